This is an optimization exercise on Yosys and OpenROAD, whose aim is small area and a short achievable clock period, not a production implementation. At most, simulation tests tie the RTL to the original design; equivalence was not proved. Runs are listed by start time; runs that overlapped did not see each other's results, and the first one shown may already differ from the original design. Some runs may be left out. An edit can pass the tests and still lose a function that they never use. No functional check of the RTL was part of runs 2 to 6, 9 to 12, 15 to 17, 21, 23, 31, 33 and 36.

==> design/flow/config.mk <==
export PLATFORM = sky130hd
export DESIGN_NAME = BMD_64_RWDMA_FSM
export DESIGN_NICKNAME = BMD_64_RWDMA_FSM
export VERILOG_FILES = /design/flow/design.v
export SDC_FILE = /design/flow/constraint.sdc
export NUM_CORES = 4
export LEC_CHECK = 0
export CAP_MARGIN = 20
export CORE_MARGIN = 2
export CORE_UTILIZATION = 40
export PLACE_DENSITY = 0.6
export SLEW_MARGIN = 20
==> design/flow/design.v <==
`timescale 1ns/1ns
module BMD_64_RWDMA_FSM (
    clk,
    rst_n,
    init_rst_i,
    wdma_rst_o,
    mwr_len_i,
    mwr_count_i,
    wdma_start_o,
    wdma_addr_o,
    wdma_done_i,
    wdma_irq_o,
    next_wdma_addr_i,
    next_wdma_up_addr_i,
    next_wdma_valid_i,
    wdma_start_i,
    wdma_stop_i,
    wdma_running_o,
    wdma_frame_len_i,
    timeframe_end_i,
    wdma_buf_ptr_o,
    wdma_status_o,
    cc_timeout_o
);
input           clk;
input           rst_n;
input           init_rst_i;
output          wdma_rst_o;
input  [9:0]    mwr_len_i;
input  [15:0]   mwr_count_i;
output          wdma_start_o;
output [39:0]   wdma_addr_o;
input           wdma_done_i;
output          wdma_irq_o;
input  [31:0]   next_wdma_addr_i;
input  [7:0]    next_wdma_up_addr_i;
input           next_wdma_valid_i;
input           wdma_start_i;
input           wdma_stop_i;
output          wdma_running_o;
input  [15:0]   wdma_frame_len_i;
input           timeframe_end_i;
output [15:0]   wdma_buf_ptr_o;
output [3:0]    wdma_status_o;
output          cc_timeout_o;
reg    [39:0]   wdma_addr_o;
reg             wdma_irq_o;
reg             wdma_start_o;
reg             wdma_running_o;
reg    [3:0]    wdma_status_o;
reg             timeframe_end_prev;
reg [15:0]      wdma_buf_cnt;
reg [5:0]       wdma_state;
reg [5:0]       wdma_state_prev;
wire [31:0]     wdma_frame_size  = 4 * mwr_len_i * mwr_count_i;
wire [15:0]     wdma_buf_size = wdma_frame_len_i[15:0];
wire            wdma_rst_o = timeframe_end_i && (wdma_state == 6'h04);
wire [15:0]     wdma_buf_ptr_o = wdma_buf_cnt;
reg         next_wdma_valid;
reg         wdma_stop;
reg [15:0]  cnt_16bit;
wire        cc_timeout_o = cnt_16bit[15];
always @ (posedge clk)
begin
    if (!rst_n) begin
        cnt_16bit <= 0;
    end
    else begin
        if (init_rst_i || timeframe_end_i)
            cnt_16bit <= 0;
        else if (!cnt_16bit[15] && wdma_state == 6'h04)
            cnt_16bit <= cnt_16bit + 1;
    end
end
always @ (posedge clk)
begin
    if (!rst_n) begin
        wdma_state <= 6'h01;
        timeframe_end_prev <= 1'b0;
        wdma_addr_o <= 40'h0;
        wdma_irq_o <= 1'b0;
        wdma_start_o <= 1'b0;
        wdma_buf_cnt <=  16'h0;
        next_wdma_valid <= 1'b0;
        wdma_running_o <= 1'b0;
        wdma_status_o <= 4'b0000;
        wdma_stop <= 1'b0;
    end
    else begin
        if (init_rst_i) begin
            wdma_state <= 6'h01;
            wdma_state_prev <= 6'h01;
            wdma_addr_o <= 40'h0;
            wdma_irq_o <= 1'b0;
            wdma_start_o <= 1'b0;
            wdma_buf_cnt <=  16'h0;
            wdma_running_o <= 1'b0;
            wdma_status_o <= 4'b0000;
            wdma_stop <= 1'b0;
        end
        wdma_state_prev <= wdma_state;
        timeframe_end_prev <= timeframe_end_i;
        if (next_wdma_valid_i)
            next_wdma_valid <= 1'b1;
        else if ((wdma_state == 6'h02 && next_wdma_valid && !wdma_stop)
                        || wdma_state == 6'h20)
            next_wdma_valid <= 1'b0;
        if (wdma_stop_i)
            wdma_stop <= 1'b1;
        else if (wdma_state == 6'h20)
            wdma_stop <= 1'b0;
        case (wdma_state)
            6'h01 : begin
                if (wdma_start_i)
                    wdma_state <= 6'h02;
            end
            6'h02 : begin
                wdma_buf_cnt <= 16'h0;
                if (next_wdma_valid && !wdma_stop) begin
                    wdma_state <= 6'h04;
                    wdma_addr_o <= {next_wdma_up_addr_i, next_wdma_addr_i};
                    wdma_running_o <= 1'b1;
                end
                else begin
                    wdma_state <= 6'h20;
                end
                if ((!next_wdma_valid || wdma_stop) && wdma_state_prev != 6'h10)
                    wdma_irq_o <= 1'b1;
                else
                    wdma_irq_o <= 1'b0;
            end
            6'h04 : begin
                if (cc_timeout_o) begin
                    wdma_state <= 6'h20;
                    wdma_irq_o <= 1'b1;
                end
                else if (timeframe_end_prev) begin
                    wdma_start_o <= 1'b1;
                    wdma_state <= 6'h08;
                end
            end
            6'h08 : begin
                wdma_start_o <= 1'b0;
                if (wdma_done_i) begin
                    wdma_addr_o <= wdma_addr_o + wdma_frame_size;
                    wdma_buf_cnt <=  wdma_buf_cnt + 1;
                    wdma_state <= 6'h10;
                end
            end
            6'h10 : begin
                if (wdma_stop) begin
                    wdma_state <= 6'h20;
                    wdma_irq_o <= 1'b1;
                end
                else if (wdma_buf_cnt == wdma_buf_size) begin
                    wdma_irq_o <= 1'b1;
                    wdma_state <= 6'h02;
                end
                else
                    wdma_state <= 6'h04;
            end
            6'h20 : begin
                wdma_irq_o <= 1'b0;
                wdma_running_o <= 1'b0;
            end
        endcase
        if (wdma_state == 6'h02 && wdma_state_prev == 6'h10 && next_wdma_valid && !wdma_stop)
            wdma_status_o <= 4'b0001;
        else if (wdma_state == 6'h02 && wdma_state_prev == 6'h10 && !next_wdma_valid && !wdma_stop)
            wdma_status_o <= 4'b0011;
        else if (wdma_state == 6'h02 && wdma_state_prev != 6'h10 && !next_wdma_valid && !wdma_stop)
            wdma_status_o <= 4'b0010;
        else if ((wdma_state == 6'h10 || wdma_state == 6'h02) && wdma_stop)
            wdma_status_o <= 4'b0100;
        else if (wdma_state == 6'h04 && cc_timeout_o)
            wdma_status_o <= 4'b1000;
    end
end
endmodule
==> design/flow/run.sh <==
#!/bin/bash
# synth_recipe.tcl (not shown) runs the flow's synth.tcl, then flattens the netlist and writes it again
# the make line also repeats each setting of config.mk as NAME=value (left out here)
make -C /OpenROAD-flow-scripts/flow DESIGN_CONFIG=/design/flow/config.mk WORK_HOME=/design/flow/orfs CLKGATE_MAP_FILE= SYNTH_SCRIPT=/design/flow/synth_recipe.tcl finish
==> design/flow/constraint.sdc <==
create_clock -name core_clock -period 8.5 [get_ports {clk}]
set_input_delay 1.7000 -clock core_clock [delete_from_list [all_inputs] [get_ports {clk}]]
set_output_delay 1.7000 -clock core_clock [all_outputs]
set_load 0.01 [all_outputs]
==> reports/results.ini, run 1 <==
[synthesis]
async_flop_share_pct=0
postSynthCellCount=1338
synth-edff-count=6
avgSynthCellArea_um2=8.23
synth.lib_cells_used.distinct=72
number_of_warnings_issued_by_yosys=1
synth-main-ff-cell=sky130_fd_sc_hd__dfxtp_1
postSynthRegisterBits=94
syn-cell-area_um2=11000
ys_seq_area_share_pct=17.6

[floorplan]
initial_utilization_pct=40.8
die-height_um=170
number_of_placed_i_o_pins=155
core_area_um2=27000
placement_rows=60
fp.dieArea_um2=28900
fp.dieW_um=170

[place]
post_dp_cell_area_um2=13800
port-buffer-count=154
placedCellCount=1912
dp_hpwl_um=24900
place.gp.congestion=0.861

[cts]
htree_levels=3
clk_slew_on_worst_s_h_paths_ns=0.07
worst_skew_late_latency_ns=0.35
numCtsBuffers=9
clock-sinks=94
cts-root-to-sink-buffers=2
root_buffer=sky130_fd_sc_hd__clkbuf_16
clock_tree_from_tritoncts=built

[setup_path]
critical_path_required_ns=8.80
endpoint_kind=flop
crit_type=in -> reg
slowest_stage=sky130_fd_sc_hd__fa_1
worst_path_largest_cell_delay_ns=0.54
worst-endpoint-arrival_ns=8.56
critical_path.max_fanout=8
critical_path.startpoint_type=input pin

[cells_and_area]
register_area_um2=1940
layout.cells.most_common_list=186 x sky130_fd_sc_hd__nand2_1, 145 x sky130_fd_sc_hd__buf_4, 144 x sky130_fd_sc_hd__inv_1, 134 x sky130_fd_sc_hd__clkdlybuf4s50_1, 109 x sky130_fd_sc_hd__fa_1
final_layout_size_suffix_gt1_share_pct=15.1
antenna_cells_inserted=0
layoutNonFillerInstCount=1941
n_fill_cell=2587
fin_nets=1887
areaGrowthSynthToFinish_pct=31.4
post-route-util_pct=53.7
finish.instance_area_um2=14500
layout.cells.most_common=sky130_fd_sc_hd__nand2_1
multi_input_area_um2=8550

[timing]
fin_worst_skew_ns=0.00819
hold_violations=0
slew_headroom_pct=33.0
period_needed_ns=8.27
timing.final.crit_share_pct=97.2
final_slew_viol_count=0
hold_slack_ns=0.470
max_slew.worst_pin.slew_ns=1.00
fmaxAchievable_mhz=121
setup_viol=0

[detailed_routing]
wirelength_um=32000
post_drt_via_cell_ratio=5.35
pre_antenna_drt_iters=5
met3_wirelength_um=1260
met2WireLength_um=15500
m1WireLength_um=15000
wl_per_cell_um=16.5
drc=0
detailroute.via_count=10400
dr.first_iter.drc_count=607
ant_nets=0
maxUsedRoutingLayer=met4

[grt]
antenna_violations_before_repair=0
overflow=0
grt_first_pass_wirelength_um=52200
grt_max_degree=57
groute.usage.overall_pct=22.4
first_global_vias=10300

[outcome]
status=complete, no violations

[min_path]
kind_of_path_behind_the_tightest_hold_check=reg -> reg

[job]
drv_cap=0

-- logic make-up (layout without fill, tap and decap cells) --
logic type,count (synthesis),count (layout),synth area share (%)
AND/OR/NAND/NOR,491,491,22.0
AO/OA/AOI/OAI,271,271,16.5
buffers and inverters,206,468,7.37
adder cells (fa/ha/maj),201,201,30.4
flip-flops,94,94,17.6
XOR/XNOR,71,71,5.65
multiplexers,4,4,0.375
-- path summary, 6_finish.rpt --
check | endpoint | startpoint | slack (ns) | cells past startpoint
setup / recovery | wdma_addr_o[33] | mwr_count_i[3] | 0.23 | 29
hold / removal | wdma_running_o | wdma_running_o | 0.47 | 2
setup reg to reg | wdma_addr_o[16] | wdma_state[1] | 5.23 | 7
hold reg to reg | wdma_running_o | wdma_running_o | 0.47 | 2
-- cell type report --
class                   instances  share of cell area [%]
clock inverters                 4                   0.346
multi-input cells            1038                    59.1
clock buffers                  11                    1.83
repair buffers                306                    18.5
well taps                     341                    2.95
flip-flops and latches         94                    13.4
inverters                     147                    3.81
-- worst max-delay path, delay by kind of cell --
| kind | cells | cell delay, ns |
|---|---|---|
| AND/OR/NAND/NOR | 4 | 1.05 |
| XOR/XNOR | 1 | 0.14 |
| adder cells (fa/ha/maj) | 7 | 2.99 |
| buffers and inverters | 8 | 1.18 |
| AO/OA/AOI/OAI | 9 | 1.50 |
-- cell usage after synthesis (6+ instances only) --
cell | instances | area (um2)
sky130_fd_sc_hd__nor3b_1 | 6 | 45.0
sky130_fd_sc_hd__a211oi_1 | 13 | 97.6
sky130_fd_sc_hd__a22oi_1 | 25 | 188
sky130_fd_sc_hd__nor4_1 | 9 | 56.3
sky130_fd_sc_hd__o211ai_1 | 14 | 105
sky130_fd_sc_hd__edfxtp_1 | 6 | 180
sky130_fd_sc_hd__fa_1 | 111 | 2220
sky130_fd_sc_hd__nor2b_1 | 9 | 56.3
sky130_fd_sc_hd__xor2_1 | 22 | 193
sky130_fd_sc_hd__ha_1 | 90 | 1130
sky130_fd_sc_hd__nand4_1 | 15 | 93.8
sky130_fd_sc_hd__xnor2_1 | 49 | 429
sky130_fd_sc_hd__a22o_1 | 6 | 52.6
sky130_fd_sc_hd__a21oi_1 | 67 | 335
sky130_fd_sc_hd__a21o_1 | 21 | 158
sky130_fd_sc_hd__o21ai_0 | 39 | 195
sky130_fd_sc_hd__and2_1 | 88 | 551
sky130_fd_sc_hd__or3_1 | 7 | 43.8
sky130_fd_sc_hd__o21bai_1 | 7 | 52.6
sky130_fd_sc_hd__nand2b_1 | 6 | 37.5
sky130_fd_sc_hd__inv_1 | 147 | 552
sky130_fd_sc_hd__and3_1 | 12 | 75.1
sky130_fd_sc_hd__nor2_1 | 83 | 312
sky130_fd_sc_hd__nand2_1 | 188 | 706
sky130_fd_sc_hd__clkbuf_1 | 50 | 188
sky130_fd_sc_hd__a311oi_1 | 6 | 52.6
sky130_fd_sc_hd__dfxtp_1 | 88 | 1760
sky130_fd_sc_hd__a31oi_1 | 18 | 113
sky130_fd_sc_hd__o21a_1 | 11 | 82.6
sky130_fd_sc_hd__a221oi_1 | 7 | 61.3
sky130_fd_sc_hd__nand3_1 | 24 | 120
sky130_fd_sc_hd__nor3_1 | 13 | 65.1
-- stage by stage --
step / worst slack, ns / setup TNS (ns)
after floorplan: 0.182 / 0
after global placement: -0.518 / -7.86
after detailed placement: -0.661 / -8.64
after CTS: 0.00225 / 0
after global routing: -0.0335 / -0.0719
final: 0.234 / 0
-- layer usage --
| layer | global-route usage, % | vias up |
|---|---|---|
| met5 | 0 | - |
| met2 | 37.5 | 229 |
| li1 | - | 5042 |
| met4 | 2.19 | 0 |
| met3 | 3.14 | 14 |
| met1 | 32.0 | 5094 |
-- state kept, by name, summed over array words and instances (netlist names) --
register / count
timeframe_end_prev: 1
wdma_buf_cnt: 16
wdma_start_o: 1
cnt_16bit: 16
wdma_state: 6
next_wdma_valid: 1
wdma_irq_o: 1
wdma_stop: 1
wdma_running_o: 1
wdma_addr_o: 40
wdma_status_o: 4
wdma_state_prev: 6
-- timing repair --
action | in CTS | in global routing
gates resized for setup | 19 | 82
buffers inserted | 4 | 6
hold buffers | 0 | 0
pin swaps | 10 | 50
gates cloned | 0 | 4
setup endpoints to repair | 15 | 20
Power of run 1 is not shown: the default activity estimate is doubtful for this run.
==> run 2: changes to the inputs <==
==> design/flow/design.v (replaced) <==
`timescale 1ns/1ns
module BMD_64_RWDMA_FSM (
    clk,
    rst_n,
    init_rst_i,
    wdma_rst_o,
    mwr_len_i,
    mwr_count_i,
    wdma_start_o,
    wdma_addr_o,
    wdma_done_i,
    wdma_irq_o,
    next_wdma_addr_i,
    next_wdma_up_addr_i,
    next_wdma_valid_i,
    wdma_start_i,
    wdma_stop_i,
    wdma_running_o,
    wdma_frame_len_i,
    timeframe_end_i,
    wdma_buf_ptr_o,
    wdma_status_o,
    cc_timeout_o
);
input           clk;
input           rst_n;
input           init_rst_i;
output          wdma_rst_o;
input  [9:0]    mwr_len_i;
input  [15:0]   mwr_count_i;
output          wdma_start_o;
output [39:0]   wdma_addr_o;
input           wdma_done_i;
output          wdma_irq_o;
input  [31:0]   next_wdma_addr_i;
input  [7:0]    next_wdma_up_addr_i;
input           next_wdma_valid_i;
input           wdma_start_i;
input           wdma_stop_i;
output          wdma_running_o;
input  [15:0]   wdma_frame_len_i;
input           timeframe_end_i;
output [15:0]   wdma_buf_ptr_o;
output [3:0]    wdma_status_o;
output          cc_timeout_o;
reg             wdma_irq_o;
reg             wdma_start_o;
reg             wdma_running_o;
reg    [3:0]    wdma_status_o;
reg             st_idle, st_load, st_wait, st_dma, st_check, st_stop;
reg             prev_check;          
reg             timeframe_end_prev;
reg [15:0]      wdma_buf_cnt;
reg             next_wdma_valid;
reg             wdma_stop;
reg [15:0]      cnt_16bit;
reg [1:0]       a_lo;
reg [11:0]      a_hi;
reg [26:0]      s_q;
reg [26:0]      c_q;
wire            cc_timeout_o = cnt_16bit[15];
wire            wdma_rst_o = timeframe_end_i & st_wait;
wire [15:0]     wdma_buf_ptr_o = wdma_buf_cnt;
wire [26:0]     mid = s_q + c_q;
wire [11:0]     a_hi_inc = a_hi + 12'd1;
wire [11:0]     out_hi = mid[26] ? a_hi_inc : a_hi;
assign wdma_addr_o = {out_hi, mid[25:0], a_lo};
wire [25:0]     x = s_q[25:0];
wire [26:0]     ts;
wire [26:0]     tc;
    wire pp0_0 = mwr_len_i[0] & mwr_count_i[0];
    wire pp0_1 = mwr_len_i[0] & mwr_count_i[1];
    wire pp0_2 = mwr_len_i[0] & mwr_count_i[2];
    wire pp0_3 = mwr_len_i[0] & mwr_count_i[3];
    wire pp0_4 = mwr_len_i[0] & mwr_count_i[4];
    wire pp0_5 = mwr_len_i[0] & mwr_count_i[5];
    wire pp0_6 = mwr_len_i[0] & mwr_count_i[6];
    wire pp0_7 = mwr_len_i[0] & mwr_count_i[7];
    wire pp0_8 = mwr_len_i[0] & mwr_count_i[8];
    wire pp0_9 = mwr_len_i[0] & mwr_count_i[9];
    wire pp0_10 = mwr_len_i[0] & mwr_count_i[10];
    wire pp0_11 = mwr_len_i[0] & mwr_count_i[11];
    wire pp0_12 = mwr_len_i[0] & mwr_count_i[12];
    wire pp0_13 = mwr_len_i[0] & mwr_count_i[13];
    wire pp0_14 = mwr_len_i[0] & mwr_count_i[14];
    wire pp0_15 = mwr_len_i[0] & mwr_count_i[15];
    wire pp1_0 = mwr_len_i[1] & mwr_count_i[0];
    wire pp1_1 = mwr_len_i[1] & mwr_count_i[1];
    wire pp1_2 = mwr_len_i[1] & mwr_count_i[2];
    wire pp1_3 = mwr_len_i[1] & mwr_count_i[3];
    wire pp1_4 = mwr_len_i[1] & mwr_count_i[4];
    wire pp1_5 = mwr_len_i[1] & mwr_count_i[5];
    wire pp1_6 = mwr_len_i[1] & mwr_count_i[6];
    wire pp1_7 = mwr_len_i[1] & mwr_count_i[7];
    wire pp1_8 = mwr_len_i[1] & mwr_count_i[8];
    wire pp1_9 = mwr_len_i[1] & mwr_count_i[9];
    wire pp1_10 = mwr_len_i[1] & mwr_count_i[10];
    wire pp1_11 = mwr_len_i[1] & mwr_count_i[11];
    wire pp1_12 = mwr_len_i[1] & mwr_count_i[12];
    wire pp1_13 = mwr_len_i[1] & mwr_count_i[13];
    wire pp1_14 = mwr_len_i[1] & mwr_count_i[14];
    wire pp1_15 = mwr_len_i[1] & mwr_count_i[15];
    wire pp2_0 = mwr_len_i[2] & mwr_count_i[0];
    wire pp2_1 = mwr_len_i[2] & mwr_count_i[1];
    wire pp2_2 = mwr_len_i[2] & mwr_count_i[2];
    wire pp2_3 = mwr_len_i[2] & mwr_count_i[3];
    wire pp2_4 = mwr_len_i[2] & mwr_count_i[4];
    wire pp2_5 = mwr_len_i[2] & mwr_count_i[5];
    wire pp2_6 = mwr_len_i[2] & mwr_count_i[6];
    wire pp2_7 = mwr_len_i[2] & mwr_count_i[7];
    wire pp2_8 = mwr_len_i[2] & mwr_count_i[8];
    wire pp2_9 = mwr_len_i[2] & mwr_count_i[9];
    wire pp2_10 = mwr_len_i[2] & mwr_count_i[10];
    wire pp2_11 = mwr_len_i[2] & mwr_count_i[11];
    wire pp2_12 = mwr_len_i[2] & mwr_count_i[12];
    wire pp2_13 = mwr_len_i[2] & mwr_count_i[13];
    wire pp2_14 = mwr_len_i[2] & mwr_count_i[14];
    wire pp2_15 = mwr_len_i[2] & mwr_count_i[15];
    wire pp3_0 = mwr_len_i[3] & mwr_count_i[0];
    wire pp3_1 = mwr_len_i[3] & mwr_count_i[1];
    wire pp3_2 = mwr_len_i[3] & mwr_count_i[2];
    wire pp3_3 = mwr_len_i[3] & mwr_count_i[3];
    wire pp3_4 = mwr_len_i[3] & mwr_count_i[4];
    wire pp3_5 = mwr_len_i[3] & mwr_count_i[5];
    wire pp3_6 = mwr_len_i[3] & mwr_count_i[6];
    wire pp3_7 = mwr_len_i[3] & mwr_count_i[7];
    wire pp3_8 = mwr_len_i[3] & mwr_count_i[8];
    wire pp3_9 = mwr_len_i[3] & mwr_count_i[9];
    wire pp3_10 = mwr_len_i[3] & mwr_count_i[10];
    wire pp3_11 = mwr_len_i[3] & mwr_count_i[11];
    wire pp3_12 = mwr_len_i[3] & mwr_count_i[12];
    wire pp3_13 = mwr_len_i[3] & mwr_count_i[13];
    wire pp3_14 = mwr_len_i[3] & mwr_count_i[14];
    wire pp3_15 = mwr_len_i[3] & mwr_count_i[15];
    wire pp4_0 = mwr_len_i[4] & mwr_count_i[0];
    wire pp4_1 = mwr_len_i[4] & mwr_count_i[1];
    wire pp4_2 = mwr_len_i[4] & mwr_count_i[2];
    wire pp4_3 = mwr_len_i[4] & mwr_count_i[3];
    wire pp4_4 = mwr_len_i[4] & mwr_count_i[4];
    wire pp4_5 = mwr_len_i[4] & mwr_count_i[5];
    wire pp4_6 = mwr_len_i[4] & mwr_count_i[6];
    wire pp4_7 = mwr_len_i[4] & mwr_count_i[7];
    wire pp4_8 = mwr_len_i[4] & mwr_count_i[8];
    wire pp4_9 = mwr_len_i[4] & mwr_count_i[9];
    wire pp4_10 = mwr_len_i[4] & mwr_count_i[10];
    wire pp4_11 = mwr_len_i[4] & mwr_count_i[11];
    wire pp4_12 = mwr_len_i[4] & mwr_count_i[12];
    wire pp4_13 = mwr_len_i[4] & mwr_count_i[13];
    wire pp4_14 = mwr_len_i[4] & mwr_count_i[14];
    wire pp4_15 = mwr_len_i[4] & mwr_count_i[15];
    wire pp5_0 = mwr_len_i[5] & mwr_count_i[0];
    wire pp5_1 = mwr_len_i[5] & mwr_count_i[1];
    wire pp5_2 = mwr_len_i[5] & mwr_count_i[2];
    wire pp5_3 = mwr_len_i[5] & mwr_count_i[3];
    wire pp5_4 = mwr_len_i[5] & mwr_count_i[4];
    wire pp5_5 = mwr_len_i[5] & mwr_count_i[5];
    wire pp5_6 = mwr_len_i[5] & mwr_count_i[6];
    wire pp5_7 = mwr_len_i[5] & mwr_count_i[7];
    wire pp5_8 = mwr_len_i[5] & mwr_count_i[8];
    wire pp5_9 = mwr_len_i[5] & mwr_count_i[9];
    wire pp5_10 = mwr_len_i[5] & mwr_count_i[10];
    wire pp5_11 = mwr_len_i[5] & mwr_count_i[11];
    wire pp5_12 = mwr_len_i[5] & mwr_count_i[12];
    wire pp5_13 = mwr_len_i[5] & mwr_count_i[13];
    wire pp5_14 = mwr_len_i[5] & mwr_count_i[14];
    wire pp5_15 = mwr_len_i[5] & mwr_count_i[15];
    wire pp6_0 = mwr_len_i[6] & mwr_count_i[0];
    wire pp6_1 = mwr_len_i[6] & mwr_count_i[1];
    wire pp6_2 = mwr_len_i[6] & mwr_count_i[2];
    wire pp6_3 = mwr_len_i[6] & mwr_count_i[3];
    wire pp6_4 = mwr_len_i[6] & mwr_count_i[4];
    wire pp6_5 = mwr_len_i[6] & mwr_count_i[5];
    wire pp6_6 = mwr_len_i[6] & mwr_count_i[6];
    wire pp6_7 = mwr_len_i[6] & mwr_count_i[7];
    wire pp6_8 = mwr_len_i[6] & mwr_count_i[8];
    wire pp6_9 = mwr_len_i[6] & mwr_count_i[9];
    wire pp6_10 = mwr_len_i[6] & mwr_count_i[10];
    wire pp6_11 = mwr_len_i[6] & mwr_count_i[11];
    wire pp6_12 = mwr_len_i[6] & mwr_count_i[12];
    wire pp6_13 = mwr_len_i[6] & mwr_count_i[13];
    wire pp6_14 = mwr_len_i[6] & mwr_count_i[14];
    wire pp6_15 = mwr_len_i[6] & mwr_count_i[15];
    wire pp7_0 = mwr_len_i[7] & mwr_count_i[0];
    wire pp7_1 = mwr_len_i[7] & mwr_count_i[1];
    wire pp7_2 = mwr_len_i[7] & mwr_count_i[2];
    wire pp7_3 = mwr_len_i[7] & mwr_count_i[3];
    wire pp7_4 = mwr_len_i[7] & mwr_count_i[4];
    wire pp7_5 = mwr_len_i[7] & mwr_count_i[5];
    wire pp7_6 = mwr_len_i[7] & mwr_count_i[6];
    wire pp7_7 = mwr_len_i[7] & mwr_count_i[7];
    wire pp7_8 = mwr_len_i[7] & mwr_count_i[8];
    wire pp7_9 = mwr_len_i[7] & mwr_count_i[9];
    wire pp7_10 = mwr_len_i[7] & mwr_count_i[10];
    wire pp7_11 = mwr_len_i[7] & mwr_count_i[11];
    wire pp7_12 = mwr_len_i[7] & mwr_count_i[12];
    wire pp7_13 = mwr_len_i[7] & mwr_count_i[13];
    wire pp7_14 = mwr_len_i[7] & mwr_count_i[14];
    wire pp7_15 = mwr_len_i[7] & mwr_count_i[15];
    wire pp8_0 = mwr_len_i[8] & mwr_count_i[0];
    wire pp8_1 = mwr_len_i[8] & mwr_count_i[1];
    wire pp8_2 = mwr_len_i[8] & mwr_count_i[2];
    wire pp8_3 = mwr_len_i[8] & mwr_count_i[3];
    wire pp8_4 = mwr_len_i[8] & mwr_count_i[4];
    wire pp8_5 = mwr_len_i[8] & mwr_count_i[5];
    wire pp8_6 = mwr_len_i[8] & mwr_count_i[6];
    wire pp8_7 = mwr_len_i[8] & mwr_count_i[7];
    wire pp8_8 = mwr_len_i[8] & mwr_count_i[8];
    wire pp8_9 = mwr_len_i[8] & mwr_count_i[9];
    wire pp8_10 = mwr_len_i[8] & mwr_count_i[10];
    wire pp8_11 = mwr_len_i[8] & mwr_count_i[11];
    wire pp8_12 = mwr_len_i[8] & mwr_count_i[12];
    wire pp8_13 = mwr_len_i[8] & mwr_count_i[13];
    wire pp8_14 = mwr_len_i[8] & mwr_count_i[14];
    wire pp8_15 = mwr_len_i[8] & mwr_count_i[15];
    wire pp9_0 = mwr_len_i[9] & mwr_count_i[0];
    wire pp9_1 = mwr_len_i[9] & mwr_count_i[1];
    wire pp9_2 = mwr_len_i[9] & mwr_count_i[2];
    wire pp9_3 = mwr_len_i[9] & mwr_count_i[3];
    wire pp9_4 = mwr_len_i[9] & mwr_count_i[4];
    wire pp9_5 = mwr_len_i[9] & mwr_count_i[5];
    wire pp9_6 = mwr_len_i[9] & mwr_count_i[6];
    wire pp9_7 = mwr_len_i[9] & mwr_count_i[7];
    wire pp9_8 = mwr_len_i[9] & mwr_count_i[8];
    wire pp9_9 = mwr_len_i[9] & mwr_count_i[9];
    wire pp9_10 = mwr_len_i[9] & mwr_count_i[10];
    wire pp9_11 = mwr_len_i[9] & mwr_count_i[11];
    wire pp9_12 = mwr_len_i[9] & mwr_count_i[12];
    wire pp9_13 = mwr_len_i[9] & mwr_count_i[13];
    wire pp9_14 = mwr_len_i[9] & mwr_count_i[14];
    wire pp9_15 = mwr_len_i[9] & mwr_count_i[15];
    wire hs0 = x[8] ^ pp0_8;
    wire hc0 = x[8] & pp0_8;
    wire fs0 = x[9] ^ pp0_9 ^ pp1_8;
    wire fc0 = (x[9] & pp0_9) | (x[9] & pp1_8) | (pp0_9 & pp1_8);
    wire hs1 = pp2_7 ^ pp3_6;
    wire hc1 = pp2_7 & pp3_6;
    wire fs1 = x[10] ^ pp0_10 ^ pp1_9;
    wire fc1 = (x[10] & pp0_10) | (x[10] & pp1_9) | (pp0_10 & pp1_9);
    wire fs2 = pp2_8 ^ pp3_7 ^ pp4_6;
    wire fc2 = (pp2_8 & pp3_7) | (pp2_8 & pp4_6) | (pp3_7 & pp4_6);
    wire fs3 = x[11] ^ pp0_11 ^ pp1_10;
    wire fc3 = (x[11] & pp0_11) | (x[11] & pp1_10) | (pp0_11 & pp1_10);
    wire fs4 = pp2_9 ^ pp3_8 ^ pp4_7;
    wire fc4 = (pp2_9 & pp3_8) | (pp2_9 & pp4_7) | (pp3_8 & pp4_7);
    wire fs5 = x[12] ^ pp0_12 ^ pp1_11;
    wire fc5 = (x[12] & pp0_12) | (x[12] & pp1_11) | (pp0_12 & pp1_11);
    wire fs6 = pp2_10 ^ pp3_9 ^ pp4_8;
    wire fc6 = (pp2_10 & pp3_9) | (pp2_10 & pp4_8) | (pp3_9 & pp4_8);
    wire fs7 = x[13] ^ pp0_13 ^ pp1_12;
    wire fc7 = (x[13] & pp0_13) | (x[13] & pp1_12) | (pp0_13 & pp1_12);
    wire fs8 = pp2_11 ^ pp3_10 ^ pp4_9;
    wire fc8 = (pp2_11 & pp3_10) | (pp2_11 & pp4_9) | (pp3_10 & pp4_9);
    wire fs9 = x[14] ^ pp0_14 ^ pp1_13;
    wire fc9 = (x[14] & pp0_14) | (x[14] & pp1_13) | (pp0_14 & pp1_13);
    wire fs10 = pp2_12 ^ pp3_11 ^ pp4_10;
    wire fc10 = (pp2_12 & pp3_11) | (pp2_12 & pp4_10) | (pp3_11 & pp4_10);
    wire fs11 = x[15] ^ pp0_15 ^ pp1_14;
    wire fc11 = (x[15] & pp0_15) | (x[15] & pp1_14) | (pp0_15 & pp1_14);
    wire fs12 = pp2_13 ^ pp3_12 ^ pp4_11;
    wire fc12 = (pp2_13 & pp3_12) | (pp2_13 & pp4_11) | (pp3_12 & pp4_11);
    wire fs13 = x[16] ^ pp1_15 ^ pp2_14;
    wire fc13 = (x[16] & pp1_15) | (x[16] & pp2_14) | (pp1_15 & pp2_14);
    wire hs2 = pp3_13 ^ pp4_12;
    wire hc2 = pp3_13 & pp4_12;
    wire fs14 = x[17] ^ pp2_15 ^ pp3_14;
    wire fc14 = (x[17] & pp2_15) | (x[17] & pp3_14) | (pp2_15 & pp3_14);
    wire hs3 = x[5] ^ pp0_5;
    wire hc3 = x[5] & pp0_5;
    wire fs15 = x[6] ^ pp0_6 ^ pp1_5;
    wire fc15 = (x[6] & pp0_6) | (x[6] & pp1_5) | (pp0_6 & pp1_5);
    wire hs4 = pp2_4 ^ pp3_3;
    wire hc4 = pp2_4 & pp3_3;
    wire fs16 = x[7] ^ pp0_7 ^ pp1_6;
    wire fc16 = (x[7] & pp0_7) | (x[7] & pp1_6) | (pp0_7 & pp1_6);
    wire fs17 = pp2_5 ^ pp3_4 ^ pp4_3;
    wire fc17 = (pp2_5 & pp3_4) | (pp2_5 & pp4_3) | (pp3_4 & pp4_3);
    wire hs5 = pp5_2 ^ pp6_1;
    wire hc5 = pp5_2 & pp6_1;
    wire fs18 = pp1_7 ^ pp2_6 ^ pp3_5;
    wire fc18 = (pp1_7 & pp2_6) | (pp1_7 & pp3_5) | (pp2_6 & pp3_5);
    wire fs19 = pp4_4 ^ pp5_3 ^ pp6_2;
    wire fc19 = (pp4_4 & pp5_3) | (pp4_4 & pp6_2) | (pp5_3 & pp6_2);
    wire fs20 = pp7_1 ^ pp8_0 ^ hs0;
    wire fc20 = (pp7_1 & pp8_0) | (pp7_1 & hs0) | (pp8_0 & hs0);
    wire fs21 = pp4_5 ^ pp5_4 ^ pp6_3;
    wire fc21 = (pp4_5 & pp5_4) | (pp4_5 & pp6_3) | (pp5_4 & pp6_3);
    wire fs22 = pp7_2 ^ pp8_1 ^ pp9_0;
    wire fc22 = (pp7_2 & pp8_1) | (pp7_2 & pp9_0) | (pp8_1 & pp9_0);
    wire fs23 = hc0 ^ hs1 ^ fs0;
    wire fc23 = (hc0 & hs1) | (hc0 & fs0) | (hs1 & fs0);
    wire fs24 = pp5_5 ^ pp6_4 ^ pp7_3;
    wire fc24 = (pp5_5 & pp6_4) | (pp5_5 & pp7_3) | (pp6_4 & pp7_3);
    wire fs25 = pp8_2 ^ pp9_1 ^ hc1;
    wire fc25 = (pp8_2 & pp9_1) | (pp8_2 & hc1) | (pp9_1 & hc1);
    wire fs26 = fc0 ^ fs1 ^ fs2;
    wire fc26 = (fc0 & fs1) | (fc0 & fs2) | (fs1 & fs2);
    wire fs27 = pp5_6 ^ pp6_5 ^ pp7_4;
    wire fc27 = (pp5_6 & pp6_5) | (pp5_6 & pp7_4) | (pp6_5 & pp7_4);
    wire fs28 = pp8_3 ^ pp9_2 ^ fc1;
    wire fc28 = (pp8_3 & pp9_2) | (pp8_3 & fc1) | (pp9_2 & fc1);
    wire fs29 = fc2 ^ fs3 ^ fs4;
    wire fc29 = (fc2 & fs3) | (fc2 & fs4) | (fs3 & fs4);
    wire fs30 = pp5_7 ^ pp6_6 ^ pp7_5;
    wire fc30 = (pp5_7 & pp6_6) | (pp5_7 & pp7_5) | (pp6_6 & pp7_5);
    wire fs31 = pp8_4 ^ pp9_3 ^ fc3;
    wire fc31 = (pp8_4 & pp9_3) | (pp8_4 & fc3) | (pp9_3 & fc3);
    wire fs32 = fc4 ^ fs5 ^ fs6;
    wire fc32 = (fc4 & fs5) | (fc4 & fs6) | (fs5 & fs6);
    wire fs33 = pp5_8 ^ pp6_7 ^ pp7_6;
    wire fc33 = (pp5_8 & pp6_7) | (pp5_8 & pp7_6) | (pp6_7 & pp7_6);
    wire fs34 = pp8_5 ^ pp9_4 ^ fc5;
    wire fc34 = (pp8_5 & pp9_4) | (pp8_5 & fc5) | (pp9_4 & fc5);
    wire fs35 = fc6 ^ fs7 ^ fs8;
    wire fc35 = (fc6 & fs7) | (fc6 & fs8) | (fs7 & fs8);
    wire fs36 = pp5_9 ^ pp6_8 ^ pp7_7;
    wire fc36 = (pp5_9 & pp6_8) | (pp5_9 & pp7_7) | (pp6_8 & pp7_7);
    wire fs37 = pp8_6 ^ pp9_5 ^ fc7;
    wire fc37 = (pp8_6 & pp9_5) | (pp8_6 & fc7) | (pp9_5 & fc7);
    wire fs38 = fc8 ^ fs9 ^ fs10;
    wire fc38 = (fc8 & fs9) | (fc8 & fs10) | (fs9 & fs10);
    wire fs39 = pp5_10 ^ pp6_9 ^ pp7_8;
    wire fc39 = (pp5_10 & pp6_9) | (pp5_10 & pp7_8) | (pp6_9 & pp7_8);
    wire fs40 = pp8_7 ^ pp9_6 ^ fc9;
    wire fc40 = (pp8_7 & pp9_6) | (pp8_7 & fc9) | (pp9_6 & fc9);
    wire fs41 = fc10 ^ fs11 ^ fs12;
    wire fc41 = (fc10 & fs11) | (fc10 & fs12) | (fs11 & fs12);
    wire fs42 = pp5_11 ^ pp6_10 ^ pp7_9;
    wire fc42 = (pp5_11 & pp6_10) | (pp5_11 & pp7_9) | (pp6_10 & pp7_9);
    wire fs43 = pp8_8 ^ pp9_7 ^ hs2;
    wire fc43 = (pp8_8 & pp9_7) | (pp8_8 & hs2) | (pp9_7 & hs2);
    wire fs44 = fc11 ^ fc12 ^ fs13;
    wire fc44 = (fc11 & fc12) | (fc11 & fs13) | (fc12 & fs13);
    wire fs45 = pp4_13 ^ pp5_12 ^ pp6_11;
    wire fc45 = (pp4_13 & pp5_12) | (pp4_13 & pp6_11) | (pp5_12 & pp6_11);
    wire fs46 = pp7_10 ^ pp8_9 ^ pp9_8;
    wire fc46 = (pp7_10 & pp8_9) | (pp7_10 & pp9_8) | (pp8_9 & pp9_8);
    wire fs47 = hc2 ^ fc13 ^ fs14;
    wire fc47 = (hc2 & fc13) | (hc2 & fs14) | (fc13 & fs14);
    wire fs48 = x[18] ^ pp3_15 ^ pp4_14;
    wire fc48 = (x[18] & pp3_15) | (x[18] & pp4_14) | (pp3_15 & pp4_14);
    wire fs49 = pp5_13 ^ pp6_12 ^ pp7_11;
    wire fc49 = (pp5_13 & pp6_12) | (pp5_13 & pp7_11) | (pp6_12 & pp7_11);
    wire fs50 = pp8_10 ^ pp9_9 ^ fc14;
    wire fc50 = (pp8_10 & pp9_9) | (pp8_10 & fc14) | (pp9_9 & fc14);
    wire fs51 = x[19] ^ pp4_15 ^ pp5_14;
    wire fc51 = (x[19] & pp4_15) | (x[19] & pp5_14) | (pp4_15 & pp5_14);
    wire fs52 = pp6_13 ^ pp7_12 ^ pp8_11;
    wire fc52 = (pp6_13 & pp7_12) | (pp6_13 & pp8_11) | (pp7_12 & pp8_11);
    wire fs53 = x[20] ^ pp5_15 ^ pp6_14;
    wire fc53 = (x[20] & pp5_15) | (x[20] & pp6_14) | (pp5_15 & pp6_14);
    wire hs6 = x[3] ^ pp0_3;
    wire hc6 = x[3] & pp0_3;
    wire fs54 = x[4] ^ pp0_4 ^ pp1_3;
    wire fc54 = (x[4] & pp0_4) | (x[4] & pp1_3) | (pp0_4 & pp1_3);
    wire hs7 = pp2_2 ^ pp3_1;
    wire hc7 = pp2_2 & pp3_1;
    wire fs55 = pp1_4 ^ pp2_3 ^ pp3_2;
    wire fc55 = (pp1_4 & pp2_3) | (pp1_4 & pp3_2) | (pp2_3 & pp3_2);
    wire fs56 = pp4_1 ^ pp5_0 ^ hs3;
    wire fc56 = (pp4_1 & pp5_0) | (pp4_1 & hs3) | (pp5_0 & hs3);
    wire fs57 = pp4_2 ^ pp5_1 ^ pp6_0;
    wire fc57 = (pp4_2 & pp5_1) | (pp4_2 & pp6_0) | (pp5_1 & pp6_0);
    wire fs58 = hc3 ^ hs4 ^ fs15;
    wire fc58 = (hc3 & hs4) | (hc3 & fs15) | (hs4 & fs15);
    wire fs59 = pp7_0 ^ hc4 ^ hs5;
    wire fc59 = (pp7_0 & hc4) | (pp7_0 & hs5) | (hc4 & hs5);
    wire fs60 = fc15 ^ fs16 ^ fs17;
    wire fc60 = (fc15 & fs16) | (fc15 & fs17) | (fs16 & fs17);
    wire fs61 = hc5 ^ fc16 ^ fc17;
    wire fc61 = (hc5 & fc16) | (hc5 & fc17) | (fc16 & fc17);
    wire fs62 = fs18 ^ fs19 ^ fs20;
    wire fc62 = (fs18 & fs19) | (fs18 & fs20) | (fs19 & fs20);
    wire fs63 = fc18 ^ fc19 ^ fs21;
    wire fc63 = (fc18 & fc19) | (fc18 & fs21) | (fc19 & fs21);
    wire fs64 = fs22 ^ fc20 ^ fs23;
    wire fc64 = (fs22 & fc20) | (fs22 & fs23) | (fc20 & fs23);
    wire fs65 = fc21 ^ fc22 ^ fs24;
    wire fc65 = (fc21 & fc22) | (fc21 & fs24) | (fc22 & fs24);
    wire fs66 = fs25 ^ fc23 ^ fs26;
    wire fc66 = (fs25 & fc23) | (fs25 & fs26) | (fc23 & fs26);
    wire fs67 = fc24 ^ fs27 ^ fc25;
    wire fc67 = (fc24 & fs27) | (fc24 & fc25) | (fs27 & fc25);
    wire fs68 = fc26 ^ fs28 ^ fs29;
    wire fc68 = (fc26 & fs28) | (fc26 & fs29) | (fs28 & fs29);
    wire fs69 = fc27 ^ fs30 ^ fc28;
    wire fc69 = (fc27 & fs30) | (fc27 & fc28) | (fs30 & fc28);
    wire fs70 = fc29 ^ fs31 ^ fs32;
    wire fc70 = (fc29 & fs31) | (fc29 & fs32) | (fs31 & fs32);
    wire fs71 = fc30 ^ fs33 ^ fc31;
    wire fc71 = (fc30 & fs33) | (fc30 & fc31) | (fs33 & fc31);
    wire fs72 = fc32 ^ fs34 ^ fs35;
    wire fc72 = (fc32 & fs34) | (fc32 & fs35) | (fs34 & fs35);
    wire fs73 = fc33 ^ fs36 ^ fc34;
    wire fc73 = (fc33 & fs36) | (fc33 & fc34) | (fs36 & fc34);
    wire fs74 = fc35 ^ fs37 ^ fs38;
    wire fc74 = (fc35 & fs37) | (fc35 & fs38) | (fs37 & fs38);
    wire fs75 = fc36 ^ fs39 ^ fc37;
    wire fc75 = (fc36 & fs39) | (fc36 & fc37) | (fs39 & fc37);
    wire fs76 = fc38 ^ fs40 ^ fs41;
    wire fc76 = (fc38 & fs40) | (fc38 & fs41) | (fs40 & fs41);
    wire fs77 = fc39 ^ fs42 ^ fs43;
    wire fc77 = (fc39 & fs42) | (fc39 & fs43) | (fs42 & fs43);
    wire fs78 = fc40 ^ fc41 ^ fs44;
    wire fc78 = (fc40 & fc41) | (fc40 & fs44) | (fc41 & fs44);
    wire fs79 = fc42 ^ fs45 ^ fs46;
    wire fc79 = (fc42 & fs45) | (fc42 & fs46) | (fs45 & fs46);
    wire fs80 = fc43 ^ fc44 ^ fs47;
    wire fc80 = (fc43 & fc44) | (fc43 & fs47) | (fc44 & fs47);
    wire fs81 = fc45 ^ fc46 ^ fs48;
    wire fc81 = (fc45 & fc46) | (fc45 & fs48) | (fc46 & fs48);
    wire fs82 = fs49 ^ fc47 ^ fs50;
    wire fc82 = (fs49 & fc47) | (fs49 & fs50) | (fc47 & fs50);
    wire fs83 = pp9_10 ^ fc48 ^ fc49;
    wire fc83 = (pp9_10 & fc48) | (pp9_10 & fc49) | (fc48 & fc49);
    wire fs84 = fs51 ^ fs52 ^ fc50;
    wire fc84 = (fs51 & fs52) | (fs51 & fc50) | (fs52 & fc50);
    wire fs85 = pp7_13 ^ pp8_12 ^ pp9_11;
    wire fc85 = (pp7_13 & pp8_12) | (pp7_13 & pp9_11) | (pp8_12 & pp9_11);
    wire fs86 = fc51 ^ fc52 ^ fs53;
    wire fc86 = (fc51 & fc52) | (fc51 & fs53) | (fc52 & fs53);
    wire fs87 = x[21] ^ pp6_15 ^ pp7_14;
    wire fc87 = (x[21] & pp6_15) | (x[21] & pp7_14) | (pp6_15 & pp7_14);
    wire fs88 = pp8_13 ^ pp9_12 ^ fc53;
    wire fc88 = (pp8_13 & pp9_12) | (pp8_13 & fc53) | (pp9_12 & fc53);
    wire fs89 = x[22] ^ pp7_15 ^ pp8_14;
    wire fc89 = (x[22] & pp7_15) | (x[22] & pp8_14) | (pp7_15 & pp8_14);
    wire hs8 = x[2] ^ pp0_2;
    wire hc8 = x[2] & pp0_2;
    wire fs90 = pp1_2 ^ pp2_1 ^ pp3_0;
    wire fc90 = (pp1_2 & pp2_1) | (pp1_2 & pp3_0) | (pp2_1 & pp3_0);
    wire fs91 = pp4_0 ^ hc6 ^ hs7;
    wire fc91 = (pp4_0 & hc6) | (pp4_0 & hs7) | (hc6 & hs7);
    wire fs92 = hc7 ^ fc54 ^ fs55;
    wire fc92 = (hc7 & fc54) | (hc7 & fs55) | (fc54 & fs55);
    wire fs93 = fc55 ^ fs57 ^ fc56;
    wire fc93 = (fc55 & fs57) | (fc55 & fc56) | (fs57 & fc56);
    wire fs94 = fc57 ^ fs59 ^ fc58;
    wire fc94 = (fc57 & fs59) | (fc57 & fc58) | (fs59 & fc58);
    wire fs95 = fc59 ^ fc60 ^ fs61;
    wire fc95 = (fc59 & fc60) | (fc59 & fs61) | (fc60 & fs61);
    wire fs96 = fc61 ^ fs63 ^ fc62;
    wire fc96 = (fc61 & fs63) | (fc61 & fc62) | (fs63 & fc62);
    wire fs97 = fc63 ^ fs65 ^ fc64;
    wire fc97 = (fc63 & fs65) | (fc63 & fc64) | (fs65 & fc64);
    wire fs98 = fc65 ^ fs67 ^ fc66;
    wire fc98 = (fc65 & fs67) | (fc65 & fc66) | (fs67 & fc66);
    wire fs99 = fc67 ^ fc68 ^ fs69;
    wire fc99 = (fc67 & fc68) | (fc67 & fs69) | (fc68 & fs69);
    wire fs100 = fc69 ^ fc70 ^ fs71;
    wire fc100 = (fc69 & fc70) | (fc69 & fs71) | (fc70 & fs71);
    wire fs101 = fc71 ^ fc72 ^ fs73;
    wire fc101 = (fc71 & fc72) | (fc71 & fs73) | (fc72 & fs73);
    wire fs102 = fc73 ^ fc74 ^ fs75;
    wire fc102 = (fc73 & fc74) | (fc73 & fs75) | (fc74 & fs75);
    wire fs103 = fs77 ^ fc75 ^ fc76;
    wire fc103 = (fs77 & fc75) | (fs77 & fc76) | (fc75 & fc76);
    wire fs104 = fs79 ^ fc77 ^ fc78;
    wire fc104 = (fs79 & fc77) | (fs79 & fc78) | (fc77 & fc78);
    wire fs105 = fc79 ^ fs81 ^ fc80;
    wire fc105 = (fc79 & fs81) | (fc79 & fc80) | (fs81 & fc80);
    wire fs106 = fc81 ^ fs83 ^ fc82;
    wire fc106 = (fc81 & fs83) | (fc81 & fc82) | (fs83 & fc82);
    wire fs107 = fs85 ^ fc83 ^ fs86;
    wire fc107 = (fs85 & fc83) | (fs85 & fs86) | (fc83 & fs86);
    wire fs108 = fc85 ^ fs87 ^ fc86;
    wire fc108 = (fc85 & fs87) | (fc85 & fc86) | (fs87 & fc86);
    wire fs109 = pp9_13 ^ fc87 ^ fs89;
    wire fc109 = (pp9_13 & fc87) | (pp9_13 & fs89) | (fc87 & fs89);
    wire fs110 = x[23] ^ pp8_15 ^ pp9_14;
    wire fc110 = (x[23] & pp8_15) | (x[23] & pp9_14) | (pp8_15 & pp9_14);
    wire hs9 = x[1] ^ pp0_1;
    wire hc9 = x[1] & pp0_1;
    wire fs111 = pp1_1 ^ pp2_0 ^ hs8;
    wire fc111 = (pp1_1 & pp2_0) | (pp1_1 & hs8) | (pp2_0 & hs8);
    wire fs112 = hc8 ^ hs6 ^ fs90;
    wire fc112 = (hc8 & hs6) | (hc8 & fs90) | (hs6 & fs90);
    wire fs113 = fc90 ^ fs54 ^ fs91;
    wire fc113 = (fc90 & fs54) | (fc90 & fs91) | (fs54 & fs91);
    wire fs114 = fc91 ^ fs56 ^ fs92;
    wire fc114 = (fc91 & fs56) | (fc91 & fs92) | (fs56 & fs92);
    wire fs115 = fc92 ^ fs58 ^ fs93;
    wire fc115 = (fc92 & fs58) | (fc92 & fs93) | (fs58 & fs93);
    wire fs116 = fs60 ^ fc93 ^ fs94;
    wire fc116 = (fs60 & fc93) | (fs60 & fs94) | (fc93 & fs94);
    wire fs117 = fs62 ^ fc94 ^ fs95;
    wire fc117 = (fs62 & fc94) | (fs62 & fs95) | (fc94 & fs95);
    wire fs118 = fc95 ^ fs64 ^ fs96;
    wire fc118 = (fc95 & fs64) | (fc95 & fs96) | (fs64 & fs96);
    wire fs119 = fs66 ^ fc96 ^ fs97;
    wire fc119 = (fs66 & fc96) | (fs66 & fs97) | (fc96 & fs97);
    wire fs120 = fs68 ^ fc97 ^ fs98;
    wire fc120 = (fs68 & fc97) | (fs68 & fs98) | (fc97 & fs98);
    wire fs121 = fs70 ^ fc98 ^ fs99;
    wire fc121 = (fs70 & fc98) | (fs70 & fs99) | (fc98 & fs99);
    wire fs122 = fs72 ^ fc99 ^ fs100;
    wire fc122 = (fs72 & fc99) | (fs72 & fs100) | (fc99 & fs100);
    wire fs123 = fs74 ^ fc100 ^ fs101;
    wire fc123 = (fs74 & fc100) | (fs74 & fs101) | (fc100 & fs101);
    wire fs124 = fs76 ^ fc101 ^ fs102;
    wire fc124 = (fs76 & fc101) | (fs76 & fs102) | (fc101 & fs102);
    wire fs125 = fs78 ^ fc102 ^ fs103;
    wire fc125 = (fs78 & fc102) | (fs78 & fs103) | (fc102 & fs103);
    wire fs126 = fs80 ^ fc103 ^ fs104;
    wire fc126 = (fs80 & fc103) | (fs80 & fs104) | (fc103 & fs104);
    wire fs127 = fs82 ^ fc104 ^ fs105;
    wire fc127 = (fs82 & fc104) | (fs82 & fs105) | (fc104 & fs105);
    wire fs128 = fs84 ^ fc105 ^ fs106;
    wire fc128 = (fs84 & fc105) | (fs84 & fs106) | (fc105 & fs106);
    wire fs129 = fs107 ^ fc84 ^ fc106;
    wire fc129 = (fs107 & fc84) | (fs107 & fc106) | (fc84 & fc106);
    wire fs130 = fs88 ^ fc107 ^ fs108;
    wire fc130 = (fs88 & fc107) | (fs88 & fs108) | (fc107 & fs108);
    wire fs131 = fs109 ^ fc88 ^ fc108;
    wire fc131 = (fs109 & fc88) | (fs109 & fc108) | (fc88 & fc108);
    wire fs132 = fs110 ^ fc89 ^ fc109;
    wire fc132 = (fs110 & fc89) | (fs110 & fc109) | (fc89 & fc109);
    wire fs133 = x[24] ^ pp9_15 ^ fc110;
    wire fc133 = (x[24] & pp9_15) | (x[24] & fc110) | (pp9_15 & fc110);
    assign ts[0] = x[0];
    assign tc[0] = pp0_0;
    assign ts[1] = pp1_0;
    assign tc[1] = hs9;
    assign ts[2] = hc9;
    assign tc[2] = fs111;
    assign ts[3] = fc111;
    assign tc[3] = fs112;
    assign ts[4] = fc112;
    assign tc[4] = fs113;
    assign ts[5] = fc113;
    assign tc[5] = fs114;
    assign ts[6] = fc114;
    assign tc[6] = fs115;
    assign ts[7] = fc115;
    assign tc[7] = fs116;
    assign ts[8] = fc116;
    assign tc[8] = fs117;
    assign ts[9] = fc117;
    assign tc[9] = fs118;
    assign ts[10] = fc118;
    assign tc[10] = fs119;
    assign ts[11] = fc119;
    assign tc[11] = fs120;
    assign ts[12] = fc120;
    assign tc[12] = fs121;
    assign ts[13] = fc121;
    assign tc[13] = fs122;
    assign ts[14] = fc122;
    assign tc[14] = fs123;
    assign ts[15] = fc123;
    assign tc[15] = fs124;
    assign ts[16] = fc124;
    assign tc[16] = fs125;
    assign ts[17] = fc125;
    assign tc[17] = fs126;
    assign ts[18] = fc126;
    assign tc[18] = fs127;
    assign ts[19] = fc127;
    assign tc[19] = fs128;
    assign ts[20] = fc128;
    assign tc[20] = fs129;
    assign ts[21] = fs130;
    assign tc[21] = fc129;
    assign ts[22] = fc130;
    assign tc[22] = fs131;
    assign ts[23] = fs132;
    assign tc[23] = fc131;
    assign ts[24] = fs133;
    assign tc[24] = fc132;
    assign ts[25] = x[25];
    assign tc[25] = fc133;
    assign ts[26] = 1'b0;
    assign tc[26] = 1'b0;
wire            load_go  = st_load & next_wdma_valid & ~wdma_stop;
wire            dma_done = st_dma & wdma_done_i;
wire            buf_full = (wdma_buf_cnt == wdma_frame_len_i);
always @(posedge clk) begin
    if (!rst_n) begin
        a_lo <= 2'b0;
        a_hi <= 12'b0;
        s_q  <= 27'b0;
        c_q  <= 27'b0;
    end
    else if (load_go) begin
        a_lo <= next_wdma_addr_i[1:0];
        a_hi <= {next_wdma_up_addr_i, next_wdma_addr_i[31:28]};
        s_q  <= {1'b0, next_wdma_addr_i[27:2]};
        c_q  <= 27'b0;
    end
    else if (dma_done) begin
        a_hi <= out_hi;
        s_q  <= ts;
        c_q  <= tc;
    end
    else if (init_rst_i) begin
        a_lo <= 2'b0;
        a_hi <= 12'b0;
        s_q  <= 27'b0;
        c_q  <= 27'b0;
    end
    else begin
        a_hi <= out_hi;
        s_q  <= {1'b0, mid[25:0]};
        c_q  <= 27'b0;
    end
end
always @(posedge clk) begin
    if (!rst_n) begin
        cnt_16bit <= 16'b0;
    end
    else if (init_rst_i || timeframe_end_i) begin
        cnt_16bit <= 16'b0;
    end
    else if (!cnt_16bit[15] && st_wait) begin
        cnt_16bit <= cnt_16bit + 16'd1;
    end
end
always @(posedge clk) begin
    prev_check <= st_check;
end
always @(posedge clk) begin
    if (!rst_n) begin
        st_idle  <= 1'b1;
        st_load  <= 1'b0;
        st_wait  <= 1'b0;
        st_dma   <= 1'b0;
        st_check <= 1'b0;
        st_stop  <= 1'b0;
        timeframe_end_prev <= 1'b0;
        wdma_irq_o <= 1'b0;
        wdma_start_o <= 1'b0;
        wdma_buf_cnt <= 16'h0;
        next_wdma_valid <= 1'b0;
        wdma_running_o <= 1'b0;
        wdma_status_o <= 4'b0000;
        wdma_stop <= 1'b0;
    end
    else begin
        timeframe_end_prev <= timeframe_end_i;
        st_idle  <= (st_idle & ~wdma_start_i)
                  | (init_rst_i & ((st_wait & ~cc_timeout_o & ~timeframe_end_prev)
                                   | (st_dma & ~wdma_done_i) | st_stop));
        st_load  <= (st_idle & wdma_start_i) | (st_check & ~wdma_stop & buf_full);
        st_wait  <= load_go
                  | (st_wait & ~cc_timeout_o & ~timeframe_end_prev & ~init_rst_i)
                  | (st_check & ~wdma_stop & ~buf_full);
        st_dma   <= (st_wait & ~cc_timeout_o & timeframe_end_prev)
                  | (st_dma & ~wdma_done_i & ~init_rst_i);
        st_check <= dma_done;
        st_stop  <= (st_load & ~(next_wdma_valid & ~wdma_stop))
                  | (st_wait & cc_timeout_o)
                  | (st_check & wdma_stop)
                  | (st_stop & ~init_rst_i);
        if (next_wdma_valid_i)
            next_wdma_valid <= 1'b1;
        else if (load_go || st_stop)
            next_wdma_valid <= 1'b0;
        if (wdma_stop_i)
            wdma_stop <= 1'b1;
        else if (st_stop || init_rst_i)
            wdma_stop <= 1'b0;
        if (st_load)
            wdma_irq_o <= (~next_wdma_valid | wdma_stop) & ~prev_check;
        else if ((st_wait & cc_timeout_o) | (st_check & (wdma_stop | buf_full)))
            wdma_irq_o <= 1'b1;
        else if (st_stop || init_rst_i)
            wdma_irq_o <= 1'b0;
        if (st_wait & ~cc_timeout_o & timeframe_end_prev)
            wdma_start_o <= 1'b1;
        else if (st_dma || init_rst_i)
            wdma_start_o <= 1'b0;
        if (st_load || (init_rst_i && !dma_done))
            wdma_buf_cnt <= 16'h0;
        else if (dma_done)
            wdma_buf_cnt <= wdma_buf_cnt + 16'd1;
        if (load_go)
            wdma_running_o <= 1'b1;
        else if (st_stop || init_rst_i)
            wdma_running_o <= 1'b0;
        if (st_load & ~wdma_stop & (prev_check | ~next_wdma_valid))
            wdma_status_o <= {2'b00, ~next_wdma_valid, prev_check};
        else if ((st_check | st_load) & wdma_stop)
            wdma_status_o <= 4'b0100;
        else if (st_wait & cc_timeout_o)
            wdma_status_o <= 4'b1000;
        else if (init_rst_i)
            wdma_status_o <= 4'b0000;
    end
end
endmodule
==> reports/results.ini, run 2 <==
[outcome]
status=complete, no violations

[synthesis]
syn-cell-area_um2=10400  ; -5.8%
number_of_warnings_issued_by_yosys=1  ; unchanged
ys_seq_area_share_pct=22.2  ; +4.6 points
synth-main-ff-cell=sky130_fd_sc_hd__dfxtp_1
synth_simple_gate_area_share_pct=21.1  ; -0.91 points
synth.area.mux_share_pct=0.109  ; -0.27 points
avgSynthCellArea_um2=8.66  ; +5.2%
async_flop_share_pct=0  ; unchanged
synth_top_family_by_area=adder cells
synth_top_cell_by_area=sky130_fd_sc_hd__fa_1
ys_top_cells_by_area=sky130_fd_sc_hd__fa_1 25%, sky130_fd_sc_hd__dfxtp_1 22%, sky130_fd_sc_hd__and2_1 6.5%
synth-compound-area-share_pct=12.2  ; -4.4 points
ys_top_cells_by_count=139 x sky130_fd_sc_hd__nand2_1, 136 x sky130_fd_sc_hd__inv_1, 130 x sky130_fd_sc_hd__fa_1
synth_fa_ha_area_share_pct=30.4  ; about the same
yosys.area_share.xor_xnor_pct=7.01  ; +1.4 points
postSynthCellCount=1198  ; -10%
synth.lib_cells_used.distinct=57  ; -21%
postSynthRegisterBits=115  ; +22%
synth-edff-count=0  ; -6
synthMostInstantiatedCell=sky130_fd_sc_hd__nand2_1
synthDominantCellAreaShare_pct=25.1  ; +4.9 points

[setup_path]
crit_family=simple AND/OR/NAND/NOR gates
worst_path_largest_cell_delay_ns=0.56  ; +0.02 ns
timing.reg2reg.worst_path_depth=9  ; +2
path_buf_inv=1  ; -7
worst-endpoint-arrival_ns=3.76  ; -4.80 ns
slowest_stage=sky130_fd_sc_hd__or4_4
critical_path.startpoint_type=flop
endpoint_kind=output port
critical_path_required_ns=6.80  ; -2.00 ns
critical_path.max_fanout=8  ; unchanged
crit_path_cell_chain=ha_1 > fa_1 > a21o_1 > a221oi_2 > or4_4 > a211oi_4 > nor2_1 > nor3_1 > xor2_1 > clkdlybuf4s50_1
reg2reg_to=s_q[15]
crit_type=reg -> out
regToRegSetupSlack_ns=5.31  ; +0.08 ns
worst_r2r_startpoint=s_q[12]

[cts]
cts.hold.buffers_added=0  ; unchanged
clock-sinks=115  ; +22%
root_buffer=sky130_fd_sc_hd__clkbuf_16
cts_post_setup_buffers_inserted=0  ; -4
worst_skew_late_latency_ns=0.41  ; +0.06 ns
post_cts_resize_count=0  ; -19
clk_slew_on_worst_s_h_paths_ns=0.06  ; about the same
cts-root-to-sink-buffers=2  ; unchanged
numCtsBuffers=17  ; +8
clock_tree_from_tritoncts=built
htree_levels=4  ; +1

[timing]
fmaxAchievable_mhz=183  ; +51%
max_slew.worst_pin.slew_ns=1.13  ; +0.123 ns
period_needed_ns=5.46  ; -2.81 ns
totalNegativeSetupSlack_ns=0  ; unchanged
hold_violations=0  ; unchanged
final_slew_viol_count=0  ; unchanged
slew_headroom_pct=24.6  ; -8.3 points
rsz0062_at_grt=false
fin_worst_skew_ns=0.0103  ; +0.00209 ns
setup_viol=0  ; unchanged
timing.final.crit_share_pct=64.2  ; -33 points

[place]
place.gp.congestion=0.873  ; +1.4%
dp_hpwl_um=22700  ; -8.8%
port-buffer-count=154  ; unchanged

[cells_and_area]
areaGrowthSynthToFinish_pct=23.0
final_layout_size_suffix_gt1_share_pct=3.60  ; -12 points
reg_top3=c_q (26), s_q (26)
n_fill_cell=2388  ; -7.7%
layout.cells.most_common_list=154 x sky130_fd_sc_hd__clkdlybuf4s50_1, 139 x sky130_fd_sc_hd__nand2_1, 136 x sky130_fd_sc_hd__inv_1, 130 x sky130_fd_sc_hd__fa_1, 115 x sky130_fd_sc_hd__dfxtp_1
antenna_cells_inserted=0  ; unchanged
fin_nets=1584  ; -16%
layout.cells.most_common=sky130_fd_sc_hd__clkdlybuf4s50_1

[detailed_routing]
pre_antenna_drt_iters=5  ; unchanged
dr.first_iter.drc_count=578  ; -4.8%
wl_per_cell_um=17.7  ; +7.5%
ant_nets=0  ; unchanged
post_drt_via_cell_ratio=5.18  ; -3.2%
wirelength_um=29400  ; -7.9%
detailroute.via_count=8609  ; -17%
drc=0  ; unchanged

[floorplan]
number_of_placed_i_o_pins=155  ; unchanged
fp.dieW_um=165  ; -2.9%
die-height_um=165  ; -2.9%
initial_utilization_pct=40.9  ; +0.10 points
fp.dieArea_um2=27200  ; -5.7%
placement_rows=58  ; -3.3%
core_area_um2=25300  ; -6.0%

[min_path]
min_from=st_check
hold_path_end=prev_check
hold-path-cell-count=0  ; -2
kind_of_path_behind_the_tightest_hold_check=reg -> reg

[job]
drv_cap=0  ; unchanged

[grt]
grt_first_pass_wirelength_um=47400  ; -9.1%
overflow=0  ; unchanged
groute.usage.overall_pct=22.7  ; +0.27 points
grt_max_degree=38  ; -33%
first_global_vias=8878  ; -14%
antenna_violations_before_repair=0  ; unchanged

==> run 2: cell types whose count changed after synthesis, moves of 18 or more <==
cell	previous run	this run
sky130_fd_sc_hd__fa_1	111	130
sky130_fd_sc_hd__ha_1	90	44
sky130_fd_sc_hd__a22oi_1	25	4
sky130_fd_sc_hd__dfxtp_1	88	115
sky130_fd_sc_hd__nand2_1	188	139
sky130_fd_sc_hd__and2_1	88	108
sky130_fd_sc_hd__xor2_1	22	40
==> run 2: worst max path at each step <==
stage          slack [ns]              end  depth (start not counted)         start
2_1_floorplan        3.77          s_q[18]                         12  mwr_len_i[1]
3_3_place_gp         3.01          s_q[18]                         12  mwr_len_i[1]
3_5_place_dp         2.95          s_q[17]                         11  mwr_len_i[4]
4_1_cts              3.05  wdma_addr_o[36]                         10        s_q[0]
5_1_grt              2.89  wdma_addr_o[25]                          8        s_q[3]
6_report             3.04  wdma_addr_o[36]                         10        s_q[0]
==> run 2: stage by stage <==
stage               cells  setup slack, ns  hold slack (ns)  util (%)  cell area (um2)
detailed placement   1631             2.95            0.414      48.0            12200
floorplan            1198             3.77            0.383         -            10400
global placement     1631             3.01            0.410      48.0            12200
CTS                  1663             3.05            0.406      50.3            12700
finish               1663             3.04            0.415      50.4            12800
global route         1663             2.89            0.438      50.4            12800
==> run 2: logic make-up (layout without fill, tap and decap cells) <==
family	count (synthesis)	count (layout)
multiplexers	1	1
buffers and inverters	193	328
AND/OR/NAND/NOR	445	445
XOR/XNOR	83	83
AO/OA/AOI/OAI	187	187
adder cells (fa/ha/maj)	174	174
flip-flops	115	115
==> run 2: layer usage <==
layer / part of all wire (%) / vias up / track usage [%]
met4: 1.3 / 0 / 4.90
met3: 3.3 / 24 / 2.94
met2: 49 / 179 / 38.6
met1: 46 / 4269 / 31.0
li1: - / 4137 / -
met5: 0 / - / 0
==> run 2: layout make-up <==
type                       instances  area, um2  share of cell area, %
multi-input combinational        890       7350                   57.7
sequential                       115       2300                   18.1
timing repair buffer             159       1580                   12.4
inverter                         137        514                   4.03
clock buffer                      18        439                   3.44
tap                              330        413                   3.24
clock inverter                    14        153                   1.20
Power of run 2 is not shown: the default activity estimate is doubtful for this run.
==> run 3: changes to the inputs <==
==> design/flow/flow/run.sh (new file) <==
#!/bin/bash
# Standard layout, but with sky130_fd_sc_hd__buf_1 as the port buffer cell
# (instead of the default clkdlybuf4s50_1, which is larger and slower).
set -euo pipefail
export BUFFER_PORTS_ARGS="-buffer_cell sky130_fd_sc_hd__buf_1"
bash standard.sh finish > flow_make.log 2>&1
==> design/flow/standard.sh (new file) <==
#!/bin/bash
# synth_recipe.tcl (not shown) runs the flow's synth.tcl, then flattens the netlist and writes it again
# the make line also repeats each setting of config.mk as NAME=value (left out here)
make -C /OpenROAD-flow-scripts/flow DESIGN_CONFIG=/design/flow/config.mk WORK_HOME=/design/flow/orfs CLKGATE_MAP_FILE= SYNTH_SCRIPT=/design/flow/synth_recipe.tcl "${@:-finish}"
--- a/design/flow/config.mk
+++ b/design/flow/config.mk
@@ -9,4 +9,5 @@
 export CORE_MARGIN = 2
 export CORE_UTILIZATION = 40
 export PLACE_DENSITY = 0.6
+export SETUP_SLACK_MARGIN = 4.0
 export SLEW_MARGIN = 20
removed: design/flow/run.sh
==> reports/results.ini, run 3 <==
[detailed_routing]
drc=0  ; unchanged
detailroute.via_count=8881  ; +3.2%
wl_per_cell_um=18.0  ; +1.7%
wirelength_um=30500  ; +3.7%
dr.first_iter.drc_count=699  ; +21%
post_drt_via_cell_ratio=5.24  ; +1.2%
pre_antenna_drt_iters=6  ; +1
ant_nets=0  ; unchanged

[cells_and_area]
layout.cells.most_common_list=136 x sky130_fd_sc_hd__nand2_1, 133 x sky130_fd_sc_hd__inv_1, 116 x sky130_fd_sc_hd__buf_1, 114 x sky130_fd_sc_hd__fa_1, 112 x sky130_fd_sc_hd__dfxtp_1
reg_top3=c_q (26), s_q (26)
layout.cells.most_common=sky130_fd_sc_hd__nand2_1
antenna_cells_inserted=0  ; unchanged
final_layout_size_suffix_gt1_share_pct=15.3  ; +12 points
areaGrowthSynthToFinish_pct=22.1
n_fill_cell=2403  ; +0.63%
fin_nets=1617  ; +2.1%

[setup_path]
path_buf_inv=2  ; +1
endpoint_kind=output port
critical_path.startpoint_type=flop
worst_path_largest_cell_delay_ns=0.54  ; -0.02 ns
crit_family=simple AND/OR/NAND/NOR gates
worst-endpoint-arrival_ns=2.97  ; -0.79 ns
crit_path_cell_chain=ha_4 > fa_2 > a21o_1 > a221oi_4 > or4_4 > a211oi_4 > buf_6 > nor2_4 > nor3_4 > xor2_1 > buf_2
slowest_stage=sky130_fd_sc_hd__or4_4
crit_type=reg -> out
critical_path_required_ns=6.80  ; about the same
critical_path.max_fanout=5  ; -3

[synthesis]
ys_top_cells_by_count=139 x sky130_fd_sc_hd__nand2_1, 136 x sky130_fd_sc_hd__inv_1, 130 x sky130_fd_sc_hd__fa_1
synth.lib_cells_used.distinct=57  ; unchanged
postSynthCellCount=1198  ; unchanged
async_flop_share_pct=0  ; unchanged
postSynthRegisterBits=115  ; unchanged
synthMostInstantiatedCell=sky130_fd_sc_hd__nand2_1
number_of_warnings_issued_by_yosys=1  ; unchanged
ys_top_cells_by_area=sky130_fd_sc_hd__fa_1 25%, sky130_fd_sc_hd__dfxtp_1 22%, sky130_fd_sc_hd__and2_1 6.5%
syn-cell-area_um2=10400  ; unchanged
avgSynthCellArea_um2=8.66  ; unchanged
synth-main-ff-cell=sky130_fd_sc_hd__dfxtp_1
synth-edff-count=0  ; unchanged
ys_seq_area_share_pct=22.2  ; unchanged
synthDominantCellAreaShare_pct=25.1  ; unchanged
synth_top_cell_by_area=sky130_fd_sc_hd__fa_1

[cts]
cts-root-to-sink-buffers=2  ; unchanged
cts.hold.buffers_added=0  ; unchanged
clock-sinks=115  ; unchanged
htree_levels=4  ; unchanged
worst_skew_late_latency_ns=0.42  ; about the same
numCtsBuffers=17  ; unchanged
root_buffer=sky130_fd_sc_hd__clkbuf_16
clock_tree_from_tritoncts=built
clk_slew_on_worst_s_h_paths_ns=0.05  ; about the same

[grt]
groute.usage.overall_pct=23.1  ; +0.43 points
antenna_violations_before_repair=0  ; unchanged
grt_max_degree=38  ; unchanged
overflow=0  ; unchanged
first_global_vias=9238  ; +4.1%
grt_first_pass_wirelength_um=48400  ; +2.0%

[timing]
fin_worst_skew_ns=0.00771  ; -0.00258 ns
max_slew.worst_pin.slew_ns=1.03  ; -0.0995 ns
fmaxAchievable_mhz=214  ; +17%
slew_headroom_pct=31.3  ; +6.7 points
final_slew_viol_count=0  ; unchanged
period_needed_ns=4.67  ; -0.792 ns
hold_violations=0  ; unchanged
timing.final.crit_share_pct=54.9  ; -9.3 points
totalNegativeSetupSlack_ns=0  ; unchanged
setup_viol=0  ; unchanged
rsz0062_at_grt=true

[floorplan]
core_area_um2=25300  ; unchanged
number_of_placed_i_o_pins=155  ; unchanged
initial_utilization_pct=40.9  ; unchanged
placement_rows=58  ; unchanged
fp.dieW_um=165  ; unchanged
die-height_um=165  ; unchanged
fp.dieArea_um2=27200  ; unchanged

[place]
port-buffer-count=154  ; unchanged
place.gp.congestion=0.850  ; -2.6%
dp_hpwl_um=22800  ; +0.58%

[job]
drv_cap=0  ; unchanged

[outcome]
status=complete, no violations

[min_path]
kind_of_path_behind_the_tightest_hold_check=reg -> reg

-- run 3: path summary, 6_finish.rpt --
path | start | end | slack [ns] | cells past startpoint
max | s_q[0] | wdma_addr_o[36] | 3.83 | 11
min | st_check | prev_check | 0.43 | 0
max reg2reg | s_q[16] | s_q[18] | 5.31 | 11
min reg2reg | st_check | prev_check | 0.43 | 0
-- run 3: worst reg2reg max path: cells and delay by family, from the launching register on --
family,cells,cell delay (ns)
fa+ha+maj,5,2.16
flops,1,0.34
compound gates,1,0.27
buf+inv,4,0.25
simple gates,1,0.07
-- run 3: cell type report --
class / count / area (um2) / share of cell area, %
sequential: 115 / 2310 / 18.2
multi-input combinational: 890 / 7890 / 62.3
inverter: 137 / 514 / 4.06
clock inverter: 12 / 140 / 1.11
tap: 330 / 413 / 3.26
clock buffer: 19 / 433 / 3.42
timing repair buffer: 192 / 962 / 7.60
-- run 3: routing by layer --
metal | global-route usage [%] | up-vias | wire length (um)
li1 | - | 4190 | -
met1 | 30.9 | 4380 | 13400
met2 | 38.2 | 253 | 14800
met3 | 3.44 | 58 | 1420
met4 | 8.30 | 0 | 926
met5 | 0 | - | 0
-- run 3: what timing repair did --
item	4_1_cts	5_1_grt
resized for setup	80	67
setup endpoints to repair	47	36
buffers inserted	17	12
pin swaps	19	18
-- run 3: logic make-up after synthesis --
logic type,after synthesis,share of synthesized area (%)
AO/OA/AOI/OAI,187,12.2
XOR/XNOR,83,7.01
adder cells (fa/ha/maj),174,30.4
buffers and inverters,193,6.99
flip-flops,115,22.2
multiplexers,1,0.109
AND/OR/NAND/NOR,445,21.1
-- run 3: stage by stage --
stage | utilization (%) | std cells | setup slack [ns] | hold slack [ns] | cell area (um2)
finish | 50.0 | 1695 | 3.83 | 0.431 | 12700
global route | 50.0 | 1695 | 3.73 | 0.439 | 12700
CTS | 48.7 | 1683 | 3.82 | 0.424 | 12300
detailed placement | 44.8 | 1635 | 3.23 | 0.418 | 11300
global placement | 44.8 | 1634 | 3.29 | 0.416 | 11300
floorplan | - | 1198 | 3.90 | 0.383 | 10600
Power of run 3 is not shown: the default activity estimate is doubtful for this run.
==> run 4: changes to the inputs <==
--- a/design/flow/config.mk
+++ b/design/flow/config.mk
@@ -9,5 +9,4 @@
 export CORE_MARGIN = 2
 export CORE_UTILIZATION = 40
 export PLACE_DENSITY = 0.6
-export SETUP_SLACK_MARGIN = 4.0
 export SLEW_MARGIN = 20
==> reports/results.ini, run 4 <==
[outcome]
status=complete, no violations

[cells_and_area]
areaGrowthSynthToFinish_pct=14.3
multi_input_area_um2=7350  ; -6.9%
layout.cells.most_common_list=154 x sky130_fd_sc_hd__buf_1, 139 x sky130_fd_sc_hd__nand2_1, 136 x sky130_fd_sc_hd__inv_1, 130 x sky130_fd_sc_hd__fa_1, 115 x sky130_fd_sc_hd__dfxtp_1
layout.cells.most_common=sky130_fd_sc_hd__buf_1
n_fill_cell=2503  ; +4.2%
antenna_cells_inserted=0  ; unchanged
post-route-util_pct=46.8  ; -3.2 points
register_area_um2=2300  ; -0.16%
reg_top3=c_q (26), s_q (26)
final_layout_size_suffix_gt1_share_pct=3.67  ; -12 points
fin_nets=1587  ; -1.9%

[place]
place.gp.congestion=0.890  ; +4.6%
port-buffer-count=154  ; unchanged
dp_hpwl_um=22700  ; -0.30%

[setup_path]
path_buf_inv=1  ; -1
reg2reg_to=s_q[18]
slowest_stage=sky130_fd_sc_hd__or4_4
endpoint_kind=output port
crit_family=simple AND/OR/NAND/NOR gates
worst-endpoint-arrival_ns=3.37  ; +0.40 ns
critical_path_required_ns=6.80  ; about the same
worst_r2r_startpoint=s_q[16]
crit_path_cell_chain=ha_1 > and3_1 > a221oi_2 > or4_4 > a211oi_4 > nor2_1 > nor3_1 > xor2_1 > buf_1
critical_path.startpoint_type=flop
critical_path.max_fanout=8  ; +3
worst_path_largest_cell_delay_ns=0.56  ; +0.02 ns
timing.reg2reg.worst_path_depth=11  ; unchanged
crit_type=reg -> out
regToRegSetupSlack_ns=5.32  ; about the same

[floorplan]
placement_rows=58  ; unchanged
initial_utilization_pct=40.9  ; unchanged
core_area_um2=25300  ; unchanged
fp.dieArea_um2=27200  ; unchanged
number_of_placed_i_o_pins=155  ; unchanged
die-height_um=165  ; unchanged
fp.dieW_um=165  ; unchanged

[cts]
clock_tree_from_tritoncts=built
htree_levels=4  ; unchanged
clock-sinks=115  ; unchanged
cts_post_setup_buffers_inserted=0  ; -17
cts-root-to-sink-buffers=2  ; unchanged
cts.hold.buffers_added=0  ; unchanged
root_buffer=sky130_fd_sc_hd__clkbuf_16
worst_skew_late_latency_ns=0.42  ; about the same
post_cts_resize_count=0  ; -100%
clk_slew_on_worst_s_h_paths_ns=0.05  ; about the same
numCtsBuffers=17  ; unchanged

[synthesis]
number_of_warnings_issued_by_yosys=1  ; unchanged
synth_simple_gate_area_share_pct=21.1  ; unchanged
avgSynthCellArea_um2=8.66  ; unchanged
postSynthCellCount=1198  ; unchanged
async_flop_share_pct=0  ; unchanged
yosys.area_share.xor_xnor_pct=7.01  ; unchanged
synthDominantCellAreaShare_pct=25.1  ; unchanged
synth-compound-area-share_pct=12.2  ; unchanged
ys_seq_area_share_pct=22.2  ; unchanged
ys_top_cells_by_area=sky130_fd_sc_hd__fa_1 25%, sky130_fd_sc_hd__dfxtp_1 22%, sky130_fd_sc_hd__and2_1 6.5%
synth.area.mux_share_pct=0.109  ; unchanged
synth-main-ff-cell=sky130_fd_sc_hd__dfxtp_1
ys_top_cells_by_count=139 x sky130_fd_sc_hd__nand2_1, 136 x sky130_fd_sc_hd__inv_1, 130 x sky130_fd_sc_hd__fa_1
synth-edff-count=0  ; unchanged
synth_top_family_by_area=adder cells
synth_fa_ha_area_share_pct=30.4  ; unchanged
synthMostInstantiatedCell=sky130_fd_sc_hd__nand2_1
syn-cell-area_um2=10400  ; unchanged
postSynthRegisterBits=115  ; unchanged
synth.lib_cells_used.distinct=57  ; unchanged
synth_top_cell_by_area=sky130_fd_sc_hd__fa_1

[grt]
global_route.usage.met2_pct=37.3  ; -0.98 points
antenna_violations_before_repair=0  ; unchanged
globalRouteMet3Util_pct=2.74  ; -0.70 points
grt_max_degree=38  ; unchanged
grt_first_pass_wirelength_um=46600  ; -3.8%
grt_busiest_layer=met2
groute.usage.overall_pct=22.3  ; -0.82 points
grt_util_met1_pct=29.6  ; -1.3 points
overflow=0  ; unchanged
first_global_vias=8876  ; -3.9%

[timing]
rsz0062_at_grt=false
fin_worst_skew_ns=0.0108  ; +0.00308 ns
max_slew.worst_pin.slew_ns=1.09  ; +0.0615 ns
totalNegativeSetupSlack_ns=0  ; unchanged
slew_headroom_pct=27.0  ; -4.2 points
fmaxAchievable_mhz=197  ; -8.0%
period_needed_ns=5.07  ; +0.405 ns
final_slew_viol_count=0  ; unchanged
hold_violations=0  ; unchanged
timing.final.crit_share_pct=59.7  ; +4.8 points
setup_viol=0  ; unchanged

[min_path]
min_from=st_check
hold-path-cell-count=0  ; unchanged
hold_path_end=prev_check
kind_of_path_behind_the_tightest_hold_check=reg -> reg

[detailed_routing]
wl_per_cell_um=17.4  ; -3.2%
pre_antenna_drt_iters=6  ; unchanged
dr.first_iter.drc_count=549  ; -21%
detailroute.via_count=8725  ; -1.8%
drc=0  ; unchanged
ant_nets=0  ; unchanged
post_drt_via_cell_ratio=5.24  ; about the same
wirelength_um=29000  ; -4.9%

[job]
drv_cap=0  ; unchanged

## run 4: cell counts after synthesis
No cell type changed its count.
## run 4: how the worst max path moves through the flow
stage / start / to / slack (ns) / cells after the start
3_5_place_dp: mwr_len_i[1] / s_q[18] / 3.27 / 12
3_3_place_gp: mwr_len_i[1] / s_q[18] / 3.32 / 12
5_1_grt: s_q[0] / wdma_addr_o[36] / 3.21 / 10
2_1_floorplan: mwr_len_i[1] / s_q[18] / 3.77 / 12
6_report: s_q[4] / wdma_addr_o[36] / 3.43 / 9
4_1_cts: s_q[4] / wdma_addr_o[36] / 3.42 / 9
## run 4: per-layer routing
layer	up-vias	routed length [um]	part of all wire (%)
li1	4137	-	-
met1	4303	13100	45
met2	226	13900	48
met3	59	1150	4.0
met4	0	890	3.1
met5	-	0	0
## run 4: through the flow
step | cell area [um2] | worst slack [ns] | instances | hold WS [ns]
global placement | 11200 | 3.32 | 1633 | 0.419
CTS | 11800 | 3.42 | 1665 | 0.422
finish | 11900 | 3.43 | 1666 | 0.431
global route | 11900 | 3.21 | 1666 | 0.444
detailed placement | 11200 | 3.27 | 1633 | 0.402
floorplan | 10400 | 3.77 | 1198 | 0.383
## run 4: area by class of cell
| type | instances | area share [%] |
|---|---|---|
| Sequential cell | 115 | 19.4 |
| Clock inverter | 9 | 1.27 |
| Clock buffer | 23 | 4.12 |
| Timing Repair Buffer | 162 | 5.38 |
| Tap cell | 330 | 3.48 |
| Inverter | 137 | 4.34 |
| Multi-Input combinational cell | 890 | 62.0 |
## run 4: worst reg2reg max path: stages, from the launching register on
cell and delay [ns]:
sky130_fd_sc_hd__dfxtp_1 0.34, sky130_fd_sc_hd__inv_1 0.08, sky130_fd_sc_hd__fa_1 0.53, sky130_fd_sc_hd__inv_1 0.05, sky130_fd_sc_hd__fa_1 0.47, sky130_fd_sc_hd__inv_1 0.05
sky130_fd_sc_hd__fa_1 0.35, sky130_fd_sc_hd__inv_1 0.07, sky130_fd_sc_hd__fa_1 0.43, sky130_fd_sc_hd__fa_1 0.37, sky130_fd_sc_hd__a221oi_1 0.26, sky130_fd_sc_hd__nor2_1 0.07
## run 4: kinds of logic (layout without fill, tap and decap cells)
logic type,after synthesis,in the layout
buffers and inverters,193,331
AOI/OAI and AO/OA,187,187
adders and majority gates,174,174
and+or+nand+nor,445,445
xor gates and xnor gates,83,83
DFF,115,115
muxes,1,1
Power of run 4 is not shown: the default activity estimate is doubtful for this run.
==> run 5: too many edits to list; what changed since run 4 <==
design/flow/design.v: 689 -> 969 lines; modules unchanged: 0
  BMD_64_RWDMA_FSM: edited, 688 -> 951 lines, not shown
  rw_fa: new, 4 lines
  rw_ha: new, 4 lines
  rw_ao21: new, 3 lines
  rw_a2: new, 3 lines
  rw_x2: new, 3 lines
==> module rw_fa as of run 5 <==
module rw_fa (input a, input b, input c, output s, output co);
assign s = a ^ b ^ c;
assign co = (a & b) | (a & c) | (b & c);
endmodule
==> module rw_ha as of run 5 <==
module rw_ha (input a, input b, output s, output co);
assign s = a ^ b;
assign co = a & b;
endmodule
==> module rw_ao21 as of run 5 <==
module rw_ao21 (input a, input b, input c, output y);
assign y = a | (b & c);
endmodule
==> module rw_a2 as of run 5 <==
module rw_a2 (input a, input b, output y);
assign y = a & b;
endmodule
==> module rw_x2 as of run 5 <==
module rw_x2 (input a, input b, output y);
assign y = a ^ b;
endmodule
--- a/design/flow/config.mk
+++ b/design/flow/config.mk
@@ -10,3 +10,5 @@
 export CORE_UTILIZATION = 40
 export PLACE_DENSITY = 0.6
 export SLEW_MARGIN = 20
+export SYNTH_HIERARCHICAL = 1
+export SYNTH_MINIMUM_KEEP_SIZE = 0
==> reports/results.ini, run 5 <==
[synthesis]
synth_top_cell_by_area=sky130_fd_sc_hd__fa_1
postSynthCellCount=1065  ; -11%
async_flop_share_pct=0  ; unchanged
synth.lib_cells_used.distinct=47  ; -18%
synth-main-ff-cell=sky130_fd_sc_hd__dfxtp_1
avgSynthCellArea_um2=9.70  ; +12%
syn-cell-area_um2=10300  ; -0.41%
synth-edff-count=0  ; unchanged
number_of_warnings_issued_by_yosys=7  ; +6
ys_top_cells_by_count=224 x sky130_fd_sc_hd__and2_1, 134 x sky130_fd_sc_hd__fa_1, 115 x sky130_fd_sc_hd__dfxtp_1
ys_seq_area_share_pct=22.3  ; +0.091 points
ys_top_cells_by_area=sky130_fd_sc_hd__fa_1 26%, sky130_fd_sc_hd__dfxtp_1 22%, sky130_fd_sc_hd__and2_1 14%
synthDominantCellAreaShare_pct=26.0  ; +0.88 points
postSynthRegisterBits=115  ; unchanged
synthMostInstantiatedCell=sky130_fd_sc_hd__and2_1

[grt]
grt_first_pass_wirelength_um=42100  ; -9.6%
overflow=0  ; unchanged
groute.usage.overall_pct=20.1  ; -2.2 points
antenna_violations_before_repair=1  ; +1
first_global_vias=8023  ; -9.6%
grt_max_degree=82  ; +120%

[cells_and_area]
finish.instance_area_um2=11600  ; -2.0%
post-route-util_pct=46.0  ; -0.82 points
layout.cells.most_common=sky130_fd_sc_hd__and2_1
reg_top3=c_q (26), s_q (26)
layout.cells.most_common_list=224 x sky130_fd_sc_hd__and2_1, 153 x sky130_fd_sc_hd__buf_1, 134 x sky130_fd_sc_hd__fa_1, 115 x sky130_fd_sc_hd__dfxtp_1, 89 x sky130_fd_sc_hd__xor2_1
final_layout_size_suffix_gt1_share_pct=3.62  ; -0.045 points
areaGrowthSynthToFinish_pct=12.4
fin_nets=1410  ; -11%

[cts]
post_cts_resize_count=0  ; unchanged
numCtsBuffers=17  ; unchanged
worst_skew_late_latency_ns=0.42  ; about the same
htree_levels=4  ; unchanged
cts_post_setup_buffers_inserted=0  ; unchanged
clock-sinks=115  ; unchanged
root_buffer=sky130_fd_sc_hd__clkbuf_16
clk_slew_on_worst_s_h_paths_ns=0.06  ; about the same
cts.hold.buffers_added=0  ; unchanged
clock_tree_from_tritoncts=built
cts-root-to-sink-buffers=2  ; unchanged

[setup_path]
critical_path.max_fanout=12  ; +4
slowest_stage=sky130_fd_sc_hd__xor2_1
critPathMostFrequentCell=sky130_fd_sc_hd__a21o_1
critical_path.startpoint_type=flop
crit_path_cell_chain=xor2_1 > and2_1 > a21o_1 > a21o_1 > a21o_1 > a21o_1 > xor2_1 > and2_1 > xor2_1 > buf_1
timing.reg2reg.worst_path_depth=11  ; unchanged
worst_r2r_startpoint=s_q[2]
crit_type=reg -> out
worst-endpoint-arrival_ns=3.73  ; +0.36 ns
worst_path_largest_cell_delay_ns=0.63  ; +0.07 ns
crit_family=compound AO/OA/AOI/OAI gates
critical_path_required_ns=6.80  ; about the same
path_buf_inv=1  ; unchanged
endpoint_kind=output port
regToRegSetupSlack_ns=5.06  ; -0.26 ns
reg2reg_to=a_hi[11]

[min_path]
hold_path_end=prev_check
hold-path-cell-count=0  ; unchanged
kind_of_path_behind_the_tightest_hold_check=reg -> reg
min_from=st_check

[detailed_routing]
ant_nets=0  ; unchanged
wl_per_cell_um=17.1  ; -2.2%
dr.first_iter.drc_count=402  ; -27%
detailroute.via_count=7897  ; -9.5%
drc=0  ; unchanged
post_drt_via_cell_ratio=5.20  ; -0.67%
wirelength_um=25900  ; -11%
pre_antenna_drt_iters=5  ; -1

[timing]
rsz0062_at_grt=false
final_slew_viol_count=0  ; unchanged
setup_viol=0  ; unchanged
timing.final.crit_share_pct=63.8  ; +4.2 points
max_slew.worst_pin.slew_ns=1.11  ; +0.0228 ns
fin_worst_skew_ns=0.0129  ; +0.00213 ns
hold_violations=0  ; unchanged
slew_headroom_pct=25.9  ; -1.1 points
fmaxAchievable_mhz=184  ; -6.5%
totalNegativeSetupSlack_ns=0  ; unchanged
period_needed_ns=5.43  ; +0.355 ns

[place]
post_dp_cell_area_um2=11000  ; -1.8%
port-buffer-count=154  ; unchanged
dp_hpwl_um=19800  ; -13%
place.gp.congestion=0.794  ; -11%

[floorplan]
fp.dieW_um=165  ; -0.20%
core_area_um2=25300  ; -0.29%
fp.dieArea_um2=27100  ; -0.40%
die-height_um=165  ; -0.20%
initial_utilization_pct=40.9  ; -0.051 points
number_of_placed_i_o_pins=155  ; unchanged
placement_rows=58  ; unchanged

[outcome]
status=complete, no violations

[job]
drv_cap=0  ; unchanged

## run 5: changes by cell type in the layout (fill, tap and decap cells not counted), moves of 17 or more
| cell | before | now |
|---|---|---|
| sky130_fd_sc_hd__nor2_1 | 90 | 24 |
| sky130_fd_sc_hd__nand2_1 | 139 | 49 |
| sky130_fd_sc_hd__o21ai_0 | 31 | 14 |
| sky130_fd_sc_hd__inv_1 | 136 | 9 |
| sky130_fd_sc_hd__nand3b_1 | 2 | 28 |
| sky130_fd_sc_hd__o211a_1 | 0 | 27 |
| sky130_fd_sc_hd__xnor2_1 | 43 | 10 |
| sky130_fd_sc_hd__and3_1 | 25 | 48 |
| sky130_fd_sc_hd__ha_1 | 44 | 12 |
| sky130_fd_sc_hd__nor2b_1 | 5 | 23 |
| sky130_fd_sc_hd__and2_1 | 108 | 224 |
| sky130_fd_sc_hd__a21o_1 | 13 | 57 |
| sky130_fd_sc_hd__a21oi_1 | 53 | 14 |
| sky130_fd_sc_hd__xor2_1 | 40 | 89 |
## run 5: routing by layer
metal | GRT usage [%] | up-vias | wire [um]
met5 | 0 | - | 0
met4 | 4.98 | 0 | 400
met3 | 3.97 | 29 | 1060
met2 | 33.8 | 145 | 12700
met1 | 26.7 | 3963 | 11800
li1 | - | 3760 | -
## run 5: logic make-up (layout without fill, tap and decap cells)
logic type      count (synthesis)  count (layout)  share of synthesized area [%]
compound gates                145             145                           10.5
flops                         115             115                           22.3
fa+ha+maj                     146             146                           27.4
buf+inv                        79             200                           3.83
other cells                     2               4                         0.0727
xor+xnor                       99              99                           8.40
simple gates                  479             479                           27.4
## run 5: worst max-delay path by stage
| stage | depth (start not counted) | slack, ns | startpoint | to |
|---|---|---|---|---|
| finish | 10 | 3.07 | s_q[2] | wdma_addr_o[34] |
| global route | 10 | 2.77 | s_q[2] | wdma_addr_o[38] |
| CTS | 10 | 3.07 | s_q[2] | wdma_addr_o[36] |
| detailed placement | 10 | 3.27 | mwr_len_i[5] | s_q[14] |
| global placement | 10 | 3.32 | mwr_len_i[5] | s_q[15] |
| floorplan | 10 | 3.82 | mwr_len_i[0] | s_q[11] |
## run 5: through the flow
step           hold slack [ns]  setup WS, ns  instances
2_1_floorplan            0.393          3.82       1066
3_3_place_gp             0.443          3.32       1485
3_5_place_dp             0.440          3.27       1485
4_1_cts                  0.446          3.07       1517
5_1_grt                  0.475          2.77       1517
6_report                 0.438          3.07       1518
## run 5: modules after synthesis (local to each module, per instance)
module	cell area [um2]	cells	flip-flops and latches	times used
BMD_64_RWDMA_FSM	6450	787	115	1
rw_fa	20.0	1	0	134
rw_ha	12.5	1	0	10
rw_x2	8.76	1	0	65
rw_ao21	7.51	1	0	57
rw_a2	6.26	1	0	12
## run 5: layout make-up
type	count	area (um2)
fill	2505	13600
multi-input combinational	872	7640
sequential	115	2300
timing repair buffer	159	617
clock buffer	23	478
tap	330	413
clock inverter	9	126
inverter	9	33.8
antenna	1	2.50
Power of run 5 is not shown: the default activity estimate is doubtful for this run.
==> run 6: changes to the inputs <==
--- a/design/flow/config.mk
+++ b/design/flow/config.mk
@@ -7,8 +7,9 @@
 export LEC_CHECK = 0
 export CAP_MARGIN = 20
 export CORE_MARGIN = 2
-export CORE_UTILIZATION = 40
-export PLACE_DENSITY = 0.6
+export CORE_UTILIZATION = 60
+export PLACE_DENSITY = 0.75
+export SETUP_SLACK_MARGIN = 4.3
 export SLEW_MARGIN = 20
 export SYNTH_HIERARCHICAL = 1
 export SYNTH_MINIMUM_KEEP_SIZE = 0
==> reports/results.ini, run 6 <==
[min_path]
hold_path_end=prev_check
hold-path-cell-count=0  ; unchanged
min_from=st_check
kind_of_path_behind_the_tightest_hold_check=reg -> reg

[grt]
first_global_vias=8425  ; +5.0%
grt_max_degree=82  ; unchanged
grt_first_pass_wirelength_um=42600  ; +1.0%
antenna_violations_before_repair=0  ; -1
grt_util_met1_pct=40.5  ; +14 points
grt_busiest_layer=met2
globalRouteMet3Util_pct=5.01  ; +1.0 points
global_route.usage.met2_pct=50.4  ; +17 points
groute.usage.overall_pct=29.9  ; +9.8 points
overflow=0  ; unchanged

[cts]
cts-root-to-sink-buffers=2  ; unchanged
clk_slew_on_worst_s_h_paths_ns=0.06  ; about the same
numCtsBuffers=17  ; unchanged
clock_tree_from_tritoncts=built
htree_levels=4  ; unchanged
cts.hold.buffers_added=0  ; unchanged
root_buffer=sky130_fd_sc_hd__clkbuf_16
clock-sinks=115  ; unchanged
worst_skew_late_latency_ns=0.42  ; about the same

[synthesis]
synth.area.mux_share_pct=0  ; unchanged
synth_top_cell_by_area=sky130_fd_sc_hd__fa_1
syn-cell-area_um2=10300  ; unchanged
synth.lib_cells_used.distinct=47  ; unchanged
avgSynthCellArea_um2=9.70  ; unchanged
ys_top_cells_by_count=224 x sky130_fd_sc_hd__and2_1, 134 x sky130_fd_sc_hd__fa_1, 115 x sky130_fd_sc_hd__dfxtp_1
synth-compound-area-share_pct=10.5  ; unchanged
postSynthRegisterBits=115  ; unchanged
synth-main-ff-cell=sky130_fd_sc_hd__dfxtp_1
synthMostInstantiatedCell=sky130_fd_sc_hd__and2_1
number_of_warnings_issued_by_yosys=7  ; unchanged
async_flop_share_pct=0  ; unchanged
ys_top_cells_by_area=sky130_fd_sc_hd__fa_1 26%, sky130_fd_sc_hd__dfxtp_1 22%, sky130_fd_sc_hd__and2_1 14%
ys_seq_area_share_pct=22.3  ; unchanged
postSynthCellCount=1065  ; unchanged
synthDominantCellAreaShare_pct=26.0  ; unchanged
synth_top_family_by_area=simple AND/OR/NAND/NOR gates
synth-edff-count=0  ; unchanged
synth_simple_gate_area_share_pct=27.4  ; unchanged
yosys.area_share.xor_xnor_pct=8.40  ; unchanged
synth_fa_ha_area_share_pct=27.4  ; unchanged

[place]
port-buffer-count=154  ; unchanged
dp_hpwl_um=18300  ; -7.2%
post_dp_cell_area_um2=11100  ; +0.45%
placedCellCount=1375  ; -7.4%
place.gp.congestion=0.851  ; +7.1%

[job]
drv_cap=0  ; unchanged

[setup_path]
crit_path_cell_chain=xor2_4 > a21o_1 > a21o_1 > a21o_1 > a21o_1 > a21o_4 > xor2_4 > and2_4 > xor2_2 > buf_2
worst-endpoint-arrival_ns=2.78  ; -0.95 ns
critical_path_required_ns=6.80  ; about the same
critical_path.startpoint_type=flop
crit_type=reg -> out
endpoint_kind=output port
critPathMostFrequentCell=sky130_fd_sc_hd__a21o_1
number_of_logic_stages_on_the_critical_path_including_buffering=10  ; unchanged
crit_family=compound AO/OA/AOI/OAI gates
path_buf_inv=1  ; unchanged
worst_r2r_startpoint=s_q[17]
reg2reg_to=a_hi[10]
regToRegSetupSlack_ns=5.73  ; +0.67 ns
worst_path_largest_cell_delay_ns=0.37  ; -0.26 ns
slowest_stage=sky130_fd_sc_hd__dfxtp_4
critical_path.max_fanout=6  ; -6
timing.reg2reg.worst_path_depth=13  ; +2

[timing]
fin_worst_skew_ns=0.0168  ; +0.00389 ns
final_slew_viol_count=0  ; unchanged
hold_slack_ns=0.450  ; +0.0121 ns
totalNegativeSetupSlack_ns=0  ; unchanged
period_needed_ns=4.48  ; -0.949 ns
slew_headroom_pct=29.6  ; +3.6 points
timing.final.crit_share_pct=52.7  ; -11 points
fmaxAchievable_mhz=223  ; +21%
setup_viol=0  ; unchanged
rsz0062_at_grt=true
max_slew.worst_pin.slew_ns=1.06  ; -0.0545 ns
hold_violations=0  ; unchanged

[detailed_routing]
wirelength_um=27400  ; +5.9%
drc=0  ; unchanged
pre_antenna_drt_iters=5  ; unchanged
wl_per_cell_um=18.9  ; +11%
ant_nets=0  ; unchanged
post_drt_via_cell_ratio=5.69  ; +9.4%
dr.first_iter.drc_count=438  ; +9.0%
detailroute.via_count=8261  ; +4.6%

[cells_and_area]
final_layout_size_suffix_gt1_share_pct=27.1  ; +23 points
layout.cells.most_common=sky130_fd_sc_hd__and2_1
reg_top3=c_q (26), s_q (26)
finish.instance_area_um2=12900  ; +11%
fin_nets=1455  ; +3.2%
areaGrowthSynthToFinish_pct=25.1
antenna_cells_inserted=0  ; -1
layout.cells.most_common_list=169 x sky130_fd_sc_hd__and2_1, 110 x sky130_fd_sc_hd__buf_1, 91 x sky130_fd_sc_hd__dfxtp_1, 70 x sky130_fd_sc_hd__fa_1, 64 x sky130_fd_sc_hd__fa_2
layoutNonFillerInstCount=1452  ; -4.3%

[outcome]
status=complete, no violations

[floorplan]
number_of_placed_i_o_pins=155  ; unchanged
placement_rows=47  ; -19%
fp.dieW_um=135  ; -18%
fp.dieArea_um2=18300  ; -33%
initial_utilization_pct=61.8  ; +21 points
die-height_um=135  ; -18%
core_area_um2=16700  ; -34%

run 6: changes by cell type in the layout (fill, tap and decap cells not counted), moves of 7 or more:
cell                      before  now
sky130_fd_sc_hd__and2_1      224  169
sky130_fd_sc_hd__xor2_4        0    9
sky130_fd_sc_hd__xor2_1       89   48
sky130_fd_sc_hd__fa_2          0   64
sky130_fd_sc_hd__xor2_2        0   33
sky130_fd_sc_hd__buf_2         0   25
sky130_fd_sc_hd__and2_4        0   55
sky130_fd_sc_hd__dfxtp_4       0    7
sky130_fd_sc_hd__buf_12        0   12
sky130_fd_sc_hd__buf_1       153  110
sky130_fd_sc_hd__fa_1        134   70
sky130_fd_sc_hd__dfxtp_2       0   17
sky130_fd_sc_hd__buf_4         5   45
sky130_fd_sc_hd__dfxtp_1     115   91
run 6: worst reg2reg max path, cell delays in order (launching register included):
cell	delay (ns)
sky130_fd_sc_hd__dfxtp_4	0.37
sky130_fd_sc_hd__xor2_4	0.20
sky130_fd_sc_hd__a21o_1	0.23
sky130_fd_sc_hd__a21o_1	0.22
sky130_fd_sc_hd__a21o_1	0.20
sky130_fd_sc_hd__a21o_1	0.18
sky130_fd_sc_hd__a21o_4	0.23
sky130_fd_sc_hd__xor2_4	0.22
sky130_fd_sc_hd__and2_4	0.19
sky130_fd_sc_hd__xor2_2	0.14
sky130_fd_sc_hd__buf_4	0.13
sky130_fd_sc_hd__buf_4	0.12
sky130_fd_sc_hd__a22oi_1	0.15
sky130_fd_sc_hd__nor2b_1	0.07
run 6: routing by layer:
layer / vias to the layer above / part of all wire, %
met5: - / 0
met4: 0 / 1.9
met3: 43 / 5.7
met2: 262 / 50
met1: 4134 / 42
li1: 3822 / -
run 6: worst max path at each step:
stage                             from  slack (ns)               to
final                          s_q[17]        4.02  wdma_addr_o[39]
after global routing           s_q[17]        3.94  wdma_addr_o[28]
after CTS                       c_q[1]        4.04  wdma_addr_o[28]
after detailed placement  mwr_len_i[5]        3.31          s_q[14]
after global placement    mwr_len_i[5]        3.41          s_q[14]
after floorplan           mwr_len_i[2]        3.97          s_q[14]
run 6: cell type report:
cell class	count	area (um2)
clock buffer	19	453
clock inverter	13	98.8
fill	1136	3780
inverter	9	33.8
multi-input combinational	873	8440
sequential	115	2350
tap	220	275
timing repair buffer	203	1260
run 6: Yosys stat by module, one instance, submodules excluded:
module,cell area [um2],flops+latches,cells inside
rw_x2,8.76,0,1
rw_ao21,7.51,0,1
rw_fa,20.0,0,1
rw_ha,12.5,0,1
rw_a2,6.26,0,1
BMD_64_RWDMA_FSM,6450,115,787
run 6: through the flow:
step | utilization [%] | setup WS, ns
2_1_floorplan | - | 3.97
3_3_place_gp | 66.2 | 3.41
3_5_place_dp | 66.2 | 3.31
4_1_cts | 73.5 | 4.04
5_1_grt | 77.3 | 3.94
6_report | 77.3 | 4.02
run 6: timing repair:
action,4_1_cts,5_1_grt
gates cloned,1,2
setup buffers,14,28
setup endpoints to repair,55,48
pin swaps,59,71
resized for setup,156,97
run 6: cells by family after synthesis:
kind of cell	after synthesis
compound gates	145
simple gates	479
buf+inv	79
fa+ha+maj	146
flops	115
other cells	2
xor+xnor	99
Power of run 6 is not shown: the default activity estimate is doubtful for this run.
==> run 7: too many edits to list; what changed since run 6 <==
design/flow/design.v: 969 -> 995 lines; modules unchanged: 4
  BMD_64_RWDMA_FSM: edited, 951 -> 969 lines, shown in part
  rw_xn2: new, 3 lines
  rw_or2: new, 3 lines
  rw_o21ai: new, 3 lines
  rw_nor2: new, 3 lines
  removed: rw_ha
==> module BMD_64_RWDMA_FSM as of run 7, first 64 of 969 lines <==
module BMD_64_RWDMA_FSM (
    clk,
    rst_n,
    init_rst_i,
    wdma_rst_o,
    mwr_len_i,
    mwr_count_i,
    wdma_start_o,
    wdma_addr_o,
    wdma_done_i,
    wdma_irq_o,
    next_wdma_addr_i,
    next_wdma_up_addr_i,
    next_wdma_valid_i,
    wdma_start_i,
    wdma_stop_i,
    wdma_running_o,
    wdma_frame_len_i,
    timeframe_end_i,
    wdma_buf_ptr_o,
    wdma_status_o,
    cc_timeout_o
);
input           clk;
input           rst_n;
input           init_rst_i;
output          wdma_rst_o;
input  [9:0]    mwr_len_i;
input  [15:0]   mwr_count_i;
output          wdma_start_o;
output [39:0]   wdma_addr_o;
input           wdma_done_i;
output          wdma_irq_o;
input  [31:0]   next_wdma_addr_i;
input  [7:0]    next_wdma_up_addr_i;
input           next_wdma_valid_i;
input           wdma_start_i;
input           wdma_stop_i;
output          wdma_running_o;
input  [15:0]   wdma_frame_len_i;
input           timeframe_end_i;
output [15:0]   wdma_buf_ptr_o;
output [3:0]    wdma_status_o;
output          cc_timeout_o;
reg             wdma_irq_o;
reg             wdma_start_o;
reg             wdma_running_o;
reg    [3:0]    wdma_status_o;
reg             st_idle, st_load, st_wait, st_dma, st_check, st_stop;
reg             prev_check;          
reg             timeframe_end_prev;
reg [15:0]      wdma_buf_cnt;
reg             next_wdma_valid;
reg             wdma_stop;
reg [15:0]      cnt_16bit;
reg [1:0]       a_lo;
reg [11:0]      a_hi;
reg [26:0]      s_q;
reg [26:0]      c_q;
wire            cc_timeout_o = cnt_16bit[15];
wire            wdma_rst_o = timeframe_end_i & st_wait;
wire [15:0]     wdma_buf_ptr_o = wdma_buf_cnt;
wire [26:0]     mid;
    wire ag0 = s_q[0] & c_q[0];
==> module rw_xn2 as of run 7 <==
module rw_xn2 (input a, input b, output y);
assign y = ~(a ^ b);
endmodule
==> module rw_or2 as of run 7 <==
module rw_or2 (input a, input b, output y);
assign y = a | b;
endmodule
==> module rw_o21ai as of run 7 <==
module rw_o21ai (input a1, input a2, input b1, output y);
assign y = ~((a1 | a2) & b1);
endmodule
==> module rw_nor2 as of run 7 <==
module rw_nor2 (input a, input b, output y);
assign y = ~(a | b);
endmodule
--- a/design/flow/config.mk
+++ b/design/flow/config.mk
@@ -9,7 +9,6 @@
 export CORE_MARGIN = 2
 export CORE_UTILIZATION = 60
 export PLACE_DENSITY = 0.75
-export SETUP_SLACK_MARGIN = 4.3
 export SLEW_MARGIN = 20
 export SYNTH_HIERARCHICAL = 1
 export SYNTH_MINIMUM_KEEP_SIZE = 0
==> reports/results.ini, run 7 <==
[setup_path]
critPathMostFrequentCell=sky130_fd_sc_hd__a21o_1
worst-endpoint-arrival_ns=3.63  ; +0.85 ns
crit_type=reg -> out
critical_path_required_ns=6.80  ; about the same
crit_path_cell_chain=xor2_1 > a21o_1 > a21o_1 > a21o_1 > a21o_1 > a21o_1 > xor2_1 > and2_1 > xor2_1 > buf_1
critical_path.startpoint_type=flop
critical_path.max_fanout=12  ; +6
slowest_stage=sky130_fd_sc_hd__xor2_1
endpoint_kind=output port
worst_path_largest_cell_delay_ns=0.51  ; +0.14 ns

[cts]
cts_post_setup_buffers_inserted=0  ; -14
clock-sinks=117  ; +1.7%
cts-root-to-sink-buffers=2  ; unchanged
clock_tree_from_tritoncts=built
numCtsBuffers=17  ; unchanged
root_buffer=sky130_fd_sc_hd__clkbuf_16
post_cts_resize_count=0  ; -100%
cts.hold.buffers_added=0  ; unchanged
htree_levels=4  ; unchanged
worst_skew_late_latency_ns=0.42  ; about the same
clk_slew_on_worst_s_h_paths_ns=0.05  ; about the same

[synthesis]
ys_top_cells_by_count=185 x sky130_fd_sc_hd__nand2_1, 134 x sky130_fd_sc_hd__fa_1, 117 x sky130_fd_sc_hd__dfxtp_1
async_flop_share_pct=0  ; unchanged
synth.lib_cells_used.distinct=54  ; +15%
ys_top_cells_by_area=sky130_fd_sc_hd__fa_1 28%, sky130_fd_sc_hd__dfxtp_1 24%, sky130_fd_sc_hd__xor2_1 8.0%
synth_top_cell_by_area=sky130_fd_sc_hd__fa_1
synth-main-ff-cell=sky130_fd_sc_hd__dfxtp_1
number_of_warnings_issued_by_yosys=7  ; unchanged
synthDominantCellAreaShare_pct=27.7  ; +1.7 points
synthMostInstantiatedCell=sky130_fd_sc_hd__nand2_1
syn-cell-area_um2=9700  ; -6.0%
postSynthRegisterBits=117  ; +1.7%
avgSynthCellArea_um2=9.20  ; -5.2%
postSynthCellCount=1055  ; -0.94%
synth-edff-count=0  ; unchanged
ys_seq_area_share_pct=24.1  ; +1.8 points

[detailed_routing]
ant_nets=0  ; unchanged
wirelength_um=22900  ; -17%
pre_antenna_drt_iters=5  ; unchanged
dr.first_iter.drc_count=419  ; -4.3%
wl_per_cell_um=16.5  ; -12%
met2WireLength_um=11400  ; -18%
maxUsedRoutingLayer=met4
met3_wirelength_um=1370  ; -13%
drc=0  ; unchanged
detailroute.via_count=7718  ; -6.6%
post_drt_via_cell_ratio=5.58  ; -1.9%
m1WireLength_um=9660  ; -16%

[cells_and_area]
multi_input_area_um2=6810  ; -19%
antenna_cells_inserted=0  ; unchanged
register_area_um2=2340  ; -0.32%
final_layout_size_suffix_gt1_share_pct=3.94  ; -23 points
layout.cells.most_common_list=185 x sky130_fd_sc_hd__nand2_1, 154 x sky130_fd_sc_hd__buf_1, 134 x sky130_fd_sc_hd__fa_1, 117 x sky130_fd_sc_hd__dfxtp_1, 89 x sky130_fd_sc_hd__xor2_1
layout.cells.most_common=sky130_fd_sc_hd__nand2_1
reg_top3=c_q (27), s_q (27)
areaGrowthSynthToFinish_pct=11.4
fin_nets=1380  ; -5.2%
n_fill_cell=1283  ; +13%

[grt]
first_global_vias=7762  ; -7.9%
groute.usage.overall_pct=27.3  ; -2.6 points
antenna_violations_before_repair=0  ; unchanged
overflow=0  ; unchanged
grt_first_pass_wirelength_um=37600  ; -12%
grt_max_degree=55  ; -33%

[min_path]
kind_of_path_behind_the_tightest_hold_check=reg -> reg

[floorplan]
placement_rows=46  ; -2.1%
core_area_um2=15800  ; -5.2%
fp.dieW_um=131  ; -3.0%
die-height_um=131  ; -3.0%
initial_utilization_pct=61.3  ; -0.53 points
number_of_placed_i_o_pins=155  ; unchanged
fp.dieArea_um2=17200  ; -5.9%

[place]
port-buffer-count=154  ; unchanged
dp_hpwl_um=17300  ; -5.5%
place.gp.congestion=0.853  ; +0.24%

[timing]
final_slew_viol_count=0  ; unchanged
slew_headroom_pct=22.3  ; -7.2 points
rsz0062_at_grt=false
setup_viol=0  ; unchanged
totalNegativeSetupSlack_ns=0  ; unchanged
period_needed_ns=5.33  ; +0.852 ns
max_slew.worst_pin.slew_ns=1.17  ; +0.109 ns
fin_worst_skew_ns=0.00753  ; -0.00929 ns
hold_violations=0  ; unchanged
timing.final.crit_share_pct=62.7  ; +10 points
fmaxAchievable_mhz=188  ; -16%
hold_slack_ns=0.445  ; -0.00469 ns

[outcome]
status=complete, no violations

[job]
drv_cap=0  ; unchanged

## run 7: cells by family after synthesis
group / after synthesis / share of synthesized area (%)
flops: 117 / 24.1
simple gates: 402 / 20.1
compound gates: 170 / 12.0
xor+xnor: 110 / 9.93
fa+ha+maj: 136 / 27.9
other cells: 1 / 0.0387
buf+inv: 119 / 5.87
## run 7: path summary, 6_finish.rpt
| path | startpoint | to | slack (ns) | depth (start not counted) |
|---|---|---|---|---|
| min | s_q[1] | c_q[1] | 0.45 | 2 |
| max reg2reg | s_q[1] | a_hi[3] | 5.25 | 10 |
| min reg2reg | s_q[1] | c_q[1] | 0.45 | 2 |
| max | s_q[1] | wdma_addr_o[31] | 3.17 | 10 |
## run 7: per-module statistics from Yosys, one instance, submodules excluded
module	flops+latches	cells inside	times used	area, um2
BMD_64_RWDMA_FSM	117	713	1	5560
rw_a2	0	1	12	6.26
rw_ao21	0	1	57	7.51
rw_fa	0	1	134	20.0
rw_nor2	0	1	27	3.75
rw_o21ai	0	1	27	5.00
rw_or2	0	1	10	6.26
rw_x2	0	1	65	8.76
rw_xn2	0	1	10	8.76
## run 7: area by class of cell
class / instances / area share, %
Timing Repair Buffer: 155 / 5.42
Inverter: 41 / 1.42
Clock buffer: 18 / 4.06
Multi-Input combinational cell: 822 / 63.0
Tap cell: 216 / 2.50
Clock inverter: 14 / 1.92
Sequential cell: 117 / 21.7
## run 7: metal layers
layer | global-route usage, % | up-vias
met3 | 5.36 | 41
met4 | 9.54 | 0
li1 | - | 3608
met1 | 35.9 | 3795
met2 | 45.5 | 274
met5 | 0 | -
## run 7: metrics by stage
stage | std cells | cell area, um2 | setup WS, ns | util, %
final | 1383 | 10800 | 3.17 | 68.3
after global routing | 1383 | 10800 | 2.86 | 68.3
after CTS | 1383 | 10800 | 3.14 | 68.3
after detailed placement | 1351 | 10200 | 3.27 | 64.2
after global placement | 1351 | 10200 | 3.35 | 64.2
after floorplan | 1058 | 9710 | 3.58 | -
## run 7: worst max-delay path, delay by kind of cell (launching register included)
| kind | cells | cell delay [ns] |
|---|---|---|
| AO/OA/AOI/OAI | 5 | 1.39 |
| AND/OR/NAND/NOR | 1 | 0.23 |
| flip-flops | 1 | 0.35 |
| XOR/XNOR | 3 | 1.03 |
| buffers and inverters | 1 | 0.20 |
Power of run 7 is not shown: the default activity estimate is doubtful for this run.
==> run 8: changes to the inputs <==
--- a/design/flow/config.mk
+++ b/design/flow/config.mk
@@ -9,6 +9,7 @@
 export CORE_MARGIN = 2
 export CORE_UTILIZATION = 60
 export PLACE_DENSITY = 0.75
+export SETUP_SLACK_MARGIN = 4.3
 export SLEW_MARGIN = 20
 export SYNTH_HIERARCHICAL = 1
 export SYNTH_MINIMUM_KEEP_SIZE = 0
==> reports/results.ini, run 8 <==
[outcome]
status=complete, no violations

[cells_and_area]
n_fill_cell=1142  ; -11%
final_layout_size_suffix_gt1_share_pct=18.7  ; +15 points
reg_top3=c_q (27), s_q (27)
register_area_um2=2350  ; +0.21%
antenna_cells_inserted=0  ; unchanged
areaGrowthSynthToFinish_pct=19.8
fin_nets=1399  ; +1.4%
multi_input_area_um2=7360  ; +8.1%
layout.cells.most_common=sky130_fd_sc_hd__nand2_1
layout.cells.most_common_list=171 x sky130_fd_sc_hd__nand2_1, 114 x sky130_fd_sc_hd__buf_1, 113 x sky130_fd_sc_hd__dfxtp_1, 86 x sky130_fd_sc_hd__fa_1, 60 x sky130_fd_sc_hd__nor2_1

[job]
drv_cap=0  ; unchanged

[timing]
hold_violations=0  ; unchanged
rsz0062_at_grt=true
final_slew_viol_count=0  ; unchanged
totalNegativeSetupSlack_ns=0  ; unchanged
slew_headroom_pct=27.3  ; +4.9 points
setup_viol=0  ; unchanged
fmaxAchievable_mhz=222  ; +18%
timing.final.crit_share_pct=53.0  ; -9.7 points
max_slew.worst_pin.slew_ns=1.09  ; -0.0742 ns
fin_worst_skew_ns=0.00876  ; +0.00123 ns
finalWorstSetupSlack_ns=4.00  ; +0.825 ns
period_needed_ns=4.50  ; -0.825 ns

[min_path]
kind_of_path_behind_the_tightest_hold_check=reg -> reg
hold_path_end=prev_check
min_from=st_check
hold-path-cell-count=0  ; -2

[floorplan]
fp.dieW_um=131  ; unchanged
placement_rows=46  ; unchanged
fp.dieArea_um2=17200  ; unchanged
initial_utilization_pct=61.3  ; unchanged
number_of_placed_i_o_pins=155  ; unchanged
die-height_um=131  ; unchanged
core_area_um2=15800  ; unchanged

[synthesis]
synth-edff-count=0  ; unchanged
ys_top_cells_by_area=sky130_fd_sc_hd__fa_1 28%, sky130_fd_sc_hd__dfxtp_1 24%, sky130_fd_sc_hd__xor2_1 8.0%
postSynthCellCount=1055  ; unchanged
synth_top_cell_by_area=sky130_fd_sc_hd__fa_1
avgSynthCellArea_um2=9.20  ; unchanged
syn-cell-area_um2=9700  ; unchanged
synth-main-ff-cell=sky130_fd_sc_hd__dfxtp_1
ys_top_cells_by_count=185 x sky130_fd_sc_hd__nand2_1, 134 x sky130_fd_sc_hd__fa_1, 117 x sky130_fd_sc_hd__dfxtp_1
synthMostInstantiatedCell=sky130_fd_sc_hd__nand2_1
postSynthRegisterBits=117  ; unchanged
async_flop_share_pct=0  ; unchanged
synthDominantCellAreaShare_pct=27.7  ; unchanged
synth.lib_cells_used.distinct=54  ; unchanged
number_of_warnings_issued_by_yosys=7  ; unchanged
ys_seq_area_share_pct=24.1  ; unchanged

[setup_path]
timing.reg2reg.worst_path_depth=12  ; +2
crit_family=compound AO/OA/AOI/OAI gates
worst_r2r_startpoint=c_q[3]
path_buf_inv=1  ; unchanged
worst_path_largest_cell_delay_ns=0.33  ; -0.18 ns
reg2reg_to=a_hi[6]
critPathMostFrequentCell=sky130_fd_sc_hd__a21o_4
slowest_stage=sky130_fd_sc_hd__dfxtp_2
crit_type=reg -> out
critical_path.max_fanout=6  ; -6
critical_path.startpoint_type=flop
endpoint_kind=output port
regToRegSetupSlack_ns=5.80  ; +0.55 ns
crit_path_cell_chain=xor2_2 > and2_1 > a21o_1 > a21o_4 > a21o_4 > a21o_4 > xor2_4 > and2_4 > xor2_4 > buf_2
worst-endpoint-arrival_ns=2.80  ; -0.83 ns
critical_path_required_ns=6.80  ; about the same

[cts]
htree_levels=4  ; unchanged
numCtsBuffers=17  ; unchanged
clock_tree_from_tritoncts=built
cts.hold.buffers_added=0  ; unchanged
clk_slew_on_worst_s_h_paths_ns=0.05  ; about the same
worst_skew_late_latency_ns=0.42  ; about the same
root_buffer=sky130_fd_sc_hd__clkbuf_16
cts-root-to-sink-buffers=2  ; unchanged
clock-sinks=117  ; unchanged

[grt]
first_global_vias=7902  ; +1.8%
antenna_violations_before_repair=0  ; unchanged
overflow=0  ; unchanged
grt_max_degree=55  ; unchanged
grt_first_pass_wirelength_um=38500  ; +2.3%
groute.usage.overall_pct=28.1  ; +0.77 points

[place]
place.gp.congestion=0.838  ; -1.7%
port-buffer-count=154  ; unchanged
dp_hpwl_um=17500  ; +0.72%
dpl_worst_slack_ns=3.27  ; +0.00781 ns

[detailed_routing]
pre_antenna_drt_iters=5  ; unchanged
met3_wirelength_um=1390  ; +1.5%
maxUsedRoutingLayer=met4
drc=0  ; unchanged
wirelength_um=23900  ; +4.6%
detailroute.via_count=7827  ; +1.4%
post_drt_via_cell_ratio=5.59  ; +0.11%
met2WireLength_um=11700  ; +3.1%
dr.first_iter.drc_count=454  ; +8.4%
ant_nets=0  ; unchanged
m1WireLength_um=9840  ; +1.9%
wl_per_cell_um=17.1  ; +3.2%

-- run 8: worst register-to-register path, stage by stage, from the launching register on --
cell and delay [ns]:
sky130_fd_sc_hd__dfxtp_2 0.33, sky130_fd_sc_hd__xor2_2 0.18, sky130_fd_sc_hd__and2_1 0.16, sky130_fd_sc_hd__a21o_1 0.21, sky130_fd_sc_hd__a21o_4 0.24, sky130_fd_sc_hd__a21o_4 0.21, sky130_fd_sc_hd__a21o_4 0.26, sky130_fd_sc_hd__xor2_4 0.19
sky130_fd_sc_hd__and2_4 0.20, sky130_fd_sc_hd__xor2_2 0.17, sky130_fd_sc_hd__buf_4 0.13, sky130_fd_sc_hd__buf_4 0.12, sky130_fd_sc_hd__a22o_1 0.18
-- run 8: worst max path at each step --
stage | from | to | cells after the start
3_5_place_dp | mwr_len_i[2] | c_q[16] | 8
5_1_grt | s_q[16] | wdma_addr_o[35] | 10
2_1_floorplan | mwr_len_i[1] | c_q[11] | 9
3_3_place_gp | mwr_len_i[2] | c_q[16] | 8
4_1_cts | s_q[1] | wdma_addr_o[35] | 10
6_report | c_q[3] | wdma_addr_o[35] | 10
-- run 8: Yosys stat by module, one instance, submodules excluded --
module            flip-flops and latches  cells  copies in the design  area (um2)
rw_xn2                                 0      1                    10        8.76
rw_ao21                                0      1                    57        7.51
rw_o21ai                               0      1                    27        5.00
rw_nor2                                0      1                    27        3.75
BMD_64_RWDMA_FSM                     117    713                     1        5560
rw_fa                                  0      1                   134        20.0
rw_or2                                 0      1                    10        6.26
rw_x2                                  0      1                    65        8.76
rw_a2                                  0      1                    12        6.26
-- run 8: per-layer routing --
| metal | track usage [%] | up-vias |
|---|---|---|
| met1 | 36.0 | 3847 |
| met3 | 5.48 | 69 |
| li1 | - | 3615 |
| met2 | 46.3 | 296 |
| met4 | 13.3 | 0 |
| met5 | 0 | - |
-- run 8: final cells by class --
cell class                      instances  area share, %
Multi-Input combinational cell        823           63.4
Sequential cell                       117           20.2
Timing Repair Buffer                  173           7.42
Clock buffer                           22           4.08
Tap cell                              216           2.33
Inverter                               41           1.32
Clock inverter                          9           1.29
-- run 8: cells by family (layout without fill, tap and decap cells) --
kind of cell    after synthesis  count (layout)  share of synthesized area (%)
simple gates                402             402                           20.1
compound gates              170             170                           12.0
fa+ha+maj                   136             136                           27.9
buf+inv                     119             245                           5.87
flops                       117             117                           24.1
xor+xnor                    110             111                           9.93
other cells                   1               4                         0.0387
-- run 8: repair_timing --
| item | 4_1_cts | 5_1_grt |
|---|---|---|
| resized for setup | 101 | 49 |
| setup endpoints to repair | 58 | 36 |
| cloned | 1 | 0 |
| pin swaps | 10 | 26 |
| setup buffers | 9 | 9 |
-- run 8: stage by stage --
| stage | hold WS [ns] | utilization [%] | instance area (um2) | instances |
|---|---|---|---|---|
| after detailed placement | 0.421 | 65.3 | 10300 | 1351 |
| after global routing | 0.446 | 73.4 | 11600 | 1401 |
| after global placement | 0.429 | 65.3 | 10300 | 1351 |
| final | 0.439 | 73.4 | 11600 | 1401 |
| after floorplan | 0.392 | - | 10100 | 1058 |
| after CTS | 0.433 | 71.7 | 11400 | 1392 |
Power of run 8 is not shown: the default activity estimate is doubtful for this run.
==> run 9: changes to the inputs <==
--- a/design/flow/design.v
+++ b/design/flow/design.v
@@ -315,6 +315,10 @@
     wire ap26;
     rw_x2 u_ap26 (.a(s_q[26]), .b(c_q[26]), .y(ap26));
     rw_x2 u_sum26 (.a(ap26), .b(g16_25), .y(mid[26]));
+    assign c26 = g16_25;
+    assign p26 = ap26;
+wire            c26;
+wire            p26;
 wire [11:0]     hi_ones;
 wire [11:0]     out_hi;
 assign hi_ones[0] = 1'b1;
@@ -322,10 +326,10 @@
 generate for (gi = 1; gi < 12; gi = gi + 1) begin : g_hi
     assign hi_ones[gi] = hi_ones[gi-1] & a_hi[gi-1];
 end endgenerate
+wire [11:0]     hi_c0 = a_hi ^ (hi_ones & {12{p26}});
+wire [11:0]     hi_c1 = a_hi ^ (hi_ones & {12{~p26}});
 generate for (gi = 0; gi < 12; gi = gi + 1) begin : g_hx
-    wire inc;
-    rw_a2 u_hc (.a(mid[26]), .b(hi_ones[gi]), .y(inc));
-    rw_x2 u_hx (.a(a_hi[gi]), .b(inc), .y(out_hi[gi]));
+    rw_mux2 u_hm (.a(hi_c0[gi]), .b(hi_c1[gi]), .s(c26), .y(out_hi[gi]));
 end endgenerate
 assign wdma_addr_o = {out_hi, mid[25:0], a_lo};
 wire [25:0]     x = s_q[25:0];
@@ -987,6 +991,9 @@
 module rw_nor2 (input a, input b, output y);
 assign y = ~(a | b);
 endmodule
+module rw_mux2 (input a, input b, input s, output y);
+assign y = s ? b : a;
+endmodule
 module rw_a2 (input a, input b, output y);
 assign y = a & b;
 endmodule
==> reports/results.ini, run 9 <==
[grt]
first_global_vias=8200  ; +3.8%
grt_max_degree=55  ; unchanged
groute.usage.overall_pct=30.0  ; +1.9 points
antenna_violations_before_repair=0  ; unchanged
grt_first_pass_wirelength_um=41400  ; +7.5%
overflow=0  ; unchanged

[detailed_routing]
ant_nets=0  ; unchanged
post_drt_via_cell_ratio=5.63  ; +0.83%
dr.first_iter.drc_count=413  ; -9.0%
pre_antenna_drt_iters=4  ; -1
detailroute.via_count=8106  ; +3.6%
wirelength_um=25800  ; +8.0%
drc=0  ; unchanged
wl_per_cell_um=17.9  ; +5.1%

[timing]
final_slew_viol_count=0  ; unchanged
fin_worst_skew_ns=0.00812  ; -0.000638 ns
rsz0062_at_grt=true
fmaxAchievable_mhz=235  ; +5.9%
period_needed_ns=4.25  ; -0.250 ns
setup_viol=0  ; unchanged
totalNegativeSetupSlack_ns=0  ; unchanged
timing.final.crit_share_pct=50.0  ; -2.9 points
slew_headroom_pct=30.7  ; +3.4 points
hold_violations=0  ; unchanged
max_slew.worst_pin.slew_ns=1.04  ; -0.0537 ns

[synthesis]
synth.lib_cells_used.distinct=54  ; unchanged
avgSynthCellArea_um2=9.19  ; about the same
ys_top_cells_by_area=sky130_fd_sc_hd__fa_1 27%, sky130_fd_sc_hd__dfxtp_1 24%, sky130_fd_sc_hd__xor2_1 7.8%
synth_top_cell_by_area=sky130_fd_sc_hd__fa_1
postSynthRegisterBits=117  ; unchanged
postSynthCellCount=1064  ; +0.85%
ys_seq_area_share_pct=24.0  ; -0.19 points
synthMostInstantiatedCell=sky130_fd_sc_hd__nand2_1
synthDominantCellAreaShare_pct=27.4  ; -0.22 points
ys_top_cells_by_count=189 x sky130_fd_sc_hd__nand2_1, 134 x sky130_fd_sc_hd__fa_1, 117 x sky130_fd_sc_hd__dfxtp_1
number_of_warnings_issued_by_yosys=7  ; unchanged
syn-cell-area_um2=9780  ; +0.80%
async_flop_share_pct=0  ; unchanged
synth-main-ff-cell=sky130_fd_sc_hd__dfxtp_1
synth-edff-count=0  ; unchanged

[cts]
clk_slew_on_worst_s_h_paths_ns=0.06  ; about the same
numCtsBuffers=17  ; unchanged
clock-sinks=117  ; unchanged
clock_tree_from_tritoncts=built
cts.hold.buffers_added=0  ; unchanged
cts-root-to-sink-buffers=2  ; unchanged
worst_skew_late_latency_ns=0.42  ; about the same
root_buffer=sky130_fd_sc_hd__clkbuf_16
htree_levels=4  ; unchanged

[setup_path]
crit_type=reg -> out
critical_path.max_fanout=6  ; unchanged
critical_path_required_ns=6.80  ; about the same
endpoint_kind=output port
critical_path.startpoint_type=flop
worst-endpoint-arrival_ns=2.55  ; -0.25 ns

[job]
drv_cap=0  ; unchanged

[cells_and_area]
fin_nets=1438  ; +2.8%
n_fill_cell=1184  ; +3.7%
areaGrowthSynthToFinish_pct=21.1
reg_top3=c_q (27), s_q (27)
final_layout_size_suffix_gt1_share_pct=18.3  ; -0.42 points
layout.cells.most_common=sky130_fd_sc_hd__nand2_1
antenna_cells_inserted=0  ; unchanged
layout.cells.most_common_list=174 x sky130_fd_sc_hd__nand2_1, 110 x sky130_fd_sc_hd__buf_1, 105 x sky130_fd_sc_hd__dfxtp_1, 87 x sky130_fd_sc_hd__fa_1, 70 x sky130_fd_sc_hd__xor2_1

[min_path]
kind_of_path_behind_the_tightest_hold_check=reg -> reg

[floorplan]
fp.dieW_um=132  ; +0.39%
core_area_um2=15900  ; +0.36%
die-height_um=132  ; +0.39%
initial_utilization_pct=61.6  ; +0.27 points
placement_rows=46  ; unchanged
number_of_placed_i_o_pins=155  ; unchanged
fp.dieArea_um2=17300  ; +0.77%

[place]
place.gp.congestion=0.895  ; +6.8%
port-buffer-count=154  ; unchanged
dp_hpwl_um=18000  ; +3.0%

[outcome]
status=complete, no violations

## run 9: changes by cell type after synthesis, sizes merged, moves of 5 or more
cell,before,now
xnor2,21,34
buf,44,17
clkbuf,34,40
and2,64,44
a21oi,18,11
mux2,0,13
nand4,6,15
nor3,8,13
nor2,61,70
## run 9: critical path, stage by stage (launching register included)
cell,delay [ns]
sky130_fd_sc_hd__dfxtp_1,0.35
sky130_fd_sc_hd__xor2_2,0.20
sky130_fd_sc_hd__and2_4,0.19
sky130_fd_sc_hd__a21o_1,0.21
sky130_fd_sc_hd__a21o_1,0.23
sky130_fd_sc_hd__a21o_4,0.24
sky130_fd_sc_hd__a21o_4,0.25
sky130_fd_sc_hd__mux2_4,0.33
sky130_fd_sc_hd__buf_6,0.12
## run 9: final timing paths
check            from               to  slack [ns]  cells after the start
max           s_q[19]  wdma_addr_o[28]        4.25                      8
max reg2reg   s_q[18]          c_q[19]        5.89                      6
min          st_check       prev_check        0.44                      0
min reg2reg  st_check       prev_check        0.44                      0
## run 9: cells by family after synthesis
family / count (synthesis) / share of synthesized area (%)
muxes: 14 / 2.06
adders and majority gates: 138 / 27.9
buffers and inverters: 101 / 4.02
other: 1 / 0.0383
DFF: 117 / 24.0
AOI/OAI and AO/OA: 162 / 11.6
and+or+nand+nor: 410 / 19.6
xor gates and xnor gates: 121 / 10.8
## run 9: through the flow
stage / setup WS [ns] / hold WS (ns) / instances / area (um2) / utilization [%]
2_1_floorplan: 3.99 / 0.392 / 1066 / 10200 / -
3_3_place_gp: 3.35 / 0.430 / 1382 / 10600 / 66.8
3_5_place_dp: 3.23 / 0.422 / 1382 / 10600 / 66.8
4_1_cts: 4.21 / 0.439 / 1427 / 11600 / 72.8
5_1_grt: 4.19 / 0.458 / 1439 / 11800 / 74.6
6_report: 4.25 / 0.443 / 1439 / 11800 / 74.6
## run 9: area by class of cell
type | count | area, um2 | share of cell area, %
well taps | 216 | 270 | 2.28
repair buffers | 181 | 1010 | 8.54
clock inverters | 15 | 183 | 1.54
multi-input cells | 849 | 7430 | 62.7
flip-flops and latches | 117 | 2360 | 19.9
clock buffers | 17 | 425 | 3.59
inverters | 44 | 165 | 1.39
## run 9: timing repair
action	4_1_cts	5_1_grt
pin swaps	9	26
setup buffers	12	12
gates resized for setup	93	63
cloned	1	0
setup endpoints to repair	57	37
## run 9: modules after synthesis (local to each module, per instance)
| module | flops+latches | times used | area [um2] |
|---|---|---|---|
| BMD_64_RWDMA_FSM | 117 | 1 | 5650 |
| rw_fa | 0 | 134 | 20.0 |
| rw_mux2 | 0 | 12 | 15.0 |
| rw_x2 | 0 | 52 | 8.76 |
| rw_xn2 | 0 | 10 | 8.76 |
| rw_ao21 | 0 | 57 | 7.51 |
| rw_or2 | 0 | 10 | 6.26 |
| rw_o21ai | 0 | 27 | 5.00 |
| rw_nor2 | 0 | 27 | 3.75 |
## run 9: per-layer routing
| metal | share of wire (%) | global-route usage, % | vias to the layer above | routed length [um] |
|---|---|---|---|---|
| met5 | 0 | 0 | - | 0 |
| li1 | - | - | 3772 | - |
| met4 | 2.3 | 9.96 | 0 | 592 |
| met1 | 42 | 38.9 | 4010 | 10900 |
| met2 | 50 | 50.9 | 282 | 13000 |
| met3 | 5.4 | 5.67 | 42 | 1380 |
Power of run 9 is not shown: the default activity estimate is doubtful for this run.
==> run 10: changes to the inputs <==
--- a/design/flow/config.mk
+++ b/design/flow/config.mk
@@ -9,7 +9,7 @@
 export CORE_MARGIN = 2
 export CORE_UTILIZATION = 60
 export PLACE_DENSITY = 0.75
-export SETUP_SLACK_MARGIN = 4.3
+export SETUP_SLACK_MARGIN = 4.5
 export SLEW_MARGIN = 20
 export SYNTH_HIERARCHICAL = 1
 export SYNTH_MINIMUM_KEEP_SIZE = 0
==> reports/results.ini, run 10 <==
[min_path]
kind_of_path_behind_the_tightest_hold_check=reg -> reg
hold_path_end=prev_check
hold-path-cell-count=0  ; unchanged
min_from=st_check

[cts]
worst_skew_late_latency_ns=0.42  ; about the same
clk_slew_on_worst_s_h_paths_ns=0.06  ; about the same
numCtsBuffers=17  ; unchanged
cts-root-to-sink-buffers=2  ; unchanged
cts.hold.buffers_added=0  ; unchanged
clock-sinks=117  ; unchanged
htree_levels=4  ; unchanged
root_buffer=sky130_fd_sc_hd__clkbuf_16
clock_tree_from_tritoncts=built

[setup_path]
slowest_stage=sky130_fd_sc_hd__dfxtp_1
critical_path.startpoint_type=flop
critical_path.max_fanout=6  ; unchanged
crit_path_cell_chain=xor2_2 > and2_2 > nand2_1 > nor2b_1 > a21o_4 > a21o_4 > mux2_4 > buf_6
worst-endpoint-arrival_ns=2.61  ; +0.06 ns
crit_family=simple AND/OR/NAND/NOR gates
worst_path_largest_cell_delay_ns=0.40  ; +0.05 ns
path_buf_inv=1  ; unchanged
worst_r2r_startpoint=s_q[16]
regToRegSetupSlack_ns=5.82  ; -0.07 ns
critPathMostFrequentCell=sky130_fd_sc_hd__a21o_4
endpoint_kind=output port
critical_path_required_ns=6.80  ; about the same
reg2reg_to=c_q[17]
crit_type=reg -> out
number_of_logic_stages_on_the_critical_path_including_buffering=8  ; unchanged
timing.reg2reg.worst_path_depth=6  ; unchanged

[cells_and_area]
fin_nets=1459  ; +1.5%
final_layout_size_suffix_gt1_share_pct=24.8  ; +6.5 points
reg_top3=c_q (27), s_q (27)
n_fill_cell=1071  ; -9.5%
areaGrowthSynthToFinish_pct=27.6
register_area_um2=2360  ; unchanged
post-route-util_pct=78.6  ; +4.0 points
multi_input_area_um2=7690  ; +3.5%
layout.cells.most_common_list=155 x sky130_fd_sc_hd__nand2_1, 107 x sky130_fd_sc_hd__dfxtp_1, 99 x sky130_fd_sc_hd__buf_1, 74 x sky130_fd_sc_hd__fa_2, 69 x sky130_fd_sc_hd__nor2_1
layout.cells.most_common=sky130_fd_sc_hd__nand2_1
antenna_cells_inserted=0  ; unchanged

[synthesis]
synth_fa_ha_area_share_pct=27.9  ; unchanged
synth-main-ff-cell=sky130_fd_sc_hd__dfxtp_1
async_flop_share_pct=0  ; unchanged
synth_simple_gate_area_share_pct=19.6  ; unchanged
number_of_warnings_issued_by_yosys=7  ; unchanged
ys_top_cells_by_area=sky130_fd_sc_hd__fa_1 27%, sky130_fd_sc_hd__dfxtp_1 24%, sky130_fd_sc_hd__xor2_1 7.8%
avgSynthCellArea_um2=9.19  ; unchanged
ys_top_cells_by_count=189 x sky130_fd_sc_hd__nand2_1, 134 x sky130_fd_sc_hd__fa_1, 117 x sky130_fd_sc_hd__dfxtp_1
synth-compound-area-share_pct=11.6  ; unchanged
yosys.area_share.xor_xnor_pct=10.8  ; unchanged
postSynthCellCount=1064  ; unchanged
synth.lib_cells_used.distinct=54  ; unchanged
synth-edff-count=0  ; unchanged
synth_top_cell_by_area=sky130_fd_sc_hd__fa_1
synthMostInstantiatedCell=sky130_fd_sc_hd__nand2_1
ys_seq_area_share_pct=24.0  ; unchanged
syn-cell-area_um2=9780  ; unchanged
synthDominantCellAreaShare_pct=27.4  ; unchanged
synth_top_family_by_area=adder cells
synth.area.mux_share_pct=2.06  ; unchanged
postSynthRegisterBits=117  ; unchanged

[detailed_routing]
post_drt_via_cell_ratio=5.76  ; +2.2%
wirelength_um=27600  ; +6.9%
drc=0  ; unchanged
ant_nets=0  ; unchanged
wl_per_cell_um=18.9  ; +5.3%
pre_antenna_drt_iters=6  ; +2
dr.first_iter.drc_count=534  ; +29%
detailroute.via_count=8406  ; +3.7%

[grt]
grt_max_degree=40  ; -27%
antenna_violations_before_repair=0  ; unchanged
groute.usage.overall_pct=30.6  ; +0.58 points
grt_first_pass_wirelength_um=41900  ; +1.3%
overflow=0  ; unchanged
first_global_vias=8398  ; +2.4%

[floorplan]
fp.dieArea_um2=17300  ; unchanged
die-height_um=132  ; unchanged
core_area_um2=15900  ; unchanged
initial_utilization_pct=61.6  ; unchanged
number_of_placed_i_o_pins=155  ; unchanged
placement_rows=46  ; unchanged
fp.dieW_um=132  ; unchanged

[timing]
hold_slack_ns=0.439  ; -0.00471 ns
final_slew_viol_count=0  ; unchanged
totalNegativeSetupSlack_ns=0  ; unchanged
timing.final.crit_share_pct=50.7  ; +0.69 points
hold_violations=0  ; unchanged
slew_headroom_pct=30.6  ; -0.067 points
rsz0062_at_grt=true
fin_worst_skew_ns=0.00967  ; +0.00155 ns
fmaxAchievable_mhz=232  ; -1.4%
max_slew.worst_pin.slew_ns=1.04  ; +0.000996 ns
period_needed_ns=4.31  ; +0.0586 ns
setup_viol=0  ; unchanged

[place]
dp_hpwl_um=18200  ; +1.4%
place.gp.congestion=0.883  ; -1.4%
port-buffer-count=154  ; unchanged

[outcome]
status=complete, no violations

[job]
drv_cap=0  ; unchanged

[run 10: cell counts after synthesis]
No cell type changed its count.
[run 10: through the flow]
step | cells | worst slack (ns) | instance area (um2)
2_1_floorplan | 1066 | 3.99 | 10200
3_3_place_gp | 1382 | 3.38 | 10600
3_5_place_dp | 1382 | 3.26 | 10600
4_1_cts | 1440 | 4.20 | 11900
5_1_grt | 1460 | 4.14 | 12500
6_report | 1460 | 4.19 | 12500
[run 10: modules after synthesis, one instance, submodules excluded]
module	flops+latches	copies in the design	cells
BMD_64_RWDMA_FSM	117	1	735
rw_o21ai	0	27	1
rw_ao21	0	57	1
rw_nor2	0	27	1
rw_xn2	0	10	1
rw_x2	0	52	1
rw_mux2	0	12	1
rw_fa	0	134	1
rw_or2	0	10	1
[run 10: metal layers]
| metal | GRT usage (%) | vias to the layer above | part of all wire (%) |
|---|---|---|---|
| met4 | 11.6 | 0 | 3.3 |
| met2 | 51.5 | 406 | 50 |
| met3 | 4.98 | 79 | 6.6 |
| met1 | 39.9 | 4114 | 40 |
| li1 | - | 3807 | - |
| met5 | 0 | - | 0 |
[run 10: cells by family after synthesis]
| logic type | count (synthesis) |
|---|---|
| adder cells (fa/ha/maj) | 138 |
| buffers and inverters | 101 |
| XOR/XNOR | 121 |
| AND/OR/NAND/NOR | 410 |
| other | 1 |
| flip-flops | 117 |
| multiplexers | 14 |
| AO/OA/AOI/OAI | 162 |
[run 10: layout make-up]
class | instances | share of cell area [%]
multi-input combinational | 849 | 61.6
sequential | 117 | 18.9
timing repair buffer | 202 | 11.3
clock buffer | 19 | 3.55
tap | 216 | 2.16
inverter | 44 | 1.32
clock inverter | 13 | 1.17
[run 10: worst max path at each step]
stage / start / to
2_1_floorplan: mwr_len_i[1] / c_q[11]
3_3_place_gp: mwr_len_i[2] / c_q[17]
3_5_place_dp: mwr_len_i[5] / c_q[16]
4_1_cts: s_q[0] / wdma_addr_o[28]
5_1_grt: s_q[13] / wdma_addr_o[28]
6_report: s_q[8] / wdma_addr_o[28]
[run 10: timing repair]
item / CTS / global route
pin swaps: 36 / 65
buffers inserted: 25 / 18
hold endpoints to repair: 0 / 0
endpoints found under the setup margin: 65 / 51
cloned: 1 / 2
gates resized for setup: 179 / 97
Power of run 10 is not shown: the default activity estimate is doubtful for this run.
==> run 11: changes to the inputs <==
--- a/design/flow/design.v
+++ b/design/flow/design.v
@@ -53,12 +53,13 @@
 reg [15:0]      wdma_buf_cnt;
 reg             next_wdma_valid;
 reg             wdma_stop;
-reg [15:0]      cnt_16bit;
+reg [14:0]      to_lfsr;
+reg             cc_timeout_q;
 reg [1:0]       a_lo;
 reg [11:0]      a_hi;
 reg [26:0]      s_q;
 reg [26:0]      c_q;
-wire            cc_timeout_o = cnt_16bit[15];
+wire            cc_timeout_o = cc_timeout_q;
 wire            wdma_rst_o = timeframe_end_i & st_wait;
 wire [15:0]     wdma_buf_ptr_o = wdma_buf_cnt;
 wire [26:0]     mid;
@@ -888,15 +889,16 @@
         a_hi <= out_hi;
     end
 end
+wire            to_fb = to_lfsr[14] ^ to_lfsr[13] ^ (to_lfsr[13:0] == 14'd0);
 always @(posedge clk) begin
-    if (!rst_n) begin
-        cnt_16bit <= 16'b0;
-    end
-    else if (init_rst_i || timeframe_end_i) begin
-        cnt_16bit <= 16'b0;
+    if (!rst_n || init_rst_i || timeframe_end_i) begin
+        to_lfsr <= 15'd0;
+        cc_timeout_q <= 1'b0;
     end
-    else if (!cnt_16bit[15] && st_wait) begin
-        cnt_16bit <= cnt_16bit + 16'd1;
+    else if (!cc_timeout_q && st_wait) begin
+        to_lfsr <= {to_lfsr[13:0], to_fb};
+        if (to_lfsr == 15'h4000)
+            cc_timeout_q <= 1'b1;
     end
 end
 always @(posedge clk) begin
--- a/design/flow/config.mk
+++ b/design/flow/config.mk
@@ -9,7 +9,7 @@
 export CORE_MARGIN = 2
 export CORE_UTILIZATION = 60
 export PLACE_DENSITY = 0.75
-export SETUP_SLACK_MARGIN = 4.5
+export SETUP_SLACK_MARGIN = 4.3
 export SLEW_MARGIN = 20
 export SYNTH_HIERARCHICAL = 1
 export SYNTH_MINIMUM_KEEP_SIZE = 0
==> reports/results.ini, run 11 <==
[place]
dp_hpwl_um=17500  ; -4.2%
dpl_worst_slack_ns=3.24  ; -0.0208 ns
port-buffer-count=154  ; unchanged
place.gp.congestion=0.882  ; -0.10%

[detailed_routing]
wirelength_um=23700  ; -14%
drc=0  ; unchanged
post_drt_via_cell_ratio=5.57  ; -3.2%
pre_antenna_drt_iters=5  ; -1
dr.first_iter.drc_count=486  ; -9.0%
detailroute.via_count=7881  ; -6.2%
wl_per_cell_um=16.8  ; -11%
ant_nets=0  ; unchanged

[setup_path]
crit_family=compound AO/OA/AOI/OAI gates
worst-endpoint-arrival_ns=2.49  ; -0.12 ns
critical_path.startpoint_type=flop
slowest_stage=sky130_fd_sc_hd__dfxtp_2
critical_path_required_ns=6.80  ; about the same
worst_path_largest_cell_delay_ns=0.33  ; -0.07 ns
endpoint_kind=output port
path_buf_inv=2  ; +1
crit_type=reg -> out
critical_path.max_fanout=10  ; +4
number_of_logic_stages_on_the_critical_path_including_buffering=9  ; +1
timing.reg2reg.worst_path_depth=6  ; unchanged
crit_path_cell_chain=xor2_2 > and2_1 > a21o_1 > a21o_4 > a21o_4 > buf_12 > a21o_1 > xor2_2 > buf_2

[floorplan]
placement_rows=46  ; unchanged
number_of_placed_i_o_pins=155  ; unchanged
fp.dieW_um=131  ; -0.52%
core_area_um2=15800  ; -0.36%
fp.dieArea_um2=17200  ; -1.0%
die-height_um=131  ; -0.52%
initial_utilization_pct=61.1  ; -0.44 points

[timing]
slew_headroom_pct=24.5  ; -6.1 points
timing.final.crit_share_pct=49.2  ; -1.5 points
fmaxAchievable_mhz=239  ; +3.0%
hold_violations=0  ; unchanged
rsz0062_at_grt=true
period_needed_ns=4.19  ; -0.128 ns
hold_slack_ns=0.440  ; +0.00108 ns
setup_viol=0  ; unchanged
totalNegativeSetupSlack_ns=0  ; unchanged
finalWorstSetupSlack_ns=4.31  ; +0.128 ns
fin_worst_skew_ns=0.00908  ; -0.000592 ns
final_slew_viol_count=0  ; unchanged
max_slew.worst_pin.slew_ns=1.13  ; +0.0934 ns

[grt]
grt_first_pass_wirelength_um=37800  ; -9.9%
grt_util_met1_pct=37.5  ; -2.4 points
global_route.usage.met2_pct=47.6  ; -3.8 points
groute.usage.overall_pct=28.5  ; -2.1 points
antenna_violations_before_repair=0  ; unchanged
grt_busiest_layer=met2
first_global_vias=7804  ; -7.1%
grt_max_degree=55  ; +38%
globalRouteMet3Util_pct=5.94  ; +0.97 points
overflow=0  ; unchanged

[cells_and_area]
layout.cells.most_common_list=195 x sky130_fd_sc_hd__nand2_1, 113 x sky130_fd_sc_hd__buf_1, 110 x sky130_fd_sc_hd__dfxtp_1, 88 x sky130_fd_sc_hd__fa_1, 64 x sky130_fd_sc_hd__xor2_1
layout.cells.most_common=sky130_fd_sc_hd__nand2_1
n_fill_cell=1202  ; +12%
areaGrowthSynthToFinish_pct=20.7
fin_nets=1412  ; -3.2%
final_layout_size_suffix_gt1_share_pct=17.4  ; -7.5 points
antenna_cells_inserted=0  ; unchanged
reg_top3=c_q (27), s_q (27), wdma_buf_cnt (16)

[synthesis]
synthMostInstantiatedCell=sky130_fd_sc_hd__nand2_1
postSynthRegisterBits=117  ; unchanged
synth.lib_cells_used.distinct=51  ; -5.6%
ys_seq_area_share_pct=24.2  ; +0.26 points
syn-cell-area_um2=9670  ; -1.1%
number_of_warnings_issued_by_yosys=7  ; unchanged
postSynthCellCount=1050  ; -1.3%
ys_top_cells_by_count=211 x sky130_fd_sc_hd__nand2_1, 134 x sky130_fd_sc_hd__fa_1, 117 x sky130_fd_sc_hd__dfxtp_1
async_flop_share_pct=0  ; unchanged
synth_top_cell_by_area=sky130_fd_sc_hd__fa_1
synth-main-ff-cell=sky130_fd_sc_hd__dfxtp_1
ys_top_cells_by_area=sky130_fd_sc_hd__fa_1 28%, sky130_fd_sc_hd__dfxtp_1 24%, sky130_fd_sc_hd__nand2_1 8.2%
synthDominantCellAreaShare_pct=27.7  ; +0.30 points
avgSynthCellArea_um2=9.21  ; +0.24%
synth-edff-count=0  ; unchanged

[cts]
numCtsBuffers=17  ; unchanged
htree_levels=4  ; unchanged
clock_tree_from_tritoncts=built
cts.hold.buffers_added=0  ; unchanged
root_buffer=sky130_fd_sc_hd__clkbuf_16
clock-sinks=117  ; unchanged
cts-root-to-sink-buffers=2  ; unchanged
clk_slew_on_worst_s_h_paths_ns=0.05  ; about the same
worst_skew_late_latency_ns=0.41  ; about the same

[min_path]
kind_of_path_behind_the_tightest_hold_check=reg -> reg
hold-path-cell-count=2  ; +2

[job]
drv_cap=0  ; unchanged

[outcome]
status=complete, no violations

run 11: per-stage QoR:
step,util (%),std cells,instance area (um2)
after global routing,73.8,1414,11700
after CTS,71.9,1405,11400
after floorplan,-,1052,10100
final,73.8,1414,11700
after global placement,66.2,1363,10500
after detailed placement,66.2,1363,10500
run 11: tightest hold or removal path: stages, from the launching register on:
cell and delay (ns):
sky130_fd_sc_hd__dfxtp_1 0.32, sky130_fd_sc_hd__inv_1 0.05, sky130_fd_sc_hd__nor2_1 0.03
run 11: layer usage:
layer | share of wire (%) | up-vias | routed length [um]
met5 | 0 | - | 0
met4 | 1.9 | 0 | 450
met3 | 6.3 | 37 | 1480
met2 | 49 | 298 | 11700
met1 | 42 | 3855 | 10100
li1 | - | 3691 | -
run 11: what timing repair did:
action	in CTS	in global routing
gates cloned	1	0
endpoints found under the setup margin	58	36
setup buffers	9	9
resized for setup	84	74
pin swaps	11	23
run 11: modules after synthesis, one instance, submodules excluded:
| module | flops+latches | area [um2] | cells |
|---|---|---|---|
| BMD_64_RWDMA_FSM | 117 | 5540 | 721 |
| rw_ao21 | 0 | 7.51 | 1 |
| rw_fa | 0 | 20.0 | 1 |
| rw_mux2 | 0 | 15.0 | 1 |
| rw_nor2 | 0 | 3.75 | 1 |
| rw_o21ai | 0 | 5.00 | 1 |
| rw_or2 | 0 | 6.26 | 1 |
| rw_x2 | 0 | 8.76 | 1 |
| rw_xn2 | 0 | 8.76 | 1 |
run 11: layout make-up:
cell class | count | area [um2] | share of cell area, %
Clock inverter | 8 | 98.8 | 0.846
Inverter | 36 | 135 | 1.16
Tap cell | 216 | 270 | 2.31
Clock buffer | 24 | 482 | 4.13
Sequential cell | 117 | 2350 | 20.1
Timing Repair Buffer | 173 | 966 | 8.27
Multi-Input combinational cell | 840 | 7370 | 63.2
run 11: cell families (layout without fill, tap and decap cells):
logic type / count (synthesis) / after routing / synth area share, %
other: 1 / 3 / 0.0388
AND/OR/NAND/NOR: 399 / 399 / 19.4
AO/OA/AOI/OAI: 178 / 179 / 12.5
adder cells (fa/ha/maj): 137 / 137 / 28.1
buffers and inverters: 96 / 241 / 3.88
flip-flops: 117 / 117 / 24.2
XOR/XNOR: 110 / 110 / 9.96
multiplexers: 12 / 12 / 1.86
run 11: worst paths after layout:
kind | from | to | slack, ns
worst min register to register | s_q[25] | c_q[25] | 0.44
worst min-delay path | s_q[25] | c_q[25] | 0.44
worst max register to register | s_q[18] | c_q[19] | 5.92
worst max-delay path | c_q[3] | wdma_addr_o[19] | 4.31
Power of run 11 is not shown: the default activity estimate is doubtful for this run.
==> run 12: changes to the inputs <==
--- a/design/flow/config.mk
+++ b/design/flow/config.mk
@@ -7,8 +7,9 @@
 export LEC_CHECK = 0
 export CAP_MARGIN = 20
 export CORE_MARGIN = 2
-export CORE_UTILIZATION = 60
-export PLACE_DENSITY = 0.75
+export CORE_UTILIZATION = 70
+export CTS_BUF_LIST = sky130_fd_sc_hd__clkbuf_4 sky130_fd_sc_hd__clkbuf_8
+export PLACE_DENSITY = 0.8
 export SETUP_SLACK_MARGIN = 4.3
 export SLEW_MARGIN = 20
 export SYNTH_HIERARCHICAL = 1
==> reports/results.ini, run 12 <==
[outcome]
status=complete, no violations

[synthesis]
ys_top_cells_by_count=211 x sky130_fd_sc_hd__nand2_1, 134 x sky130_fd_sc_hd__fa_1, 117 x sky130_fd_sc_hd__dfxtp_1
synth-main-ff-cell=sky130_fd_sc_hd__dfxtp_1
ys_seq_area_share_pct=24.2  ; unchanged
async_flop_share_pct=0  ; unchanged
synth_top_cell_by_area=sky130_fd_sc_hd__fa_1
synth.lib_cells_used.distinct=51  ; unchanged
syn-cell-area_um2=9670  ; unchanged
synthDominantCellAreaShare_pct=27.7  ; unchanged
postSynthCellCount=1050  ; unchanged
synth-edff-count=0  ; unchanged
ys_top_cells_by_area=sky130_fd_sc_hd__fa_1 28%, sky130_fd_sc_hd__dfxtp_1 24%, sky130_fd_sc_hd__nand2_1 8.2%
number_of_warnings_issued_by_yosys=7  ; unchanged
avgSynthCellArea_um2=9.21  ; unchanged
synthMostInstantiatedCell=sky130_fd_sc_hd__nand2_1
postSynthRegisterBits=117  ; unchanged

[timing]
hold_violations=0  ; unchanged
final_slew_viol_count=0  ; unchanged
rsz0062_at_grt=true
fmaxAchievable_mhz=233  ; -2.5%
fin_worst_skew_ns=0.0131  ; +0.00398 ns
totalNegativeSetupSlack_ns=0  ; unchanged
max_slew.worst_pin.slew_ns=1.11  ; -0.0191 ns
setup_viol=0  ; unchanged
period_needed_ns=4.29  ; +0.109 ns
slew_headroom_pct=25.8  ; +1.3 points
timing.final.crit_share_pct=50.5  ; +1.3 points

[setup_path]
crit_type=reg -> out
critical_path_required_ns=6.80  ; about the same
timing.reg2reg.worst_path_depth=6  ; unchanged
crit_path_start=c_q[5]
endpoint_kind=output port
worst-endpoint-arrival_ns=2.59  ; +0.10 ns
worst_r2r_startpoint=s_q[14]
critical_path.max_fanout=6  ; -4
critical_path.startpoint_type=flop

[cells_and_area]
final_layout_size_suffix_gt1_share_pct=17.4  ; +0.083 points
n_fill_cell=727  ; -40%
fin_nets=1412  ; unchanged
antenna_cells_inserted=0  ; unchanged
layout.cells.most_common=sky130_fd_sc_hd__nand2_1
reg_top3=c_q (27), s_q (27), wdma_buf_cnt (16)
areaGrowthSynthToFinish_pct=18.6
layout.cells.most_common_list=197 x sky130_fd_sc_hd__nand2_1, 118 x sky130_fd_sc_hd__buf_1, 110 x sky130_fd_sc_hd__dfxtp_1, 88 x sky130_fd_sc_hd__fa_1, 59 x sky130_fd_sc_hd__xor2_1

[grt]
overflow=0  ; unchanged
grt_first_pass_wirelength_um=39100  ; +3.4%
antenna_violations_before_repair=0  ; unchanged
groute.usage.overall_pct=34.1  ; +5.5 points
first_global_vias=8134  ; +4.2%
grt_max_degree=55  ; unchanged

[detailed_routing]
wl_per_cell_um=18.7  ; +11%
dr.first_iter.drc_count=781  ; +61%
post_drt_via_cell_ratio=6.01  ; +7.8%
detailroute.via_count=8253  ; +4.7%
pre_antenna_drt_iters=5  ; unchanged
wirelength_um=25700  ; +8.3%
ant_nets=0  ; unchanged
drc=0  ; unchanged

[cts]
cts-root-to-sink-buffers=2  ; unchanged
clock_tree_from_tritoncts=built
root_buffer=sky130_fd_sc_hd__clkbuf_8
worst_skew_late_latency_ns=0.45  ; +0.04 ns
numCtsBuffers=17  ; unchanged
clk_slew_on_worst_s_h_paths_ns=0.07  ; +0.02 ns
clock-sinks=117  ; unchanged
cts.hold.buffers_added=0  ; unchanged
htree_levels=4  ; unchanged

[place]
place.gp.congestion=0.867  ; -1.6%
dp_hpwl_um=17400  ; -0.20%
port-buffer-count=154  ; unchanged

[floorplan]
fp.dieW_um=122  ; -7.2%
die-height_um=122  ; -7.2%
placement_rows=42  ; -8.7%
fp.dieArea_um2=14800  ; -14%
initial_utilization_pct=72.5  ; +11 points
core_area_um2=13300  ; -16%
number_of_placed_i_o_pins=155  ; unchanged

[min_path]
hold-path-cell-count=2  ; unchanged
min_from=s_q[1]
kind_of_path_behind_the_tightest_hold_check=reg -> reg

[job]
drv_cap=0  ; unchanged

## run 12: per-layer routing
layer,routed length [um],global-route usage [%],up-vias
li1,-,-,3681
met4,727,8.98,0
met3,2090,7.44,81
met5,0,0,-
met1,9710,44.3,4014
met2,13200,58.3,477
## run 12: cells by family (layout without fill, tap and decap cells)
group           Yosys count  after routing  share of synthesized area [%]
xor+xnor                110            110                           9.96
fa+ha+maj               137            137                           28.1
mux                      12             12                           1.86
other cells               1              3                         0.0388
buf+inv                  96            240                           3.88
simple gates            399            399                           19.4
flops                   117            117                           24.2
compound gates          178            180                           12.5
## run 12: timing repair
item                                    CTS  global route
resized for setup                        83            49
endpoints found under the setup margin   55            37
buffers inserted                          8             7
pin swaps                                 9            16
gates cloned                              2             0
## run 12: path summary, 6_finish.rpt
kind,to,slack [ns]
setup / recovery,wdma_addr_o[39],4.21
hold / removal,c_q[1],0.46
setup reg to reg,c_q[15],5.81
hold reg to reg,c_q[1],0.46
## run 12: critical path, cell delays in order (launching register included)
cell                      delay (ns)
sky130_fd_sc_hd__dfxtp_1        0.34
sky130_fd_sc_hd__xor2_2         0.20
sky130_fd_sc_hd__a21o_1         0.21
sky130_fd_sc_hd__a21o_1         0.18
sky130_fd_sc_hd__a21o_4         0.23
sky130_fd_sc_hd__a21o_4         0.26
sky130_fd_sc_hd__a21o_4         0.27
sky130_fd_sc_hd__mux2_4         0.33
sky130_fd_sc_hd__buf_6          0.12
## run 12: layout make-up
cell class | count | area (um2) | share of cell area [%]
flip-flops and latches | 117 | 2350 | 20.5
inverters | 36 | 135 | 1.18
repair buffers | 172 | 892 | 7.77
clock inverters | 10 | 170 | 1.48
multi-input cells | 841 | 7420 | 64.6
well taps | 176 | 220 | 1.92
clock buffers | 22 | 290 | 2.53
## run 12: Yosys stat by module (local to each module, per instance)
module | cell area [um2] | copies in the design | flip-flops and latches | cells inside
rw_xn2 | 8.76 | 10 | 0 | 1
rw_mux2 | 15.0 | 12 | 0 | 1
rw_nor2 | 3.75 | 27 | 0 | 1
BMD_64_RWDMA_FSM | 5540 | 1 | 117 | 721
rw_o21ai | 5.00 | 27 | 0 | 1
rw_or2 | 6.26 | 10 | 0 | 1
rw_ao21 | 7.51 | 57 | 0 | 1
rw_fa | 20.0 | 134 | 0 | 1
rw_x2 | 8.76 | 52 | 0 | 1
## run 12: stage by stage
stage               worst slack [ns]  std cells  hold WS, ns  utilization [%]  area [um2]
global placement                3.37       1325        0.428             78.2       10400
CTS                             4.19       1367        0.444             84.1       11200
finish                          4.21       1374        0.460             86.0       11500
global route                    4.12       1374        0.481             86.0       11500
detailed placement              3.30       1325        0.435             78.2       10400
floorplan                       3.99       1052        0.392                -       10100
Power of run 12 is not shown: the default activity estimate is doubtful for this run.
==> run 13: too many edits to list; what changed since run 12 <==
design/flow/design.v: 1004 -> 1004 lines; modules unchanged: 9
  BMD_64_RWDMA_FSM: edited, 975 -> 975 lines, shown in part
==> module BMD_64_RWDMA_FSM, changes in run 13, first 36 of 462 lines <==
@@ -497,307 +497,307 @@
     wire pp9_15 = ~(mwr_len_i[9] & mwr_count_i[15]);
     wire [25:0] xn = ~x;
     wire hs0, hc0;
-    rw_xn2 u_hs0 (.a(pp0_8), .b(pp1_7), .y(hs0));
-    rw_or2 u_hc0 (.a(pp0_8), .b(pp1_7), .y(hc0));
+    rw_xn2 u_hs0 (.a(xn[8]), .b(pp0_8), .y(hs0));
+    rw_or2 u_hc0 (.a(xn[8]), .b(pp0_8), .y(hc0));
     wire fs0, fc0;
-    rw_fa u_fa0 (.a(pp0_9), .b(pp1_8), .c(pp2_7), .s(fs0), .co(fc0));
+    rw_fa u_fa0 (.a(xn[9]), .b(pp0_9), .c(pp1_8), .s(fs0), .co(fc0));
     wire hs1, hc1;
-    rw_xn2 u_hs1 (.a(pp3_6), .b(pp4_5), .y(hs1));
-    rw_or2 u_hc1 (.a(pp3_6), .b(pp4_5), .y(hc1));
+    rw_xn2 u_hs1 (.a(pp2_7), .b(pp3_6), .y(hs1));
+    rw_or2 u_hc1 (.a(pp2_7), .b(pp3_6), .y(hc1));
     wire fs1, fc1;
-    rw_fa u_fa1 (.a(pp0_10), .b(pp1_9), .c(pp2_8), .s(fs1), .co(fc1));
+    rw_fa u_fa1 (.a(xn[10]), .b(pp0_10), .c(pp1_9), .s(fs1), .co(fc1));
     wire fs2, fc2;
-    rw_fa u_fa2 (.a(pp3_7), .b(pp4_6), .c(pp5_5), .s(fs2), .co(fc2));
+    rw_fa u_fa2 (.a(pp2_8), .b(pp3_7), .c(pp4_6), .s(fs2), .co(fc2));
     wire fs3, fc3;
-    rw_fa u_fa3 (.a(pp0_11), .b(pp1_10), .c(pp2_9), .s(fs3), .co(fc3));
+    rw_fa u_fa3 (.a(xn[11]), .b(pp0_11), .c(pp1_10), .s(fs3), .co(fc3));
     wire fs4, fc4;
-    rw_fa u_fa4 (.a(pp3_8), .b(pp4_7), .c(pp5_6), .s(fs4), .co(fc4));
+    rw_fa u_fa4 (.a(pp2_9), .b(pp3_8), .c(pp4_7), .s(fs4), .co(fc4));
     wire fs5, fc5;
-    rw_fa u_fa5 (.a(pp0_12), .b(pp1_11), .c(pp2_10), .s(fs5), .co(fc5));
+    rw_fa u_fa5 (.a(xn[12]), .b(pp0_12), .c(pp1_11), .s(fs5), .co(fc5));
     wire fs6, fc6;
-    rw_fa u_fa6 (.a(pp3_9), .b(pp4_8), .c(pp5_7), .s(fs6), .co(fc6));
+    rw_fa u_fa6 (.a(pp2_10), .b(pp3_9), .c(pp4_8), .s(fs6), .co(fc6));
     wire fs7, fc7;
-    rw_fa u_fa7 (.a(pp0_13), .b(pp1_12), .c(pp2_11), .s(fs7), .co(fc7));
==> reports/results.ini, run 13 <==
[floorplan]
fp.dieArea_um2=14800  ; unchanged
initial_utilization_pct=72.5  ; unchanged
die-height_um=122  ; unchanged
core_area_um2=13300  ; unchanged
number_of_placed_i_o_pins=155  ; unchanged
fp.dieW_um=122  ; unchanged
placement_rows=42  ; unchanged

[job]
drv_cap=0  ; unchanged

[timing]
final_slew_viol_count=0  ; unchanged
max_slew.worst_pin.slew_ns=0.958  ; -0.155 ns
hold_violations=0  ; unchanged
fmaxAchievable_mhz=229  ; -1.7%
finalWorstSetupSlack_ns=4.13  ; -0.0761 ns
totalNegativeSetupSlack_ns=0  ; unchanged
slew_headroom_pct=36.0  ; +10 points
fin_worst_skew_ns=0.00931  ; -0.00376 ns
timing.final.crit_share_pct=51.4  ; +0.89 points
setup_viol=0  ; unchanged
period_needed_ns=4.37  ; +0.0761 ns
rsz0062_at_grt=true

[synthesis]
synthMostInstantiatedCell=sky130_fd_sc_hd__nand2_1
synth-main-ff-cell=sky130_fd_sc_hd__dfxtp_1
postSynthCellCount=1050  ; unchanged
ys_top_cells_by_area=sky130_fd_sc_hd__fa_1 28%, sky130_fd_sc_hd__dfxtp_1 24%, sky130_fd_sc_hd__nand2_1 8.2%
synth-edff-count=0  ; unchanged
synth_top_cell_by_area=sky130_fd_sc_hd__fa_1
synthDominantCellAreaShare_pct=27.7  ; unchanged
avgSynthCellArea_um2=9.21  ; unchanged
postSynthRegisterBits=117  ; unchanged
ys_top_cells_by_count=211 x sky130_fd_sc_hd__nand2_1, 134 x sky130_fd_sc_hd__fa_1, 117 x sky130_fd_sc_hd__dfxtp_1
ys_seq_area_share_pct=24.2  ; unchanged
async_flop_share_pct=0  ; unchanged
syn-cell-area_um2=9670  ; unchanged
number_of_warnings_issued_by_yosys=7  ; unchanged
synth.lib_cells_used.distinct=51  ; unchanged

[place]
dp_hpwl_um=17700  ; +1.5%
port-buffer-count=154  ; unchanged
dpl_worst_slack_ns=3.28  ; -0.0229 ns
place.gp.congestion=0.877  ; +1.1%

[setup_path]
endpoint_kind=output port
crit_path_start=s_q[5]
critical_path_required_ns=6.80  ; about the same
worst-endpoint-arrival_ns=2.67  ; +0.08 ns
worst_r2r_startpoint=s_q[12]
critical_path.max_fanout=7  ; +1
crit_type=reg -> out
critical_path.startpoint_type=flop

[min_path]
min_from=s_q[25]
kind_of_path_behind_the_tightest_hold_check=reg -> reg

[cells_and_area]
antenna_cells_inserted=0  ; unchanged
fin_nets=1415  ; +0.21%
post-route-util_pct=84.7  ; -1.3 points
areaGrowthSynthToFinish_pct=16.9
reg_top3=c_q (27), s_q (27), wdma_buf_cnt (16)
layout.cells.most_common_list=206 x sky130_fd_sc_hd__nand2_1, 111 x sky130_fd_sc_hd__buf_1, 110 x sky130_fd_sc_hd__fa_1, 110 x sky130_fd_sc_hd__dfxtp_1, 56 x sky130_fd_sc_hd__xor2_1
layout.cells.most_common=sky130_fd_sc_hd__nand2_1
final_layout_size_suffix_gt1_share_pct=16.1  ; -1.4 points

[cts]
clock_tree_from_tritoncts=built
root_buffer=sky130_fd_sc_hd__clkbuf_8
worst_skew_late_latency_ns=0.45  ; about the same
cts.hold.buffers_added=0  ; unchanged
clk_slew_on_worst_s_h_paths_ns=0.08  ; about the same
htree_levels=4  ; unchanged
numCtsBuffers=17  ; unchanged
cts-root-to-sink-buffers=2  ; unchanged
clock-sinks=117  ; unchanged

[detailed_routing]
post_drt_via_cell_ratio=5.98  ; -0.48%
drc=0  ; unchanged
wirelength_um=25700  ; +0.14%
dr.first_iter.drc_count=529  ; -32%
detailroute.via_count=8231  ; -0.27%
ant_nets=0  ; unchanged
pre_antenna_drt_iters=6  ; +1
wl_per_cell_um=18.7  ; about the same

[outcome]
status=complete, no violations

[grt]
grt_first_pass_wirelength_um=38500  ; -1.5%
overflow=0  ; unchanged
grt_max_degree=55  ; unchanged
groute.usage.overall_pct=33.9  ; -0.12 points
antenna_violations_before_repair=0  ; unchanged
first_global_vias=8015  ; -1.5%

[run 13: cells by family after synthesis]
family / after synthesis / share of synthesized area [%]
DFF: 117 / 24.2
AOI/OAI and AO/OA: 178 / 12.5
and+or+nand+nor: 399 / 19.4
buffers and inverters: 96 / 3.88
other: 1 / 0.0388
xor gates and xnor gates: 110 / 9.96
adders and majority gates: 137 / 28.1
muxes: 12 / 1.86
[run 13: final timing paths]
path	to	slack (ns)	cells after the start
setup reg to reg	c_q[14]	5.34	7
hold / removal	c_q[25]	0.46	2
setup / recovery	wdma_addr_o[13]	4.13	9
hold reg to reg	c_q[25]	0.46	2
[run 13: stage by stage]
| step | hold slack (ns) | area, um2 | instances |
|---|---|---|---|
| 2_1_floorplan | 0.392 | 9950 | 1052 |
| 3_3_place_gp | 0.430 | 10300 | 1323 |
| 3_5_place_dp | 0.448 | 10300 | 1323 |
| 4_1_cts | 0.458 | 11000 | 1367 |
| 5_1_grt | 0.479 | 11300 | 1377 |
| 6_report | 0.460 | 11300 | 1377 |
[run 13: modules after synthesis, one instance, submodules excluded]
module            cell area [um2]  cells  flip-flops and latches  copies in the design
rw_o21ai                     5.00      1                       0                    27
BMD_64_RWDMA_FSM             5540    721                     117                     1
rw_mux2                      15.0      1                       0                    12
rw_or2                       6.26      1                       0                    10
rw_xn2                       8.76      1                       0                    10
rw_ao21                      7.51      1                       0                    57
rw_x2                        8.76      1                       0                    52
rw_fa                        20.0      1                       0                   134
rw_nor2                      3.75      1                       0                    27
[run 13: routing by layer]
| metal | vias to the layer above | GRT usage (%) | part of all wire, % |
|---|---|---|---|
| li1 | 3689 | - | - |
| met1 | 4078 | 44.3 | 40 |
| met2 | 401 | 55.9 | 49 |
| met3 | 63 | 6.79 | 7.4 |
| met4 | 0 | 14.2 | 3.2 |
| met5 | - | 0 | 0 |
[run 13: timing repair]
item	4_1_cts	5_1_grt
setup endpoints to repair	49	37
gates cloned	2	0
pin swaps	9	16
setup buffers	10	10
gates resized for setup	72	56
[run 13: worst max-delay path, stage by stage, from the launching register on]
cell and delay (ns):
sky130_fd_sc_hd__dfxtp_1 0.36, sky130_fd_sc_hd__xor2_2 0.19, sky130_fd_sc_hd__a21o_1 0.23, sky130_fd_sc_hd__a21o_1 0.20, sky130_fd_sc_hd__a21o_4 0.23, sky130_fd_sc_hd__buf_4 0.16
sky130_fd_sc_hd__buf_4 0.16, sky130_fd_sc_hd__a21o_1 0.19, sky130_fd_sc_hd__xor2_1 0.31, sky130_fd_sc_hd__clkbuf_2 0.20
[run 13: final cells by class]
class,count,area [um2]
tap,176,220
sequential,117,2350
inverter,36,135
timing repair buffer,175,887
clock inverter,13,103
clock buffer,19,262
multi-input combinational,841,7350
fill,793,2040
Power of run 13 is not shown: the default activity estimate is doubtful for this run.
==> run 14: changes to the inputs <==
--- a/design/flow/config.mk
+++ b/design/flow/config.mk
@@ -10,7 +10,7 @@
 export CORE_UTILIZATION = 70
 export CTS_BUF_LIST = sky130_fd_sc_hd__clkbuf_4 sky130_fd_sc_hd__clkbuf_8
 export PLACE_DENSITY = 0.8
-export SETUP_SLACK_MARGIN = 4.3
+export SETUP_SLACK_MARGIN = 4.4
 export SLEW_MARGIN = 20
 export SYNTH_HIERARCHICAL = 1
 export SYNTH_MINIMUM_KEEP_SIZE = 0
==> reports/results.ini, run 14 <==
[outcome]
status=complete, no violations

[timing]
finalWorstSetupSlack_ns=4.14  ; +0.00869 ns
setup_viol=0  ; unchanged
hold_violations=0  ; unchanged
fmaxAchievable_mhz=229  ; +0.20%
timing.final.crit_share_pct=51.3  ; -0.10 points
slew_headroom_pct=32.8  ; -3.2 points
rsz0062_at_grt=true
period_needed_ns=4.36  ; -0.00869 ns
final_slew_viol_count=0  ; unchanged
fin_worst_skew_ns=0.0173  ; +0.00795 ns
max_slew.worst_pin.slew_ns=1.01  ; +0.0482 ns
totalNegativeSetupSlack_ns=0  ; unchanged

[floorplan]
fp.dieArea_um2=14800  ; unchanged
number_of_placed_i_o_pins=155  ; unchanged
core_area_um2=13300  ; unchanged
fp.dieW_um=122  ; unchanged
placement_rows=42  ; unchanged
initial_utilization_pct=72.5  ; unchanged
die-height_um=122  ; unchanged

[setup_path]
worst-endpoint-arrival_ns=2.66  ; about the same
critical_path_required_ns=6.80  ; about the same
timing.reg2reg.worst_path_depth=7  ; unchanged
crit_type=reg -> out
critical_path.startpoint_type=flop
regToRegSetupSlack_ns=5.34  ; about the same
endpoint_kind=output port
critical_path.max_fanout=7  ; unchanged

[cells_and_area]
n_fill_cell=729  ; -8.1%
final_layout_size_suffix_gt1_share_pct=17.9  ; +1.9 points
fin_nets=1424  ; +0.64%
areaGrowthSynthToFinish_pct=19.3
antenna_cells_inserted=0  ; unchanged
reg_top3=c_q (27), s_q (27), wdma_buf_cnt (16)
finish.instance_area_um2=11500  ; +2.0%
layoutNonFillerInstCount=1385  ; +0.58%
layout.cells.most_common=sky130_fd_sc_hd__nand2_1
layout.cells.most_common_list=206 x sky130_fd_sc_hd__nand2_1, 109 x sky130_fd_sc_hd__dfxtp_1, 106 x sky130_fd_sc_hd__fa_1, 103 x sky130_fd_sc_hd__buf_1, 54 x sky130_fd_sc_hd__a21o_1

[min_path]
hold-path-cell-count=2  ; unchanged
kind_of_path_behind_the_tightest_hold_check=reg -> reg

[place]
dp_hpwl_um=17600  ; -0.34%
port-buffer-count=154  ; unchanged
dpl_worst_slack_ns=3.42  ; +0.136 ns
placedCellCount=1324  ; +0.076%
place.gp.congestion=0.915  ; +4.3%
post_dp_cell_area_um2=10400  ; +0.22%

[job]
drv_cap=0  ; unchanged

[grt]
grt_first_pass_wirelength_um=40000  ; +4.1%
overflow=0  ; unchanged
first_global_vias=8116  ; +1.3%
grt_max_degree=55  ; unchanged
groute.usage.overall_pct=35.2  ; +1.3 points
antenna_violations_before_repair=0  ; unchanged

[detailed_routing]
ant_nets=0  ; unchanged
dr.first_iter.drc_count=760  ; +44%
drc=0  ; unchanged
post_drt_via_cell_ratio=6.10  ; +2.1%
pre_antenna_drt_iters=5  ; -1
wirelength_um=27300  ; +6.2%
wl_per_cell_um=19.7  ; +5.6%
detailroute.via_count=8450  ; +2.7%

[synthesis]
avgSynthCellArea_um2=9.21  ; unchanged
async_flop_share_pct=0  ; unchanged
ys_top_cells_by_count=211 x sky130_fd_sc_hd__nand2_1, 134 x sky130_fd_sc_hd__fa_1, 117 x sky130_fd_sc_hd__dfxtp_1
synthMostInstantiatedCell=sky130_fd_sc_hd__nand2_1
synth-main-ff-cell=sky130_fd_sc_hd__dfxtp_1
postSynthRegisterBits=117  ; unchanged
synth.lib_cells_used.distinct=51  ; unchanged
ys_seq_area_share_pct=24.2  ; unchanged
number_of_warnings_issued_by_yosys=7  ; unchanged
syn-cell-area_um2=9670  ; unchanged
synth-edff-count=0  ; unchanged
ys_top_cells_by_area=sky130_fd_sc_hd__fa_1 28%, sky130_fd_sc_hd__dfxtp_1 24%, sky130_fd_sc_hd__nand2_1 8.2%
synthDominantCellAreaShare_pct=27.7  ; unchanged
postSynthCellCount=1050  ; unchanged
synth_top_cell_by_area=sky130_fd_sc_hd__fa_1

[cts]
clock-sinks=117  ; unchanged
root_buffer=sky130_fd_sc_hd__clkbuf_8
worst_skew_late_latency_ns=0.45  ; about the same
numCtsBuffers=17  ; unchanged
clock_tree_from_tritoncts=built
clk_slew_on_worst_s_h_paths_ns=0.08  ; about the same
cts-root-to-sink-buffers=2  ; unchanged
htree_levels=4  ; unchanged

[run 14: cell counts after synthesis]
Identical to the previous run, type by type.
[run 14: what timing repair did]
action                                  in CTS  in global routing
resized for setup                           90                 74
pin swaps                                   14                 26
hold buffers                                 0                  0
endpoints found under the setup margin      55                 42
buffers inserted                            13                 15
cloned                                       1                  0
[run 14: cell families after synthesis]
family / synth area share (%)
other cells: 0.0388
flops: 24.2
simple gates: 19.4
buf+inv: 3.88
fa+ha+maj: 28.1
compound gates: 12.5
xor+xnor: 9.96
mux: 1.86
[run 14: area by class of cell]
class                           instances  area, um2  area share (%)
Multi-Input combinational cell        840       7420            64.3
Sequential cell                       117       2350            20.4
Timing Repair Buffer                  185       1030            8.91
Clock buffer                           19        255            2.21
Tap cell                              176        220            1.91
Inverter                               36        135            1.17
Clock inverter                         12        131            1.14
[run 14: path summary, 6_finish.rpt]
kind | startpoint | endpoint
worst max register to register | s_q[15] | c_q[16]
worst max-delay path | s_q[7] | wdma_addr_o[31]
worst min-delay path | s_q[25] | c_q[25]
worst min register to register | s_q[25] | c_q[25]
[run 14: stage by stage]
stage                     hold slack (ns)  utilization (%)
after detailed placement            0.436             77.6
final                               0.463             86.4
after CTS                           0.449             83.5
after global routing                0.485             86.4
after global placement              0.429             77.6
after floorplan                     0.392                -
[run 14: layer usage]
metal	vias up	share of wire, %	global-route usage [%]
met5	-	0	0
met4	0	3.4	12.9
met3	98	9.6	9.83
met2	504	48	57.0
met1	4140	39	45.7
li1	3708	-	-
[run 14: critical path, stage by stage (launching register included)]
cell,delay [ns]
sky130_fd_sc_hd__dfxtp_1,0.40
sky130_fd_sc_hd__xor2_1,0.36
sky130_fd_sc_hd__and2_1,0.23
sky130_fd_sc_hd__and2_1,0.19
sky130_fd_sc_hd__a21o_4,0.15
sky130_fd_sc_hd__a21o_4,0.20
sky130_fd_sc_hd__a21o_4,0.23
sky130_fd_sc_hd__mux2_4,0.33
sky130_fd_sc_hd__buf_6,0.12
[run 14: per-module statistics from Yosys, one instance, submodules excluded]
module,flip-flops and latches,cells
rw_o21ai,0,1
rw_or2,0,1
rw_fa,0,1
rw_nor2,0,1
BMD_64_RWDMA_FSM,117,721
rw_ao21,0,1
rw_mux2,0,1
rw_xn2,0,1
rw_x2,0,1
Power of run 14 is not shown: the default activity estimate is doubtful for this run.
==> run 15: too many edits to list; what changed since run 14 <==
design/flow/design.v: 1004 -> 1033 lines; modules unchanged: 9
  BMD_64_RWDMA_FSM: edited, 975 -> 992 lines, shown in part
  rw_nor3: new, 3 lines
  rw_gfa: new, 6 lines
  rw_mj3: new, 3 lines
==> module BMD_64_RWDMA_FSM as of run 15, first 68 of 992 lines <==
module BMD_64_RWDMA_FSM (
    clk,
    rst_n,
    init_rst_i,
    wdma_rst_o,
    mwr_len_i,
    mwr_count_i,
    wdma_start_o,
    wdma_addr_o,
    wdma_done_i,
    wdma_irq_o,
    next_wdma_addr_i,
    next_wdma_up_addr_i,
    next_wdma_valid_i,
    wdma_start_i,
    wdma_stop_i,
    wdma_running_o,
    wdma_frame_len_i,
    timeframe_end_i,
    wdma_buf_ptr_o,
    wdma_status_o,
    cc_timeout_o
);
input           clk;
input           rst_n;
input           init_rst_i;
output          wdma_rst_o;
input  [9:0]    mwr_len_i;
input  [15:0]   mwr_count_i;
output          wdma_start_o;
output [39:0]   wdma_addr_o;
input           wdma_done_i;
output          wdma_irq_o;
input  [31:0]   next_wdma_addr_i;
input  [7:0]    next_wdma_up_addr_i;
input           next_wdma_valid_i;
input           wdma_start_i;
input           wdma_stop_i;
output          wdma_running_o;
input  [15:0]   wdma_frame_len_i;
input           timeframe_end_i;
output [15:0]   wdma_buf_ptr_o;
output [3:0]    wdma_status_o;
output          cc_timeout_o;
reg             wdma_irq_o;
reg             wdma_start_o;
reg             wdma_running_o;
reg    [3:0]    wdma_status_o;
reg             st_idle, st_load, st_wait, st_dma, st_check, st_stop;
reg             prev_check;          
reg             timeframe_end_prev;
reg [15:0]      wdma_buf_cnt;
reg             next_wdma_valid;
reg             wdma_stop;
reg [14:0]      to_lfsr;
reg             cc_timeout_q;
reg [1:0]       a_lo;
reg [11:0]      a_hi;
reg [26:0]      p_q;
reg [25:0]      g_q;
wire            cc_timeout_o = cc_timeout_q;
wire            wdma_rst_o = timeframe_end_i & st_wait;
wire [15:0]     wdma_buf_ptr_o = wdma_buf_cnt;
wire [26:0]     mid;
    wire ag0 = g_q[0];
    wire ap0 = p_q[0];
    wire ag1 = g_q[1];
    wire ap1 = p_q[1];
==> module rw_nor3 as of run 15 <==
module rw_nor3 (input a, input b, input c, output y);
assign y = ~(a | b | c);
endmodule
==> module rw_gfa as of run 15 <==
module rw_gfa (input a, input b, input c, output s, output co);
wire ab;
rw_x2 u_ab (.a(a), .b(b), .y(ab));
rw_x2 u_s (.a(ab), .b(c), .y(s));
rw_mj3 u_co (.a(a), .b(b), .c(c), .y(co));
endmodule
==> module rw_mj3 as of run 15 <==
module rw_mj3 (input a, input b, input c, output y);
assign y = (a & b) | (a & c) | (b & c);
endmodule
==> reports/results.ini, run 15 <==
[outcome]
status=complete, no violations

[cells_and_area]
reg_top3=p_q (27), g_q (26), wdma_buf_cnt (16)
layout.cells.most_common_list=203 x sky130_fd_sc_hd__xor2_1, 190 x sky130_fd_sc_hd__nand2_1, 114 x sky130_fd_sc_hd__buf_1, 108 x sky130_fd_sc_hd__dfxtp_1, 78 x sky130_fd_sc_hd__maj3_2
n_fill_cell=935  ; +28%
largest_register_ffs=27
layoutNonFillerInstCount=1536  ; +11%
final_layout_size_suffix_gt1_share_pct=21.8  ; +3.8 points
areaGrowthSynthToFinish_pct=16.5
registers.top_by_ff_count=p_q
fin_nets=1489  ; +4.6%
layout.cells.most_common=sky130_fd_sc_hd__xor2_1

[floorplan]
placement_rows=44  ; +4.8%
number_of_placed_i_o_pins=155  ; unchanged
fp.dieArea_um2=15700  ; +6.5%
fp.dieW_um=125  ; +3.2%
die-height_um=125  ; +3.2%
core_area_um2=14500  ; +8.5%
initial_utilization_pct=71.3  ; -1.1 points

[place]
port-buffer-count=154  ; unchanged
dp_hpwl_um=18400  ; +4.5%
dpl_worst_slack_ns=3.34  ; -0.0721 ns
place.gp.congestion=0.859  ; -6.1%
placedCellCount=1465  ; +11%

[min_path]
kind_of_path_behind_the_tightest_hold_check=reg -> reg

[synthesis]
postSynthRegisterBits=116  ; -0.85%
avgSynthCellArea_um2=8.73  ; -5.2%
synthDominantCellAreaShare_pct=22.5  ; -5.2 points
synth_top_cell_by_area=sky130_fd_sc_hd__dfxtp_1
synth.lib_cells_used.distinct=58  ; +14%
synth-main-ff-cell=sky130_fd_sc_hd__dfxtp_1
ys_seq_area_share_pct=22.5  ; -1.7 points
async_flop_share_pct=0  ; unchanged
ys_top_cells_by_area=sky130_fd_sc_hd__dfxtp_1 22%, sky130_fd_sc_hd__xor2_1 18%, sky130_fd_sc_hd__fa_1 11%
syn-cell-area_um2=10300  ; +6.8%
synth-edff-count=0  ; unchanged
postSynthCellCount=1183  ; +13%
number_of_warnings_issued_by_yosys=7  ; unchanged
ys_top_cells_by_count=212 x sky130_fd_sc_hd__nand2_1, 212 x sky130_fd_sc_hd__xor2_1, 116 x sky130_fd_sc_hd__dfxtp_1

[setup_path]
endpoint_kind=output port
crit_type=reg -> out
critical_path.max_fanout=6  ; -1
critical_path_required_ns=6.80  ; about the same
critical_path.startpoint_type=flop
worst-endpoint-arrival_ns=2.44  ; -0.22 ns
regToRegSetupSlack_ns=5.52  ; +0.18 ns

[timing]
max_slew.worst_pin.slew_ns=0.956  ; -0.0503 ns
setup_viol=0  ; unchanged
totalNegativeSetupSlack_ns=0  ; unchanged
hold_violations=0  ; unchanged
period_needed_ns=4.14  ; -0.225 ns
timing.final.crit_share_pct=48.7  ; -2.6 points
rsz0062_at_grt=true
final_slew_viol_count=0  ; unchanged
fin_worst_skew_ns=0.0168  ; -0.000449 ns
fmaxAchievable_mhz=242  ; +5.4%
finalWorstSetupSlack_ns=4.36  ; +0.225 ns
slew_headroom_pct=36.1  ; +3.4 points

[grt]
overflow=0  ; unchanged
groute.usage.overall_pct=32.1  ; -3.1 points
grt_max_degree=54  ; -1.8%
first_global_vias=8681  ; +7.0%
grt_first_pass_wirelength_um=41600  ; +4.0%
antenna_violations_before_repair=0  ; unchanged

[detailed_routing]
detailroute.via_count=8996  ; +6.5%
post_drt_via_cell_ratio=5.86  ; -4.0%
ant_nets=0  ; unchanged
drc=0  ; unchanged
dr.first_iter.drc_count=652  ; -14%
wl_per_cell_um=17.2  ; -13%
pre_antenna_drt_iters=5  ; unchanged
wirelength_um=26500  ; -3.2%

[cts]
clock-sinks=116  ; -0.85%
root_buffer=sky130_fd_sc_hd__clkbuf_8
htree_levels=4  ; unchanged
cts-root-to-sink-buffers=2  ; unchanged
numCtsBuffers=17  ; unchanged
worst_skew_late_latency_ns=0.45  ; about the same
clk_slew_on_worst_s_h_paths_ns=0.07  ; about the same
clock_tree_from_tritoncts=built
cts.hold.buffers_added=0  ; unchanged

[job]
drv_cap=0  ; unchanged

run 15: repair_timing:
item,in CTS,in global routing
setup buffers,9,30
gates cloned,1,0
pin swaps,11,71
setup endpoints to repair,58,40
gates resized for setup,72,89
run 15: worst max-delay path, stage by stage, from the launching register on:
cell and delay [ns]:
sky130_fd_sc_hd__dfxtp_2 0.34, sky130_fd_sc_hd__a21o_1 0.19, sky130_fd_sc_hd__a21o_1 0.26, sky130_fd_sc_hd__a21o_1 0.23
sky130_fd_sc_hd__a21o_1 0.24, sky130_fd_sc_hd__a21o_4 0.27, sky130_fd_sc_hd__mux2_4 0.33, sky130_fd_sc_hd__clkbuf_2 0.13
run 15: path summary, 6_finish.rpt:
check,end,cells after the start,start
worst max-delay path,wdma_addr_o[33],7,p_q[17]
worst min-delay path,prev_check,0,st_check
worst min register to register,prev_check,0,st_check
worst max register to register,p_q[16],12,p_q[16]
run 15: per-stage QoR:
stage / hold WS [ns] / instance area [um2] / utilization, %
finish: 0.436 / 12000 / 83.1
global route: 0.453 / 12000 / 83.1
CTS: 0.437 / 11500 / 79.7
detailed placement: 0.426 / 11000 / 76.1
global placement: 0.428 / 11000 / 76.1
floorplan: 0.392 / 10800 / -
run 15: logic make-up (layout without fill, tap and decap cells):
group | count (synthesis) | after routing | synth area share [%]
compound gates | 175 | 176 | 11.7
xor+xnor | 267 | 267 | 22.6
simple gates | 375 | 375 | 17.9
fa+ha+maj | 137 | 137 | 19.7
mux | 12 | 12 | 1.74
buf+inv | 100 | 266 | 3.80
other cells | 1 | 3 | 0.0363
flops | 116 | 116 | 22.5
run 15: final cells by class:
type                            instances  area [um2]  share of cell area (%)
Antenna cell                            1        2.50                  0.0208
Sequential cell                       116        2330                    19.4
Timing Repair Buffer                  195        1100                    9.12
Clock buffer                           25         325                    2.70
Inverter                               41         154                    1.28
Tap cell                              184         230                    1.91
Clock inverter                          5        25.0                   0.208
Multi-Input combinational cell        969        7870                    65.4
run 15: routing by layer:
layer / track usage, % / part of all wire [%] / vias up
li1: - / - / 4262
met1: 43.2 / 42 / 4286
met4: 8.76 / 1.3 / 0
met3: 6.29 / 7.9 / 43
met2: 53.2 / 49 / 405
met5: 0 / 0 / -
run 15: modules after synthesis, one instance, submodules excluded, a selection:
module,area [um2],cells inside
rw_o21ai,5.00,1
rw_fa,20.0,1
rw_ao21,7.51,1
rw_or2,6.26,1
rw_x2,8.76,1
rw_xn2,8.76,1
BMD_64_RWDMA_FSM,5360,700
rw_mux2,15.0,1
rw_mj3,11.3,1
rw_nor3,10.0,1
Power of run 15 is not shown: the default activity estimate is doubtful for this run.
==> run 16: changes to the inputs <==
--- a/design/flow/design.v
+++ b/design/flow/design.v
@@ -488,36 +488,36 @@
     rw_xn2 u_hs1 (.a(pp2_7), .b(pp3_6), .y(hs1));
     rw_or2 u_hc1 (.a(pp2_7), .b(pp3_6), .y(hc1));
     wire fs1, fc1;
-    rw_gfa u_fs1 (.a(xn[10]), .b(pp0_10), .c(pp1_9), .s(fs1), .co(fc1));
+    rw_fa u_fs1 (.a(xn[10]), .b(pp0_10), .c(pp1_9), .s(fs1), .co(fc1));
     wire fs2, fc2;
-    rw_gfa u_fs2 (.a(pp2_8), .b(pp3_7), .c(pp4_6), .s(fs2), .co(fc2));
+    rw_fa u_fs2 (.a(pp2_8), .b(pp3_7), .c(pp4_6), .s(fs2), .co(fc2));
     wire fs3, fc3;
-    rw_gfa u_fs3 (.a(xn[11]), .b(pp0_11), .c(pp1_10), .s(fs3), .co(fc3));
+    rw_fa u_fs3 (.a(xn[11]), .b(pp0_11), .c(pp1_10), .s(fs3), .co(fc3));
     wire fs4, fc4;
-    rw_gfa u_fs4 (.a(pp2_9), .b(pp3_8), .c(pp4_7), .s(fs4), .co(fc4));
+    rw_fa u_fs4 (.a(pp2_9), .b(pp3_8), .c(pp4_7), .s(fs4), .co(fc4));
     wire fs5, fc5;
-    rw_gfa u_fs5 (.a(xn[12]), .b(pp0_12), .c(pp1_11), .s(fs5), .co(fc5));
+    rw_fa u_fs5 (.a(xn[12]), .b(pp0_12), .c(pp1_11), .s(fs5), .co(fc5));
     wire fs6, fc6;
-    rw_gfa u_fs6 (.a(pp2_10), .b(pp3_9), .c(pp4_8), .s(fs6), .co(fc6));
+    rw_fa u_fs6 (.a(pp2_10), .b(pp3_9), .c(pp4_8), .s(fs6), .co(fc6));
     wire fs7, fc7;
-    rw_gfa u_fs7 (.a(xn[13]), .b(pp0_13), .c(pp1_12), .s(fs7), .co(fc7));
+    rw_fa u_fs7 (.a(xn[13]), .b(pp0_13), .c(pp1_12), .s(fs7), .co(fc7));
     wire fs8, fc8;
-    rw_gfa u_fs8 (.a(pp2_11), .b(pp3_10), .c(pp4_9), .s(fs8), .co(fc8));
+    rw_fa u_fs8 (.a(pp2_11), .b(pp3_10), .c(pp4_9), .s(fs8), .co(fc8));
     wire fs9, fc9;
-    rw_gfa u_fs9 (.a(xn[14]), .b(pp0_14), .c(pp1_13), .s(fs9), .co(fc9));
+    rw_fa u_fs9 (.a(xn[14]), .b(pp0_14), .c(pp1_13), .s(fs9), .co(fc9));
     wire fs10, fc10;
-    rw_gfa u_fs10 (.a(pp2_12), .b(pp3_11), .c(pp4_10), .s(fs10), .co(fc10));
+    rw_fa u_fs10 (.a(pp2_12), .b(pp3_11), .c(pp4_10), .s(fs10), .co(fc10));
     wire fs11, fc11;
-    rw_gfa u_fs11 (.a(xn[15]), .b(pp0_15), .c(pp1_14), .s(fs11), .co(fc11));
+    rw_fa u_fs11 (.a(xn[15]), .b(pp0_15), .c(pp1_14), .s(fs11), .co(fc11));
     wire fs12, fc12;
-    rw_gfa u_fs12 (.a(pp2_13), .b(pp3_12), .c(pp4_11), .s(fs12), .co(fc12));
+    rw_fa u_fs12 (.a(pp2_13), .b(pp3_12), .c(pp4_11), .s(fs12), .co(fc12));
     wire fs13, fc13;
-    rw_gfa u_fs13 (.a(xn[16]), .b(pp1_15), .c(pp2_14), .s(fs13), .co(fc13));
+    rw_fa u_fs13 (.a(xn[16]), .b(pp1_15), .c(pp2_14), .s(fs13), .co(fc13));
     wire hs2, hc2;
     rw_xn2 u_hs2 (.a(pp3_13), .b(pp4_12), .y(hs2));
     rw_or2 u_hc2 (.a(pp3_13), .b(pp4_12), .y(hc2));
     wire fs14, fc14;
-    rw_gfa u_fs14 (.a(xn[17]), .b(pp2_15), .c(pp3_14), .s(fs14), .co(fc14));
+    rw_fa u_fs14 (.a(xn[17]), .b(pp2_15), .c(pp3_14), .s(fs14), .co(fc14));
     wire hs3, hc3;
     rw_xn2 u_hs3 (.a(xn[5]), .b(pp0_5), .y(hs3));
     rw_or2 u_hc3 (.a(xn[5]), .b(pp0_5), .y(hc3));
@@ -598,7 +598,7 @@
     wire fs49, fc49;
     rw_fa u_fs49 (.a(pp5_13), .b(pp6_12), .c(pp7_11), .s(fs49), .co(fc49));
     wire fs50, fc50;
-    rw_gfa u_fs50 (.a(pp8_10), .b(pp9_9), .c(fc14), .s(fs50), .co(fc50));
+    rw_fa u_fs50 (.a(pp8_10), .b(pp9_9), .c(fc14), .s(fs50), .co(fc50));
     wire fs51, fc51;
     rw_fa u_fs51 (.a(xn[19]), .b(pp4_15), .c(pp5_14), .s(fs51), .co(fc51));
     wire fs52, fc52;
@@ -628,41 +628,41 @@
     wire fs61, fc61;
     rw_fa u_fs61 (.a(hc5), .b(fs18), .c(fs19), .s(fs61), .co(fc61));
     wire fs62, fc62;
-    rw_gfa u_fs62 (.a(fc16), .b(fc17), .c(fs20), .s(fs62), .co(fc62));
+    rw_fa u_fs62 (.a(fc16), .b(fc17), .c(fs20), .s(fs62), .co(fc62));
     wire fs63, fc63;
-    rw_gfa u_fs63 (.a(fs21), .b(fs22), .c(fc18), .s(fs63), .co(fc63));
+    rw_fa u_fs63 (.a(fs21), .b(fs22), .c(fc18), .s(fs63), .co(fc63));
     wire fs64, fc64;
-    rw_gfa u_fs64 (.a(fc19), .b(fs23), .c(fc20), .s(fs64), .co(fc64));
+    rw_fa u_fs64 (.a(fc19), .b(fs23), .c(fc20), .s(fs64), .co(fc64));
     wire fs65, fc65;
-    rw_gfa u_fs65 (.a(fs24), .b(fc21), .c(fc22), .s(fs65), .co(fc65));
+    rw_fa u_fs65 (.a(fs24), .b(fc21), .c(fc22), .s(fs65), .co(fc65));
     wire fs66, fc66;
     rw_fa u_fs66 (.a(fs25), .b(fs26), .c(fc23), .s(fs66), .co(fc66));
     wire fs67, fc67;
-    rw_gfa u_fs67 (.a(fs27), .b(fc24), .c(fs28), .s(fs67), .co(fc67));
+    rw_fa u_fs67 (.a(fs27), .b(fc24), .c(fs28), .s(fs67), .co(fc67));
     wire fs68, fc68;
     rw_gfa u_fs68 (.a(fc25), .b(fs29), .c(fc26), .s(fs68), .co(fc68));
     wire fs69, fc69;
-    rw_gfa u_fs69 (.a(fs30), .b(fc27), .c(fs31), .s(fs69), .co(fc69));
+    rw_fa u_fs69 (.a(fs30), .b(fc27), .c(fs31), .s(fs69), .co(fc69));
     wire fs70, fc70;
     rw_gfa u_fs70 (.a(fc28), .b(fs32), .c(fc29), .s(fs70), .co(fc70));
     wire fs71, fc71;
-    rw_gfa u_fs71 (.a(fs33), .b(fc30), .c(fs34), .s(fs71), .co(fc71));
+    rw_fa u_fs71 (.a(fs33), .b(fc30), .c(fs34), .s(fs71), .co(fc71));
     wire fs72, fc72;
     rw_gfa u_fs72 (.a(fc31), .b(fs35), .c(fc32), .s(fs72), .co(fc72));
     wire fs73, fc73;
-    rw_gfa u_fs73 (.a(fs36), .b(fc33), .c(fs37), .s(fs73), .co(fc73));
+    rw_fa u_fs73 (.a(fs36), .b(fc33), .c(fs37), .s(fs73), .co(fc73));
     wire fs74, fc74;
     rw_gfa u_fs74 (.a(fc34), .b(fs38), .c(fc35), .s(fs74), .co(fc74));
     wire fs75, fc75;
-    rw_gfa u_fs75 (.a(fs39), .b(fc36), .c(fs40), .s(fs75), .co(fc75));
+    rw_fa u_fs75 (.a(fs39), .b(fc36), .c(fs40), .s(fs75), .co(fc75));
     wire fs76, fc76;
     rw_gfa u_fs76 (.a(fc37), .b(fs41), .c(fc38), .s(fs76), .co(fc76));
     wire fs77, fc77;
-    rw_gfa u_fs77 (.a(fs42), .b(fc39), .c(fs43), .s(fs77), .co(fc77));
+    rw_fa u_fs77 (.a(fs42), .b(fc39), .c(fs43), .s(fs77), .co(fc77));
     wire fs78, fc78;
     rw_gfa u_fs78 (.a(fc40), .b(fs44), .c(fc41), .s(fs78), .co(fc78));
     wire fs79, fc79;
-    rw_gfa u_fs79 (.a(fs45), .b(fs46), .c(fc42), .s(fs79), .co(fc79));
+    rw_fa u_fs79 (.a(fs45), .b(fs46), .c(fc42), .s(fs79), .co(fc79));
     wire fs80, fc80;
     rw_gfa u_fs80 (.a(fc43), .b(fs47), .c(fc44), .s(fs80), .co(fc80));
     wire fs81, fc81;
@@ -672,7 +672,7 @@
     wire fs83, fc83;
     rw_fa u_fs83 (.a(pp9_10), .b(fs51), .c(fs52), .s(fs83), .co(fc83));
     wire fs84, fc84;
-    rw_gfa u_fs84 (.a(fc48), .b(fc49), .c(fc50), .s(fs84), .co(fc84));
+    rw_fa u_fs84 (.a(fc48), .b(fc49), .c(fc50), .s(fs84), .co(fc84));
     wire fs85, fc85;
     rw_fa u_fs85 (.a(pp7_13), .b(pp8_12), .c(pp9_11), .s(fs85), .co(fc85));
     wire fs86, fc86;
@@ -693,15 +693,15 @@
     wire fs92, fc92;
     rw_fa u_fs92 (.a(hc7), .b(fs55), .c(fc54), .s(fs92), .co(fc92));
     wire fs93, fc93;
-    rw_gfa u_fs93 (.a(fs57), .b(fc55), .c(fs58), .s(fs93), .co(fc93));
+    rw_fa u_fs93 (.a(fs57), .b(fc55), .c(fs58), .s(fs93), .co(fc93));
     wire fs94, fc94;
-    rw_gfa u_fs94 (.a(fc57), .b(fs59), .c(fs60), .s(fs94), .co(fc94));
+    rw_fa u_fs94 (.a(fc57), .b(fs59), .c(fs60), .s(fs94), .co(fc94));
     wire fs95, fc95;
     rw_gfa u_fs95 (.a(fc59), .b(fs61), .c(fs62), .s(fs95), .co(fc95));
     wire fs96, fc96;
-    rw_gfa u_fs96 (.a(fs63), .b(fc61), .c(fc62), .s(fs96), .co(fc96));
+    rw_fa u_fs96 (.a(fs63), .b(fc61), .c(fc62), .s(fs96), .co(fc96));
     wire fs97, fc97;
-    rw_gfa u_fs97 (.a(fs65), .b(fc63), .c(fc64), .s(fs97), .co(fc97));
+    rw_fa u_fs97 (.a(fs65), .b(fc63), .c(fc64), .s(fs97), .co(fc97));
     wire fs98, fc98;
     rw_gfa u_fs98 (.a(fs67), .b(fc65), .c(fs68), .s(fs98), .co(fc98));
     wire fs99, fc99;
@@ -721,7 +721,7 @@
     wire fs106, fc106;
     rw_gfa u_fs106 (.a(fs83), .b(fc81), .c(fs84), .s(fs106), .co(fc106));
     wire fs107, fc107;
-    rw_gfa u_fs107 (.a(fs85), .b(fc83), .c(fs86), .s(fs107), .co(fc107));
+    rw_fa u_fs107 (.a(fs85), .b(fc83), .c(fs86), .s(fs107), .co(fc107));
     wire fs108, fc108;
     rw_fa u_fs108 (.a(fs87), .b(fc85), .c(fs88), .s(fs108), .co(fc108));
     wire fs109, fc109;
@@ -744,7 +744,7 @@
     wire fs116, fc116;
     rw_gfa u_fs116 (.a(fc58), .b(fs94), .c(fc93), .s(fs116), .co(fc116));
     wire fs117, fc117;
-    rw_gfa u_fs117 (.a(fc60), .b(fs95), .c(fc94), .s(fs117), .co(fc117));
+    rw_fa u_fs117 (.a(fc60), .b(fs95), .c(fc94), .s(fs117), .co(fc117));
     wire fs118, fc118;
     rw_gfa u_fs118 (.a(fs64), .b(fs96), .c(fc95), .s(fs118), .co(fc118));
     wire fs119, fc119;
@@ -770,7 +770,7 @@
     wire fs129, fc129;
     rw_gfa u_fs129 (.a(fs107), .b(fc84), .c(fc106), .s(fs129), .co(fc129));
     wire fs130, fc130;
-    rw_gfa u_fs130 (.a(fc86), .b(fs108), .c(fc107), .s(fs130), .co(fc130));
+    rw_fa u_fs130 (.a(fc86), .b(fs108), .c(fc107), .s(fs130), .co(fc130));
     wire fs131, fc131;
     rw_fa u_fs131 (.a(fs109), .b(fc88), .c(fc108), .s(fs131), .co(fc131));
     wire fs132, fc132;
==> reports/results.ini, run 16 <==
[cells_and_area]
largest_register_ffs=27  ; unchanged
n_fill_cell=779  ; -17%
areaGrowthSynthToFinish_pct=19.6
layout.cells.most_common_list=193 x sky130_fd_sc_hd__nand2_1, 141 x sky130_fd_sc_hd__xor2_1, 117 x sky130_fd_sc_hd__buf_1, 111 x sky130_fd_sc_hd__dfxtp_1, 81 x sky130_fd_sc_hd__fa_1
layout.cells.most_common=sky130_fd_sc_hd__nand2_1
final_layout_size_suffix_gt1_share_pct=21.2  ; -0.58 points
antenna_cells_inserted=0  ; -1
reg_top3=p_q (27), g_q (26), wdma_buf_cnt (16)
fin_nets=1473  ; -1.1%
registers.top_by_ff_count=p_q
finish.instance_area_um2=12000  ; -0.30%

[cts]
numCtsBuffers=17  ; unchanged
htree_levels=4  ; unchanged
clk_slew_on_worst_s_h_paths_ns=0.07  ; about the same
clock_tree_from_tritoncts=built
root_buffer=sky130_fd_sc_hd__clkbuf_8
worst_skew_late_latency_ns=0.45  ; about the same
cts-root-to-sink-buffers=2  ; unchanged
clock-sinks=116  ; unchanged

[setup_path]
critical_path.startpoint_type=input pin
worst_path_largest_cell_delay_ns=0.59  ; +0.25 ns
path_buf_inv=2  ; +1
endpoint_kind=flop
worst-endpoint-arrival_ns=4.62  ; +2.18 ns
crit_type=in -> reg
critical_path_required_ns=8.80  ; +2.00 ns
critPathMostFrequentCell=sky130_fd_sc_hd__xor2_1
critical_path.max_fanout=7  ; +1
crit_family=XOR/XNOR gates
crit_path_cell_chain=buf_12 > buf_12 > nand2_4 > fa_1 > xor2_1 > xor2_1 > xor2_1 > xor2_1 > xor2_1 > xor2_1 > xor2_1 > xnor2_1 > o21ai_1
regToRegSetupSlack_ns=5.17  ; -0.35 ns
slowest_stage=sky130_fd_sc_hd__fa_1

[outcome]
status=complete, no violations

[min_path]
kind_of_path_behind_the_tightest_hold_check=reg -> reg

[timing]
slew_headroom_pct=28.6  ; -7.5 points
totalNegativeSetupSlack_ns=0  ; unchanged
setup_viol=0  ; unchanged
fmaxAchievable_mhz=231  ; -4.3%
rsz0062_at_grt=true
max_slew.worst_pin.slew_ns=1.07  ; +0.114 ns
timing.final.crit_share_pct=50.9  ; +2.2 points
hold_violations=0  ; unchanged
final_slew_viol_count=0  ; unchanged
fin_worst_skew_ns=0.0115  ; -0.00533 ns
period_needed_ns=4.32  ; +0.186 ns
finalWorstSetupSlack_ns=4.18  ; -0.186 ns

[synthesis]
async_flop_share_pct=0  ; unchanged
syn-cell-area_um2=10000  ; -2.9%
number_of_warnings_issued_by_yosys=7  ; unchanged
ys_seq_area_share_pct=23.2  ; +0.67 points
postSynthCellCount=1115  ; -5.7%
synth_top_cell_by_area=sky130_fd_sc_hd__dfxtp_1
ys_top_cells_by_count=212 x sky130_fd_sc_hd__nand2_1, 144 x sky130_fd_sc_hd__xor2_1, 116 x sky130_fd_sc_hd__dfxtp_1
synth-edff-count=0  ; unchanged
avgSynthCellArea_um2=9.00  ; +3.0%
synth.lib_cells_used.distinct=58  ; unchanged
synthDominantCellAreaShare_pct=23.2  ; +0.67 points
synth-main-ff-cell=sky130_fd_sc_hd__dfxtp_1
postSynthRegisterBits=116  ; unchanged
synthMostInstantiatedCell=sky130_fd_sc_hd__nand2_1
ys_top_cells_by_area=sky130_fd_sc_hd__dfxtp_1 23%, sky130_fd_sc_hd__fa_1 18%, sky130_fd_sc_hd__xor2_1 13%

[grt]
overflow=0  ; unchanged
antenna_violations_before_repair=0  ; unchanged
groute.usage.overall_pct=32.3  ; +0.16 points
first_global_vias=8116  ; -6.5%
grt_first_pass_wirelength_um=38300  ; -8.0%
grt_max_degree=54  ; unchanged

[detailed_routing]
dr.first_iter.drc_count=687  ; +5.4%
wirelength_um=28700  ; +8.3%
pre_antenna_drt_iters=5  ; unchanged
ant_nets=0  ; unchanged
wl_per_cell_um=19.3  ; +12%
drc=0  ; unchanged
detailroute.via_count=9120  ; +1.4%
post_drt_via_cell_ratio=6.15  ; +5.0%

[floorplan]
placement_rows=43  ; -2.3%
fp.dieW_um=124  ; -1.4%
number_of_placed_i_o_pins=155  ; unchanged
initial_utilization_pct=72.0  ; +0.65 points
core_area_um2=13900  ; -3.8%
die-height_um=124  ; -1.4%
fp.dieArea_um2=15300  ; -2.8%

[place]
dpl_worst_slack_ns=3.22  ; -0.119 ns
place.gp.congestion=0.893  ; +4.0%
dp_hpwl_um=17800  ; -3.3%
port-buffer-count=154  ; unchanged
post_dp_cell_area_um2=10700  ; -2.9%

[job]
drv_cap=0  ; unchanged

[run 16: per-layer routing]
metal  share of wire, %  up-vias  track usage, %
met5                  0        -               0
met4                5.1        0            11.8
met3                9.4      145            7.55
met2                 48      552            54.6
met1                 37     4360            40.4
li1                   -     4063               -
[run 16: final cells by class]
class	instances	area, um2	area share (%)
repair buffers	213	1350	11.2
clock buffers	18	241	2.01
inverters	41	155	1.29
multi-input cells	901	7540	62.8
well taps	180	225	1.88
clock inverters	14	163	1.36
flip-flops and latches	116	2330	19.4
[run 16: final timing paths]
path	start	cells after the start	end
setup / recovery	mwr_len_i[3]	13	p_q[11]
hold / removal	to_lfsr[12]	2	to_lfsr[13]
setup reg to reg	p_q[11]	11	p_q[11]
hold reg to reg	to_lfsr[12]	2	to_lfsr[13]
[run 16: cells by family (layout without fill, tap and decap cells)]
logic type	Yosys count	count (layout)	synth area share (%)
muxes	12	12	1.80
other	1	2	0.0374
adders and majority gates	137	137	23.3
DFF	116	116	23.2
AOI/OAI and AO/OA	175	176	12.1
xor gates and xnor gates	199	199	17.4
and+or+nand+nor	375	375	18.4
buffers and inverters	100	286	3.92
[run 16: Yosys stat by module (local to each module, per instance), a selection]
module / cells inside / flip-flops and latches / cell area, um2 / times used
rw_or2: 1 / 0 / 6.26 / 10
rw_fa: 1 / 0 / 20.0 / 90
rw_nor3: 1 / 0 / 10.0 / 26
rw_x2: 1 / 0 / 8.76 / 113
BMD_64_RWDMA_FSM: 700 / 116 / 5360 / 1
rw_o21ai: 1 / 0 / 5.00 / 27
rw_ao21: 1 / 0 / 7.51 / 57
rw_mux2: 1 / 0 / 15.0 / 12
[run 16: metrics by stage]
stage               hold WS [ns]  utilization [%]  cells
finish                     0.460             86.1   1483
global route               0.490             86.1   1483
CTS                        0.458             81.8   1444
detailed placement         0.442             76.8   1393
global placement           0.447             76.8   1393
floorplan                  0.392                -   1116
[run 16: worst register-to-register path: cells and delay by family (launching register included)]
kind | cells | cell delay [ns]
AOI/OAI and AO/OA | 1 | 0.10
adders and majority gates | 2 | 1.12
DFF | 1 | 0.39
xor gates and xnor gates | 6 | 1.37
buffers and inverters | 2 | 0.20
[run 16: repair_timing]
action / in CTS / in global routing
hold buffers: 0 / 0
gates cloned: 1 / 1
gates resized for setup: 82 / 85
pin swaps: 19 / 71
endpoints found under the setup margin: 57 / 46
setup buffers: 18 / 38
Power of run 16 is not shown: the default activity estimate is doubtful for this run.
==> run 17: changes to the inputs <==
--- a/design/flow/design.v
+++ b/design/flow/design.v
@@ -63,236 +63,10 @@
 wire            wdma_rst_o = timeframe_end_i & st_wait;
 wire [15:0]     wdma_buf_ptr_o = wdma_buf_cnt;
 wire [26:0]     mid;
-    wire ag0 = g_q[0];
-    wire ap0 = p_q[0];
-    wire ag1 = g_q[1];
-    wire ap1 = p_q[1];
-    wire ag2 = g_q[2];
-    wire ap2 = p_q[2];
-    wire ag3 = g_q[3];
-    wire ap3 = p_q[3];
-    wire ag4 = g_q[4];
-    wire ap4 = p_q[4];
-    wire ag5 = g_q[5];
-    wire ap5 = p_q[5];
-    wire ag6 = g_q[6];
-    wire ap6 = p_q[6];
-    wire ag7 = g_q[7];
-    wire ap7 = p_q[7];
-    wire ag8 = g_q[8];
-    wire ap8 = p_q[8];
-    wire ag9 = g_q[9];
-    wire ap9 = p_q[9];
-    wire ag10 = g_q[10];
-    wire ap10 = p_q[10];
-    wire ag11 = g_q[11];
-    wire ap11 = p_q[11];
-    wire ag12 = g_q[12];
-    wire ap12 = p_q[12];
-    wire ag13 = g_q[13];
-    wire ap13 = p_q[13];
-    wire ag14 = g_q[14];
-    wire ap14 = p_q[14];
-    wire ag15 = g_q[15];
-    wire ap15 = p_q[15];
-    wire ag16 = g_q[16];
-    wire ap16 = p_q[16];
-    wire ag17 = g_q[17];
-    wire ap17 = p_q[17];
-    wire ag18 = g_q[18];
-    wire ap18 = p_q[18];
-    wire ag19 = g_q[19];
-    wire ap19 = p_q[19];
-    wire ag20 = g_q[20];
-    wire ap20 = p_q[20];
-    wire ag21 = g_q[21];
-    wire ap21 = p_q[21];
-    wire ag22 = g_q[22];
-    wire ap22 = p_q[22];
-    wire ag23 = g_q[23];
-    wire ap23 = p_q[23];
-    wire ag24 = g_q[24];
-    wire ap24 = p_q[24];
-    wire ag25 = g_q[25];
-    wire ap25 = p_q[25];
-    wire g1_1;
-    rw_ao21 u_g1_1 (.a(ag1), .b(ap1), .c(ag0), .y(g1_1));
-    wire g1_3;
-    rw_ao21 u_g1_3 (.a(ag3), .b(ap3), .c(ag2), .y(g1_3));
-    wire p1_3 = ap3 & ap2;
-    wire g1_5;
-    rw_ao21 u_g1_5 (.a(ag5), .b(ap5), .c(ag4), .y(g1_5));
-    wire p1_5 = ap5 & ap4;
-    wire g1_7;
-    rw_ao21 u_g1_7 (.a(ag7), .b(ap7), .c(ag6), .y(g1_7));
-    wire p1_7 = ap7 & ap6;
-    wire g1_9;
-    rw_ao21 u_g1_9 (.a(ag9), .b(ap9), .c(ag8), .y(g1_9));
-    wire p1_9 = ap9 & ap8;
-    wire g1_11;
-    rw_ao21 u_g1_11 (.a(ag11), .b(ap11), .c(ag10), .y(g1_11));
-    wire p1_11 = ap11 & ap10;
-    wire g1_13;
-    rw_ao21 u_g1_13 (.a(ag13), .b(ap13), .c(ag12), .y(g1_13));
-    wire p1_13 = ap13 & ap12;
-    wire g1_15;
-    rw_ao21 u_g1_15 (.a(ag15), .b(ap15), .c(ag14), .y(g1_15));
-    wire p1_15 = ap15 & ap14;
-    wire g1_17;
-    rw_ao21 u_g1_17 (.a(ag17), .b(ap17), .c(ag16), .y(g1_17));
-    wire p1_17 = ap17 & ap16;
-    wire g1_19;
-    rw_ao21 u_g1_19 (.a(ag19), .b(ap19), .c(ag18), .y(g1_19));
-    wire p1_19 = ap19 & ap18;
-    wire g1_21;
-    rw_ao21 u_g1_21 (.a(ag21), .b(ap21), .c(ag20), .y(g1_21));
-    wire p1_21 = ap21 & ap20;
-    wire g1_23;
-    rw_ao21 u_g1_23 (.a(ag23), .b(ap23), .c(ag22), .y(g1_23));
-    wire p1_23 = ap23 & ap22;
-    wire g1_25;
-    rw_ao21 u_g1_25 (.a(ag25), .b(ap25), .c(ag24), .y(g1_25));
-    wire p1_25 = ap25 & ap24;
-    wire g2_2;
-    rw_ao21 u_g2_2 (.a(ag2), .b(ap2), .c(g1_1), .y(g2_2));
-    wire g2_3;
-    rw_ao21 u_g2_3 (.a(g1_3), .b(p1_3), .c(g1_1), .y(g2_3));
-    wire g2_6;
-    rw_ao21 u_g2_6 (.a(ag6), .b(ap6), .c(g1_5), .y(g2_6));
-    wire p2_6 = ap6 & p1_5;
-    wire g2_7;
-    rw_ao21 u_g2_7 (.a(g1_7), .b(p1_7), .c(g1_5), .y(g2_7));
-    wire p2_7 = p1_7 & p1_5;
-    wire g2_10;
-    rw_ao21 u_g2_10 (.a(ag10), .b(ap10), .c(g1_9), .y(g2_10));
-    wire p2_10 = ap10 & p1_9;
-    wire g2_11;
-    rw_ao21 u_g2_11 (.a(g1_11), .b(p1_11), .c(g1_9), .y(g2_11));
-    wire p2_11 = p1_11 & p1_9;
-    wire g2_14;
-    rw_ao21 u_g2_14 (.a(ag14), .b(ap14), .c(g1_13), .y(g2_14));
-    wire p2_14 = ap14 & p1_13;
-    wire g2_15;
-    rw_ao21 u_g2_15 (.a(g1_15), .b(p1_15), .c(g1_13), .y(g2_15));
-    wire p2_15 = p1_15 & p1_13;
-    wire g2_18;
-    rw_ao21 u_g2_18 (.a(ag18), .b(ap18), .c(g1_17), .y(g2_18));
-    wire p2_18 = ap18 & p1_17;
-    wire g2_19;
-    rw_ao21 u_g2_19 (.a(g1_19), .b(p1_19), .c(g1_17), .y(g2_19));
-    wire p2_19 = p1_19 & p1_17;
-    wire g2_22;
-    rw_ao21 u_g2_22 (.a(ag22), .b(ap22), .c(g1_21), .y(g2_22));
-    wire p2_22 = ap22 & p1_21;
-    wire g2_23;
-    rw_ao21 u_g2_23 (.a(g1_23), .b(p1_23), .c(g1_21), .y(g2_23));
-    wire p2_23 = p1_23 & p1_21;
-    wire g4_4;
-    rw_ao21 u_g4_4 (.a(ag4), .b(ap4), .c(g2_3), .y(g4_4));
-    wire g4_5;
-    rw_ao21 u_g4_5 (.a(g1_5), .b(p1_5), .c(g2_3), .y(g4_5));
-    wire g4_6;
-    rw_ao21 u_g4_6 (.a(g2_6), .b(p2_6), .c(g2_3), .y(g4_6));
-    wire g4_7;
-    rw_ao21 u_g4_7 (.a(g2_7), .b(p2_7), .c(g2_3), .y(g4_7));
-    wire g4_12;
-    rw_ao21 u_g4_12 (.a(ag12), .b(ap12), .c(g2_11), .y(g4_12));
-    wire p4_12 = ap12 & p2_11;
-    wire g4_13;
-    rw_ao21 u_g4_13 (.a(g1_13), .b(p1_13), .c(g2_11), .y(g4_13));
-    wire p4_13 = p1_13 & p2_11;
-    wire g4_14;
-    rw_ao21 u_g4_14 (.a(g2_14), .b(p2_14), .c(g2_11), .y(g4_14));
-    wire p4_14 = p2_14 & p2_11;
-    wire g4_15;
-    rw_ao21 u_g4_15 (.a(g2_15), .b(p2_15), .c(g2_11), .y(g4_15));
-    wire p4_15 = p2_15 & p2_11;
-    wire g4_20;
-    rw_ao21 u_g4_20 (.a(ag20), .b(ap20), .c(g2_19), .y(g4_20));
-    wire p4_20 = ap20 & p2_19;
-    wire g4_21;
-    rw_ao21 u_g4_21 (.a(g1_21), .b(p1_21), .c(g2_19), .y(g4_21));
-    wire p4_21 = p1_21 & p2_19;
-    wire g4_22;
-    rw_ao21 u_g4_22 (.a(g2_22), .b(p2_22), .c(g2_19), .y(g4_22));
-    wire p4_22 = p2_22 & p2_19;
-    wire g4_23;
-    rw_ao21 u_g4_23 (.a(g2_23), .b(p2_23), .c(g2_19), .y(g4_23));
-    wire p4_23 = p2_23 & p2_19;
-    wire g8_8;
-    rw_ao21 u_g8_8 (.a(ag8), .b(ap8), .c(g4_7), .y(g8_8));
-    wire g8_9;
-    rw_ao21 u_g8_9 (.a(g1_9), .b(p1_9), .c(g4_7), .y(g8_9));
-    wire g8_10;
-    rw_ao21 u_g8_10 (.a(g2_10), .b(p2_10), .c(g4_7), .y(g8_10));
-    wire g8_11;
-    rw_ao21 u_g8_11 (.a(g2_11), .b(p2_11), .c(g4_7), .y(g8_11));
-    wire g8_12;
-    rw_ao21 u_g8_12 (.a(g4_12), .b(p4_12), .c(g4_7), .y(g8_12));
-    wire g8_13;
-    rw_ao21 u_g8_13 (.a(g4_13), .b(p4_13), .c(g4_7), .y(g8_13));
-    wire g8_14;
-    rw_ao21 u_g8_14 (.a(g4_14), .b(p4_14), .c(g4_7), .y(g8_14));
-    wire g8_15;
-    rw_ao21 u_g8_15 (.a(g4_15), .b(p4_15), .c(g4_7), .y(g8_15));
-    wire g8_24;
-    rw_ao21 u_g8_24 (.a(ag24), .b(ap24), .c(g4_23), .y(g8_24));
-    wire p8_24 = ap24 & p4_23;
-    wire g8_25;
-    rw_ao21 u_g8_25 (.a(g1_25), .b(p1_25), .c(g4_23), .y(g8_25));
-    wire p8_25 = p1_25 & p4_23;
-    wire g16_16;
-    rw_ao21 u_g16_16 (.a(ag16), .b(ap16), .c(g8_15), .y(g16_16));
-    wire g16_17;
-    rw_ao21 u_g16_17 (.a(g1_17), .b(p1_17), .c(g8_15), .y(g16_17));
-    wire g16_18;
-    rw_ao21 u_g16_18 (.a(g2_18), .b(p2_18), .c(g8_15), .y(g16_18));
-    wire g16_19;
-    rw_ao21 u_g16_19 (.a(g2_19), .b(p2_19), .c(g8_15), .y(g16_19));
-    wire g16_20;
-    rw_ao21 u_g16_20 (.a(g4_20), .b(p4_20), .c(g8_15), .y(g16_20));
-    wire g16_21;
-    rw_ao21 u_g16_21 (.a(g4_21), .b(p4_21), .c(g8_15), .y(g16_21));
-    wire g16_22;
-    rw_ao21 u_g16_22 (.a(g4_22), .b(p4_22), .c(g8_15), .y(g16_22));
-    wire g16_23;
-    rw_ao21 u_g16_23 (.a(g4_23), .b(p4_23), .c(g8_15), .y(g16_23));
-    wire g16_24;
-    rw_ao21 u_g16_24 (.a(g8_24), .b(p8_24), .c(g8_15), .y(g16_24));
-    wire g16_25;
-    rw_ao21 u_g16_25 (.a(g8_25), .b(p8_25), .c(g8_15), .y(g16_25));
-    assign mid[0] = ap0;
-    rw_x2 u_sum1 (.a(ap1), .b(ag0), .y(mid[1]));
-    rw_x2 u_sum2 (.a(ap2), .b(g1_1), .y(mid[2]));
-    rw_x2 u_sum3 (.a(ap3), .b(g2_2), .y(mid[3]));
-    rw_x2 u_sum4 (.a(ap4), .b(g2_3), .y(mid[4]));
-    rw_x2 u_sum5 (.a(ap5), .b(g4_4), .y(mid[5]));
-    rw_x2 u_sum6 (.a(ap6), .b(g4_5), .y(mid[6]));
-    rw_x2 u_sum7 (.a(ap7), .b(g4_6), .y(mid[7]));
-    rw_x2 u_sum8 (.a(ap8), .b(g4_7), .y(mid[8]));
-    rw_x2 u_sum9 (.a(ap9), .b(g8_8), .y(mid[9]));
-    rw_x2 u_sum10 (.a(ap10), .b(g8_9), .y(mid[10]));
-    rw_x2 u_sum11 (.a(ap11), .b(g8_10), .y(mid[11]));
-    rw_x2 u_sum12 (.a(ap12), .b(g8_11), .y(mid[12]));
-    rw_x2 u_sum13 (.a(ap13), .b(g8_12), .y(mid[13]));
-    rw_x2 u_sum14 (.a(ap14), .b(g8_13), .y(mid[14]));
-    rw_x2 u_sum15 (.a(ap15), .b(g8_14), .y(mid[15]));
-    rw_x2 u_sum16 (.a(ap16), .b(g8_15), .y(mid[16]));
-    rw_x2 u_sum17 (.a(ap17), .b(g16_16), .y(mid[17]));
-    rw_x2 u_sum18 (.a(ap18), .b(g16_17), .y(mid[18]));
-    rw_x2 u_sum19 (.a(ap19), .b(g16_18), .y(mid[19]));
-    rw_x2 u_sum20 (.a(ap20), .b(g16_19), .y(mid[20]));
-    rw_x2 u_sum21 (.a(ap21), .b(g16_20), .y(mid[21]));
-    rw_x2 u_sum22 (.a(ap22), .b(g16_21), .y(mid[22]));
-    rw_x2 u_sum23 (.a(ap23), .b(g16_22), .y(mid[23]));
-    rw_x2 u_sum24 (.a(ap24), .b(g16_23), .y(mid[24]));
-    rw_x2 u_sum25 (.a(ap25), .b(g16_24), .y(mid[25]));
-    wire ap26 = p_q[26];
-    rw_x2 u_sum26 (.a(ap26), .b(g16_25), .y(mid[26]));
-    assign c26 = g16_25;
-    assign p26 = ap26;
-wire            c26;
+wire            c26;             
 wire            p26;
+    rw_add u_add (.p(p_q), .g(g_q), .mid(mid), .c26(c26));
+    assign p26 = p_q[26];
 wire [11:0]     hi_ones;
 wire [11:0]     out_hi;
 assign hi_ones[0] = 1'b1;
@@ -488,36 +262,36 @@
     rw_xn2 u_hs1 (.a(pp2_7), .b(pp3_6), .y(hs1));
     rw_or2 u_hc1 (.a(pp2_7), .b(pp3_6), .y(hc1));
     wire fs1, fc1;
-    rw_fa u_fs1 (.a(xn[10]), .b(pp0_10), .c(pp1_9), .s(fs1), .co(fc1));
+    rw_gfa u_fs1 (.a(xn[10]), .b(pp0_10), .c(pp1_9), .s(fs1), .co(fc1));
     wire fs2, fc2;
-    rw_fa u_fs2 (.a(pp2_8), .b(pp3_7), .c(pp4_6), .s(fs2), .co(fc2));
+    rw_gfa u_fs2 (.a(pp2_8), .b(pp3_7), .c(pp4_6), .s(fs2), .co(fc2));
     wire fs3, fc3;
-    rw_fa u_fs3 (.a(xn[11]), .b(pp0_11), .c(pp1_10), .s(fs3), .co(fc3));
+    rw_gfa u_fs3 (.a(xn[11]), .b(pp0_11), .c(pp1_10), .s(fs3), .co(fc3));
     wire fs4, fc4;
-    rw_fa u_fs4 (.a(pp2_9), .b(pp3_8), .c(pp4_7), .s(fs4), .co(fc4));
+    rw_gfa u_fs4 (.a(pp2_9), .b(pp3_8), .c(pp4_7), .s(fs4), .co(fc4));
     wire fs5, fc5;
-    rw_fa u_fs5 (.a(xn[12]), .b(pp0_12), .c(pp1_11), .s(fs5), .co(fc5));
+    rw_gfa u_fs5 (.a(xn[12]), .b(pp0_12), .c(pp1_11), .s(fs5), .co(fc5));
     wire fs6, fc6;
-    rw_fa u_fs6 (.a(pp2_10), .b(pp3_9), .c(pp4_8), .s(fs6), .co(fc6));
+    rw_gfa u_fs6 (.a(pp2_10), .b(pp3_9), .c(pp4_8), .s(fs6), .co(fc6));
     wire fs7, fc7;
-    rw_fa u_fs7 (.a(xn[13]), .b(pp0_13), .c(pp1_12), .s(fs7), .co(fc7));
+    rw_gfa u_fs7 (.a(xn[13]), .b(pp0_13), .c(pp1_12), .s(fs7), .co(fc7));
     wire fs8, fc8;
-    rw_fa u_fs8 (.a(pp2_11), .b(pp3_10), .c(pp4_9), .s(fs8), .co(fc8));
+    rw_gfa u_fs8 (.a(pp2_11), .b(pp3_10), .c(pp4_9), .s(fs8), .co(fc8));
     wire fs9, fc9;
-    rw_fa u_fs9 (.a(xn[14]), .b(pp0_14), .c(pp1_13), .s(fs9), .co(fc9));
+    rw_gfa u_fs9 (.a(xn[14]), .b(pp0_14), .c(pp1_13), .s(fs9), .co(fc9));
     wire fs10, fc10;
-    rw_fa u_fs10 (.a(pp2_12), .b(pp3_11), .c(pp4_10), .s(fs10), .co(fc10));
+    rw_gfa u_fs10 (.a(pp2_12), .b(pp3_11), .c(pp4_10), .s(fs10), .co(fc10));
     wire fs11, fc11;
-    rw_fa u_fs11 (.a(xn[15]), .b(pp0_15), .c(pp1_14), .s(fs11), .co(fc11));
+    rw_gfa u_fs11 (.a(xn[15]), .b(pp0_15), .c(pp1_14), .s(fs11), .co(fc11));
     wire fs12, fc12;
-    rw_fa u_fs12 (.a(pp2_13), .b(pp3_12), .c(pp4_11), .s(fs12), .co(fc12));
+    rw_gfa u_fs12 (.a(pp2_13), .b(pp3_12), .c(pp4_11), .s(fs12), .co(fc12));
     wire fs13, fc13;
-    rw_fa u_fs13 (.a(xn[16]), .b(pp1_15), .c(pp2_14), .s(fs13), .co(fc13));
+    rw_gfa u_fs13 (.a(xn[16]), .b(pp1_15), .c(pp2_14), .s(fs13), .co(fc13));
     wire hs2, hc2;
     rw_xn2 u_hs2 (.a(pp3_13), .b(pp4_12), .y(hs2));
     rw_or2 u_hc2 (.a(pp3_13), .b(pp4_12), .y(hc2));
     wire fs14, fc14;
-    rw_fa u_fs14 (.a(xn[17]), .b(pp2_15), .c(pp3_14), .s(fs14), .co(fc14));
+    rw_gfa u_fs14 (.a(xn[17]), .b(pp2_15), .c(pp3_14), .s(fs14), .co(fc14));
     wire hs3, hc3;
     rw_xn2 u_hs3 (.a(xn[5]), .b(pp0_5), .y(hs3));
     rw_or2 u_hc3 (.a(xn[5]), .b(pp0_5), .y(hc3));
@@ -598,7 +372,7 @@
     wire fs49, fc49;
     rw_fa u_fs49 (.a(pp5_13), .b(pp6_12), .c(pp7_11), .s(fs49), .co(fc49));
     wire fs50, fc50;
-    rw_fa u_fs50 (.a(pp8_10), .b(pp9_9), .c(fc14), .s(fs50), .co(fc50));
+    rw_gfa u_fs50 (.a(pp8_10), .b(pp9_9), .c(fc14), .s(fs50), .co(fc50));
     wire fs51, fc51;
     rw_fa u_fs51 (.a(xn[19]), .b(pp4_15), .c(pp5_14), .s(fs51), .co(fc51));
     wire fs52, fc52;
@@ -628,41 +402,41 @@
     wire fs61, fc61;
     rw_fa u_fs61 (.a(hc5), .b(fs18), .c(fs19), .s(fs61), .co(fc61));
     wire fs62, fc62;
-    rw_fa u_fs62 (.a(fc16), .b(fc17), .c(fs20), .s(fs62), .co(fc62));
+    rw_gfa u_fs62 (.a(fc16), .b(fc17), .c(fs20), .s(fs62), .co(fc62));
     wire fs63, fc63;
-    rw_fa u_fs63 (.a(fs21), .b(fs22), .c(fc18), .s(fs63), .co(fc63));
+    rw_gfa u_fs63 (.a(fs21), .b(fs22), .c(fc18), .s(fs63), .co(fc63));
     wire fs64, fc64;
-    rw_fa u_fs64 (.a(fc19), .b(fs23), .c(fc20), .s(fs64), .co(fc64));
+    rw_gfa u_fs64 (.a(fc19), .b(fs23), .c(fc20), .s(fs64), .co(fc64));
     wire fs65, fc65;
-    rw_fa u_fs65 (.a(fs24), .b(fc21), .c(fc22), .s(fs65), .co(fc65));
+    rw_gfa u_fs65 (.a(fs24), .b(fc21), .c(fc22), .s(fs65), .co(fc65));
     wire fs66, fc66;
     rw_fa u_fs66 (.a(fs25), .b(fs26), .c(fc23), .s(fs66), .co(fc66));
     wire fs67, fc67;
-    rw_fa u_fs67 (.a(fs27), .b(fc24), .c(fs28), .s(fs67), .co(fc67));
+    rw_gfa u_fs67 (.a(fs27), .b(fc24), .c(fs28), .s(fs67), .co(fc67));
     wire fs68, fc68;
     rw_gfa u_fs68 (.a(fc25), .b(fs29), .c(fc26), .s(fs68), .co(fc68));
     wire fs69, fc69;
-    rw_fa u_fs69 (.a(fs30), .b(fc27), .c(fs31), .s(fs69), .co(fc69));
+    rw_gfa u_fs69 (.a(fs30), .b(fc27), .c(fs31), .s(fs69), .co(fc69));
     wire fs70, fc70;
     rw_gfa u_fs70 (.a(fc28), .b(fs32), .c(fc29), .s(fs70), .co(fc70));
     wire fs71, fc71;
-    rw_fa u_fs71 (.a(fs33), .b(fc30), .c(fs34), .s(fs71), .co(fc71));
+    rw_gfa u_fs71 (.a(fs33), .b(fc30), .c(fs34), .s(fs71), .co(fc71));
     wire fs72, fc72;
     rw_gfa u_fs72 (.a(fc31), .b(fs35), .c(fc32), .s(fs72), .co(fc72));
     wire fs73, fc73;
-    rw_fa u_fs73 (.a(fs36), .b(fc33), .c(fs37), .s(fs73), .co(fc73));
+    rw_gfa u_fs73 (.a(fs36), .b(fc33), .c(fs37), .s(fs73), .co(fc73));
     wire fs74, fc74;
     rw_gfa u_fs74 (.a(fc34), .b(fs38), .c(fc35), .s(fs74), .co(fc74));
     wire fs75, fc75;
-    rw_fa u_fs75 (.a(fs39), .b(fc36), .c(fs40), .s(fs75), .co(fc75));
+    rw_gfa u_fs75 (.a(fs39), .b(fc36), .c(fs40), .s(fs75), .co(fc75));
     wire fs76, fc76;
     rw_gfa u_fs76 (.a(fc37), .b(fs41), .c(fc38), .s(fs76), .co(fc76));
     wire fs77, fc77;
-    rw_fa u_fs77 (.a(fs42), .b(fc39), .c(fs43), .s(fs77), .co(fc77));
+    rw_gfa u_fs77 (.a(fs42), .b(fc39), .c(fs43), .s(fs77), .co(fc77));
     wire fs78, fc78;
     rw_gfa u_fs78 (.a(fc40), .b(fs44), .c(fc41), .s(fs78), .co(fc78));
     wire fs79, fc79;
-    rw_fa u_fs79 (.a(fs45), .b(fs46), .c(fc42), .s(fs79), .co(fc79));
+    rw_gfa u_fs79 (.a(fs45), .b(fs46), .c(fc42), .s(fs79), .co(fc79));
     wire fs80, fc80;
     rw_gfa u_fs80 (.a(fc43), .b(fs47), .c(fc44), .s(fs80), .co(fc80));
     wire fs81, fc81;
@@ -672,7 +446,7 @@
     wire fs83, fc83;
     rw_fa u_fs83 (.a(pp9_10), .b(fs51), .c(fs52), .s(fs83), .co(fc83));
     wire fs84, fc84;
-    rw_fa u_fs84 (.a(fc48), .b(fc49), .c(fc50), .s(fs84), .co(fc84));
+    rw_gfa u_fs84 (.a(fc48), .b(fc49), .c(fc50), .s(fs84), .co(fc84));
     wire fs85, fc85;
     rw_fa u_fs85 (.a(pp7_13), .b(pp8_12), .c(pp9_11), .s(fs85), .co(fc85));
     wire fs86, fc86;
@@ -693,15 +467,15 @@
     wire fs92, fc92;
     rw_fa u_fs92 (.a(hc7), .b(fs55), .c(fc54), .s(fs92), .co(fc92));
     wire fs93, fc93;
-    rw_fa u_fs93 (.a(fs57), .b(fc55), .c(fs58), .s(fs93), .co(fc93));
+    rw_gfa u_fs93 (.a(fs57), .b(fc55), .c(fs58), .s(fs93), .co(fc93));
     wire fs94, fc94;
-    rw_fa u_fs94 (.a(fc57), .b(fs59), .c(fs60), .s(fs94), .co(fc94));
+    rw_gfa u_fs94 (.a(fc57), .b(fs59), .c(fs60), .s(fs94), .co(fc94));
     wire fs95, fc95;
     rw_gfa u_fs95 (.a(fc59), .b(fs61), .c(fs62), .s(fs95), .co(fc95));
     wire fs96, fc96;
-    rw_fa u_fs96 (.a(fs63), .b(fc61), .c(fc62), .s(fs96), .co(fc96));
+    rw_gfa u_fs96 (.a(fs63), .b(fc61), .c(fc62), .s(fs96), .co(fc96));
     wire fs97, fc97;
-    rw_fa u_fs97 (.a(fs65), .b(fc63), .c(fc64), .s(fs97), .co(fc97));
+    rw_gfa u_fs97 (.a(fs65), .b(fc63), .c(fc64), .s(fs97), .co(fc97));
     wire fs98, fc98;
     rw_gfa u_fs98 (.a(fs67), .b(fc65), .c(fs68), .s(fs98), .co(fc98));
     wire fs99, fc99;
@@ -721,7 +495,7 @@
     wire fs106, fc106;
     rw_gfa u_fs106 (.a(fs83), .b(fc81), .c(fs84), .s(fs106), .co(fc106));
     wire fs107, fc107;
-    rw_fa u_fs107 (.a(fs85), .b(fc83), .c(fs86), .s(fs107), .co(fc107));
+    rw_gfa u_fs107 (.a(fs85), .b(fc83), .c(fs86), .s(fs107), .co(fc107));
     wire fs108, fc108;
     rw_fa u_fs108 (.a(fs87), .b(fc85), .c(fs88), .s(fs108), .co(fc108));
     wire fs109, fc109;
@@ -744,7 +518,7 @@
     wire fs116, fc116;
     rw_gfa u_fs116 (.a(fc58), .b(fs94), .c(fc93), .s(fs116), .co(fc116));
     wire fs117, fc117;
-    rw_fa u_fs117 (.a(fc60), .b(fs95), .c(fc94), .s(fs117), .co(fc117));
+    rw_gfa u_fs117 (.a(fc60), .b(fs95), .c(fc94), .s(fs117), .co(fc117));
     wire fs118, fc118;
     rw_gfa u_fs118 (.a(fs64), .b(fs96), .c(fc95), .s(fs118), .co(fc118));
     wire fs119, fc119;
@@ -770,7 +544,7 @@
     wire fs129, fc129;
     rw_gfa u_fs129 (.a(fs107), .b(fc84), .c(fc106), .s(fs129), .co(fc129));
     wire fs130, fc130;
-    rw_fa u_fs130 (.a(fc86), .b(fs108), .c(fc107), .s(fs130), .co(fc130));
+    rw_gfa u_fs130 (.a(fc86), .b(fs108), .c(fc107), .s(fs130), .co(fc130));
     wire fs131, fc131;
     rw_fa u_fs131 (.a(fs109), .b(fc88), .c(fc108), .s(fs131), .co(fc131));
     wire fs132, fc132;
@@ -1031,3 +805,122 @@
 module rw_x2 (input a, input b, output y);
 assign y = a ^ b;
 endmodule
+module rw_add (input [26:0] p, input [25:0] g, output [26:0] mid, output c26);
+wire G1_1 = g[1] | (p[1] & g[0]);
+wire G1_3 = g[3] | (p[3] & g[2]);
+wire P1_3 = p[3] & p[2];
+wire G1_5 = g[5] | (p[5] & g[4]);
+wire P1_5 = p[5] & p[4];
+wire G1_7 = g[7] | (p[7] & g[6]);
+wire P1_7 = p[7] & p[6];
+wire G1_9 = g[9] | (p[9] & g[8]);
+wire P1_9 = p[9] & p[8];
+wire G1_11 = g[11] | (p[11] & g[10]);
+wire P1_11 = p[11] & p[10];
+wire G1_13 = g[13] | (p[13] & g[12]);
+wire P1_13 = p[13] & p[12];
+wire G1_15 = g[15] | (p[15] & g[14]);
+wire P1_15 = p[15] & p[14];
+wire G1_17 = g[17] | (p[17] & g[16]);
+wire P1_17 = p[17] & p[16];
+wire G1_19 = g[19] | (p[19] & g[18]);
+wire P1_19 = p[19] & p[18];
+wire G1_21 = g[21] | (p[21] & g[20]);
+wire P1_21 = p[21] & p[20];
+wire G1_23 = g[23] | (p[23] & g[22]);
+wire P1_23 = p[23] & p[22];
+wire G1_25 = g[25] | (p[25] & g[24]);
+wire P1_25 = p[25] & p[24];
+wire G2_2 = g[2] | (p[2] & G1_1);
+wire G2_3 = G1_3 | (P1_3 & G1_1);
+wire G2_6 = g[6] | (p[6] & G1_5);
+wire P2_6 = p[6] & P1_5;
+wire G2_7 = G1_7 | (P1_7 & G1_5);
+wire P2_7 = P1_7 & P1_5;
+wire G2_10 = g[10] | (p[10] & G1_9);
+wire P2_10 = p[10] & P1_9;
+wire G2_11 = G1_11 | (P1_11 & G1_9);
+wire P2_11 = P1_11 & P1_9;
+wire G2_14 = g[14] | (p[14] & G1_13);
+wire P2_14 = p[14] & P1_13;
+wire G2_15 = G1_15 | (P1_15 & G1_13);
+wire P2_15 = P1_15 & P1_13;
+wire G2_18 = g[18] | (p[18] & G1_17);
+wire P2_18 = p[18] & P1_17;
+wire G2_19 = G1_19 | (P1_19 & G1_17);
+wire P2_19 = P1_19 & P1_17;
+wire G2_22 = g[22] | (p[22] & G1_21);
+wire P2_22 = p[22] & P1_21;
+wire G2_23 = G1_23 | (P1_23 & G1_21);
+wire P2_23 = P1_23 & P1_21;
+wire G4_4 = g[4] | (p[4] & G2_3);
+wire G4_5 = G1_5 | (P1_5 & G2_3);
+wire G4_6 = G2_6 | (P2_6 & G2_3);
+wire G4_7 = G2_7 | (P2_7 & G2_3);
+wire G4_12 = g[12] | (p[12] & G2_11);
+wire P4_12 = p[12] & P2_11;
+wire G4_13 = G1_13 | (P1_13 & G2_11);
+wire P4_13 = P1_13 & P2_11;
+wire G4_14 = G2_14 | (P2_14 & G2_11);
+wire P4_14 = P2_14 & P2_11;
+wire G4_15 = G2_15 | (P2_15 & G2_11);
+wire P4_15 = P2_15 & P2_11;
+wire G4_20 = g[20] | (p[20] & G2_19);
+wire P4_20 = p[20] & P2_19;
+wire G4_21 = G1_21 | (P1_21 & G2_19);
+wire P4_21 = P1_21 & P2_19;
+wire G4_22 = G2_22 | (P2_22 & G2_19);
+wire P4_22 = P2_22 & P2_19;
+wire G4_23 = G2_23 | (P2_23 & G2_19);
+wire P4_23 = P2_23 & P2_19;
+wire G8_8 = g[8] | (p[8] & G4_7);
+wire G8_9 = G1_9 | (P1_9 & G4_7);
+wire G8_10 = G2_10 | (P2_10 & G4_7);
+wire G8_11 = G2_11 | (P2_11 & G4_7);
+wire G8_12 = G4_12 | (P4_12 & G4_7);
+wire G8_13 = G4_13 | (P4_13 & G4_7);
+wire G8_14 = G4_14 | (P4_14 & G4_7);
+wire G8_15 = G4_15 | (P4_15 & G4_7);
+wire G8_24 = g[24] | (p[24] & G4_23);
+wire P8_24 = p[24] & P4_23;
+wire G8_25 = G1_25 | (P1_25 & G4_23);
+wire P8_25 = P1_25 & P4_23;
+wire G16_16 = g[16] | (p[16] & G8_15);
+wire G16_17 = G1_17 | (P1_17 & G8_15);
+wire G16_18 = G2_18 | (P2_18 & G8_15);
+wire G16_19 = G2_19 | (P2_19 & G8_15);
+wire G16_20 = G4_20 | (P4_20 & G8_15);
+wire G16_21 = G4_21 | (P4_21 & G8_15);
+wire G16_22 = G4_22 | (P4_22 & G8_15);
+wire G16_23 = G4_23 | (P4_23 & G8_15);
+wire G16_24 = G8_24 | (P8_24 & G8_15);
+wire G16_25 = G8_25 | (P8_25 & G8_15);
+assign mid[0] = p[0];
+assign mid[1] = p[1] ^ g[0];
+assign mid[2] = p[2] ^ G1_1;
+assign mid[3] = p[3] ^ G2_2;
+assign mid[4] = p[4] ^ G2_3;
+assign mid[5] = p[5] ^ G4_4;
+assign mid[6] = p[6] ^ G4_5;
+assign mid[7] = p[7] ^ G4_6;
+assign mid[8] = p[8] ^ G4_7;
+assign mid[9] = p[9] ^ G8_8;
+assign mid[10] = p[10] ^ G8_9;
+assign mid[11] = p[11] ^ G8_10;
+assign mid[12] = p[12] ^ G8_11;
+assign mid[13] = p[13] ^ G8_12;
+assign mid[14] = p[14] ^ G8_13;
+assign mid[15] = p[15] ^ G8_14;
+assign mid[16] = p[16] ^ G8_15;
+assign mid[17] = p[17] ^ G16_16;
+assign mid[18] = p[18] ^ G16_17;
+assign mid[19] = p[19] ^ G16_18;
+assign mid[20] = p[20] ^ G16_19;
+assign mid[21] = p[21] ^ G16_20;
+assign mid[22] = p[22] ^ G16_21;
+assign mid[23] = p[23] ^ G16_22;
+assign mid[24] = p[24] ^ G16_23;
+assign mid[25] = p[25] ^ G16_24;
+assign mid[26] = p[26] ^ G16_25;
+assign c26 = G16_25;
+endmodule
==> reports/results.ini, run 17 <==
[timing]
fmaxAchievable_mhz=230  ; -0.51%
timing.final.crit_share_pct=51.1  ; +0.26 points
totalNegativeSetupSlack_ns=0  ; unchanged
hold_slack_ns=0.452  ; -0.00780 ns
rsz0062_at_grt=true
fin_worst_skew_ns=0.0186  ; +0.00709 ns
finalWorstSetupSlack_ns=4.15  ; -0.0221 ns
slew_headroom_pct=29.6  ; +1.0 points
period_needed_ns=4.35  ; +0.0221 ns
setup_viol=0  ; unchanged
final_slew_viol_count=0  ; unchanged
hold_violations=0  ; unchanged
max_slew.worst_pin.slew_ns=1.05  ; -0.0182 ns

[job]
drv_cap=0  ; unchanged

[detailed_routing]
ant_nets=0  ; unchanged
wirelength_um=26500  ; -7.7%
drc=0  ; unchanged
maxUsedRoutingLayer=met4
pre_antenna_drt_iters=8  ; +3
met2WireLength_um=13100  ; -6.0%
detailroute.via_count=9181  ; +0.67%
m1WireLength_um=10700  ; +0.74%
post_drt_via_cell_ratio=5.99  ; -2.6%
wl_per_cell_um=17.3  ; -11%
dr.first_iter.drc_count=816  ; +19%
met3_wirelength_um=1940  ; -28%

[synthesis]
avgSynthCellArea_um2=8.68  ; -3.5%
syn-cell-area_um2=10300  ; +2.5%
number_of_warnings_issued_by_yosys=7  ; unchanged
postSynthCellCount=1184  ; +6.2%

[setup_path]
crit_type=reg -> out
slowest_stage=sky130_fd_sc_hd__dfxtp_4
critical_path.startpoint_type=flop
path_buf_inv=2  ; unchanged
endpoint_kind=output port
worst-endpoint-arrival_ns=2.65  ; -1.97 ns
critical_path_required_ns=6.80  ; -2.00 ns
crit_path_cell_chain=and4_1 > and3_1 > o2111a_2 > o21ai_2 > a311oi_4 > buf_12 > mux2_4 > buf_1
critical_path.max_fanout=12  ; +5
worst_path_largest_cell_delay_ns=0.40  ; -0.19 ns
crit_family=compound AO/OA/AOI/OAI gates

[floorplan]
placement_rows=44  ; +2.3%
core_area_um2=14400  ; +3.5%
die-height_um=125  ; +1.2%
initial_utilization_pct=71.3  ; -0.70 points
number_of_placed_i_o_pins=155  ; unchanged
fp.dieArea_um2=15700  ; +2.4%
fp.dieW_um=125  ; +1.2%

[cts]
clock_tree_from_tritoncts=built
htree_levels=4  ; unchanged
clk_slew_on_worst_s_h_paths_ns=0.08  ; about the same
cts-root-to-sink-buffers=2  ; unchanged
clock-sinks=116  ; unchanged
worst_skew_late_latency_ns=0.43  ; -0.02 ns
root_buffer=sky130_fd_sc_hd__clkbuf_8
numCtsBuffers=17  ; unchanged

[cells_and_area]
layoutNonFillerInstCount=1533  ; +3.4%
registers.top_by_ff_count=p_q
n_fill_cell=914  ; +17%
layout.cells.most_common=sky130_fd_sc_hd__xor2_1
antenna_cells_inserted=0  ; unchanged
areaGrowthSynthToFinish_pct=17.2
largest_register_ffs=27  ; unchanged
final_layout_size_suffix_gt1_share_pct=22.1  ; +0.91 points
fin_nets=1490  ; +1.2%
reg_top3=p_q (27), g_q (26), wdma_buf_cnt (16)
layout.cells.most_common_list=190 x sky130_fd_sc_hd__xor2_1, 187 x sky130_fd_sc_hd__nand2_1, 117 x sky130_fd_sc_hd__buf_1, 107 x sky130_fd_sc_hd__dfxtp_1, 78 x sky130_fd_sc_hd__maj3_2

[grt]
grt_first_pass_wirelength_um=42800  ; +12%
antenna_violations_before_repair=0  ; unchanged
grt_max_degree=54  ; unchanged
overflow=0  ; unchanged
groute.usage.overall_pct=33.2  ; +0.91 points
first_global_vias=8913  ; +9.8%

[outcome]
status=complete, no violations

[place]
dpl_worst_slack_ns=3.40  ; +0.173 ns
port-buffer-count=154  ; unchanged
placedCellCount=1467  ; +5.3%
place.gp.congestion=0.880  ; -1.5%
dp_hpwl_um=19400  ; +8.7%

[min_path]
kind_of_path_behind_the_tightest_hold_check=reg -> reg

run 17: timing repair:
action                     CTS  global route
setup buffers               10            24
setup endpoints to repair   60            49
hold buffers                 0             0
gates resized for setup     79            84
pin swaps                   14            77
run 17: final timing paths:
kind              cells past startpoint  slack, ns     start               to
hold / removal                        0       0.45  st_check       prev_check
setup reg to reg                     12       5.48   p_q[16]          p_q[16]
hold reg to reg                       0       0.45  st_check       prev_check
setup / recovery                      8       4.15   p_q[12]  wdma_addr_o[39]
run 17: area by class of cell:
type	instances	area [um2]	area share (%)
Tap cell	184	230	1.91
Multi-Input combinational cell	962	7860	65.2
Timing Repair Buffer	192	1040	8.62
Clock buffer	17	234	1.94
Clock inverter	15	171	1.42
Inverter	47	176	1.46
Sequential cell	116	2340	19.4
run 17: metal layers:
metal,track usage (%),up-vias
li1,-,4284
met1,41.7,4388
met2,57.3,431
met3,6.08,78
met4,12.2,0
met5,0,-
run 17: through the flow:
| step | instance area, um2 | utilization (%) |
|---|---|---|
| floorplan | 10800 | - |
| global placement | 11000 | 76.3 |
| detailed placement | 11000 | 76.3 |
| CTS | 11600 | 80.7 |
| global route | 12000 | 83.5 |
| finish | 12000 | 83.5 |
run 17: worst register-to-register path, cell delays in order, from the launching register on:
cell and delay (ns):
sky130_fd_sc_hd__dfxtp_1 0.52, sky130_fd_sc_hd__inv_1 0.14, sky130_fd_sc_hd__xor2_1 0.20, sky130_fd_sc_hd__xor2_1 0.24, sky130_fd_sc_hd__xor2_1 0.21, sky130_fd_sc_hd__xor2_1 0.24
sky130_fd_sc_hd__xor2_1 0.20, sky130_fd_sc_hd__xor2_1 0.24, sky130_fd_sc_hd__xor2_1 0.24, sky130_fd_sc_hd__xor2_1 0.19, sky130_fd_sc_hd__xor2_1 0.25, sky130_fd_sc_hd__xnor2_1 0.15
sky130_fd_sc_hd__o21ai_1 0.07
Power of run 17 is not shown: the default activity estimate is doubtful for this run.
==> run 18: changes to the inputs <==
==> design/flow/design.v: back to that of run 13 <==
==> design/flow/flow/run.sh (replaced) <==
#!/bin/bash
# Standard layout (standard.sh, unchanged synthesis), with two changes:
# - the port buffers are sky130_fd_sc_hd__buf_1 instead of the default
#   clkdlybuf4s50_1, which is larger and slower;
# - clock tree synthesis does not add dummy loads (it otherwise uses the same
#   arguments as ORFS: sink clustering, clock-net repair, CTS_BUF_LIST).
set -euo pipefail
export BUFFER_PORTS_ARGS="-buffer_cell sky130_fd_sc_hd__buf_1"
export CTS_ARGS="-sink_clustering_enable -repair_clock_nets -dont_use_dummy_load -buf_list {sky130_fd_sc_hd__clkbuf_4 sky130_fd_sc_hd__clkbuf_8}"
bash standard.sh finish > flow_make.log 2>&1
--- a/design/flow/config.mk
+++ b/design/flow/config.mk
@@ -10,7 +10,7 @@
 export CORE_UTILIZATION = 70
 export CTS_BUF_LIST = sky130_fd_sc_hd__clkbuf_4 sky130_fd_sc_hd__clkbuf_8
 export PLACE_DENSITY = 0.8
-export SETUP_SLACK_MARGIN = 4.4
+export SETUP_SLACK_MARGIN = 4.3
 export SLEW_MARGIN = 20
 export SYNTH_HIERARCHICAL = 1
 export SYNTH_MINIMUM_KEEP_SIZE = 0
==> reports/results.ini, run 18 <==
[outcome]
status=complete, no violations

[synthesis]
synth_top_family_by_area=adder cells
yosys.area_share.xor_xnor_pct=9.96
synth-compound-area-share_pct=12.5
ys_seq_area_share_pct=24.2
synth_simple_gate_area_share_pct=19.4
async_flop_share_pct=0
synthMostInstantiatedCell=sky130_fd_sc_hd__nand2_1
synth-main-ff-cell=sky130_fd_sc_hd__dfxtp_1
avgSynthCellArea_um2=9.21  ; +6.1%
synth_fa_ha_area_share_pct=28.1
postSynthCellCount=1050  ; -11%
ys_top_cells_by_area=sky130_fd_sc_hd__fa_1 28%, sky130_fd_sc_hd__dfxtp_1 24%, sky130_fd_sc_hd__nand2_1 8.2%
synth.area.mux_share_pct=1.86
synth_top_cell_by_area=sky130_fd_sc_hd__fa_1
syn-cell-area_um2=9670  ; -5.9%
number_of_warnings_issued_by_yosys=7  ; unchanged
synth.lib_cells_used.distinct=51
synthDominantCellAreaShare_pct=27.7
synth-edff-count=0
postSynthRegisterBits=117
ys_top_cells_by_count=211 x sky130_fd_sc_hd__nand2_1, 134 x sky130_fd_sc_hd__fa_1, 117 x sky130_fd_sc_hd__dfxtp_1

[floorplan]
die-height_um=122  ; -2.9%
placement_rows=42  ; -4.5%
core_area_um2=13300  ; -7.5%
initial_utilization_pct=72.5  ; +1.2 points
number_of_placed_i_o_pins=155  ; unchanged
fp.dieArea_um2=14800  ; -5.7%
fp.dieW_um=122  ; -2.9%

[setup_path]
crit_path_cell_chain=and2_1 > a21o_1 > a21o_1 > a21o_1 > a21o_1 > a21o_4 > mux2_4 > buf_6
crit_type=reg -> out
reg2reg_to=c_q[17]
crit_path_start=s_q[16]
critical_path.max_fanout=6  ; -6
crit_family=compound AO/OA/AOI/OAI gates
endpoint_kind=output port
number_of_logic_stages_on_the_critical_path_including_buffering=8  ; unchanged
path_buf_inv=1  ; -1
worst_path_largest_cell_delay_ns=0.36  ; -0.04 ns
worst_r2r_startpoint=s_q[16]
regToRegSetupSlack_ns=5.36  ; -0.12 ns
worst-endpoint-arrival_ns=2.61  ; -0.04 ns
timing.reg2reg.worst_path_depth=7  ; -5
critPathMostFrequentCell=sky130_fd_sc_hd__a21o_1
critical_path.startpoint_type=flop
critical_path_required_ns=6.80  ; about the same
cp-endpoint=wdma_addr_o[39]
slowest_stage=sky130_fd_sc_hd__dfxtp_1

[cells_and_area]
final_layout_size_suffix_gt1_share_pct=14.7  ; -7.4 points
finish.instance_area_um2=11200  ; -7.3%
register_area_um2=2360  ; +0.64%
layout.cells.most_common_list=206 x sky130_fd_sc_hd__nand2_1, 116 x sky130_fd_sc_hd__buf_1, 110 x sky130_fd_sc_hd__fa_1, 106 x sky130_fd_sc_hd__dfxtp_1, 61 x sky130_fd_sc_hd__xor2_1
layout.cells.most_common=sky130_fd_sc_hd__nand2_1
n_fill_cell=816  ; -11%
reg_top3=c_q (27), s_q (27), wdma_buf_cnt (16)
multi_input_area_um2=7310  ; -6.9%
post-route-util_pct=83.6  ; +0.12 points
antenna_cells_inserted=0  ; unchanged
fin_nets=1416  ; -5.0%
areaGrowthSynthToFinish_pct=15.4

[place]
dp_hpwl_um=17700  ; -8.7%
port-buffer-count=154  ; unchanged
place.gp.congestion=0.877  ; -0.28%
post_dp_cell_area_um2=10300  ; -6.0%

[cts]
cts-root-to-sink-buffers=2  ; unchanged
htree_levels=4  ; unchanged
clock_tree_from_tritoncts=built
worst_skew_late_latency_ns=0.44  ; about the same
root_buffer=sky130_fd_sc_hd__clkbuf_8
numCtsBuffers=17  ; unchanged
clock-sinks=117  ; +0.86%
clk_slew_on_worst_s_h_paths_ns=0.07  ; about the same

[timing]
fin_worst_skew_ns=0.0192  ; +0.000655 ns
hold_violations=0  ; unchanged
slew_headroom_pct=37.1  ; +7.5 points
max_slew.worst_pin.slew_ns=0.942  ; -0.111 ns
fmaxAchievable_mhz=232  ; +0.79%
timing.final.crit_share_pct=50.7  ; -0.40 points
setup_viol=0  ; unchanged
final_slew_viol_count=0  ; unchanged
period_needed_ns=4.31  ; -0.0342 ns
rsz0062_at_grt=true
totalNegativeSetupSlack_ns=0  ; unchanged

[min_path]
kind_of_path_behind_the_tightest_hold_check=reg -> reg

[detailed_routing]
drc=0  ; unchanged
dr.first_iter.drc_count=666  ; -18%
ant_nets=0  ; unchanged
wl_per_cell_um=18.5  ; +7.3%
detailroute.via_count=8151  ; -11%
post_drt_via_cell_ratio=5.98  ; -0.15%
wirelength_um=25300  ; -4.6%
pre_antenna_drt_iters=6  ; -2

[grt]
overflow=0  ; unchanged
first_global_vias=8003  ; -10%
antenna_violations_before_repair=0  ; unchanged
groute.usage.overall_pct=33.7  ; +0.52 points
grt_first_pass_wirelength_um=38300  ; -11%
grt_max_degree=55  ; +1.9%

[job]
drv_cap=0  ; unchanged

==> run 18: worst min path at each step <==
stage / startpoint / end / slack (ns) / depth (start not counted)
after detailed placement: s_q[25] / c_q[25] / 0.45 / 2
final: s_q[25] / c_q[25] / 0.47 / 2
after floorplan: st_check / prev_check / 0.39 / 0
after global routing: st_check / prev_check / 0.48 / 0
after CTS: s_q[25] / c_q[25] / 0.46 / 2
after global placement: s_q[25] / c_q[25] / 0.43 / 2
==> run 18: per-stage QoR <==
stage / worst slack [ns] / instances / hold slack (ns)
floorplan: 4.03 / 1052 / 0.392
global placement: 3.45 / 1323 / 0.430
detailed placement: 3.28 / 1323 / 0.448
CTS: 4.22 / 1351 / 0.458
global route: 4.14 / 1363 / 0.476
finish: 4.19 / 1363 / 0.467
==> run 18: cells by family after synthesis <==
| group | Yosys count |
|---|---|
| fa+ha+maj | 137 |
| compound gates | 178 |
| buf+inv | 96 |
| xor+xnor | 110 |
| other cells | 1 |
| simple gates | 399 |
| flops | 117 |
| mux | 12 |
==> run 18: timing repair <==
| action | 4_1_cts | 5_1_grt |
|---|---|---|
| pin swaps | 9 | 18 |
| endpoints found under the hold margin | 0 | 0 |
| gates resized for setup | 84 | 36 |
| setup endpoints to repair | 49 | 34 |
| cloned | 1 | 0 |
| buffers inserted | 10 | 12 |
| hold buffers | 0 | 0 |
==> run 18: final cells by class <==
class / count / share of cell area, %
well taps: 176 / 1.97
clock buffers: 17 / 2.10
repair buffers: 177 / 8.10
multi-input cells: 840 / 65.5
flip-flops and latches: 117 / 21.1
inverters: 36 / 1.21
==> run 18: per-module statistics from Yosys (local to each module, per instance), excerpt <==
module | flops+latches | cell area (um2)
rw_mux2 | 0 | 15.0
BMD_64_RWDMA_FSM | 117 | 5540
rw_ao21 | 0 | 7.51
rw_x2 | 0 | 8.76
rw_fa | 0 | 20.0
rw_o21ai | 0 | 5.00
==> run 18: worst register-to-register path, cell delays in order (launching register included) <==
cell and delay (ns):
sky130_fd_sc_hd__dfxtp_1 0.43, sky130_fd_sc_hd__inv_1 0.12, sky130_fd_sc_hd__fa_1 0.58, sky130_fd_sc_hd__fa_1 0.46
sky130_fd_sc_hd__fa_2 0.38, sky130_fd_sc_hd__fa_2 0.47, sky130_fd_sc_hd__fa_2 0.54, sky130_fd_sc_hd__nor2_1 0.04
==> run 18: metal layers <==
| metal | global-route usage, % | wire [um] | vias up |
|---|---|---|---|
| met1 | 44.2 | 10100 | 3983 |
| met2 | 55.7 | 12300 | 419 |
| li1 | - | - | 3674 |
| met3 | 6.74 | 2020 | 75 |
| met4 | 13.3 | 848 | 0 |
| met5 | 0 | 0 | - |
Power of run 18 is not shown: the default activity estimate is doubtful for this run.
==> run 19: changes to the inputs <==
--- a/design/flow/config.mk
+++ b/design/flow/config.mk
@@ -10,7 +10,7 @@
 export CORE_UTILIZATION = 70
 export CTS_BUF_LIST = sky130_fd_sc_hd__clkbuf_4 sky130_fd_sc_hd__clkbuf_8
 export PLACE_DENSITY = 0.8
-export SETUP_SLACK_MARGIN = 4.3
+export SETUP_SLACK_MARGIN = 4.2
 export SLEW_MARGIN = 20
 export SYNTH_HIERARCHICAL = 1
 export SYNTH_MINIMUM_KEEP_SIZE = 0
==> reports/results.ini, run 19 <==
[place]
dp_hpwl_um=17700  ; +0.13%
place.gp.congestion=0.907  ; +3.4%
port-buffer-count=154  ; unchanged

[cts]
root_buffer=sky130_fd_sc_hd__clkbuf_8
cts.hold.buffers_added=0  ; unchanged
htree_levels=4  ; unchanged
clk_slew_on_worst_s_h_paths_ns=0.07  ; about the same
clock-sinks=117  ; unchanged
worst_skew_late_latency_ns=0.44  ; about the same
numCtsBuffers=17  ; unchanged
cts-root-to-sink-buffers=2  ; unchanged
clock_tree_from_tritoncts=built

[setup_path]
endpoint_kind=output port
crit_type=reg -> out
regToRegSetupSlack_ns=5.42  ; +0.06 ns
critical_path.max_fanout=6  ; unchanged
critPathMostFrequentCell=sky130_fd_sc_hd__a21o_1
timing.reg2reg.worst_path_depth=7  ; unchanged
worst-endpoint-arrival_ns=2.56  ; -0.05 ns
slowest_stage=sky130_fd_sc_hd__dfxtp_1
worst_path_largest_cell_delay_ns=0.35  ; about the same
critical_path_required_ns=6.80  ; about the same
crit_path_cell_chain=and2_1 > a21o_1 > a21o_1 > a21o_1 > a21o_1 > a21o_4 > mux2_4 > buf_6
critical_path.startpoint_type=flop
worst_r2r_startpoint=s_q[14]
reg2reg_to=c_q[15]

[cells_and_area]
areaGrowthSynthToFinish_pct=14.5
layout.cells.most_common_list=209 x sky130_fd_sc_hd__nand2_1, 123 x sky130_fd_sc_hd__buf_1, 117 x sky130_fd_sc_hd__fa_1, 111 x sky130_fd_sc_hd__dfxtp_1, 60 x sky130_fd_sc_hd__xor2_1
final_layout_size_suffix_gt1_share_pct=12.5  ; -2.2 points
reg_top3=c_q (27), s_q (27), wdma_buf_cnt (16)
layout.cells.most_common=sky130_fd_sc_hd__nand2_1
multi_input_area_um2=7290  ; -0.38%
fin_nets=1414  ; -0.14%
register_area_um2=2350  ; -0.27%
antenna_cells_inserted=0  ; unchanged
n_fill_cell=846  ; +3.7%

[timing]
rsz0062_at_grt=true
setup_viol=0  ; unchanged
hold_slack_ns=0.442  ; -0.0256 ns
totalNegativeSetupSlack_ns=0  ; unchanged
slew_headroom_pct=21.7  ; -15 points
period_needed_ns=4.26  ; -0.0507 ns
max_slew.worst_pin.slew_ns=1.17  ; +0.232 ns
timing.final.crit_share_pct=50.1  ; -0.60 points
hold_violations=0  ; unchanged
fin_worst_skew_ns=0.0217  ; +0.00253 ns
fmaxAchievable_mhz=235  ; +1.2%
final_slew_viol_count=0  ; unchanged

[synthesis]
ys_top_cells_by_area=sky130_fd_sc_hd__fa_1 28%, sky130_fd_sc_hd__dfxtp_1 24%, sky130_fd_sc_hd__nand2_1 8.2%
synthMostInstantiatedCell=sky130_fd_sc_hd__nand2_1
postSynthRegisterBits=117  ; unchanged
ys_top_cells_by_count=211 x sky130_fd_sc_hd__nand2_1, 134 x sky130_fd_sc_hd__fa_1, 117 x sky130_fd_sc_hd__dfxtp_1
avgSynthCellArea_um2=9.21  ; unchanged
synth_top_cell_by_area=sky130_fd_sc_hd__fa_1
synthDominantCellAreaShare_pct=27.7  ; unchanged
ys_seq_area_share_pct=24.2  ; unchanged
synth.lib_cells_used.distinct=51  ; unchanged
postSynthCellCount=1050  ; unchanged
synth-main-ff-cell=sky130_fd_sc_hd__dfxtp_1
number_of_warnings_issued_by_yosys=7  ; unchanged
syn-cell-area_um2=9670  ; unchanged
async_flop_share_pct=0  ; unchanged
synth-edff-count=0  ; unchanged

[detailed_routing]
post_drt_via_cell_ratio=6.03  ; +0.90%
detailroute.via_count=8212  ; +0.75%
pre_antenna_drt_iters=5  ; -1
drc=0  ; unchanged
wl_per_cell_um=18.4  ; -0.74%
ant_nets=0  ; unchanged
dr.first_iter.drc_count=675  ; +1.4%
wirelength_um=25000  ; -0.89%

[min_path]
hold_path_end=c_q[25]
hold-path-cell-count=2  ; unchanged
min_from=s_q[25]
kind_of_path_behind_the_tightest_hold_check=reg -> reg

[floorplan]
fp.dieArea_um2=14800  ; unchanged
number_of_placed_i_o_pins=155  ; unchanged
placement_rows=42  ; unchanged
fp.dieW_um=122  ; unchanged
die-height_um=122  ; unchanged
initial_utilization_pct=72.5  ; unchanged
core_area_um2=13300  ; unchanged

[grt]
antenna_violations_before_repair=0  ; unchanged
overflow=0  ; unchanged
first_global_vias=8077  ; +0.92%
grt_max_degree=55  ; unchanged
groute.usage.overall_pct=33.8  ; +0.12 points
grt_first_pass_wirelength_um=38900  ; +1.6%

[job]
drv_cap=0  ; unchanged

[outcome]
status=complete, no violations

## run 19: how the worst max path moves through the flow
stage / end / depth (start not counted) / slack, ns / from
floorplan: c_q[11] / 9 / 4.03 / mwr_len_i[2]
global placement: c_q[14] / 8 / 3.48 / mwr_len_i[2]
detailed placement: c_q[17] / 8 / 3.40 / mwr_len_i[0]
CTS: wdma_addr_o[34] / 8 / 4.19 / s_q[1]
global route: wdma_addr_o[33] / 8 / 4.17 / s_q[3]
finish: wdma_addr_o[37] / 8 / 4.24 / s_q[16]
## run 19: cells by family after synthesis
group           count (synthesis)  share of synthesized area [%]
simple gates                  399                           19.4
compound gates                178                           12.5
fa+ha+maj                     137                           28.1
flops                         117                           24.2
xor+xnor                      110                           9.96
buf+inv                        96                           3.88
mux                            12                           1.86
other cells                     1                         0.0388
## run 19: layout make-up
cell class,count,share of cell area (%)
clock buffers,17,2.11
inverters,36,1.22
multi-input cells,840,65.8
flip-flops and latches,117,21.2
well taps,176,1.99
repair buffers,175,7.69
## run 19: through the flow
step | instance area, um2 | instances | util [%] | worst slack [ns]
2_1_floorplan | 9900 | 1052 | - | 4.03
3_3_place_gp | 10300 | 1324 | 77.3 | 3.48
3_5_place_dp | 10300 | 1324 | 77.3 | 3.40
4_1_cts | 10700 | 1349 | 80.5 | 4.19
5_1_grt | 11100 | 1361 | 83.0 | 4.17
6_report | 11100 | 1361 | 83.0 | 4.24
## run 19: layer usage
metal	vias to the layer above	share of wire (%)	GRT usage, %
li1	3667	-	-
met1	4039	40	44.6
met2	417	49	55.5
met3	89	8.2	7.26
met4	0	3.0	12.8
met5	-	0	0
## run 19: repair_timing
| item | 4_1_cts | 5_1_grt |
|---|---|---|
| endpoints found under the setup margin | 47 | 43 |
| endpoints found under the hold margin | 0 | 0 |
| setup buffers | 7 | 12 |
| pin swaps | 6 | 17 |
| cloned | 1 | 0 |
| gates resized for setup | 40 | 74 |
## run 19: critical path, delay by kind of cell (launching register included)
family	cells	cell delay (ns)
buffers and inverters	1	0.12
muxes	1	0.33
DFF	1	0.35
AOI/OAI and AO/OA	5	1.16
and+or+nand+nor	1	0.18
## run 19: per-module statistics from Yosys (local to each module, per instance)
module	copies in the design	area (um2)	flip-flops and latches
rw_mux2	12	15.0	0
rw_fa	134	20.0	0
rw_or2	10	6.26	0
rw_ao21	57	7.51	0
BMD_64_RWDMA_FSM	1	5540	117
rw_xn2	10	8.76	0
rw_nor2	27	3.75	0
rw_o21ai	27	5.00	0
rw_x2	52	8.76	0
Power of run 19 is not shown: the default activity estimate is doubtful for this run.
==> run 20: changes to the inputs <==
--- a/design/flow/config.mk
+++ b/design/flow/config.mk
@@ -7,9 +7,9 @@
 export LEC_CHECK = 0
 export CAP_MARGIN = 20
 export CORE_MARGIN = 2
-export CORE_UTILIZATION = 70
+export CORE_UTILIZATION = 80
 export CTS_BUF_LIST = sky130_fd_sc_hd__clkbuf_4 sky130_fd_sc_hd__clkbuf_8
-export PLACE_DENSITY = 0.8
+export PLACE_DENSITY = 0.88
 export SETUP_SLACK_MARGIN = 4.2
 export SLEW_MARGIN = 20
 export SYNTH_HIERARCHICAL = 1
==> reports/results.ini, run 20 <==
[detailed_routing]
drc=0  ; unchanged
detailroute.via_count=9152  ; +11%
post_drt_via_cell_ratio=6.90  ; +14%
wirelength_um=30900  ; +23%
pre_antenna_drt_iters=12  ; +7
wl_per_cell_um=23.3  ; +26%
dr.first_iter.drc_count=1258  ; +86%
ant_nets=0  ; unchanged

[setup_path]
timing.reg2reg.worst_path_depth=7  ; unchanged
path_buf_inv=1  ; unchanged
crit_type=reg -> out
critical_path.max_fanout=6  ; unchanged
critical_path_required_ns=6.80  ; about the same
worst_path_largest_cell_delay_ns=0.46  ; +0.11 ns
crit_path_cell_chain=xor2_2 > and2_1 > a21o_1 > a21o_1 > a21o_4 > a21o_4 > mux2_4 > buf_6
worst-endpoint-arrival_ns=2.73  ; +0.17 ns
regToRegSetupSlack_ns=5.21  ; -0.21 ns
number_of_logic_stages_on_the_critical_path_including_buffering=8  ; unchanged
worst_r2r_startpoint=s_q[11]
endpoint_kind=output port
reg2reg_to=c_q[12]
slowest_stage=sky130_fd_sc_hd__dfxtp_1
critical_path.startpoint_type=flop
crit_family=compound AO/OA/AOI/OAI gates

[synthesis]
syn-cell-area_um2=9670  ; unchanged
number_of_warnings_issued_by_yosys=7  ; unchanged
async_flop_share_pct=0  ; unchanged
synth-edff-count=0  ; unchanged
postSynthCellCount=1050  ; unchanged
synth_top_cell_by_area=sky130_fd_sc_hd__fa_1
synthMostInstantiatedCell=sky130_fd_sc_hd__nand2_1
ys_top_cells_by_area=sky130_fd_sc_hd__fa_1 28%, sky130_fd_sc_hd__dfxtp_1 24%, sky130_fd_sc_hd__nand2_1 8.2%
avgSynthCellArea_um2=9.21  ; unchanged
ys_seq_area_share_pct=24.2  ; unchanged
ys_top_cells_by_count=211 x sky130_fd_sc_hd__nand2_1, 134 x sky130_fd_sc_hd__fa_1, 117 x sky130_fd_sc_hd__dfxtp_1
synth.lib_cells_used.distinct=51  ; unchanged
synthDominantCellAreaShare_pct=27.7  ; unchanged
synth-main-ff-cell=sky130_fd_sc_hd__dfxtp_1
postSynthRegisterBits=117  ; unchanged

[cells_and_area]
layout.cells.most_common_list=209 x sky130_fd_sc_hd__nand2_1, 122 x sky130_fd_sc_hd__buf_1, 117 x sky130_fd_sc_hd__fa_1, 112 x sky130_fd_sc_hd__dfxtp_1, 69 x sky130_fd_sc_hd__xor2_1
layout.cells.most_common=sky130_fd_sc_hd__nand2_1
antenna_cells_inserted=0  ; unchanged
reg_top3=c_q (27), s_q (27), wdma_buf_cnt (16)
fin_nets=1408  ; -0.42%
areaGrowthSynthToFinish_pct=13.1
final_layout_size_suffix_gt1_share_pct=11.4  ; -1.1 points

[cts]
cts-root-to-sink-buffers=2  ; unchanged
cts.hold.buffers_added=0  ; unchanged
htree_levels=4  ; unchanged
clock-sinks=117  ; unchanged
clock_tree_from_tritoncts=built
numCtsBuffers=17  ; unchanged
clk_slew_on_worst_s_h_paths_ns=0.07  ; about the same
root_buffer=sky130_fd_sc_hd__clkbuf_8
worst_skew_late_latency_ns=0.45  ; about the same

[timing]
fin_worst_skew_ns=0.0264  ; +0.00461 ns
final_slew_viol_count=0  ; unchanged
hold_violations=0  ; unchanged
timing.final.crit_share_pct=52.1  ; +2.0 points
setup_viol=0  ; unchanged
rsz0062_at_grt=true
period_needed_ns=4.43  ; +0.166 ns
fmaxAchievable_mhz=226  ; -3.8%
totalNegativeSetupSlack_ns=0  ; unchanged
slew_headroom_pct=32.7  ; +11 points
max_slew.worst_pin.slew_ns=1.01  ; -0.167 ns

[grt]
overflow=0  ; unchanged
antenna_violations_before_repair=0  ; unchanged
groute.usage.overall_pct=41.9  ; +8.1 points
grt_max_degree=55  ; unchanged
first_global_vias=8496  ; +5.2%
grt_first_pass_wirelength_um=42000  ; +8.0%

[min_path]
min_from=s_q[25]
kind_of_path_behind_the_tightest_hold_check=reg -> reg
hold_path_end=c_q[25]
hold-path-cell-count=2  ; unchanged

[floorplan]
initial_utilization_pct=81.2  ; +8.7 points
placement_rows=40  ; -4.8%
core_area_um2=11900  ; -11%
fp.dieW_um=114  ; -6.2%
number_of_placed_i_o_pins=155  ; unchanged
fp.dieArea_um2=13000  ; -12%
die-height_um=114  ; -6.2%

[place]
dp_hpwl_um=18500  ; +4.5%
place.gp.congestion=0.924  ; +1.8%
port-buffer-count=154  ; unchanged

[outcome]
status=complete, no violations

[job]
drv_cap=0  ; unchanged

-- run 20: cells by family after synthesis --
kind of cell               Yosys count  share of synthesized area [%]
and+or+nand+nor                    399                           19.4
AOI/OAI and AO/OA                  178                           12.5
adders and majority gates          137                           28.1
DFF                                117                           24.2
xor gates and xnor gates           110                           9.96
buffers and inverters               96                           3.88
muxes                               12                           1.86
other                                1                         0.0388
-- run 20: layout make-up --
| type | count | area [um2] |
|---|---|---|
| inverter | 36 | 135 |
| tap | 147 | 184 |
| multi-input combinational | 841 | 7230 |
| timing repair buffer | 168 | 810 |
| clock buffer | 17 | 234 |
| fill | 498 | 970 |
| sequential | 117 | 2350 |
-- run 20: metrics by stage --
step	std cells	util (%)	hold WS, ns	area [um2]	setup WS (ns)
after floorplan	1052	-	0.392	9900	4.03
final	1326	91.9	0.442	10900	4.07
after CTS	1317	89.6	0.433	10700	4.20
after global routing	1326	91.9	0.463	10900	4.07
after detailed placement	1294	86.2	0.440	10300	3.37
after global placement	1294	86.2	0.432	10300	3.48
-- run 20: timing repair --
action                                 4_1_cts  5_1_grt
gates resized for setup                     40       63
setup endpoints to repair                   46       41
gates cloned                                 2        0
pin swaps                                    6       11
endpoints found under the hold margin        0        0
setup buffers                                4        9
-- run 20: worst register-to-register path, stage by stage (launching register included) --
cell	delay (ns)
sky130_fd_sc_hd__dfxtp_1	0.46
sky130_fd_sc_hd__inv_1	0.16
sky130_fd_sc_hd__fa_1	0.61
sky130_fd_sc_hd__fa_1	0.48
sky130_fd_sc_hd__fa_2	0.36
sky130_fd_sc_hd__fa_1	0.49
sky130_fd_sc_hd__fa_1	0.54
sky130_fd_sc_hd__nor2_1	0.05
-- run 20: worst max-delay path by stage --
| stage | start | to | slack (ns) |
|---|---|---|---|
| floorplan | mwr_len_i[2] | c_q[11] | 4.03 |
| global placement | mwr_len_i[2] | c_q[14] | 3.48 |
| detailed placement | mwr_len_i[0] | c_q[15] | 3.37 |
| CTS | s_q[18] | wdma_addr_o[34] | 4.20 |
| global route | s_q[21] | wdma_addr_o[37] | 4.07 |
| finish | s_q[11] | wdma_addr_o[37] | 4.07 |
-- run 20: Yosys stat by module (local to each module, per instance), a selection --
module,times used,flip-flops and latches
rw_mux2,12,0
rw_nor2,27,0
rw_x2,52,0
rw_ao21,57,0
rw_o21ai,27,0
rw_fa,134,0
BMD_64_RWDMA_FSM,1,117
-- run 20: per-layer routing --
metal | part of all wire (%) | GRT usage, % | vias to the layer above | wire, um
met1 | 33 | 51.3 | 4330 | 10000
met4 | 7.1 | 22.3 | 0 | 2200
met3 | 13 | 10.8 | 260 | 4050
met5 | 0 | 0 | - | 0
met2 | 47 | 68.7 | 886 | 14600
li1 | - | - | 3676 | -
Power of run 20 is not shown: the default activity estimate is doubtful for this run.
==> run 21: too many edits to list; what changed since run 20 <==
design/flow/design.v: 1004 -> 1075 lines; modules unchanged: 9
  BMD_64_RWDMA_FSM: edited, 975 -> 1028 lines, shown in part
  rw_aoi21: new, 3 lines
  rw_oai21: new, 3 lines
  rw_nand2: new, 3 lines
  rw_gfa: new, 6 lines
  rw_mj3: new, 3 lines
==> module BMD_64_RWDMA_FSM as of run 21, first 48 of 1028 lines <==
module BMD_64_RWDMA_FSM (
    clk,
    rst_n,
    init_rst_i,
    wdma_rst_o,
    mwr_len_i,
    mwr_count_i,
    wdma_start_o,
    wdma_addr_o,
    wdma_done_i,
    wdma_irq_o,
    next_wdma_addr_i,
    next_wdma_up_addr_i,
    next_wdma_valid_i,
    wdma_start_i,
    wdma_stop_i,
    wdma_running_o,
    wdma_frame_len_i,
    timeframe_end_i,
    wdma_buf_ptr_o,
    wdma_status_o,
    cc_timeout_o
);
input           clk;
input           rst_n;
input           init_rst_i;
output          wdma_rst_o;
input  [9:0]    mwr_len_i;
input  [15:0]   mwr_count_i;
output          wdma_start_o;
output [39:0]   wdma_addr_o;
input           wdma_done_i;
output          wdma_irq_o;
input  [31:0]   next_wdma_addr_i;
input  [7:0]    next_wdma_up_addr_i;
input           next_wdma_valid_i;
input           wdma_start_i;
input           wdma_stop_i;
output          wdma_running_o;
input  [15:0]   wdma_frame_len_i;
input           timeframe_end_i;
output [15:0]   wdma_buf_ptr_o;
output [3:0]    wdma_status_o;
output          cc_timeout_o;
reg             wdma_irq_o;
reg             wdma_start_o;
reg             wdma_running_o;
reg    [3:0]    wdma_status_o;
==> module rw_aoi21 as of run 21 <==
module rw_aoi21 (input a1, input a2, input b1, output y);
assign y = ~((a1 & a2) | b1);
endmodule
==> module rw_oai21 as of run 21 <==
module rw_oai21 (input a1, input a2, input b1, output y);
assign y = ~((a1 | a2) & b1);
endmodule
==> module rw_nand2 as of run 21 <==
module rw_nand2 (input a, input b, output y);
assign y = ~(a & b);
endmodule
==> module rw_gfa as of run 21 <==
module rw_gfa (input a, input b, input c, output s, output co);
wire ab;
rw_x2 u_ab (.a(a), .b(b), .y(ab));
rw_x2 u_s (.a(ab), .b(c), .y(s));
rw_mj3 u_co (.a(a), .b(b), .c(c), .y(co));
endmodule
==> module rw_mj3 as of run 21 <==
module rw_mj3 (input a, input b, input c, output y);
assign y = (a & b) | (a & c) | (b & c);
endmodule
--- a/design/flow/config.mk
+++ b/design/flow/config.mk
@@ -7,10 +7,10 @@
 export LEC_CHECK = 0
 export CAP_MARGIN = 20
 export CORE_MARGIN = 2
-export CORE_UTILIZATION = 80
+export CORE_UTILIZATION = 70
 export CTS_BUF_LIST = sky130_fd_sc_hd__clkbuf_4 sky130_fd_sc_hd__clkbuf_8
-export PLACE_DENSITY = 0.88
-export SETUP_SLACK_MARGIN = 4.2
+export PLACE_DENSITY = 0.8
+export SETUP_SLACK_MARGIN = 4.4
 export SLEW_MARGIN = 20
 export SYNTH_HIERARCHICAL = 1
 export SYNTH_MINIMUM_KEEP_SIZE = 0
==> reports/results.ini, run 21 <==
[outcome]
status=complete, no violations

[detailed_routing]
post_drt_via_cell_ratio=5.81  ; -16%
wirelength_um=23900  ; -22%
detailroute.via_count=8601  ; -6.0%
wl_per_cell_um=16.2  ; -31%
drc=0  ; unchanged
dr.first_iter.drc_count=590  ; -53%
ant_nets=0  ; unchanged
pre_antenna_drt_iters=5  ; -7

[timing]
fin_worst_skew_ns=0.0279  ; +0.00158 ns
hold_violations=0  ; unchanged
max_slew.worst_pin.slew_ns=1.08  ; +0.0767 ns
totalNegativeSetupSlack_ns=0  ; unchanged
rsz0062_at_grt=true
final_slew_viol_count=0  ; unchanged
setup_viol=0  ; unchanged
slew_headroom_pct=27.6  ; -5.1 points
fmaxAchievable_mhz=240  ; +6.3%
period_needed_ns=4.16  ; -0.263 ns
finalWorstSetupSlack_ns=4.34  ; +0.263 ns
timing.final.crit_share_pct=49.0  ; -3.1 points
hold_slack_ns=0.447  ; +0.00495 ns

[cells_and_area]
fin_nets=1479  ; +5.0%
layout.cells.most_common_list=241 x sky130_fd_sc_hd__nand2_1, 146 x sky130_fd_sc_hd__xor2_1, 131 x sky130_fd_sc_hd__buf_1, 113 x sky130_fd_sc_hd__dfxtp_1, 80 x sky130_fd_sc_hd__fa_1
antenna_cells_inserted=0  ; unchanged
reg_top3=c_q (27), s_q (27), wdma_buf_cnt (16)
n_fill_cell=978  ; +96%
post-route-util_pct=80.8  ; -11 points
layout.cells.most_common=sky130_fd_sc_hd__nand2_1
final_layout_size_suffix_gt1_share_pct=15.3  ; +3.9 points
areaGrowthSynthToFinish_pct=12.5

[synthesis]
synth_top_cell_by_area=sky130_fd_sc_hd__dfxtp_1
synth-main-ff-cell=sky130_fd_sc_hd__dfxtp_1
synth-edff-count=0  ; unchanged
async_flop_share_pct=0  ; unchanged
postSynthRegisterBits=117  ; unchanged
ys_top_cells_by_count=241 x sky130_fd_sc_hd__nand2_1, 149 x sky130_fd_sc_hd__xor2_1, 117 x sky130_fd_sc_hd__dfxtp_1
avgSynthCellArea_um2=8.55  ; -7.2%
postSynthCellCount=1171  ; +12%
ys_seq_area_share_pct=23.4  ; -0.81 points
synth.lib_cells_used.distinct=53  ; +3.9%
number_of_warnings_issued_by_yosys=7  ; unchanged
synthMostInstantiatedCell=sky130_fd_sc_hd__nand2_1
ys_top_cells_by_area=sky130_fd_sc_hd__dfxtp_1 23%, sky130_fd_sc_hd__fa_1 17%, sky130_fd_sc_hd__xor2_1 13%
syn-cell-area_um2=10000  ; +3.5%
synthDominantCellAreaShare_pct=23.4  ; -4.3 points

[cts]
cts-root-to-sink-buffers=2  ; unchanged
htree_levels=4  ; unchanged
worst_skew_late_latency_ns=0.44  ; about the same
clock-sinks=117  ; unchanged
numCtsBuffers=17  ; unchanged
clock_tree_from_tritoncts=built
clk_slew_on_worst_s_h_paths_ns=0.07  ; about the same
root_buffer=sky130_fd_sc_hd__clkbuf_8

[setup_path]
critical_path_required_ns=6.80  ; about the same
worst_path_largest_cell_delay_ns=0.34  ; -0.12 ns
critical_path.startpoint_type=flop
crit_type=reg -> out
crit_path_cell_chain=xnor2_2 > o21ai_2 > a21oi_2 > o21ai_2 > a21oi_4 > buf_4 > o21ai_1 > xnor2_1 > buf_2
critPathMostFrequentCell=sky130_fd_sc_hd__o21ai_2
slowest_stage=sky130_fd_sc_hd__dfxtp_1
worst-endpoint-arrival_ns=2.46  ; -0.27 ns
endpoint_kind=output port
regToRegSetupSlack_ns=5.86  ; +0.65 ns
critical_path.max_fanout=4  ; -2

[grt]
overflow=0  ; unchanged
grt_max_degree=55  ; unchanged
antenna_violations_before_repair=0  ; unchanged
grt_first_pass_wirelength_um=37300  ; -11%
first_global_vias=7818  ; -8.0%
groute.usage.overall_pct=31.1  ; -11 points

[floorplan]
fp.dieW_um=124  ; +8.4%
core_area_um2=13900  ; +17%
fp.dieArea_um2=15300  ; +18%
die-height_um=124  ; +8.4%
initial_utilization_pct=71.8  ; -9.4 points
number_of_placed_i_o_pins=155  ; unchanged
placement_rows=43  ; +7.5%

[min_path]
kind_of_path_behind_the_tightest_hold_check=reg -> reg

[place]
dpl_worst_slack_ns=3.86  ; +0.489 ns
place.gp.congestion=0.881  ; -4.6%
dp_hpwl_um=18000  ; -2.7%
port-buffer-count=154  ; unchanged

[job]
drv_cap=0  ; unchanged

-- run 21: path summary, 6_finish.rpt --
path,startpoint,endpoint,cells past startpoint
hold / removal,to_lfsr[4],to_lfsr[5],2
setup reg to reg,s_q[12],c_q[15],8
hold reg to reg,to_lfsr[4],to_lfsr[5],2
setup / recovery,c_q[9],wdma_addr_o[24],9
-- run 21: layout make-up --
class | instances | area [um2] | area share [%]
clock buffers | 17 | 234 | 2.08
multi-input cells | 937 | 7480 | 66.4
inverters | 58 | 218 | 1.93
repair buffers | 172 | 754 | 6.70
flip-flops and latches | 117 | 2350 | 20.9
well taps | 180 | 225 | 2.00
-- run 21: kinds of logic after synthesis --
family,share of synthesized area [%]
AND/OR/NAND/NOR,16.8
buffers and inverters,4.81
XOR/XNOR,18.6
AO/OA/AOI/OAI,11.8
multiplexers,1.90
flip-flops,23.4
adder cells (fa/ha/maj),22.7
other,0.0375
-- run 21: metal layers --
metal  global-route usage [%]  up-vias  wire length (um)
li1                         -     4084                 -
met3                     4.67       60              1680
met1                     42.0     4096             10200
met2                     52.1      361             11500
met5                        0        -                 0
met4                     9.16        0               526
-- run 21: per-module statistics from Yosys (local to each module, per instance), excerpt --
module | times used | cells inside | area (um2) | flops+latches
BMD_64_RWDMA_FSM | 1 | 682 | 5270 | 117
rw_fa | 83 | 1 | 20.0 | 0
rw_mj3 | 51 | 1 | 11.3 | 0
rw_nor2 | 49 | 1 | 3.75 | 0
rw_oai21 | 35 | 1 | 5.00 | 0
rw_o21ai | 27 | 1 | 5.00 | 0
-- run 21: worst max-delay path: cells and delay by family, from the launching register on --
| family | cells | cell delay, ns |
|---|---|---|
| flip-flops | 1 | 0.34 |
| AO/OA/AOI/OAI | 5 | 0.76 |
| buffers and inverters | 2 | 0.38 |
| XOR/XNOR | 2 | 0.56 |
-- run 21: timing repair --
item | 4_1_cts | 5_1_grt
resized for setup | 36 | 41
endpoints found under the setup margin | 39 | 54
buffers inserted | 9 | 7
pin swaps | 14 | 9
hold buffers | 0 | 0
-- run 21: stage by stage --
stage | cells | cell area [um2]
global route | 1481 | 11300
detailed placement | 1448 | 10600
CTS | 1474 | 11100
global placement | 1448 | 10600
finish | 1481 | 11300
floorplan | 1173 | 10100
Power of run 21 is not shown: the default activity estimate is doubtful for this run.
==> run 22: changes to the inputs <==
--- a/design/flow/design.v
+++ b/design/flow/design.v
@@ -561,34 +561,34 @@
     wire fs1, fc1;
     rw_fa u_fs1 (.a(xn[10]), .b(pp0_10), .c(pp1_9), .s(fs1), .co(fc1));
     wire fs2, fc2;
-    rw_gfa u_fs2 (.a(pp2_8), .b(pp3_7), .c(pp4_6), .s(fs2), .co(fc2));
+    rw_fa u_fs2 (.a(pp2_8), .b(pp3_7), .c(pp4_6), .s(fs2), .co(fc2));
     wire fs3, fc3;
     rw_fa u_fs3 (.a(xn[11]), .b(pp0_11), .c(pp1_10), .s(fs3), .co(fc3));
     wire fs4, fc4;
-    rw_gfa u_fs4 (.a(pp2_9), .b(pp3_8), .c(pp4_7), .s(fs4), .co(fc4));
+    rw_fa u_fs4 (.a(pp2_9), .b(pp3_8), .c(pp4_7), .s(fs4), .co(fc4));
     wire fs5, fc5;
     rw_fa u_fs5 (.a(xn[12]), .b(pp0_12), .c(pp1_11), .s(fs5), .co(fc5));
     wire fs6, fc6;
-    rw_gfa u_fs6 (.a(pp2_10), .b(pp3_9), .c(pp4_8), .s(fs6), .co(fc6));
+    rw_fa u_fs6 (.a(pp2_10), .b(pp3_9), .c(pp4_8), .s(fs6), .co(fc6));
     wire fs7, fc7;
     rw_fa u_fs7 (.a(xn[13]), .b(pp0_13), .c(pp1_12), .s(fs7), .co(fc7));
     wire fs8, fc8;
-    rw_gfa u_fs8 (.a(pp2_11), .b(pp3_10), .c(pp4_9), .s(fs8), .co(fc8));
+    rw_fa u_fs8 (.a(pp2_11), .b(pp3_10), .c(pp4_9), .s(fs8), .co(fc8));
     wire fs9, fc9;
     rw_fa u_fs9 (.a(xn[14]), .b(pp0_14), .c(pp1_13), .s(fs9), .co(fc9));
     wire fs10, fc10;
-    rw_gfa u_fs10 (.a(pp2_12), .b(pp3_11), .c(pp4_10), .s(fs10), .co(fc10));
+    rw_fa u_fs10 (.a(pp2_12), .b(pp3_11), .c(pp4_10), .s(fs10), .co(fc10));
     wire fs11, fc11;
     rw_fa u_fs11 (.a(xn[15]), .b(pp0_15), .c(pp1_14), .s(fs11), .co(fc11));
     wire fs12, fc12;
-    rw_gfa u_fs12 (.a(pp2_13), .b(pp3_12), .c(pp4_11), .s(fs12), .co(fc12));
+    rw_fa u_fs12 (.a(pp2_13), .b(pp3_12), .c(pp4_11), .s(fs12), .co(fc12));
     wire fs13, fc13;
     rw_fa u_fs13 (.a(xn[16]), .b(pp1_15), .c(pp2_14), .s(fs13), .co(fc13));
     wire hs2, hc2;
     rw_xn2 u_hs2 (.a(pp3_13), .b(pp4_12), .y(hs2));
     rw_or2 u_hc2 (.a(pp3_13), .b(pp4_12), .y(hc2));
     wire fs14, fc14;
-    rw_gfa u_fs14 (.a(xn[17]), .b(pp2_15), .c(pp3_14), .s(fs14), .co(fc14));
+    rw_fa u_fs14 (.a(xn[17]), .b(pp2_15), .c(pp3_14), .s(fs14), .co(fc14));
     wire hs3, hc3;
     rw_xn2 u_hs3 (.a(xn[5]), .b(pp0_5), .y(hs3));
     rw_or2 u_hc3 (.a(xn[5]), .b(pp0_5), .y(hc3));
@@ -615,55 +615,55 @@
     wire fs22, fc22;
     rw_fa u_fs22 (.a(pp7_2), .b(pp8_1), .c(pp9_0), .s(fs22), .co(fc22));
     wire fs23, fc23;
-    rw_gfa u_fs23 (.a(hc0), .b(hs1), .c(fs0), .s(fs23), .co(fc23));
+    rw_fa u_fs23 (.a(hc0), .b(hs1), .c(fs0), .s(fs23), .co(fc23));
     wire fs24, fc24;
     rw_fa u_fs24 (.a(pp5_5), .b(pp6_4), .c(pp7_3), .s(fs24), .co(fc24));
     wire fs25, fc25;
     rw_fa u_fs25 (.a(pp8_2), .b(pp9_1), .c(hc1), .s(fs25), .co(fc25));
     wire fs26, fc26;
-    rw_gfa u_fs26 (.a(fc0), .b(fs1), .c(fs2), .s(fs26), .co(fc26));
+    rw_fa u_fs26 (.a(fs1), .b(fs2), .c(fc0), .s(fs26), .co(fc26));
     wire fs27, fc27;
     rw_fa u_fs27 (.a(pp5_6), .b(pp6_5), .c(pp7_4), .s(fs27), .co(fc27));
     wire fs28, fc28;
-    rw_fa u_fs28 (.a(pp8_3), .b(pp9_2), .c(fc1), .s(fs28), .co(fc28));
+    rw_fa u_fs28 (.a(pp8_3), .b(pp9_2), .c(fs3), .s(fs28), .co(fc28));
     wire fs29, fc29;
-    rw_gfa u_fs29 (.a(fc2), .b(fs3), .c(fs4), .s(fs29), .co(fc29));
+    rw_fa u_fs29 (.a(fs4), .b(fc1), .c(fc2), .s(fs29), .co(fc29));
     wire fs30, fc30;
     rw_fa u_fs30 (.a(pp5_7), .b(pp6_6), .c(pp7_5), .s(fs30), .co(fc30));
     wire fs31, fc31;
-    rw_fa u_fs31 (.a(pp8_4), .b(pp9_3), .c(fc3), .s(fs31), .co(fc31));
+    rw_fa u_fs31 (.a(pp8_4), .b(pp9_3), .c(fs5), .s(fs31), .co(fc31));
     wire fs32, fc32;
-    rw_gfa u_fs32 (.a(fc4), .b(fs5), .c(fs6), .s(fs32), .co(fc32));
+    rw_fa u_fs32 (.a(fs6), .b(fc3), .c(fc4), .s(fs32), .co(fc32));
     wire fs33, fc33;
     rw_fa u_fs33 (.a(pp5_8), .b(pp6_7), .c(pp7_6), .s(fs33), .co(fc33));
     wire fs34, fc34;
-    rw_fa u_fs34 (.a(pp8_5), .b(pp9_4), .c(fc5), .s(fs34), .co(fc34));
+    rw_fa u_fs34 (.a(pp8_5), .b(pp9_4), .c(fs7), .s(fs34), .co(fc34));
     wire fs35, fc35;
-    rw_gfa u_fs35 (.a(fc6), .b(fs7), .c(fs8), .s(fs35), .co(fc35));
+    rw_fa u_fs35 (.a(fs8), .b(fc5), .c(fc6), .s(fs35), .co(fc35));
     wire fs36, fc36;
     rw_fa u_fs36 (.a(pp5_9), .b(pp6_8), .c(pp7_7), .s(fs36), .co(fc36));
     wire fs37, fc37;
-    rw_fa u_fs37 (.a(pp8_6), .b(pp9_5), .c(fc7), .s(fs37), .co(fc37));
+    rw_fa u_fs37 (.a(pp8_6), .b(pp9_5), .c(fs9), .s(fs37), .co(fc37));
     wire fs38, fc38;
-    rw_gfa u_fs38 (.a(fc8), .b(fs9), .c(fs10), .s(fs38), .co(fc38));
+    rw_fa u_fs38 (.a(fs10), .b(fc7), .c(fc8), .s(fs38), .co(fc38));
     wire fs39, fc39;
     rw_fa u_fs39 (.a(pp5_10), .b(pp6_9), .c(pp7_8), .s(fs39), .co(fc39));
     wire fs40, fc40;
-    rw_fa u_fs40 (.a(pp8_7), .b(pp9_6), .c(fc9), .s(fs40), .co(fc40));
+    rw_fa u_fs40 (.a(pp8_7), .b(pp9_6), .c(fs11), .s(fs40), .co(fc40));
     wire fs41, fc41;
-    rw_gfa u_fs41 (.a(fc10), .b(fs11), .c(fs12), .s(fs41), .co(fc41));
+    rw_fa u_fs41 (.a(fs12), .b(fc9), .c(fc10), .s(fs41), .co(fc41));
     wire fs42, fc42;
     rw_fa u_fs42 (.a(pp5_11), .b(pp6_10), .c(pp7_9), .s(fs42), .co(fc42));
     wire fs43, fc43;
     rw_fa u_fs43 (.a(pp8_8), .b(pp9_7), .c(hs2), .s(fs43), .co(fc43));
     wire fs44, fc44;
-    rw_gfa u_fs44 (.a(fc11), .b(fc12), .c(fs13), .s(fs44), .co(fc44));
+    rw_fa u_fs44 (.a(fs13), .b(fc11), .c(fc12), .s(fs44), .co(fc44));
     wire fs45, fc45;
     rw_fa u_fs45 (.a(pp4_13), .b(pp5_12), .c(pp6_11), .s(fs45), .co(fc45));
     wire fs46, fc46;
     rw_fa u_fs46 (.a(pp7_10), .b(pp8_9), .c(pp9_8), .s(fs46), .co(fc46));
     wire fs47, fc47;
-    rw_gfa u_fs47 (.a(hc2), .b(fc13), .c(fs14), .s(fs47), .co(fc47));
+    rw_fa u_fs47 (.a(hc2), .b(fs14), .c(fc13), .s(fs47), .co(fc47));
     wire fs48, fc48;
     rw_fa u_fs48 (.a(xn[18]), .b(pp3_15), .c(pp4_14), .s(fs48), .co(fc48));
     wire fs49, fc49;
@@ -695,59 +695,59 @@
     wire fs59, fc59;
     rw_fa u_fs59 (.a(pp7_0), .b(hc4), .c(hs5), .s(fs59), .co(fc59));
     wire fs60, fc60;
-    rw_fa u_fs60 (.a(fc15), .b(fs16), .c(fs17), .s(fs60), .co(fc60));
+    rw_fa u_fs60 (.a(fs16), .b(fs17), .c(fc15), .s(fs60), .co(fc60));
     wire fs61, fc61;
-    rw_fa u_fs61 (.a(hc5), .b(fc16), .c(fc17), .s(fs61), .co(fc61));
+    rw_fa u_fs61 (.a(hc5), .b(fs18), .c(fs19), .s(fs61), .co(fc61));
     wire fs62, fc62;
-    rw_fa u_fs62 (.a(fs18), .b(fs19), .c(fs20), .s(fs62), .co(fc62));
+    rw_fa u_fs62 (.a(fc16), .b(fc17), .c(fs20), .s(fs62), .co(fc62));
     wire fs63, fc63;
-    rw_fa u_fs63 (.a(fc18), .b(fc19), .c(fs21), .s(fs63), .co(fc63));
+    rw_fa u_fs63 (.a(fs21), .b(fs22), .c(fc18), .s(fs63), .co(fc63));
     wire fs64, fc64;
-    rw_gfa u_fs64 (.a(fs22), .b(fc20), .c(fs23), .s(fs64), .co(fc64));
+    rw_fa u_fs64 (.a(fc19), .b(fs23), .c(fc20), .s(fs64), .co(fc64));
     wire fs65, fc65;
-    rw_fa u_fs65 (.a(fc21), .b(fc22), .c(fs24), .s(fs65), .co(fc65));
+    rw_fa u_fs65 (.a(fs24), .b(fc21), .c(fc22), .s(fs65), .co(fc65));
     wire fs66, fc66;
-    rw_gfa u_fs66 (.a(fs25), .b(fc23), .c(fs26), .s(fs66), .co(fc66));
+    rw_fa u_fs66 (.a(fs25), .b(fs26), .c(fc23), .s(fs66), .co(fc66));
     wire fs67, fc67;
-    rw_fa u_fs67 (.a(fc24), .b(fs27), .c(fc25), .s(fs67), .co(fc67));
+    rw_fa u_fs67 (.a(fs27), .b(fc24), .c(fs28), .s(fs67), .co(fc67));
     wire fs68, fc68;
-    rw_gfa u_fs68 (.a(fs28), .b(fc26), .c(fs29), .s(fs68), .co(fc68));
+    rw_fa u_fs68 (.a(fc25), .b(fs29), .c(fc26), .s(fs68), .co(fc68));
     wire fs69, fc69;
-    rw_gfa u_fs69 (.a(fc27), .b(fs30), .c(fc28), .s(fs69), .co(fc69));
+    rw_fa u_fs69 (.a(fs30), .b(fc27), .c(fs31), .s(fs69), .co(fc69));
     wire fs70, fc70;
-    rw_gfa u_fs70 (.a(fs31), .b(fc29), .c(fs32), .s(fs70), .co(fc70));
+    rw_fa u_fs70 (.a(fc28), .b(fs32), .c(fc29), .s(fs70), .co(fc70));
     wire fs71, fc71;
-    rw_gfa u_fs71 (.a(fc30), .b(fs33), .c(fc31), .s(fs71), .co(fc71));
+    rw_fa u_fs71 (.a(fs33), .b(fc30), .c(fs34), .s(fs71), .co(fc71));
     wire fs72, fc72;
-    rw_gfa u_fs72 (.a(fs34), .b(fc32), .c(fs35), .s(fs72), .co(fc72));
+    rw_fa u_fs72 (.a(fc31), .b(fs35), .c(fc32), .s(fs72), .co(fc72));
     wire fs73, fc73;
-    rw_gfa u_fs73 (.a(fc33), .b(fs36), .c(fc34), .s(fs73), .co(fc73));
+    rw_fa u_fs73 (.a(fs36), .b(fc33), .c(fs37), .s(fs73), .co(fc73));
     wire fs74, fc74;
-    rw_gfa u_fs74 (.a(fs37), .b(fc35), .c(fs38), .s(fs74), .co(fc74));
+    rw_fa u_fs74 (.a(fc34), .b(fs38), .c(fc35), .s(fs74), .co(fc74));
     wire fs75, fc75;
-    rw_gfa u_fs75 (.a(fc36), .b(fs39), .c(fc37), .s(fs75), .co(fc75));
+    rw_fa u_fs75 (.a(fs39), .b(fc36), .c(fs40), .s(fs75), .co(fc75));
     wire fs76, fc76;
-    rw_gfa u_fs76 (.a(fs40), .b(fc38), .c(fs41), .s(fs76), .co(fc76));
+    rw_fa u_fs76 (.a(fc37), .b(fs41), .c(fc38), .s(fs76), .co(fc76));
     wire fs77, fc77;
-    rw_fa u_fs77 (.a(fc39), .b(fs42), .c(fs43), .s(fs77), .co(fc77));
+    rw_fa u_fs77 (.a(fs42), .b(fc39), .c(fs43), .s(fs77), .co(fc77));
     wire fs78, fc78;
-    rw_gfa u_fs78 (.a(fc40), .b(fc41), .c(fs44), .s(fs78), .co(fc78));
+    rw_fa u_fs78 (.a(fc40), .b(fs44), .c(fc41), .s(fs78), .co(fc78));
     wire fs79, fc79;
-    rw_fa u_fs79 (.a(fc42), .b(fs45), .c(fs46), .s(fs79), .co(fc79));
+    rw_fa u_fs79 (.a(fs45), .b(fs46), .c(fc42), .s(fs79), .co(fc79));
     wire fs80, fc80;
-    rw_gfa u_fs80 (.a(fc43), .b(fc44), .c(fs47), .s(fs80), .co(fc80));
+    rw_fa u_fs80 (.a(fc43), .b(fs47), .c(fc44), .s(fs80), .co(fc80));
     wire fs81, fc81;
-    rw_fa u_fs81 (.a(fc45), .b(fc46), .c(fs48), .s(fs81), .co(fc81));
+    rw_fa u_fs81 (.a(fs48), .b(fs49), .c(fc45), .s(fs81), .co(fc81));
     wire fs82, fc82;
-    rw_fa u_fs82 (.a(fs49), .b(fs50), .c(fc47), .s(fs82), .co(fc82));
+    rw_fa u_fs82 (.a(fc46), .b(fs50), .c(fc47), .s(fs82), .co(fc82));
     wire fs83, fc83;
-    rw_fa u_fs83 (.a(pp9_10), .b(fc48), .c(fc49), .s(fs83), .co(fc83));
+    rw_fa u_fs83 (.a(pp9_10), .b(fs51), .c(fs52), .s(fs83), .co(fc83));
     wire fs84, fc84;
-    rw_fa u_fs84 (.a(fs51), .b(fs52), .c(fc50), .s(fs84), .co(fc84));
+    rw_fa u_fs84 (.a(fc48), .b(fc49), .c(fc50), .s(fs84), .co(fc84));
     wire fs85, fc85;
     rw_fa u_fs85 (.a(pp7_13), .b(pp8_12), .c(pp9_11), .s(fs85), .co(fc85));
     wire fs86, fc86;
-    rw_fa u_fs86 (.a(fc51), .b(fc52), .c(fs53), .s(fs86), .co(fc86));
+    rw_fa u_fs86 (.a(fs53), .b(fc51), .c(fc52), .s(fs86), .co(fc86));
     wire fs87, fc87;
     rw_fa u_fs87 (.a(xn[21]), .b(pp6_15), .c(pp7_14), .s(fs87), .co(fc87));
     wire fs88, fc88;
@@ -762,41 +762,41 @@
     wire fs91, fc91;
     rw_fa u_fs91 (.a(pp4_0), .b(hc6), .c(hs7), .s(fs91), .co(fc91));
     wire fs92, fc92;
-    rw_fa u_fs92 (.a(hc7), .b(fc54), .c(fs55), .s(fs92), .co(fc92));
+    rw_fa u_fs92 (.a(hc7), .b(fs55), .c(fc54), .s(fs92), .co(fc92));
     wire fs93, fc93;
-    rw_fa u_fs93 (.a(fc55), .b(fs57), .c(fc56), .s(fs93), .co(fc93));
+    rw_fa u_fs93 (.a(fs57), .b(fc55), .c(fs58), .s(fs93), .co(fc93));
     wire fs94, fc94;
-    rw_fa u_fs94 (.a(fc57), .b(fs59), .c(fc58), .s(fs94), .co(fc94));
+    rw_fa u_fs94 (.a(fc57), .b(fs59), .c(fs60), .s(fs94), .co(fc94));
     wire fs95, fc95;
-    rw_fa u_fs95 (.a(fc59), .b(fs61), .c(fc60), .s(fs95), .co(fc95));
+    rw_fa u_fs95 (.a(fc59), .b(fs61), .c(fs62), .s(fs95), .co(fc95));
     wire fs96, fc96;
-    rw_fa u_fs96 (.a(fc61), .b(fs63), .c(fc62), .s(fs96), .co(fc96));
+    rw_fa u_fs96 (.a(fs63), .b(fc61), .c(fc62), .s(fs96), .co(fc96));
     wire fs97, fc97;
-    rw_gfa u_fs97 (.a(fc63), .b(fs65), .c(fc64), .s(fs97), .co(fc97));
+    rw_fa u_fs97 (.a(fs65), .b(fc63), .c(fc64), .s(fs97), .co(fc97));
     wire fs98, fc98;
-    rw_gfa u_fs98 (.a(fc65), .b(fs67), .c(fc66), .s(fs98), .co(fc98));
+    rw_fa u_fs98 (.a(fs67), .b(fc65), .c(fs68), .s(fs98), .co(fc98));
     wire fs99, fc99;
-    rw_gfa u_fs99 (.a(fc67), .b(fs69), .c(fc68), .s(fs99), .co(fc99));
+    rw_fa u_fs99 (.a(fs69), .b(fc67), .c(fs70), .s(fs99), .co(fc99));
     wire fs100, fc100;
-    rw_gfa u_fs100 (.a(fc69), .b(fs71), .c(fc70), .s(fs100), .co(fc100));
+    rw_fa u_fs100 (.a(fs71), .b(fc69), .c(fs72), .s(fs100), .co(fc100));
     wire fs101, fc101;
-    rw_gfa u_fs101 (.a(fc71), .b(fs73), .c(fc72), .s(fs101), .co(fc101));
+    rw_fa u_fs101 (.a(fs73), .b(fc71), .c(fs74), .s(fs101), .co(fc101));
     wire fs102, fc102;
-    rw_gfa u_fs102 (.a(fc73), .b(fs75), .c(fc74), .s(fs102), .co(fc102));
+    rw_fa u_fs102 (.a(fs75), .b(fc73), .c(fs76), .s(fs102), .co(fc102));
     wire fs103, fc103;
-    rw_gfa u_fs103 (.a(fc75), .b(fs77), .c(fc76), .s(fs103), .co(fc103));
+    rw_fa u_fs103 (.a(fs77), .b(fc75), .c(fs78), .s(fs103), .co(fc103));
     wire fs104, fc104;
-    rw_gfa u_fs104 (.a(fc77), .b(fs79), .c(fc78), .s(fs104), .co(fc104));
+    rw_fa u_fs104 (.a(fs79), .b(fc77), .c(fs80), .s(fs104), .co(fc104));
     wire fs105, fc105;
-    rw_gfa u_fs105 (.a(fc79), .b(fs81), .c(fc80), .s(fs105), .co(fc105));
+    rw_fa u_fs105 (.a(fs81), .b(fc79), .c(fs82), .s(fs105), .co(fc105));
     wire fs106, fc106;
-    rw_gfa u_fs106 (.a(fc81), .b(fs83), .c(fs84), .s(fs106), .co(fc106));
+    rw_fa u_fs106 (.a(fs83), .b(fc81), .c(fs84), .s(fs106), .co(fc106));
     wire fs107, fc107;
     rw_fa u_fs107 (.a(fs85), .b(fc83), .c(fs86), .s(fs107), .co(fc107));
     wire fs108, fc108;
-    rw_fa u_fs108 (.a(fc85), .b(fs87), .c(fs88), .s(fs108), .co(fc108));
+    rw_fa u_fs108 (.a(fs87), .b(fc85), .c(fs88), .s(fs108), .co(fc108));
     wire fs109, fc109;
-    rw_fa u_fs109 (.a(pp9_13), .b(fc87), .c(fs89), .s(fs109), .co(fc109));
+    rw_fa u_fs109 (.a(pp9_13), .b(fs89), .c(fc87), .s(fs109), .co(fc109));
     wire fs110, fc110;
     rw_fa u_fs110 (.a(xn[23]), .b(pp8_15), .c(pp9_14), .s(fs110), .co(fc110));
     wire hs9, hc9;
@@ -807,45 +807,45 @@
     wire fs112, fc112;
     rw_fa u_fs112 (.a(hc8), .b(hs6), .c(fs90), .s(fs112), .co(fc112));
     wire fs113, fc113;
-    rw_fa u_fs113 (.a(fc90), .b(fs54), .c(fs91), .s(fs113), .co(fc113));
+    rw_fa u_fs113 (.a(fs54), .b(fc90), .c(fs91), .s(fs113), .co(fc113));
     wire fs114, fc114;
-    rw_fa u_fs114 (.a(fc91), .b(fs56), .c(fs92), .s(fs114), .co(fc114));
+    rw_fa u_fs114 (.a(fs56), .b(fc91), .c(fs92), .s(fs114), .co(fc114));
     wire fs115, fc115;
-    rw_fa u_fs115 (.a(fc92), .b(fs58), .c(fs93), .s(fs115), .co(fc115));
+    rw_fa u_fs115 (.a(fc56), .b(fc92), .c(fs93), .s(fs115), .co(fc115));
     wire fs116, fc116;
-    rw_fa u_fs116 (.a(fc93), .b(fs60), .c(fs94), .s(fs116), .co(fc116));
+    rw_fa u_fs116 (.a(fc58), .b(fs94), .c(fc93), .s(fs116), .co(fc116));
     wire fs117, fc117;
-    rw_fa u_fs117 (.a(fs62), .b(fc94), .c(fs95), .s(fs117), .co(fc117));
+    rw_fa u_fs117 (.a(fc60), .b(fs95), .c(fc94), .s(fs117), .co(fc117));
     wire fs118, fc118;
-    rw_gfa u_fs118 (.a(fc95), .b(fs64), .c(fs96), .s(fs118), .co(fc118));
+    rw_fa u_fs118 (.a(fs64), .b(fs96), .c(fc95), .s(fs118), .co(fc118));
     wire fs119, fc119;
-    rw_gfa u_fs119 (.a(fc96), .b(fs66), .c(fs97), .s(fs119), .co(fc119));
+    rw_fa u_fs119 (.a(fs66), .b(fs97), .c(fc96), .s(fs119), .co(fc119));
     wire fs120, fc120;
-    rw_gfa u_fs120 (.a(fs68), .b(fc97), .c(fs98), .s(fs120), .co(fc120));
+    rw_fa u_fs120 (.a(fc66), .b(fs98), .c(fc97), .s(fs120), .co(fc120));
     wire fs121, fc121;
-    rw_gfa u_fs121 (.a(fs70), .b(fc98), .c(fs99), .s(fs121), .co(fc121));
+    rw_fa u_fs121 (.a(fc68), .b(fs99), .c(fc98), .s(fs121), .co(fc121));
     wire fs122, fc122;
-    rw_gfa u_fs122 (.a(fs72), .b(fc99), .c(fs100), .s(fs122), .co(fc122));
+    rw_fa u_fs122 (.a(fc70), .b(fs100), .c(fc99), .s(fs122), .co(fc122));
     wire fs123, fc123;
-    rw_gfa u_fs123 (.a(fs74), .b(fc100), .c(fs101), .s(fs123), .co(fc123));
+    rw_fa u_fs123 (.a(fc72), .b(fs101), .c(fc100), .s(fs123), .co(fc123));
     wire fs124, fc124;
-    rw_gfa u_fs124 (.a(fs76), .b(fc101), .c(fs102), .s(fs124), .co(fc124));
+    rw_fa u_fs124 (.a(fc74), .b(fs102), .c(fc101), .s(fs124), .co(fc124));
     wire fs125, fc125;
-    rw_gfa u_fs125 (.a(fs78), .b(fc102), .c(fs103), .s(fs125), .co(fc125));
+    rw_fa u_fs125 (.a(fc76), .b(fs103), .c(fc102), .s(fs125), .co(fc125));
     wire fs126, fc126;
-    rw_gfa u_fs126 (.a(fs80), .b(fc103), .c(fs104), .s(fs126), .co(fc126));
+    rw_fa u_fs126 (.a(fc78), .b(fs104), .c(fc103), .s(fs126), .co(fc126));
     wire fs127, fc127;
-    rw_gfa u_fs127 (.a(fs82), .b(fc104), .c(fs105), .s(fs127), .co(fc127));
+    rw_fa u_fs127 (.a(fc80), .b(fs105), .c(fc104), .s(fs127), .co(fc127));
     wire fs128, fc128;
-    rw_gfa u_fs128 (.a(fc82), .b(fs106), .c(fc105), .s(fs128), .co(fc128));
+    rw_fa u_fs128 (.a(fc82), .b(fs106), .c(fc105), .s(fs128), .co(fc128));
     wire fs129, fc129;
-    rw_gfa u_fs129 (.a(fc84), .b(fs107), .c(fc106), .s(fs129), .co(fc129));
+    rw_fa u_fs129 (.a(fs107), .b(fc84), .c(fc106), .s(fs129), .co(fc129));
     wire fs130, fc130;
     rw_fa u_fs130 (.a(fc86), .b(fs108), .c(fc107), .s(fs130), .co(fc130));
     wire fs131, fc131;
-    rw_fa u_fs131 (.a(fc88), .b(fs109), .c(fc108), .s(fs131), .co(fc131));
+    rw_fa u_fs131 (.a(fs109), .b(fc88), .c(fc108), .s(fs131), .co(fc131));
     wire fs132, fc132;
-    rw_fa u_fs132 (.a(fc89), .b(fs110), .c(fc109), .s(fs132), .co(fc132));
+    rw_fa u_fs132 (.a(fs110), .b(fc89), .c(fc109), .s(fs132), .co(fc132));
     wire fs133, fc133;
     rw_fa u_fs133 (.a(xn[24]), .b(pp9_15), .c(fc110), .s(fs133), .co(fc133));
     assign ts_n[0] = xn[0];
--- a/design/flow/config.mk
+++ b/design/flow/config.mk
@@ -10,7 +10,7 @@
 export CORE_UTILIZATION = 70
 export CTS_BUF_LIST = sky130_fd_sc_hd__clkbuf_4 sky130_fd_sc_hd__clkbuf_8
 export PLACE_DENSITY = 0.8
-export SETUP_SLACK_MARGIN = 4.4
+export SETUP_SLACK_MARGIN = 4.2
 export SLEW_MARGIN = 20
 export SYNTH_HIERARCHICAL = 1
 export SYNTH_MINIMUM_KEEP_SIZE = 0
==> reports/results.ini, run 22 <==
[synthesis]
number_of_warnings_issued_by_yosys=7  ; unchanged
postSynthRegisterBits=117  ; unchanged
synthMostInstantiatedCell=sky130_fd_sc_hd__nand2_1
synth-main-ff-cell=sky130_fd_sc_hd__dfxtp_1
async_flop_share_pct=0  ; unchanged
yosys.area_share.xor_xnor_pct=10.1  ; -8.5 points
ys_top_cells_by_count=241 x sky130_fd_sc_hd__nand2_1, 134 x sky130_fd_sc_hd__fa_1, 117 x sky130_fd_sc_hd__dfxtp_1
synth.lib_cells_used.distinct=52  ; -1.9%
synth_top_cell_by_area=sky130_fd_sc_hd__fa_1
synth-compound-area-share_pct=12.4  ; +0.55 points
synth_top_family_by_area=adder cells
synth.area.mux_share_pct=1.99  ; +0.089 points
postSynthCellCount=1069  ; -8.7%
synth-edff-count=0  ; unchanged
syn-cell-area_um2=9560  ; -4.5%
synthDominantCellAreaShare_pct=28.1  ; +4.7 points
ys_top_cells_by_area=sky130_fd_sc_hd__fa_1 28%, sky130_fd_sc_hd__dfxtp_1 24%, sky130_fd_sc_hd__nand2_1 9.5%
synth_fa_ha_area_share_pct=28.4  ; +5.7 points
avgSynthCellArea_um2=8.94  ; +4.7%
synth_simple_gate_area_share_pct=17.6  ; +0.78 points
ys_seq_area_share_pct=24.5  ; +1.1 points

[grt]
first_global_vias=7952  ; +1.7%
grt_max_degree=55  ; unchanged
groute.usage.overall_pct=33.6  ; +2.5 points
antenna_violations_before_repair=0  ; unchanged
grt_first_pass_wirelength_um=38300  ; +2.7%
overflow=0  ; unchanged

[cts]
clock-sinks=117  ; unchanged
cts-root-to-sink-buffers=2  ; unchanged
worst_skew_late_latency_ns=0.45  ; about the same
cts.hold.buffers_added=0  ; unchanged
numCtsBuffers=17  ; unchanged
clock_tree_from_tritoncts=built
root_buffer=sky130_fd_sc_hd__clkbuf_8
htree_levels=4  ; unchanged
clk_slew_on_worst_s_h_paths_ns=0.07  ; about the same

[setup_path]
crit_path_cell_chain=clkbuf_4 > nand2_1 > fa_2 > fa_1 > fa_1 > fa_2 > fa_2 > nor2_1
critical_path.max_fanout=10  ; +6
slowest_stage=sky130_fd_sc_hd__fa_2
crit_type=in -> reg
critical_path.startpoint_type=input pin
critical_path_required_ns=8.80  ; +2.00 ns
worst_path_largest_cell_delay_ns=0.54  ; +0.20 ns
crit_path_start=mwr_count_i[11]
endpoint_kind=flop
crit_family=adder cells
worst-endpoint-arrival_ns=4.56  ; +2.10 ns
critPathMostFrequentCell=sky130_fd_sc_hd__fa_2
path_buf_inv=1  ; -1
worst_r2r_startpoint=s_q[15]

[detailed_routing]
met2WireLength_um=11700  ; +1.8%
ant_nets=0  ; unchanged
met3_wirelength_um=2130  ; +26%
wirelength_um=24000  ; +0.10%
post_drt_via_cell_ratio=5.89  ; +1.4%
pre_antenna_drt_iters=5  ; unchanged
wl_per_cell_um=17.5  ; +8.5%
detailroute.via_count=8047  ; -6.4%
maxUsedRoutingLayer=met4
dr.first_iter.drc_count=712  ; +21%
drc=0  ; unchanged
m1WireLength_um=9690  ; -5.2%

[floorplan]
fp.dieW_um=121  ; -2.2%
initial_utilization_pct=71.9  ; +0.094 points
die-height_um=121  ; -2.2%
fp.dieArea_um2=14600  ; -4.3%
core_area_um2=13300  ; -4.6%
placement_rows=42  ; -2.3%
number_of_placed_i_o_pins=155  ; unchanged

[cells_and_area]
layout.cells.most_common_list=234 x sky130_fd_sc_hd__nand2_1, 133 x sky130_fd_sc_hd__buf_1, 117 x sky130_fd_sc_hd__fa_1, 117 x sky130_fd_sc_hd__dfxtp_1, 72 x sky130_fd_sc_hd__nor2_1
final_layout_size_suffix_gt1_share_pct=11.3  ; -4.0 points
post-route-util_pct=80.8  ; about the same
fin_nets=1419  ; -4.1%
layoutNonFillerInstCount=1366  ; -7.8%
antenna_cells_inserted=0  ; unchanged
reg_top3=c_q (27), s_q (27), wdma_buf_cnt (16)
layout.cells.most_common=sky130_fd_sc_hd__nand2_1
areaGrowthSynthToFinish_pct=12.4  ; about the same
n_fill_cell=896  ; -8.4%

[timing]
fmaxAchievable_mhz=235  ; -2.2%
final_slew_viol_count=0  ; unchanged
hold_violations=0  ; unchanged
totalNegativeSetupSlack_ns=0  ; unchanged
setup_viol=0  ; unchanged
rsz0062_at_grt=true
period_needed_ns=4.26  ; +0.0919 ns
slew_headroom_pct=26.0  ; -1.6 points
timing.final.crit_share_pct=50.1  ; +1.1 points
max_slew.worst_pin.slew_ns=1.11  ; +0.0239 ns
fin_worst_skew_ns=0.0341  ; +0.00615 ns

[min_path]
kind_of_path_behind_the_tightest_hold_check=reg -> reg
min_from=s_q[25]

[place]
port-buffer-count=154  ; unchanged
dp_hpwl_um=17100  ; -5.0%
placedCellCount=1342  ; -7.3%
place.gp.congestion=0.873  ; -0.99%

[job]
drv_cap=0  ; unchanged

[outcome]
status=complete, no violations

[run 22: changes by cell type in the layout (fill, tap and decap cells not counted), moves of 6 or more]
| cell | change |
|---|---|
| sky130_fd_sc_hd__xor2_1 | -100 |
| sky130_fd_sc_hd__maj3_2 | -51 |
| sky130_fd_sc_hd__fa_1 | +37 |
| sky130_fd_sc_hd__clkbuf_2 | -17 |
| sky130_fd_sc_hd__fa_2 | +14 |
| sky130_fd_sc_hd__xnor2_1 | +11 |
| sky130_fd_sc_hd__xnor2_2 | -10 |
| sky130_fd_sc_hd__nand2_1 | -7 |
| sky130_fd_sc_hd__buf_4 | -6 |
[run 22: final timing paths]
kind | endpoint | slack [ns] | cells past startpoint
setup reg to reg | c_q[15] | 5.27 | 7
hold reg to reg | c_q[25] | 0.45 | 2
setup / recovery | c_q[15] | 4.24 | 8
hold / removal | c_q[25] | 0.45 | 2
[run 22: layout make-up]
class | instances | area (um2) | area share, %
clock buffer | 17 | 234 | 2.18
inverter | 58 | 218 | 2.03
multi-input combinational | 835 | 6970 | 64.8
sequential | 117 | 2340 | 21.8
tap | 176 | 220 | 2.05
timing repair buffer | 163 | 764 | 7.11
[run 22: tightest hold or removal path: cells and delay by family, from the launching register on]
kind          cells  cell delay (ns)
buf+inv           1             0.05
simple gates      1             0.03
flops             1             0.33
[run 22: per-module statistics from Yosys, one instance, submodules excluded]
module / cell area, um2 / flip-flops and latches / times used / cells
rw_oai21: 5.00 / 0 / 35 / 1
rw_mux2: 15.0 / 0 / 12 / 1
rw_o21ai: 5.00 / 0 / 27 / 1
BMD_64_RWDMA_FSM: 5270 / 117 / 1 / 682
rw_x2: 8.76 / 0 / 13 / 1
rw_aoi21: 8.76 / 0 / 22 / 1
rw_nor2: 3.75 / 0 / 49 / 1
rw_fa: 20.0 / 0 / 134 / 1
rw_xn2: 8.76 / 0 / 49 / 1
rw_or2: 6.26 / 0 / 10 / 1
rw_nand2: 3.75 / 0 / 36 / 1
[run 22: metal layers]
layer,global-route usage (%),vias up
li1,-,3701
met1,45.8,3934
met2,54.2,374
met3,7.52,38
met4,9.74,0
met5,0,-
[run 22: cell families (layout without fill, tap and decap cells)]
group	Yosys count	after routing
AND/OR/NAND/NOR	393	393
AO/OA/AOI/OAI	179	179
adder cells (fa/ha/maj)	137	137
buffers and inverters	119	238
flip-flops	117	117
XOR/XNOR	110	110
multiplexers	13	13
other	1	3
[run 22: repair_timing]
action	4_1_cts	5_1_grt
buffers inserted	3	4
pin swaps	3	4
setup endpoints to repair	54	31
endpoints found under the hold margin	0	0
resized for setup	52	26
[run 22: metrics by stage]
stage / worst slack, ns / hold WS, ns / instance area (um2)
floorplan: 3.91 / 0.392 / 9930
global placement: 3.30 / 0.435 / 10200
detailed placement: 3.20 / 0.445 / 10200
CTS: 4.20 / 0.454 / 10600
global route: 4.16 / 0.465 / 10700
finish: 4.24 / 0.453 / 10700
Power of run 22 is not shown: the default activity estimate is doubtful for this run.
==> run 23: too many edits to list; what changed since run 22 <==
design/flow/design.v: 1075 -> 1042 lines; modules unchanged: 14
  BMD_64_RWDMA_FSM: edited, 1028 -> 992 lines, shown in part
  rw_nor3: new, 3 lines
==> module BMD_64_RWDMA_FSM as of run 23, first 67 of 992 lines <==
module BMD_64_RWDMA_FSM (
    clk,
    rst_n,
    init_rst_i,
    wdma_rst_o,
    mwr_len_i,
    mwr_count_i,
    wdma_start_o,
    wdma_addr_o,
    wdma_done_i,
    wdma_irq_o,
    next_wdma_addr_i,
    next_wdma_up_addr_i,
    next_wdma_valid_i,
    wdma_start_i,
    wdma_stop_i,
    wdma_running_o,
    wdma_frame_len_i,
    timeframe_end_i,
    wdma_buf_ptr_o,
    wdma_status_o,
    cc_timeout_o
);
input           clk;
input           rst_n;
input           init_rst_i;
output          wdma_rst_o;
input  [9:0]    mwr_len_i;
input  [15:0]   mwr_count_i;
output          wdma_start_o;
output [39:0]   wdma_addr_o;
input           wdma_done_i;
output          wdma_irq_o;
input  [31:0]   next_wdma_addr_i;
input  [7:0]    next_wdma_up_addr_i;
input           next_wdma_valid_i;
input           wdma_start_i;
input           wdma_stop_i;
output          wdma_running_o;
input  [15:0]   wdma_frame_len_i;
input           timeframe_end_i;
output [15:0]   wdma_buf_ptr_o;
output [3:0]    wdma_status_o;
output          cc_timeout_o;
reg             wdma_irq_o;
reg             wdma_start_o;
reg             wdma_running_o;
reg    [3:0]    wdma_status_o;
reg             st_idle, st_load, st_wait, st_dma, st_check, st_stop;
reg             prev_check;          
reg             timeframe_end_prev;
reg [15:0]      wdma_buf_cnt;
reg             next_wdma_valid;
reg             wdma_stop;
reg [14:0]      to_lfsr;
reg             cc_timeout_q;
reg [1:0]       a_lo;
reg [11:0]      a_hi;
reg [26:0]      p_q;
reg [25:0]      g_q;
wire            cc_timeout_o = cc_timeout_q;
wire            wdma_rst_o = timeframe_end_i & st_wait;
wire [15:0]     wdma_buf_ptr_o = wdma_buf_cnt;
wire [26:0]     mid;
wire            c26;             
wire            p26;
    wire G1_1;
==> module rw_nor3 as of run 23 <==
module rw_nor3 (input a, input b, input c, output y);
assign y = ~(a | b | c);
endmodule
--- a/design/flow/config.mk
+++ b/design/flow/config.mk
@@ -10,7 +10,7 @@
 export CORE_UTILIZATION = 70
 export CTS_BUF_LIST = sky130_fd_sc_hd__clkbuf_4 sky130_fd_sc_hd__clkbuf_8
 export PLACE_DENSITY = 0.8
-export SETUP_SLACK_MARGIN = 4.2
+export SETUP_SLACK_MARGIN = 4.4
 export SLEW_MARGIN = 20
 export SYNTH_HIERARCHICAL = 1
 export SYNTH_MINIMUM_KEEP_SIZE = 0
==> reports/results.ini, run 23 <==
[outcome]
status=complete, no violations

[grt]
overflow=0  ; unchanged
grt_max_degree=54  ; -1.8%
antenna_violations_before_repair=0  ; unchanged
groute.usage.overall_pct=31.6  ; -2.0 points
grt_first_pass_wirelength_um=40400  ; +5.6%
first_global_vias=8537  ; +7.4%

[synthesis]
synth.lib_cells_used.distinct=50  ; -3.8%
synth_top_cell_by_area=sky130_fd_sc_hd__dfxtp_1
postSynthRegisterBits=116  ; -0.85%
postSynthCellCount=1177  ; +10%
synth-main-ff-cell=sky130_fd_sc_hd__dfxtp_1
avgSynthCellArea_um2=8.68  ; -3.0%
syn-cell-area_um2=10200  ; +6.8%
async_flop_share_pct=0  ; unchanged
synthMostInstantiatedCell=sky130_fd_sc_hd__nand2_1
number_of_warnings_issued_by_yosys=7  ; unchanged
ys_top_cells_by_area=sky130_fd_sc_hd__dfxtp_1 23%, sky130_fd_sc_hd__xor2_1 16%, sky130_fd_sc_hd__fa_1 13%
synthDominantCellAreaShare_pct=22.7  ; -5.3 points
ys_top_cells_by_count=230 x sky130_fd_sc_hd__nand2_1, 187 x sky130_fd_sc_hd__xor2_1, 116 x sky130_fd_sc_hd__dfxtp_1
synth-edff-count=0  ; unchanged
ys_seq_area_share_pct=22.7  ; -1.8 points

[cts]
htree_levels=4  ; unchanged
cts.hold.buffers_added=0  ; unchanged
clock_tree_from_tritoncts=built
numCtsBuffers=17  ; unchanged
root_buffer=sky130_fd_sc_hd__clkbuf_8
worst_skew_late_latency_ns=0.44  ; about the same
clock-sinks=116  ; -0.85%
cts-root-to-sink-buffers=2  ; unchanged
clk_slew_on_worst_s_h_paths_ns=0.07  ; about the same

[floorplan]
number_of_placed_i_o_pins=155  ; unchanged
fp.dieW_um=125  ; +3.2%
core_area_um2=14400  ; +8.1%
fp.dieArea_um2=15600  ; +6.6%
placement_rows=44  ; +4.8%
die-height_um=125  ; +3.2%
initial_utilization_pct=71.1  ; -0.83 points

[setup_path]
endpoint_kind=output port
regToRegSetupSlack_ns=5.52  ; +0.25 ns
critical_path.startpoint_type=flop
critPathMostFrequentCell=sky130_fd_sc_hd__a21oi_2
critical_path.max_fanout=12  ; +2
critical_path_required_ns=6.80  ; -2.00 ns
worst_r2r_startpoint=p_q[20]
worst-endpoint-arrival_ns=2.41  ; -2.15 ns
slowest_stage=sky130_fd_sc_hd__dfxtp_1
crit_path_cell_chain=a21oi_2 > o21ai_4 > a21oi_2 > o21ai_1 > a21oi_4 > clkinvlp_4 > buf_12 > mux2_4 > buf_1
crit_type=reg -> out
crit_path_start=p_q[19]
worst_path_largest_cell_delay_ns=0.37  ; -0.17 ns

[timing]
final_slew_viol_count=0  ; unchanged
setup_viol=0  ; unchanged
timing.final.crit_share_pct=48.3  ; -1.7 points
period_needed_ns=4.11  ; -0.148 ns
finalWorstSetupSlack_ns=4.39  ; +0.148 ns
hold_violations=0  ; unchanged
max_slew.worst_pin.slew_ns=1.03  ; -0.0759 ns
fin_worst_skew_ns=0.0273  ; -0.00675 ns
rsz0062_at_grt=true
hold_slack_ns=0.454  ; +0.000966 ns
fmaxAchievable_mhz=243  ; +3.6%
slew_headroom_pct=31.1  ; +5.1 points
totalNegativeSetupSlack_ns=0  ; unchanged

[detailed_routing]
wirelength_um=24400  ; +1.6%
wl_per_cell_um=16.4  ; -6.6%
post_drt_via_cell_ratio=5.78  ; -1.8%
drc=0  ; unchanged
ant_nets=0  ; unchanged
pre_antenna_drt_iters=5  ; unchanged
dr.first_iter.drc_count=454  ; -36%
detailroute.via_count=8596  ; +6.8%

[cells_and_area]
layout.cells.most_common=sky130_fd_sc_hd__nand2_1
final_layout_size_suffix_gt1_share_pct=19.2  ; +8.0 points
largest_register_ffs=27
registers.top_by_ff_count=p_q
layout.cells.most_common_list=213 x sky130_fd_sc_hd__nand2_1, 185 x sky130_fd_sc_hd__xor2_1, 130 x sky130_fd_sc_hd__buf_1, 107 x sky130_fd_sc_hd__dfxtp_1, 68 x sky130_fd_sc_hd__maj3_2
reg_top3=p_q (27), g_q (26), wdma_buf_cnt (16)
post-route-util_pct=79.5  ; -1.4 points
fin_nets=1462  ; +3.0%
areaGrowthSynthToFinish_pct=11.8

[job]
drv_cap=0  ; unchanged

[place]
dp_hpwl_um=18200  ; +6.3%
dpl_worst_slack_ns=3.32  ; +0.121 ns
place.gp.congestion=0.862  ; -1.2%
port-buffer-count=154  ; unchanged

[min_path]
min_from=st_check
kind_of_path_behind_the_tightest_hold_check=reg -> reg

## run 23: cell count changes in the layout (fill, tap and decap cells not counted), sizes merged, moves of 11 or more
cell   delta
o21ai    -12
a21oi    +11
nor3     +31
xor2    +140
maj3     +68
nor2     -42
fa       -68
## run 23: logic make-up (layout without fill, tap and decap cells)
family	count (synthesis)	count (layout)	synth area share [%]
AND/OR/NAND/NOR	376	376	17.7
multiplexers	12	12	1.76
buffers and inverters	114	237	4.35
flip-flops	116	116	22.7
other	1	3	0.0367
AO/OA/AOI/OAI	173	173	11.4
adder cells (fa/ha/maj)	137	137	20.8
XOR/XNOR	248	248	21.3
## run 23: layout make-up
type                            count  area (um2)
Timing Repair Buffer              164         723
Inverter                           56         214
Fill cell                        1052        2950
Sequential cell                   116        2330
Multi-Input combinational cell    948        7680
Clock buffer                       17         234
Tap cell                          184         230
Antenna cell                        1        2.50
## run 23: metrics by stage
stage	cells	area, um2
5_1_grt	1485	11400
3_5_place_dp	1460	10900
3_3_place_gp	1460	10900
2_1_floorplan	1178	10700
4_1_cts	1482	11300
6_report	1486	11400
## run 23: layer usage
| layer | share of wire (%) | GRT usage (%) |
|---|---|---|
| met2 | 50 | 54.7 |
| met1 | 43 | 40.7 |
| met4 | 2.1 | 8.99 |
| met3 | 5.7 | 5.50 |
| met5 | 0 | 0 |
## run 23: critical path, delay by kind of cell, from the launching register on
kind / cells / cell delay (ns)
compound gates: 5 / 0.85
buf+inv: 3 / 0.42
flops: 1 / 0.37
mux: 1 / 0.32
## run 23: modules after synthesis, one instance, submodules excluded, a selection
module	cells inside	area [um2]
BMD_64_RWDMA_FSM	682	5230
rw_aoi21	1	8.76
rw_fa	1	20.0
rw_mj3	1	11.3
rw_mux2	1	15.0
rw_nand2	1	3.75
rw_nor2	1	3.75
rw_nor3	1	10.0
rw_o21ai	1	5.00
rw_oai21	1	5.00
rw_or2	1	6.26
rw_x2	1	8.76
rw_xn2	1	8.76
## run 23: worst paths after layout
check                                  endpoint  depth (start not counted)
worst min-delay path                 prev_check                          0
worst max register to register          p_q[20]                          8
worst min register to register       prev_check                          0
worst max-delay path            wdma_addr_o[28]                          9
## run 23: what timing repair did
item	in CTS	in global routing
resized for setup	63	25
setup endpoints to repair	59	36
pin swaps	4	2
buffers inserted	5	2
Power of run 23 is not shown: the default activity estimate is doubtful for this run.
==> run 24: changes to the inputs <==
==> design/flow/design.v: back to that of run 22 <==
==> design/flow/flow/run.sh (replaced) <==
#!/bin/bash
# The standard layout (standard.sh), with the standard synthesis unchanged:
#  1. synthesis: `standard.sh synth`, as is;
#  2. the rest of the flow, with these layout choices:
#     - port buffers are sky130_fd_sc_hd__buf_1 (the default pick, clkdlybuf4s50_1,
#       is larger and slower);
#     - the delay cells (clkdlybuf4s*, dlygate4sd*, dlymetal6s*) are not used by
#       placement/timing repair, which otherwise picks them to drive fanout;
#     - clock tree synthesis adds no dummy loads (same arguments as ORFS otherwise).
set -euo pipefail
bash standard.sh synth > flow_synth.log 2>&1
export BUFFER_PORTS_ARGS="-buffer_cell sky130_fd_sc_hd__buf_1"
export CTS_ARGS="-sink_clustering_enable -repair_clock_nets -dont_use_dummy_load -buf_list {sky130_fd_sc_hd__clkbuf_4 sky130_fd_sc_hd__clkbuf_8}"
export DONT_USE_CELLS="sky130_fd_sc_hd__clkdlybuf4s15_1 sky130_fd_sc_hd__clkdlybuf4s15_2 sky130_fd_sc_hd__clkdlybuf4s18_1 sky130_fd_sc_hd__clkdlybuf4s18_2 sky130_fd_sc_hd__clkdlybuf4s25_1 sky130_fd_sc_hd__clkdlybuf4s25_2 sky130_fd_sc_hd__clkdlybuf4s50_1 sky130_fd_sc_hd__clkdlybuf4s50_2 sky130_fd_sc_hd__dlygate4sd1_1 sky130_fd_sc_hd__dlygate4sd2_1 sky130_fd_sc_hd__dlygate4sd3_1 sky130_fd_sc_hd__dlymetal6s2s_1 sky130_fd_sc_hd__dlymetal6s4s_1 sky130_fd_sc_hd__dlymetal6s6s_1"
bash standard.sh finish > flow_make.log 2>&1
--- a/design/flow/config.mk
+++ b/design/flow/config.mk
@@ -10,7 +10,7 @@
 export CORE_UTILIZATION = 70
 export CTS_BUF_LIST = sky130_fd_sc_hd__clkbuf_4 sky130_fd_sc_hd__clkbuf_8
 export PLACE_DENSITY = 0.8
-export SETUP_SLACK_MARGIN = 4.4
+export SETUP_SLACK_MARGIN = 4.2
 export SLEW_MARGIN = 20
 export SYNTH_HIERARCHICAL = 1
 export SYNTH_MINIMUM_KEEP_SIZE = 0
==> reports/results.ini, run 24 <==
[outcome]
status=complete, no violations

[cts]
worst_skew_late_latency_ns=0.45  ; about the same
clock-sinks=117  ; +0.86%
cts.hold.buffers_added=0  ; unchanged
htree_levels=4  ; unchanged
cts-root-to-sink-buffers=2  ; unchanged
root_buffer=sky130_fd_sc_hd__clkbuf_8
numCtsBuffers=17  ; unchanged
clk_slew_on_worst_s_h_paths_ns=0.07  ; about the same
clock_tree_from_tritoncts=built

[place]
place.gp.congestion=0.873  ; +1.2%
port-buffer-count=154  ; unchanged
dp_hpwl_um=17100  ; -5.9%

[setup_path]
critical_path.startpoint_type=input pin
reg2reg_to=c_q[15]
timing.reg2reg.worst_path_depth=7  ; -1
cp-endpoint=c_q[15]
endpoint_kind=flop
crit_path_start=mwr_count_i[11]
crit_type=in -> reg
critical_path.max_fanout=10  ; -2
worst-endpoint-arrival_ns=4.56  ; +2.15 ns
critical_path_required_ns=8.80  ; +2.00 ns
worst_r2r_startpoint=s_q[15]
regToRegSetupSlack_ns=5.27  ; -0.25 ns

[floorplan]
fp.dieW_um=121  ; -3.1%
placement_rows=42  ; -4.5%
number_of_placed_i_o_pins=155  ; unchanged
initial_utilization_pct=71.9  ; +0.83 points
die-height_um=121  ; -3.1%
fp.dieArea_um2=14600  ; -6.2%
core_area_um2=13300  ; -7.5%

[timing]
fin_worst_skew_ns=0.0341  ; +0.00675 ns
totalNegativeSetupSlack_ns=0  ; unchanged
setup_viol=0  ; unchanged
timing.final.crit_share_pct=50.1  ; +1.7 points
fmaxAchievable_mhz=235  ; -3.5%
hold_violations=0  ; unchanged
rsz0062_at_grt=true
slew_headroom_pct=26.0  ; -5.1 points
final_slew_viol_count=0  ; unchanged
max_slew.worst_pin.slew_ns=1.11  ; +0.0759 ns
period_needed_ns=4.26  ; +0.148 ns

[synthesis]
synth-main-ff-cell=sky130_fd_sc_hd__dfxtp_1
syn-cell-area_um2=9560  ; -6.4%
number_of_warnings_issued_by_yosys=7  ; unchanged
ys_top_cells_by_count=241 x sky130_fd_sc_hd__nand2_1, 134 x sky130_fd_sc_hd__fa_1, 117 x sky130_fd_sc_hd__dfxtp_1
synth-edff-count=0  ; unchanged
postSynthRegisterBits=117  ; +0.86%
synth_top_cell_by_area=sky130_fd_sc_hd__fa_1
synthDominantCellAreaShare_pct=28.1  ; +5.3 points
postSynthCellCount=1069  ; -9.2%
avgSynthCellArea_um2=8.94  ; +3.1%
async_flop_share_pct=0  ; unchanged
ys_seq_area_share_pct=24.5  ; +1.8 points
synthMostInstantiatedCell=sky130_fd_sc_hd__nand2_1
ys_top_cells_by_area=sky130_fd_sc_hd__fa_1 28%, sky130_fd_sc_hd__dfxtp_1 24%, sky130_fd_sc_hd__nand2_1 9.5%
synth.lib_cells_used.distinct=52  ; +4.0%

[grt]
first_global_vias=7952  ; -6.9%
antenna_violations_before_repair=0  ; unchanged
grt_first_pass_wirelength_um=38300  ; -5.3%
grt_max_degree=55  ; +1.9%
groute.usage.overall_pct=33.6  ; +2.0 points
overflow=0  ; unchanged

[cells_and_area]
register_area_um2=2340  ; +0.38%
fin_nets=1419  ; -2.9%
final_layout_size_suffix_gt1_share_pct=11.3  ; -8.0 points
antenna_cells_inserted=0  ; -1
multi_input_area_um2=6970  ; -9.3%
areaGrowthSynthToFinish_pct=12.4
n_fill_cell=896  ; -15%
layout.cells.most_common_list=234 x sky130_fd_sc_hd__nand2_1, 133 x sky130_fd_sc_hd__buf_1, 117 x sky130_fd_sc_hd__fa_1, 117 x sky130_fd_sc_hd__dfxtp_1, 72 x sky130_fd_sc_hd__nor2_1
layout.cells.most_common=sky130_fd_sc_hd__nand2_1
reg_top3=c_q (27), s_q (27), wdma_buf_cnt (16)

[job]
drv_cap=0  ; unchanged

[detailed_routing]
ant_nets=0  ; unchanged
post_drt_via_cell_ratio=5.89  ; +1.8%
drc=0  ; unchanged
pre_antenna_drt_iters=5  ; unchanged
detailroute.via_count=8047  ; -6.4%
wirelength_um=24000  ; -1.6%
dr.first_iter.drc_count=712  ; +57%
wl_per_cell_um=17.5  ; +7.1%

[min_path]
kind_of_path_behind_the_tightest_hold_check=reg -> reg

-- run 24: cell types whose count changed in the layout (fill, tap and decap cells not counted), moves of 8 or more --
cell / delta
sky130_fd_sc_hd__a21oi_2: -11
sky130_fd_sc_hd__buf_2: -9
sky130_fd_sc_hd__xnor2_2: +8
sky130_fd_sc_hd__dfxtp_1: +10
sky130_fd_sc_hd__maj3_2: -68
sky130_fd_sc_hd__nor3_2: -27
sky130_fd_sc_hd__dfxtp_2: -9
sky130_fd_sc_hd__nand2_4: -8
sky130_fd_sc_hd__nand2_1: +21
sky130_fd_sc_hd__xor2_1: -139
sky130_fd_sc_hd__fa_1: +59
sky130_fd_sc_hd__fa_2: +9
sky130_fd_sc_hd__nor2_1: +39
sky130_fd_sc_hd__o21ai_1: +12
-- run 24: worst min-delay path by stage --
| stage | start | end | depth (start not counted) |
|---|---|---|---|
| floorplan | st_check | prev_check | 0 |
| detailed placement | s_q[25] | c_q[25] | 2 |
| global route | s_q[25] | c_q[25] | 2 |
| CTS | s_q[25] | c_q[25] | 2 |
| global placement | s_q[25] | c_q[25] | 2 |
| finish | s_q[25] | c_q[25] | 2 |
-- run 24: logic make-up (layout without fill, tap and decap cells) --
group                      count (synthesis)  in the layout  share of synthesized area (%)
other                                      1              3                         0.0392
buffers and inverters                    119            238                           5.04
muxes                                     13             13                           1.99
DFF                                      117            117                           24.5
adders and majority gates                137            137                           28.4
xor gates and xnor gates                 110            110                           10.1
AOI/OAI and AO/OA                        179            179                           12.4
and+or+nand+nor                          393            393                           17.6
-- run 24: critical path, cell delays in order --
cell and delay, ns:
sky130_fd_sc_hd__clkbuf_4 0.20, sky130_fd_sc_hd__nand2_1 0.10, sky130_fd_sc_hd__fa_2 0.54, sky130_fd_sc_hd__fa_1 0.43
sky130_fd_sc_hd__fa_1 0.53, sky130_fd_sc_hd__fa_2 0.47, sky130_fd_sc_hd__fa_2 0.54, sky130_fd_sc_hd__nor2_1 0.05
-- run 24: what timing repair did --
| action | CTS | global route |
|---|---|---|
| pin swaps | 3 | 4 |
| buffers inserted | 3 | 4 |
| setup endpoints to repair | 54 | 31 |
| resized for setup | 52 | 26 |
-- run 24: layer usage --
layer | vias up | GRT usage, % | routed length (um)
li1 | 3701 | - | -
met1 | 3934 | 45.8 | 9690
met2 | 374 | 54.2 | 11700
met3 | 38 | 7.52 | 2130
met4 | 0 | 9.74 | 427
met5 | - | 0 | 0
-- run 24: stage by stage --
step           utilization, %  setup slack, ns  hold slack, ns  instances  cell area, um2
2_1_floorplan               -             3.91           0.392       1071            9930
3_3_place_gp             76.8             3.30           0.435       1342           10200
3_5_place_dp             76.8             3.20           0.445       1342           10200
4_1_cts                  79.8             4.20           0.454       1362           10600
5_1_grt                  80.8             4.16           0.465       1366           10700
6_report                 80.8             4.24           0.453       1366           10700
-- run 24: cell type report --
class	instances	area share [%]
Multi-Input combinational cell	835	64.8
Sequential cell	117	21.8
Timing Repair Buffer	163	7.11
Clock buffer	17	2.18
Tap cell	176	2.05
Inverter	58	2.03
-- run 24: per-module statistics from Yosys (local to each module, per instance), excerpt --
module	area, um2	copies in the design
rw_mux2	15.0	12
rw_x2	8.76	13
rw_aoi21	8.76	22
rw_xn2	8.76	49
rw_or2	6.26	10
rw_o21ai	5.00	27
rw_oai21	5.00	35
rw_nor2	3.75	49
rw_nand2	3.75	36
Power of run 24 is not shown: the default activity estimate is doubtful for this run.
==> run 25: changes to the inputs <==
==> design/flow/flow/run.sh (replaced) <==
#!/bin/bash
# Standard layout (standard.sh, unchanged synthesis), with two changes:
# - the port buffers are sky130_fd_sc_hd__buf_1 instead of the default
#   clkdlybuf4s50_1, which is larger and slower;
# - clock tree synthesis does not add dummy loads (it otherwise uses the same
#   arguments as ORFS: sink clustering, clock-net repair, CTS_BUF_LIST).
set -euo pipefail
export BUFFER_PORTS_ARGS="-buffer_cell sky130_fd_sc_hd__buf_1"
export CTS_ARGS="-sink_clustering_enable -repair_clock_nets -dont_use_dummy_load -buf_list {sky130_fd_sc_hd__clkbuf_4 sky130_fd_sc_hd__clkbuf_8}"
bash standard.sh finish > flow_make.log 2>&1
--- a/design/flow/config.mk
+++ b/design/flow/config.mk
@@ -10,7 +10,7 @@
 export CORE_UTILIZATION = 70
 export CTS_BUF_LIST = sky130_fd_sc_hd__clkbuf_4 sky130_fd_sc_hd__clkbuf_8
 export PLACE_DENSITY = 0.8
-export SETUP_SLACK_MARGIN = 4.2
+export SETUP_SLACK_MARGIN = 4.1
 export SLEW_MARGIN = 20
 export SYNTH_HIERARCHICAL = 1
 export SYNTH_MINIMUM_KEEP_SIZE = 0
==> reports/results.ini, run 25 <==
[outcome]
status=complete, no violations

[grt]
overflow=0  ; unchanged
first_global_vias=7754  ; -2.5%
grt_first_pass_wirelength_um=37600  ; -1.7%
antenna_violations_before_repair=0  ; unchanged
groute.usage.overall_pct=33.0  ; -0.62 points
grt_max_degree=55  ; unchanged

[cells_and_area]
areaGrowthSynthToFinish_pct=11.1
antenna_cells_inserted=0  ; unchanged
final_layout_size_suffix_gt1_share_pct=10.0  ; -1.2 points
reg_top3=c_q (27), s_q (27), wdma_buf_cnt (16)
n_fill_cell=948  ; +5.8%
multi_input_area_um2=6920  ; -0.65%
layout.cells.most_common=sky130_fd_sc_hd__nand2_1
layout.cells.most_common_list=235 x sky130_fd_sc_hd__nand2_1, 134 x sky130_fd_sc_hd__buf_1, 126 x sky130_fd_sc_hd__fa_1, 117 x sky130_fd_sc_hd__dfxtp_1, 73 x sky130_fd_sc_hd__nor2_1
fin_nets=1417  ; -0.14%
register_area_um2=2340  ; unchanged

[setup_path]
worst_r2r_startpoint=s_q[15]
critical_path.startpoint_type=input pin
crit_type=in -> reg
regToRegSetupSlack_ns=5.29  ; +0.02 ns
endpoint_kind=flop
critical_path.max_fanout=16  ; +6
worst-endpoint-arrival_ns=4.61  ; +0.05 ns
crit_path_cell_chain=clkbuf_4 > nand2_1 > fa_1 > fa_1 > fa_1 > fa_2 > fa_1 > nor2_1
critPathMostFrequentCell=sky130_fd_sc_hd__fa_1
timing.reg2reg.worst_path_depth=7  ; unchanged
reg2reg_to=c_q[15]
slowest_stage=sky130_fd_sc_hd__fa_1
path_buf_inv=1  ; unchanged
critical_path_required_ns=8.80  ; about the same
crit_family=adder cells
worst_path_largest_cell_delay_ns=0.58  ; +0.04 ns

[floorplan]
initial_utilization_pct=71.9  ; unchanged
die-height_um=121  ; unchanged
number_of_placed_i_o_pins=155  ; unchanged
fp.dieW_um=121  ; unchanged
core_area_um2=13300  ; unchanged
fp.dieArea_um2=14600  ; unchanged
placement_rows=42  ; unchanged

[cts]
clock-sinks=117  ; unchanged
clock_tree_from_tritoncts=built
clk_slew_on_worst_s_h_paths_ns=0.06  ; about the same
root_buffer=sky130_fd_sc_hd__clkbuf_8
cts-root-to-sink-buffers=2  ; unchanged
numCtsBuffers=17  ; unchanged
worst_skew_late_latency_ns=0.45  ; about the same
cts.hold.buffers_added=0  ; unchanged
htree_levels=4  ; unchanged

[min_path]
kind_of_path_behind_the_tightest_hold_check=reg -> reg
min_from=s_q[25]
hold-path-cell-count=2  ; unchanged
hold_path_end=c_q[25]

[synthesis]
synthMostInstantiatedCell=sky130_fd_sc_hd__nand2_1
ys_top_cells_by_count=241 x sky130_fd_sc_hd__nand2_1, 134 x sky130_fd_sc_hd__fa_1, 117 x sky130_fd_sc_hd__dfxtp_1
avgSynthCellArea_um2=8.94  ; unchanged
synth-edff-count=0  ; unchanged
synth-main-ff-cell=sky130_fd_sc_hd__dfxtp_1
number_of_warnings_issued_by_yosys=7  ; unchanged
synth_top_cell_by_area=sky130_fd_sc_hd__fa_1
async_flop_share_pct=0  ; unchanged
postSynthRegisterBits=117  ; unchanged
synth.lib_cells_used.distinct=52  ; unchanged
postSynthCellCount=1069  ; unchanged
ys_seq_area_share_pct=24.5  ; unchanged
syn-cell-area_um2=9560  ; unchanged
synthDominantCellAreaShare_pct=28.1  ; unchanged
ys_top_cells_by_area=sky130_fd_sc_hd__fa_1 28%, sky130_fd_sc_hd__dfxtp_1 24%, sky130_fd_sc_hd__nand2_1 9.5%

[detailed_routing]
dr.first_iter.drc_count=549  ; -23%
pre_antenna_drt_iters=5  ; unchanged
detailroute.via_count=7943  ; -1.3%
wl_per_cell_um=16.9  ; -3.4%
ant_nets=0  ; unchanged
drc=0  ; unchanged
wirelength_um=23100  ; -3.6%
post_drt_via_cell_ratio=5.82  ; -1.1%

[timing]
setup_viol=0  ; unchanged
period_needed_ns=4.31  ; +0.0563 ns
timing.final.crit_share_pct=50.7  ; +0.66 points
fmaxAchievable_mhz=232  ; -1.3%
fin_worst_skew_ns=0.0291  ; -0.00502 ns
max_slew.worst_pin.slew_ns=1.16  ; +0.0510 ns
totalNegativeSetupSlack_ns=0  ; unchanged
rsz0062_at_grt=false
hold_violations=0  ; unchanged
final_slew_viol_count=0  ; unchanged
slew_headroom_pct=22.6  ; -3.4 points

[place]
dp_hpwl_um=17200  ; +0.19%
port-buffer-count=154  ; unchanged
place.gp.congestion=0.861  ; -1.3%

[job]
drv_cap=0  ; unchanged

==> run 25: cell types whose count changed in the layout (fill, tap and decap cells not counted), moves of 4 or more <==
cell	change
sky130_fd_sc_hd__buf_2	+5
sky130_fd_sc_hd__buf_4	-5
sky130_fd_sc_hd__buf_6	-5
sky130_fd_sc_hd__clkbuf_2	+5
sky130_fd_sc_hd__clkdlybuf4s15_2	-4
sky130_fd_sc_hd__fa_1	+9
sky130_fd_sc_hd__fa_2	-9
==> run 25: worst register-to-register path, cell delays in order, from the launching register on <==
cell                      delay (ns)
sky130_fd_sc_hd__dfxtp_1        0.37
sky130_fd_sc_hd__inv_1          0.10
sky130_fd_sc_hd__fa_1           0.58
sky130_fd_sc_hd__fa_1           0.46
sky130_fd_sc_hd__fa_1           0.58
sky130_fd_sc_hd__fa_2           0.45
sky130_fd_sc_hd__fa_1           0.50
sky130_fd_sc_hd__nor2_1         0.04
==> run 25: timing repair <==
| item | 4_1_cts | 5_1_grt |
|---|---|---|
| endpoints found under the setup margin | 41 | 44 |
| buffers inserted | 4 | 0 |
| pin swaps | 2 | 1 |
| resized for setup | 27 | 30 |
==> run 25: layout make-up <==
| class | count | share of cell area, % |
|---|---|---|
| multi-input cells | 835 | 65.2 |
| flip-flops and latches | 117 | 22.0 |
| repair buffers | 161 | 6.46 |
| clock buffers | 17 | 2.20 |
| well taps | 176 | 2.07 |
| inverters | 58 | 2.05 |
==> run 25: through the flow <==
stage               area [um2]  utilization [%]  cells  hold WS [ns]  worst slack, ns
floorplan                 9800                -   1071         0.392             3.91
global placement         10200             76.6   1343         0.435             3.32
detailed placement       10200             76.6   1343         0.428             3.21
CTS                      10500             79.2   1364         0.458             4.11
global route             10600             79.9   1364         0.477             4.06
finish                   10600             79.9   1364         0.457             4.19
==> run 25: worst max path at each step <==
stage | start | to | slack (ns) | cells past startpoint
finish | mwr_len_i[0] | c_q[15] | 4.19 | 8
global route | c_q[26] | wdma_addr_o[38] | 4.06 | 7
CTS | mwr_len_i[5] | c_q[9] | 4.11 | 7
detailed placement | mwr_len_i[4] | c_q[14] | 3.21 | 8
global placement | mwr_len_i[4] | c_q[14] | 3.32 | 8
floorplan | mwr_len_i[4] | c_q[11] | 3.91 | 9
==> run 25: layer usage <==
metal	track usage (%)	part of all wire (%)
met1	44.7	42
met2	53.3	48
met3	7.71	8.2
met4	9.45	1.7
met5	0	0
==> run 25: cell families after synthesis <==
group	Yosys count	share of synthesized area (%)
buf+inv	119	5.04
simple gates	393	17.6
compound gates	179	12.4
mux	13	1.99
xor+xnor	110	10.1
fa+ha+maj	137	28.4
flops	117	24.5
other cells	1	0.0392
==> run 25: Yosys stat by module, one instance, submodules excluded <==
module            cell area (um2)  flops+latches  times used  cells inside
rw_o21ai                     5.00              0          27             1
rw_mux2                      15.0              0          12             1
rw_x2                        8.76              0          13             1
rw_or2                       6.26              0          10             1
rw_nor2                      3.75              0          49             1
rw_nand2                     3.75              0          36             1
rw_oai21                     5.00              0          35             1
BMD_64_RWDMA_FSM             5270            117           1           682
rw_xn2                       8.76              0          49             1
rw_aoi21                     8.76              0          22             1
rw_fa                        20.0              0         134             1
Power of run 25 is not shown: the default activity estimate is doubtful for this run.
==> run 26: changes to the inputs <==
--- a/design/flow/config.mk
+++ b/design/flow/config.mk
@@ -10,7 +10,7 @@
 export CORE_UTILIZATION = 70
 export CTS_BUF_LIST = sky130_fd_sc_hd__clkbuf_4 sky130_fd_sc_hd__clkbuf_8
 export PLACE_DENSITY = 0.8
-export SETUP_SLACK_MARGIN = 4.1
+export SETUP_SLACK_MARGIN = 4.3
 export SLEW_MARGIN = 20
 export SYNTH_HIERARCHICAL = 1
 export SYNTH_MINIMUM_KEEP_SIZE = 0
==> reports/results.ini, run 26 <==
[outcome]
status=complete, no violations

[cells_and_area]
fin_nets=1439  ; +1.6%
post-route-util_pct=84.3  ; +4.4 points
antenna_cells_inserted=0  ; unchanged
areaGrowthSynthToFinish_pct=17.3
final_layout_size_suffix_gt1_share_pct=16.4  ; +6.4 points
reg_top3=c_q (27), s_q (27), wdma_buf_cnt (16)
layout.cells.most_common=sky130_fd_sc_hd__nand2_1
layout.cells.most_common_list=225 x sky130_fd_sc_hd__nand2_1, 130 x sky130_fd_sc_hd__buf_1, 112 x sky130_fd_sc_hd__fa_1, 111 x sky130_fd_sc_hd__dfxtp_1, 69 x sky130_fd_sc_hd__nor2_1

[floorplan]
initial_utilization_pct=71.9  ; unchanged
number_of_placed_i_o_pins=155  ; unchanged
fp.dieW_um=121  ; unchanged
placement_rows=42  ; unchanged
fp.dieArea_um2=14600  ; unchanged
core_area_um2=13300  ; unchanged
die-height_um=121  ; unchanged

[timing]
hold_violations=0  ; unchanged
timing.final.crit_share_pct=49.2  ; -1.5 points
period_needed_ns=4.18  ; -0.131 ns
totalNegativeSetupSlack_ns=0  ; unchanged
fmaxAchievable_mhz=239  ; +3.1%
setup_viol=0  ; unchanged
final_slew_viol_count=0  ; unchanged
fin_worst_skew_ns=0.0312  ; +0.00218 ns
finalWorstSetupSlack_ns=4.32  ; +0.131 ns
rsz0062_at_grt=true
max_slew.worst_pin.slew_ns=1.01  ; -0.150 ns
slew_headroom_pct=32.6  ; +10 points

[detailed_routing]
pre_antenna_drt_iters=7  ; +2
ant_nets=0  ; unchanged
post_drt_via_cell_ratio=5.97  ; +2.6%
dr.first_iter.drc_count=789  ; +44%
drc=0  ; unchanged
detailroute.via_count=8277  ; +4.2%
wl_per_cell_um=18.2  ; +7.4%
wirelength_um=25200  ; +9.1%

[setup_path]
endpoint_kind=output port
critical_path.max_fanout=5  ; -11
crit_path_cell_chain=xnor2_2 > o21ai_2 > a21oi_2 > o21ai_2 > a21oi_4 > inv_4 > a21oi_2 > xor2_1 > buf_1
crit_type=reg -> out
critical_path.startpoint_type=flop
worst-endpoint-arrival_ns=2.48  ; -2.13 ns
slowest_stage=sky130_fd_sc_hd__dfxtp_2
critical_path_required_ns=6.80  ; -2.00 ns
worst_path_largest_cell_delay_ns=0.34  ; -0.24 ns

[cts]
root_buffer=sky130_fd_sc_hd__clkbuf_8
clock_tree_from_tritoncts=built
worst_skew_late_latency_ns=0.44  ; about the same
cts.hold.buffers_added=0  ; unchanged
clk_slew_on_worst_s_h_paths_ns=0.08  ; +0.02 ns
clock-sinks=117  ; unchanged
cts-root-to-sink-buffers=2  ; unchanged
numCtsBuffers=17  ; unchanged
htree_levels=4  ; unchanged

[min_path]
kind_of_path_behind_the_tightest_hold_check=reg -> reg

[place]
dp_hpwl_um=17200  ; +0.25%
place.gp.congestion=0.846  ; -1.8%
port-buffer-count=154  ; unchanged
dpl_worst_slack_ns=3.20  ; -0.00774 ns

[synthesis]
number_of_warnings_issued_by_yosys=7  ; unchanged
synth.lib_cells_used.distinct=52  ; unchanged
synth_top_cell_by_area=sky130_fd_sc_hd__fa_1
syn-cell-area_um2=9560  ; unchanged
postSynthRegisterBits=117  ; unchanged
synth-main-ff-cell=sky130_fd_sc_hd__dfxtp_1
async_flop_share_pct=0  ; unchanged
postSynthCellCount=1069  ; unchanged
ys_top_cells_by_area=sky130_fd_sc_hd__fa_1 28%, sky130_fd_sc_hd__dfxtp_1 24%, sky130_fd_sc_hd__nand2_1 9.5%
synth-edff-count=0  ; unchanged
ys_seq_area_share_pct=24.5  ; unchanged
synthDominantCellAreaShare_pct=28.1  ; unchanged
avgSynthCellArea_um2=8.94  ; unchanged
ys_top_cells_by_count=241 x sky130_fd_sc_hd__nand2_1, 134 x sky130_fd_sc_hd__fa_1, 117 x sky130_fd_sc_hd__dfxtp_1
synthMostInstantiatedCell=sky130_fd_sc_hd__nand2_1

[grt]
grt_max_degree=55  ; unchanged
overflow=0  ; unchanged
groute.usage.overall_pct=33.9  ; +0.96 points
antenna_violations_before_repair=0  ; unchanged
grt_first_pass_wirelength_um=38800  ; +3.2%
first_global_vias=8029  ; +3.5%

[job]
drv_cap=0  ; unchanged

run 26: worst paths after layout:
check                           slack (ns)     start  depth (start not counted)              end
worst min register to register        0.44  st_check                          0       prev_check
worst min-delay path                  0.44  st_check                          0       prev_check
worst max register to register        5.26   s_q[11]                          7          c_q[11]
worst max-delay path                  4.32    s_q[9]                          9  wdma_addr_o[23]
run 26: metrics by stage:
| step | cells | hold WS (ns) | instance area [um2] |
|---|---|---|---|
| global placement | 1343 | 0.425 | 10200 |
| floorplan | 1071 | 0.392 | 9970 |
| detailed placement | 1343 | 0.425 | 10200 |
| finish | 1386 | 0.444 | 11200 |
| global route | 1386 | 0.469 | 11200 |
| CTS | 1365 | 0.438 | 10800 |
run 26: critical path: cells and delay by family, from the launching register on:
kind                   cells  cell delay [ns]
AO/OA/AOI/OAI              5             0.91
XOR/XNOR                   2             0.49
flip-flops                 1             0.34
buffers and inverters      2             0.29
run 26: logic make-up after synthesis:
logic type | Yosys count | synth area share (%)
XOR/XNOR | 110 | 10.1
AO/OA/AOI/OAI | 179 | 12.4
AND/OR/NAND/NOR | 393 | 17.6
adder cells (fa/ha/maj) | 137 | 28.4
other | 1 | 0.0392
multiplexers | 13 | 1.99
buffers and inverters | 119 | 5.04
flip-flops | 117 | 24.5
run 26: timing repair:
| action | 4_1_cts | 5_1_grt |
|---|---|---|
| setup buffers | 5 | 20 |
| pin swaps | 6 | 45 |
| endpoints found under the setup margin | 55 | 34 |
| resized for setup | 77 | 86 |
run 26: Yosys stat by module, one instance, submodules excluded, a selection:
module            times used  cells inside  area (um2)  flops+latches
rw_nor2                   49             1        3.75              0
rw_nand2                  36             1        3.75              0
rw_xn2                    49             1        8.76              0
rw_fa                    134             1        20.0              0
rw_or2                    10             1        6.26              0
BMD_64_RWDMA_FSM           1           682        5270            117
rw_oai21                  35             1        5.00              0
run 26: routing by layer:
metal  wire length (um)  GRT usage [%]  vias up
met5                  0              0        -
met4                694           11.1        0
met3               2060           6.63       82
met2              12400           55.2      444
met1              10000           46.0     4018
li1                   -              -     3733
run 26: area by class of cell:
type                       instances  area (um2)
multi-input combinational        835        7180
sequential                       117        2350
fill                             828        2080
timing repair buffer             183        1010
clock buffer                      17         234
inverter                          58         220
tap                              176         220
Power of run 26 is not shown: the default activity estimate is doubtful for this run.
==> run 27: changes to the inputs <==
--- a/design/flow/config.mk
+++ b/design/flow/config.mk
@@ -10,7 +10,7 @@
 export CORE_UTILIZATION = 70
 export CTS_BUF_LIST = sky130_fd_sc_hd__clkbuf_4 sky130_fd_sc_hd__clkbuf_8
 export PLACE_DENSITY = 0.8
-export SETUP_SLACK_MARGIN = 4.3
+export SETUP_SLACK_MARGIN = 4.0
 export SLEW_MARGIN = 20
 export SYNTH_HIERARCHICAL = 1
 export SYNTH_MINIMUM_KEEP_SIZE = 0
==> reports/results.ini, run 27 <==
[outcome]
status=complete, no violations

[place]
dp_hpwl_um=17200  ; -0.10%
place.gp.congestion=0.861  ; +1.8%
port-buffer-count=154  ; unchanged

[cells_and_area]
layout.cells.most_common=sky130_fd_sc_hd__nand2_1
areaGrowthSynthToFinish_pct=10.1
register_area_um2=2340  ; -0.32%
final_layout_size_suffix_gt1_share_pct=8.51  ; -7.9 points
fin_nets=1416  ; -1.6%
multi_input_area_um2=6840  ; -4.8%
layout.cells.most_common_list=235 x sky130_fd_sc_hd__nand2_1, 135 x sky130_fd_sc_hd__buf_1, 127 x sky130_fd_sc_hd__fa_1, 117 x sky130_fd_sc_hd__dfxtp_1, 78 x sky130_fd_sc_hd__nor2_1
n_fill_cell=961  ; +16%
reg_top3=c_q (27), s_q (27), wdma_buf_cnt (16)
antenna_cells_inserted=0  ; unchanged

[synthesis]
synth-main-ff-cell=sky130_fd_sc_hd__dfxtp_1
synthDominantCellAreaShare_pct=28.1  ; unchanged
ys_top_cells_by_area=sky130_fd_sc_hd__fa_1 28%, sky130_fd_sc_hd__dfxtp_1 24%, sky130_fd_sc_hd__nand2_1 9.5%
avgSynthCellArea_um2=8.94  ; unchanged
postSynthCellCount=1069  ; unchanged
ys_seq_area_share_pct=24.5  ; unchanged
number_of_warnings_issued_by_yosys=7  ; unchanged
synth.lib_cells_used.distinct=52  ; unchanged
postSynthRegisterBits=117  ; unchanged
syn-cell-area_um2=9560  ; unchanged
synth-edff-count=0  ; unchanged
synthMostInstantiatedCell=sky130_fd_sc_hd__nand2_1
synth_top_cell_by_area=sky130_fd_sc_hd__fa_1
async_flop_share_pct=0  ; unchanged
ys_top_cells_by_count=241 x sky130_fd_sc_hd__nand2_1, 134 x sky130_fd_sc_hd__fa_1, 117 x sky130_fd_sc_hd__dfxtp_1

[job]
drv_cap=0  ; unchanged

[floorplan]
number_of_placed_i_o_pins=155  ; unchanged
fp.dieArea_um2=14600  ; unchanged
initial_utilization_pct=71.9  ; unchanged
fp.dieW_um=121  ; unchanged
placement_rows=42  ; unchanged
die-height_um=121  ; unchanged
core_area_um2=13300  ; unchanged

[detailed_routing]
ant_nets=0  ; unchanged
pre_antenna_drt_iters=5  ; -2
wl_per_cell_um=17.1  ; -5.8%
post_drt_via_cell_ratio=5.91  ; -1.1%
wirelength_um=23400  ; -7.4%
drc=0  ; unchanged
dr.first_iter.drc_count=525  ; -33%
detailroute.via_count=8050  ; -2.7%

[timing]
slew_headroom_pct=28.3  ; -4.3 points
setup_viol=0  ; unchanged
fin_worst_skew_ns=0.0326  ; +0.00140 ns
totalNegativeSetupSlack_ns=0  ; unchanged
hold_violations=0  ; unchanged
period_needed_ns=4.40  ; +0.222 ns
max_slew.worst_pin.slew_ns=1.07  ; +0.0646 ns
rsz0062_at_grt=false
fmaxAchievable_mhz=227  ; -5.0%
timing.final.crit_share_pct=51.8  ; +2.6 points
final_slew_viol_count=0  ; unchanged

[grt]
first_global_vias=7834  ; -2.4%
grt_first_pass_wirelength_um=38000  ; -2.0%
groute.usage.overall_pct=33.4  ; -0.48 points
overflow=0  ; unchanged
antenna_violations_before_repair=0  ; unchanged
grt_max_degree=55  ; unchanged

[setup_path]
critical_path.max_fanout=10  ; +5
worst-endpoint-arrival_ns=4.70  ; +2.22 ns
critical_path_required_ns=8.80  ; +2.00 ns
critical_path.startpoint_type=input pin
endpoint_kind=flop
crit_type=in -> reg

[cts]
root_buffer=sky130_fd_sc_hd__clkbuf_8
clock-sinks=117  ; unchanged
numCtsBuffers=17  ; unchanged
clock_tree_from_tritoncts=built
cts-root-to-sink-buffers=2  ; unchanged
htree_levels=4  ; unchanged
worst_skew_late_latency_ns=0.45  ; about the same
clk_slew_on_worst_s_h_paths_ns=0.07  ; about the same

[min_path]
kind_of_path_behind_the_tightest_hold_check=reg -> reg

run 27: cell counts after synthesis:
Identical to the previous run, type by type.
run 27: cells by family after synthesis:
group                      Yosys count  synth area share [%]
DFF                                117                  24.5
adders and majority gates          137                  28.4
other                                1                0.0392
xor gates and xnor gates           110                  10.1
buffers and inverters              119                  5.04
muxes                               13                  1.99
AOI/OAI and AO/OA                  179                  12.4
and+or+nand+nor                    393                  17.6
run 27: what timing repair did:
action                                  in CTS  in global routing
gates resized for setup                     14                 18
endpoints found under the setup margin      34                 36
hold buffers                                 0                  0
pin swaps                                    2                  1
buffers inserted                             2                  1
run 27: critical path: stages:
cell and delay (ns):
sky130_fd_sc_hd__buf_1 0.44, sky130_fd_sc_hd__nand2_1 0.14, sky130_fd_sc_hd__fa_2 0.38, sky130_fd_sc_hd__fa_1 0.56, sky130_fd_sc_hd__fa_1 0.45, sky130_fd_sc_hd__fa_1 0.48
sky130_fd_sc_hd__fa_1 0.50, sky130_fd_sc_hd__nor2_1 0.04
run 27: final timing paths:
kind                                      from  slack (ns)      end  cells after the start
worst max-delay path            mwr_count_i[6]        4.10  c_q[11]                      8
worst min-delay path                   s_q[25]        0.46  c_q[25]                      2
worst max register to register         s_q[15]        5.33  c_q[15]                      7
worst min register to register         s_q[25]        0.46  c_q[25]                      2
run 27: metrics by stage:
stage / hold slack [ns] / util [%] / std cells / cell area [um2] / setup slack (ns)
after floorplan: 0.392 / - / 1071 / 9760 / 3.91
after global placement: 0.433 / 76.6 / 1343 / 10200 / 3.34
after detailed placement: 0.452 / 76.6 / 1343 / 10200 / 3.29
after CTS: 0.461 / 78.8 / 1362 / 10500 / 4.01
after global routing: 0.480 / 79.2 / 1363 / 10500 / 4.00
final: 0.463 / 79.2 / 1363 / 10500 / 4.10
run 27: routing by layer:
metal	vias up	GRT usage, %	wire [um]
met4	0	8.28	403
met5	-	0	0
met1	3953	46.2	9690
met3	35	8.46	2010
met2	375	53.3	11300
li1	3687	-	-
run 27: final cells by class:
| type | count | area share, % |
|---|---|---|
| clock buffers | 17 | 2.22 |
| repair buffers | 160 | 6.36 |
| flip-flops and latches | 117 | 22.3 |
| multi-input cells | 835 | 65.0 |
| inverters | 58 | 2.07 |
| well taps | 176 | 2.09 |
run 27: modules after synthesis, one instance, submodules excluded, a selection:
module | flip-flops and latches | cells | copies in the design | cell area [um2]
rw_or2 | 0 | 1 | 10 | 6.26
rw_nor2 | 0 | 1 | 49 | 3.75
rw_x2 | 0 | 1 | 13 | 8.76
rw_aoi21 | 0 | 1 | 22 | 8.76
rw_xn2 | 0 | 1 | 49 | 8.76
rw_mux2 | 0 | 1 | 12 | 15.0
BMD_64_RWDMA_FSM | 117 | 682 | 1 | 5270
rw_oai21 | 0 | 1 | 35 | 5.00
rw_o21ai | 0 | 1 | 27 | 5.00
rw_nand2 | 0 | 1 | 36 | 3.75
Power of run 27 is not shown: the default activity estimate is doubtful for this run.
==> run 28: changes to the inputs <==
--- a/design/flow/config.mk
+++ b/design/flow/config.mk
@@ -10,7 +10,7 @@
 export CORE_UTILIZATION = 70
 export CTS_BUF_LIST = sky130_fd_sc_hd__clkbuf_4 sky130_fd_sc_hd__clkbuf_8
 export PLACE_DENSITY = 0.8
-export SETUP_SLACK_MARGIN = 4.0
+export SETUP_SLACK_MARGIN = 3.9
 export SLEW_MARGIN = 20
 export SYNTH_HIERARCHICAL = 1
 export SYNTH_MINIMUM_KEEP_SIZE = 0
==> reports/results.ini, run 28 <==
[timing]
final_slew_viol_count=0  ; unchanged
slew_headroom_pct=20.6  ; -7.7 points
setup_viol=0  ; unchanged
timing.final.crit_share_pct=53.0  ; +1.2 points
fmaxAchievable_mhz=222  ; -2.3%
fin_worst_skew_ns=0.0275  ; -0.00512 ns
totalNegativeSetupSlack_ns=0  ; unchanged
rsz0062_at_grt=false
max_slew.worst_pin.slew_ns=1.19  ; +0.115 ns
hold_violations=0  ; unchanged
period_needed_ns=4.51  ; +0.104 ns

[detailed_routing]
drc=0  ; unchanged
ant_nets=0  ; unchanged
wl_per_cell_um=17.2  ; about the same
wirelength_um=23400  ; about the same
dr.first_iter.drc_count=641  ; +22%
detailroute.via_count=7992  ; -0.72%
post_drt_via_cell_ratio=5.86  ; -0.72%
pre_antenna_drt_iters=5  ; unchanged

[floorplan]
initial_utilization_pct=71.9  ; unchanged
fp.dieArea_um2=14600  ; unchanged
number_of_placed_i_o_pins=155  ; unchanged
core_area_um2=13300  ; unchanged
placement_rows=42  ; unchanged
die-height_um=121  ; unchanged
fp.dieW_um=121  ; unchanged

[grt]
first_global_vias=7910  ; +0.97%
global_route.usage.met2_pct=55.0  ; +1.7 points
overflow=0  ; unchanged
grt_util_met1_pct=45.4  ; -0.78 points
globalRouteMet3Util_pct=5.92  ; -2.5 points
grt_first_pass_wirelength_um=38100  ; +0.27%
groute.usage.overall_pct=33.5  ; about the same
grt_max_degree=55  ; unchanged
antenna_violations_before_repair=0  ; unchanged
grt_busiest_layer=met2

[cells_and_area]
layout.cells.most_common=sky130_fd_sc_hd__nand2_1
layout.cells.most_common_list=240 x sky130_fd_sc_hd__nand2_1, 144 x sky130_fd_sc_hd__buf_1, 130 x sky130_fd_sc_hd__fa_1, 117 x sky130_fd_sc_hd__dfxtp_1, 78 x sky130_fd_sc_hd__nor2_1
reg_top3=c_q (27), s_q (27), wdma_buf_cnt (16)
register_area_um2=2340  ; unchanged
n_fill_cell=971  ; +1.0%
post-route-util_pct=78.7  ; -0.42 points
antenna_cells_inserted=0  ; unchanged
areaGrowthSynthToFinish_pct=9.47
finish.instance_area_um2=10500  ; -0.53%
layoutNonFillerInstCount=1363  ; unchanged
fin_nets=1416  ; unchanged
multi_input_area_um2=6810  ; -0.51%
final_layout_size_suffix_gt1_share_pct=6.99  ; -1.5 points

[synthesis]
ys_top_cells_by_count=241 x sky130_fd_sc_hd__nand2_1, 134 x sky130_fd_sc_hd__fa_1, 117 x sky130_fd_sc_hd__dfxtp_1
synthMostInstantiatedCell=sky130_fd_sc_hd__nand2_1
ys_top_cells_by_area=sky130_fd_sc_hd__fa_1 28%, sky130_fd_sc_hd__dfxtp_1 24%, sky130_fd_sc_hd__nand2_1 9.5%
avgSynthCellArea_um2=8.94  ; unchanged
syn-cell-area_um2=9560  ; unchanged
postSynthRegisterBits=117  ; unchanged
number_of_warnings_issued_by_yosys=7  ; unchanged
synth-main-ff-cell=sky130_fd_sc_hd__dfxtp_1
synthDominantCellAreaShare_pct=28.1  ; unchanged
synth-edff-count=0  ; unchanged
async_flop_share_pct=0  ; unchanged
synth_top_cell_by_area=sky130_fd_sc_hd__fa_1
postSynthCellCount=1069  ; unchanged
synth.lib_cells_used.distinct=52  ; unchanged
ys_seq_area_share_pct=24.5  ; unchanged

[setup_path]
crit_path_cell_chain=buf_1 > nand2_1 > fa_1 > fa_1 > fa_1 > fa_1 > nor2_1
critPathMostFrequentCell=sky130_fd_sc_hd__fa_1
crit_path_start=mwr_len_i[6]
slowest_stage=sky130_fd_sc_hd__buf_1
timing.reg2reg.worst_path_depth=7  ; unchanged
critical_path_required_ns=8.79  ; about the same
regToRegSetupSlack_ns=5.34  ; about the same
worst_path_largest_cell_delay_ns=0.73  ; +0.17 ns
endpoint_kind=flop
path_buf_inv=1  ; unchanged
crit_type=in -> reg
critical_path.max_fanout=16  ; +6
critical_path.startpoint_type=input pin
reg2reg_to=c_q[16]
crit_family=adder cells
worst_r2r_startpoint=s_q[16]
worst-endpoint-arrival_ns=4.79  ; +0.09 ns

[cts]
clk_slew_on_worst_s_h_paths_ns=0.06  ; about the same
numCtsBuffers=17  ; unchanged
htree_levels=4  ; unchanged
root_buffer=sky130_fd_sc_hd__clkbuf_8
clock_tree_from_tritoncts=built
clock-sinks=117  ; unchanged
cts-root-to-sink-buffers=2  ; unchanged
worst_skew_late_latency_ns=0.45  ; about the same

[min_path]
hold-path-cell-count=2  ; unchanged
hold_path_end=c_q[25]
kind_of_path_behind_the_tightest_hold_check=reg -> reg
min_from=s_q[25]

[job]
drv_cap=0  ; unchanged

[place]
port-buffer-count=154  ; unchanged
placedCellCount=1343  ; unchanged
dp_hpwl_um=17400  ; +1.5%
place.gp.congestion=0.860  ; -0.14%
post_dp_cell_area_um2=10200  ; -0.20%

[outcome]
status=complete, no violations

run 28: logic make-up after synthesis:
| kind of cell | Yosys count | share of synthesized area [%] |
|---|---|---|
| flip-flops | 117 | 24.5 |
| multiplexers | 13 | 1.99 |
| AND/OR/NAND/NOR | 393 | 17.6 |
| buffers and inverters | 119 | 5.04 |
| XOR/XNOR | 110 | 10.1 |
| AO/OA/AOI/OAI | 179 | 12.4 |
| adder cells (fa/ha/maj) | 137 | 28.4 |
| other | 1 | 0.0392 |
run 28: worst max-delay path by stage:
stage | to | slack [ns] | depth (start not counted)
global route | wdma_addr_o[26] | 3.91 | 9
finish | c_q[10] | 3.99 | 7
detailed placement | c_q[14] | 3.25 | 8
floorplan | c_q[12] | 3.89 | 9
global placement | c_q[15] | 3.34 | 8
CTS | wdma_addr_o[27] | 3.91 | 9
run 28: Yosys stat by module, one instance, submodules excluded:
| module | cells | flip-flops and latches | times used | cell area (um2) |
|---|---|---|---|---|
| rw_aoi21 | 1 | 0 | 22 | 8.76 |
| rw_fa | 1 | 0 | 134 | 20.0 |
| rw_xn2 | 1 | 0 | 49 | 8.76 |
| rw_nor2 | 1 | 0 | 49 | 3.75 |
| rw_or2 | 1 | 0 | 10 | 6.26 |
| rw_mux2 | 1 | 0 | 12 | 15.0 |
| rw_x2 | 1 | 0 | 13 | 8.76 |
| rw_o21ai | 1 | 0 | 27 | 5.00 |
| BMD_64_RWDMA_FSM | 682 | 117 | 1 | 5270 |
| rw_oai21 | 1 | 0 | 35 | 5.00 |
| rw_nand2 | 1 | 0 | 36 | 3.75 |
run 28: tightest hold or removal path: cells and delay by family, from the launching register on:
| family | cells | cell delay, ns |
|---|---|---|
| DFF | 1 | 0.33 |
| and+or+nand+nor | 1 | 0.03 |
| buffers and inverters | 1 | 0.06 |
run 28: metrics by stage:
| stage | hold WS [ns] | setup slack (ns) |
|---|---|---|
| after floorplan | 0.392 | 3.89 |
| after global placement | 0.435 | 3.34 |
| after detailed placement | 0.435 | 3.25 |
| after CTS | 0.450 | 3.91 |
| after global routing | 0.469 | 3.91 |
| final | 0.451 | 3.99 |
run 28: timing repair:
item,4_1_cts,5_1_grt
buffers inserted,1,2
gates cloned,0,0
setup endpoints to repair,32,18
gates resized for setup,8,9
pin swaps,1,1
hold buffers,0,0
run 28: final cells by class:
| cell class | count | share of cell area (%) |
|---|---|---|
| multi-input cells | 835 | 65.0 |
| flip-flops and latches | 117 | 22.4 |
| well taps | 176 | 2.10 |
| clock buffers | 17 | 2.24 |
| repair buffers | 160 | 6.19 |
| inverters | 58 | 2.08 |
run 28: metal layers:
layer / vias to the layer above / part of all wire, %
met1: 3915 / 42
met4: 0 / 2.4
met5: - / 0
li1: 3677 / -
met3: 50 / 7.8
met2: 350 / 48
Power of run 28 is not shown: the default activity estimate is doubtful for this run.
==> run 29: changes to the inputs <==
--- a/design/flow/config.mk
+++ b/design/flow/config.mk
@@ -9,8 +9,8 @@
 export CORE_MARGIN = 2
 export CORE_UTILIZATION = 70
 export CTS_BUF_LIST = sky130_fd_sc_hd__clkbuf_4 sky130_fd_sc_hd__clkbuf_8
-export PLACE_DENSITY = 0.8
-export SETUP_SLACK_MARGIN = 3.9
+export PLACE_DENSITY = 0.7
+export SETUP_SLACK_MARGIN = 4.2
 export SLEW_MARGIN = 20
 export SYNTH_HIERARCHICAL = 1
 export SYNTH_MINIMUM_KEEP_SIZE = 0
==> reports/results.ini, run 29 <==
[synthesis]
synth-main-ff-cell=sky130_fd_sc_hd__dfxtp_1
syn-cell-area_um2=9560  ; unchanged
ys_top_cells_by_area=sky130_fd_sc_hd__fa_1 28%, sky130_fd_sc_hd__dfxtp_1 24%, sky130_fd_sc_hd__nand2_1 9.5%
async_flop_share_pct=0  ; unchanged
ys_top_cells_by_count=241 x sky130_fd_sc_hd__nand2_1, 134 x sky130_fd_sc_hd__fa_1, 117 x sky130_fd_sc_hd__dfxtp_1
postSynthCellCount=1069  ; unchanged
ys_seq_area_share_pct=24.5  ; unchanged
synthMostInstantiatedCell=sky130_fd_sc_hd__nand2_1
synth-edff-count=0  ; unchanged
number_of_warnings_issued_by_yosys=7  ; unchanged
synth.lib_cells_used.distinct=52  ; unchanged
avgSynthCellArea_um2=8.94  ; unchanged
synthDominantCellAreaShare_pct=28.1  ; unchanged
postSynthRegisterBits=117  ; unchanged
synth_top_cell_by_area=sky130_fd_sc_hd__fa_1

[grt]
antenna_violations_before_repair=0  ; unchanged
groute.usage.overall_pct=33.6  ; +0.12 points
first_global_vias=7952  ; +0.53%
overflow=0  ; unchanged
grt_first_pass_wirelength_um=38300  ; +0.36%
grt_max_degree=55  ; unchanged

[setup_path]
critical_path.max_fanout=10  ; -6
timing.reg2reg.worst_path_depth=7  ; unchanged
critPathMostFrequentCell=sky130_fd_sc_hd__fa_2
critical_path_required_ns=8.80  ; about the same
worst_r2r_startpoint=s_q[15]
regToRegSetupSlack_ns=5.27  ; -0.07 ns
reg2reg_to=c_q[15]
critical_path.startpoint_type=input pin
worst_path_largest_cell_delay_ns=0.54  ; -0.19 ns
endpoint_kind=flop
crit_path_cell_chain=clkbuf_4 > nand2_1 > fa_2 > fa_1 > fa_1 > fa_2 > fa_2 > nor2_1
slowest_stage=sky130_fd_sc_hd__fa_2
crit_type=in -> reg
worst-endpoint-arrival_ns=4.56  ; -0.23 ns

[min_path]
hold-path-cell-count=2  ; unchanged
hold_path_end=c_q[25]
kind_of_path_behind_the_tightest_hold_check=reg -> reg
min_from=s_q[25]

[detailed_routing]
dr.first_iter.drc_count=712  ; +11%
ant_nets=0  ; unchanged
maxUsedRoutingLayer=met4
pre_antenna_drt_iters=5  ; unchanged
drc=0  ; unchanged
post_drt_via_cell_ratio=5.89  ; +0.47%
wirelength_um=24000  ; +2.5%
met2WireLength_um=11700  ; +4.4%
detailroute.via_count=8047  ; +0.69%
m1WireLength_um=9690  ; -0.86%
wl_per_cell_um=17.5  ; +2.3%
met3_wirelength_um=2130  ; +17%

[timing]
timing.final.crit_share_pct=50.1  ; -3.0 points
max_slew.worst_pin.slew_ns=1.11  ; -0.0807 ns
hold_violations=0  ; unchanged
final_slew_viol_count=0  ; unchanged
period_needed_ns=4.26  ; -0.252 ns
slew_headroom_pct=26.0  ; +5.4 points
rsz0062_at_grt=true
fin_worst_skew_ns=0.0341  ; +0.00655 ns
fmaxAchievable_mhz=235  ; +5.9%
totalNegativeSetupSlack_ns=0  ; unchanged
setup_viol=0  ; unchanged

[cts]
htree_levels=4  ; unchanged
clk_slew_on_worst_s_h_paths_ns=0.07  ; about the same
numCtsBuffers=17  ; unchanged
clock_tree_from_tritoncts=built
root_buffer=sky130_fd_sc_hd__clkbuf_8
cts-root-to-sink-buffers=2  ; unchanged
worst_skew_late_latency_ns=0.45  ; about the same
clock-sinks=117  ; unchanged

[place]
place.gp.congestion=0.873  ; +1.4%
port-buffer-count=154  ; unchanged
dp_hpwl_um=17100  ; -1.8%

[cells_and_area]
layout.cells.most_common=sky130_fd_sc_hd__nand2_1
areaGrowthSynthToFinish_pct=12.4
n_fill_cell=896  ; -7.7%
register_area_um2=2340  ; unchanged
reg_top3=c_q (27), s_q (27), wdma_buf_cnt (16)
fin_nets=1419  ; +0.21%
multi_input_area_um2=6970  ; +2.4%
antenna_cells_inserted=0  ; unchanged
final_layout_size_suffix_gt1_share_pct=11.3  ; +4.3 points
layout.cells.most_common_list=234 x sky130_fd_sc_hd__nand2_1, 133 x sky130_fd_sc_hd__buf_1, 117 x sky130_fd_sc_hd__fa_1, 117 x sky130_fd_sc_hd__dfxtp_1, 72 x sky130_fd_sc_hd__nor2_1

[floorplan]
die-height_um=121  ; unchanged
fp.dieW_um=121  ; unchanged
core_area_um2=13300  ; unchanged
fp.dieArea_um2=14600  ; unchanged
placement_rows=42  ; unchanged
number_of_placed_i_o_pins=155  ; unchanged
initial_utilization_pct=71.9  ; unchanged

[outcome]
status=complete, no violations

[job]
drv_cap=0  ; unchanged

==> run 29: worst max-delay path by stage <==
| stage | start | end | slack [ns] | cells after the start |
|---|---|---|---|---|
| 6_report | mwr_count_i[11] | c_q[15] | 4.24 | 8 |
| 5_1_grt | c_q[13] | wdma_addr_o[19] | 4.16 | 9 |
| 4_1_cts | mwr_count_i[13] | c_q[13] | 4.20 | 8 |
| 3_5_place_dp | mwr_len_i[4] | c_q[15] | 3.20 | 8 |
| 3_3_place_gp | mwr_len_i[3] | c_q[14] | 3.30 | 8 |
| 2_1_floorplan | mwr_len_i[4] | c_q[11] | 3.91 | 9 |
==> run 29: layer usage <==
metal  GRT usage [%]  vias to the layer above
met3            7.52                       38
met1            45.8                     3934
met4            9.74                        0
li1                -                     3701
met2            54.2                      374
met5               0                        -
==> run 29: metrics by stage <==
stage               utilization (%)  hold slack [ns]  instance area (um2)  setup slack [ns]  instances
global route                   80.8            0.465                10700              4.16       1366
finish                         80.8            0.453                10700              4.24       1366
CTS                            79.8            0.454                10600              4.20       1362
detailed placement             76.8            0.445                10200              3.20       1342
global placement               76.8            0.435                10200              3.30       1342
floorplan                         -            0.392                 9930              3.91       1071
==> run 29: critical path: cells and delay by family <==
family | cells | cell delay [ns]
and+or+nand+nor | 2 | 0.15
adders and majority gates | 5 | 2.51
buffers and inverters | 1 | 0.20
==> run 29: kinds of logic after synthesis <==
family | Yosys count | share of synthesized area (%)
adders and majority gates | 137 | 28.4
other | 1 | 0.0392
buffers and inverters | 119 | 5.04
AOI/OAI and AO/OA | 179 | 12.4
muxes | 13 | 1.99
xor gates and xnor gates | 110 | 10.1
and+or+nand+nor | 393 | 17.6
DFF | 117 | 24.5
==> run 29: Yosys stat by module, one instance, submodules excluded <==
module | cells | copies in the design | area (um2)
BMD_64_RWDMA_FSM | 682 | 1 | 5270
rw_o21ai | 1 | 27 | 5.00
rw_nand2 | 1 | 36 | 3.75
rw_x2 | 1 | 13 | 8.76
rw_xn2 | 1 | 49 | 8.76
rw_nor2 | 1 | 49 | 3.75
rw_fa | 1 | 134 | 20.0
rw_aoi21 | 1 | 22 | 8.76
rw_oai21 | 1 | 35 | 5.00
rw_mux2 | 1 | 12 | 15.0
rw_or2 | 1 | 10 | 6.26
==> run 29: final cells by class <==
cell class                      count  area share [%]
Timing Repair Buffer              163            7.11
Clock buffer                       17            2.18
Sequential cell                   117            21.8
Inverter                           58            2.03
Multi-Input combinational cell    835            64.8
Tap cell                          176            2.05
==> run 29: what timing repair did <==
action,4_1_cts,5_1_grt
resized for setup,52,26
hold buffers,0,0
buffers inserted,3,4
endpoints found under the hold margin,0,0
setup endpoints to repair,54,31
gates cloned,0,0
pin swaps,3,4
Power of run 29 is not shown: the default activity estimate is doubtful for this run.
==> run 30: changes to the inputs <==
==> design/flow/flow/run.sh (replaced) <==
#!/bin/bash
# The standard layout (standard.sh, synthesis unchanged), with two layout choices:
# - the port buffers are sky130_fd_sc_hd__buf_1 (the default pick, clkdlybuf4s50_1,
#   is larger and slower);
# - clock tree synthesis adds no dummy loads and clusters up to 30 sinks per
#   buffer (otherwise the same arguments as ORFS: sink clustering, clock-net repair,
#   the CTS_BUF_LIST buffers).
set -euo pipefail
export BUFFER_PORTS_ARGS="-buffer_cell sky130_fd_sc_hd__buf_1"
export CTS_ARGS="-sink_clustering_enable -repair_clock_nets -dont_use_dummy_load -sink_clustering_size 30 -sink_clustering_max_diameter 200 -buf_list {sky130_fd_sc_hd__clkbuf_4 sky130_fd_sc_hd__clkbuf_8}"
bash standard.sh finish > flow_make.log 2>&1
--- a/design/flow/config.mk
+++ b/design/flow/config.mk
@@ -9,7 +9,7 @@
 export CORE_MARGIN = 2
 export CORE_UTILIZATION = 70
 export CTS_BUF_LIST = sky130_fd_sc_hd__clkbuf_4 sky130_fd_sc_hd__clkbuf_8
-export PLACE_DENSITY = 0.7
+export PLACE_DENSITY = 0.8
 export SETUP_SLACK_MARGIN = 4.2
 export SLEW_MARGIN = 20
 export SYNTH_HIERARCHICAL = 1
==> reports/results.ini, run 30 <==
[outcome]
status=complete, no violations

[synthesis]
ys_seq_area_share_pct=24.5  ; unchanged
ys_top_cells_by_count=241 x sky130_fd_sc_hd__nand2_1, 134 x sky130_fd_sc_hd__fa_1, 117 x sky130_fd_sc_hd__dfxtp_1
synth.lib_cells_used.distinct=52  ; unchanged
ys_top_cells_by_area=sky130_fd_sc_hd__fa_1 28%, sky130_fd_sc_hd__dfxtp_1 24%, sky130_fd_sc_hd__nand2_1 9.5%
synth-edff-count=0  ; unchanged
syn-cell-area_um2=9560  ; unchanged
synthDominantCellAreaShare_pct=28.1  ; unchanged
number_of_warnings_issued_by_yosys=7  ; unchanged
postSynthRegisterBits=117  ; unchanged
avgSynthCellArea_um2=8.94  ; unchanged
postSynthCellCount=1069  ; unchanged
synthMostInstantiatedCell=sky130_fd_sc_hd__nand2_1
async_flop_share_pct=0  ; unchanged
synth-main-ff-cell=sky130_fd_sc_hd__dfxtp_1
synth_top_cell_by_area=sky130_fd_sc_hd__fa_1

[setup_path]
critical_path.max_fanout=10  ; unchanged
crit_type=in -> reg
timing.reg2reg.worst_path_depth=7  ; unchanged
endpoint_kind=flop
worst_r2r_startpoint=s_q[15]
critical_path_required_ns=8.80  ; about the same
critical_path.startpoint_type=input pin
regToRegSetupSlack_ns=5.27  ; about the same
worst-endpoint-arrival_ns=4.56  ; about the same
reg2reg_to=c_q[15]

[grt]
first_global_vias=7952  ; unchanged
groute.usage.overall_pct=33.6  ; unchanged
grt_max_degree=55  ; unchanged
overflow=0  ; unchanged
grt_first_pass_wirelength_um=38300  ; unchanged
antenna_violations_before_repair=0  ; unchanged

[job]
drv_cap=0  ; unchanged

[cts]
clk_slew_on_worst_s_h_paths_ns=0.07  ; about the same
numCtsBuffers=17  ; unchanged
cts-root-to-sink-buffers=2  ; unchanged
cts.hold.buffers_added=0  ; unchanged
worst_skew_late_latency_ns=0.45  ; about the same
root_buffer=sky130_fd_sc_hd__clkbuf_8
htree_levels=4  ; unchanged
clock-sinks=117  ; unchanged
clock_tree_from_tritoncts=built

[floorplan]
die-height_um=121  ; unchanged
placement_rows=42  ; unchanged
number_of_placed_i_o_pins=155  ; unchanged
core_area_um2=13300  ; unchanged
fp.dieW_um=121  ; unchanged
initial_utilization_pct=71.9  ; unchanged
fp.dieArea_um2=14600  ; unchanged

[cells_and_area]
layout.cells.most_common_list=234 x sky130_fd_sc_hd__nand2_1, 133 x sky130_fd_sc_hd__buf_1, 117 x sky130_fd_sc_hd__fa_1, 117 x sky130_fd_sc_hd__dfxtp_1, 72 x sky130_fd_sc_hd__nor2_1
layout.cells.most_common=sky130_fd_sc_hd__nand2_1
finish.instance_area_um2=10700  ; unchanged
antenna_cells_inserted=0  ; unchanged
final_layout_size_suffix_gt1_share_pct=11.3  ; unchanged
areaGrowthSynthToFinish_pct=12.4  ; unchanged
layoutNonFillerInstCount=1366  ; unchanged
fin_nets=1419  ; unchanged
reg_top3=c_q (27), s_q (27), wdma_buf_cnt (16)

[timing]
rsz0062_at_grt=true
slew_headroom_pct=26.0  ; unchanged
final_slew_viol_count=0  ; unchanged
timing.final.crit_share_pct=50.1  ; unchanged
fmaxAchievable_mhz=235  ; unchanged
hold_violations=0  ; unchanged
setup_viol=0  ; unchanged
totalNegativeSetupSlack_ns=0  ; unchanged
max_slew.worst_pin.slew_ns=1.11  ; unchanged
fin_worst_skew_ns=0.0341  ; unchanged
period_needed_ns=4.26  ; unchanged

[detailed_routing]
wirelength_um=24000  ; unchanged
wl_per_cell_um=17.5  ; unchanged
pre_antenna_drt_iters=5  ; unchanged
met3_wirelength_um=2130  ; unchanged
drc=0  ; unchanged
post_drt_via_cell_ratio=5.89  ; unchanged
maxUsedRoutingLayer=met4
met2WireLength_um=11700  ; unchanged
ant_nets=0  ; unchanged
m1WireLength_um=9690  ; unchanged
detailroute.via_count=8047  ; unchanged
dr.first_iter.drc_count=712  ; unchanged

[min_path]
min_from=s_q[25]
hold-path-cell-count=2  ; unchanged
kind_of_path_behind_the_tightest_hold_check=reg -> reg
hold_path_end=c_q[25]

[place]
place.gp.congestion=0.873  ; unchanged
port-buffer-count=154  ; unchanged
dp_hpwl_um=17100  ; unchanged
placedCellCount=1342  ; unchanged
post_dp_cell_area_um2=10200  ; unchanged

run 30: cell counts after synthesis:
Identical to the previous run, type by type.
run 30: repair_timing:
action | 4_1_cts | 5_1_grt
hold endpoints to repair | 0 | 0
pin swaps | 3 | 4
endpoints found under the setup margin | 54 | 31
setup buffers | 3 | 4
gates cloned | 0 | 0
resized for setup | 52 | 26
run 30: metrics by stage:
step	utilization, %	setup WS (ns)	hold WS [ns]
after floorplan	-	3.91	0.392
after global placement	76.8	3.30	0.435
after detailed placement	76.8	3.20	0.445
after CTS	79.8	4.20	0.454
after global routing	80.8	4.16	0.465
final	80.8	4.24	0.453
run 30: worst max-delay path by stage:
stage / from / to / slack (ns) / cells after the start
final: mwr_count_i[11] / c_q[15] / 4.24 / 8
after global placement: mwr_len_i[3] / c_q[14] / 3.30 / 8
after floorplan: mwr_len_i[4] / c_q[11] / 3.91 / 9
after detailed placement: mwr_len_i[4] / c_q[15] / 3.20 / 8
after global routing: c_q[13] / wdma_addr_o[19] / 4.16 / 9
after CTS: mwr_count_i[13] / c_q[13] / 4.20 / 8
run 30: cell families after synthesis:
| family | share of synthesized area, % |
|---|---|
| xor gates and xnor gates | 10.1 |
| adders and majority gates | 28.4 |
| DFF | 24.5 |
| muxes | 1.99 |
| and+or+nand+nor | 17.6 |
| AOI/OAI and AO/OA | 12.4 |
| other | 0.0392 |
| buffers and inverters | 5.04 |
run 30: Yosys stat by module (local to each module, per instance):
module / flip-flops and latches / cells / area [um2] / copies in the design
rw_o21ai: 0 / 1 / 5.00 / 27
rw_aoi21: 0 / 1 / 8.76 / 22
rw_oai21: 0 / 1 / 5.00 / 35
rw_mux2: 0 / 1 / 15.0 / 12
rw_xn2: 0 / 1 / 8.76 / 49
rw_fa: 0 / 1 / 20.0 / 134
rw_nand2: 0 / 1 / 3.75 / 36
rw_x2: 0 / 1 / 8.76 / 13
BMD_64_RWDMA_FSM: 117 / 682 / 5270 / 1
rw_nor2: 0 / 1 / 3.75 / 49
rw_or2: 0 / 1 / 6.26 / 10
run 30: final cells by class:
class / count / area (um2)
multi-input combinational: 835 / 6970
fill: 896 / 2550
sequential: 117 / 2340
timing repair buffer: 163 / 764
clock buffer: 17 / 234
tap: 176 / 220
inverter: 58 / 218
run 30: metal layers:
metal / GRT usage, % / up-vias
li1: - / 3701
met1: 45.8 / 3934
met2: 54.2 / 374
met3: 7.52 / 38
met4: 9.74 / 0
met5: 0 / -
run 30: worst max-delay path, cell delays in order:
cell and delay [ns]:
sky130_fd_sc_hd__clkbuf_4 0.20, sky130_fd_sc_hd__nand2_1 0.10, sky130_fd_sc_hd__fa_2 0.54, sky130_fd_sc_hd__fa_1 0.43, sky130_fd_sc_hd__fa_1 0.53, sky130_fd_sc_hd__fa_2 0.47
sky130_fd_sc_hd__fa_2 0.54, sky130_fd_sc_hd__nor2_1 0.05
Power of run 30 is not shown: the default activity estimate is doubtful for this run.
--- run 31: outline of the changes from run 30 ---
design/flow/design.v: 1075 -> 1102 lines; modules unchanged: 14
  BMD_64_RWDMA_FSM: edited, 1028 -> 1055 lines, not shown
==> design/flow/flow/run.sh (replaced) <==
#!/bin/bash
# Standard layout (standard.sh, unchanged synthesis), with two changes:
# - the port buffers are sky130_fd_sc_hd__buf_1 instead of the default
#   clkdlybuf4s50_1, which is larger and slower;
# - clock tree synthesis does not add dummy loads (it otherwise uses the same
#   arguments as ORFS: sink clustering, clock-net repair, CTS_BUF_LIST).
set -euo pipefail
export BUFFER_PORTS_ARGS="-buffer_cell sky130_fd_sc_hd__buf_1"
export CTS_ARGS="-sink_clustering_enable -repair_clock_nets -dont_use_dummy_load -buf_list {sky130_fd_sc_hd__clkbuf_4 sky130_fd_sc_hd__clkbuf_8}"
bash standard.sh finish > flow_make.log 2>&1
==> reports/results.ini, run 31 <==
[cts]
root_buffer=sky130_fd_sc_hd__clkbuf_8
htree_levels=4  ; unchanged
worst_skew_late_latency_ns=0.45  ; about the same
clock-sinks=117  ; unchanged
clk_slew_on_worst_s_h_paths_ns=0.06  ; about the same
clock_tree_from_tritoncts=built
cts-root-to-sink-buffers=2  ; unchanged
cts.hold.buffers_added=0  ; unchanged
numCtsBuffers=17  ; unchanged

[detailed_routing]
post_drt_via_cell_ratio=5.85  ; -0.67%
ant_nets=0  ; unchanged
pre_antenna_drt_iters=5  ; unchanged
wl_per_cell_um=16.8  ; -4.5%
drc=0  ; unchanged
detailroute.via_count=8104  ; +0.71%
wirelength_um=23200  ; -3.1%
dr.first_iter.drc_count=638  ; -10%

[setup_path]
reg2reg_to=c_q[12]
crit_path_start=mwr_len_i[0]
endpoint_kind=flop
critical_path.max_fanout=16  ; +6
timing.reg2reg.worst_path_depth=7  ; unchanged
worst_r2r_startpoint=s_q[11]
critical_path.startpoint_type=input pin
worst-endpoint-arrival_ns=4.53  ; -0.03 ns
cp-endpoint=c_q[12]
crit_type=in -> reg
regToRegSetupSlack_ns=5.43  ; +0.16 ns
critical_path_required_ns=8.79  ; about the same

[min_path]
kind_of_path_behind_the_tightest_hold_check=reg -> reg

[cells_and_area]
areaGrowthSynthToFinish_pct=10.4
register_area_um2=2340  ; unchanged
n_fill_cell=946  ; +5.6%
layout.cells.most_common_list=240 x sky130_fd_sc_hd__nand2_1, 135 x sky130_fd_sc_hd__buf_1, 117 x sky130_fd_sc_hd__fa_1, 117 x sky130_fd_sc_hd__dfxtp_1, 91 x sky130_fd_sc_hd__nor2_1
multi_input_area_um2=6960  ; -0.11%
reg_top3=c_q (27), s_q (27), wdma_buf_cnt (16)
antenna_cells_inserted=0  ; unchanged
fin_nets=1438  ; +1.3%
final_layout_size_suffix_gt1_share_pct=9.68  ; -1.6 points
layout.cells.most_common=sky130_fd_sc_hd__nand2_1

[synthesis]
async_flop_share_pct=0  ; unchanged
synth.lib_cells_used.distinct=52  ; unchanged
synthDominantCellAreaShare_pct=27.8  ; -0.24 points
yosys.area_share.xor_xnor_pct=9.99  ; -0.085 points
ys_seq_area_share_pct=24.3  ; -0.21 points
avgSynthCellArea_um2=8.85  ; -1.1%
synthMostInstantiatedCell=sky130_fd_sc_hd__nand2_1
synth-compound-area-share_pct=12.2  ; -0.10 points
postSynthCellCount=1090  ; +2.0%
postSynthRegisterBits=117  ; unchanged
synth_top_cell_by_area=sky130_fd_sc_hd__fa_1
synth_top_family_by_area=adder cells
synth.area.mux_share_pct=1.97  ; -0.017 points
synth_fa_ha_area_share_pct=28.2  ; -0.24 points
ys_top_cells_by_count=242 x sky130_fd_sc_hd__nand2_1, 134 x sky130_fd_sc_hd__fa_1, 117 x sky130_fd_sc_hd__dfxtp_1
synth-edff-count=0  ; unchanged
synth-main-ff-cell=sky130_fd_sc_hd__dfxtp_1
synth_simple_gate_area_share_pct=18.2  ; +0.68 points
ys_top_cells_by_area=sky130_fd_sc_hd__fa_1 28%, sky130_fd_sc_hd__dfxtp_1 24%, sky130_fd_sc_hd__nand2_1 9.4%
syn-cell-area_um2=9640  ; +0.85%
number_of_warnings_issued_by_yosys=7  ; unchanged

[floorplan]
number_of_placed_i_o_pins=155  ; unchanged
fp.dieW_um=121  ; +0.41%
placement_rows=42  ; unchanged
initial_utilization_pct=72.2  ; +0.33 points
fp.dieArea_um2=14700  ; +0.82%
die-height_um=121  ; +0.41%
core_area_um2=13300  ; +0.39%

[grt]
grt_first_pass_wirelength_um=38200  ; -0.31%
groute.usage.overall_pct=33.1  ; -0.48 points
first_global_vias=7894  ; -0.73%
antenna_violations_before_repair=0  ; unchanged
grt_max_degree=55  ; unchanged
overflow=0  ; unchanged

[place]
dp_hpwl_um=17800  ; +3.6%
place.gp.congestion=0.912  ; +4.5%
port-buffer-count=154  ; unchanged

[timing]
final_slew_viol_count=0  ; unchanged
timing.final.crit_share_pct=49.9  ; -0.16 points
period_needed_ns=4.24  ; -0.0138 ns
hold_violations=0  ; unchanged
max_slew.worst_pin.slew_ns=1.09  ; -0.0157 ns
fin_worst_skew_ns=0.0233  ; -0.0108 ns
totalNegativeSetupSlack_ns=0  ; unchanged
rsz0062_at_grt=true
fmaxAchievable_mhz=236  ; +0.32%
setup_viol=0  ; unchanged
slew_headroom_pct=27.1  ; +1.0 points

[outcome]
status=complete, no violations

[job]
drv_cap=0  ; unchanged

==> run 31: worst min-delay path by stage <==
stage                        start             end  slack (ns)  depth (start not counted)
floorplan                 st_check      prev_check        0.39                          0
global placement      wdma_start_o    wdma_start_o        0.45                          2
detailed placement        st_check      prev_check        0.44                          0
CTS                 wdma_running_o  wdma_running_o        0.46                          2
global route              st_check      prev_check        0.47                          0
finish              wdma_running_o  wdma_running_o        0.46                          2
==> run 31: cells by family after synthesis <==
group | after synthesis
compound gates | 179
xor+xnor | 110
fa+ha+maj | 137
buf+inv | 119
flops | 117
mux | 13
other cells | 1
simple gates | 414
==> run 31: area by class of cell <==
class                           instances  area share, %
Inverter                               58           2.04
Tap cell                              176           2.07
Sequential cell                       117           22.0
Multi-Input combinational cell        856           65.4
Clock buffer                           17           2.20
Timing Repair Buffer                  161           6.31
==> run 31: critical path, stage by stage <==
cell	delay [ns]
sky130_fd_sc_hd__buf_2	0.29
sky130_fd_sc_hd__nand2_1	0.13
sky130_fd_sc_hd__fa_1	0.59
sky130_fd_sc_hd__fa_1	0.46
sky130_fd_sc_hd__fa_2	0.35
sky130_fd_sc_hd__fa_1	0.47
sky130_fd_sc_hd__fa_1	0.50
sky130_fd_sc_hd__nor2_1	0.05
==> run 31: routing by layer <==
metal / global-route usage [%] / share of wire (%) / vias up
met5: 0 / 0 / -
met3: 6.39 / 7.7 / 36
li1: - / - / 3755
met1: 44.8 / 42 / 3960
met4: 10.4 / 1.8 / 0
met2: 54.3 / 48 / 353
==> run 31: per-module statistics from Yosys, one instance, submodules excluded, excerpt <==
| module | area (um2) | cells |
|---|---|---|
| rw_or2 | 6.26 | 1 |
| rw_x2 | 8.76 | 1 |
| rw_nor2 | 3.75 | 1 |
| rw_fa | 20.0 | 1 |
| rw_oai21 | 5.00 | 1 |
| rw_xn2 | 8.76 | 1 |
| BMD_64_RWDMA_FSM | 5260 | 678 |
| rw_nand2 | 3.75 | 1 |
| rw_mux2 | 15.0 | 1 |
| rw_o21ai | 5.00 | 1 |
==> run 31: metrics by stage <==
stage	setup WS, ns	hold slack [ns]	cells	utilization (%)	area (um2)
floorplan	4.03	0.392	1092	-	9870
global placement	3.50	0.445	1363	77.0	10300
detailed placement	3.42	0.441	1363	77.0	10300
CTS	4.21	0.456	1383	79.3	10600
global route	4.19	0.465	1385	79.8	10600
finish	4.26	0.459	1385	79.8	10600
==> run 31: what timing repair did <==
item                                    4_1_cts  5_1_grt
buffers inserted                              3        2
resized for setup                            17       23
cloned                                        0        0
pin swaps                                     2        1
endpoints found under the setup margin       49       33
Power of run 31 is not shown: the default activity estimate is doubtful for this run.
==> run 32: changes to the inputs <==
--- a/design/flow/design.v
+++ b/design/flow/design.v
@@ -799,23 +799,23 @@
     wire fs96, fc96;
     rw_fa u_fs96 (.a(fc61), .b(fs63), .c(fc62), .s(fs96), .co(fc96));
     wire fs97, fc97;
-    rw_fa u_fs97 (.a(fc63), .b(fs65), .c(fc64), .s(fs97), .co(fc97));
+    rw_gfa u_fs97 (.a(fc63), .b(fs65), .c(fc64), .s(fs97), .co(fc97));
     wire fs98, fc98;
-    rw_fa u_fs98 (.a(fc65), .b(fs67), .c(fc66), .s(fs98), .co(fc98));
+    rw_gfa u_fs98 (.a(fc65), .b(fs67), .c(fc66), .s(fs98), .co(fc98));
     wire fs99, fc99;
-    rw_fa u_fs99 (.a(fc67), .b(fs69), .c(fc68), .s(fs99), .co(fc99));
+    rw_gfa u_fs99 (.a(fc67), .b(fs69), .c(fc68), .s(fs99), .co(fc99));
     wire fs100, fc100;
-    rw_fa u_fs100 (.a(fc69), .b(fs71), .c(fc70), .s(fs100), .co(fc100));
+    rw_gfa u_fs100 (.a(fc69), .b(fs71), .c(fc70), .s(fs100), .co(fc100));
     wire fs101, fc101;
-    rw_fa u_fs101 (.a(fc71), .b(fs73), .c(fc72), .s(fs101), .co(fc101));
+    rw_gfa u_fs101 (.a(fc71), .b(fs73), .c(fc72), .s(fs101), .co(fc101));
     wire fs102, fc102;
-    rw_fa u_fs102 (.a(fc73), .b(fs75), .c(fc74), .s(fs102), .co(fc102));
+    rw_gfa u_fs102 (.a(fc73), .b(fs75), .c(fc74), .s(fs102), .co(fc102));
     wire fs103, fc103;
-    rw_fa u_fs103 (.a(fc75), .b(fs77), .c(fc76), .s(fs103), .co(fc103));
+    rw_gfa u_fs103 (.a(fc75), .b(fs77), .c(fc76), .s(fs103), .co(fc103));
     wire fs104, fc104;
-    rw_fa u_fs104 (.a(fc77), .b(fs79), .c(fc78), .s(fs104), .co(fc104));
+    rw_gfa u_fs104 (.a(fc77), .b(fs79), .c(fc78), .s(fs104), .co(fc104));
     wire fs105, fc105;
-    rw_fa u_fs105 (.a(fc79), .b(fs81), .c(fc80), .s(fs105), .co(fc105));
+    rw_gfa u_fs105 (.a(fc79), .b(fs81), .c(fc80), .s(fs105), .co(fc105));
     wire fs106, fc106;
     rw_fa u_fs106 (.a(fc81), .b(fs83), .c(fs84), .s(fs106), .co(fc106));
     wire fs107, fc107;
@@ -846,25 +846,25 @@
     wire fs118, fc118;
     rw_fa u_fs118 (.a(fc95), .b(fs64), .c(fs96), .s(fs118), .co(fc118));
     wire fs119, fc119;
-    rw_fa u_fs119 (.a(fc96), .b(fs66), .c(fs97), .s(fs119), .co(fc119));
+    rw_gfa u_fs119 (.a(fc96), .b(fs66), .c(fs97), .s(fs119), .co(fc119));
     wire fs120, fc120;
-    rw_fa u_fs120 (.a(fs68), .b(fc97), .c(fs98), .s(fs120), .co(fc120));
+    rw_gfa u_fs120 (.a(fs68), .b(fc97), .c(fs98), .s(fs120), .co(fc120));
     wire fs121, fc121;
-    rw_fa u_fs121 (.a(fs70), .b(fc98), .c(fs99), .s(fs121), .co(fc121));
+    rw_gfa u_fs121 (.a(fs70), .b(fc98), .c(fs99), .s(fs121), .co(fc121));
     wire fs122, fc122;
-    rw_fa u_fs122 (.a(fs72), .b(fc99), .c(fs100), .s(fs122), .co(fc122));
+    rw_gfa u_fs122 (.a(fs72), .b(fc99), .c(fs100), .s(fs122), .co(fc122));
     wire fs123, fc123;
-    rw_fa u_fs123 (.a(fs74), .b(fc100), .c(fs101), .s(fs123), .co(fc123));
+    rw_gfa u_fs123 (.a(fs74), .b(fc100), .c(fs101), .s(fs123), .co(fc123));
     wire fs124, fc124;
-    rw_fa u_fs124 (.a(fs76), .b(fc101), .c(fs102), .s(fs124), .co(fc124));
+    rw_gfa u_fs124 (.a(fs76), .b(fc101), .c(fs102), .s(fs124), .co(fc124));
     wire fs125, fc125;
-    rw_fa u_fs125 (.a(fs78), .b(fc102), .c(fs103), .s(fs125), .co(fc125));
+    rw_gfa u_fs125 (.a(fs78), .b(fc102), .c(fs103), .s(fs125), .co(fc125));
     wire fs126, fc126;
-    rw_fa u_fs126 (.a(fs80), .b(fc103), .c(fs104), .s(fs126), .co(fc126));
+    rw_gfa u_fs126 (.a(fs80), .b(fc103), .c(fs104), .s(fs126), .co(fc126));
     wire fs127, fc127;
-    rw_fa u_fs127 (.a(fs82), .b(fc104), .c(fs105), .s(fs127), .co(fc127));
+    rw_gfa u_fs127 (.a(fs82), .b(fc104), .c(fs105), .s(fs127), .co(fc127));
     wire fs128, fc128;
-    rw_fa u_fs128 (.a(fc82), .b(fs106), .c(fc105), .s(fs128), .co(fc128));
+    rw_gfa u_fs128 (.a(fc82), .b(fs106), .c(fc105), .s(fs128), .co(fc128));
     wire fs129, fc129;
     rw_fa u_fs129 (.a(fc84), .b(fs107), .c(fc106), .s(fs129), .co(fc129));
     wire fs130, fc130;
==> reports/results.ini, run 32 <==
[setup_path]
worst_path_largest_cell_delay_ns=0.56  ; -0.03 ns
crit_family=adder cells
critical_path.startpoint_type=input pin
regToRegSetupSlack_ns=5.63  ; +0.20 ns
worst_r2r_startpoint=s_q[10]
crit_path_cell_chain=buf_1 > nand2_1 > fa_1 > fa_1 > fa_1 > fa_1 > nor2_1
slowest_stage=sky130_fd_sc_hd__fa_1
path_buf_inv=1  ; unchanged
timing.reg2reg.worst_path_depth=8  ; +1
reg2reg_to=c_q[12]
endpoint_kind=flop
critical_path.max_fanout=16  ; unchanged
crit_type=in -> reg
critPathMostFrequentCell=sky130_fd_sc_hd__fa_1
worst-endpoint-arrival_ns=4.49  ; -0.04 ns
critical_path_required_ns=8.81  ; +0.02 ns

[detailed_routing]
post_drt_via_cell_ratio=5.81  ; -0.63%
ant_nets=0  ; unchanged
dr.first_iter.drc_count=615  ; -3.6%
drc=0  ; unchanged
pre_antenna_drt_iters=6  ; +1
wirelength_um=23400  ; +0.87%
wl_per_cell_um=16.4  ; -2.1%
detailroute.via_count=8297  ; +2.4%

[timing]
fin_worst_skew_ns=0.0311  ; +0.00780 ns
hold_violations=0  ; unchanged
period_needed_ns=4.18  ; -0.0605 ns
final_slew_viol_count=0  ; unchanged
max_slew.worst_pin.slew_ns=1.03  ; -0.0610 ns
setup_viol=0  ; unchanged
slew_headroom_pct=31.2  ; +4.1 points
fmaxAchievable_mhz=239  ; +1.4%
rsz0062_at_grt=true
timing.final.crit_share_pct=49.2  ; -0.71 points
totalNegativeSetupSlack_ns=0  ; unchanged

[synthesis]
number_of_warnings_issued_by_yosys=7  ; unchanged
ys_top_cells_by_area=sky130_fd_sc_hd__dfxtp_1 24%, sky130_fd_sc_hd__fa_1 23%, sky130_fd_sc_hd__nand2_1 9.3%
synth-main-ff-cell=sky130_fd_sc_hd__dfxtp_1
synthDominantCellAreaShare_pct=23.9  ; -3.9 points
postSynthRegisterBits=117  ; unchanged
ys_top_cells_by_count=242 x sky130_fd_sc_hd__nand2_1, 117 x sky130_fd_sc_hd__dfxtp_1, 115 x sky130_fd_sc_hd__fa_1
syn-cell-area_um2=9810  ; +1.7%
postSynthCellCount=1128  ; +3.5%
ys_seq_area_share_pct=23.9  ; -0.41 points
synth_top_cell_by_area=sky130_fd_sc_hd__dfxtp_1
avgSynthCellArea_um2=8.70  ; -1.7%
synthMostInstantiatedCell=sky130_fd_sc_hd__nand2_1
synth.lib_cells_used.distinct=53  ; +1.9%
synth-edff-count=0  ; unchanged
async_flop_share_pct=0  ; unchanged

[cts]
clock_tree_from_tritoncts=built
clk_slew_on_worst_s_h_paths_ns=0.07  ; about the same
worst_skew_late_latency_ns=0.45  ; about the same
numCtsBuffers=17  ; unchanged
clock-sinks=117  ; unchanged
cts-root-to-sink-buffers=2  ; unchanged
cts.hold.buffers_added=0  ; unchanged
htree_levels=4  ; unchanged
root_buffer=sky130_fd_sc_hd__clkbuf_8

[place]
place.gp.congestion=0.900  ; -1.2%
post_dp_cell_area_um2=10400  ; +1.1%
port-buffer-count=154  ; unchanged
dp_hpwl_um=17900  ; +0.80%

[cells_and_area]
fin_nets=1456  ; +1.3%
finish.instance_area_um2=10700  ; +0.88%
layout.cells.most_common=sky130_fd_sc_hd__nand2_1
layout.cells.most_common_list=242 x sky130_fd_sc_hd__nand2_1, 148 x sky130_fd_sc_hd__buf_1, 117 x sky130_fd_sc_hd__dfxtp_1, 114 x sky130_fd_sc_hd__fa_1, 92 x sky130_fd_sc_hd__nor2_1
areaGrowthSynthToFinish_pct=9.50
reg_top3=c_q (27), s_q (27), wdma_buf_cnt (16)
post-route-util_pct=78.0  ; -1.8 points
final_layout_size_suffix_gt1_share_pct=8.35  ; -1.3 points

[job]
drv_cap=0  ; unchanged

[grt]
groute.usage.overall_pct=32.2  ; -0.86 points
overflow=0  ; unchanged
grt_max_degree=55  ; unchanged
first_global_vias=7924  ; +0.38%
antenna_violations_before_repair=0  ; unchanged
grt_first_pass_wirelength_um=37600  ; -1.4%

[min_path]
min_from=s_q[25]
hold-path-cell-count=2  ; unchanged
hold_path_end=c_q[25]
kind_of_path_behind_the_tightest_hold_check=reg -> reg

[floorplan]
core_area_um2=13800  ; +3.2%
fp.dieArea_um2=15000  ; +1.7%
placement_rows=43  ; +2.4%
initial_utilization_pct=71.2  ; -1.0 points
die-height_um=122  ; +0.83%
fp.dieW_um=122  ; +0.83%
number_of_placed_i_o_pins=155  ; unchanged

[outcome]
status=complete, no violations

[run 32: cell count changes in the layout (fill, tap and decap cells not counted), moves of 3 or more]
| cell | previous run | this run |
|---|---|---|
| sky130_fd_sc_hd__buf_1 | 135 | 148 |
| sky130_fd_sc_hd__clkbuf_2 | 10 | 1 |
| sky130_fd_sc_hd__fa_1 | 117 | 114 |
| sky130_fd_sc_hd__fa_2 | 17 | 1 |
| sky130_fd_sc_hd__maj3_2 | 0 | 19 |
| sky130_fd_sc_hd__xor2_1 | 42 | 80 |
[run 32: worst register-to-register path, cell delays in order (launching register included)]
cell	delay [ns]
sky130_fd_sc_hd__dfxtp_1	0.45
sky130_fd_sc_hd__inv_1	0.10
sky130_fd_sc_hd__fa_1	0.57
sky130_fd_sc_hd__fa_1	0.44
sky130_fd_sc_hd__fa_1	0.42
sky130_fd_sc_hd__maj3_2	0.35
sky130_fd_sc_hd__xor2_1	0.18
sky130_fd_sc_hd__xor2_1	0.16
sky130_fd_sc_hd__nor2_1	0.05
[run 32: cell type report]
type / count / area, um2
diodes: 1 / 2.50
clock buffers: 17 / 234
fillers: 1023 / 3030
inverters: 58 / 218
multi-input cells: 894 / 7080
flip-flops and latches: 117 / 2340
well taps: 180 / 225
repair buffers: 160 / 643
[run 32: logic make-up after synthesis]
kind of cell,synth area share (%)
compound gates,12.0
xor+xnor,13.2
fa+ha+maj,26.0
buf+inv,4.92
flops,23.9
mux,1.94
other cells,0.0382
simple gates,17.9
[run 32: layer usage]
layer | part of all wire [%] | wire, um | vias up | track usage [%]
li1 | - | - | 3898 | -
met1 | 42 | 9870 | 4012 | 41.5
met2 | 48 | 11300 | 350 | 54.2
met3 | 8.3 | 1940 | 37 | 8.09
met4 | 1.5 | 345 | 0 | 9.12
met5 | 0 | 0 | - | 0
[run 32: modules after synthesis (local to each module, per instance), a selection]
module            copies in the design  cell area (um2)  cells inside  flip-flops and latches
rw_nor2                             74             3.75             1                       0
rw_fa                              115             20.0             1                       0
rw_o21ai                            27             5.00             1                       0
rw_x2                               51             8.76             1                       0
rw_or2                              10             6.26             1                       0
rw_mux2                             12             15.0             1                       0
rw_xn2                              49             8.76             1                       0
rw_mj3                              19             11.3             1                       0
rw_nand2                            36             3.75             1                       0
rw_oai21                            35             5.00             1                       0
BMD_64_RWDMA_FSM                     1             5260           678                     117
rw_aoi21                            22             8.76             1                       0
[run 32: worst max path at each step]
| stage | depth (start not counted) | to | slack [ns] | start |
|---|---|---|---|---|
| after floorplan | 10 | c_q[12] | 4.18 | mwr_len_i[2] |
| after global placement | 8 | wdma_addr_o[31] | 3.70 | s_q[0] |
| after detailed placement | 9 | c_q[11] | 3.63 | mwr_len_i[0] |
| after CTS | 6 | wdma_addr_o[39] | 4.21 | a_hi[4] |
| after global routing | 9 | wdma_addr_o[23] | 4.18 | c_q[9] |
| final | 7 | c_q[9] | 4.32 | mwr_len_i[5] |
[run 32: what timing repair did]
item / CTS / global route
gates resized for setup: 10 / 11
endpoints found under the setup margin: 43 / 22
pin swaps: 2 / 0
hold endpoints to repair: 0 / 0
buffers inserted: 4 / 0
[run 32: through the flow]
| stage | worst slack, ns | hold slack [ns] | std cells |
|---|---|---|---|
| floorplan | 4.18 | 0.392 | 1130 |
| global placement | 3.70 | 0.440 | 1405 |
| detailed placement | 3.63 | 0.445 | 1405 |
| CTS | 4.21 | 0.448 | 1426 |
| global route | 4.18 | 0.472 | 1426 |
| finish | 4.32 | 0.448 | 1427 |
Power of run 32 is not shown: the default activity estimate is doubtful for this run.
==> run 33: changes to the inputs <==
--- a/design/flow/design.v
+++ b/design/flow/design.v
@@ -615,7 +615,7 @@
     rw_xn2 u_hs2 (.a(pp3_13), .b(pp4_12), .y(hs2));
     rw_or2 u_hc2 (.a(pp3_13), .b(pp4_12), .y(hc2));
     wire fs14, fc14;
-    rw_fa u_fs14 (.a(xn[17]), .b(pp2_15), .c(pp3_14), .s(fs14), .co(fc14));
+    rw_gfa u_fs14 (.a(xn[17]), .b(pp2_15), .c(pp3_14), .s(fs14), .co(fc14));
     wire hs3, hc3;
     rw_xn2 u_hs3 (.a(xn[5]), .b(pp0_5), .y(hs3));
     rw_or2 u_hc3 (.a(xn[5]), .b(pp0_5), .y(hc3));
@@ -642,49 +642,49 @@
     wire fs22, fc22;
     rw_fa u_fs22 (.a(pp7_2), .b(pp8_1), .c(pp9_0), .s(fs22), .co(fc22));
     wire fs23, fc23;
-    rw_fa u_fs23 (.a(hc0), .b(hs1), .c(fs0), .s(fs23), .co(fc23));
+    rw_gfa u_fs23 (.a(hc0), .b(hs1), .c(fs0), .s(fs23), .co(fc23));
     wire fs24, fc24;
     rw_fa u_fs24 (.a(pp5_5), .b(pp6_4), .c(pp7_3), .s(fs24), .co(fc24));
     wire fs25, fc25;
     rw_fa u_fs25 (.a(pp8_2), .b(pp9_1), .c(hc1), .s(fs25), .co(fc25));
     wire fs26, fc26;
-    rw_fa u_fs26 (.a(fc0), .b(fs1), .c(fs2), .s(fs26), .co(fc26));
+    rw_gfa u_fs26 (.a(fc0), .b(fs1), .c(fs2), .s(fs26), .co(fc26));
     wire fs27, fc27;
     rw_fa u_fs27 (.a(pp5_6), .b(pp6_5), .c(pp7_4), .s(fs27), .co(fc27));
     wire fs28, fc28;
     rw_fa u_fs28 (.a(pp8_3), .b(pp9_2), .c(fc1), .s(fs28), .co(fc28));
     wire fs29, fc29;
-    rw_fa u_fs29 (.a(fc2), .b(fs3), .c(fs4), .s(fs29), .co(fc29));
+    rw_gfa u_fs29 (.a(fc2), .b(fs3), .c(fs4), .s(fs29), .co(fc29));
     wire fs30, fc30;
     rw_fa u_fs30 (.a(pp5_7), .b(pp6_6), .c(pp7_5), .s(fs30), .co(fc30));
     wire fs31, fc31;
     rw_fa u_fs31 (.a(pp8_4), .b(pp9_3), .c(fc3), .s(fs31), .co(fc31));
     wire fs32, fc32;
-    rw_fa u_fs32 (.a(fc4), .b(fs5), .c(fs6), .s(fs32), .co(fc32));
+    rw_gfa u_fs32 (.a(fc4), .b(fs5), .c(fs6), .s(fs32), .co(fc32));
     wire fs33, fc33;
     rw_fa u_fs33 (.a(pp5_8), .b(pp6_7), .c(pp7_6), .s(fs33), .co(fc33));
     wire fs34, fc34;
     rw_fa u_fs34 (.a(pp8_5), .b(pp9_4), .c(fc5), .s(fs34), .co(fc34));
     wire fs35, fc35;
-    rw_fa u_fs35 (.a(fc6), .b(fs7), .c(fs8), .s(fs35), .co(fc35));
+    rw_gfa u_fs35 (.a(fc6), .b(fs7), .c(fs8), .s(fs35), .co(fc35));
     wire fs36, fc36;
     rw_fa u_fs36 (.a(pp5_9), .b(pp6_8), .c(pp7_7), .s(fs36), .co(fc36));
     wire fs37, fc37;
     rw_fa u_fs37 (.a(pp8_6), .b(pp9_5), .c(fc7), .s(fs37), .co(fc37));
     wire fs38, fc38;
-    rw_fa u_fs38 (.a(fc8), .b(fs9), .c(fs10), .s(fs38), .co(fc38));
+    rw_gfa u_fs38 (.a(fc8), .b(fs9), .c(fs10), .s(fs38), .co(fc38));
     wire fs39, fc39;
     rw_fa u_fs39 (.a(pp5_10), .b(pp6_9), .c(pp7_8), .s(fs39), .co(fc39));
     wire fs40, fc40;
     rw_fa u_fs40 (.a(pp8_7), .b(pp9_6), .c(fc9), .s(fs40), .co(fc40));
     wire fs41, fc41;
-    rw_fa u_fs41 (.a(fc10), .b(fs11), .c(fs12), .s(fs41), .co(fc41));
+    rw_gfa u_fs41 (.a(fc10), .b(fs11), .c(fs12), .s(fs41), .co(fc41));
     wire fs42, fc42;
     rw_fa u_fs42 (.a(pp5_11), .b(pp6_10), .c(pp7_9), .s(fs42), .co(fc42));
     wire fs43, fc43;
     rw_fa u_fs43 (.a(pp8_8), .b(pp9_7), .c(hs2), .s(fs43), .co(fc43));
     wire fs44, fc44;
-    rw_fa u_fs44 (.a(fc11), .b(fc12), .c(fs13), .s(fs44), .co(fc44));
+    rw_gfa u_fs44 (.a(fc11), .b(fc12), .c(fs13), .s(fs44), .co(fc44));
     wire fs45, fc45;
     rw_fa u_fs45 (.a(pp4_13), .b(pp5_12), .c(pp6_11), .s(fs45), .co(fc45));
     wire fs46, fc46;
@@ -730,35 +730,35 @@
     wire fs63, fc63;
     rw_fa u_fs63 (.a(fc18), .b(fc19), .c(fs21), .s(fs63), .co(fc63));
     wire fs64, fc64;
-    rw_fa u_fs64 (.a(fs22), .b(fc20), .c(fs23), .s(fs64), .co(fc64));
+    rw_gfa u_fs64 (.a(fs22), .b(fc20), .c(fs23), .s(fs64), .co(fc64));
     wire fs65, fc65;
     rw_fa u_fs65 (.a(fc21), .b(fc22), .c(fs24), .s(fs65), .co(fc65));
     wire fs66, fc66;
-    rw_fa u_fs66 (.a(fs25), .b(fc23), .c(fs26), .s(fs66), .co(fc66));
+    rw_gfa u_fs66 (.a(fs25), .b(fc23), .c(fs26), .s(fs66), .co(fc66));
     wire fs67, fc67;
     rw_fa u_fs67 (.a(fc24), .b(fs27), .c(fc25), .s(fs67), .co(fc67));
     wire fs68, fc68;
-    rw_fa u_fs68 (.a(fs28), .b(fc26), .c(fs29), .s(fs68), .co(fc68));
+    rw_gfa u_fs68 (.a(fs28), .b(fc26), .c(fs29), .s(fs68), .co(fc68));
     wire fs69, fc69;
     rw_fa u_fs69 (.a(fc27), .b(fs30), .c(fc28), .s(fs69), .co(fc69));
     wire fs70, fc70;
-    rw_fa u_fs70 (.a(fs31), .b(fc29), .c(fs32), .s(fs70), .co(fc70));
+    rw_gfa u_fs70 (.a(fs31), .b(fc29), .c(fs32), .s(fs70), .co(fc70));
     wire fs71, fc71;
     rw_fa u_fs71 (.a(fc30), .b(fs33), .c(fc31), .s(fs71), .co(fc71));
     wire fs72, fc72;
-    rw_fa u_fs72 (.a(fs34), .b(fc32), .c(fs35), .s(fs72), .co(fc72));
+    rw_gfa u_fs72 (.a(fs34), .b(fc32), .c(fs35), .s(fs72), .co(fc72));
     wire fs73, fc73;
     rw_fa u_fs73 (.a(fc33), .b(fs36), .c(fc34), .s(fs73), .co(fc73));
     wire fs74, fc74;
-    rw_fa u_fs74 (.a(fs37), .b(fc35), .c(fs38), .s(fs74), .co(fc74));
+    rw_gfa u_fs74 (.a(fs37), .b(fc35), .c(fs38), .s(fs74), .co(fc74));
     wire fs75, fc75;
     rw_fa u_fs75 (.a(fc36), .b(fs39), .c(fc37), .s(fs75), .co(fc75));
     wire fs76, fc76;
-    rw_fa u_fs76 (.a(fs40), .b(fc38), .c(fs41), .s(fs76), .co(fc76));
+    rw_gfa u_fs76 (.a(fs40), .b(fc38), .c(fs41), .s(fs76), .co(fc76));
     wire fs77, fc77;
     rw_fa u_fs77 (.a(fc39), .b(fs42), .c(fs43), .s(fs77), .co(fc77));
     wire fs78, fc78;
-    rw_fa u_fs78 (.a(fc40), .b(fc41), .c(fs44), .s(fs78), .co(fc78));
+    rw_gfa u_fs78 (.a(fc40), .b(fc41), .c(fs44), .s(fs78), .co(fc78));
     wire fs79, fc79;
     rw_fa u_fs79 (.a(fc42), .b(fs45), .c(fs46), .s(fs79), .co(fc79));
     wire fs80, fc80;
@@ -866,7 +866,7 @@
     wire fs128, fc128;
     rw_gfa u_fs128 (.a(fc82), .b(fs106), .c(fc105), .s(fs128), .co(fc128));
     wire fs129, fc129;
-    rw_fa u_fs129 (.a(fc84), .b(fs107), .c(fc106), .s(fs129), .co(fc129));
+    rw_gfa u_fs129 (.a(fc84), .b(fs107), .c(fc106), .s(fs129), .co(fc129));
     wire fs130, fc130;
     rw_fa u_fs130 (.a(fc86), .b(fs108), .c(fc107), .s(fs130), .co(fc130));
     wire fs131, fc131;
--- a/design/flow/config.mk
+++ b/design/flow/config.mk
@@ -10,7 +10,7 @@
 export CORE_UTILIZATION = 70
 export CTS_BUF_LIST = sky130_fd_sc_hd__clkbuf_4 sky130_fd_sc_hd__clkbuf_8
 export PLACE_DENSITY = 0.8
-export SETUP_SLACK_MARGIN = 4.2
+export SETUP_SLACK_MARGIN = 4.3
 export SLEW_MARGIN = 20
 export SYNTH_HIERARCHICAL = 1
 export SYNTH_MINIMUM_KEEP_SIZE = 0
==> reports/results.ini, run 33 <==
[timing]
timing.final.crit_share_pct=48.5  ; -0.73 points
totalNegativeSetupSlack_ns=0  ; unchanged
period_needed_ns=4.12  ; -0.0623 ns
rsz0062_at_grt=true
final_slew_viol_count=0  ; unchanged
max_slew.worst_pin.slew_ns=1.00  ; -0.0277 ns
fmaxAchievable_mhz=243  ; +1.5%
setup_viol=0  ; unchanged
fin_worst_skew_ns=0.0192  ; -0.0118 ns
hold_violations=0  ; unchanged
slew_headroom_pct=33.0  ; +1.9 points

[floorplan]
number_of_placed_i_o_pins=155  ; unchanged
fp.dieW_um=123  ; +0.77%
initial_utilization_pct=71.8  ; +0.58 points
core_area_um2=13900  ; +0.78%
placement_rows=43  ; unchanged
fp.dieArea_um2=15200  ; +1.6%
die-height_um=123  ; +0.77%

[cells_and_area]
antenna_cells_inserted=0  ; -1
fin_nets=1475  ; +1.3%
n_fill_cell=1040  ; +1.7%
final_layout_size_suffix_gt1_share_pct=10.6  ; +2.3 points
register_area_um2=2340  ; unchanged
multi_input_area_um2=7270  ; +2.8%
areaGrowthSynthToFinish_pct=9.87
layout.cells.most_common_list=242 x sky130_fd_sc_hd__nand2_1, 141 x sky130_fd_sc_hd__buf_1, 117 x sky130_fd_sc_hd__dfxtp_1, 115 x sky130_fd_sc_hd__xor2_1, 97 x sky130_fd_sc_hd__fa_1
reg_top3=c_q (27), s_q (27), wdma_buf_cnt (16)
layout.cells.most_common=sky130_fd_sc_hd__nand2_1

[min_path]
kind_of_path_behind_the_tightest_hold_check=reg -> reg

[detailed_routing]
drc=0  ; unchanged
wirelength_um=23600  ; +0.59%
dr.first_iter.drc_count=584  ; -5.0%
wl_per_cell_um=16.1  ; -1.9%
detailroute.via_count=8467  ; +2.0%
post_drt_via_cell_ratio=5.79  ; -0.46%
pre_antenna_drt_iters=5  ; -1
ant_nets=0  ; unchanged

[synthesis]
synthDominantCellAreaShare_pct=23.5  ; -0.38 points
synth-main-ff-cell=sky130_fd_sc_hd__dfxtp_1
async_flop_share_pct=0  ; unchanged
syn-cell-area_um2=9970  ; +1.6%
synthMostInstantiatedCell=sky130_fd_sc_hd__nand2_1
postSynthRegisterBits=117  ; unchanged
number_of_warnings_issued_by_yosys=7  ; unchanged
postSynthCellCount=1164  ; +3.2%
ys_seq_area_share_pct=23.5  ; -0.38 points
avgSynthCellArea_um2=8.56  ; -1.5%
synth.lib_cells_used.distinct=53  ; unchanged
ys_top_cells_by_area=sky130_fd_sc_hd__dfxtp_1 23%, sky130_fd_sc_hd__fa_1 19%, sky130_fd_sc_hd__xor2_1 10%
synth_top_cell_by_area=sky130_fd_sc_hd__dfxtp_1
ys_top_cells_by_count=242 x sky130_fd_sc_hd__nand2_1, 117 x sky130_fd_sc_hd__dfxtp_1, 116 x sky130_fd_sc_hd__xor2_1
synth-edff-count=0  ; unchanged

[cts]
clock-sinks=117  ; unchanged
numCtsBuffers=17  ; unchanged
htree_levels=4  ; unchanged
clk_slew_on_worst_s_h_paths_ns=0.06  ; about the same
root_buffer=sky130_fd_sc_hd__clkbuf_8
worst_skew_late_latency_ns=0.44  ; about the same
clock_tree_from_tritoncts=built
cts-root-to-sink-buffers=2  ; unchanged

[setup_path]
critical_path.startpoint_type=flop
slowest_stage=sky130_fd_sc_hd__dfxtp_1
crit_family=simple AND/OR/NAND/NOR gates
crit_type=reg -> out
path_buf_inv=2  ; +1
critical_path.max_fanout=12  ; -4
critPathMostFrequentCell=sky130_fd_sc_hd__nor2_2
worst_path_largest_cell_delay_ns=0.46  ; -0.10 ns
critical_path_required_ns=6.80  ; -2.01 ns
crit_path_cell_chain=nor2_2 > nor2_1 > nand2_1 > nor2_2 > a21oi_4 > o21ai_4 > buf_12 > mux2_4 > buf_1
worst-endpoint-arrival_ns=2.42  ; -2.07 ns
regToRegSetupSlack_ns=5.71  ; +0.08 ns
endpoint_kind=output port

[grt]
global_route.usage.met2_pct=53.7  ; -0.46 points
grt_util_met1_pct=41.7  ; +0.20 points
grt_max_degree=55  ; unchanged
grt_first_pass_wirelength_um=38100  ; +1.3%
globalRouteMet3Util_pct=6.09  ; -2.0 points
antenna_violations_before_repair=0  ; unchanged
groute.usage.overall_pct=31.9  ; -0.35 points
overflow=0  ; unchanged
grt_busiest_layer=met2
first_global_vias=8062  ; +1.7%

[outcome]
status=complete, no violations

[place]
dp_hpwl_um=18000  ; +0.78%
place.gp.congestion=0.908  ; +0.83%
port-buffer-count=154  ; unchanged

[job]
drv_cap=0  ; unchanged

## run 33: cell count changes after synthesis
cell                     change
sky130_fd_sc_hd__maj3_2     +18
sky130_fd_sc_hd__fa_1       -18
sky130_fd_sc_hd__xor2_1     +36
## run 33: cell type report
| class | count | area share, % |
|---|---|---|
| inverters | 58 | 1.99 |
| multi-input cells | 930 | 66.4 |
| flip-flops and latches | 117 | 21.4 |
| clock buffers | 17 | 2.14 |
| well taps | 180 | 2.06 |
| repair buffers | 161 | 6.02 |
## run 33: routing by layer
metal / up-vias / wire, um
met5: - / 0
met4: 0 / 385
met3: 40 / 1660
met2: 312 / 11500
met1: 4083 / 10000
li1: 4032 / -
## run 33: cell families (layout without fill, tap and decap cells)
| group | Yosys count | after routing | synth area share, % |
|---|---|---|---|
| AO/OA/AOI/OAI | 179 | 179 | 11.9 |
| XOR/XNOR | 184 | 184 | 16.2 |
| adder cells (fa/ha/maj) | 137 | 137 | 24.0 |
| buffers and inverters | 119 | 236 | 4.85 |
| flip-flops | 117 | 117 | 23.5 |
| multiplexers | 13 | 13 | 1.91 |
| other | 1 | 3 | 0.0376 |
| AND/OR/NAND/NOR | 414 | 414 | 17.7 |
## run 33: worst paths after layout
path / startpoint / to / cells past startpoint
worst min register to register: st_check / prev_check / 0
worst min-delay path: st_check / prev_check / 0
worst max-delay path: s_q[10] / wdma_addr_o[38] / 9
worst max register to register: s_q[10] / c_q[13] / 8
## run 33: repair_timing
action,in CTS,in global routing
gates resized for setup,12,30
pin swaps,2,2
buffers inserted,5,0
setup endpoints to repair,38,39
hold buffers,0,0
## run 33: metrics by stage
stage	hold WS [ns]	utilization, %	setup WS, ns	std cells	cell area (um2)
6_report	0.454	78.9	4.38	1463	11000
5_1_grt	0.467	78.9	4.25	1463	11000
4_1_cts	0.440	78.3	4.30	1463	10900
2_1_floorplan	0.392	-	4.17	1166	10000
3_5_place_dp	0.431	76.0	3.68	1441	10500
3_3_place_gp	0.442	76.0	3.69	1441	10500
## run 33: worst register-to-register path: stages (launching register included)
cell and delay (ns):
sky130_fd_sc_hd__dfxtp_1 0.46, sky130_fd_sc_hd__inv_1 0.13, sky130_fd_sc_hd__fa_1 0.45, sky130_fd_sc_hd__fa_1 0.39, sky130_fd_sc_hd__fa_1 0.49, sky130_fd_sc_hd__maj3_2 0.35
sky130_fd_sc_hd__xor2_1 0.19, sky130_fd_sc_hd__xor2_1 0.16, sky130_fd_sc_hd__nor2_1 0.05
## run 33: modules after synthesis (local to each module, per instance), excerpt
module            flip-flops and latches  cell area, um2
rw_fa                                  0            20.0
BMD_64_RWDMA_FSM                     117            5260
rw_x2                                  0            8.76
rw_oai21                               0            5.00
rw_o21ai                               0            5.00
rw_nand2                               0            3.75
rw_or2                                 0            6.26
rw_nor2                                0            3.75
rw_mux2                                0            15.0
rw_xn2                                 0            8.76
rw_aoi21                               0            8.76
Power of run 33 is not shown: the default activity estimate is doubtful for this run.
==> run 34: changes to the inputs <==
==> design/flow/design.v: back to that of run 32 <==
==> reports/results.ini, run 34 <==
[outcome]
status=complete, no violations

[setup_path]
worst-endpoint-arrival_ns=2.40  ; -0.02 ns
endpoint_kind=output port
reg2reg_to=c_q[13]
critPathMostFrequentCell=sky130_fd_sc_hd__o21ai_4
crit_path_cell_chain=nand2_1 > o21ai_4 > a21oi_4 > o21ai_4 > a21oi_4 > o21ai_4 > buf_12 > mux2_4 > buf_1
crit_type=reg -> out
timing.reg2reg.worst_path_depth=8  ; unchanged
path_buf_inv=2  ; unchanged
regToRegSetupSlack_ns=5.62  ; -0.09 ns
critical_path_required_ns=6.80  ; about the same
worst_r2r_startpoint=s_q[11]
slowest_stage=sky130_fd_sc_hd__dfxtp_1
crit_family=compound AO/OA/AOI/OAI gates
worst_path_largest_cell_delay_ns=0.37  ; -0.09 ns
critical_path.startpoint_type=flop
critical_path.max_fanout=12  ; unchanged

[min_path]
min_from=st_check
hold_path_end=prev_check
kind_of_path_behind_the_tightest_hold_check=reg -> reg
hold-path-cell-count=0  ; unchanged

[timing]
max_slew.worst_pin.slew_ns=1.04  ; +0.0380 ns
setup_viol=0  ; unchanged
period_needed_ns=4.10  ; -0.0225 ns
rsz0062_at_grt=false
timing.final.crit_share_pct=48.2  ; -0.27 points
slew_headroom_pct=30.5  ; -2.5 points
final_slew_viol_count=0  ; unchanged
totalNegativeSetupSlack_ns=0  ; unchanged
fmaxAchievable_mhz=244  ; +0.55%
hold_violations=0  ; unchanged
fin_worst_skew_ns=0.0339  ; +0.0146 ns

[detailed_routing]
detailroute.via_count=8377  ; -1.1%
dr.first_iter.drc_count=596  ; +2.1%
pre_antenna_drt_iters=5  ; unchanged
drc=0  ; unchanged
post_drt_via_cell_ratio=5.85  ; +1.1%
wirelength_um=24400  ; +3.7%
wl_per_cell_um=17.1  ; +6.0%
ant_nets=0  ; unchanged

[cts]
htree_levels=4  ; unchanged
clock_tree_from_tritoncts=built
clock-sinks=117  ; unchanged
clk_slew_on_worst_s_h_paths_ns=0.08  ; +0.02 ns
numCtsBuffers=17  ; unchanged
worst_skew_late_latency_ns=0.44  ; about the same
root_buffer=sky130_fd_sc_hd__clkbuf_8
cts-root-to-sink-buffers=2  ; unchanged
cts.hold.buffers_added=0  ; unchanged

[synthesis]
synth-edff-count=0  ; unchanged
synth.lib_cells_used.distinct=53  ; unchanged
synth-main-ff-cell=sky130_fd_sc_hd__dfxtp_1
postSynthRegisterBits=117  ; unchanged
synthDominantCellAreaShare_pct=23.9  ; +0.38 points
synth_top_cell_by_area=sky130_fd_sc_hd__dfxtp_1
async_flop_share_pct=0  ; unchanged
ys_seq_area_share_pct=23.9  ; +0.38 points
avgSynthCellArea_um2=8.70  ; +1.6%
ys_top_cells_by_area=sky130_fd_sc_hd__dfxtp_1 24%, sky130_fd_sc_hd__fa_1 23%, sky130_fd_sc_hd__nand2_1 9.3%
postSynthCellCount=1128  ; -3.1%
number_of_warnings_issued_by_yosys=7  ; unchanged
syn-cell-area_um2=9810  ; -1.6%
synthMostInstantiatedCell=sky130_fd_sc_hd__nand2_1
ys_top_cells_by_count=242 x sky130_fd_sc_hd__nand2_1, 117 x sky130_fd_sc_hd__dfxtp_1, 115 x sky130_fd_sc_hd__fa_1

[cells_and_area]
final_layout_size_suffix_gt1_share_pct=12.1  ; +1.5 points
fin_nets=1461  ; -0.95%
n_fill_cell=984  ; -5.4%
layout.cells.most_common_list=241 x sky130_fd_sc_hd__nand2_1, 133 x sky130_fd_sc_hd__buf_1, 113 x sky130_fd_sc_hd__dfxtp_1, 106 x sky130_fd_sc_hd__fa_1, 81 x sky130_fd_sc_hd__nor2_1
layout.cells.most_common=sky130_fd_sc_hd__nand2_1
antenna_cells_inserted=0  ; unchanged
reg_top3=c_q (27), s_q (27), wdma_buf_cnt (16)
areaGrowthSynthToFinish_pct=11.3

[floorplan]
number_of_placed_i_o_pins=155  ; unchanged
core_area_um2=13800  ; -0.78%
fp.dieW_um=122  ; -0.77%
placement_rows=43  ; unchanged
die-height_um=122  ; -0.77%
initial_utilization_pct=71.2  ; -0.58 points
fp.dieArea_um2=15000  ; -1.5%

[job]
drv_cap=0  ; unchanged

[grt]
antenna_violations_before_repair=0  ; unchanged
overflow=0  ; unchanged
grt_max_degree=55  ; unchanged
groute.usage.overall_pct=33.2  ; +1.4 points
grt_first_pass_wirelength_um=38900  ; +2.1%
first_global_vias=8200  ; +1.7%

[place]
dp_hpwl_um=18000  ; about the same
port-buffer-count=154  ; unchanged
place.gp.congestion=0.906  ; -0.22%

-- run 34: cell types whose count changed after synthesis --
cell and delta:
sky130_fd_sc_hd__fa_1 +18, sky130_fd_sc_hd__maj3_2 -18, sky130_fd_sc_hd__xor2_1 -36
-- run 34: timing repair --
action,4_1_cts,5_1_grt
resized for setup,17,55
pin swaps,2,7
endpoints found under the setup margin,51,47
buffers inserted,4,5
-- run 34: how the worst max path moves through the flow --
stage	startpoint	to	depth (start not counted)
after floorplan	mwr_len_i[2]	c_q[12]	10
after global placement	mwr_len_i[2]	c_q[19]	9
after detailed placement	mwr_len_i[2]	c_q[19]	9
after CTS	s_q[8]	wdma_addr_o[30]	9
after global routing	c_q[26]	wdma_addr_o[39]	8
final	s_q[0]	wdma_addr_o[30]	9
-- run 34: modules after synthesis (local to each module, per instance), a selection --
module | cells inside | area (um2) | flip-flops and latches
rw_o21ai | 1 | 5.00 | 0
rw_mux2 | 1 | 15.0 | 0
rw_or2 | 1 | 6.26 | 0
rw_mj3 | 1 | 11.3 | 0
rw_oai21 | 1 | 5.00 | 0
rw_aoi21 | 1 | 8.76 | 0
rw_fa | 1 | 20.0 | 0
rw_nand2 | 1 | 3.75 | 0
BMD_64_RWDMA_FSM | 678 | 5260 | 117
rw_nor2 | 1 | 3.75 | 0
rw_x2 | 1 | 8.76 | 0
rw_xn2 | 1 | 8.76 | 0
-- run 34: cell families after synthesis --
| group | count (synthesis) | share of synthesized area [%] |
|---|---|---|
| adders and majority gates | 137 | 26.0 |
| other | 1 | 0.0382 |
| xor gates and xnor gates | 148 | 13.2 |
| DFF | 117 | 23.9 |
| muxes | 13 | 1.94 |
| buffers and inverters | 119 | 4.92 |
| and+or+nand+nor | 414 | 17.9 |
| AOI/OAI and AO/OA | 179 | 12.0 |
-- run 34: final cells by class --
type / count / area (um2) / area share, %
clock buffer: 17 / 234 / 2.14
inverter: 58 / 218 / 1.99
multi-input combinational: 894 / 7190 / 65.9
sequential: 117 / 2350 / 21.5
tap: 180 / 225 / 2.06
timing repair buffer: 165 / 702 / 6.43
-- run 34: layer usage --
| layer | track usage, % | routed length [um] | vias up |
|---|---|---|---|
| met3 | 7.02 | 2060 | 49 |
| met2 | 56.3 | 11900 | 416 |
| met5 | 0 | 0 | - |
| met4 | 10.9 | 517 | 0 |
| met1 | 42.7 | 9980 | 4009 |
| li1 | - | - | 3903 |
-- run 34: metrics by stage --
stage               util, %  std cells  instance area (um2)  setup slack, ns  hold slack [ns]
CTS                    78.0       1426                10700             4.29            0.432
global placement       75.6       1405                10400             3.71            0.438
detailed placement     75.6       1405                10400             3.54            0.435
finish                 79.3       1431                10900             4.40            0.438
floorplan                 -       1130                 9970             4.26            0.392
global route           79.3       1431                10900             4.28            0.443
-- run 34: worst reg2reg max path: cells and delay by family, from the launching register on --
family / cells / cell delay, ns
XOR/XNOR: 2 / 0.34
adder cells (fa/ha/maj): 4 / 1.80
buffers and inverters: 1 / 0.14
flip-flops: 1 / 0.42
AND/OR/NAND/NOR: 1 / 0.05
Power of run 34 is not shown: the default activity estimate is doubtful for this run.
==> run 35: changes to the inputs <==
--- a/design/flow/config.mk
+++ b/design/flow/config.mk
@@ -10,7 +10,7 @@
 export CORE_UTILIZATION = 70
 export CTS_BUF_LIST = sky130_fd_sc_hd__clkbuf_4 sky130_fd_sc_hd__clkbuf_8
 export PLACE_DENSITY = 0.8
-export SETUP_SLACK_MARGIN = 4.3
+export SETUP_SLACK_MARGIN = 4.4
 export SLEW_MARGIN = 20
 export SYNTH_HIERARCHICAL = 1
 export SYNTH_MINIMUM_KEEP_SIZE = 0
==> reports/results.ini, run 35 <==
[outcome]
status=complete, no violations

[grt]
groute.usage.overall_pct=32.4  ; -0.85 points
grt_util_met1_pct=42.4  ; -0.31 points
overflow=0  ; unchanged
first_global_vias=7850  ; -4.3%
grt_first_pass_wirelength_um=37700  ; -3.1%
grt_busiest_layer=met2
antenna_violations_before_repair=0  ; unchanged
grt_max_degree=55  ; unchanged
global_route.usage.met2_pct=54.4  ; -1.9 points
globalRouteMet3Util_pct=6.78  ; -0.23 points

[synthesis]
ys_top_cells_by_area=sky130_fd_sc_hd__dfxtp_1 24%, sky130_fd_sc_hd__fa_1 23%, sky130_fd_sc_hd__nand2_1 9.3%
async_flop_share_pct=0  ; unchanged
synth_top_cell_by_area=sky130_fd_sc_hd__dfxtp_1
synthMostInstantiatedCell=sky130_fd_sc_hd__nand2_1
ys_seq_area_share_pct=23.9  ; unchanged
synth.lib_cells_used.distinct=53  ; unchanged
postSynthRegisterBits=117  ; unchanged
number_of_warnings_issued_by_yosys=7  ; unchanged
postSynthCellCount=1128  ; unchanged
synth-main-ff-cell=sky130_fd_sc_hd__dfxtp_1
avgSynthCellArea_um2=8.70  ; unchanged
synthDominantCellAreaShare_pct=23.9  ; unchanged
ys_top_cells_by_count=242 x sky130_fd_sc_hd__nand2_1, 117 x sky130_fd_sc_hd__dfxtp_1, 115 x sky130_fd_sc_hd__fa_1
synth-edff-count=0  ; unchanged
syn-cell-area_um2=9810  ; unchanged

[cts]
cts-root-to-sink-buffers=2  ; unchanged
clk_slew_on_worst_s_h_paths_ns=0.05  ; -0.03 ns
clock_tree_from_tritoncts=built
htree_levels=4  ; unchanged
worst_skew_late_latency_ns=0.45  ; about the same
clock-sinks=117  ; unchanged
numCtsBuffers=17  ; unchanged
root_buffer=sky130_fd_sc_hd__clkbuf_8

[timing]
final_slew_viol_count=0  ; unchanged
max_slew.worst_pin.slew_ns=1.03  ; -0.0147 ns
period_needed_ns=4.07  ; -0.0293 ns
fmaxAchievable_mhz=246  ; +0.72%
fin_worst_skew_ns=0.0202  ; -0.0136 ns
rsz0062_at_grt=true
timing.final.crit_share_pct=47.9  ; -0.34 points
totalNegativeSetupSlack_ns=0  ; unchanged
slew_headroom_pct=31.5  ; +0.98 points
setup_viol=0  ; unchanged
hold_violations=0  ; unchanged

[detailed_routing]
pre_antenna_drt_iters=9  ; +4
ant_nets=0  ; unchanged
wirelength_um=24300  ; -0.69%
dr.first_iter.drc_count=652  ; +9.4%
post_drt_via_cell_ratio=5.91  ; +0.94%
wl_per_cell_um=16.9  ; -1.1%
drc=0  ; unchanged
detailroute.via_count=8491  ; +1.4%

[cells_and_area]
post-route-util_pct=80.6  ; +1.3 points
fin_nets=1467  ; +0.41%
layout.cells.most_common=sky130_fd_sc_hd__nand2_1
n_fill_cell=982  ; -0.20%
antenna_cells_inserted=0  ; unchanged
areaGrowthSynthToFinish_pct=13.1
final_layout_size_suffix_gt1_share_pct=15.4  ; +3.4 points
layout.cells.most_common_list=230 x sky130_fd_sc_hd__nand2_1, 131 x sky130_fd_sc_hd__buf_1, 104 x sky130_fd_sc_hd__dfxtp_1, 101 x sky130_fd_sc_hd__fa_1, 80 x sky130_fd_sc_hd__xor2_1
reg_top3=c_q (27), s_q (27), wdma_buf_cnt (16)

[floorplan]
fp.dieArea_um2=15000  ; unchanged
placement_rows=43  ; unchanged
initial_utilization_pct=71.2  ; unchanged
fp.dieW_um=122  ; unchanged
die-height_um=122  ; unchanged
number_of_placed_i_o_pins=155  ; unchanged
core_area_um2=13800  ; unchanged

[min_path]
kind_of_path_behind_the_tightest_hold_check=reg -> reg

[setup_path]
crit_type=reg -> out
critical_path.startpoint_type=flop
critical_path.max_fanout=5  ; -7
endpoint_kind=output port
critical_path_required_ns=6.80  ; about the same
worst-endpoint-arrival_ns=2.37  ; -0.03 ns
regToRegSetupSlack_ns=5.64  ; +0.02 ns

[place]
port-buffer-count=154  ; unchanged
dp_hpwl_um=17800  ; -1.4%
place.gp.congestion=0.914  ; +0.87%

[job]
drv_cap=0  ; unchanged

[run 35: cells by family (layout without fill, tap and decap cells)]
logic type | count (synthesis) | count (layout) | synth area share (%)
compound gates | 179 | 179 | 12.0
xor+xnor | 148 | 148 | 13.2
fa+ha+maj | 137 | 137 | 26.0
buf+inv | 119 | 246 | 4.92
flops | 117 | 117 | 23.9
mux | 13 | 13 | 1.94
other cells | 1 | 3 | 0.0382
simple gates | 414 | 414 | 17.9
[run 35: stage by stage]
step                      setup slack, ns  hold WS (ns)  cells  cell area [um2]
after floorplan                      4.27         0.392   1130            10100
after global placement               3.72         0.444   1405            10500
after detailed placement             3.63         0.448   1405            10500
after CTS                            4.35         0.450   1426            10800
after global routing                 4.31         0.468   1437            11100
final                                4.43         0.458   1437            11100
[run 35: repair_timing]
item,CTS,global route
gates resized for setup,27,71
buffers inserted,4,11
endpoints found under the setup margin,56,49
hold buffers,0,0
pin swaps,2,10
[run 35: critical path: stages (launching register included)]
cell and delay [ns]:
sky130_fd_sc_hd__dfxtp_1 0.32, sky130_fd_sc_hd__nor2_1 0.22, sky130_fd_sc_hd__nor2_2 0.10, sky130_fd_sc_hd__a21oi_4 0.22, sky130_fd_sc_hd__o21ai_2 0.11, sky130_fd_sc_hd__a21oi_4 0.24, sky130_fd_sc_hd__inv_2 0.14, sky130_fd_sc_hd__a21oi_2 0.20
sky130_fd_sc_hd__xor2_1 0.21, sky130_fd_sc_hd__clkbuf_2 0.17
[run 35: layout make-up]
class / instances / area [um2] / share of cell area, %
timing repair buffer: 171 / 754 / 6.80
multi-input combinational: 894 / 7310 / 65.8
tap: 180 / 225 / 2.03
inverter: 58 / 218 / 1.96
sequential: 117 / 2360 / 21.3
clock buffer: 17 / 234 / 2.11
[run 35: path summary, 6_finish.rpt]
check,startpoint,endpoint,cells after the start
min reg2reg,wdma_start_o,wdma_start_o,2
max reg2reg,s_q[17],c_q[19],8
min,wdma_start_o,wdma_start_o,2
max,c_q[11],wdma_addr_o[20],9
[run 35: routing by layer]
metal	vias up	routed length (um)	share of wire [%]
met5	-	0	0
met4	0	537	2.2
met3	48	1960	8.1
met2	411	11800	49
met1	4125	9940	41
li1	3907	-	-
[run 35: modules after synthesis, one instance, submodules excluded, excerpt]
module            flip-flops and latches  copies in the design
rw_nor2                                0                    74
BMD_64_RWDMA_FSM                     117                     1
rw_o21ai                               0                    27
rw_oai21                               0                    35
rw_nand2                               0                    36
rw_aoi21                               0                    22
rw_fa                                  0                   115
rw_mux2                                0                    12
rw_mj3                                 0                    19
rw_x2                                  0                    51
rw_or2                                 0                    10
rw_xn2                                 0                    49
Power of run 35 is not shown: the default activity estimate is doubtful for this run.
==> run 36: changes to the inputs <==
==> design/flow/design.v: back to that of run 33 <==
--- a/design/flow/config.mk
+++ b/design/flow/config.mk
@@ -10,7 +10,7 @@
 export CORE_UTILIZATION = 70
 export CTS_BUF_LIST = sky130_fd_sc_hd__clkbuf_4 sky130_fd_sc_hd__clkbuf_8
 export PLACE_DENSITY = 0.8
-export SETUP_SLACK_MARGIN = 4.4
+export SETUP_SLACK_MARGIN = 4.5
 export SLEW_MARGIN = 20
 export SYNTH_HIERARCHICAL = 1
 export SYNTH_MINIMUM_KEEP_SIZE = 0
==> reports/results.ini, run 36 <==
[setup_path]
crit_type=reg -> out
endpoint_kind=output port
regToRegSetupSlack_ns=5.77  ; +0.13 ns
worst-endpoint-arrival_ns=2.39  ; +0.02 ns
worst_r2r_startpoint=s_q[17]
reg2reg_to=c_q[19]
critical_path_required_ns=6.80  ; about the same
critical_path.startpoint_type=flop
timing.reg2reg.worst_path_depth=8  ; unchanged
critical_path.max_fanout=12  ; +7

[cts]
htree_levels=4  ; unchanged
cts-root-to-sink-buffers=2  ; unchanged
worst_skew_late_latency_ns=0.44  ; about the same
clock_tree_from_tritoncts=built
root_buffer=sky130_fd_sc_hd__clkbuf_8
numCtsBuffers=17  ; unchanged
clock-sinks=117  ; unchanged
clk_slew_on_worst_s_h_paths_ns=0.07  ; +0.02 ns

[detailed_routing]
ant_nets=0  ; unchanged
pre_antenna_drt_iters=5  ; -4
detailroute.via_count=8532  ; +0.48%
dr.first_iter.drc_count=488  ; -25%
post_drt_via_cell_ratio=5.79  ; -2.0%
wirelength_um=24300  ; +0.21%
drc=0  ; unchanged
wl_per_cell_um=16.5  ; -2.3%

[cells_and_area]
finish.instance_area_um2=11300  ; +1.9%
final_layout_size_suffix_gt1_share_pct=17.9  ; +2.5 points
reg_top3=c_q (27), s_q (27), wdma_buf_cnt (16)
layout.cells.most_common=sky130_fd_sc_hd__nand2_1
antenna_cells_inserted=0  ; unchanged
n_fill_cell=971  ; -1.1%
layout.cells.most_common_list=233 x sky130_fd_sc_hd__nand2_1, 120 x sky130_fd_sc_hd__buf_1, 116 x sky130_fd_sc_hd__xor2_1, 97 x sky130_fd_sc_hd__dfxtp_1, 83 x sky130_fd_sc_hd__fa_1
areaGrowthSynthToFinish_pct=13.5
fin_nets=1486  ; +1.3%

[timing]
final_slew_viol_count=0  ; unchanged
hold_violations=0  ; unchanged
setup_viol=0  ; unchanged
slew_headroom_pct=32.4  ; +0.95 points
timing.final.crit_share_pct=48.1  ; +0.29 points
rsz0062_at_grt=true
period_needed_ns=4.09  ; +0.0250 ns
fmaxAchievable_mhz=244  ; -0.61%
fin_worst_skew_ns=0.0234  ; +0.00316 ns
totalNegativeSetupSlack_ns=0  ; unchanged
max_slew.worst_pin.slew_ns=1.01  ; -0.0145 ns

[synthesis]
ys_seq_area_share_pct=23.5  ; -0.38 points
syn-cell-area_um2=9970  ; +1.6%
synthMostInstantiatedCell=sky130_fd_sc_hd__nand2_1
synth-main-ff-cell=sky130_fd_sc_hd__dfxtp_1
postSynthCellCount=1164  ; +3.2%
avgSynthCellArea_um2=8.56  ; -1.5%
async_flop_share_pct=0  ; unchanged
synth-edff-count=0  ; unchanged
ys_top_cells_by_area=sky130_fd_sc_hd__dfxtp_1 23%, sky130_fd_sc_hd__fa_1 19%, sky130_fd_sc_hd__xor2_1 10%
number_of_warnings_issued_by_yosys=7  ; unchanged
synth.lib_cells_used.distinct=53  ; unchanged
postSynthRegisterBits=117  ; unchanged
ys_top_cells_by_count=242 x sky130_fd_sc_hd__nand2_1, 117 x sky130_fd_sc_hd__dfxtp_1, 116 x sky130_fd_sc_hd__xor2_1
synthDominantCellAreaShare_pct=23.5  ; -0.38 points
synth_top_cell_by_area=sky130_fd_sc_hd__dfxtp_1

[floorplan]
initial_utilization_pct=71.8  ; +0.58 points
die-height_um=123  ; +0.77%
number_of_placed_i_o_pins=155  ; unchanged
fp.dieArea_um2=15200  ; +1.6%
placement_rows=43  ; unchanged
core_area_um2=13900  ; +0.78%
fp.dieW_um=123  ; +0.77%

[grt]
antenna_violations_before_repair=0  ; unchanged
groute.usage.overall_pct=32.4  ; +0.046 points
first_global_vias=8101  ; +3.2%
grt_first_pass_wirelength_um=38600  ; +2.5%
overflow=0  ; unchanged
grt_max_degree=55  ; unchanged

[place]
post_dp_cell_area_um2=10600  ; +1.5%
dp_hpwl_um=18000  ; +1.2%
place.gp.congestion=0.897  ; -1.9%
port-buffer-count=154  ; unchanged

[min_path]
kind_of_path_behind_the_tightest_hold_check=reg -> reg
min_from=to_lfsr[5]
hold-path-cell-count=2  ; unchanged
hold_path_end=to_lfsr[6]

[outcome]
status=complete, no violations

[job]
drv_cap=0  ; unchanged

[run 36: cell types whose count changed in the layout (fill, tap and decap cells not counted), moves of 3 or more]
cell | previous run | this run
sky130_fd_sc_hd__dfxtp_2 | 13 | 17
sky130_fd_sc_hd__xor2_1 | 80 | 116
sky130_fd_sc_hd__dfxtp_4 | 0 | 3
sky130_fd_sc_hd__maj3_2 | 19 | 37
sky130_fd_sc_hd__buf_1 | 131 | 120
sky130_fd_sc_hd__fa_1 | 101 | 83
sky130_fd_sc_hd__clkbuf_2 | 13 | 16
sky130_fd_sc_hd__dfxtp_1 | 104 | 97
sky130_fd_sc_hd__buf_2 | 7 | 12
sky130_fd_sc_hd__nand2_1 | 230 | 233
[run 36: repair_timing]
action | CTS | global route
pin swaps | 18 | 11
hold buffers | 0 | 0
setup buffers | 12 | 4
hold endpoints to repair | 0 | 0
cloned | 0 | 0
setup endpoints to repair | 60 | 46
gates resized for setup | 61 | 62
[run 36: cells by family (layout without fill, tap and decap cells)]
family / count (synthesis) / in the layout / synth area share [%]
simple gates: 414 / 414 / 17.7
xor+xnor: 184 / 184 / 16.2
compound gates: 179 / 179 / 11.9
fa+ha+maj: 137 / 137 / 24.0
buf+inv: 119 / 247 / 4.85
flops: 117 / 117 / 23.5
mux: 13 / 13 / 1.91
other cells: 1 / 3 / 0.0376
[run 36: layout make-up]
class	count	area, um2	area share, %
multi-input combinational	930	7470	66.0
sequential	117	2370	21.0
timing repair buffer	172	795	7.02
clock buffer	17	234	2.07
tap	180	225	1.99
inverter	58	218	1.92
[run 36: worst max-delay path: stages (launching register included)]
cell,delay (ns)
sky130_fd_sc_hd__dfxtp_1,0.41
sky130_fd_sc_hd__nor2_2,0.08
sky130_fd_sc_hd__nor2_2,0.21
sky130_fd_sc_hd__nand2_2,0.14
sky130_fd_sc_hd__nor2_2,0.18
sky130_fd_sc_hd__nand2_1,0.12
sky130_fd_sc_hd__o21ai_4,0.18
sky130_fd_sc_hd__buf_12,0.17
sky130_fd_sc_hd__mux2_4,0.32
sky130_fd_sc_hd__buf_1,0.13
[run 36: worst max-delay path by stage]
| stage | startpoint | endpoint | slack, ns | cells past startpoint |
|---|---|---|---|---|
| final | s_q[18] | wdma_addr_o[38] | 4.41 | 9 |
| after global routing | s_q[18] | wdma_addr_o[39] | 4.25 | 9 |
| after CTS | s_q[0] | wdma_addr_o[38] | 4.48 | 9 |
| after detailed placement | mwr_len_i[0] | c_q[14] | 3.75 | 9 |
| after global placement | mwr_len_i[2] | c_q[19] | 3.84 | 9 |
| after floorplan | mwr_len_i[5] | c_q[9] | 4.37 | 8 |
[run 36: Yosys stat by module (local to each module, per instance), excerpt]
module            times used  cells
rw_or2                    10      1
rw_mux2                   12      1
rw_fa                     97      1
rw_aoi21                  22      1
rw_xn2                    49      1
rw_mj3                    37      1
rw_nor2                   74      1
rw_x2                     87      1
BMD_64_RWDMA_FSM           1    678
rw_o21ai                  27      1
rw_nand2                  36      1
rw_oai21                  35      1
[run 36: layer usage]
layer	wire length, um	part of all wire, %	GRT usage, %
met3	1610	6.6	7.80
met1	10300	42	41.9
met4	484	2.0	9.59
met2	11900	49	54.2
met5	0	0	0
[run 36: through the flow]
stage | util, % | worst slack (ns) | hold WS (ns) | std cells
3_5_place_dp | 76.5 | 3.75 | 0.449 | 1441
4_1_cts | 80.1 | 4.48 | 0.445 | 1470
2_1_floorplan | - | 4.37 | 0.392 | 1166
6_report | 81.5 | 4.41 | 0.444 | 1474
3_3_place_gp | 76.5 | 3.84 | 0.442 | 1441
5_1_grt | 81.5 | 4.25 | 0.456 | 1474
Power of run 36 is not shown: the default activity estimate is doubtful for this run.
==> run 37: changes to the inputs <==
==> design/flow/design.v: back to that of run 32 <==
==> reports/results.ini, run 37 <==
[grt]
groute.usage.overall_pct=32.7  ; +0.25 points
grt_first_pass_wirelength_um=38500  ; -0.38%
grt_max_degree=41  ; -25%
overflow=0  ; unchanged
first_global_vias=8111  ; +0.12%
antenna_violations_before_repair=0  ; unchanged

[cells_and_area]
final_layout_size_suffix_gt1_share_pct=17.4  ; -0.48 points
reg_top3=c_q (27), s_q (27), wdma_buf_cnt (16)
post-route-util_pct=81.4  ; -0.11 points
finish.instance_area_um2=11200  ; -0.91%
layout.cells.most_common_list=229 x sky130_fd_sc_hd__nand2_1, 122 x sky130_fd_sc_hd__buf_1, 104 x sky130_fd_sc_hd__dfxtp_1, 96 x sky130_fd_sc_hd__fa_1, 79 x sky130_fd_sc_hd__xor2_1
antenna_cells_inserted=0  ; unchanged
n_fill_cell=914  ; -5.9%
areaGrowthSynthToFinish_pct=14.3
layout.cells.most_common=sky130_fd_sc_hd__nand2_1
fin_nets=1471  ; -1.0%

[floorplan]
fp.dieW_um=122  ; -0.77%
number_of_placed_i_o_pins=155  ; unchanged
die-height_um=122  ; -0.77%
initial_utilization_pct=71.2  ; -0.58 points
core_area_um2=13800  ; -0.78%
fp.dieArea_um2=15000  ; -1.5%
placement_rows=43  ; unchanged

[cts]
numCtsBuffers=17  ; unchanged
root_buffer=sky130_fd_sc_hd__clkbuf_8
cts-root-to-sink-buffers=2  ; unchanged
clock_tree_from_tritoncts=built
cts.hold.buffers_added=0  ; unchanged
worst_skew_late_latency_ns=0.43  ; about the same
htree_levels=4  ; unchanged
clk_slew_on_worst_s_h_paths_ns=0.07  ; about the same
clock-sinks=117  ; unchanged

[job]
drv_cap=0  ; unchanged

[synthesis]
synthDominantCellAreaShare_pct=23.9  ; +0.38 points
ys_seq_area_share_pct=23.9  ; +0.38 points
ys_top_cells_by_count=242 x sky130_fd_sc_hd__nand2_1, 117 x sky130_fd_sc_hd__dfxtp_1, 115 x sky130_fd_sc_hd__fa_1
synth-main-ff-cell=sky130_fd_sc_hd__dfxtp_1
synth-edff-count=0  ; unchanged
synth.lib_cells_used.distinct=53  ; unchanged
number_of_warnings_issued_by_yosys=7  ; unchanged
synth_top_cell_by_area=sky130_fd_sc_hd__dfxtp_1
postSynthCellCount=1128  ; -3.1%
syn-cell-area_um2=9810  ; -1.6%
synthMostInstantiatedCell=sky130_fd_sc_hd__nand2_1
postSynthRegisterBits=117  ; unchanged
async_flop_share_pct=0  ; unchanged
avgSynthCellArea_um2=8.70  ; +1.6%
ys_top_cells_by_area=sky130_fd_sc_hd__dfxtp_1 24%, sky130_fd_sc_hd__fa_1 23%, sky130_fd_sc_hd__nand2_1 9.3%

[timing]
max_slew.worst_pin.slew_ns=1.05  ; +0.0335 ns
period_needed_ns=4.09  ; +0.000140 ns
timing.final.crit_share_pct=48.1  ; about the same
setup_viol=0  ; unchanged
hold_violations=0  ; unchanged
slew_headroom_pct=30.2  ; -2.2 points
final_slew_viol_count=0  ; unchanged
fin_worst_skew_ns=0.0265  ; +0.00312 ns
hold_slack_ns=0.451  ; +0.00681 ns
totalNegativeSetupSlack_ns=0  ; unchanged
rsz0062_at_grt=true
fmaxAchievable_mhz=244  ; about the same

[detailed_routing]
detailroute.via_count=8461  ; -0.83%
drc=0  ; unchanged
wl_per_cell_um=16.9  ; +2.3%
post_drt_via_cell_ratio=5.87  ; +1.4%
ant_nets=0  ; unchanged
dr.first_iter.drc_count=734  ; +50%
pre_antenna_drt_iters=6  ; +1
wirelength_um=24300  ; about the same

[place]
port-buffer-count=154  ; unchanged
dp_hpwl_um=18300  ; +1.9%
post_dp_cell_area_um2=10500  ; -1.2%
place.gp.congestion=0.901  ; +0.49%

[min_path]
kind_of_path_behind_the_tightest_hold_check=reg -> reg

[setup_path]
regToRegSetupSlack_ns=5.64  ; -0.13 ns
timing.reg2reg.worst_path_depth=8  ; unchanged
reg2reg_to=c_q[19]
crit_type=reg -> out
critical_path_required_ns=6.80  ; about the same
critical_path.startpoint_type=flop
critical_path.max_fanout=12  ; unchanged
worst_r2r_startpoint=s_q[17]
crit_path_start=s_q[8]
endpoint_kind=output port
worst-endpoint-arrival_ns=2.39  ; about the same
cp-endpoint=wdma_addr_o[37]

[outcome]
status=complete, no violations

## run 37: cell types whose count changed after synthesis, sizes merged
| cell | delta |
|---|---|
| maj3 | -18 |
| fa | +18 |
| xor2 | -36 |
## run 37: timing repair
item,CTS,global route
endpoints found under the setup margin,60,41
hold endpoints to repair,0,0
buffers inserted,12,7
cloned,0,0
pin swaps,13,17
resized for setup,63,68
## run 37: layout make-up
cell class / instances / area, um2 / area share [%]
repair buffers: 175 / 821 / 7.32
flip-flops and latches: 117 / 2360 / 21.0
inverters: 58 / 225 / 2.01
clock buffers: 17 / 234 / 2.09
multi-input cells: 894 / 7350 / 65.5
well taps: 180 / 225 / 2.01
## run 37: kinds of logic (layout without fill, tap and decap cells)
logic type / count (synthesis) / after routing / synth area share, %
other: 1 / 3 / 0.0382
AOI/OAI and AO/OA: 179 / 179 / 12.0
and+or+nand+nor: 414 / 414 / 17.9
adders and majority gates: 137 / 137 / 26.0
DFF: 117 / 117 / 23.9
muxes: 13 / 13 / 1.94
xor gates and xnor gates: 148 / 148 / 13.2
buffers and inverters: 119 / 250 / 4.92
## run 37: worst min-delay path by stage
stage                       from           end  slack, ns  depth (start not counted)
floorplan               st_check    prev_check       0.39                          0
global placement    wdma_start_o  wdma_start_o       0.44                          2
detailed placement      st_check    prev_check       0.44                          0
CTS                     st_check    prev_check       0.44                          0
global route          to_lfsr[2]    to_lfsr[3]       0.48                          2
finish                  st_check    prev_check       0.45                          0
## run 37: per-module statistics from Yosys (local to each module, per instance), excerpt
module | area, um2 | times used | flip-flops and latches | cells inside
rw_fa | 20.0 | 115 | 0 | 1
BMD_64_RWDMA_FSM | 5260 | 1 | 117 | 678
rw_xn2 | 8.76 | 49 | 0 | 1
rw_nand2 | 3.75 | 36 | 0 | 1
rw_x2 | 8.76 | 51 | 0 | 1
rw_oai21 | 5.00 | 35 | 0 | 1
## run 37: metrics by stage
step / instances / worst slack [ns]
6_report: 1441 / 4.41
5_1_grt: 1441 / 4.32
4_1_cts: 1434 / 4.46
3_5_place_dp: 1405 / 3.60
3_3_place_gp: 1405 / 3.70
2_1_floorplan: 1130 / 4.30
## run 37: critical path, cell delays in order (launching register included)
cell	delay, ns
sky130_fd_sc_hd__dfxtp_1	0.38
sky130_fd_sc_hd__nand2_1	0.17
sky130_fd_sc_hd__o21ai_4	0.23
sky130_fd_sc_hd__a21oi_4	0.11
sky130_fd_sc_hd__o21ai_2	0.19
sky130_fd_sc_hd__a21oi_4	0.08
sky130_fd_sc_hd__o21ai_4	0.17
sky130_fd_sc_hd__buf_12	0.18
sky130_fd_sc_hd__mux2_4	0.32
sky130_fd_sc_hd__buf_1	0.13
## run 37: routing by layer
layer,wire length [um],track usage [%],share of wire [%],vias up
li1,-,-,-,3919
met2,11900,55.0,49,385
met3,1830,5.67,7.5,51
met1,10100,43.2,41,4106
met4,506,10.3,2.1,0
met5,0,0,0,-
Power of run 37 is not shown: the default activity estimate is doubtful for this run.
==> run 38: changes to the inputs <==
--- a/design/flow/config.mk
+++ b/design/flow/config.mk
@@ -7,10 +7,10 @@
 export LEC_CHECK = 0
 export CAP_MARGIN = 20
 export CORE_MARGIN = 2
-export CORE_UTILIZATION = 70
+export CORE_UTILIZATION = 65
 export CTS_BUF_LIST = sky130_fd_sc_hd__clkbuf_4 sky130_fd_sc_hd__clkbuf_8
 export PLACE_DENSITY = 0.8
-export SETUP_SLACK_MARGIN = 4.5
+export SETUP_SLACK_MARGIN = 4.3
 export SLEW_MARGIN = 20
 export SYNTH_HIERARCHICAL = 1
 export SYNTH_MINIMUM_KEEP_SIZE = 0
==> reports/results.ini, run 38 <==
[timing]
hold_violations=0  ; unchanged
timing.final.crit_share_pct=48.4  ; +0.28 points
slew_headroom_pct=33.8  ; +3.7 points
fin_worst_skew_ns=0.0358  ; +0.00933 ns
totalNegativeSetupSlack_ns=0  ; unchanged
finalWorstSetupSlack_ns=4.38  ; -0.0236 ns
setup_viol=0  ; unchanged
max_slew.worst_pin.slew_ns=0.990  ; -0.0553 ns
period_needed_ns=4.12  ; +0.0236 ns
final_slew_viol_count=0  ; unchanged
rsz0062_at_grt=true
fmaxAchievable_mhz=243  ; -0.57%

[synthesis]
number_of_warnings_issued_by_yosys=7  ; unchanged
avgSynthCellArea_um2=8.70  ; unchanged
synth_top_cell_by_area=sky130_fd_sc_hd__dfxtp_1
async_flop_share_pct=0  ; unchanged
synth.lib_cells_used.distinct=53  ; unchanged
postSynthCellCount=1128  ; unchanged
synth-edff-count=0  ; unchanged
ys_seq_area_share_pct=23.9  ; unchanged
postSynthRegisterBits=117  ; unchanged
ys_top_cells_by_area=sky130_fd_sc_hd__dfxtp_1 24%, sky130_fd_sc_hd__fa_1 23%, sky130_fd_sc_hd__nand2_1 9.3%
synth-main-ff-cell=sky130_fd_sc_hd__dfxtp_1
synthMostInstantiatedCell=sky130_fd_sc_hd__nand2_1
synthDominantCellAreaShare_pct=23.9  ; unchanged
syn-cell-area_um2=9810  ; unchanged
ys_top_cells_by_count=242 x sky130_fd_sc_hd__nand2_1, 117 x sky130_fd_sc_hd__dfxtp_1, 115 x sky130_fd_sc_hd__fa_1

[detailed_routing]
pre_antenna_drt_iters=5  ; -1
wl_per_cell_um=16.5  ; -2.1%
detailroute.via_count=8291  ; -2.0%
dr.first_iter.drc_count=520  ; -29%
wirelength_um=23600  ; -2.7%
post_drt_via_cell_ratio=5.79  ; -1.4%
ant_nets=0  ; unchanged
drc=0  ; unchanged

[cts]
worst_skew_late_latency_ns=0.44  ; about the same
numCtsBuffers=17  ; unchanged
htree_levels=4  ; unchanged
clk_slew_on_worst_s_h_paths_ns=0.06  ; about the same
cts.hold.buffers_added=0  ; unchanged
clock_tree_from_tritoncts=built
cts-root-to-sink-buffers=2  ; unchanged
root_buffer=sky130_fd_sc_hd__clkbuf_8
clock-sinks=117  ; unchanged

[setup_path]
crit_type=reg -> out
regToRegSetupSlack_ns=5.63  ; about the same
worst-endpoint-arrival_ns=2.42  ; +0.03 ns
critical_path.startpoint_type=flop
critPathMostFrequentCell=sky130_fd_sc_hd__o21ai_2
reg2reg_to=c_q[18]
crit_path_cell_chain=nor2_2 > o21ai_2 > a21oi_2 > o21ai_2 > a21oi_4 > buf_4 > o21ai_1 > xnor2_1 > buf_1
critical_path.max_fanout=4  ; -8
worst_path_largest_cell_delay_ns=0.33  ; -0.05 ns
endpoint_kind=output port
timing.reg2reg.worst_path_depth=8  ; unchanged
critical_path_required_ns=6.80  ; about the same
slowest_stage=sky130_fd_sc_hd__dfxtp_1
worst_r2r_startpoint=s_q[16]

[grt]
overflow=0  ; unchanged
groute.usage.overall_pct=29.9  ; -2.8 points
first_global_vias=8043  ; -0.84%
grt_max_degree=55  ; +34%
antenna_violations_before_repair=0  ; unchanged
grt_first_pass_wirelength_um=38600  ; +0.45%

[cells_and_area]
areaGrowthSynthToFinish_pct=10.8
reg_top3=c_q (27), s_q (27), wdma_buf_cnt (16)
post-route-util_pct=74.2  ; -7.2 points
fin_nets=1458  ; -0.88%
final_layout_size_suffix_gt1_share_pct=11.1  ; -6.3 points
antenna_cells_inserted=0  ; unchanged
layout.cells.most_common_list=241 x sky130_fd_sc_hd__nand2_1, 134 x sky130_fd_sc_hd__buf_1, 117 x sky130_fd_sc_hd__dfxtp_1, 106 x sky130_fd_sc_hd__fa_1, 85 x sky130_fd_sc_hd__nor2_1
layout.cells.most_common=sky130_fd_sc_hd__nand2_1

[place]
place.gp.congestion=0.879  ; -2.5%
dp_hpwl_um=17900  ; -2.2%
dpl_worst_slack_ns=3.62  ; +0.0183 ns
port-buffer-count=154  ; unchanged

[floorplan]
placement_rows=44  ; +2.3%
fp.dieW_um=127  ; +3.6%
fp.dieArea_um2=16100  ; +7.4%
number_of_placed_i_o_pins=155  ; unchanged
initial_utilization_pct=67.0  ; -4.2 points
die-height_um=127  ; +3.6%
core_area_um2=14600  ; +6.3%

[min_path]
hold-path-cell-count=0  ; unchanged
hold_path_end=prev_check
min_from=st_check
kind_of_path_behind_the_tightest_hold_check=reg -> reg

[job]
drv_cap=0  ; unchanged

[outcome]
status=complete, no violations

[run 38: cell counts after synthesis]
No cell type changed its count.
[run 38: logic make-up (layout without fill, tap and decap cells)]
kind of cell | count (synthesis) | in the layout | synth area share [%]
buf+inv | 119 | 237 | 4.92
flops | 117 | 117 | 23.9
compound gates | 179 | 179 | 12.0
simple gates | 414 | 414 | 17.9
mux | 13 | 13 | 1.94
xor+xnor | 148 | 148 | 13.2
other cells | 1 | 3 | 0.0382
fa+ha+maj | 137 | 137 | 26.0
[run 38: how the worst max path moves through the flow]
stage,slack (ns),endpoint,from,cells after the start
6_report,4.38,wdma_addr_o[19],c_q[9],9
5_1_grt,4.28,wdma_addr_o[36],s_q[6],9
4_1_cts,4.30,wdma_addr_o[31],s_q[8],9
3_5_place_dp,3.62,c_q[18],mwr_len_i[2],9
3_3_place_gp,3.72,wdma_addr_o[38],s_q[0],8
2_1_floorplan,4.26,c_q[12],mwr_len_i[2],10
[run 38: metrics by stage]
step           area, um2  std cells  hold WS (ns)
6_report           10900       1432         0.442
5_1_grt            10900       1432         0.451
4_1_cts            10800       1432         0.433
3_5_place_dp       10400       1409         0.426
3_3_place_gp       10400       1409         0.429
2_1_floorplan       9970       1130         0.392
[run 38: cell type report]
class,instances,area (um2)
multi-input combinational,894,7160
sequential,117,2340
clock buffer,17,234
timing repair buffer,162,678
tap,184,230
inverter,58,220
fill,1132,3780
[run 38: per-module statistics from Yosys (local to each module, per instance), a selection]
module / cells / cell area, um2 / flops+latches / times used
rw_nand2: 1 / 3.75 / 0 / 36
rw_or2: 1 / 6.26 / 0 / 10
rw_oai21: 1 / 5.00 / 0 / 35
rw_x2: 1 / 8.76 / 0 / 51
rw_mux2: 1 / 15.0 / 0 / 12
rw_aoi21: 1 / 8.76 / 0 / 22
rw_fa: 1 / 20.0 / 0 / 115
rw_xn2: 1 / 8.76 / 0 / 49
BMD_64_RWDMA_FSM: 678 / 5260 / 117 / 1
rw_o21ai: 1 / 5.00 / 0 / 27
rw_mj3: 1 / 11.3 / 0 / 19
rw_nor2: 1 / 3.75 / 0 / 74
[run 38: per-layer routing]
metal	share of wire [%]	GRT usage, %	vias to the layer above	routed length (um)
met3	7.3	7.04	43	1730
met4	2.0	9.05	0	482
met1	42	38.5	4003	9980
met2	48	50.3	355	11500
li1	-	-	3890	-
met5	0	0	-	0
[run 38: worst max-delay path, delay by kind of cell, from the launching register on]
family	cells	cell delay [ns]
AND/OR/NAND/NOR	1	0.17
buffers and inverters	2	0.37
AO/OA/AOI/OAI	5	0.83
XOR/XNOR	1	0.27
flip-flops	1	0.33
[run 38: timing repair]
item                       CTS  global route
pin swaps                    3             4
setup buffers                6             0
resized for setup           16            40
setup endpoints to repair   50            42
Power of run 38 is not shown: the default activity estimate is doubtful for this run.
==> run 39: changes to the inputs <==
--- a/design/flow/config.mk
+++ b/design/flow/config.mk
@@ -7,7 +7,7 @@
 export LEC_CHECK = 0
 export CAP_MARGIN = 20
 export CORE_MARGIN = 2
-export CORE_UTILIZATION = 65
+export CORE_UTILIZATION = 75
 export CTS_BUF_LIST = sky130_fd_sc_hd__clkbuf_4 sky130_fd_sc_hd__clkbuf_8
 export PLACE_DENSITY = 0.8
 export SETUP_SLACK_MARGIN = 4.3
==> reports/results.ini, run 39 <==
[timing]
slew_headroom_pct=29.0  ; -4.8 points
period_needed_ns=4.19  ; +0.0751 ns
final_slew_viol_count=0  ; unchanged
totalNegativeSetupSlack_ns=0  ; unchanged
rsz0062_at_grt=false
max_slew.worst_pin.slew_ns=1.06  ; +0.0727 ns
setup_viol=0  ; unchanged
finalWorstSetupSlack_ns=4.31  ; -0.0751 ns
timing.final.crit_share_pct=49.3  ; +0.88 points
hold_slack_ns=0.447  ; +0.00580 ns
hold_violations=0  ; unchanged
fmaxAchievable_mhz=239  ; -1.8%
fin_worst_skew_ns=0.0254  ; -0.0104 ns

[cells_and_area]
layout.cells.most_common=sky130_fd_sc_hd__nand2_1
antenna_cells_inserted=0  ; unchanged
fin_nets=1471  ; +0.89%
final_layout_size_suffix_gt1_share_pct=15.5  ; +4.3 points
finish.instance_area_um2=11100  ; +2.3%
n_fill_cell=705  ; -38%
reg_top3=c_q (27), s_q (27), wdma_buf_cnt (16)
layout.cells.most_common_list=237 x sky130_fd_sc_hd__nand2_1, 130 x sky130_fd_sc_hd__buf_1, 106 x sky130_fd_sc_hd__fa_1, 87 x sky130_fd_sc_hd__dfxtp_1, 82 x sky130_fd_sc_hd__nor2_1
areaGrowthSynthToFinish_pct=13.3

[floorplan]
core_area_um2=12700  ; -13%
die-height_um=118  ; -6.7%
fp.dieW_um=118  ; -6.7%
placement_rows=41  ; -6.8%
number_of_placed_i_o_pins=155  ; unchanged
initial_utilization_pct=77.4  ; +10 points
fp.dieArea_um2=14000  ; -13%

[detailed_routing]
wirelength_um=25700  ; +8.6%
post_drt_via_cell_ratio=6.12  ; +5.6%
detailroute.via_count=8763  ; +5.7%
wl_per_cell_um=17.9  ; +8.5%
dr.first_iter.drc_count=787  ; +51%
drc=0  ; unchanged
pre_antenna_drt_iters=6  ; +1
ant_nets=0  ; unchanged

[setup_path]
critical_path.max_fanout=5  ; +1
endpoint_kind=output port
crit_type=reg -> out
critical_path.startpoint_type=flop
critical_path_required_ns=6.80  ; about the same
timing.reg2reg.worst_path_depth=8  ; unchanged
worst-endpoint-arrival_ns=2.49  ; +0.07 ns

[synthesis]
number_of_warnings_issued_by_yosys=7  ; unchanged
synth-main-ff-cell=sky130_fd_sc_hd__dfxtp_1
synth_top_cell_by_area=sky130_fd_sc_hd__dfxtp_1
synthMostInstantiatedCell=sky130_fd_sc_hd__nand2_1
postSynthCellCount=1128  ; unchanged
ys_seq_area_share_pct=23.9  ; unchanged
synth-edff-count=0  ; unchanged
avgSynthCellArea_um2=8.70  ; unchanged
async_flop_share_pct=0  ; unchanged
ys_top_cells_by_count=242 x sky130_fd_sc_hd__nand2_1, 117 x sky130_fd_sc_hd__dfxtp_1, 115 x sky130_fd_sc_hd__fa_1
ys_top_cells_by_area=sky130_fd_sc_hd__dfxtp_1 24%, sky130_fd_sc_hd__fa_1 23%, sky130_fd_sc_hd__nand2_1 9.3%
postSynthRegisterBits=117  ; unchanged
syn-cell-area_um2=9810  ; unchanged
synth.lib_cells_used.distinct=53  ; unchanged
synthDominantCellAreaShare_pct=23.9  ; unchanged

[grt]
grt_max_degree=55  ; unchanged
first_global_vias=8378  ; +4.2%
grt_first_pass_wirelength_um=39300  ; +1.8%
groute.usage.overall_pct=34.9  ; +5.0 points
antenna_violations_before_repair=0  ; unchanged
overflow=0  ; unchanged

[place]
port-buffer-count=154  ; unchanged
dp_hpwl_um=18000  ; +0.16%
post_dp_cell_area_um2=10400  ; -0.14%
place.gp.congestion=0.914  ; +4.0%
dpl_worst_slack_ns=3.61  ; -0.00251 ns

[cts]
worst_skew_late_latency_ns=0.45  ; about the same
numCtsBuffers=17  ; unchanged
clock_tree_from_tritoncts=built
clock-sinks=117  ; unchanged
clk_slew_on_worst_s_h_paths_ns=0.07  ; about the same
root_buffer=sky130_fd_sc_hd__clkbuf_8
htree_levels=4  ; unchanged
cts-root-to-sink-buffers=2  ; unchanged
cts.hold.buffers_added=0  ; unchanged

[outcome]
status=complete, no violations

[min_path]
kind_of_path_behind_the_tightest_hold_check=reg -> reg
hold-path-cell-count=2  ; +2

[job]
drv_cap=0  ; unchanged

## run 39: cell count changes in the layout (fill, tap and decap cells not counted), moves of 3 or more
cell	change
sky130_fd_sc_hd__clkbuf_2	+3
sky130_fd_sc_hd__dfxtp_4	+6
sky130_fd_sc_hd__o21ai_1	-4
sky130_fd_sc_hd__nand2_1	-4
sky130_fd_sc_hd__buf_1	-4
sky130_fd_sc_hd__dfxtp_1	-30
sky130_fd_sc_hd__nor2_1	-3
sky130_fd_sc_hd__buf_4	+11
sky130_fd_sc_hd__o21ai_4	+3
sky130_fd_sc_hd__dfxtp_2	+24
sky130_fd_sc_hd__buf_6	+3
sky130_fd_sc_hd__nand2_2	+4
## run 39: final timing paths
| check | start | endpoint | slack, ns |
|---|---|---|---|
| worst max-delay path | s_q[11] | wdma_addr_o[20] | 4.31 |
| worst min-delay path | to_lfsr[11] | to_lfsr[12] | 0.45 |
| worst max register to register | s_q[17] | c_q[19] | 5.63 |
| worst min register to register | to_lfsr[11] | to_lfsr[12] | 0.45 |
## run 39: cell type report
class | instances | area [um2] | area share [%]
clock buffer | 17 | 234 | 2.10
inverter | 58 | 218 | 1.96
multi-input combinational | 894 | 7240 | 65.1
sequential | 117 | 2390 | 21.5
tap | 172 | 215 | 1.94
timing repair buffer | 175 | 818 | 7.36
## run 39: modules after synthesis (local to each module, per instance), excerpt
module | times used | flops+latches | cells
BMD_64_RWDMA_FSM | 1 | 117 | 678
rw_aoi21 | 22 | 0 | 1
rw_fa | 115 | 0 | 1
rw_mj3 | 19 | 0 | 1
rw_mux2 | 12 | 0 | 1
rw_nand2 | 36 | 0 | 1
rw_nor2 | 74 | 0 | 1
rw_o21ai | 27 | 0 | 1
rw_oai21 | 35 | 0 | 1
rw_or2 | 10 | 0 | 1
rw_x2 | 51 | 0 | 1
rw_xn2 | 49 | 0 | 1
## run 39: critical path: stages (launching register included)
cell and delay [ns]:
sky130_fd_sc_hd__dfxtp_4 0.37, sky130_fd_sc_hd__nor2_1 0.21, sky130_fd_sc_hd__nor2_2 0.12, sky130_fd_sc_hd__a21oi_4 0.24, sky130_fd_sc_hd__o21ai_4 0.08, sky130_fd_sc_hd__a21oi_4 0.20, sky130_fd_sc_hd__inv_1 0.20, sky130_fd_sc_hd__a21oi_2 0.17
sky130_fd_sc_hd__xor2_1 0.27, sky130_fd_sc_hd__buf_1 0.19
## run 39: repair_timing
action                                  4_1_cts  5_1_grt
endpoints found under the setup margin       51       38
pin swaps                                     2       19
gates resized for setup                      19       95
buffers inserted                              6       12
cloned                                        0        1
## run 39: cells by family (layout without fill, tap and decap cells)
family	after synthesis	count (layout)	share of synthesized area, %
compound gates	179	179	12.0
simple gates	414	414	17.9
other cells	1	3	0.0382
fa+ha+maj	137	137	26.0
mux	13	13	1.94
xor+xnor	148	148	13.2
flops	117	117	23.9
buf+inv	119	250	4.92
## run 39: per-layer routing
layer | global-route usage, % | routed length [um]
met1 | 44.3 | 10000
met2 | 58.8 | 12700
met3 | 8.06 | 2240
met4 | 12.0 | 716
met5 | 0 | 0
## run 39: through the flow
stage | instances | utilization, %
after global routing | 1433 | 87.7
after CTS | 1420 | 85.0
after global placement | 1397 | 82.1
after detailed placement | 1397 | 82.1
after floorplan | 1130 | -
final | 1433 | 87.7
Power of run 39 is not shown: the default activity estimate is doubtful for this run.

port drivers added, routing unchanged:
No port has a modelled driver above. Below, the same layouts with a new extraction and two added sets of constraints.
Step 1 assumes that a clkbuf_16 drives the clock port and a buf_2 every other input.
Step 2, shift: input delay + t, output delay - t, t = (earliest + latest rising clock arrival at the registers) / 2. This alone moves slack from input paths to output paths.
Slacks: no drivers / after step 1 / after step 2; pairs: no drivers / after step 1.
run	t (ns)	setup slack, ns	worst hold slack (ns)
run 1	0.395	0.234 / 0.253 / -0.142	0.470 / 0.470 / 0.470
run 2	0.454	3.042 / 2.997 / 2.901	0.415 / 0.415 / 0.415
run 3	0.454	3.834 / 3.794 / 3.685	0.431 / 0.431 / 0.431
run 4	0.456	3.429 / 3.388 / 3.271	0.431 / 0.431 / 0.431
run 5	0.457	3.074 / 3.031 / 3.264	0.438 / 0.438 / 0.438
run 6	0.457	4.023 / 3.978 / 3.787	0.450 / 0.450 / 0.450
run 7	0.452	3.171 / 3.133 / 3.242	0.445 / 0.445 / 0.445
run 8	0.458	3.996 / 3.955 / 3.883	0.439 / 0.439 / 0.439
run 9	0.459	4.246 / 4.205 / 3.870	0.443 / 0.443 / 0.443
run 10	0.458	4.187 / 4.148 / 3.805	0.439 / 0.439 / 0.439
run 11	0.446	4.315 / 4.274 / 3.902	0.440 / 0.440 / 0.440
run 12	0.475	4.206 / 4.169 / 3.814	0.460 / 0.460 / 0.460
run 13	0.485	4.129 / 4.091 / 3.817	0.460 / 0.460 / 0.460
run 14	0.476	4.138 / 4.102 / 3.921	0.463 / 0.463 / 0.463
run 15	0.475	4.363 / 4.328 / 3.982	0.436 / 0.436 / 0.436
run 16	0.477	4.176 / 4.143 / 3.666	0.460 / 0.460 / 0.460
run 17	0.460	4.154 / 4.118 / 3.994	0.452 / 0.452 / 0.452
run 18	0.470	4.188 / 4.150 / 3.885	0.467 / 0.467 / 0.467
run 19	0.461	4.239 / 4.204 / 3.820	0.442 / 0.442 / 0.442
run 20	0.475	4.073 / 4.032 / 3.660	0.442 / 0.442 / 0.442
run 21	0.457	4.336 / 4.301 / 4.072	0.447 / 0.447 / 0.447
run 22	0.468	4.244 / 4.243 / 3.775	0.453 / 0.453 / 0.453
run 23	0.466	4.393 / 4.356 / 4.023	0.454 / 0.454 / 0.454
run 24	0.468	4.244 / 4.243 / 3.775	0.453 / 0.453 / 0.453
run 25	0.472	4.188 / 4.159 / 3.707	0.457 / 0.457 / 0.457
run 26	0.464	4.319 / 4.281 / 3.837	0.444 / 0.444 / 0.444
run 27	0.469	4.096 / 4.105 / 3.637	0.463 / 0.463 / 0.463
run 28	0.468	3.993 / 4.001 / 3.533	0.451 / 0.451 / 0.451
run 29	0.468	4.244 / 4.243 / 3.775	0.453 / 0.453 / 0.453
run 30	0.468	4.244 / 4.243 / 3.775	0.453 / 0.453 / 0.453
run 31	0.472	4.258 / 4.232 / 3.761	0.459 / 0.459 / 0.459
run 32	0.474	4.318 / 4.282 / 3.855	0.448 / 0.448 / 0.448
run 33	0.465	4.381 / 4.346 / 3.997	0.454 / 0.454 / 0.454
run 34	0.464	4.403 / 4.365 / 3.952	0.438 / 0.438 / 0.438
run 35	0.473	4.433 / 4.396 / 4.009	0.458 / 0.458 / 0.458
run 36	0.469	4.408 / 4.370 / 4.096	0.444 / 0.444 / 0.444
run 37	0.454	4.407 / 4.373 / 4.071	0.451 / 0.451 / 0.451
run 38	0.460	4.384 / 4.349 / 3.960	0.442 / 0.442 / 0.442
run 39	0.472	4.309 / 4.271 / 3.933	0.447 / 0.447 / 0.447
Met with ideal ports but missed after step 2: setup timing in run 1. The setup slack of run 16, which loses most, moves by -0.033 ns with the drivers and by -0.510 ns with both steps.
